Background: an optimization exercise with open tools, aiming at small area. Do not read the settings as production practice.
At most, simulation tests tie the RTL to the original design; equivalence was not proved.
Runs are listed by start time; runs that overlapped did not see each other's results, and the first one shown may already differ from the original design.
Not every run is shown, and edits may drop behaviour that the tests do not exercise.
For run 1, only the layout was checked, not whether the RTL still works.

==> flow/design.v <==
package mips_pkg;
parameter [31:0] EXC_Vector_Base_Reset          = 32'h0000_0010;     
parameter [31:0] EXC_Vector_Base_Other_NoBoot   = 32'h0000_0000;     
parameter [31:0] EXC_Vector_Base_Other_Boot     = 32'h0000_0000;     
parameter [31:0] EXC_Vector_Offset_General      = 32'h0000_0000;     
parameter [31:0] EXC_Vector_Offset_Special      = 32'h0000_0008;     
parameter [31:0] UMem_Lower = 32'h08000000;
parameter Big_Endian = 1'b1;
parameter [5:0] Op_Type_R   = 6'b00_0000;   
parameter [5:0] Op_Type_R2  = 6'b01_1100;   
parameter [5:0] Op_Type_BI  = 6'b00_0001;   
parameter [5:0] Op_Type_CP0 = 6'b01_0000;   
parameter [5:0] Op_Type_CP1 = 6'b01_0001;   
parameter [5:0] Op_Type_CP2 = 6'b01_0010;   
parameter [5:0] Op_Type_CP3 = 6'b01_0011;   
parameter [5:0] Op_Add      = Op_Type_R;
parameter [5:0] Op_Addi     = 6'b00_1000;
parameter [5:0] Op_Addiu    = 6'b00_1001;
parameter [5:0] Op_Addu     = Op_Type_R;
parameter [5:0] Op_And      = Op_Type_R;
parameter [5:0] Op_Andi     = 6'b00_1100;
parameter [5:0] Op_Beq      = 6'b00_0100;
parameter [5:0] Op_Bgez     = Op_Type_BI;
parameter [5:0] Op_Bgezal   = Op_Type_BI;
parameter [5:0] Op_Bgtz     = 6'b00_0111;
parameter [5:0] Op_Blez     = 6'b00_0110;
parameter [5:0] Op_Bltz     = Op_Type_BI;
parameter [5:0] Op_Bltzal   = Op_Type_BI;
parameter [5:0] Op_Bne      = 6'b00_0101;
parameter [5:0] Op_Break    = Op_Type_R;
parameter [5:0] Op_Clo      = Op_Type_R2;
parameter [5:0] Op_Clz      = Op_Type_R2;
parameter [5:0] Op_Div      = Op_Type_R;
parameter [5:0] Op_Divu     = Op_Type_R;
parameter [5:0] Op_Eret     = Op_Type_CP0;
parameter [5:0] Op_J        = 6'b00_0010;
parameter [5:0] Op_Jal      = 6'b00_0011;
parameter [5:0] Op_Jalr     = Op_Type_R;
parameter [5:0] Op_Jr       = Op_Type_R;
parameter [5:0] Op_Lb       = 6'b10_0000;
parameter [5:0] Op_Lbu      = 6'b10_0100;
parameter [5:0] Op_Lh       = 6'b10_0001;
parameter [5:0] Op_Lhu      = 6'b10_0101;
parameter [5:0] Op_Ll       = 6'b11_0000;
parameter [5:0] Op_Lui      = 6'b00_1111;
parameter [5:0] Op_Lw       = 6'b10_0011;
parameter [5:0] Op_Lwl      = 6'b10_0010;
parameter [5:0] Op_Lwr      = 6'b10_0110;
parameter [5:0] Op_Madd     = Op_Type_R2;
parameter [5:0] Op_Maddu    = Op_Type_R2;
parameter [5:0] Op_Mfc0     = Op_Type_CP0;
parameter [5:0] Op_Mfhi     = Op_Type_R;
parameter [5:0] Op_Mflo     = Op_Type_R;
parameter [5:0] Op_Movn     = Op_Type_R;
parameter [5:0] Op_Movz     = Op_Type_R;
parameter [5:0] Op_Msub     = Op_Type_R2;
parameter [5:0] Op_Msubu    = Op_Type_R2;
parameter [5:0] Op_Mtc0     = Op_Type_CP0;
parameter [5:0] Op_Mthi     = Op_Type_R;
parameter [5:0] Op_Mtlo     = Op_Type_R;
parameter [5:0] Op_Mul      = Op_Type_R2;
parameter [5:0] Op_Mult     = Op_Type_R;
parameter [5:0] Op_Multu    = Op_Type_R;
parameter [5:0] Op_Nor      = Op_Type_R;
parameter [5:0] Op_Or       = Op_Type_R;
parameter [5:0] Op_Ori      = 6'b00_1101;
parameter [5:0] Op_Pref     = 6'b11_0011;  
parameter [5:0] Op_Sb       = 6'b10_1000;
parameter [5:0] Op_Sc       = 6'b11_1000;
parameter [5:0] Op_Sh       = 6'b10_1001;
parameter [5:0] Op_Sll      = Op_Type_R;
parameter [5:0] Op_Sllv     = Op_Type_R;
parameter [5:0] Op_Slt      = Op_Type_R;
parameter [5:0] Op_Slti     = 6'b00_1010;
parameter [5:0] Op_Sltiu    = 6'b00_1011;
parameter [5:0] Op_Sltu     = Op_Type_R;
parameter [5:0] Op_Sra      = Op_Type_R;
parameter [5:0] Op_Srav     = Op_Type_R;
parameter [5:0] Op_Srl      = Op_Type_R;
parameter [5:0] Op_Srlv     = Op_Type_R;
parameter [5:0] Op_Sub      = Op_Type_R;
parameter [5:0] Op_Subu     = Op_Type_R;
parameter [5:0] Op_Sw       = 6'b10_1011;
parameter [5:0] Op_Swl      = 6'b10_1010;
parameter [5:0] Op_Swr      = 6'b10_1110;
parameter [5:0] Op_Syscall  = Op_Type_R;
parameter [5:0] Op_Teq      = Op_Type_R;
parameter [5:0] Op_Teqi     = Op_Type_BI;
parameter [5:0] Op_Tge      = Op_Type_R;
parameter [5:0] Op_Tgei     = Op_Type_BI;
parameter [5:0] Op_Tgeiu    = Op_Type_BI;
parameter [5:0] Op_Tgeu     = Op_Type_R;
parameter [5:0] Op_Tlt      = Op_Type_R;
parameter [5:0] Op_Tlti     = Op_Type_BI;
parameter [5:0] Op_Tltiu    = Op_Type_BI;
parameter [5:0] Op_Tltu     = Op_Type_R;
parameter [5:0] Op_Tne      = Op_Type_R;
parameter [5:0] Op_Tnei     = Op_Type_BI;
parameter [5:0] Op_Xor      = Op_Type_R;
parameter [5:0] Op_Xori     = 6'b00_1110;
parameter [4:0] OpRt_Bgez   = 5'b00001;
parameter [4:0] OpRt_Bgezal = 5'b10001;
parameter [4:0] OpRt_Bltz   = 5'b00000;
parameter [4:0] OpRt_Bltzal = 5'b10000;
parameter [4:0] OpRt_Teqi   = 5'b01100;
parameter [4:0] OpRt_Tgei   = 5'b01000;
parameter [4:0] OpRt_Tgeiu  = 5'b01001;
parameter [4:0] OpRt_Tlti   = 5'b01010;
parameter [4:0] OpRt_Tltiu  = 5'b01011;
parameter [4:0] OpRt_Tnei   = 5'b01110;
parameter [4:0] OpRs_MF     = 5'b00000;
parameter [4:0] OpRs_MT     = 5'b00100;
parameter [4:0] OpRs_ERET   = 5'b10000;
parameter [5:0] Funct_ERET  = 6'b011000;
parameter [5:0] Funct_Add     = 6'b10_0000;
parameter [5:0] Funct_Addu    = 6'b10_0001;
parameter [5:0] Funct_And     = 6'b10_0100;
parameter [5:0] Funct_Break   = 6'b00_1101;
parameter [5:0] Funct_Clo     = 6'b10_0001;  
parameter [5:0] Funct_Clz     = 6'b10_0000;  
parameter [5:0] Funct_Div     = 6'b01_1010;
parameter [5:0] Funct_Divu    = 6'b01_1011;
parameter [5:0] Funct_Jr      = 6'b00_1000;
parameter [5:0] Funct_Jalr    = 6'b00_1001;
parameter [5:0] Funct_Madd    = 6'b00_0000;
parameter [5:0] Funct_Maddu   = 6'b00_0001;
parameter [5:0] Funct_Mfhi    = 6'b01_0000;
parameter [5:0] Funct_Mflo    = 6'b01_0010;
parameter [5:0] Funct_Movn    = 6'b00_1011;
parameter [5:0] Funct_Movz    = 6'b00_1010;
parameter [5:0] Funct_Msub    = 6'b00_0100;  
parameter [5:0] Funct_Msubu   = 6'b00_0101;
parameter [5:0] Funct_Mthi    = 6'b01_0001;
parameter [5:0] Funct_Mtlo    = 6'b01_0011;
parameter [5:0] Funct_Mul     = 6'b00_0010;  
parameter [5:0] Funct_Mult    = 6'b01_1000;
parameter [5:0] Funct_Multu   = 6'b01_1001;
parameter [5:0] Funct_Nor     = 6'b10_0111;
parameter [5:0] Funct_Or      = 6'b10_0101;
parameter [5:0] Funct_Sll     = 6'b00_0000;
parameter [5:0] Funct_Sllv    = 6'b00_0100;
parameter [5:0] Funct_Slt     = 6'b10_1010;
parameter [5:0] Funct_Sltu    = 6'b10_1011;
parameter [5:0] Funct_Sra     = 6'b00_0011;
parameter [5:0] Funct_Srav    = 6'b00_0111;
parameter [5:0] Funct_Srl     = 6'b00_0010;
parameter [5:0] Funct_Srlv    = 6'b00_0110;
parameter [5:0] Funct_Sub     = 6'b10_0010;
parameter [5:0] Funct_Subu    = 6'b10_0011;
parameter [5:0] Funct_Syscall = 6'b00_1100;
parameter [5:0] Funct_Teq     = 6'b11_0100;
parameter [5:0] Funct_Tge     = 6'b11_0000;
parameter [5:0] Funct_Tgeu    = 6'b11_0001;
parameter [5:0] Funct_Tlt     = 6'b11_0010;
parameter [5:0] Funct_Tltu    = 6'b11_0011;
parameter [5:0] Funct_Tne     = 6'b11_0110;
parameter [5:0] Funct_Xor     = 6'b10_0110;
parameter [4:0] AluOp_Add    = 5'd1;
parameter [4:0] AluOp_Addu   = 5'd0;
parameter [4:0] AluOp_And    = 5'd2;
parameter [4:0] AluOp_Clo    = 5'd3;
parameter [4:0] AluOp_Clz    = 5'd4;
parameter [4:0] AluOp_Div    = 5'd5;
parameter [4:0] AluOp_Divu   = 5'd6;
parameter [4:0] AluOp_Madd   = 5'd7;
parameter [4:0] AluOp_Maddu  = 5'd8;
parameter [4:0] AluOp_Mfhi   = 5'd9;
parameter [4:0] AluOp_Mflo   = 5'd10;
parameter [4:0] AluOp_Msub   = 5'd13;
parameter [4:0] AluOp_Msubu  = 5'd14;
parameter [4:0] AluOp_Mthi   = 5'd11;
parameter [4:0] AluOp_Mtlo   = 5'd12;
parameter [4:0] AluOp_Mul    = 5'd15;
parameter [4:0] AluOp_Mult   = 5'd16;
parameter [4:0] AluOp_Multu  = 5'd17;
parameter [4:0] AluOp_Nor    = 5'd18;
parameter [4:0] AluOp_Or     = 5'd19;
parameter [4:0] AluOp_Sll    = 5'd20;
parameter [4:0] AluOp_Sllc   = 5'd21;   
parameter [4:0] AluOp_Sllv   = 5'd22;
parameter [4:0] AluOp_Slt    = 5'd23;
parameter [4:0] AluOp_Sltu   = 5'd24;
parameter [4:0] AluOp_Sra    = 5'd25;
parameter [4:0] AluOp_Srav   = 5'd26;
parameter [4:0] AluOp_Srl    = 5'd27;
parameter [4:0] AluOp_Srlv   = 5'd28;
parameter [4:0] AluOp_Sub    = 5'd29;
parameter [4:0] AluOp_Subu   = 5'd30;
parameter [4:0] AluOp_Xor    = 5'd31;
parameter [15:0] DP_None        = 16'b000_00000_000000_00;     
parameter [15:0] DP_RType       = 16'b000_00001_000000_10;     
parameter [15:0] DP_IType       = 16'b000_10000_000000_10;     
parameter [15:0] DP_Branch      = 16'b100_00000_000000_00;     
parameter [15:0] DP_BranchLink  = 16'b101_00000_000000_10;     
parameter [15:0] DP_HiLoWr      = 16'b000_00000_000000_00;     
parameter [15:0] DP_Jump        = 16'b010_00000_000000_00;     
parameter [15:0] DP_JumpLink    = 16'b011_00000_000000_10;     
parameter [15:0] DP_JumpLinkReg = 16'b111_00000_000000_10;     
parameter [15:0] DP_JumpReg     = 16'b110_00000_000000_00;     
parameter [15:0] DP_LoadByteS   = 16'b000_10000_010011_11;     
parameter [15:0] DP_LoadByteU   = 16'b000_10000_010010_11;     
parameter [15:0] DP_LoadHalfS   = 16'b000_10000_010101_11;     
parameter [15:0] DP_LoadHalfU   = 16'b000_10000_010100_11;     
parameter [15:0] DP_LoadWord    = 16'b000_10000_010000_11;     
parameter [15:0] DP_ExtWrRt     = 16'b000_00000_000000_10;     
parameter [15:0] DP_ExtWrRd     = 16'b000_00001_000000_10;     
parameter [15:0] DP_Movc        = 16'b000_01001_000000_10;     
parameter [15:0] DP_LoadLinked  = 16'b000_10000_110000_11;     
parameter [15:0] DP_StoreCond   = 16'b000_10000_101000_11;     
parameter [15:0] DP_StoreByte   = 16'b000_10000_001010_00;     
parameter [15:0] DP_StoreHalf   = 16'b000_10000_001100_00;     
parameter [15:0] DP_StoreWord   = 16'b000_10000_001000_00;     
parameter [15:0] DP_TrapRegCNZ  = 16'b000_00110_000000_00;     
parameter [15:0] DP_TrapRegCZ   = 16'b000_00100_000000_00;     
parameter [15:0] DP_TrapImmCNZ  = 16'b000_10110_000000_00;     
parameter [15:0] DP_TrapImmCZ   = 16'b000_10100_000000_00;     
parameter [15:0] DP_Add     = DP_RType;
parameter [15:0] DP_Addi    = DP_IType;
parameter [15:0] DP_Addiu   = DP_IType;
parameter [15:0] DP_Addu    = DP_RType;
parameter [15:0] DP_And     = DP_RType;
parameter [15:0] DP_Andi    = DP_IType;
parameter [15:0] DP_Beq     = DP_Branch;
parameter [15:0] DP_Bgez    = DP_Branch;
parameter [15:0] DP_Bgezal  = DP_BranchLink;
parameter [15:0] DP_Bgtz    = DP_Branch;
parameter [15:0] DP_Blez    = DP_Branch;
parameter [15:0] DP_Bltz    = DP_Branch;
parameter [15:0] DP_Bltzal  = DP_BranchLink;
parameter [15:0] DP_Bne     = DP_Branch;
parameter [15:0] DP_Break   = DP_None;
parameter [15:0] DP_Clo     = DP_RType;
parameter [15:0] DP_Clz     = DP_RType;
parameter [15:0] DP_Div     = DP_HiLoWr;
parameter [15:0] DP_Divu    = DP_HiLoWr;
parameter [15:0] DP_Eret    = DP_None;
parameter [15:0] DP_J       = DP_Jump;
parameter [15:0] DP_Jal     = DP_JumpLink;
parameter [15:0] DP_Jalr    = DP_JumpLinkReg;
parameter [15:0] DP_Jr      = DP_JumpReg;
parameter [15:0] DP_Lb      = DP_LoadByteS;
parameter [15:0] DP_Lbu     = DP_LoadByteU;
parameter [15:0] DP_Lh      = DP_LoadHalfS;
parameter [15:0] DP_Lhu     = DP_LoadHalfU;
parameter [15:0] DP_Ll      = DP_LoadLinked;
parameter [15:0] DP_Lui     = DP_IType;
parameter [15:0] DP_Lw      = DP_LoadWord;
parameter [15:0] DP_Lwl     = DP_LoadWord;
parameter [15:0] DP_Lwr     = DP_LoadWord;
parameter [15:0] DP_Madd    = DP_HiLoWr;
parameter [15:0] DP_Maddu   = DP_HiLoWr;
parameter [15:0] DP_Mfc0    = DP_ExtWrRt;
parameter [15:0] DP_Mfhi    = DP_ExtWrRd;
parameter [15:0] DP_Mflo    = DP_ExtWrRd;
parameter [15:0] DP_Movn    = DP_Movc;
parameter [15:0] DP_Movz    = DP_Movc;
parameter [15:0] DP_Msub    = DP_HiLoWr;
parameter [15:0] DP_Msubu   = DP_HiLoWr;
parameter [15:0] DP_Mtc0    = DP_None;
parameter [15:0] DP_Mthi    = DP_HiLoWr;
parameter [15:0] DP_Mtlo    = DP_HiLoWr;
parameter [15:0] DP_Mul     = DP_RType;
parameter [15:0] DP_Mult    = DP_HiLoWr;
parameter [15:0] DP_Multu   = DP_HiLoWr;
parameter [15:0] DP_Nor     = DP_RType;
parameter [15:0] DP_Or      = DP_RType;
parameter [15:0] DP_Ori     = DP_IType;
parameter [15:0] DP_Pref    = DP_None;  
parameter [15:0] DP_Sb      = DP_StoreByte;
parameter [15:0] DP_Sc      = DP_StoreCond;
parameter [15:0] DP_Sh      = DP_StoreHalf;
parameter [15:0] DP_Sll     = DP_RType;
parameter [15:0] DP_Sllv    = DP_RType;
parameter [15:0] DP_Slt     = DP_RType;
parameter [15:0] DP_Slti    = DP_IType;
parameter [15:0] DP_Sltiu   = DP_IType;
parameter [15:0] DP_Sltu    = DP_RType;
parameter [15:0] DP_Sra     = DP_RType;
parameter [15:0] DP_Srav    = DP_RType;
parameter [15:0] DP_Srl     = DP_RType;
parameter [15:0] DP_Srlv    = DP_RType;
parameter [15:0] DP_Sub     = DP_RType;
parameter [15:0] DP_Subu    = DP_RType;
parameter [15:0] DP_Sw      = DP_StoreWord;
parameter [15:0] DP_Swl     = DP_StoreWord;
parameter [15:0] DP_Swr     = DP_StoreWord;
parameter [15:0] DP_Syscall = DP_None;
parameter [15:0] DP_Teq     = DP_TrapRegCZ;
parameter [15:0] DP_Teqi    = DP_TrapImmCZ;
parameter [15:0] DP_Tge     = DP_TrapRegCZ;
parameter [15:0] DP_Tgei    = DP_TrapImmCZ;
parameter [15:0] DP_Tgeiu   = DP_TrapImmCZ;
parameter [15:0] DP_Tgeu    = DP_TrapRegCZ;
parameter [15:0] DP_Tlt     = DP_TrapRegCNZ;
parameter [15:0] DP_Tlti    = DP_TrapImmCNZ;
parameter [15:0] DP_Tltiu   = DP_TrapImmCNZ;
parameter [15:0] DP_Tltu    = DP_TrapRegCNZ;
parameter [15:0] DP_Tne     = DP_TrapRegCNZ;
parameter [15:0] DP_Tnei    = DP_TrapImmCNZ;
parameter [15:0] DP_Xor     = DP_RType;
parameter [15:0] DP_Xori    = DP_IType;
parameter [2:0] EXC_None = 3'b000;
parameter [2:0] EXC_ID   = 3'b100;
parameter [2:0] EXC_EX   = 3'b010;
parameter [2:0] EXC_MEM  = 3'b001;
parameter [2:0] EXC_Add     = EXC_EX;
parameter [2:0] EXC_Addi    = EXC_EX;
parameter [2:0] EXC_Addiu   = EXC_None;
parameter [2:0] EXC_Addu    = EXC_None;
parameter [2:0] EXC_And     = EXC_None;
parameter [2:0] EXC_Andi    = EXC_None;
parameter [2:0] EXC_Beq     = EXC_None;
parameter [2:0] EXC_Bgez    = EXC_None;
parameter [2:0] EXC_Bgezal  = EXC_None;
parameter [2:0] EXC_Bgtz    = EXC_None;
parameter [2:0] EXC_Blez    = EXC_None;
parameter [2:0] EXC_Bltz    = EXC_None;
parameter [2:0] EXC_Bltzal  = EXC_None;
parameter [2:0] EXC_Bne     = EXC_None;
parameter [2:0] EXC_Break   = EXC_ID;
parameter [2:0] EXC_Clo     = EXC_None;
parameter [2:0] EXC_Clz     = EXC_None;
parameter [2:0] EXC_Div     = EXC_None;
parameter [2:0] EXC_Divu    = EXC_None;
parameter [2:0] EXC_Eret    = EXC_ID;
parameter [2:0] EXC_J       = EXC_None;
parameter [2:0] EXC_Jal     = EXC_None;
parameter [2:0] EXC_Jalr    = EXC_None;
parameter [2:0] EXC_Jr      = EXC_None;
parameter [2:0] EXC_Lb      = EXC_MEM;
parameter [2:0] EXC_Lbu     = EXC_MEM;
parameter [2:0] EXC_Lh      = EXC_MEM;
parameter [2:0] EXC_Lhu     = EXC_MEM;
parameter [2:0] EXC_Ll      = EXC_MEM;
parameter [2:0] EXC_Lui     = EXC_None;
parameter [2:0] EXC_Lw      = EXC_MEM;
parameter [2:0] EXC_Lwl     = EXC_MEM;
parameter [2:0] EXC_Lwr     = EXC_MEM;
parameter [2:0] EXC_Madd    = EXC_None;
parameter [2:0] EXC_Maddu   = EXC_None;
parameter [2:0] EXC_Mfc0    = EXC_ID;
parameter [2:0] EXC_Mfhi    = EXC_None;
parameter [2:0] EXC_Mflo    = EXC_None;
parameter [2:0] EXC_Movn    = EXC_None;
parameter [2:0] EXC_Movz    = EXC_None;
parameter [2:0] EXC_Msub    = EXC_None;
parameter [2:0] EXC_Msubu   = EXC_None;
parameter [2:0] EXC_Mtc0    = EXC_ID;
parameter [2:0] EXC_Mthi    = EXC_None;
parameter [2:0] EXC_Mtlo    = EXC_None;
parameter [2:0] EXC_Mul     = EXC_None;
parameter [2:0] EXC_Mult    = EXC_None;
parameter [2:0] EXC_Multu   = EXC_None;
parameter [2:0] EXC_Nor     = EXC_None;
parameter [2:0] EXC_Or      = EXC_None;
parameter [2:0] EXC_Ori     = EXC_None;
parameter [2:0] EXC_Pref    = EXC_None;  
parameter [2:0] EXC_Sb      = EXC_MEM;
parameter [2:0] EXC_Sc      = EXC_MEM;
parameter [2:0] EXC_Sh      = EXC_MEM;
parameter [2:0] EXC_Sll     = EXC_None;
parameter [2:0] EXC_Sllv    = EXC_None;
parameter [2:0] EXC_Slt     = EXC_None;
parameter [2:0] EXC_Slti    = EXC_None;
parameter [2:0] EXC_Sltiu   = EXC_None;
parameter [2:0] EXC_Sltu    = EXC_None;
parameter [2:0] EXC_Sra     = EXC_None;
parameter [2:0] EXC_Srav    = EXC_None;
parameter [2:0] EXC_Srl     = EXC_None;
parameter [2:0] EXC_Srlv    = EXC_None;
parameter [2:0] EXC_Sub     = EXC_EX;
parameter [2:0] EXC_Subu    = EXC_None;
parameter [2:0] EXC_Sw      = EXC_MEM;
parameter [2:0] EXC_Swl     = EXC_MEM;
parameter [2:0] EXC_Swr     = EXC_MEM;
parameter [2:0] EXC_Syscall = EXC_ID;
parameter [2:0] EXC_Teq     = EXC_MEM;
parameter [2:0] EXC_Teqi    = EXC_MEM;
parameter [2:0] EXC_Tge     = EXC_MEM;
parameter [2:0] EXC_Tgei    = EXC_MEM;
parameter [2:0] EXC_Tgeiu   = EXC_MEM;
parameter [2:0] EXC_Tgeu    = EXC_MEM;
parameter [2:0] EXC_Tlt     = EXC_MEM;
parameter [2:0] EXC_Tlti    = EXC_MEM;
parameter [2:0] EXC_Tltiu   = EXC_MEM;
parameter [2:0] EXC_Tltu    = EXC_MEM;
parameter [2:0] EXC_Tne     = EXC_MEM;
parameter [2:0] EXC_Tnei    = EXC_MEM;
parameter [2:0] EXC_Xor     = EXC_None;
parameter [2:0] EXC_Xori    = EXC_None;
parameter [7:0] HAZ_Nothing  = 8'b00000000;  
parameter [7:0] HAZ_IDRsIDRt = 8'b11110000;  
parameter [7:0] HAZ_IDRs     = 8'b11000000;  
parameter [7:0] HAZ_IDRt     = 8'b00110000;  
parameter [7:0] HAZ_IDRtEXRs = 8'b10111100;  
parameter [7:0] HAZ_EXRsEXRt = 8'b10101111;  
parameter [7:0] HAZ_EXRs     = 8'b10001100;  
parameter [7:0] HAZ_EXRsWRt  = 8'b10101110;  
parameter [7:0] HAZ_EXRt     = 8'b00100011;  
parameter [7:0] HAZ_Add     = HAZ_EXRsEXRt;
parameter [7:0] HAZ_Addi    = HAZ_EXRs;
parameter [7:0] HAZ_Addiu   = HAZ_EXRs;
parameter [7:0] HAZ_Addu    = HAZ_EXRsEXRt;
parameter [7:0] HAZ_And     = HAZ_EXRsEXRt;
parameter [7:0] HAZ_Andi    = HAZ_EXRs;
parameter [7:0] HAZ_Beq     = HAZ_IDRsIDRt;
parameter [7:0] HAZ_Bgez    = HAZ_IDRs;
parameter [7:0] HAZ_Bgezal  = HAZ_IDRs;
parameter [7:0] HAZ_Bgtz    = HAZ_IDRs;
parameter [7:0] HAZ_Blez    = HAZ_IDRs;
parameter [7:0] HAZ_Bltz    = HAZ_IDRs;
parameter [7:0] HAZ_Bltzal  = HAZ_IDRs;
parameter [7:0] HAZ_Bne     = HAZ_IDRsIDRt;
parameter [7:0] HAZ_Break   = HAZ_Nothing;
parameter [7:0] HAZ_Clo     = HAZ_EXRs;
parameter [7:0] HAZ_Clz     = HAZ_EXRs;
parameter [7:0] HAZ_Div     = HAZ_EXRsEXRt;
parameter [7:0] HAZ_Divu    = HAZ_EXRsEXRt;
parameter [7:0] HAZ_Eret    = HAZ_Nothing;
parameter [7:0] HAZ_J       = HAZ_Nothing;
parameter [7:0] HAZ_Jal     = HAZ_Nothing;
parameter [7:0] HAZ_Jalr    = HAZ_IDRs;
parameter [7:0] HAZ_Jr      = HAZ_IDRs;
parameter [7:0] HAZ_Lb      = HAZ_EXRs;
parameter [7:0] HAZ_Lbu     = HAZ_EXRs;
parameter [7:0] HAZ_Lh      = HAZ_EXRs;
parameter [7:0] HAZ_Lhu     = HAZ_EXRs;
parameter [7:0] HAZ_Ll      = HAZ_EXRs;
parameter [7:0] HAZ_Lui     = HAZ_Nothing;
parameter [7:0] HAZ_Lw      = HAZ_EXRs;
parameter [7:0] HAZ_Lwl     = HAZ_EXRsEXRt;
parameter [7:0] HAZ_Lwr     = HAZ_EXRsEXRt;
parameter [7:0] HAZ_Madd    = HAZ_EXRsEXRt;
parameter [7:0] HAZ_Maddu   = HAZ_EXRsEXRt;
parameter [7:0] HAZ_Mfc0    = HAZ_Nothing;
parameter [7:0] HAZ_Mfhi    = HAZ_Nothing;
parameter [7:0] HAZ_Mflo    = HAZ_Nothing;
parameter [7:0] HAZ_Movn    = HAZ_IDRtEXRs;
parameter [7:0] HAZ_Movz    = HAZ_IDRtEXRs;
parameter [7:0] HAZ_Msub    = HAZ_EXRsEXRt;
parameter [7:0] HAZ_Msubu   = HAZ_EXRsEXRt;
parameter [7:0] HAZ_Mtc0    = HAZ_IDRt;
parameter [7:0] HAZ_Mthi    = HAZ_EXRs;
parameter [7:0] HAZ_Mtlo    = HAZ_EXRs;
parameter [7:0] HAZ_Mul     = HAZ_EXRsEXRt;
parameter [7:0] HAZ_Mult    = HAZ_EXRsEXRt;
parameter [7:0] HAZ_Multu   = HAZ_EXRsEXRt;
parameter [7:0] HAZ_Nor     = HAZ_EXRsEXRt;
parameter [7:0] HAZ_Or      = HAZ_EXRsEXRt;
parameter [7:0] HAZ_Ori     = HAZ_EXRs;
parameter [7:0] HAZ_Pref    = HAZ_Nothing;  
parameter [7:0] HAZ_Sb      = HAZ_EXRsWRt;
parameter [7:0] HAZ_Sc      = HAZ_EXRsWRt;
parameter [7:0] HAZ_Sh      = HAZ_EXRsWRt;
parameter [7:0] HAZ_Sll     = HAZ_EXRt;
parameter [7:0] HAZ_Sllv    = HAZ_EXRsEXRt;
parameter [7:0] HAZ_Slt     = HAZ_EXRsEXRt;
parameter [7:0] HAZ_Slti    = HAZ_EXRs;
parameter [7:0] HAZ_Sltiu   = HAZ_EXRs;
parameter [7:0] HAZ_Sltu    = HAZ_EXRsEXRt;
parameter [7:0] HAZ_Sra     = HAZ_EXRt;
parameter [7:0] HAZ_Srav    = HAZ_EXRsEXRt;
parameter [7:0] HAZ_Srl     = HAZ_EXRt;
parameter [7:0] HAZ_Srlv    = HAZ_EXRsEXRt;
parameter [7:0] HAZ_Sub     = HAZ_EXRsEXRt;
parameter [7:0] HAZ_Subu    = HAZ_EXRsEXRt;
parameter [7:0] HAZ_Sw      = HAZ_EXRsWRt;
parameter [7:0] HAZ_Swl     = HAZ_EXRsWRt;
parameter [7:0] HAZ_Swr     = HAZ_EXRsWRt;
parameter [7:0] HAZ_Syscall = HAZ_Nothing;
parameter [7:0] HAZ_Teq     = HAZ_EXRsEXRt;
parameter [7:0] HAZ_Teqi    = HAZ_EXRs;
parameter [7:0] HAZ_Tge     = HAZ_EXRsEXRt;
parameter [7:0] HAZ_Tgei    = HAZ_EXRs;
parameter [7:0] HAZ_Tgeiu   = HAZ_EXRs;
parameter [7:0] HAZ_Tgeu    = HAZ_EXRsEXRt;
parameter [7:0] HAZ_Tlt     = HAZ_EXRsEXRt;
parameter [7:0] HAZ_Tlti    = HAZ_EXRs;
parameter [7:0] HAZ_Tltiu   = HAZ_EXRs;
parameter [7:0] HAZ_Tltu    = HAZ_EXRsEXRt;
parameter [7:0] HAZ_Tne     = HAZ_EXRsEXRt;
parameter [7:0] HAZ_Tnei    = HAZ_EXRs;
parameter [7:0] HAZ_Xor     = HAZ_EXRsEXRt;
parameter [7:0] HAZ_Xori    = HAZ_EXRs;
endpackage
`timescale 1ns / 1ps
module Add(
    input  [31:0] A,
    input  [31:0] B,
    output [31:0] C
    );
    assign C = (A + B);
endmodule
`timescale 1ns / 1ps
import mips_pkg::*;
module ALU(
    input  clock,
    input  reset,
    input  EX_Stall,
    input  EX_Flush,
    input  [31:0] A, B,
    input  [4:0]  Operation,
    input  signed [4:0] Shamt,
    output reg signed [31:0] Result,
    output BZero,            
    output reg EXC_Ov,
    output ALU_Stall         
    );
    reg  [63:0] HILO;
    reg  HILO_Access;                    
    reg  [5:0] CLO_Result, CLZ_Result;   
    reg  div_fsm;
    wire [31:0] HI, LO;
    wire HILO_Commit;
    wire signed [31:0] As, Bs;
    wire AddSub_Add;
    wire signed [31:0] AddSub_Result;
    wire signed [63:0] Mult_Result;
    wire [63:0] Multu_Result;
    wire [31:0] Quotient;
    wire [31:0] Remainder;
    wire Div_Stall;
    wire Div_Start, Divu_Start;
    wire DivOp;
    wire Div_Commit;
    assign HI = HILO[63:32];
    assign LO = HILO[31:0];
    assign HILO_Commit = ~(EX_Stall | EX_Flush);
    assign As = A;
    assign Bs = B;
    assign AddSub_Add = ((Operation == AluOp_Add) | (Operation == AluOp_Addu));
    assign AddSub_Result = (AddSub_Add) ? (A + B) : (A - B);
    assign Mult_Result = As * Bs;
    assign Multu_Result = A * B;
    assign BZero = (B == 32'h00000000);
    assign DivOp = (Operation == AluOp_Div) || (Operation == AluOp_Divu);
    assign Div_Commit   = (div_fsm == 1'b1) && (Div_Stall == 1'b0);
    assign Div_Start    = (div_fsm == 1'b0) && (Operation == AluOp_Div)  && (HILO_Commit == 1'b1);
    assign Divu_Start   = (div_fsm == 1'b0) && (Operation == AluOp_Divu) && (HILO_Commit == 1'b1);
    assign ALU_Stall    = (div_fsm == 1'b1) && (HILO_Access == 1'b1);
    always_comb
    begin
        case (Operation)
            AluOp_Add   : Result <= AddSub_Result;
            AluOp_Addu  : Result <= AddSub_Result;
            AluOp_And   : Result <= A & B;
            AluOp_Clo   : Result <= {26'b0, CLO_Result};
            AluOp_Clz   : Result <= {26'b0, CLZ_Result};
            AluOp_Mfhi  : Result <= HI;
            AluOp_Mflo  : Result <= LO;
            AluOp_Mul   : Result <= Mult_Result[31:0];
            AluOp_Nor   : Result <= ~(A | B);
            AluOp_Or    : Result <= A | B;
            AluOp_Sll   : Result <= B << Shamt;
            AluOp_Sllc  : Result <= {B[15:0], 16'b0};
            AluOp_Sllv  : Result <= B << A[4:0];
            AluOp_Slt   : Result <= (As < Bs) ? 32'h00000001 : 32'h00000000;
            AluOp_Sltu  : Result <= (A < B)   ? 32'h00000001 : 32'h00000000;
            AluOp_Sra   : Result <= Bs >>> Shamt;
            AluOp_Srav  : Result <= Bs >>> As[4:0];
            AluOp_Srl   : Result <= B >> Shamt;
            AluOp_Srlv  : Result <= B >> A[4:0];
            AluOp_Sub   : Result <= AddSub_Result;
            AluOp_Subu  : Result <= AddSub_Result;
            AluOp_Xor   : Result <= A ^ B;
            default     : Result <= 32'h00000000;    
        endcase
    end
    always_ff @(posedge clock) begin
        if (reset) begin
            HILO <= 64'h00000000_00000000;
        end
        else if (Div_Commit) begin
            HILO <= {Remainder, Quotient};
        end
        else if (HILO_Commit) begin
            case (Operation)
                AluOp_Mult  : HILO <= Mult_Result;
                AluOp_Multu : HILO <= Multu_Result;
                AluOp_Madd  : HILO <= HILO + Mult_Result;
                AluOp_Maddu : HILO <= HILO + Multu_Result;
                AluOp_Msub  : HILO <= HILO - Mult_Result;
                AluOp_Msubu : HILO <= HILO - Multu_Result;
                AluOp_Mthi  : HILO <= {A, LO};
                AluOp_Mtlo  : HILO <= {HI, B};
                default     : HILO <= HILO;
            endcase
        end
        else begin
            HILO <= HILO;
        end
    end
    always_comb
    begin
        case (Operation)
            AluOp_Div   : HILO_Access <= 1;
            AluOp_Divu  : HILO_Access <= 1;
            AluOp_Mfhi  : HILO_Access <= 1;
            AluOp_Mflo  : HILO_Access <= 1;
            AluOp_Mult  : HILO_Access <= 1;
            AluOp_Multu : HILO_Access <= 1;
            AluOp_Madd  : HILO_Access <= 1;
            AluOp_Maddu : HILO_Access <= 1;
            AluOp_Msub  : HILO_Access <= 1;
            AluOp_Msubu : HILO_Access <= 1;
            AluOp_Mthi  : HILO_Access <= 1;
            AluOp_Mtlo  : HILO_Access <= 1;
            default     : HILO_Access <= 0;
        endcase
    end
    always_ff @(posedge clock) begin
        if (reset) begin
            div_fsm <= 1'd0;
        end
        else begin
            case (div_fsm)
                1'd0 : div_fsm <= (DivOp & HILO_Commit) ? 1'd1 : 1'd0;
                1'd1 : div_fsm <= (~Div_Stall) ? 1'd0 : 1'd1;
            endcase
        end
    end
    always_comb
    begin
        case (Operation)
            AluOp_Add : EXC_Ov <= ((A[31] ~^ B[31]) & (A[31] ^ AddSub_Result[31]));
            AluOp_Sub : EXC_Ov <= ((A[31]  ^ B[31]) & (A[31] ^ AddSub_Result[31]));
            default   : EXC_Ov <= 0;
        endcase
    end
    always_comb
    begin
        case (A)
            A[31]==0: 			CLO_Result <= 6'd0;
            A[31:30] == 2'b10: 	CLO_Result <= 6'd1;
            A[31:29] == 3'b110: CLO_Result <= 6'd2;
            A[31:28] == 4'b1110: CLO_Result <= 6'd3;
            A[31:27] == 5'b1111_0: CLO_Result <= 6'd4;
            A[31:26] == 6'b1111_10: CLO_Result <= 6'd5;
            A[31:25] == 7'b1111_110: CLO_Result <= 6'd6;
            A[31:24] == 8'b1111_1110: CLO_Result <= 6'd7;
            A[31:23] == 9'b1111_1111_0: CLO_Result <= 6'd8;
            A[31:22] == 10'b1111_1111_10: CLO_Result <= 6'd9;
            A[31:21] == 11'b1111_1111_110: CLO_Result <= 6'd10;
            A[31:20] == 12'b1111_1111_1110: CLO_Result <= 6'd11;
            A[31:19] == 13'b1111_1111_1111_0: CLO_Result <= 6'd12;
            A[31:18] == 14'b1111_1111_1111_10: CLO_Result <= 6'd13;
            A[31:17] == 15'b1111_1111_1111_110: CLO_Result <= 6'd14;
            A[31:16] == 16'b1111_1111_1111_1110: CLO_Result <= 6'd15;
            A[31:15] == 17'b1111_1111_1111_1111_0: CLO_Result <= 6'd16;
            A[31:14] == 18'b1111_1111_1111_1111_10: CLO_Result <= 6'd17;
            A[31:13] == 19'b1111_1111_1111_1111_110: CLO_Result <= 6'd18;
            A[31:12] == 20'b1111_1111_1111_1111_1110: CLO_Result <= 6'd19;
            A[31:11] == 21'b1111_1111_1111_1111_1111_0: CLO_Result <= 6'd20;
            A[31:10] == 22'b1111_1111_1111_1111_1111_10: CLO_Result <= 6'd21;
            A[31:9]  == 23'b1111_1111_1111_1111_1111_110: CLO_Result <= 6'd22;
            A[31:8]  == 24'b1111_1111_1111_1111_1111_1110: CLO_Result <= 6'd23;
            A[31:7]  == 25'b1111_1111_1111_1111_1111_1111_0: CLO_Result <= 6'd24;
            A[31:6]  == 26'b1111_1111_1111_1111_1111_1111_10: CLO_Result <= 6'd25;
            A[31:5]  == 27'b1111_1111_1111_1111_1111_1111_110: CLO_Result <= 6'd26;
            A[31:4]  == 28'b1111_1111_1111_1111_1111_1111_1110: CLO_Result <= 6'd27;
            A[31:3]  == 29'b1111_1111_1111_1111_1111_1111_1111_0: CLO_Result <= 6'd28;
            A[31:2]  == 30'b1111_1111_1111_1111_1111_1111_1111_10: CLO_Result <= 6'd29;
            A[31:1]  == 31'b1111_1111_1111_1111_1111_1111_1111_110: CLO_Result <= 6'd30;
            A[31:0]  == 32'b1111_1111_1111_1111_1111_1111_1111_1110 : CLO_Result <= 6'd31;
            A[31:0]  == 32'b1111_1111_1111_1111_1111_1111_1111_1111: CLO_Result <= 6'd32;
            default : CLO_Result <= 6'd0;
        endcase
    end
    always_comb
    begin
        case (A)
            A[31]==1'b1 : CLZ_Result <= 6'd0;
            A[31:30]==2'b01: CLZ_Result <= 6'd1;
            A[31:29]==3'b001 : CLZ_Result <= 6'd2;
            A[31:28]==4'b0001: CLZ_Result <= 6'd3;
            A[31:27]==5'b0000_1: CLZ_Result <= 6'd4;
            A[31:26]==6'b0000_01: CLZ_Result <= 6'd5;
            A[31:25]==7'b0000_001: CLZ_Result <= 6'd6;
            A[31:24]==8'b0000_0001: CLZ_Result <= 6'd7;
            A[31:23]==9'b0000_0000_1: CLZ_Result <= 6'd8;
            A[31:22]==10'b0000_0000_01: CLZ_Result <= 6'd9;
            A[31:21]==11'b0000_0000_001: CLZ_Result <= 6'd10;
            A[31:20]==12'b0000_0000_0001: CLZ_Result <= 6'd11;
            A[31:19]==13'b0000_0000_0000_1: CLZ_Result <= 6'd12;
            A[31:18]==14'b0000_0000_0000_01: CLZ_Result <= 6'd13;
            A[31:17]==15'b0000_0000_0000_001: CLZ_Result <= 6'd14;
            A[31:16]==16'b0000_0000_0000_0001: CLZ_Result <= 6'd15;
            A[31:15]==17'b0000_0000_0000_0000_1: CLZ_Result <= 6'd16;
            A[31:14]==18'b0000_0000_0000_0000_01: CLZ_Result <= 6'd17;
            A[31:13]==19'b0000_0000_0000_0000_001: CLZ_Result <= 6'd18;
            A[31:12]==20'b0000_0000_0000_0000_0001: CLZ_Result <= 6'd19;
            A[31:11]==21'b0000_0000_0000_0000_0000_1: CLZ_Result <= 6'd20;
            A[31:10] == 22'b0000_0000_0000_0000_0000_01: CLZ_Result <= 6'd21;
            A[31:9]  == 23'b0000_0000_0000_0000_0000_001: CLZ_Result <= 6'd22;
            A[31:8]  == 24'b0000_0000_0000_0000_0000_0001: CLZ_Result <= 6'd23;
            A[31:7]  == 25'b0000_0000_0000_0000_0000_0000_1: CLZ_Result <= 6'd24;
            A[31:6]  == 26'b0000_0000_0000_0000_0000_0000_01: CLZ_Result <= 6'd25;
            A[31:5]  == 27'b0000_0000_0000_0000_0000_0000_001: CLZ_Result <= 6'd26;
            A[31:4]  == 28'b0000_0000_0000_0000_0000_0000_0001: CLZ_Result <= 6'd27;
            A[31:3]  == 29'b0000_0000_0000_0000_0000_0000_0000_1: CLZ_Result <= 6'd28;
            A[31:2]  == 30'b0000_0000_0000_0000_0000_0000_0000_01: CLZ_Result <= 6'd29;
            A[31:1]  == 31'b0000_0000_0000_0000_0000_0000_0000_001: CLZ_Result <= 6'd30;
            A[31:0]  == 32'b0000_0000_0000_0000_0000_0000_0000_0001: CLZ_Result <= 6'd31;
            A[31:0]  == 32'b0000_0000_0000_0000_0000_0000_0000_0000: CLZ_Result <= 6'd32;
            default : CLZ_Result <= 6'd0;
        endcase
    end
    Divide Divider (
        .clock      (clock),
        .reset      (reset),
        .OP_div     (Div_Start),
        .OP_divu    (Divu_Start),
        .Dividend   (A),
        .Divisor    (B),
        .Quotient   (Quotient),
        .Remainder  (Remainder),
        .Stall      (Div_Stall)
    );
endmodule
`timescale 1ns / 1ps
module Compare(
    input  [31:0] A,
    input  [31:0] B,
    output EQ,
    output GZ,
    output LZ,
    output GEZ,
    output LEZ
    );
    wire   ZeroA = (A == 32'b0);
    assign EQ  = ( A == B);
    assign GZ  = (~A[31] & ~ZeroA);
    assign LZ  =   A[31];
    assign GEZ =  ~A[31];
    assign LEZ = ( A[31] |  ZeroA);
endmodule
    `timescale 1ns / 1ps
import mips_pkg::*;
module Control(
    input  ID_Stall,
    input  [5:0] OpCode,
    input  [5:0] Funct,
    input  [4:0] Rs,         
    input  [4:0] Rt,         
    input  Cmp_EQ,
    input  Cmp_GZ,
    input  Cmp_GEZ,
    input  Cmp_LZ,
    input  Cmp_LEZ,
    output IF_Flush,
    output reg [7:0] DP_Hazards,
    output [1:0] PCSrc,
    output SignExtend,
    output Link,
    output Movn,
    output Movz,
    output Mfc0,
    output Mtc0,
    output CP1,
    output CP2,
    output CP3,
    output Eret,
    output Trap,
    output TrapCond,
    output EXC_Sys,
    output EXC_Bp,
    output EXC_RI,
    output ID_CanErr,
    output EX_CanErr,
    output M_CanErr,
    output NextIsDelay,
    output RegDst,
    output ALUSrcImm,
    output reg [4:0] ALUOp,
    output LLSC,
    output MemWrite,
    output MemRead,
    output MemByte,
    output MemHalf,
    output MemSignExtend,
    output Left,
    output Right,
    output RegWrite,
    output MemtoReg
    );
    wire Movc;
    wire Branch, Branch_EQ, Branch_GTZ, Branch_LEZ, Branch_NEQ, Branch_GEZ, Branch_LTZ;
    wire Unaligned_Mem;
    reg [15:0] Datapath;
    assign PCSrc[0]      = Datapath[14];
    assign Link          = Datapath[13];
    assign ALUSrcImm     = Datapath[12];
    assign Movc          = Datapath[11];
    assign Trap          = Datapath[10];
    assign TrapCond      = Datapath[9];
    assign RegDst        = Datapath[8];
    assign LLSC          = Datapath[7];
    assign MemRead       = Datapath[6];
    assign MemWrite      = Datapath[5];
    assign MemHalf       = Datapath[4];
    assign MemByte       = Datapath[3];
    assign MemSignExtend = Datapath[2];
    assign RegWrite      = Datapath[1];
    assign MemtoReg      = Datapath[0];
    reg [2:0] DP_Exceptions;
    assign ID_CanErr = DP_Exceptions[2];
    assign EX_CanErr = DP_Exceptions[1];
    assign  M_CanErr = DP_Exceptions[0];
    always_comb
    begin
        if (ID_Stall)
            Datapath <= DP_None;
        else begin
            case (OpCode)
                Op_Type_R  :
                    begin
                        case (Funct)
                            Funct_Add     : Datapath <= DP_Add;
                            Funct_Addu    : Datapath <= DP_Addu;
                            Funct_And     : Datapath <= DP_And;
                            Funct_Break   : Datapath <= DP_Break;
                            Funct_Div     : Datapath <= DP_Div;
                            Funct_Divu    : Datapath <= DP_Divu;
                            Funct_Jalr    : Datapath <= DP_Jalr;
                            Funct_Jr      : Datapath <= DP_Jr;
                            Funct_Mfhi    : Datapath <= DP_Mfhi;
                            Funct_Mflo    : Datapath <= DP_Mflo;
                            Funct_Movn    : Datapath <= DP_Movn;
                            Funct_Movz    : Datapath <= DP_Movz;
                            Funct_Mthi    : Datapath <= DP_Mthi;
                            Funct_Mtlo    : Datapath <= DP_Mtlo;
                            Funct_Mult    : Datapath <= DP_Mult;
                            Funct_Multu   : Datapath <= DP_Multu;
                            Funct_Nor     : Datapath <= DP_Nor;
                            Funct_Or      : Datapath <= DP_Or;
                            Funct_Sll     : Datapath <= DP_Sll;
                            Funct_Sllv    : Datapath <= DP_Sllv;
                            Funct_Slt     : Datapath <= DP_Slt;
                            Funct_Sltu    : Datapath <= DP_Sltu;
                            Funct_Sra     : Datapath <= DP_Sra;
                            Funct_Srav    : Datapath <= DP_Srav;
                            Funct_Srl     : Datapath <= DP_Srl;
                            Funct_Srlv    : Datapath <= DP_Srlv;
                            Funct_Sub     : Datapath <= DP_Sub;
                            Funct_Subu    : Datapath <= DP_Subu;
                            Funct_Syscall : Datapath <= DP_Syscall;
                            Funct_Teq     : Datapath <= DP_Teq;
                            Funct_Tge     : Datapath <= DP_Tge;
                            Funct_Tgeu    : Datapath <= DP_Tgeu;
                            Funct_Tlt     : Datapath <= DP_Tlt;
                            Funct_Tltu    : Datapath <= DP_Tltu;
                            Funct_Tne     : Datapath <= DP_Tne;
                            Funct_Xor     : Datapath <= DP_Xor;
                            default       : Datapath <= DP_None;
                        endcase
                    end
                Op_Type_R2 :
                    begin
                        case (Funct)
                            Funct_Clo   : Datapath <= DP_Clo;
                            Funct_Clz   : Datapath <= DP_Clz;
                            Funct_Madd  : Datapath <= DP_Madd;
                            Funct_Maddu : Datapath <= DP_Maddu;
                            Funct_Msub  : Datapath <= DP_Msub;
                            Funct_Msubu : Datapath <= DP_Msubu;
                            Funct_Mul   : Datapath <= DP_Mul;
                            default     : Datapath <= DP_None;
                        endcase
                    end
                Op_Addi    : Datapath <= DP_Addi;
                Op_Addiu   : Datapath <= DP_Addiu;
                Op_Andi    : Datapath <= DP_Andi;
                Op_Ori     : Datapath <= DP_Ori;
                Op_Pref    : Datapath <= DP_Pref;
                Op_Slti    : Datapath <= DP_Slti;
                Op_Sltiu   : Datapath <= DP_Sltiu;
                Op_Xori    : Datapath <= DP_Xori;
                Op_J       : Datapath <= DP_J;
                Op_Jal     : Datapath <= DP_Jal;
                Op_Type_BI :
                    begin
                        case (Rt)
                            OpRt_Bgez   : Datapath <= DP_Bgez;
                            OpRt_Bgezal : Datapath <= DP_Bgezal;
                            OpRt_Bltz   : Datapath <= DP_Bltz;
                            OpRt_Bltzal : Datapath <= DP_Bltzal;
                            OpRt_Teqi   : Datapath <= DP_Teqi;
                            OpRt_Tgei   : Datapath <= DP_Tgei;
                            OpRt_Tgeiu  : Datapath <= DP_Tgeiu;
                            OpRt_Tlti   : Datapath <= DP_Tlti;
                            OpRt_Tltiu  : Datapath <= DP_Tltiu;
                            OpRt_Tnei   : Datapath <= DP_Tnei;
                            default     : Datapath <= DP_None;
                        endcase
                    end                         
                Op_Beq     : Datapath <= DP_Beq;
                Op_Bgtz    : Datapath <= DP_Bgtz;
                Op_Blez    : Datapath <= DP_Blez;
                Op_Bne     : Datapath <= DP_Bne;
                Op_Type_CP0 :
                    begin
                        case (Rs)
                            OpRs_MF   : Datapath <= DP_Mfc0;
                            OpRs_MT   : Datapath <= DP_Mtc0;
                            OpRs_ERET : Datapath <= (Funct == Funct_ERET) ? DP_Eret : DP_None;
                            default   : Datapath <= DP_None;
                        endcase
                    end
                Op_Lb   : Datapath <= DP_Lb;
                Op_Lbu  : Datapath <= DP_Lbu;
                Op_Lh   : Datapath <= DP_Lh;
                Op_Lhu  : Datapath <= DP_Lhu;
                Op_Ll   : Datapath <= DP_Ll;
                Op_Lui  : Datapath <= DP_Lui;
                Op_Lw   : Datapath <= DP_Lw;
                Op_Lwl  : Datapath <= DP_Lwl;
                Op_Lwr  : Datapath <= DP_Lwr;
                Op_Sb   : Datapath <= DP_Sb;
                Op_Sc   : Datapath <= DP_Sc;
                Op_Sh   : Datapath <= DP_Sh;
                Op_Sw   : Datapath <= DP_Sw;
                Op_Swl  : Datapath <= DP_Swl;
                Op_Swr  : Datapath <= DP_Swr;
                default : Datapath <= DP_None;
            endcase
        end
    end
    always_comb
    begin
        DP_Hazards <= HAZ_Nothing;       
        DP_Exceptions <= EXC_None;
        case (OpCode)
            Op_Type_R  :
                begin
                    case (Funct)
                        Funct_Add     : begin DP_Hazards <= HAZ_Add;     DP_Exceptions <= EXC_Add;     end
                        Funct_Addu    : begin DP_Hazards <= HAZ_Addu;    DP_Exceptions <= EXC_Addu;    end
                        Funct_And     : begin DP_Hazards <= HAZ_And;     DP_Exceptions <= EXC_And;     end
                        Funct_Break   : begin DP_Hazards <= HAZ_Break;   DP_Exceptions <= EXC_Break;   end
                        Funct_Div     : begin DP_Hazards <= HAZ_Div;     DP_Exceptions <= EXC_Div;     end
                        Funct_Divu    : begin DP_Hazards <= HAZ_Divu;    DP_Exceptions <= EXC_Divu;    end
                        Funct_Jalr    : begin DP_Hazards <= HAZ_Jalr;    DP_Exceptions <= EXC_Jalr;    end
                        Funct_Jr      : begin DP_Hazards <= HAZ_Jr;      DP_Exceptions <= EXC_Jr;      end
                        Funct_Mfhi    : begin DP_Hazards <= HAZ_Mfhi;    DP_Exceptions <= EXC_Mfhi;    end
                        Funct_Mflo    : begin DP_Hazards <= HAZ_Mflo;    DP_Exceptions <= EXC_Mflo;    end
                        Funct_Movn    : begin DP_Hazards <= HAZ_Movn;    DP_Exceptions <= EXC_Movn;    end
                        Funct_Movz    : begin DP_Hazards <= HAZ_Movz;    DP_Exceptions <= EXC_Movz;    end
                        Funct_Mthi    : begin DP_Hazards <= HAZ_Mthi;    DP_Exceptions <= EXC_Mthi;    end
                        Funct_Mtlo    : begin DP_Hazards <= HAZ_Mtlo;    DP_Exceptions <= EXC_Mtlo;    end
                        Funct_Mult    : begin DP_Hazards <= HAZ_Mult;    DP_Exceptions <= EXC_Mult;    end
                        Funct_Multu   : begin DP_Hazards <= HAZ_Multu;   DP_Exceptions <= EXC_Multu;   end
                        Funct_Nor     : begin DP_Hazards <= HAZ_Nor;     DP_Exceptions <= EXC_Nor;     end
                        Funct_Or      : begin DP_Hazards <= HAZ_Or;      DP_Exceptions <= EXC_Or;      end
                        Funct_Sll     : begin DP_Hazards <= HAZ_Sll;     DP_Exceptions <= EXC_Sll;     end
                        Funct_Sllv    : begin DP_Hazards <= HAZ_Sllv;    DP_Exceptions <= EXC_Sllv;    end
                        Funct_Slt     : begin DP_Hazards <= HAZ_Slt;     DP_Exceptions <= EXC_Slt;     end
                        Funct_Sltu    : begin DP_Hazards <= HAZ_Sltu;    DP_Exceptions <= EXC_Sltu;    end
                        Funct_Sra     : begin DP_Hazards <= HAZ_Sra;     DP_Exceptions <= EXC_Sra;     end
                        Funct_Srav    : begin DP_Hazards <= HAZ_Srav;    DP_Exceptions <= EXC_Srav;    end
                        Funct_Srl     : begin DP_Hazards <= HAZ_Srl;     DP_Exceptions <= EXC_Srl;     end
                        Funct_Srlv    : begin DP_Hazards <= HAZ_Srlv;    DP_Exceptions <= EXC_Srlv;    end
                        Funct_Sub     : begin DP_Hazards <= HAZ_Sub;     DP_Exceptions <= EXC_Sub;     end
                        Funct_Subu    : begin DP_Hazards <= HAZ_Subu;    DP_Exceptions <= EXC_Subu;    end
                        Funct_Syscall : begin DP_Hazards <= HAZ_Syscall; DP_Exceptions <= EXC_Syscall; end
                        Funct_Teq     : begin DP_Hazards <= HAZ_Teq;     DP_Exceptions <= EXC_Teq;     end
                        Funct_Tge     : begin DP_Hazards <= HAZ_Tge;     DP_Exceptions <= EXC_Tge;     end
                        Funct_Tgeu    : begin DP_Hazards <= HAZ_Tgeu;    DP_Exceptions <= EXC_Tgeu;    end
                        Funct_Tlt     : begin DP_Hazards <= HAZ_Tlt;     DP_Exceptions <= EXC_Tlt;     end
                        Funct_Tltu    : begin DP_Hazards <= HAZ_Tltu;    DP_Exceptions <= EXC_Tltu;    end
                        Funct_Tne     : begin DP_Hazards <= HAZ_Tne;     DP_Exceptions <= EXC_Tne;     end
                        Funct_Xor     : begin DP_Hazards <= HAZ_Xor;     DP_Exceptions <= EXC_Xor;     end
                    endcase
                end
            Op_Type_R2 :
                begin
                    case (Funct)
                        Funct_Clo   : begin DP_Hazards <= HAZ_Clo;   DP_Exceptions <= EXC_Clo;   end
                        Funct_Clz   : begin DP_Hazards <= HAZ_Clz;   DP_Exceptions <= EXC_Clz;   end
                        Funct_Madd  : begin DP_Hazards <= HAZ_Madd;  DP_Exceptions <= EXC_Madd;  end
                        Funct_Maddu : begin DP_Hazards <= HAZ_Maddu; DP_Exceptions <= EXC_Maddu; end
                        Funct_Msub  : begin DP_Hazards <= HAZ_Msub;  DP_Exceptions <= EXC_Msub;  end
                        Funct_Msubu : begin DP_Hazards <= HAZ_Msubu; DP_Exceptions <= EXC_Msubu; end
                        Funct_Mul   : begin DP_Hazards <= HAZ_Mul;   DP_Exceptions <= EXC_Mul;   end
                    endcase
                end
            Op_Addi    : begin DP_Hazards <= HAZ_Addi;  DP_Exceptions <= EXC_Addi;  end
            Op_Addiu   : begin DP_Hazards <= HAZ_Addiu; DP_Exceptions <= EXC_Addiu; end
            Op_Andi    : begin DP_Hazards <= HAZ_Andi;  DP_Exceptions <= EXC_Andi;  end
            Op_Ori     : begin DP_Hazards <= HAZ_Ori;   DP_Exceptions <= EXC_Ori;   end
            Op_Pref    : begin DP_Hazards <= HAZ_Pref;  DP_Exceptions <= EXC_Pref;  end
            Op_Slti    : begin DP_Hazards <= HAZ_Slti;  DP_Exceptions <= EXC_Slti;  end
            Op_Sltiu   : begin DP_Hazards <= HAZ_Sltiu; DP_Exceptions <= EXC_Sltiu; end
            Op_Xori    : begin DP_Hazards <= HAZ_Xori;  DP_Exceptions <= EXC_Xori;  end
            Op_J       : begin DP_Hazards <= HAZ_J;     DP_Exceptions <= EXC_J;     end
            Op_Jal     : begin DP_Hazards <= HAZ_Jal;   DP_Exceptions <= EXC_Jal;   end
            Op_Type_BI :
                begin
                    case (Rt)
                        OpRt_Bgez   : begin DP_Hazards <= HAZ_Bgez;   DP_Exceptions <= EXC_Bgez;   end
                        OpRt_Bgezal : begin DP_Hazards <= HAZ_Bgezal; DP_Exceptions <= EXC_Bgezal; end
                        OpRt_Bltz   : begin DP_Hazards <= HAZ_Bltz;   DP_Exceptions <= EXC_Bltz;   end
                        OpRt_Bltzal : begin DP_Hazards <= HAZ_Bltzal; DP_Exceptions <= EXC_Bltzal; end
                        OpRt_Teqi   : begin DP_Hazards <= HAZ_Teqi;   DP_Exceptions <= EXC_Teqi;   end
                        OpRt_Tgei   : begin DP_Hazards <= HAZ_Tgei;   DP_Exceptions <= EXC_Tgei;   end
                        OpRt_Tgeiu  : begin DP_Hazards <= HAZ_Tgeiu;  DP_Exceptions <= EXC_Tgeiu;  end
                        OpRt_Tlti   : begin DP_Hazards <= HAZ_Tlti;   DP_Exceptions <= EXC_Tlti;   end
                        OpRt_Tltiu  : begin DP_Hazards <= HAZ_Tltiu;  DP_Exceptions <= EXC_Tltiu;  end
                        OpRt_Tnei   : begin DP_Hazards <= HAZ_Tnei;   DP_Exceptions <= EXC_Tnei;   end
                    endcase
                end                         
            Op_Beq     : begin DP_Hazards <= HAZ_Beq;  DP_Exceptions <= EXC_Beq;  end
            Op_Bgtz    : begin DP_Hazards <= HAZ_Bgtz; DP_Exceptions <= EXC_Bgtz; end
            Op_Blez    : begin DP_Hazards <= HAZ_Blez; DP_Exceptions <= EXC_Blez; end
            Op_Bne     : begin DP_Hazards <= HAZ_Bne;  DP_Exceptions <= EXC_Bne;  end
            Op_Type_CP0 :
                begin
                    case (Rs)
                        OpRs_MF   : begin DP_Hazards <= HAZ_Mfc0; DP_Exceptions <= EXC_Mfc0; end
                        OpRs_MT   : begin DP_Hazards <= HAZ_Mtc0; DP_Exceptions <= EXC_Mtc0; end
                        OpRs_ERET : begin 
                        	if(Funct == Funct_ERET)
                        	DP_Hazards <= HAZ_Eret;
                        	DP_Exceptions <= EXC_Eret;
                        	end
                    endcase
                end
            Op_Lb   : begin DP_Hazards <= HAZ_Lb;  DP_Exceptions <= EXC_Lb;  end
            Op_Lbu  : begin DP_Hazards <= HAZ_Lbu; DP_Exceptions <= EXC_Lbu; end
            Op_Lh   : begin DP_Hazards <= HAZ_Lh;  DP_Exceptions <= EXC_Lh;  end
            Op_Lhu  : begin DP_Hazards <= HAZ_Lhu; DP_Exceptions <= EXC_Lhu; end
            Op_Ll   : begin DP_Hazards <= HAZ_Ll;  DP_Exceptions <= EXC_Ll;  end
            Op_Lui  : begin DP_Hazards <= HAZ_Lui; DP_Exceptions <= EXC_Lui; end
            Op_Lw   : begin DP_Hazards <= HAZ_Lw;  DP_Exceptions <= EXC_Lw;  end
            Op_Lwl  : begin DP_Hazards <= HAZ_Lwl; DP_Exceptions <= EXC_Lwl; end
            Op_Lwr  : begin DP_Hazards <= HAZ_Lwr; DP_Exceptions <= EXC_Lwr; end
            Op_Sb   : begin DP_Hazards <= HAZ_Sb;  DP_Exceptions <= EXC_Sb;  end
            Op_Sc   : begin DP_Hazards <= HAZ_Sc;  DP_Exceptions <= EXC_Sc;  end
            Op_Sh   : begin DP_Hazards <= HAZ_Sh;  DP_Exceptions <= EXC_Sh;  end
            Op_Sw   : begin DP_Hazards <= HAZ_Sw;  DP_Exceptions <= EXC_Sw;  end
            Op_Swl  : begin DP_Hazards <= HAZ_Swl; DP_Exceptions <= EXC_Swl; end
            Op_Swr  : begin DP_Hazards <= HAZ_Swr; DP_Exceptions <= EXC_Swr; end
        endcase
    end
    always_comb
    begin
        if (ID_Stall)
            ALUOp <= AluOp_Addu;   
        else begin
            case (OpCode)
                Op_Type_R  :
                    begin
                        case (Funct)
                            Funct_Add     : ALUOp <= AluOp_Add;
                            Funct_Addu    : ALUOp <= AluOp_Addu;
                            Funct_And     : ALUOp <= AluOp_And;
                            Funct_Div     : ALUOp <= AluOp_Div;
                            Funct_Divu    : ALUOp <= AluOp_Divu;
                            Funct_Jalr    : ALUOp <= AluOp_Addu;
                            Funct_Mfhi    : ALUOp <= AluOp_Mfhi;
                            Funct_Mflo    : ALUOp <= AluOp_Mflo;
                            Funct_Movn    : ALUOp <= AluOp_Addu;
                            Funct_Movz    : ALUOp <= AluOp_Addu;
                            Funct_Mthi    : ALUOp <= AluOp_Mthi;
                            Funct_Mtlo    : ALUOp <= AluOp_Mtlo;
                            Funct_Mult    : ALUOp <= AluOp_Mult;
                            Funct_Multu   : ALUOp <= AluOp_Multu;
                            Funct_Nor     : ALUOp <= AluOp_Nor;
                            Funct_Or      : ALUOp <= AluOp_Or;
                            Funct_Sll     : ALUOp <= AluOp_Sll;
                            Funct_Sllv    : ALUOp <= AluOp_Sllv;
                            Funct_Slt     : ALUOp <= AluOp_Slt;
                            Funct_Sltu    : ALUOp <= AluOp_Sltu;
                            Funct_Sra     : ALUOp <= AluOp_Sra;
                            Funct_Srav    : ALUOp <= AluOp_Srav;
                            Funct_Srl     : ALUOp <= AluOp_Srl;
                            Funct_Srlv    : ALUOp <= AluOp_Srlv;
                            Funct_Sub     : ALUOp <= AluOp_Sub;
                            Funct_Subu    : ALUOp <= AluOp_Subu;
                            Funct_Syscall : ALUOp <= AluOp_Addu;
                            Funct_Teq     : ALUOp <= AluOp_Subu;
                            Funct_Tge     : ALUOp <= AluOp_Slt;
                            Funct_Tgeu    : ALUOp <= AluOp_Sltu;
                            Funct_Tlt     : ALUOp <= AluOp_Slt;
                            Funct_Tltu    : ALUOp <= AluOp_Sltu;
                            Funct_Tne     : ALUOp <= AluOp_Subu;
                            Funct_Xor     : ALUOp <= AluOp_Xor;
                            default       : ALUOp <= AluOp_Addu;
                        endcase
                    end
                Op_Type_R2 :
                    begin
                        case (Funct)
                            Funct_Clo   : ALUOp <= AluOp_Clo;
                            Funct_Clz   : ALUOp <= AluOp_Clz;
                            Funct_Madd  : ALUOp <= AluOp_Madd;
                            Funct_Maddu : ALUOp <= AluOp_Maddu;
                            Funct_Msub  : ALUOp <= AluOp_Msub;
                            Funct_Msubu : ALUOp <= AluOp_Msubu;
                            Funct_Mul   : ALUOp <= AluOp_Mul;
                            default     : ALUOp <= AluOp_Addu;
                        endcase
                    end
                Op_Type_BI  :
                    begin
                        case (Rt)
                            OpRt_Teqi   : ALUOp <= AluOp_Subu;
                            OpRt_Tgei   : ALUOp <= AluOp_Slt;
                            OpRt_Tgeiu  : ALUOp <= AluOp_Sltu;
                            OpRt_Tlti   : ALUOp <= AluOp_Slt;
                            OpRt_Tltiu  : ALUOp <= AluOp_Sltu;
                            OpRt_Tnei   : ALUOp <= AluOp_Subu;
                            default     : ALUOp <= AluOp_Addu;   
                        endcase
                    end
                Op_Type_CP0 : ALUOp <= AluOp_Addu;
                Op_Addi     : ALUOp <= AluOp_Add;
                Op_Addiu    : ALUOp <= AluOp_Addu;
                Op_Andi     : ALUOp <= AluOp_And;
                Op_Jal      : ALUOp <= AluOp_Addu;
                Op_Lb       : ALUOp <= AluOp_Addu;
                Op_Lbu      : ALUOp <= AluOp_Addu;
                Op_Lh       : ALUOp <= AluOp_Addu;
                Op_Lhu      : ALUOp <= AluOp_Addu;
                Op_Ll       : ALUOp <= AluOp_Addu;
                Op_Lui      : ALUOp <= AluOp_Sllc;
                Op_Lw       : ALUOp <= AluOp_Addu;
                Op_Lwl      : ALUOp <= AluOp_Addu;
                Op_Lwr      : ALUOp <= AluOp_Addu;
                Op_Ori      : ALUOp <= AluOp_Or;
                Op_Sb       : ALUOp <= AluOp_Addu;
                Op_Sc       : ALUOp <= AluOp_Addu;   
                Op_Sh       : ALUOp <= AluOp_Addu;
                Op_Slti     : ALUOp <= AluOp_Slt;
                Op_Sltiu    : ALUOp <= AluOp_Sltu;
                Op_Sw       : ALUOp <= AluOp_Addu;
                Op_Swl      : ALUOp <= AluOp_Addu;
                Op_Swr      : ALUOp <= AluOp_Addu;
                Op_Xori     : ALUOp <= AluOp_Xor;
                default     : ALUOp <= AluOp_Addu;
            endcase
        end
    end
    assign Branch_EQ  =  OpCode[2] & ~OpCode[1] & ~OpCode[0] &  Cmp_EQ;
    assign Branch_GTZ =  OpCode[2] &  OpCode[1] &  OpCode[0] &  Cmp_GZ;
    assign Branch_LEZ =  OpCode[2] &  OpCode[1] & ~OpCode[0] &  Cmp_LEZ;
    assign Branch_NEQ =  OpCode[2] & ~OpCode[1] &  OpCode[0] & ~Cmp_EQ;
    assign Branch_GEZ = ~OpCode[2] &  Rt[0] & Cmp_GEZ;
    assign Branch_LTZ = ~OpCode[2] & ~Rt[0] & Cmp_LZ;
    assign Branch = Branch_EQ | Branch_GTZ | Branch_LEZ | Branch_NEQ | Branch_GEZ | Branch_LTZ;
    assign PCSrc[1] = (Datapath[15] & ~Datapath[14]) ? Branch : Datapath[15];
    assign IF_Flush = 0;
    assign NextIsDelay = Datapath[15] | Datapath[14];
    assign SignExtend = (OpCode[5:2] != 4'b0011);
    assign Movn = Movc &  Funct[0];
    assign Movz = Movc & ~Funct[0];
    assign Mfc0 = ((OpCode == Op_Type_CP0) && (Rs == OpRs_MF));
    assign Mtc0 = ((OpCode == Op_Type_CP0) && (Rs == OpRs_MT));
    assign Eret = ((OpCode == Op_Type_CP0) && (Rs == OpRs_ERET) && (Funct == Funct_ERET));
    assign CP1 = (OpCode == Op_Type_CP1);
    assign CP2 = (OpCode == Op_Type_CP2);
    assign CP3 = (OpCode == Op_Type_CP3);
    assign EXC_Sys = ((OpCode == Op_Type_R) && (Funct == Funct_Syscall));
    assign EXC_Bp  = ((OpCode == Op_Type_R) && (Funct == Funct_Break));
    assign Unaligned_Mem = OpCode[5] & ~OpCode[4] & OpCode[1] & ~OpCode[0];
    assign Left  = Unaligned_Mem & ~OpCode[2];
    assign Right = Unaligned_Mem &  OpCode[2];
    assign EXC_RI  = 0;
endmodule
`timescale 1ns / 1ps
import mips_pkg::*;
module CPZero(
    input  clock,
    input  Mfc0,                     
    input  Mtc0,                     
    input  IF_Stall,
    input  ID_Stall,                 
    input  COP1,                     
    input  COP2,                     
    input  COP3,                     
    input  ERET,                     
    input  [4:0] Rd,                 
    input  [2:0] Sel,                
    input  [31:0] Reg_In,            
    output reg [31:0] Reg_Out,       
    output KernelMode,               
    output ReverseEndian,            
    input  [4:0] Int,                
    input  reset,                    
    input  EXC_NMI,                  
    input  EXC_AdIF,                 
    input  EXC_AdEL,                 
    input  EXC_AdES,                 
    input  EXC_Ov,                   
    input  EXC_Tr,                   
    input  EXC_Sys,                  
    input  EXC_Bp,                   
    input  EXC_RI,                   
    input  [31:0] ID_RestartPC,      
    input  [31:0] EX_RestartPC,      
    input  [31:0] M_RestartPC,       
    input  ID_IsFlushed,
    input  IF_IsBD,                  
    input  ID_IsBD,                  
    input  EX_IsBD,                  
    input  M_IsBD,                   
    input  [31:0] BadAddr_M,         
    input  [31:0] BadAddr_IF,        
    input  ID_CanErr,                
    input  EX_CanErr,                
    input  M_CanErr,                 
    output IF_Exception_Stall,
    output ID_Exception_Stall,
    output EX_Exception_Stall,
    output M_Exception_Stall,
    output IF_Exception_Flush,
    output ID_Exception_Flush,
    output EX_Exception_Flush,
    output M_Exception_Flush,
    output Exc_PC_Sel,               
    output reg [31:0] Exc_PC_Out,    
    output [7:0] IP                  
    );
    wire EXC_CpU;
    wire Int5;
    wire EXC_Int;
    wire EXC_General = EXC_AdIF | EXC_AdEL | EXC_AdES | EXC_Ov | EXC_Tr | EXC_Sys | EXC_Bp | EXC_RI | EXC_CpU;
    wire CP0_WriteCond;
    reg  [3:0] Cause_ExcCode_bits;
    reg reset_r;
    always_ff @(posedge clock) begin
        reset_r <= reset;
    end
    reg [31:0] BadVAddr;
    reg [31:0] Count;
    reg [31:0] Compare;
    wire [2:0] Status_CU_321 = 3'b000;
    reg  Status_CU_0;        
    wire Status_RP = 0;
    wire Status_FR = 0;
    reg  Status_RE;          
    wire Status_MX = 0;
    wire Status_PX = 0;
    reg  Status_BEV;         
    wire Status_TS = 0;
    wire Status_SR = 0;      
    reg  Status_NMI;         
    wire Status_RES = 0;
    wire [1:0] Status_Custom = 2'b00;
    reg [7:0] Status_IM;     
    wire Status_KX = 0;
    wire Status_SX = 0;
    wire Status_UX = 0;
    reg  Status_UM;          
    wire Status_R0 = 0;
    reg  Status_ERL;         
    reg  Status_EXL;         
    reg  Status_IE;          
    wire [31:0] Status = {Status_CU_321, Status_CU_0, Status_RP, Status_FR, Status_RE, Status_MX, 
                                 Status_PX, Status_BEV, Status_TS, Status_SR, Status_NMI, Status_RES,
                                 Status_Custom, Status_IM, Status_KX, Status_SX, Status_UX,
                                 Status_UM, Status_R0, Status_ERL, Status_EXL, Status_IE};
    reg  Cause_BD;                   
    reg  [1:0] Cause_CE;             
    reg  Cause_IV;                   
    wire Cause_WP = 0;
    reg  [7:0] Cause_IP;             
    wire Cause_ExcCode4 = 0;         
    reg  [3:0] Cause_ExcCode30;      
    wire [31:0] Cause  = {Cause_BD, 1'b0, Cause_CE, 4'b0000, Cause_IV, Cause_WP,
                                 6'b000000, Cause_IP, 1'b0, Cause_ExcCode4, Cause_ExcCode30, 2'b00};
    reg [31:0] EPC;
    wire [7:0] ID_Options = 8'b0000_0000;
    wire [7:0] ID_CID = 8'b0000_0000;
    wire [7:0] ID_PID = 8'b0000_0000;
    wire [7:0] ID_Rev = 8'b0000_0001;
    wire [31:0] PRId = {ID_Options, ID_CID, ID_PID, ID_Rev};
    wire Config_M = 1;
    wire [14:0] Config_Impl = 15'b000_0000_0000_0000;
    wire Config_BE = Big_Endian;     
    wire [1:0] Config_AT = 2'b00;
    wire [2:0] Config_AR = 3'b000;
    wire [2:0] Config_MT = 3'b000;
    wire [2:0] Config_K0 = 3'b000;
    wire [31:0] Config = {Config_M, Config_Impl, Config_BE, Config_AT, Config_AR, Config_MT, 
                                 4'b0000, Config_K0};
    wire Config1_M = 0;
    wire [5:0] Config1_MMU = 6'b000000;
    wire [2:0] Config1_IS = 3'b000;
    wire [2:0] Config1_IL = 3'b000;
    wire [2:0] Config1_IA = 3'b000;
    wire [2:0] Config1_DS = 3'b000;
    wire [2:0] Config1_DL = 3'b000;
    wire [2:0] Config1_DA = 3'b000;
    wire Config1_C2 = 0;
    wire Config1_MD = 0;
    wire Config1_PC = 0;     
    wire Config1_WR = 0;     
    wire Config1_CA = 0;
    wire Config1_EP = 0;
    wire Config1_FP = 0;
    wire [31:0] Config1 = {Config1_M, Config1_MMU, Config1_IS, Config1_IL, Config1_IA,
                                  Config1_DS, Config1_DL, Config1_DA, Config1_C2,
                                  Config1_MD, Config1_PC, Config1_WR, Config1_CA,
                                  Config1_EP, Config1_FP};
    reg [31:0] ErrorEPC;
    wire M_Exception_Detect, EX_Exception_Detect, ID_Exception_Detect, IF_Exception_Detect;
    wire M_Exception_Mask, EX_Exception_Mask, ID_Exception_Mask, IF_Exception_Mask;
    wire M_Exception_Ready, EX_Exception_Ready, ID_Exception_Ready, IF_Exception_Ready;
    assign IP = Cause_IP;
    assign EXC_CpU = COP1 | COP2 | COP3 | ((Mtc0 | Mfc0 | ERET) & ~(Status_CU_0 | KernelMode));
    assign KernelMode = ~Status_UM | Status_EXL | Status_ERL;
    assign ReverseEndian = Status_RE;
    assign Int5 = (Count == Compare);
    wire   Enabled_Interrupt = EXC_NMI | (Status_IE & ((Cause_IP[7:0] & Status_IM[7:0]) != 8'h00));
    assign EXC_Int = Enabled_Interrupt & ~Status_EXL & ~Status_ERL & ~ID_IsFlushed;
    assign CP0_WriteCond = (Status_CU_0 | KernelMode) & Mtc0 & ~ID_Stall;
    assign   M_Exception_Detect = EXC_AdEL | EXC_AdES | EXC_Tr;
    assign  EX_Exception_Detect = EXC_Ov;
    assign  ID_Exception_Detect = EXC_Sys | EXC_Bp | EXC_RI | EXC_CpU | EXC_Int;
    assign  IF_Exception_Detect = EXC_AdIF;
    assign   M_Exception_Mask = IF_Stall;
    assign  EX_Exception_Mask = IF_Stall | M_CanErr;
    assign  ID_Exception_Mask = IF_Stall | M_CanErr | EX_CanErr;
    assign  IF_Exception_Mask = M_CanErr | EX_CanErr | ID_CanErr | EXC_Int;
    assign  M_Exception_Stall  =  M_Exception_Detect  & M_Exception_Mask;
    assign  EX_Exception_Stall =  EX_Exception_Detect & EX_Exception_Mask & ~M_Exception_Detect;
    assign  ID_Exception_Stall = (ID_Exception_Detect | ERET | Mtc0) & ID_Exception_Mask & ~(EX_Exception_Detect | M_Exception_Detect);
    assign  IF_Exception_Stall =  IF_Exception_Detect & IF_Exception_Mask & ~(ID_Exception_Detect | EX_Exception_Detect | M_Exception_Detect);
    assign   M_Exception_Ready =  ~ID_Stall & M_Exception_Detect  & ~M_Exception_Mask;
    assign  EX_Exception_Ready =  ~ID_Stall & EX_Exception_Detect & ~EX_Exception_Mask;
    assign  ID_Exception_Ready =  ~ID_Stall & ID_Exception_Detect & ~ID_Exception_Mask;
    assign  IF_Exception_Ready =  ~ID_Stall & IF_Exception_Detect & ~IF_Exception_Mask;
    assign   M_Exception_Flush = M_Exception_Detect;
    assign  EX_Exception_Flush = M_Exception_Detect | EX_Exception_Detect;
    assign  ID_Exception_Flush = M_Exception_Detect | EX_Exception_Detect | ID_Exception_Detect;
    assign  IF_Exception_Flush = M_Exception_Detect | EX_Exception_Detect | ID_Exception_Detect | IF_Exception_Detect | (ERET & ~ID_Stall) | reset_r;
    always_comb
    begin
        if (Mfc0 & (Status_CU_0 | KernelMode)) begin
            case (Rd)
                5'd8  : Reg_Out <= BadVAddr;
                5'd9  : Reg_Out <= Count;
                5'd11 : Reg_Out <= Compare;
                5'd12 : Reg_Out <= Status;
                5'd13 : Reg_Out <= Cause;
                5'd14 : Reg_Out <= EPC;
                5'd15 : Reg_Out <= PRId;
                5'd16 : Reg_Out <= (Sel == 3'b000) ? Config : Config1;
                5'd30 : Reg_Out <= ErrorEPC;
                default : Reg_Out <= 32'h0000_0000;
            endcase
        end
        else begin
            Reg_Out <= 32'h0000_0000;
        end
    end
    always_ff @(posedge clock) begin
        if (reset) begin
            Status_BEV <= 1;
            Status_NMI <= 0;
            Status_ERL <= 1;
            ErrorEPC   <= 32'b0;
        end
        else if (ID_Exception_Ready & EXC_NMI) begin
            Status_BEV <= 1;
            Status_NMI <= 1;
            Status_ERL <= 1;
            ErrorEPC   <= ID_RestartPC;
        end
        else begin
            Status_BEV    <= (CP0_WriteCond & (Rd == 5'd12) & (Sel == 3'b000)) ? Reg_In[22]   : Status_BEV;
            Status_NMI    <= (CP0_WriteCond & (Rd == 5'd12) & (Sel == 3'b000)) ? Reg_In[19]   : Status_NMI;
            Status_ERL    <= (CP0_WriteCond & (Rd == 5'd12) & (Sel == 3'b000)) ? Reg_In[2]    : ((Status_ERL & ERET & ~ID_Stall) ? 1'b0 : Status_ERL);
            ErrorEPC      <= (CP0_WriteCond & (Rd == 5'd30) & (Sel == 3'b000)) ? Reg_In       : ErrorEPC;
        end
    end
    always_ff @(posedge clock) begin
        if (reset) begin
            Count         <= 32'b0;
            Compare       <= 32'b0;
            Status_CU_0   <= 0;
            Status_RE     <= 0;
            Status_IM     <= 8'b0;
            Status_UM     <= 0;
            Status_IE     <= 0;
            Cause_IV      <= 0;
            Cause_IP      <= 8'b0;
        end
        else begin
            Count         <= (CP0_WriteCond & (Rd == 5'd9 ) & (Sel == 3'b000)) ? Reg_In       : Count + 1;
            Compare       <= (CP0_WriteCond & (Rd == 5'd11) & (Sel == 3'b000)) ? Reg_In       : Compare;
            Status_CU_0   <= (CP0_WriteCond & (Rd == 5'd12) & (Sel == 3'b000)) ? Reg_In[28]   : Status_CU_0;
            Status_RE     <= (CP0_WriteCond & (Rd == 5'd12) & (Sel == 3'b000)) ? Reg_In[25]   : Status_RE;
            Status_IM     <= (CP0_WriteCond & (Rd == 5'd12) & (Sel == 3'b000)) ? Reg_In[15:8] : Status_IM;
            Status_UM     <= (CP0_WriteCond & (Rd == 5'd12) & (Sel == 3'b000)) ? Reg_In[4]    : Status_UM;
            Status_IE     <= (CP0_WriteCond & (Rd == 5'd12) & (Sel == 3'b000)) ? Reg_In[0]    : Status_IE;
            Cause_IV      <= (CP0_WriteCond & (Rd == 5'd13) & (Sel == 3'b000)) ? Reg_In[23]   : Cause_IV;
            Cause_IP[7]   <= (CP0_WriteCond & (Rd == 5'd11) & (Sel == 3'b000)) ? 1'b0 : ((Int5) ? 1'b1 : Cause_IP[7]);
            Cause_IP[6:2] <= Int[4:0];
            Cause_IP[1:0] <= (CP0_WriteCond & (Rd == 5'd13) & (Sel == 3'b000)) ? Reg_In[9:8]  : Cause_IP[1:0];
        end
    end
    always_ff @(posedge clock) begin
        if (reset) begin
            Cause_BD <= 0;
            Cause_CE <= 2'b00;
            Cause_ExcCode30 <= 4'b0000;
            Status_EXL <= 0;
            EPC <= 32'h0;
            BadVAddr <= 32'h0;
        end
        else begin
            if (M_Exception_Ready) begin
                Cause_BD <= (Status_EXL) ? Cause_BD : M_IsBD;
                Cause_CE <= (COP3) ? 2'b11 : ((COP2) ? 2'b10 : ((COP1) ? 2'b01 : 2'b00));
                Cause_ExcCode30 <= Cause_ExcCode_bits;
                Status_EXL <= 1;
                EPC <= (Status_EXL) ? EPC : M_RestartPC;
                BadVAddr <= BadAddr_M;
            end
            else if (EX_Exception_Ready) begin
                Cause_BD <= (Status_EXL) ? Cause_BD : EX_IsBD;
                Cause_CE <= (COP3) ? 2'b11 : ((COP2) ? 2'b10 : ((COP1) ? 2'b01 : 2'b00));
                Cause_ExcCode30 <= Cause_ExcCode_bits;
                Status_EXL <= 1;
                EPC <= (Status_EXL) ? EPC : EX_RestartPC;
                BadVAddr <= BadVAddr;
            end
            else if (ID_Exception_Ready) begin
                Cause_BD <= (Status_EXL) ? Cause_BD : ID_IsBD;
                Cause_CE <= (COP3) ? 2'b11 : ((COP2) ? 2'b10 : ((COP1) ? 2'b01 : 2'b00));
                Cause_ExcCode30 <= Cause_ExcCode_bits;
                Status_EXL <= 1;
                EPC <= (Status_EXL) ? EPC : ID_RestartPC;
                BadVAddr <= BadVAddr;
            end
            else if (IF_Exception_Ready) begin
                Cause_BD <= (Status_EXL) ? Cause_BD : IF_IsBD;
                Cause_CE <= (COP3) ? 2'b11 : ((COP2) ? 2'b10 : ((COP1) ? 2'b01 : 2'b00));
                Cause_ExcCode30 <= Cause_ExcCode_bits;
                Status_EXL <= 1;
                EPC <= (Status_EXL) ? EPC : BadAddr_IF;
                BadVAddr <= BadAddr_IF;
            end
            else begin
                Cause_BD <= 1'b0;
                Cause_CE <= Cause_CE;
                Cause_ExcCode30 <= Cause_ExcCode30;
                Status_EXL <= (CP0_WriteCond & (Rd == 5'd12) & (Sel == 3'b000)) ? Reg_In[1] : ((Status_EXL & ERET & ~ID_Stall) ? 1'b0 : Status_EXL);
                EPC <= (CP0_WriteCond & (Rd == 5'd14) & (Sel == 3'b000)) ? Reg_In : EPC;
                BadVAddr <= BadVAddr;
            end
        end
    end
    always_comb
    begin
        if (reset) begin
            Exc_PC_Out <= EXC_Vector_Base_Reset;
        end
        else if (ERET & ~ID_Stall) begin
            Exc_PC_Out <= (Status_ERL) ? ErrorEPC : EPC;
        end
        else if (EXC_General) begin
            Exc_PC_Out <= (Status_BEV) ? (EXC_Vector_Base_Other_Boot   + EXC_Vector_Offset_General) :
                                         (EXC_Vector_Base_Other_NoBoot + EXC_Vector_Offset_General);
        end
        else if (EXC_NMI) begin
            Exc_PC_Out <= EXC_Vector_Base_Reset;
        end
        else if (EXC_Int & Cause_IV) begin
            Exc_PC_Out <= (Status_BEV) ? (EXC_Vector_Base_Other_Boot   + EXC_Vector_Offset_Special) :
                                         (EXC_Vector_Base_Other_NoBoot + EXC_Vector_Offset_Special);
        end        
        else begin
            Exc_PC_Out <= (Status_BEV) ? (EXC_Vector_Base_Other_Boot   + EXC_Vector_Offset_General) :
                                         (EXC_Vector_Base_Other_NoBoot + EXC_Vector_Offset_General);
        end
    end
    assign Exc_PC_Sel = reset | (ERET & ~ID_Stall) | IF_Exception_Ready | ID_Exception_Ready | EX_Exception_Ready | M_Exception_Ready;
    always_comb
    begin
        if      (EXC_AdEL) Cause_ExcCode_bits <= 4'h4;      
        else if (EXC_AdES) Cause_ExcCode_bits <= 4'h5;      
        else if (EXC_Tr)   Cause_ExcCode_bits <= 4'hd;      
        else if (EXC_Ov)   Cause_ExcCode_bits <= 4'hc;      
        else if (EXC_Sys)  Cause_ExcCode_bits <= 4'h8;      
        else if (EXC_Bp)   Cause_ExcCode_bits <= 4'h9;      
        else if (EXC_RI)   Cause_ExcCode_bits <= 4'ha;      
        else if (EXC_CpU)  Cause_ExcCode_bits <= 4'hb;      
        else if (EXC_AdIF) Cause_ExcCode_bits <= 4'h4;      
        else if (EXC_Int)  Cause_ExcCode_bits <= 4'h0;      
        else               Cause_ExcCode_bits <= 4'h0;      
    end
endmodule
`timescale 1ns / 1ns
module Divide(
    input           clock,
    input           reset,
    input           OP_div,      
    input           OP_divu,     
    input  [31:0]   Dividend,
    input  [31:0]   Divisor,
    output [31:0]   Quotient,
    output [31:0]   Remainder,
    output          Stall        
    );
    reg             active;      
    reg             neg;         
    reg [4:0]       cycle;       
    reg [31:0]      result;      
    reg [31:0]      denom;       
    reg [31:0]      work;        
    wire [32:0]     sub = { work[30:0], result[31] } - denom;
    assign Quotient = !neg ? result : -result;
    assign Remainder = work;
    assign Stall = active;
    always_ff @(posedge clock) begin
        if (reset) begin
            active <= 0;
            neg <= 0;
            cycle <= 0;
            result <= 0;
            denom <= 0;
            work <= 0;
        end
        else begin
            if (OP_div) begin
                cycle <= 5'd31;
                result <= (Dividend[31] == 0) ? Dividend : -Dividend;
                denom <= (Divisor[31] == 0) ? Divisor : -Divisor;
                work <= 32'b0;
                neg <= Dividend[31] ^ Divisor[31];
                active <= 1;
            end
            else if (OP_divu) begin
                cycle <= 5'd31;
                result <= Dividend;
                denom <= Divisor;
                work <= 32'b0;
                neg <= 0;
                active <= 1;
            end
            else if (active) begin
                if (sub[32] == 0) begin
                    work <= sub[31:0];
                    result <= {result[30:0], 1'b1};
                end
                else begin
                    work <= {work[30:0], result[31]};
                    result <= {result[30:0], 1'b0};
                end
                if (cycle == 0) begin
                    active <= 0;
                end
                cycle <= cycle - 5'd1;
            end
        end
    end
endmodule
`timescale 1ns / 1ps
module EXMEM_Stage(
    input  clock,
    input  reset,
    input  EX_Flush,
    input  EX_Stall,
    input  M_Stall,
    input  EX_Movn,
    input  EX_Movz,
    input  EX_BZero,
    input  EX_RegWrite,   
    input  EX_MemtoReg,   
    input  EX_ReverseEndian,
    input  EX_LLSC,
    input  EX_MemRead,
    input  EX_MemWrite,
    input  EX_MemByte,
    input  EX_MemHalf,
    input  EX_MemSignExtend,
    input  EX_Left,
    input  EX_Right,
    input  EX_KernelMode,
    input  [31:0] EX_RestartPC,
    input  EX_IsBDS,
    input  EX_Trap,
    input  EX_TrapCond,
    input  EX_M_CanErr,
    input  [31:0] EX_ALU_Result,
    input  [31:0] EX_ReadData2,
    input  [4:0]  EX_RtRd,
    output reg M_RegWrite,
    output reg M_MemtoReg,
    output reg M_ReverseEndian,
    output reg M_LLSC,
    output reg M_MemRead,
    output reg M_MemWrite,
    output reg M_MemByte,
    output reg M_MemHalf,
    output reg M_MemSignExtend,
    output reg M_Left,
    output reg M_Right,
    output reg M_KernelMode,
    output reg [31:0] M_RestartPC,
    output reg M_IsBDS,
    output reg M_Trap,
    output reg M_TrapCond,
    output reg M_M_CanErr,
    output reg [31:0] M_ALU_Result,
    output reg [31:0] M_ReadData2,
    output reg [4:0]  M_RtRd
    );
    wire MovcRegWrite = (EX_Movn & ~EX_BZero) | (EX_Movz & EX_BZero);
    always_ff @(posedge clock) begin
        M_RegWrite      <= (reset) ? 1'b0  : ((M_Stall) ? M_RegWrite      : ((EX_Stall | EX_Flush) ? 1'b0 : EX_RegWrite));
        M_RegWrite      <= (reset) ? 1'b0  : ((M_Stall) ? M_RegWrite      : ((EX_Stall | EX_Flush) ? 1'b0 : ((EX_Movn | EX_Movz) ? MovcRegWrite : EX_RegWrite)));
        M_MemtoReg      <= (reset) ? 1'b0  : ((M_Stall) ? M_MemtoReg                                      : EX_MemtoReg);
        M_ReverseEndian <= (reset) ? 1'b0  : ((M_Stall) ? M_ReverseEndian                                 : EX_ReverseEndian);
        M_LLSC          <= (reset) ? 1'b0  : ((M_Stall) ? M_LLSC                                          : EX_LLSC);
        M_MemRead       <= (reset) ? 1'b0  : ((M_Stall) ? M_MemRead       : ((EX_Stall | EX_Flush) ? 1'b0 : EX_MemRead));
        M_MemWrite      <= (reset) ? 1'b0  : ((M_Stall) ? M_MemWrite      : ((EX_Stall | EX_Flush) ? 1'b0 : EX_MemWrite));
        M_MemByte       <= (reset) ? 1'b0  : ((M_Stall) ? M_MemByte                                       : EX_MemByte);
        M_MemHalf       <= (reset) ? 1'b0  : ((M_Stall) ? M_MemHalf                                       : EX_MemHalf);
        M_MemSignExtend <= (reset) ? 1'b0  : ((M_Stall) ? M_MemSignExtend                                 : EX_MemSignExtend);
        M_Left          <= (reset) ? 1'b0  : ((M_Stall) ? M_Left                                          : EX_Left);
        M_Right         <= (reset) ? 1'b0  : ((M_Stall) ? M_Right                                         : EX_Right);
        M_KernelMode    <= (reset) ? 1'b0  : ((M_Stall) ? M_KernelMode                                    : EX_KernelMode);
        M_RestartPC     <= (reset) ? 32'b0 : ((M_Stall) ? M_RestartPC                                     : EX_RestartPC);
        M_IsBDS         <= (reset) ? 1'b0  : ((M_Stall) ? M_IsBDS                                         : EX_IsBDS);
        M_Trap          <= (reset) ? 1'b0  : ((M_Stall) ? M_Trap          : ((EX_Stall | EX_Flush) ? 1'b0 : EX_Trap));
        M_TrapCond      <= (reset) ? 1'b0  : ((M_Stall) ? M_TrapCond                                      : EX_TrapCond);
        M_M_CanErr      <= (reset) ? 1'b0  : ((M_Stall) ? M_M_CanErr      : ((EX_Stall | EX_Flush) ? 1'b0 : EX_M_CanErr));
        M_ALU_Result    <= (reset) ? 32'b0 : ((M_Stall) ? M_ALU_Result                                    : EX_ALU_Result);
        M_ReadData2     <= (reset) ? 32'b0 : ((M_Stall) ? M_ReadData2                                     : EX_ReadData2);
        M_RtRd          <= (reset) ? 5'b0  : ((M_Stall) ? M_RtRd                                          : EX_RtRd);
    end
endmodule
`timescale 1ns / 1ps
module Hazard_Detection(
    input  [7:0] DP_Hazards,
    input  [4:0] ID_Rs,
    input  [4:0] ID_Rt,
    input  [4:0] EX_Rs,
    input  [4:0] EX_Rt,
    input  [4:0] EX_RtRd,
    input  [4:0] MEM_RtRd,
    input  [4:0] WB_RtRd,
    input  EX_Link,
    input  EX_RegWrite,
    input  MEM_RegWrite,
    input  WB_RegWrite,
    input  MEM_MemRead,
    input  MEM_MemWrite,         
    input  InstMem_Read,
    input  InstMem_Ready,
    input  Mfc0,                 
    input  IF_Exception_Stall,
    input  ID_Exception_Stall,
    input  EX_Exception_Stall,
    input  EX_ALU_Stall,
    input  M_Stall_Controller,   
    output IF_Stall,
    output ID_Stall,
    output EX_Stall,
    output M_Stall,
    output WB_Stall,
    output [1:0] ID_RsFwdSel,
    output [1:0] ID_RtFwdSel,
    output [1:0] EX_RsFwdSel,
    output [1:0] EX_RtFwdSel,
    output M_WriteDataFwdSel
    );
    wire WantRsByID, NeedRsByID, WantRtByID, NeedRtByID, WantRsByEX, NeedRsByEX, WantRtByEX, NeedRtByEX;
    assign WantRsByID = DP_Hazards[7];
    assign NeedRsByID = DP_Hazards[6];
    assign WantRtByID = DP_Hazards[5];
    assign NeedRtByID = DP_Hazards[4];
    assign WantRsByEX = DP_Hazards[3];
    assign NeedRsByEX = DP_Hazards[2];
    assign WantRtByEX = DP_Hazards[1];
    assign NeedRtByEX = DP_Hazards[0];
    wire [4:0] MEM_Rt = MEM_RtRd;
    wire EX_RtRd_NZ  = (EX_RtRd  != 5'b00000);
    wire MEM_RtRd_NZ = (MEM_RtRd != 5'b00000);
    wire WB_RtRd_NZ  = (WB_RtRd  != 5'b00000);
    wire Rs_IDEX_Match  = (ID_Rs == EX_RtRd)  & EX_RtRd_NZ  & (WantRsByID | NeedRsByID) & EX_RegWrite;
    wire Rt_IDEX_Match  = (ID_Rt == EX_RtRd)  & EX_RtRd_NZ  & (WantRtByID | NeedRtByID) & EX_RegWrite;
    wire Rs_IDMEM_Match = (ID_Rs == MEM_RtRd) & MEM_RtRd_NZ & (WantRsByID | NeedRsByID) & MEM_RegWrite;
    wire Rt_IDMEM_Match = (ID_Rt == MEM_RtRd) & MEM_RtRd_NZ & (WantRtByID | NeedRtByID) & MEM_RegWrite;
    wire Rs_IDWB_Match  = (ID_Rs == WB_RtRd)  & WB_RtRd_NZ  & (WantRsByID | NeedRsByID) & WB_RegWrite;
    wire Rt_IDWB_Match  = (ID_Rt == WB_RtRd)  & WB_RtRd_NZ  & (WantRtByID | NeedRtByID) & WB_RegWrite;
    wire Rs_EXMEM_Match = (EX_Rs == MEM_RtRd) & MEM_RtRd_NZ & (WantRsByEX | NeedRsByEX) & MEM_RegWrite;
    wire Rt_EXMEM_Match = (EX_Rt == MEM_RtRd) & MEM_RtRd_NZ & (WantRtByEX | NeedRtByEX) & MEM_RegWrite;
    wire Rs_EXWB_Match  = (EX_Rs == WB_RtRd)  & WB_RtRd_NZ  & (WantRsByEX | NeedRsByEX) & WB_RegWrite;
    wire Rt_EXWB_Match  = (EX_Rt == WB_RtRd)  & WB_RtRd_NZ  & (WantRtByEX | NeedRtByEX) & WB_RegWrite;
    wire Rt_MEMWB_Match = (MEM_Rt == WB_RtRd) & WB_RtRd_NZ  & WB_RegWrite;
    wire ID_Stall_1 = (Rs_IDEX_Match  &  NeedRsByID);
    wire ID_Stall_2 = (Rt_IDEX_Match  &  NeedRtByID);
    wire ID_Stall_3 = (Rs_IDMEM_Match &  (MEM_MemRead | MEM_MemWrite) & NeedRsByID);
    wire ID_Stall_4 = (Rt_IDMEM_Match &  (MEM_MemRead | MEM_MemWrite) & NeedRtByID);
    wire ID_Fwd_1   = (Rs_IDMEM_Match & ~(MEM_MemRead | MEM_MemWrite));
    wire ID_Fwd_2   = (Rt_IDMEM_Match & ~(MEM_MemRead | MEM_MemWrite));
    wire ID_Fwd_3   = (Rs_IDWB_Match);
    wire ID_Fwd_4   = (Rt_IDWB_Match);
    wire EX_Stall_1 = (Rs_EXMEM_Match &  (MEM_MemRead | MEM_MemWrite) & NeedRsByEX);
    wire EX_Stall_2 = (Rt_EXMEM_Match &  (MEM_MemRead | MEM_MemWrite) & NeedRtByEX);
    wire EX_Fwd_1   = (Rs_EXMEM_Match & ~(MEM_MemRead | MEM_MemWrite));
    wire EX_Fwd_2   = (Rt_EXMEM_Match & ~(MEM_MemRead | MEM_MemWrite));
    wire EX_Fwd_3   = (Rs_EXWB_Match);
    wire EX_Fwd_4   = (Rt_EXWB_Match);
    wire MEM_Fwd_1  = (Rt_MEMWB_Match);
    assign WB_Stall = M_Stall;
    assign  M_Stall = IF_Stall | M_Stall_Controller;
    assign EX_Stall = (EX_Stall_1 | EX_Stall_2 | EX_Exception_Stall) | EX_ALU_Stall | M_Stall;
    assign ID_Stall = (ID_Stall_1 | ID_Stall_2 | ID_Stall_3 | ID_Stall_4 | ID_Exception_Stall) | EX_Stall;
    assign IF_Stall = InstMem_Read | InstMem_Ready | IF_Exception_Stall;
    assign ID_RsFwdSel = (ID_Fwd_1) ? 2'b01 : ((ID_Fwd_3) ? 2'b10 : 2'b00);
    assign ID_RtFwdSel = (Mfc0) ? 2'b11 : ((ID_Fwd_2) ? 2'b01 : ((ID_Fwd_4) ? 2'b10 : 2'b00));
    assign EX_RsFwdSel = (EX_Link) ? 2'b11 : ((EX_Fwd_1) ? 2'b01 : ((EX_Fwd_3) ? 2'b10 : 2'b00));
    assign EX_RtFwdSel = (EX_Link)  ? 2'b11 : ((EX_Fwd_2) ? 2'b01 : ((EX_Fwd_4) ? 2'b10 : 2'b00));
    assign M_WriteDataFwdSel = MEM_Fwd_1;
endmodule
`timescale 1ns / 1ps
module IDEX_Stage(
    input  clock,
    input  reset,
    input  ID_Flush,
    input  ID_Stall,
    input  EX_Stall,
    input  ID_Link,
    input  ID_RegDst,
    input  ID_ALUSrcImm,
    input  [4:0] ID_ALUOp,
    input  ID_Movn,
    input  ID_Movz,
    input  ID_LLSC,
    input  ID_MemRead,
    input  ID_MemWrite,
    input  ID_MemByte,
    input  ID_MemHalf,
    input  ID_MemSignExtend,
    input  ID_Left,
    input  ID_Right,
    input  ID_RegWrite,
    input  ID_MemtoReg,
    input  ID_ReverseEndian,
    input  [4:0] ID_Rs,
    input  [4:0] ID_Rt,
    input  ID_WantRsByEX,
    input  ID_NeedRsByEX,
    input  ID_WantRtByEX,
    input  ID_NeedRtByEX,
    input  ID_KernelMode,
    input  [31:0] ID_RestartPC,
    input  ID_IsBDS,
    input  ID_Trap,
    input  ID_TrapCond,
    input  ID_EX_CanErr,
    input  ID_M_CanErr,
    input  [31:0] ID_ReadData1,
    input  [31:0] ID_ReadData2,
    input  [16:0] ID_SignExtImm,  
    output reg EX_Link,
    output [1:0] EX_LinkRegDst,
    output reg EX_ALUSrcImm,
    output reg [4:0] EX_ALUOp,
    output reg EX_Movn,
    output reg EX_Movz,
    output reg EX_LLSC,
    output reg EX_MemRead,
    output reg EX_MemWrite,
    output reg EX_MemByte,
    output reg EX_MemHalf,
    output reg EX_MemSignExtend,
    output reg EX_Left,
    output reg EX_Right,
    output reg EX_RegWrite,
    output reg EX_MemtoReg,
    output reg EX_ReverseEndian,
    output reg [4:0]  EX_Rs,
    output reg [4:0]  EX_Rt,
    output reg EX_WantRsByEX,
    output reg EX_NeedRsByEX,
    output reg EX_WantRtByEX,
    output reg EX_NeedRtByEX,
    output reg EX_KernelMode,
    output reg [31:0] EX_RestartPC,
    output reg EX_IsBDS,
    output reg EX_Trap,
    output reg EX_TrapCond,
    output reg EX_EX_CanErr,
    output reg EX_M_CanErr,
    output reg [31:0] EX_ReadData1,
    output reg [31:0] EX_ReadData2,
    output [31:0] EX_SignExtImm,
    output [4:0]      EX_Rd,
    output [4:0]      EX_Shamt
    );
    reg [16:0] EX_SignExtImm_pre;
    reg EX_RegDst;
    assign EX_LinkRegDst = (EX_Link) ? 2'b10 : ((EX_RegDst) ? 2'b01 : 2'b00);   
    assign EX_Rd = EX_SignExtImm[15:11];
    assign EX_Shamt = EX_SignExtImm[10:6];
    assign EX_SignExtImm = (EX_SignExtImm_pre[16]) ? {15'h7fff, EX_SignExtImm_pre[16:0]} : {15'h0000, EX_SignExtImm_pre[16:0]};
    always_ff @(posedge clock) begin
        EX_Link           <= (reset) ? 1'b0  : ((EX_Stall) ? EX_Link                                          : ID_Link);
        EX_RegDst         <= (reset) ? 1'b0  : ((EX_Stall) ? EX_RegDst                                        : ID_RegDst);
        EX_ALUSrcImm      <= (reset) ? 1'b0  : ((EX_Stall) ? EX_ALUSrcImm                                     : ID_ALUSrcImm);
        EX_ALUOp          <= (reset) ? 5'b0  : ((EX_Stall) ? EX_ALUOp         : ((ID_Stall | ID_Flush) ? 5'b0 : ID_ALUOp));
        EX_Movn           <= (reset) ? 1'b0  : ((EX_Stall) ? EX_Movn                                          : ID_Movn);
        EX_Movz           <= (reset) ? 1'b0  : ((EX_Stall) ? EX_Movz                                          : ID_Movz);
        EX_LLSC           <= (reset) ? 1'b0  : ((EX_Stall) ? EX_LLSC                                          : ID_LLSC);
        EX_MemRead        <= (reset) ? 1'b0  : ((EX_Stall) ? EX_MemRead       : ((ID_Stall | ID_Flush) ? 1'b0 : ID_MemRead));
        EX_MemWrite       <= (reset) ? 1'b0  : ((EX_Stall) ? EX_MemWrite      : ((ID_Stall | ID_Flush) ? 1'b0 : ID_MemWrite));
        EX_MemByte        <= (reset) ? 1'b0  : ((EX_Stall) ? EX_MemByte                                       : ID_MemByte);
        EX_MemHalf        <= (reset) ? 1'b0  : ((EX_Stall) ? EX_MemHalf                                       : ID_MemHalf);
        EX_MemSignExtend  <= (reset) ? 1'b0  : ((EX_Stall) ? EX_MemSignExtend                                 : ID_MemSignExtend);
        EX_Left           <= (reset) ? 1'b0  : ((EX_Stall) ? EX_Left                                          : ID_Left);
        EX_Right          <= (reset) ? 1'b0  : ((EX_Stall) ? EX_Right                                         : ID_Right);
        EX_RegWrite       <= (reset) ? 1'b0  : ((EX_Stall) ? EX_RegWrite      : ((ID_Stall | ID_Flush) ? 1'b0 : ID_RegWrite));
        EX_MemtoReg       <= (reset) ? 1'b0  : ((EX_Stall) ? EX_MemtoReg                                      : ID_MemtoReg);
        EX_ReverseEndian  <= (reset) ? 1'b0  : ((EX_Stall) ? EX_ReverseEndian                                 : ID_ReverseEndian);
        EX_RestartPC      <= (reset) ? 32'b0 : ((EX_Stall) ? EX_RestartPC                                     : ID_RestartPC);
        EX_IsBDS          <= (reset) ? 1'b0  : ((EX_Stall) ? EX_IsBDS                                         : ID_IsBDS);
        EX_Trap           <= (reset) ? 1'b0  : ((EX_Stall) ? EX_Trap          : ((ID_Stall | ID_Flush) ? 1'b0 : ID_Trap));
        EX_TrapCond       <= (reset) ? 1'b0  : ((EX_Stall) ? EX_TrapCond                                      : ID_TrapCond);
        EX_EX_CanErr      <= (reset) ? 1'b0  : ((EX_Stall) ? EX_EX_CanErr     : ((ID_Stall | ID_Flush) ? 1'b0 : ID_EX_CanErr));
        EX_M_CanErr       <= (reset) ? 1'b0  : ((EX_Stall) ? EX_M_CanErr      : ((ID_Stall | ID_Flush) ? 1'b0 : ID_M_CanErr));
        EX_ReadData1      <= (reset) ? 32'b0 : ((EX_Stall) ? EX_ReadData1                                     : ID_ReadData1);
        EX_ReadData2      <= (reset) ? 32'b0 : ((EX_Stall) ? EX_ReadData2                                     : ID_ReadData2);
        EX_SignExtImm_pre <= (reset) ? 17'b0 : ((EX_Stall) ? EX_SignExtImm_pre                                : ID_SignExtImm);
        EX_Rs             <= (reset) ? 5'b0  : ((EX_Stall) ? EX_Rs                                            : ID_Rs);
        EX_Rt             <= (reset) ? 5'b0  : ((EX_Stall) ? EX_Rt                                            : ID_Rt);
        EX_WantRsByEX     <= (reset) ? 1'b0  : ((EX_Stall) ? EX_WantRsByEX    : ((ID_Stall | ID_Flush) ? 1'b0 : ID_WantRsByEX));
        EX_NeedRsByEX     <= (reset) ? 1'b0  : ((EX_Stall) ? EX_NeedRsByEX    : ((ID_Stall | ID_Flush) ? 1'b0 : ID_NeedRsByEX));
        EX_WantRtByEX     <= (reset) ? 1'b0  : ((EX_Stall) ? EX_WantRtByEX    : ((ID_Stall | ID_Flush) ? 1'b0 : ID_WantRtByEX));
        EX_NeedRtByEX     <= (reset) ? 1'b0  : ((EX_Stall) ? EX_NeedRtByEX    : ((ID_Stall | ID_Flush) ? 1'b0 : ID_NeedRtByEX));
        EX_KernelMode     <= (reset) ? 1'b0  : ((EX_Stall) ? EX_KernelMode                                    : ID_KernelMode);
    end
endmodule
`timescale 1ns / 1ps
module IFID_Stage(
    input  clock,
    input  reset,
    input  IF_Flush,
    input  IF_Stall,
    input  ID_Stall,
    input  [31:0] IF_Instruction,
    input  [31:0] IF_PCAdd4,
    input  [31:0] IF_PC,
    input  IF_IsBDS,
    output reg [31:0] ID_Instruction,
    output reg [31:0] ID_PCAdd4,
    output reg [31:0] ID_RestartPC,
    output reg ID_IsBDS,
    output reg ID_IsFlushed
    );
    always_ff @(posedge clock) begin
        ID_Instruction <= (reset) ? 32'b0 : ((ID_Stall) ? ID_Instruction : ((IF_Stall | IF_Flush) ? 32'b0 : IF_Instruction));
        ID_PCAdd4      <= (reset) ? 32'b0 : ((ID_Stall) ? ID_PCAdd4                                       : IF_PCAdd4);
        ID_IsBDS       <= (reset) ? 1'b0  : ((ID_Stall) ? ID_IsBDS                                        : IF_IsBDS);
        ID_RestartPC   <= (reset) ? 32'b0 : ((ID_Stall | IF_IsBDS) ? ID_RestartPC                         : IF_PC);
        ID_IsFlushed   <= (reset) ? 1'b0  : ((ID_Stall) ? ID_IsFlushed                                    : IF_Flush);
    end
endmodule
`timescale 1ns / 1ps
import mips_pkg::*;
module MemControl(
    input  clock,
    input  reset,
    input  [31:0] DataIn,            
    input  [31:0] Address,           
    input  [31:0] MReadData,         
    input  MemRead,                  
    input  MemWrite,                 
    input  DataMem_Ready,            
    input  Byte,                     
    input  Half,                     
    input  SignExtend,               
    input  KernelMode,               
    input  ReverseEndian,            
    input  LLSC,                     
    input  ERET,                     
    input  Left,                     
    input  Right,                    
    input  M_Exception_Stall,
    input  IF_Stall,                 
    output reg [31:0] DataOut,       
    output [31:0] MWriteData,        
    output reg [3:0] WriteEnable,    
    output ReadEnable,               
    output M_Stall,
    output EXC_AdEL,                 
    output EXC_AdES                  
    );
    wire BE = KernelMode | ~ReverseEndian;
    wire Word = ~(Half | Byte | Left | Right);
    wire EXC_KernelMem = ~KernelMode & (Address < UMem_Lower);
    wire EXC_Word = Word & (Address[1] | Address[0]);
    wire EXC_Half = Half & Address[0];    
    assign EXC_AdEL = MemRead  & (EXC_KernelMem | EXC_Word | EXC_Half);
    assign EXC_AdES = MemWrite & (EXC_KernelMem | EXC_Word | EXC_Half);
    reg  [29:0] LLSC_Address;
    reg  LLSC_Atomic;
    wire LLSC_MemWrite_Mask;
    always_ff @(posedge clock) begin
        LLSC_Address <= (reset) ? 30'b0 : (MemRead & LLSC) ? Address[31:2] : LLSC_Address;
    end
    always_ff @(posedge clock) begin
        if (reset) begin
            LLSC_Atomic <= 1'b0;
        end
        else if (MemRead) begin
            LLSC_Atomic <= (LLSC) ? 1'b1 : LLSC_Atomic;
        end
        else if (ERET | (~M_Stall & ~IF_Stall & MemWrite & (Address[31:2] == LLSC_Address))) begin
            LLSC_Atomic <= 1'b0;
        end
        else begin
            LLSC_Atomic <= LLSC_Atomic;
        end
    end
    assign LLSC_MemWrite_Mask = (LLSC & MemWrite & (~LLSC_Atomic | (Address[31:2] != LLSC_Address)));
    wire WriteCondition = MemWrite & ~(EXC_KernelMem | EXC_Word | EXC_Half) & ~LLSC_MemWrite_Mask;
    wire ReadCondition  = MemRead  & ~(EXC_KernelMem | EXC_Word | EXC_Half);
    reg RW_Mask;
    always_ff @(posedge clock) begin
        RW_Mask <= (reset) ? 1'b0 : (((MemWrite | MemRead) & DataMem_Ready) ? 1'b1 : ((~M_Stall & ~IF_Stall) ? 1'b0 : RW_Mask));
    end
    assign M_Stall = ReadEnable | (WriteEnable != 4'b0000) | DataMem_Ready    | M_Exception_Stall;
    assign ReadEnable  = ReadCondition  & ~RW_Mask;
    wire Half_Access_L  = (Address[1] ^  BE);
    wire Half_Access_R  = (Address[1] ~^ BE);
    wire Byte_Access_LL = Half_Access_L & (Address[1] ~^ Address[0]);
    wire Byte_Access_LM = Half_Access_L & (Address[0] ~^ BE);
    wire Byte_Access_RM = Half_Access_R & (Address[0] ^  BE);
    wire Byte_Access_RR = Half_Access_R & (Address[1] ~^ Address[0]);
    always_comb
    begin
        if (WriteCondition & ~RW_Mask) begin
            if (Byte) begin
                WriteEnable[3] <= Byte_Access_LL;
                WriteEnable[2] <= Byte_Access_LM;
                WriteEnable[1] <= Byte_Access_RM;
                WriteEnable[0] <= Byte_Access_RR;
            end
            else if (Half) begin
                WriteEnable[3] <= Half_Access_L;
                WriteEnable[2] <= Half_Access_L;
                WriteEnable[1] <= Half_Access_R;
                WriteEnable[0] <= Half_Access_R;
            end
            else if (Left) begin
                case (Address[1:0])
                    2'b00 : WriteEnable <= (BE) ? 4'b1111 : 4'b0001;
                    2'b01 : WriteEnable <= (BE) ? 4'b0111 : 4'b0011;
                    2'b10 : WriteEnable <= (BE) ? 4'b0011 : 4'b0111;
                    2'b11 : WriteEnable <= (BE) ? 4'b0001 : 4'b1111;
                endcase
            end
            else if (Right) begin
                case (Address[1:0])
                    2'b00 : WriteEnable <= (BE) ? 4'b1000 : 4'b1111;
                    2'b01 : WriteEnable <= (BE) ? 4'b1100 : 4'b1110;
                    2'b10 : WriteEnable <= (BE) ? 4'b1110 : 4'b1100;
                    2'b11 : WriteEnable <= (BE) ? 4'b1111 : 4'b1000;
                endcase
            end
            else begin
                WriteEnable <= 4'b1111;
            end
        end
        else begin
            WriteEnable <= 4'b0000;
        end
    end
    assign MWriteData[31:24] = (Byte) ? DataIn[7:0] : ((Half) ? DataIn[15:8] : DataIn[31:24]);
    assign MWriteData[23:16] = (Byte | Half) ? DataIn[7:0] : DataIn[23:16];
    assign MWriteData[15:8]  = (Byte) ? DataIn[7:0] : DataIn[15:8];
    assign MWriteData[7:0]   = DataIn[7:0];
    always_comb
    begin
        if (Byte) begin
            if (Byte_Access_LL) begin
                DataOut <= (SignExtend & MReadData[31]) ? {24'hFFFFFF, MReadData[31:24]} : {24'h000000, MReadData[31:24]};
            end
            else if (Byte_Access_LM) begin
                DataOut <= (SignExtend & MReadData[23]) ? {24'hFFFFFF, MReadData[23:16]} : {24'h000000, MReadData[23:16]};
            end
            else if (Byte_Access_RM) begin
                DataOut <= (SignExtend & MReadData[15]) ? {24'hFFFFFF, MReadData[15:8]}  : {24'h000000, MReadData[15:8]};
            end
            else begin
                DataOut <= (SignExtend & MReadData[7])  ? {24'hFFFFFF, MReadData[7:0]}   : {24'h000000, MReadData[7:0]};
            end
        end
        else if (Half) begin
            if (Half_Access_L) begin
                DataOut <= (SignExtend & MReadData[31]) ? {16'hFFFF, MReadData[31:16]} : {16'h0000, MReadData[31:16]};
            end
            else begin
                DataOut <= (SignExtend & MReadData[15]) ? {16'hFFFF, MReadData[15:0]}  : {16'h0000, MReadData[15:0]};
            end
        end
        else if (LLSC & MemWrite) begin
            DataOut <= (LLSC_Atomic & (Address[31:2] == LLSC_Address)) ? 32'h0000_0001 : 32'h0000_0000;
        end
        else if (Left) begin
            case (Address[1:0])
                2'b00 : DataOut <= (BE) ?  MReadData                      : {MReadData[7:0],  DataIn[23:0]};
                2'b01 : DataOut <= (BE) ? {MReadData[23:0], DataIn[7:0]}  : {MReadData[15:0], DataIn[15:0]};
                2'b10 : DataOut <= (BE) ? {MReadData[15:0], DataIn[15:0]} : {MReadData[23:0], DataIn[7:0]};
                2'b11 : DataOut <= (BE) ? {MReadData[7:0],  DataIn[23:0]} :  MReadData;
            endcase
        end
        else if (Right) begin
            case (Address[1:0])
                2'b00 : DataOut <= (BE) ? {DataIn[31:8],  MReadData[31:24]} : MReadData;
                2'b01 : DataOut <= (BE) ? {DataIn[31:16], MReadData[31:16]} : {DataIn[31:24], MReadData[31:8]};
                2'b10 : DataOut <= (BE) ? {DataIn[31:24], MReadData[31:8]}  : {DataIn[31:16], MReadData[31:16]};
                2'b11 : DataOut <= (BE) ? MReadData                         : {DataIn[31:8],  MReadData[31:24]};
            endcase
        end
        else begin
            DataOut <= MReadData;
        end
    end
endmodule
`timescale 1ns / 1ps
module MEMWB_Stage(
    input  clock,
    input  reset,
    input  M_Flush,
    input  M_Stall,
    input  WB_Stall,
    input  M_RegWrite,
    input  M_MemtoReg,
    input  [31:0] M_ReadData,
    input  [31:0] M_ALU_Result,
    input  [4:0]  M_RtRd,
    output reg WB_RegWrite,
    output reg WB_MemtoReg,
    output reg [31:0] WB_ReadData,
    output reg [31:0] WB_ALU_Result,
    output reg [4:0]  WB_RtRd
    );
    always_ff @(posedge clock) begin
        WB_RegWrite   <= (reset) ? 1'b0  : ((WB_Stall) ? WB_RegWrite   : ((M_Stall | M_Flush) ? 1'b0 : M_RegWrite));
        WB_MemtoReg   <= (reset) ? 1'b0  : ((WB_Stall) ? WB_MemtoReg                                 : M_MemtoReg);
        WB_ReadData   <= (reset) ? 32'b0 : ((WB_Stall) ? WB_ReadData                                 : M_ReadData);
        WB_ALU_Result <= (reset) ? 32'b0 : ((WB_Stall) ? WB_ALU_Result                               : M_ALU_Result);
        WB_RtRd       <= (reset) ? 5'b0  : ((WB_Stall) ? WB_RtRd                                     : M_RtRd);
    end
endmodule
`timescale 1ns / 1ps
module Mux2 #(parameter WIDTH = 32)(
    input  sel,
    input  [(WIDTH-1):0] in0, in1,
    output [(WIDTH-1):0] out
    );
    assign out = (sel) ? in1 : in0;
endmodule
`timescale 1ns / 1ps
module Mux4 #(parameter WIDTH = 32)(
    input  [1:0] sel,
    input  [(WIDTH-1):0] in0, in1, in2, in3,
    output reg [(WIDTH-1):0] out
    );
    always @(*) begin
        case (sel)
            2'b00 : out <= in0;
            2'b01 : out <= in1;
            2'b10 : out <= in2;
            2'b11 : out <= in3;
        endcase
    end
endmodule
`timescale 1ns / 1ps
module RegisterFile(
    input  clock,
    input  reset,
    input  [4:0]  ReadReg1, ReadReg2, WriteReg,
    input  [31:0] WriteData,
    input  RegWrite,
    output [31:0] ReadData1, ReadData2
    );
    reg [31:0] registers [1:31];
    always_ff @(posedge clock) begin
        if (reset) begin
            for (int i=1; i<32; i=i+1) begin
                registers[i] <= 0;
            end
        end
        else begin
            if (WriteReg != 0)
                registers[WriteReg] <= (RegWrite) ? WriteData : registers[WriteReg];
        end
    end
    assign ReadData1 = (ReadReg1 == 0) ? 32'h00000000 : registers[ReadReg1];
    assign ReadData2 = (ReadReg2 == 0) ? 32'h00000000 : registers[ReadReg2];
endmodule
`timescale 1ns / 1ps
module Register #(parameter WIDTH = 32, INIT = 0)(
    input  clock,
    input  reset,
    input  enable,
    input  [(WIDTH-1):0] D,
    output reg [(WIDTH-1):0] Q
    );
    always_ff @(posedge clock) begin
        Q <= (reset) ? INIT : ((enable) ? D : Q);
    end
endmodule
`timescale 1ns / 1ps
module TrapDetect(
    input  Trap,
    input  TrapCond,
    input  [31:0] ALUResult,
    output EXC_Tr
    );
    wire ALUZero = (ALUResult == 32'h00000000);
    assign EXC_Tr = Trap & (TrapCond ^ ALUZero);
endmodule
`timescale 1ns / 1ps
import mips_pkg::*;
module Processor(
    input  clock,
    input  reset,
    input  [4:0] Interrupts,             
    input  NMI,                          
    input  [31:0] DataMem_In,
    input  DataMem_Ready,
    output DataMem_Read,
    output [3:0]  DataMem_Write,         
    output [29:0] DataMem_Address,       
    output [31:0] DataMem_Out,
    input  [31:0] InstMem_In,
    output [29:0] InstMem_Address,       
    input  InstMem_Ready,
    output InstMem_Read,
    output [7:0] IP                      
    );
    wire [31:0] Instruction;
    wire [5:0]  OpCode = Instruction[31:26];
    wire [4:0]  Rs = Instruction[25:21];
    wire [4:0]  Rt = Instruction[20:16];
    wire [4:0]  Rd = Instruction[15:11];
    wire [5:0]  Funct = Instruction[5:0];
    wire [15:0] Immediate = Instruction[15:0];
    wire [25:0] JumpAddress = Instruction[25:0];
    wire [2:0]  Cp0_Sel = Instruction[2:0];
    wire IF_Stall, IF_Flush;
    wire IF_EXC_AdIF;
    wire IF_Exception_Stall;
    wire IF_Exception_Flush;
    wire IF_IsBDS;
    wire [31:0] IF_PCAdd4, IF_PC_PreExc, IF_PCIn, IF_PCOut, IF_Instruction;
    wire ID_Stall;
    wire [1:0] ID_PCSrc;
    wire [1:0] ID_RsFwdSel, ID_RtFwdSel;
    wire ID_Link, ID_Movn, ID_Movz;
    wire ID_SignExtend;
    wire ID_LLSC;
    wire ID_RegDst, ID_ALUSrcImm, ID_MemWrite, ID_MemRead, ID_MemByte, ID_MemHalf, ID_MemSignExtend, ID_RegWrite, ID_MemtoReg;
    wire [4:0] ID_ALUOp;
    wire ID_Mfc0, ID_Mtc0, ID_Eret;
    wire ID_NextIsDelay;
    wire ID_CanErr, ID_ID_CanErr, ID_EX_CanErr, ID_M_CanErr;
    wire ID_KernelMode;
    wire ID_ReverseEndian;
    wire ID_Trap, ID_TrapCond;
    wire ID_EXC_Sys, ID_EXC_Bp, ID_EXC_RI;
    wire ID_Exception_Stall;
    wire ID_Exception_Flush;
    wire ID_PCSrc_Exc;
    wire [31:0] ID_ExceptionPC;
    wire ID_CP1, ID_CP2, ID_CP3;
    wire [31:0] ID_PCAdd4;
    wire [31:0] ID_ReadData1_RF, ID_ReadData1_End;
    wire [31:0] ID_ReadData2_RF, ID_ReadData2_End;
    wire [31:0] CP0_RegOut;
    wire ID_CmpEQ, ID_CmpGZ, ID_CmpLZ, ID_CmpGEZ, ID_CmpLEZ;
    wire [29:0] ID_SignExtImm = (ID_SignExtend & Immediate[15]) ? {14'h3FFF, Immediate} : {14'h0000, Immediate};
    wire [31:0] ID_ImmLeftShift2 = {ID_SignExtImm[29:0], 2'b00};
    wire [31:0] ID_JumpAddress = {ID_PCAdd4[31:28], JumpAddress[25:0], 2'b00};
    wire [31:0] ID_BranchAddress;
    wire [31:0] ID_RestartPC;
    wire ID_IsBDS;
    wire ID_Left, ID_Right;
    wire ID_IsFlushed;
    wire EX_ALU_Stall, EX_Stall;
    wire [1:0] EX_RsFwdSel, EX_RtFwdSel;
    wire EX_Link;
    wire [1:0] EX_LinkRegDst;
    wire EX_ALUSrcImm;
    wire [4:0] EX_ALUOp;
    wire EX_Movn, EX_Movz;
    wire EX_LLSC;
    wire EX_MemRead, EX_MemWrite, EX_MemByte, EX_MemHalf, EX_MemSignExtend, EX_RegWrite, EX_MemtoReg;
    wire [4:0] EX_Rs, EX_Rt;
    wire EX_WantRsByEX, EX_NeedRsByEX, EX_WantRtByEX, EX_NeedRtByEX;
    wire EX_Trap, EX_TrapCond;
    wire EX_CanErr, EX_EX_CanErr, EX_M_CanErr;
    wire EX_KernelMode;
    wire EX_ReverseEndian;
    wire EX_Exception_Stall;
    wire EX_Exception_Flush;
    wire [31:0] EX_ReadData1_PR, EX_ReadData1_Fwd, EX_ReadData2_PR, EX_ReadData2_Fwd, EX_ReadData2_Imm;
    wire [31:0] EX_SignExtImm;
    wire [4:0] EX_Rd, EX_RtRd, EX_Shamt;
    wire [31:0] EX_ALUResult;
    wire EX_BZero;
    wire EX_EXC_Ov;
    wire [31:0] EX_RestartPC;
    wire EX_IsBDS;
    wire EX_Left, EX_Right;
    wire M_Stall, M_Stall_Controller;
    wire M_LLSC;
    wire M_MemRead, M_MemWrite, M_MemByte, M_MemHalf, M_MemSignExtend;
    wire M_RegWrite, M_MemtoReg;
    wire M_WriteDataFwdSel;
    wire M_EXC_AdEL, M_EXC_AdES;
    wire M_M_CanErr;
    wire M_KernelMode;
    wire M_ReverseEndian;
    wire M_Trap, M_TrapCond;
    wire M_EXC_Tr;
    wire M_Exception_Flush;
    wire [31:0] M_ALUResult, M_ReadData2_PR;
    wire [4:0] M_RtRd;
    wire [31:0] M_MemReadData;
    wire [31:0] M_RestartPC;
    wire M_IsBDS;
    wire [31:0] M_WriteData_Pre;
    wire M_Left, M_Right;
    wire M_Exception_Stall;
    wire WB_Stall, WB_RegWrite, WB_MemtoReg;
    wire [31:0] WB_ReadData, WB_ALUResult;
    wire [4:0]  WB_RtRd;
    wire [31:0] WB_WriteData;
    wire [7:0] ID_DP_Hazards, HAZ_DP_Hazards;
    assign IF_Instruction = (IF_Stall) ? 32'h00000000 : InstMem_In;
    assign IF_IsBDS = ID_NextIsDelay;
    assign HAZ_DP_Hazards = {ID_DP_Hazards[7:4], EX_WantRsByEX, EX_NeedRsByEX, EX_WantRtByEX, EX_NeedRtByEX};
    assign IF_EXC_AdIF = IF_PCOut[1] | IF_PCOut[0];
    assign ID_CanErr = ID_ID_CanErr | ID_EX_CanErr | ID_M_CanErr;
    assign EX_CanErr = EX_EX_CanErr | EX_M_CanErr;
    reg IRead, IReadMask;
    assign InstMem_Address = IF_PCOut[31:2];
    assign DataMem_Address = M_ALUResult[31:2];
    always_ff @(posedge clock) begin
        IRead <= (reset) ? 1'b1 : ~InstMem_Ready;
        IReadMask <= (reset) ? 1'b0 : ((IRead & InstMem_Ready) ? 1'b1 : ((~IF_Stall) ? 1'b0 : IReadMask));
    end
    assign InstMem_Read = IRead & ~IReadMask;
    Control Controller (
        .ID_Stall       (ID_Stall),
        .OpCode         (OpCode),
        .Funct          (Funct),
        .Rs             (Rs),
        .Rt             (Rt),
        .Cmp_EQ         (ID_CmpEQ),
        .Cmp_GZ         (ID_CmpGZ),
        .Cmp_GEZ        (ID_CmpGEZ),
        .Cmp_LZ         (ID_CmpLZ),
        .Cmp_LEZ        (ID_CmpLEZ),
        .IF_Flush       (IF_Flush),
        .DP_Hazards     (ID_DP_Hazards),
        .PCSrc          (ID_PCSrc),
        .SignExtend     (ID_SignExtend),
        .Link           (ID_Link),
        .Movn           (ID_Movn),
        .Movz           (ID_Movz),
        .Mfc0           (ID_Mfc0),
        .Mtc0           (ID_Mtc0),
        .CP1            (ID_CP1),
        .CP2            (ID_CP2),
        .CP3            (ID_CP3),
        .Eret           (ID_Eret),
        .Trap           (ID_Trap),
        .TrapCond       (ID_TrapCond),
        .EXC_Sys        (ID_EXC_Sys),
        .EXC_Bp         (ID_EXC_Bp),
        .EXC_RI         (ID_EXC_RI),
        .ID_CanErr      (ID_ID_CanErr),
        .EX_CanErr      (ID_EX_CanErr),
        .M_CanErr       (ID_M_CanErr),
        .NextIsDelay    (ID_NextIsDelay),
        .RegDst         (ID_RegDst),
        .ALUSrcImm      (ID_ALUSrcImm),
        .ALUOp          (ID_ALUOp),
        .LLSC           (ID_LLSC),
        .MemWrite       (ID_MemWrite),
        .MemRead        (ID_MemRead),
        .MemByte        (ID_MemByte),
        .MemHalf        (ID_MemHalf),
        .MemSignExtend  (ID_MemSignExtend),
        .Left           (ID_Left),
        .Right          (ID_Right),
        .RegWrite       (ID_RegWrite),
        .MemtoReg       (ID_MemtoReg)
    );
    Hazard_Detection HazardControl (
        .DP_Hazards          (HAZ_DP_Hazards),
        .ID_Rs               (Rs),
        .ID_Rt               (Rt),
        .EX_Rs               (EX_Rs),
        .EX_Rt               (EX_Rt),
        .EX_RtRd             (EX_RtRd),
        .MEM_RtRd            (M_RtRd),
        .WB_RtRd             (WB_RtRd),
        .EX_Link             (EX_Link),
        .EX_RegWrite         (EX_RegWrite),
        .MEM_RegWrite        (M_RegWrite),
        .WB_RegWrite         (WB_RegWrite),
        .MEM_MemRead         (M_MemRead),
        .MEM_MemWrite        (M_MemWrite),
        .InstMem_Read        (InstMem_Read),
        .InstMem_Ready       (InstMem_Ready),
        .Mfc0                (ID_Mfc0),
        .IF_Exception_Stall  (IF_Exception_Stall),
        .ID_Exception_Stall  (ID_Exception_Stall),
        .EX_Exception_Stall  (EX_Exception_Stall),
        .EX_ALU_Stall        (EX_ALU_Stall),
        .M_Stall_Controller  (M_Stall_Controller),
        .IF_Stall            (IF_Stall),
        .ID_Stall            (ID_Stall),
        .EX_Stall            (EX_Stall),
        .M_Stall             (M_Stall),
        .WB_Stall            (WB_Stall),
        .ID_RsFwdSel         (ID_RsFwdSel),
        .ID_RtFwdSel         (ID_RtFwdSel),
        .EX_RsFwdSel         (EX_RsFwdSel),
        .EX_RtFwdSel         (EX_RtFwdSel),
        .M_WriteDataFwdSel   (M_WriteDataFwdSel)
    );
    CPZero CP0 (
        .clock               (clock),
        .Mfc0                (ID_Mfc0),
        .Mtc0                (ID_Mtc0),
        .IF_Stall            (IF_Stall),
        .ID_Stall            (ID_Stall),
        .COP1                (ID_CP1),
        .COP2                (ID_CP2),
        .COP3                (ID_CP3),
        .ERET                (ID_Eret),
        .Rd                  (Rd),
        .Sel                 (Cp0_Sel),
        .Reg_In              (ID_ReadData2_End),
        .Reg_Out             (CP0_RegOut),
        .KernelMode          (ID_KernelMode),
        .ReverseEndian       (ID_ReverseEndian),
        .Int                 (Interrupts),
        .reset               (reset),
        .EXC_NMI             (NMI),
        .EXC_AdIF            (IF_EXC_AdIF),
        .EXC_AdEL            (M_EXC_AdEL),
        .EXC_AdES            (M_EXC_AdES),
        .EXC_Ov              (EX_EXC_Ov),
        .EXC_Tr              (M_EXC_Tr),
        .EXC_Sys             (ID_EXC_Sys),
        .EXC_Bp              (ID_EXC_Bp),
        .EXC_RI              (ID_EXC_RI),
        .ID_RestartPC        (ID_RestartPC),
        .EX_RestartPC        (EX_RestartPC),
        .M_RestartPC         (M_RestartPC),
        .ID_IsFlushed        (ID_IsFlushed),
        .IF_IsBD             (IF_IsBDS),
        .ID_IsBD             (ID_IsBDS),
        .EX_IsBD             (EX_IsBDS),
        .M_IsBD              (M_IsBDS),
        .BadAddr_M           (M_ALUResult),
        .BadAddr_IF          (IF_PCOut),
        .ID_CanErr           (ID_CanErr),
        .EX_CanErr           (EX_CanErr),
        .M_CanErr            (M_M_CanErr),
        .IF_Exception_Stall  (IF_Exception_Stall),
        .ID_Exception_Stall  (ID_Exception_Stall),
        .EX_Exception_Stall  (EX_Exception_Stall),
        .M_Exception_Stall   (M_Exception_Stall),
        .IF_Exception_Flush  (IF_Exception_Flush),
        .ID_Exception_Flush  (ID_Exception_Flush),
        .EX_Exception_Flush  (EX_Exception_Flush),
        .M_Exception_Flush   (M_Exception_Flush),
        .Exc_PC_Sel          (ID_PCSrc_Exc),
        .Exc_PC_Out          (ID_ExceptionPC),
        .IP                  (IP)
    );
    Mux4 #(.WIDTH(32)) PCSrcStd_Mux (
        .sel  (ID_PCSrc),
        .in0  (IF_PCAdd4),
        .in1  (ID_JumpAddress),
        .in2  (ID_BranchAddress),
        .in3  (ID_ReadData1_End),
        .out  (IF_PC_PreExc)
    );
    Mux2 #(.WIDTH(32)) PCSrcExc_Mux (
        .sel  (ID_PCSrc_Exc),
        .in0  (IF_PC_PreExc),
        .in1  (ID_ExceptionPC),
        .out  (IF_PCIn)
    );
    Register #(.WIDTH(32), .INIT(EXC_Vector_Base_Reset)) PC (
        .clock   (clock),
        .reset   (reset),
        .enable (~(IF_Stall | ID_Stall)),
        .D       (IF_PCIn),
        .Q       (IF_PCOut)
    );
    Add PC_Add4 (
        .A  (IF_PCOut),
        .B  (32'h00000004),
        .C  (IF_PCAdd4)
    );
    IFID_Stage IFID (
        .clock           (clock),
        .reset           (reset),
        .IF_Flush        (IF_Exception_Flush | IF_Flush),
        .IF_Stall        (IF_Stall),
        .ID_Stall        (ID_Stall),
        .IF_Instruction  (IF_Instruction),
        .IF_PCAdd4       (IF_PCAdd4),
        .IF_PC           (IF_PCOut),
        .IF_IsBDS        (IF_IsBDS),
        .ID_Instruction  (Instruction),
        .ID_PCAdd4       (ID_PCAdd4),
        .ID_RestartPC    (ID_RestartPC),
        .ID_IsBDS        (ID_IsBDS),
        .ID_IsFlushed    (ID_IsFlushed)
    );
    RegisterFile RegisterFile (
        .clock      (clock),
        .reset      (reset),
        .ReadReg1   (Rs),
        .ReadReg2   (Rt),
        .WriteReg   (WB_RtRd),
        .WriteData  (WB_WriteData),
        .RegWrite   (WB_RegWrite),
        .ReadData1  (ID_ReadData1_RF),
        .ReadData2  (ID_ReadData2_RF)
    );
    Mux4 #(.WIDTH(32)) IDRsFwd_Mux (
        .sel  (ID_RsFwdSel),
        .in0  (ID_ReadData1_RF),
        .in1  (M_ALUResult),
        .in2  (WB_WriteData),
        .in3  (32'h00000000),
        .out  (ID_ReadData1_End)
    );
    Mux4 #(.WIDTH(32)) IDRtFwd_Mux (
        .sel  (ID_RtFwdSel),
        .in0  (ID_ReadData2_RF),
        .in1  (M_ALUResult),
        .in2  (WB_WriteData),
        .in3  (CP0_RegOut),
        .out  (ID_ReadData2_End)
    );
    Compare Compare (
        .A    (ID_ReadData1_End),
        .B    (ID_ReadData2_End),
        .EQ   (ID_CmpEQ),
        .GZ   (ID_CmpGZ),
        .LZ   (ID_CmpLZ),
        .GEZ  (ID_CmpGEZ),
        .LEZ  (ID_CmpLEZ)
    );
    Add BranchAddress_Add (
        .A  (ID_PCAdd4),
        .B  (ID_ImmLeftShift2),
        .C  (ID_BranchAddress)
    );
    IDEX_Stage IDEX (
        .clock             (clock),
        .reset             (reset),
        .ID_Flush          (ID_Exception_Flush),
        .ID_Stall          (ID_Stall),
        .EX_Stall          (EX_Stall),
        .ID_Link           (ID_Link),
        .ID_RegDst         (ID_RegDst),
        .ID_ALUSrcImm      (ID_ALUSrcImm),
        .ID_ALUOp          (ID_ALUOp),
        .ID_Movn           (ID_Movn),
        .ID_Movz           (ID_Movz),
        .ID_LLSC           (ID_LLSC),
        .ID_MemRead        (ID_MemRead),
        .ID_MemWrite       (ID_MemWrite),
        .ID_MemByte        (ID_MemByte),
        .ID_MemHalf        (ID_MemHalf),
        .ID_MemSignExtend  (ID_MemSignExtend),
        .ID_Left           (ID_Left),
        .ID_Right          (ID_Right),
        .ID_RegWrite       (ID_RegWrite),
        .ID_MemtoReg       (ID_MemtoReg),
        .ID_ReverseEndian  (ID_ReverseEndian),
        .ID_Rs             (Rs),
        .ID_Rt             (Rt),
        .ID_WantRsByEX     (ID_DP_Hazards[3]),
        .ID_NeedRsByEX     (ID_DP_Hazards[2]),
        .ID_WantRtByEX     (ID_DP_Hazards[1]),
        .ID_NeedRtByEX     (ID_DP_Hazards[0]),
        .ID_KernelMode     (ID_KernelMode),
        .ID_RestartPC      (ID_RestartPC),
        .ID_IsBDS          (ID_IsBDS),
        .ID_Trap           (ID_Trap),
        .ID_TrapCond       (ID_TrapCond),
        .ID_EX_CanErr      (ID_EX_CanErr),
        .ID_M_CanErr       (ID_M_CanErr),
        .ID_ReadData1      (ID_ReadData1_End),
        .ID_ReadData2      (ID_ReadData2_End),
        .ID_SignExtImm     (ID_SignExtImm[16:0]),
        .EX_Link           (EX_Link),
        .EX_LinkRegDst     (EX_LinkRegDst),
        .EX_ALUSrcImm      (EX_ALUSrcImm),
        .EX_ALUOp          (EX_ALUOp),
        .EX_Movn           (EX_Movn),
        .EX_Movz           (EX_Movz),
        .EX_LLSC           (EX_LLSC),
        .EX_MemRead        (EX_MemRead),
        .EX_MemWrite       (EX_MemWrite),
        .EX_MemByte        (EX_MemByte),
        .EX_MemHalf        (EX_MemHalf),
        .EX_MemSignExtend  (EX_MemSignExtend),
        .EX_Left           (EX_Left),
        .EX_Right          (EX_Right),
        .EX_RegWrite       (EX_RegWrite),
        .EX_MemtoReg       (EX_MemtoReg),
        .EX_ReverseEndian  (EX_ReverseEndian),
        .EX_Rs             (EX_Rs),
        .EX_Rt             (EX_Rt),
        .EX_WantRsByEX     (EX_WantRsByEX),
        .EX_NeedRsByEX     (EX_NeedRsByEX),
        .EX_WantRtByEX     (EX_WantRtByEX),
        .EX_NeedRtByEX     (EX_NeedRtByEX),
        .EX_KernelMode     (EX_KernelMode),
        .EX_RestartPC      (EX_RestartPC),
        .EX_IsBDS          (EX_IsBDS),
        .EX_Trap           (EX_Trap),
        .EX_TrapCond       (EX_TrapCond),
        .EX_EX_CanErr      (EX_EX_CanErr),
        .EX_M_CanErr       (EX_M_CanErr),
        .EX_ReadData1      (EX_ReadData1_PR),
        .EX_ReadData2      (EX_ReadData2_PR),
        .EX_SignExtImm     (EX_SignExtImm),
        .EX_Rd             (EX_Rd),
        .EX_Shamt          (EX_Shamt)
    );
    Mux4 #(.WIDTH(32)) EXRsFwd_Mux (
        .sel  (EX_RsFwdSel),
        .in0  (EX_ReadData1_PR),
        .in1  (M_ALUResult),
        .in2  (WB_WriteData),
        .in3  (EX_RestartPC),
        .out  (EX_ReadData1_Fwd)
    );
    Mux4 #(.WIDTH(32)) EXRtFwdLnk_Mux (
        .sel  (EX_RtFwdSel),
        .in0  (EX_ReadData2_PR),
        .in1  (M_ALUResult),
        .in2  (WB_WriteData),
        .in3  (32'h00000008),
        .out  (EX_ReadData2_Fwd)
    );
    Mux2 #(.WIDTH(32)) EXALUImm_Mux (
        .sel  (EX_ALUSrcImm),
        .in0  (EX_ReadData2_Fwd),
        .in1  (EX_SignExtImm),
        .out  (EX_ReadData2_Imm)
    );
    Mux4 #(.WIDTH(5)) EXRtRdLnk_Mux (
        .sel  (EX_LinkRegDst),
        .in0  (EX_Rt),
        .in1  (EX_Rd),
        .in2  (5'b11111),
        .in3  (5'b00000),
        .out  (EX_RtRd)
    );
    ALU ALU (
        .clock      (clock),
        .reset      (reset),
        .EX_Stall   (EX_Stall),
        .EX_Flush   (EX_Exception_Flush),
        .A          (EX_ReadData1_Fwd),
        .B          (EX_ReadData2_Imm),
        .Operation  (EX_ALUOp),
        .Shamt      (EX_Shamt),
        .Result     (EX_ALUResult),
        .BZero      (EX_BZero),
        .EXC_Ov     (EX_EXC_Ov),
        .ALU_Stall  (EX_ALU_Stall)
    );
    EXMEM_Stage EXMEM (
        .clock             (clock),
        .reset             (reset),
        .EX_Flush          (EX_Exception_Flush),
        .EX_Stall          (EX_Stall),
        .M_Stall           (M_Stall),
        .EX_Movn           (EX_Movn),
        .EX_Movz           (EX_Movz),
        .EX_BZero          (EX_BZero),
        .EX_RegWrite       (EX_RegWrite),
        .EX_MemtoReg       (EX_MemtoReg),
        .EX_ReverseEndian  (EX_ReverseEndian),
        .EX_LLSC           (EX_LLSC),
        .EX_MemRead        (EX_MemRead),
        .EX_MemWrite       (EX_MemWrite),
        .EX_MemByte        (EX_MemByte),
        .EX_MemHalf        (EX_MemHalf),
        .EX_MemSignExtend  (EX_MemSignExtend),
        .EX_Left           (EX_Left),
        .EX_Right          (EX_Right),
        .EX_KernelMode     (EX_KernelMode),
        .EX_RestartPC      (EX_RestartPC),
        .EX_IsBDS          (EX_IsBDS),
        .EX_Trap           (EX_Trap),
        .EX_TrapCond       (EX_TrapCond),
        .EX_M_CanErr       (EX_M_CanErr),
        .EX_ALU_Result     (EX_ALUResult),
        .EX_ReadData2      (EX_ReadData2_Fwd),
        .EX_RtRd           (EX_RtRd),
        .M_RegWrite        (M_RegWrite),
        .M_MemtoReg        (M_MemtoReg),
        .M_ReverseEndian   (M_ReverseEndian),
        .M_LLSC            (M_LLSC),
        .M_MemRead         (M_MemRead),
        .M_MemWrite        (M_MemWrite),
        .M_MemByte         (M_MemByte),
        .M_MemHalf         (M_MemHalf),
        .M_MemSignExtend   (M_MemSignExtend),
        .M_Left            (M_Left),
        .M_Right           (M_Right),
        .M_KernelMode      (M_KernelMode),
        .M_RestartPC       (M_RestartPC),
        .M_IsBDS           (M_IsBDS),
        .M_Trap            (M_Trap),
        .M_TrapCond        (M_TrapCond),
        .M_M_CanErr        (M_M_CanErr),
        .M_ALU_Result      (M_ALUResult),
        .M_ReadData2       (M_ReadData2_PR),
        .M_RtRd            (M_RtRd)
    );
    TrapDetect TrapDetect (
        .Trap       (M_Trap),
        .TrapCond   (M_TrapCond),
        .ALUResult  (M_ALUResult),
        .EXC_Tr     (M_EXC_Tr)
    );
    Mux2 #(.WIDTH(32)) MWriteData_Mux (
        .sel  (M_WriteDataFwdSel),
        .in0  (M_ReadData2_PR),
        .in1  (WB_WriteData),
        .out  (M_WriteData_Pre)
    );
    MemControl DataMem_Controller (
        .clock         (clock),
        .reset         (reset),
        .DataIn        (M_WriteData_Pre),
        .Address       (M_ALUResult),
        .MReadData     (DataMem_In),
        .MemRead       (M_MemRead),
        .MemWrite      (M_MemWrite),
        .DataMem_Ready (DataMem_Ready),
        .Byte          (M_MemByte),
        .Half          (M_MemHalf),
        .SignExtend    (M_MemSignExtend),
        .KernelMode    (M_KernelMode),
        .ReverseEndian (M_ReverseEndian),
        .LLSC          (M_LLSC),
        .ERET          (ID_Eret),
        .Left          (M_Left),
        .Right         (M_Right),
        .M_Exception_Stall (M_Exception_Stall),
        .IF_Stall (IF_Stall),
        .DataOut       (M_MemReadData),
        .MWriteData    (DataMem_Out),
        .WriteEnable   (DataMem_Write),
        .ReadEnable    (DataMem_Read),
        .M_Stall       (M_Stall_Controller),
        .EXC_AdEL      (M_EXC_AdEL),
        .EXC_AdES      (M_EXC_AdES)
    );
    MEMWB_Stage MEMWB (
        .clock          (clock),
        .reset          (reset),
        .M_Flush        (M_Exception_Flush),
        .M_Stall        (M_Stall),
        .WB_Stall       (WB_Stall),
        .M_RegWrite     (M_RegWrite),
        .M_MemtoReg     (M_MemtoReg),
        .M_ReadData     (M_MemReadData),
        .M_ALU_Result   (M_ALUResult),
        .M_RtRd         (M_RtRd),
        .WB_RegWrite    (WB_RegWrite),
        .WB_MemtoReg    (WB_MemtoReg),
        .WB_ReadData    (WB_ReadData),
        .WB_ALU_Result  (WB_ALUResult),
        .WB_RtRd        (WB_RtRd)
    );
    Mux2 #(.WIDTH(32)) WBMemtoReg_Mux (
        .sel  (WB_MemtoReg),
        .in0  (WB_ALUResult),
        .in1  (WB_ReadData),
        .out  (WB_WriteData)
    );
endmodule
==> flow/run.sh <==
#!/bin/bash
# synth_recipe.tcl (not shown) runs the flow's synth.tcl, then flattens the netlist and writes it again
# the make line also repeats each setting of config.mk as NAME=value (left out here)
make -C /OpenROAD-flow-scripts/flow DESIGN_CONFIG=/design/flow/config.mk WORK_HOME=/design/flow/orfs CLKGATE_MAP_FILE= SYNTH_SCRIPT=/design/flow/synth_recipe.tcl finish
==> flow/config.mk <==
export PLATFORM = sky130hd
export DESIGN_NAME = Processor
export DESIGN_NICKNAME = Processor
export VERILOG_FILES = /design/flow/design.v
export SDC_FILE = /design/flow/constraint.sdc
export NUM_CORES = 8
export LEC_CHECK = 0
export CAP_MARGIN = 20
export CORE_MARGIN = 2
export CORE_UTILIZATION = 40
export SLEW_MARGIN = 20
==> flow/constraint.sdc <==
create_clock -name core_clock -period 25.0 [get_ports {clock}]
set_input_delay 5.0000 -clock core_clock [delete_from_list [all_inputs] [get_ports {clock}]]
set_output_delay 5.0000 -clock core_clock [all_outputs]
set_load 0.01 [all_outputs]
==> results.cfg, run 1 <==
[sta]
fin_crit_sh = 0.760
fin_worst_hold_slack_ps = 446
setup_violations = 0
hold_viol = 0
maxSlewHeadroom = 0.0697
rsz0062_at_grt = false
report.final.slew_viol_count = 0
layout_min_cycle_time_ps = 19010
setup-tns-final_ps = 0
clock_skew_ps = 85.2
worst_pin_slew_ps = 1400
fmax_ghz = 0.0526

[logic_synthesis]
synth-adder-area-share = 0.210
yosys.area.top_type_share = 0.173
synth_simple_gate_area_frac = 0.155
synth_top_family_by_area = adder cells
synth_edf_count = 1024
async_reset_ff_frac = 0
syn_area_mm2 = 0.177
ys_seq_area_frac = 0.274
syn_area_per_cell_um2 = 9.02
yosysWarnings = 14
ys_types = 106
synthMuxAreaShare = 0.0982
syn_inst = 19700
ys.flop_type = edfxtp_1
ys_ff_latch = 1917
synth_compound_area_frac = 0.156
synth_area_leader_cell = edfxtp_1
synth_xor_xnor_area_share = 0.0305
synthTopCellsByArea = edfxtp_1, fa_1, dfxtp_1

[global_route]
met1_usage = 0.448
grt_busiest_layer = met2
grtUsageTotal = 0.385
gr-total-overflow = 0
grt_pass1_wl_mm = 1230
met2_usage = 0.567
grt_use_met3 = 0.123
grt_pass1_vias = 158000
antenna_found_initial = 107
grt_max_degree = 216

[floorplanning]
core_area_mm2 = 0.441
fp.dieW_um = 670
dieHeight_um = 670
boundaryPins = 180
initial_core_util = 0.402
rows = 244
die_area_mm2 = 0.449

[hold_path]
holdCritPathClass = flop to flop
whs_path_depth = 2
hold_end = EXMEM.M_LLSC
worstHoldStart = IDEX.EX_LLSC

[clock_tree]
clkTransAtPathRegs_ps = 70
ctsHtreeMaxLevel = 4
post_cts_buffers = 0
clk_latency_ps = 980
ctsHoldBuffers = 0
cts_made_buffers = 214
cts_resized = 0
tritoncts = done
clock-sinks = 1917
clockBufferDepth = 4
cts_root_buf = clkbuf_16

[cells_and_area]
syn_to_final_growth_pct = 9.10
mostFrequentLayoutCell = nor2_1
drive_gt1_frac = 0.107
top_regs = RegisterFile.registers (1024), ALU.HILO (64)
nets = 21300
final_util = 0.438
largest_register_ffs = 1024
layout_common_cells = nor2_1, nand2_1, inv_1
postLayoutCellArea_mm2 = 0.194
largest_register = RegisterFile.registers

[worst_setup_path]
cp_slowest_cell = nor4_1
critPathBufInv = 9
max_stage_delay_ps = 1130
r2r_end = ALU.HILO[56]
worstPathArrival_ps = 19870
worst_setup_path_end_kind = flop
rr_worst_depth = 52
start_kind = flop
crit_type = flop to flop
cp_common_cell = fa_1
r2r_start = EXMEM.M_RtRd[1]
crit_fanout = 34
cpLargestDelayFamily = simple AND/OR/NAND/NOR gates
required_ps = 25860
ff2ff_setup_slack_ps = 5990

[drt]
dr.pass1.iters = 13
drcViolationCount = 0
drt-initial-drc-count = 26700
vias = 166000
routed_wl_mm = 891
ant_nets = 0
vias_per_cell = 6.56
avgRoutedWirePerCell_um = 35.2

[placement]
portBuffers = 179
place.gp.congestion = 1.11
dp_hpwl_mm = 637
placed_cell_area_mm2 = 0.186

[run]
maxCapViolCount = 0

[outcome]
run_status = timing/DRC/antenna clean
## layout make-up
type / instances / area, um^2
diodes: 73 / 183
inverters: 1877 / 7050
clock buffers: 286 / 5930
well taps: 5904 / 7390
repair buffers: 813 / 6690
fillers: 43500 / 248000
multi-input cells: 14300 / 117000
flip-flops and latches: 1917 / 48700
clock inverters: 107 / 945
## per-stage QoR
step | std cells | worst slack (ps)
final | 25300 | 5990
after CTS | 25200 | 6820
after detailed placement | 24800 | 6820
after global placement | 24800 | 5830
after floorplan | 19700 | 10790
after global routing | 25200 | 6190
## Yosys cell counts, drive strengths merged (294+ instances only)
library cell and n:
nor2 2717, dfxtp 893, nand3 294, xnor2 423
fa 1461, o21ai 772, nand2 2225, buf 346
a21oi 1198, clkbuf 1258, inv 1860, ha 645
edfxtp 1024, mux4 640
## worst max path at each step
stage	from	endpoint	slack, ps	cells past startpoint
floorplan	EXMEM.M_RtRd[0]	ALU.HILO[63]	10790	56
global placement	EXMEM.M_RtRd[1]	ALU.HILO[56]	5830	50
detailed placement	EXMEM.M_RtRd[1]	ALU.HILO[53]	6820	51
CTS	EXMEM.M_RtRd[1]	ALU.HILO[53]	6820	51
global route	EXMEM.M_RtRd[1]	ALU.HILO[53]	6190	54
finish	EXMEM.M_RtRd[1]	ALU.HILO[56]	5990	52
## worst register-to-register path: cells and delay by family, from the launching register on
family	cells	cell delay, ps
flip-flops	1	450
AND/OR/NAND/NOR	15	5850
AO/OA/AOI/OAI	14	3860
buffers and inverters	9	2890
multiplexers	1	370
XOR/XNOR	3	1040
adder cells (fa/ha/maj)	10	4450
## kinds of logic after synthesis
logic type,count (synthesis)
compound gates,4186
xor+xnor,615
fa+ha+maj,2107
buf+inv,3481
flops,1917
mux,933
other cells,1
simple gates,6423
## routing by layer
| layer | routed length (um) | part of all wire |
|---|---|---|
| met4 | 101000 | 0.11 |
| met3 | 113000 | 0.13 |
| met1 | 300000 | 0.34 |
| met2 | 375000 | 0.42 |
| met5 | 394 | 0.00044 |
Power of run 1 is not shown: the default activity estimate is doubtful for this run.
## Run 2: large edit since run 1, in outline
flow/design.v: 2702 -> 3778 lines; modules unchanged: 10
  Add: edited, 7 -> 16 lines
  Inc: new, 13 lines
  ALU: edited, 224 -> 158 lines
  CPZero: edited, 324 -> 326 lines
  Mul2: new, 1196 lines, shown in part
  Hazard_Detection: edited, 84 -> 84 lines
  MEMWB_Stage: edited, 25 -> 19 lines
  RegisterFile: edited, 23 -> 30 lines
  Processor: edited, 579 -> 565 lines
  removed: Divide
  code outside the modules changed too, not shown
==> module Add as of run 2 <==
module Add #(parameter W = 32)(
    input  [W-1:0] A,
    input  [W-1:0] B,
    input  Cin,
    output [W-1:0] S,
    output Cout
    );
    wire [W:0] c;
    assign c[0] = Cin;
    genvar i;
    generate for (i = 0; i < W; i = i + 1) begin : bit_
        assign S[i]   = A[i] ^ B[i] ^ c[i];
        assign c[i+1] = (A[i] & B[i]) | (c[i] & (A[i] ^ B[i]));
    end endgenerate
    assign Cout = c[W];
endmodule
==> module Inc as of run 2 <==
module Inc #(parameter W = 32)(
    input  [W-1:0] A,
    input  Cin,
    output [W-1:0] S
    );
    wire [W:0] c;
    assign c[0] = Cin;
    genvar i;
    generate for (i = 0; i < W; i = i + 1) begin : bit_
        assign S[i]   = A[i] ^ c[i];
        assign c[i+1] = A[i] & c[i];
    end endgenerate
endmodule
==> module ALU as of run 2 <==
module ALU(
    input  clock,
    input  reset,
    input  EX_Stall,
    input  EX_Flush,
    input  ph0,
    input  [31:0] A, B,
    input  [4:0]  Operation,
    input  [4:0]  Shamt,
    output reg [31:0] Result,
    output BZero,            
    output reg EXC_Ov,
    output ALU_Stall         
    );
    reg  [63:0] HILO;
    wire [31:0] HI = HILO[63:32];
    wire [31:0] LO = HILO[31:0];
    wire HILO_Commit = ~(EX_Stall | EX_Flush);
    wire op_div   = (Operation == AluOp_Div);
    wire op_divu  = (Operation == AluOp_Divu);
    wire op_mult  = (Operation == AluOp_Mult);
    wire op_multu = (Operation == AluOp_Multu);
    wire op_madd  = (Operation == AluOp_Madd);
    wire op_maddu = (Operation == AluOp_Maddu);
    wire op_msub  = (Operation == AluOp_Msub);
    wire op_msubu = (Operation == AluOp_Msubu);
    wire op_mul   = (Operation == AluOp_Mul);
    wire op_mthi  = (Operation == AluOp_Mthi);
    wire op_mtlo  = (Operation == AluOp_Mtlo);
    wire op_mfhi  = (Operation == AluOp_Mfhi);
    wire op_mflo  = (Operation == AluOp_Mflo);
    wire Mul_Op   = op_mult | op_multu | op_madd | op_maddu | op_msub | op_msubu;
    wire HILO_Access = op_div | op_divu | op_mfhi | op_mflo | Mul_Op | op_mthi | op_mtlo;
    wire AddSub_Add = (Operation == AluOp_Add) | (Operation == AluOp_Addu);
    wire [31:0] AddSub_Result;
    wire AddSub_Cout;
    Add #(.W(32)) AddSub (.A(A), .B(B ^ {32{~AddSub_Add}}), .Cin(~AddSub_Add), .S(AddSub_Result), .Cout(AddSub_Cout));
    wire Ltu = ~AddSub_Cout;
    wire Lts = (A[31] ^ B[31]) ? A[31] : AddSub_Result[31];
    wire Sh_Var   = (Operation == AluOp_Sllv) | (Operation == AluOp_Srav) | (Operation == AluOp_Srlv);
    wire Sh_Left  = (Operation == AluOp_Sll)  | (Operation == AluOp_Sllv);
    wire Sh_Arith = (Operation == AluOp_Sra)  | (Operation == AluOp_Srav);
    wire [4:0] Sh_Amt = Sh_Var ? A[4:0] : Shamt;
    reg  [31:0] Sh_In, Sh_Out;
    wire signed [32:0] Sh_Ext = {Sh_Arith & B[31], Sh_In};
    wire signed [32:0] Sh_R = Sh_Ext >>> Sh_Amt;
    integer k;
    always_comb begin
        for (k = 0; k < 32; k = k + 1) Sh_In[k]  = Sh_Left ? B[31-k]    : B[k];
        for (k = 0; k < 32; k = k + 1) Sh_Out[k] = Sh_Left ? Sh_R[31-k] : Sh_R[k];
    end
    wire Mul_Signed = op_mult | op_madd | op_msub | op_mul;
    wire Mul_Acc    = op_madd | op_maddu | op_msub | op_msubu;
    wire Mul_Sub    = op_msub | op_msubu;
    wire [63:0] Mul_Addend = ph0 ? 64'd0 : ((Mul_Acc ? HILO : 64'd0) ^ {64{Mul_Sub}});
    wire [63:0] Mac_Sum;
    Mul2 Multiplier (
        .clock  (clock),
        .ph0    (ph0),
        .A      ({Mul_Signed & A[31], A}),
        .B      ({Mul_Signed & B[31], B}),
        .Addend (Mul_Addend),
        .Sum    (Mac_Sum)
    );
    wire [63:0] Mac_Result = Mac_Sum ^ {64{Mul_Sub}};
    assign BZero = (B == 32'h00000000);
    always_comb begin
        case (Operation)
            AluOp_Add   : Result = AddSub_Result;
            AluOp_Addu  : Result = AddSub_Result;
            AluOp_And   : Result = A & B;
            AluOp_Clo   : Result = {31'b0, (A == 32'h0)};                
            AluOp_Clz   : Result = (A == 32'h1) ? 32'd31 : 32'd0;       
            AluOp_Mfhi  : Result = HI;
            AluOp_Mflo  : Result = LO;
            AluOp_Mul   : Result = Mac_Sum[31:0];
            AluOp_Nor   : Result = ~(A | B);
            AluOp_Or    : Result = A | B;
            AluOp_Sll   : Result = Sh_Out;
            AluOp_Sllc  : Result = {B[15:0], 16'b0};
            AluOp_Sllv  : Result = Sh_Out;
            AluOp_Slt   : Result = {31'b0, Lts};
            AluOp_Sltu  : Result = {31'b0, Ltu};
            AluOp_Sra   : Result = Sh_Out;
            AluOp_Srav  : Result = Sh_Out;
            AluOp_Srl   : Result = Sh_Out;
            AluOp_Srlv  : Result = Sh_Out;
            AluOp_Sub   : Result = AddSub_Result;
            AluOp_Subu  : Result = AddSub_Result;
            AluOp_Xor   : Result = A ^ B;
            default     : Result = 32'h00000000;
        endcase
    end
    always_comb begin
        case (Operation)
            AluOp_Add : EXC_Ov = ((A[31] ~^ B[31]) & (A[31] ^ AddSub_Result[31]));
            AluOp_Sub : EXC_Ov = ((A[31]  ^ B[31]) & (A[31] ^ AddSub_Result[31]));
            default   : EXC_Ov = 1'b0;
        endcase
    end
    reg  div_fsm;             
    reg  div_active;          
    reg  [4:0] div_cycle;
    reg  div_neg;             
    reg  div_dneg;            
    reg  [31:0] div_denom;    
    wire Div_Start  = ~div_fsm & (op_div | op_divu) & HILO_Commit;
    wire Div_Commit = div_fsm & ~div_active;
    assign ALU_Stall = div_fsm & HILO_Access;
    wire [31:0] Neg_In  = div_fsm ? LO : A;
    wire        Neg_Do  = div_fsm ? div_neg : (op_div & A[31]);
    wire [31:0] Neg_Out;
    Inc #(.W(32)) Negator (.A(Neg_In ^ {32{Neg_Do}}), .Cin(Neg_Do), .S(Neg_Out));
    wire [31:0] Div_Diff;
    wire Div_NoBorrow;
    Add #(.W(32)) DivSub (.A({HI[30:0], LO[31]}), .B(div_denom ^ {32{~div_dneg}}), .Cin(~div_dneg), .S(Div_Diff), .Cout(Div_NoBorrow));
    wire Div_Ok = Div_NoBorrow;
    always_ff @(posedge clock) begin
        if (reset) begin
            div_fsm    <= 1'b0;
            div_active <= 1'b0;
            div_cycle  <= 5'd0;
            div_neg    <= 1'b0;
            div_dneg   <= 1'b0;
            div_denom  <= 32'd0;
        end
        else if (Div_Start) begin
            div_fsm    <= 1'b1;
            div_active <= 1'b1;
            div_cycle  <= 5'd31;
            div_neg    <= op_div & (A[31] ^ B[31]);
            div_dneg   <= op_div & B[31];
            div_denom  <= B;
        end
        else if (div_active) begin
            if (div_cycle == 5'd0) div_active <= 1'b0;
            div_cycle <= div_cycle - 5'd1;
        end
        else if (div_fsm) begin
            div_fsm <= 1'b0;
        end
    end
    always_ff @(posedge clock) begin
        if (reset)
            HILO <= 64'h0;
        else if (Div_Start)
            HILO <= {32'd0, Neg_Out};
        else if (div_active)
            HILO <= Div_Ok ? {Div_Diff, LO[30:0], 1'b1} : {HI[30:0], LO[31], LO[30:0], 1'b0};
        else if (Div_Commit)
            HILO <= {HI, Neg_Out};
        else if (HILO_Commit) begin
            if (Mul_Op)       HILO <= Mac_Result;
            else if (op_mthi) HILO <= {A, LO};
            else if (op_mtlo) HILO <= {HI, B};
        end
    end
endmodule
==> module CPZero, changes in run 2 <==
@@ -204,6 +204,8 @@
             ErrorEPC      <= (CP0_WriteCond & (Rd == 5'd30) & (Sel == 3'b000)) ? Reg_In       : ErrorEPC;
         end
     end
+    wire [31:0] Count_Plus1;
+    Inc #(.W(32)) Count_Inc (.A(Count), .Cin(1'b1), .S(Count_Plus1));
     always_ff @(posedge clock) begin
         if (reset) begin
             Count         <= 32'b0;
@@ -217,7 +219,7 @@
             Cause_IP      <= 8'b0;
         end
         else begin
-            Count         <= (CP0_WriteCond & (Rd == 5'd9 ) & (Sel == 3'b000)) ? Reg_In       : Count + 1;
+            Count         <= (CP0_WriteCond & (Rd == 5'd9 ) & (Sel == 3'b000)) ? Reg_In       : Count_Plus1;
             Compare       <= (CP0_WriteCond & (Rd == 5'd11) & (Sel == 3'b000)) ? Reg_In       : Compare;
             Status_CU_0   <= (CP0_WriteCond & (Rd == 5'd12) & (Sel == 3'b000)) ? Reg_In[28]   : Status_CU_0;
             Status_RE     <= (CP0_WriteCond & (Rd == 5'd12) & (Sel == 3'b000)) ? Reg_In[25]   : Status_RE;
==> module Mul2 as of run 2, first 57 of 1196 lines <==
module Mul2(
    input  clock,
    input  ph0,               
    input  [32:0] A,          
    input  [32:0] B,          
    input  [63:0] Addend,     
    output [63:0] Sum
    );
    reg  [48:0] PL;
    wire [48:0] xr = ph0 ? 49'd0 : PL;
    wire [63:0] ad = Addend;
    wire [16:0] y = ph0 ? {1'b0, B[15:0]} : B[32:16];
    wire [18:0] yx = {y[16], y, 1'b0};
    wire [34:0] a1 = {A[32], A[32], A};
    wire [34:0] a2 = {A[32], A, 1'b0};
    wire [8:0] neg, one, two;
    genvar g, h;
    generate for (g = 0; g < 9; g = g + 1) begin : enc
        assign neg[g] = yx[2*g+2];
        assign one[g] = yx[2*g+1] ^ yx[2*g];
        assign two[g] = (yx[2*g+2] & ~yx[2*g+1] & ~yx[2*g]) | (~yx[2*g+2] & yx[2*g+1] & yx[2*g]);
    end endgenerate
    wire [34:0] pp0_v;
    generate for (h = 0; h < 35; h = h + 1) begin : sel0
        assign pp0_v[h] = ((one[0] & a1[h]) | (two[0] & a2[h])) ^ neg[0];
    end endgenerate
    wire pp0_0 = pp0_v[0];
    wire pp0_1 = pp0_v[1];
    wire pp0_2 = pp0_v[2];
    wire pp0_3 = pp0_v[3];
    wire pp0_4 = pp0_v[4];
    wire pp0_5 = pp0_v[5];
    wire pp0_6 = pp0_v[6];
    wire pp0_7 = pp0_v[7];
    wire pp0_8 = pp0_v[8];
    wire pp0_9 = pp0_v[9];
    wire pp0_10 = pp0_v[10];
    wire pp0_11 = pp0_v[11];
    wire pp0_12 = pp0_v[12];
    wire pp0_13 = pp0_v[13];
    wire pp0_14 = pp0_v[14];
    wire pp0_15 = pp0_v[15];
    wire pp0_16 = pp0_v[16];
    wire pp0_17 = pp0_v[17];
    wire pp0_18 = pp0_v[18];
    wire pp0_19 = pp0_v[19];
    wire pp0_20 = pp0_v[20];
    wire pp0_21 = pp0_v[21];
    wire pp0_22 = pp0_v[22];
    wire pp0_23 = pp0_v[23];
    wire pp0_24 = pp0_v[24];
    wire pp0_25 = pp0_v[25];
    wire pp0_26 = pp0_v[26];
    wire pp0_27 = pp0_v[27];
    wire pp0_28 = pp0_v[28];
    wire pp0_29 = pp0_v[29];
    wire pp0_30 = pp0_v[30];
==> module Hazard_Detection, changes in run 2 <==
@@ -76,8 +76,8 @@
     assign EX_Stall = (EX_Stall_1 | EX_Stall_2 | EX_Exception_Stall) | EX_ALU_Stall | M_Stall;
     assign ID_Stall = (ID_Stall_1 | ID_Stall_2 | ID_Stall_3 | ID_Stall_4 | ID_Exception_Stall) | EX_Stall;
     assign IF_Stall = InstMem_Read | InstMem_Ready | IF_Exception_Stall;
-    assign ID_RsFwdSel = (ID_Fwd_1) ? 2'b01 : ((ID_Fwd_3) ? 2'b10 : 2'b00);
-    assign ID_RtFwdSel = (Mfc0) ? 2'b11 : ((ID_Fwd_2) ? 2'b01 : ((ID_Fwd_4) ? 2'b10 : 2'b00));
+    assign ID_RsFwdSel = (ID_Fwd_1) ? 2'b01 : 2'b00;
+    assign ID_RtFwdSel = (Mfc0) ? 2'b11 : ((ID_Fwd_2) ? 2'b01 : 2'b00);
     assign EX_RsFwdSel = (EX_Link) ? 2'b11 : ((EX_Fwd_1) ? 2'b01 : ((EX_Fwd_3) ? 2'b10 : 2'b00));
     assign EX_RtFwdSel = (EX_Link)  ? 2'b11 : ((EX_Fwd_2) ? 2'b01 : ((EX_Fwd_4) ? 2'b10 : 2'b00));
     assign M_WriteDataFwdSel = MEM_Fwd_1;
==> module MEMWB_Stage as of run 2 <==
module MEMWB_Stage(
    input  clock,
    input  reset,
    input  M_Flush,
    input  M_Stall,
    input  WB_Stall,
    input  M_RegWrite,
    input  [31:0] M_WriteData,      
    input  [4:0]  M_RtRd,
    output reg WB_RegWrite,
    output reg [31:0] WB_WriteData,
    output reg [4:0]  WB_RtRd
    );
    always_ff @(posedge clock) begin
        WB_RegWrite  <= (reset) ? 1'b0  : ((WB_Stall) ? WB_RegWrite  : ((M_Stall | M_Flush) ? 1'b0 : M_RegWrite));
        WB_WriteData <= (reset) ? 32'b0 : ((WB_Stall) ? WB_WriteData : M_WriteData);
        WB_RtRd      <= (reset) ? 5'b0  : ((WB_Stall) ? WB_RtRd      : M_RtRd);
    end
endmodule
==> module RegisterFile as of run 2 <==
module RegisterFile(
    input  clock,
    input  reset,
    input  ph0,
    input  [4:0]  ReadReg1, ReadReg2, WriteReg,
    input  [31:0] WriteData,
    input  RegWrite,
    output [31:0] ReadData1, ReadData2
    );
    reg [31:0] registers [1:31];
    reg [31:0] Rs_Hold;
    wire [31:0] WriteData_R = reset ? 32'd0 : WriteData;
    genvar i;
    generate for (i = 1; i < 32; i = i + 1) begin : r_
        always_ff @(posedge clock)
            if (reset | (RegWrite & (WriteReg == i))) registers[i] <= WriteData_R;
    end endgenerate
    wire [4:0]  ReadReg = ph0 ? ReadReg1 : ReadReg2;
    wire [31:0] regs_z [0:31];
    assign regs_z[0] = 32'd0;
    generate for (i = 1; i < 32; i = i + 1) begin : z_
        assign regs_z[i] = registers[i];
    end endgenerate
    wire [31:0] ReadPort = regs_z[ReadReg];
    wire Rs_Written = RegWrite & (WriteReg == ReadReg1) & (ReadReg1 != 5'd0);
    always_ff @(posedge clock)
        if (ph0) Rs_Hold <= Rs_Written ? WriteData : ReadPort;
    assign ReadData1 = Rs_Hold;
    assign ReadData2 = ReadPort;
endmodule
==> module Processor, changes in run 2 <==
@@ -128,6 +128,10 @@
         IReadMask <= (reset) ? 1'b0 : ((IRead & InstMem_Ready) ? 1'b1 : ((~IF_Stall) ? 1'b0 : IReadMask));
     end
     assign InstMem_Read = IRead & ~IReadMask;
+    reg ph0;
+    always_ff @(posedge clock) begin
+        ph0 <= reset | ~IF_Stall;
+    end
     Control Controller (
         .ID_Stall       (ID_Stall),
         .OpCode         (OpCode),
@@ -282,11 +286,12 @@
         .D       (IF_PCIn),
         .Q       (IF_PCOut)
     );
-    Add PC_Add4 (
-        .A  (IF_PCOut),
-        .B  (32'h00000004),
-        .C  (IF_PCAdd4)
+    Inc #(.W(30)) PC_Add4 (
+        .A   (IF_PCOut[31:2]),
+        .Cin (1'b1),
+        .S   (IF_PCAdd4[31:2])
     );
+    assign IF_PCAdd4[1:0] = IF_PCOut[1:0];
     IFID_Stage IFID (
         .clock           (clock),
         .reset           (reset),
@@ -306,6 +311,7 @@
     RegisterFile RegisterFile (
         .clock      (clock),
         .reset      (reset),
+        .ph0        (ph0),
         .ReadReg1   (Rs),
         .ReadReg2   (Rt),
         .WriteReg   (WB_RtRd),
@@ -314,22 +320,8 @@
         .ReadData1  (ID_ReadData1_RF),
         .ReadData2  (ID_ReadData2_RF)
     );
-    Mux4 #(.WIDTH(32)) IDRsFwd_Mux (
-        .sel  (ID_RsFwdSel),
-        .in0  (ID_ReadData1_RF),
-        .in1  (M_ALUResult),
-        .in2  (WB_WriteData),
-        .in3  (32'h00000000),
-        .out  (ID_ReadData1_End)
-    );
-    Mux4 #(.WIDTH(32)) IDRtFwd_Mux (
-        .sel  (ID_RtFwdSel),
-        .in0  (ID_ReadData2_RF),
-        .in1  (M_ALUResult),
-        .in2  (WB_WriteData),
-        .in3  (CP0_RegOut),
-        .out  (ID_ReadData2_End)
-    );
+    assign ID_ReadData1_End = ID_RsFwdSel[0] ? M_ALUResult : ID_ReadData1_RF;
+    assign ID_ReadData2_End = ID_RtFwdSel[1] ? CP0_RegOut : (ID_RtFwdSel[0] ? M_ALUResult : ID_ReadData2_RF);
     Compare Compare (
         .A    (ID_ReadData1_End),
         .B    (ID_ReadData2_End),
@@ -339,11 +331,14 @@
         .GEZ  (ID_CmpGEZ),
         .LEZ  (ID_CmpLEZ)
     );
-    Add BranchAddress_Add (
-        .A  (ID_PCAdd4),
-        .B  (ID_ImmLeftShift2),
-        .C  (ID_BranchAddress)
+    Add #(.W(30)) BranchAddress_Add (
+        .A    (ID_PCAdd4[31:2]),
+        .B    (ID_SignExtImm[29:0]),
+        .Cin  (1'b0),
+        .S    (ID_BranchAddress[31:2]),
+        .Cout ()
     );
+    assign ID_BranchAddress[1:0] = ID_PCAdd4[1:0];
     IDEX_Stage IDEX (
         .clock             (clock),
         .reset             (reset),
@@ -454,6 +449,7 @@
         .reset      (reset),
         .EX_Stall   (EX_Stall),
         .EX_Flush   (EX_Exception_Flush),
+        .ph0        (ph0),
         .A          (EX_ReadData1_Fwd),
         .B          (EX_ReadData2_Imm),
         .Operation  (EX_ALUOp),
@@ -560,20 +556,10 @@
         .M_Stall        (M_Stall),
         .WB_Stall       (WB_Stall),
         .M_RegWrite     (M_RegWrite),
-        .M_MemtoReg     (M_MemtoReg),
-        .M_ReadData     (M_MemReadData),
-        .M_ALU_Result   (M_ALUResult),
+        .M_WriteData    (M_MemtoReg ? M_MemReadData : M_ALUResult),
         .M_RtRd         (M_RtRd),
         .WB_RegWrite    (WB_RegWrite),
-        .WB_MemtoReg    (WB_MemtoReg),
-        .WB_ReadData    (WB_ReadData),
-        .WB_ALU_Result  (WB_ALUResult),
+        .WB_WriteData   (WB_WriteData),
         .WB_RtRd        (WB_RtRd)
     );
-    Mux2 #(.WIDTH(32)) WBMemtoReg_Mux (
-        .sel  (WB_MemtoReg),
-        .in0  (WB_ALUResult),
-        .in1  (WB_ReadData),
-        .out  (WB_WriteData)
-    );
 endmodule
==> run 2 against run 1 <==
  * Critical endpoint is now ALU.HILO[63]
  * Final cell count decreased by 34%
  * Area after synthesis shrank 33%
  * Worst setup slack got worse by 4800 ps
  * Highest routed layer unchanged
  * Worst hold slack better by 8.0 ps
  * Non-clock buffer count decreased by 91
  * Die area down 33%
  * Clock-buffer cell count is 30 lower
==> results.cfg, run 2 <==
[worst_setup_path]
cp_slowest_cell = dfxtp_1
crit_fanout = 21
max_stage_delay_ps = 840
worst_setup_path_end_kind = flop
start_kind = flop
required_ps = 25710
cp_common_cell = fa_1
worstPathArrival_ps = 24520
crit_type = flop to flop

[cells_and_area]
nets = 13200
largest_register = RegisterFile.registers
fillers = 28100
top_regs = RegisterFile.registers (992), ALU.HILO (64), ALU.Multiplier.PL (49)
regArea_mm2 = 0.0480
final_cells = 16600
mostFrequentLayoutCell = nand2_1
drive_gt1_frac = 0.0966
syn_to_final_growth_pct = 11.5
multi_input_area_mm2 = 0.0641
layout_common_cells = nand2_1, edfxtp_1, a21oi_1
largest_register_ffs = 992
postLayoutCellArea_mm2 = 0.132

[floorplanning]
boundaryPins = 180
rows = 199
dieHeight_um = 548
core_area_mm2 = 0.294
die_area_mm2 = 0.300
fp.dieW_um = 548
initial_core_util = 0.403

[clock_tree]
ctsHtreeMaxLevel = 4
post_cts_buffers = 0
clk_latency_ps = 960
tritoncts = done
clkTransAtPathRegs_ps = 60
clockBufferDepth = 4
cts_root_buf = clkbuf_16
cts_resized = 0
cts_made_buffers = 210
ctsHoldBuffers = 0
clock-sinks = 1860

[logic_synthesis]
ys.flop_type = edfxtp_1
synthTopCellsByArea = edfxtp_1, dfxtp_1, fa_1
ys_seq_area_frac = 0.405
syn_inst = 12900
synth_area_leader_cell = edfxtp_1
synth_most_common_cell = nand2_1
async_reset_ff_frac = 0
synth_edf_count = 1073
yosys.area.top_type_share = 0.272
syn_area_mm2 = 0.118
ys_types = 115
ys_ff_latch = 1860
syn_area_per_cell_um2 = 9.19
synth_common_cells = nand2_1, a21oi_1, nor2_1
yosysWarnings = 15

[global_route]
grt_pass1_vias = 105000
grt_pass1_wl_mm = 846
gr-total-overflow = 0
antenna_found_initial = 61
grtUsageTotal = 0.397
grt_max_degree = 118

[placement]
place_inst = 16200
portBuffers = 179
place.gp.congestion = 1.05
placed_cell_area_mm2 = 0.125
dp_hpwl_mm = 421

[sta]
setup_violations = 0
setup-tns-final_ps = 0
maxSlewHeadroom = 0.0872
layout_min_cycle_time_ps = 23810
worst_pin_slew_ps = 1370
report.final.slew_viol_count = 0
hold_viol = 0
fin_worst_hold_slack_ps = 454
clock_skew_ps = 112
fin_crit_sh = 0.952
fmax_ghz = 0.0420
rsz0062_at_grt = false

[drt]
drt-initial-drc-count = 21200
avgRoutedWirePerCell_um = 37.2
ant_nets = 0
routed_wl_mm = 619
vias = 114000
dr.pass1.iters = 14
drcViolationCount = 0
vias_per_cell = 6.89

[hold_path]
holdCritPathClass = flop to flop

[outcome]
run_status = timing/DRC/antenna clean

[run]
maxCapViolCount = 0
## run 2: cell types whose count changed after synthesis, moves of 459 or more
cell,delta
nand2_1,-796
mux4_2,-631
inv_1,-1334
nor2_1,-1643
ha_1,-459
fa_1,-999
## run 2: area by class of cell
class / count / share of cell area
Clock inverter: 128 / 0.0101
Inverter: 544 / 0.0155
Clock buffer: 256 / 0.0427
Timing Repair Buffer: 722 / 0.0449
Tap cell: 3919 / 0.0371
Multi-Input combinational cell: 9146 / 0.485
Antenna cell: 41 / 0.000777
Sequential cell: 1860 / 0.364
## run 2: path summary, 6_finish.rpt
| kind | startpoint | end | slack [ps] | cells after the start |
|---|---|---|---|---|
| setup reg to reg | IDEX.EX_ALUOp[3] | ALU.HILO[63] | 1190 | 77 |
| setup / recovery | IDEX.EX_ALUOp[3] | ALU.HILO[63] | 1190 | 77 |
| hold reg to reg | IFID.ID_PCAdd4[27] | IFID.ID_PCAdd4[27] | 450 | 2 |
| hold / removal | IFID.ID_PCAdd4[27] | IFID.ID_PCAdd4[27] | 450 | 2 |
## run 2: kinds of logic after synthesis
logic type | after synthesis | synth area share
muxes | 310 | 0.0275
AOI/OAI and AO/OA | 4151 | 0.236
xor gates and xnor gates | 431 | 0.0319
buffers and inverters | 1876 | 0.0646
adders and majority gates | 648 | 0.0978
DFF | 1860 | 0.405
and+or+nand+nor | 3606 | 0.136
## run 2: through the flow
stage,util,setup slack [ps]
finish,0.449,1190
global route,0.449,427
CTS,0.448,1430
detailed placement,0.425,1510
global placement,0.424,1420
floorplan,-,684
## run 2: metal layers
layer / track usage / vias up / routed length [um] / part of all wire
met5: 0.00617 / - / 549 / 0.00089
met3: 0.136 / 2083 / 90500 / 0.15
met4: 0.272 / 30 / 51100 / 0.083
met1: 0.509 / 56100 / 227000 / 0.37
li1: - / 46700 / - / -
met2: 0.558 / 9566 / 250000 / 0.40
## run 2: critical path: cells and delay by family, from the launching register on
family                     cells  cell delay, ps
and+or+nand+nor                5            1230
buffers and inverters          3             290
AOI/OAI and AO/OA              5             800
xor gates and xnor gates       1             170
adders and majority gates     63           20290
DFF                            1             840
Power of run 2 is not shown: the default activity estimate is doubtful for this run.
==> inputs of run 3 (changes only) <==
--- a/flow/design.v
+++ b/flow/design.v
@@ -569,17 +569,18 @@
     wire Mul_Signed = op_mult | op_madd | op_msub | op_mul;
     wire Mul_Acc    = op_madd | op_maddu | op_msub | op_msubu;
     wire Mul_Sub    = op_msub | op_msubu;
-    wire [63:0] Mul_Addend = ph0 ? 64'd0 : ((Mul_Acc ? HILO : 64'd0) ^ {64{Mul_Sub}});
+    wire [63:0] Mul_Addend = (Mul_Acc & ~ph0) ? HILO : 64'd0;
     wire [63:0] Mac_Sum;
     Mul2 Multiplier (
         .clock  (clock),
         .ph0    (ph0),
         .A      ({Mul_Signed & A[31], A}),
         .B      ({Mul_Signed & B[31], B}),
+        .Negate (Mul_Sub),
         .Addend (Mul_Addend),
         .Sum    (Mac_Sum)
     );
-    wire [63:0] Mac_Result = Mac_Sum ^ {64{Mul_Sub}};
+    wire [63:0] Mac_Result = Mac_Sum;
     assign BZero = (B == 32'h00000000);
     always_comb begin
         case (Operation)
@@ -636,10 +637,6 @@
         if (reset) begin
             div_fsm    <= 1'b0;
             div_active <= 1'b0;
-            div_cycle  <= 5'd0;
-            div_neg    <= 1'b0;
-            div_dneg   <= 1'b0;
-            div_denom  <= 32'd0;
         end
         else if (Div_Start) begin
             div_fsm    <= 1'b1;
@@ -1455,6 +1452,7 @@
     input  ph0,               
     input  [32:0] A,          
     input  [32:0] B,          
+    input  Negate,            
     input  [63:0] Addend,     
     output [63:0] Sum
     );
@@ -1468,7 +1466,7 @@
     wire [8:0] neg, one, two;
     genvar g, h;
     generate for (g = 0; g < 9; g = g + 1) begin : enc
-        assign neg[g] = yx[2*g+2];
+        assign neg[g] = yx[2*g+2] ^ Negate;    
         assign one[g] = yx[2*g+1] ^ yx[2*g];
         assign two[g] = (yx[2*g+2] & ~yx[2*g+1] & ~yx[2*g]) | (~yx[2*g+2] & yx[2*g+1] & yx[2*g]);
     end endgenerate
@@ -2712,14 +2710,14 @@
         M_Left          <= (reset) ? 1'b0  : ((M_Stall) ? M_Left                                          : EX_Left);
         M_Right         <= (reset) ? 1'b0  : ((M_Stall) ? M_Right                                         : EX_Right);
         M_KernelMode    <= (reset) ? 1'b0  : ((M_Stall) ? M_KernelMode                                    : EX_KernelMode);
-        M_RestartPC     <= (reset) ? 32'b0 : ((M_Stall) ? M_RestartPC                                     : EX_RestartPC);
+        M_RestartPC     <= ((M_Stall) ? M_RestartPC                                     : EX_RestartPC);
         M_IsBDS         <= (reset) ? 1'b0  : ((M_Stall) ? M_IsBDS                                         : EX_IsBDS);
         M_Trap          <= (reset) ? 1'b0  : ((M_Stall) ? M_Trap          : ((EX_Stall | EX_Flush) ? 1'b0 : EX_Trap));
         M_TrapCond      <= (reset) ? 1'b0  : ((M_Stall) ? M_TrapCond                                      : EX_TrapCond);
         M_M_CanErr      <= (reset) ? 1'b0  : ((M_Stall) ? M_M_CanErr      : ((EX_Stall | EX_Flush) ? 1'b0 : EX_M_CanErr));
-        M_ALU_Result    <= (reset) ? 32'b0 : ((M_Stall) ? M_ALU_Result                                    : EX_ALU_Result);
-        M_ReadData2     <= (reset) ? 32'b0 : ((M_Stall) ? M_ReadData2                                     : EX_ReadData2);
-        M_RtRd          <= (reset) ? 5'b0  : ((M_Stall) ? M_RtRd                                          : EX_RtRd);
+        M_ALU_Result    <= ((M_Stall) ? M_ALU_Result                                    : EX_ALU_Result);
+        M_ReadData2     <= ((M_Stall) ? M_ReadData2                                     : EX_ReadData2);
+        M_RtRd          <= ((M_Stall) ? M_RtRd                                          : EX_RtRd);
     end
 endmodule
 `timescale 1ns / 1ps
@@ -2907,17 +2905,17 @@
         EX_RegWrite       <= (reset) ? 1'b0  : ((EX_Stall) ? EX_RegWrite      : ((ID_Stall | ID_Flush) ? 1'b0 : ID_RegWrite));
         EX_MemtoReg       <= (reset) ? 1'b0  : ((EX_Stall) ? EX_MemtoReg                                      : ID_MemtoReg);
         EX_ReverseEndian  <= (reset) ? 1'b0  : ((EX_Stall) ? EX_ReverseEndian                                 : ID_ReverseEndian);
-        EX_RestartPC      <= (reset) ? 32'b0 : ((EX_Stall) ? EX_RestartPC                                     : ID_RestartPC);
+        EX_RestartPC      <= ((EX_Stall) ? EX_RestartPC                                     : ID_RestartPC);
         EX_IsBDS          <= (reset) ? 1'b0  : ((EX_Stall) ? EX_IsBDS                                         : ID_IsBDS);
         EX_Trap           <= (reset) ? 1'b0  : ((EX_Stall) ? EX_Trap          : ((ID_Stall | ID_Flush) ? 1'b0 : ID_Trap));
         EX_TrapCond       <= (reset) ? 1'b0  : ((EX_Stall) ? EX_TrapCond                                      : ID_TrapCond);
         EX_EX_CanErr      <= (reset) ? 1'b0  : ((EX_Stall) ? EX_EX_CanErr     : ((ID_Stall | ID_Flush) ? 1'b0 : ID_EX_CanErr));
         EX_M_CanErr       <= (reset) ? 1'b0  : ((EX_Stall) ? EX_M_CanErr      : ((ID_Stall | ID_Flush) ? 1'b0 : ID_M_CanErr));
-        EX_ReadData1      <= (reset) ? 32'b0 : ((EX_Stall) ? EX_ReadData1                                     : ID_ReadData1);
-        EX_ReadData2      <= (reset) ? 32'b0 : ((EX_Stall) ? EX_ReadData2                                     : ID_ReadData2);
-        EX_SignExtImm_pre <= (reset) ? 17'b0 : ((EX_Stall) ? EX_SignExtImm_pre                                : ID_SignExtImm);
-        EX_Rs             <= (reset) ? 5'b0  : ((EX_Stall) ? EX_Rs                                            : ID_Rs);
-        EX_Rt             <= (reset) ? 5'b0  : ((EX_Stall) ? EX_Rt                                            : ID_Rt);
+        EX_ReadData1      <= ((EX_Stall) ? EX_ReadData1                                     : ID_ReadData1);
+        EX_ReadData2      <= ((EX_Stall) ? EX_ReadData2                                     : ID_ReadData2);
+        EX_SignExtImm_pre <= ((EX_Stall) ? EX_SignExtImm_pre                                : ID_SignExtImm);
+        EX_Rs             <= ((EX_Stall) ? EX_Rs                                            : ID_Rs);
+        EX_Rt             <= ((EX_Stall) ? EX_Rt                                            : ID_Rt);
         EX_WantRsByEX     <= (reset) ? 1'b0  : ((EX_Stall) ? EX_WantRsByEX    : ((ID_Stall | ID_Flush) ? 1'b0 : ID_WantRsByEX));
         EX_NeedRsByEX     <= (reset) ? 1'b0  : ((EX_Stall) ? EX_NeedRsByEX    : ((ID_Stall | ID_Flush) ? 1'b0 : ID_NeedRsByEX));
         EX_WantRtByEX     <= (reset) ? 1'b0  : ((EX_Stall) ? EX_WantRtByEX    : ((ID_Stall | ID_Flush) ? 1'b0 : ID_WantRtByEX));
@@ -2944,9 +2942,9 @@
     );
     always_ff @(posedge clock) begin
         ID_Instruction <= (reset) ? 32'b0 : ((ID_Stall) ? ID_Instruction : ((IF_Stall | IF_Flush) ? 32'b0 : IF_Instruction));
-        ID_PCAdd4      <= (reset) ? 32'b0 : ((ID_Stall) ? ID_PCAdd4                                       : IF_PCAdd4);
+        ID_PCAdd4      <= ((ID_Stall) ? ID_PCAdd4                                       : IF_PCAdd4);
         ID_IsBDS       <= (reset) ? 1'b0  : ((ID_Stall) ? ID_IsBDS                                        : IF_IsBDS);
-        ID_RestartPC   <= (reset) ? 32'b0 : ((ID_Stall | IF_IsBDS) ? ID_RestartPC                         : IF_PC);
+        ID_RestartPC   <= ((ID_Stall | IF_IsBDS) ? ID_RestartPC                         : IF_PC);
         ID_IsFlushed   <= (reset) ? 1'b0  : ((ID_Stall) ? ID_IsFlushed                                    : IF_Flush);
     end
 endmodule
@@ -2991,7 +2989,7 @@
     reg  LLSC_Atomic;
     wire LLSC_MemWrite_Mask;
     always_ff @(posedge clock) begin
-        LLSC_Address <= (reset) ? 30'b0 : (MemRead & LLSC) ? Address[31:2] : LLSC_Address;
+        LLSC_Address <= (MemRead & LLSC) ? Address[31:2] : LLSC_Address;
     end
     always_ff @(posedge clock) begin
         if (reset) begin
@@ -3129,8 +3127,8 @@
     );
     always_ff @(posedge clock) begin
         WB_RegWrite  <= (reset) ? 1'b0  : ((WB_Stall) ? WB_RegWrite  : ((M_Stall | M_Flush) ? 1'b0 : M_RegWrite));
-        WB_WriteData <= (reset) ? 32'b0 : ((WB_Stall) ? WB_WriteData : M_WriteData);
-        WB_RtRd      <= (reset) ? 5'b0  : ((WB_Stall) ? WB_RtRd      : M_RtRd);
+        WB_WriteData <= ((WB_Stall) ? WB_WriteData : M_WriteData);
+        WB_RtRd      <= ((WB_Stall) ? WB_RtRd      : M_RtRd);
     end
 endmodule
 `timescale 1ns / 1ps
--- a/flow/config.mk
+++ b/flow/config.mk
@@ -7,5 +7,5 @@
 export LEC_CHECK = 0
 export CAP_MARGIN = 20
 export CORE_MARGIN = 2
-export CORE_UTILIZATION = 40
+export CORE_UTILIZATION = 55
 export SLEW_MARGIN = 20
==> run 3 against run 2 <==
  * Still clean on timing, DRC and antenna
  * Global-route usage is 11 points higher
  * Area after synthesis is 5.6% lower
  * Fmax is 2.0% lower
  * Clock-buffer cell count is 4 higher
  * Via count is 13% lower
  * Clock skew is 41 ps lower
  * Synthesized cell count is 18% lower
  * Critical path depth is 2 higher
  * Final cell count is 20% lower
  * First-iteration DRC count is 14% lower
  * Critical path type unchanged
==> results.cfg, run 3 <==
[worst_setup_path]
rr_worst_depth = 79
worst_setup_path_end_kind = flop
worstPathArrival_ps = 24880
max_stage_delay_ps = 430
cp_slowest_cell = fa_2
cp_common_cell = fa_2
start_kind = flop
required_ps = 25580
crit_type = flop to flop
crit_fanout = 7

[logic_synthesis]
synth_common_cells = edfxtp_1, nand2_1, clkbuf_1
synthTopCellsByArea = edfxtp_1, fa_1, dfxtp_1
yosys.area.top_type_share = 0.394
yosysWarnings = 15
syn_area_mm2 = 0.112
ys_seq_area_frac = 0.465
syn_area_per_cell_um2 = 10.5
syn_inst = 10600
async_reset_ff_frac = 0
synth_most_common_cell = edfxtp_1
ys_types = 112
ys.flop_type = edfxtp_1
synth_edf_count = 1467
synth_area_leader_cell = edfxtp_1
ys_ff_latch = 1860

[clock_tree]
clockBufferDepth = 3
clkTransAtPathRegs_ps = 60
cts_made_buffers = 195
clock-sinks = 1860
ctsHtreeMaxLevel = 4
tritoncts = done
clk_latency_ps = 900
cts_root_buf = clkbuf_16

[drt]
drcViolationCount = 0
routed_wl_mm = 534
ant_nets = 0
dr.pass1.iters = 10
vias_per_cell = 7.50
vias = 100000
drt-initial-drc-count = 18100
avgRoutedWirePerCell_um = 40.0

[cells_and_area]
drive_gt1_frac = 0.120
postLayoutCellArea_mm2 = 0.125
largest_register_ffs = 992
layout_common_cells = edfxtp_1, nand2_1, o21ai_0
largest_register = RegisterFile.registers
top_regs = RegisterFile.registers (992), ALU.HILO (64), ALU.Multiplier.PL (49)
mostFrequentLayoutCell = edfxtp_1
syn_to_final_growth_pct = 11.7
nets = 11200

[global_route]
gr-total-overflow = 0
grt_busiest_layer = met2
met1_usage = 0.650
grt_pass1_wl_mm = 730
grt_use_met3 = 0.232
grt_pass1_vias = 92100
grtUsageTotal = 0.505
grt_max_degree = 174
antenna_found_initial = 59
met2_usage = 0.676

[hold_path]
whs_path_depth = 2
holdCritPathClass = flop to flop

[sta]
fmax_ghz = 0.0412
setup_violations = 0
clock_skew_ps = 70.3
layout_min_cycle_time_ps = 24290
worst_pin_slew_ps = 1280
maxSlewHeadroom = 0.125
fin_crit_sh = 0.972
report.final.slew_viol_count = 0
fin_ws_ps = 705
fin_worst_hold_slack_ps = 458
hold_viol = 0
rsz0062_at_grt = false

[floorplanning]
rows = 165
dieHeight_um = 455
core_area_mm2 = 0.202
boundaryPins = 180
fp.dieW_um = 455
initial_core_util = 0.553
die_area_mm2 = 0.207

[placement]
dp_hpwl_mm = 361
place.gp.congestion = 1.06
dpl_worst_slack_ps = -462
placed_cell_area_mm2 = 0.118
portBuffers = 179

[outcome]
run_status = timing/DRC/antenna clean

[run]
maxCapViolCount = 0
-- run 3: cell types whose count changed after synthesis, sizes merged, moves of 88 or more --
cell,before,now
a21oi,1081,600
buf,345,237
nor3,279,148
a222oi,159,63
o221ai,232,56
o21ai,774,667
nor2,1076,620
a211oi,269,81
nand3,223,135
dfxtp,787,393
nand2,1432,933
clkbuf,987,757
edfxtp,1073,1467
xnor2,198,353
-- run 3: routing by layer --
layer | wire length [um] | up-vias
li1 | - | 39100
met2 | 210000 | 9623
met3 | 92700 | 2233
met4 | 44900 | 46
met1 | 185000 | 48900
met5 | 774 | -
-- run 3: critical path: cells and delay by family (launching register included) --
family / cells / cell delay, ps
XOR/XNOR: 6 / 870
buffers and inverters: 3 / 150
flip-flops: 1 / 370
adder cells (fa/ha/maj): 63 / 21690
AO/OA/AOI/OAI: 3 / 360
AND/OR/NAND/NOR: 4 / 570
-- run 3: cell families after synthesis --
group                      synth area share
AOI/OAI and AO/OA                     0.197
adders and majority gates             0.104
DFF                                   0.465
and+or+nand+nor                       0.103
xor gates and xnor gates             0.0424
buffers and inverters                0.0545
muxes                                0.0347
-- run 3: area by class of cell --
cell class | instances | area, um^2
Antenna cell | 52 | 130
Clock buffer | 260 | 5460
Clock inverter | 108 | 1320
Fill cell | 16400 | 77100
Inverter | 513 | 1940
Multi-Input combinational cell | 7220 | 55300
Sequential cell | 1860 | 51900
Tap cell | 2672 | 3340
Timing Repair Buffer | 648 | 5350
-- run 3: through the flow --
step / cells / setup TNS (ps) / utilization
3_5_place_dp: 12900 / -781 / 0.583
2_1_floorplan: 10600 / 0 / -
4_1_cts: 13300 / 0 / 0.617
5_1_grt: 13300 / 0 / 0.618
6_report: 13300 / 0 / 0.618
3_3_place_gp: 12900 / -1150 / 0.583
-- run 3: worst paths after layout --
path	start	to	slack [ps]
worst max-delay path	IDEX.EX_ALUOp[3]	ALU.Multiplier.PL[48]	710
worst min-delay path	IDEX.EX_TrapCond	EXMEM.M_TrapCond	460
worst max register to register	IDEX.EX_ALUOp[3]	ALU.Multiplier.PL[48]	710
worst min register to register	IDEX.EX_TrapCond	EXMEM.M_TrapCond	460
-- run 3: what timing repair did --
| action | in CTS | in global routing |
|---|---|---|
| hold buffers | 0 | 0 |
| pin swaps | 2 | 5 |
| setup endpoints to repair | 3 | 4 |
| gates resized for setup | 12 | 19 |
| setup buffers | 0 | 0 |
Power of run 3 is not shown: the default activity estimate is doubtful for this run.
==> inputs of run 4 (changes only) <==
--- a/flow/design.v
+++ b/flow/design.v
@@ -557,15 +557,11 @@
     wire Sh_Var   = (Operation == AluOp_Sllv) | (Operation == AluOp_Srav) | (Operation == AluOp_Srlv);
     wire Sh_Left  = (Operation == AluOp_Sll)  | (Operation == AluOp_Sllv);
     wire Sh_Arith = (Operation == AluOp_Sra)  | (Operation == AluOp_Srav);
+    wire Sh_Right = Sh_Arith | (Operation == AluOp_Srl) | (Operation == AluOp_Srlv);
+    wire Is_Shift = Sh_Left | Sh_Right;
     wire [4:0] Sh_Amt = Sh_Var ? A[4:0] : Shamt;
-    reg  [31:0] Sh_In, Sh_Out;
-    wire signed [32:0] Sh_Ext = {Sh_Arith & B[31], Sh_In};
-    wire signed [32:0] Sh_R = Sh_Ext >>> Sh_Amt;
-    integer k;
-    always_comb begin
-        for (k = 0; k < 32; k = k + 1) Sh_In[k]  = Sh_Left ? B[31-k]    : B[k];
-        for (k = 0; k < 32; k = k + 1) Sh_Out[k] = Sh_Left ? Sh_R[31-k] : Sh_R[k];
-    end
+    wire [4:0] Sh_Pow = Sh_Left ? Sh_Amt : ~Sh_Amt;
+    wire [31:0] Sh_Mult = 32'd1 << Sh_Pow;
     wire Mul_Signed = op_mult | op_madd | op_msub | op_mul;
     wire Mul_Acc    = op_madd | op_maddu | op_msub | op_msubu;
     wire Mul_Sub    = op_msub | op_msubu;
@@ -574,8 +570,8 @@
     Mul2 Multiplier (
         .clock  (clock),
         .ph0    (ph0),
-        .A      ({Mul_Signed & A[31], A}),
-        .B      ({Mul_Signed & B[31], B}),
+        .A      (Is_Shift ? {1'b0, Sh_Mult} : {Mul_Signed & A[31], A}),
+        .B      ({(Mul_Signed | Sh_Arith) & B[31], B}),
         .Negate (Mul_Sub),
         .Addend (Mul_Addend),
         .Sum    (Mac_Sum)
@@ -594,15 +590,15 @@
             AluOp_Mul   : Result = Mac_Sum[31:0];
             AluOp_Nor   : Result = ~(A | B);
             AluOp_Or    : Result = A | B;
-            AluOp_Sll   : Result = Sh_Out;
+            AluOp_Sll   : Result = Mac_Sum[31:0];
             AluOp_Sllc  : Result = {B[15:0], 16'b0};
-            AluOp_Sllv  : Result = Sh_Out;
+            AluOp_Sllv  : Result = Mac_Sum[31:0];
             AluOp_Slt   : Result = {31'b0, Lts};
             AluOp_Sltu  : Result = {31'b0, Ltu};
-            AluOp_Sra   : Result = Sh_Out;
-            AluOp_Srav  : Result = Sh_Out;
-            AluOp_Srl   : Result = Sh_Out;
-            AluOp_Srlv  : Result = Sh_Out;
+            AluOp_Sra   : Result = Mac_Sum[62:31];
+            AluOp_Srav  : Result = Mac_Sum[62:31];
+            AluOp_Srl   : Result = Mac_Sum[62:31];
+            AluOp_Srlv  : Result = Mac_Sum[62:31];
             AluOp_Sub   : Result = AddSub_Result;
             AluOp_Subu  : Result = AddSub_Result;
             AluOp_Xor   : Result = A ^ B;
@@ -2628,18 +2624,17 @@
         assign lo_s[g] = fa_a[g] ^ fa_b[g] ^ lo_c[g];
         assign lo_c[g+1] = (fa_a[g] & fa_b[g]) | (lo_c[g] & (fa_a[g] ^ fa_b[g]));
     end endgenerate
-    wire [33:0] lo = {lo_c[33], lo_s};
-    wire [31:0] hi0, hi1;
-    wire [32:0] c0, c1;
+    wire [31:0] hi0, hi;
+    wire [32:0] c0, pa;
     assign c0[0] = 1'b0;
-    assign c1[0] = 1'b1;
-    generate for (g = 0; g < 32; g = g + 1) begin : csel
+    assign pa[0] = 1'b1;
+    generate for (g = 0; g < 32; g = g + 1) begin : rhi
         assign hi0[g] = fa_a[33+g] ^ fa_b[33+g] ^ c0[g];
         assign c0[g+1] = (fa_a[33+g] & fa_b[33+g]) | (c0[g] & (fa_a[33+g] ^ fa_b[33+g]));
-        assign hi1[g] = fa_a[33+g] ^ fa_b[33+g] ^ c1[g];
-        assign c1[g+1] = (fa_a[33+g] & fa_b[33+g]) | (c1[g] & (fa_a[33+g] ^ fa_b[33+g]));
+        assign pa[g+1] = pa[g] & hi0[g];
+        assign hi[g] = hi0[g] ^ (lo_c[33] & pa[g]);
     end endgenerate
-    wire [64:0] tot = {lo[33] ? hi1 : hi0, lo[32:0]};
+    wire [64:0] tot = {hi, lo_s};
     assign Sum = tot[63:0];
     always_ff @(posedge clock)
         if (ph0) PL <= tot[64:16];
@@ -3063,53 +3058,36 @@
     assign MWriteData[23:16] = (Byte | Half) ? DataIn[7:0] : DataIn[23:16];
     assign MWriteData[15:8]  = (Byte) ? DataIn[7:0] : DataIn[15:8];
     assign MWriteData[7:0]   = DataIn[7:0];
-    always_comb
-    begin
-        if (Byte) begin
-            if (Byte_Access_LL) begin
-                DataOut <= (SignExtend & MReadData[31]) ? {24'hFFFFFF, MReadData[31:24]} : {24'h000000, MReadData[31:24]};
-            end
-            else if (Byte_Access_LM) begin
-                DataOut <= (SignExtend & MReadData[23]) ? {24'hFFFFFF, MReadData[23:16]} : {24'h000000, MReadData[23:16]};
-            end
-            else if (Byte_Access_RM) begin
-                DataOut <= (SignExtend & MReadData[15]) ? {24'hFFFFFF, MReadData[15:8]}  : {24'h000000, MReadData[15:8]};
-            end
-            else begin
-                DataOut <= (SignExtend & MReadData[7])  ? {24'hFFFFFF, MReadData[7:0]}   : {24'h000000, MReadData[7:0]};
-            end
-        end
-        else if (Half) begin
-            if (Half_Access_L) begin
-                DataOut <= (SignExtend & MReadData[31]) ? {16'hFFFF, MReadData[31:16]} : {16'h0000, MReadData[31:16]};
-            end
-            else begin
-                DataOut <= (SignExtend & MReadData[15]) ? {16'hFFFF, MReadData[15:0]}  : {16'h0000, MReadData[15:0]};
-            end
-        end
-        else if (LLSC & MemWrite) begin
-            DataOut <= (LLSC_Atomic & (Address[31:2] == LLSC_Address)) ? 32'h0000_0001 : 32'h0000_0000;
-        end
-        else if (Left) begin
-            case (Address[1:0])
-                2'b00 : DataOut <= (BE) ?  MReadData                      : {MReadData[7:0],  DataIn[23:0]};
-                2'b01 : DataOut <= (BE) ? {MReadData[23:0], DataIn[7:0]}  : {MReadData[15:0], DataIn[15:0]};
-                2'b10 : DataOut <= (BE) ? {MReadData[15:0], DataIn[15:0]} : {MReadData[23:0], DataIn[7:0]};
-                2'b11 : DataOut <= (BE) ? {MReadData[7:0],  DataIn[23:0]} :  MReadData;
-            endcase
-        end
-        else if (Right) begin
-            case (Address[1:0])
-                2'b00 : DataOut <= (BE) ? {DataIn[31:8],  MReadData[31:24]} : MReadData;
-                2'b01 : DataOut <= (BE) ? {DataIn[31:16], MReadData[31:16]} : {DataIn[31:24], MReadData[31:8]};
-                2'b10 : DataOut <= (BE) ? {DataIn[31:24], MReadData[31:8]}  : {DataIn[31:16], MReadData[31:16]};
-                2'b11 : DataOut <= (BE) ? MReadData                         : {DataIn[31:8],  MReadData[31:24]};
-            endcase
-        end
-        else begin
-            DataOut <= MReadData;
+    wire [1:0] Off = BE ? Address[1:0] : ~Address[1:0];
+    wire [7:0] MR [0:3];
+    wire [7:0] DI [0:3];
+    assign MR[0] = MReadData[31:24]; assign MR[1] = MReadData[23:16];
+    assign MR[2] = MReadData[15:8];  assign MR[3] = MReadData[7:0];
+    assign DI[0] = DataIn[31:24];    assign DI[1] = DataIn[23:16];
+    assign DI[2] = DataIn[15:8];     assign DI[3] = DataIn[7:0];
+    wire SC = LLSC & MemWrite;
+    wire SC_Ok = LLSC_Atomic & (Address[31:2] == LLSC_Address);
+    wire [7:0] ExtSrc = Byte ? MR[Off] : MR[{Off[1], 1'b0}];
+    wire Ext = SignExtend & ExtSrc[7];
+    reg  [7:0] Lane [0:3];
+    integer L;
+    always_comb begin
+        for (L = 0; L < 4; L = L + 1) begin
+            if (Byte)
+                Lane[L] = (L == 3) ? MR[Off] : {8{Ext}};
+            else if (Half)
+                Lane[L] = (L == 2) ? MR[{Off[1], 1'b0}] : ((L == 3) ? MR[{Off[1], 1'b1}] : {8{Ext}});
+            else if (SC)
+                Lane[L] = (L == 3) ? {7'b0, SC_Ok} : 8'd0;
+            else if (Left)
+                Lane[L] = (L + Off <= 3) ? MR[L + Off] : DI[L];
+            else if (Right)
+                Lane[L] = (L >= 3 - Off) ? MR[L - (3 - Off)] : DI[L];
+            else
+                Lane[L] = MR[L];
         end
     end
+    always_comb DataOut = {Lane[0], Lane[1], Lane[2], Lane[3]};
 endmodule
 `timescale 1ns / 1ps
 module MEMWB_Stage(
--- a/flow/config.mk
+++ b/flow/config.mk
@@ -7,5 +7,5 @@
 export LEC_CHECK = 0
 export CAP_MARGIN = 20
 export CORE_MARGIN = 2
-export CORE_UTILIZATION = 55
+export CORE_UTILIZATION = 40
 export SLEW_MARGIN = 20
==> run 4 against run 3 <==
  * Still clean on timing, DRC and antenna
  * Utilization is 16 points lower
  * Clock skew grew 45 ps
  * Synthesized cell count down 5.5%
  * Flip-flop and latch count stayed put
  * First-iteration DRC count shrank 12%
  * Fmax up 15%
  * Area after synthesis fell by 3.6%
  * Cell area fell by 2.5%
  * Critical path type unchanged
  * Highest routed layer unchanged
==> results.cfg, run 4 <==
[global_route]
grtUsageTotal = 0.382
gr-total-overflow = 0
grt_pass1_wl_mm = 726
grt_pass1_vias = 86700
grt_max_degree = 175
antenna_found_initial = 61

[floorplanning]
boundaryPins = 180
dieHeight_um = 523
core_area_mm2 = 0.268
initial_core_util = 0.402
rows = 190
die_area_mm2 = 0.273
fp.dieW_um = 523

[logic_synthesis]
synth_most_common_cell = edfxtp_1
synth_common_cells = edfxtp_1, nand2_1, nor2_1
ys_ff_latch = 1860
synthTopCellsByArea = edfxtp_1, fa_1, dfxtp_1
syn_area_mm2 = 0.108
yosys.area.top_type_share = 0.409
synth_edf_count = 1467
ys_seq_area_frac = 0.482
syn_inst = 10000
yosysWarnings = 16
async_reset_ff_frac = 0
ys.flop_type = edfxtp_1
ys_types = 108
syn_area_per_cell_um2 = 10.8
synth_area_leader_cell = edfxtp_1

[cells_and_area]
fillers = 24500
top_regs = RegisterFile.registers (992), ALU.HILO (64), ALU.Multiplier.PL (49)
layout_common_cells = edfxtp_1, nand2_1, nor2_1
drive_gt1_frac = 0.104
syn_to_final_growth_pct = 13.0
mostFrequentLayoutCell = edfxtp_1
multi_input_area_mm2 = 0.0511
largest_register_ffs = 992
regArea_mm2 = 0.0519
nets = 10700
largest_register = RegisterFile.registers

[clock_tree]
tritoncts = done
ctsHoldBuffers = 0
cts_made_buffers = 209
clk_latency_ps = 960
clkTransAtPathRegs_ps = 60
ctsHtreeMaxLevel = 4
clock-sinks = 1860
cts_root_buf = clkbuf_16
post_cts_buffers = 0
clockBufferDepth = 4
cts_resized = 0

[outcome]
run_status = timing/DRC/antenna clean

[sta]
hold_viol = 0
setup-tns-final_ps = 0
rsz0062_at_grt = false
worst_pin_slew_ps = 1330
maxSlewHeadroom = 0.109
setup_violations = 0
layout_min_cycle_time_ps = 21200
fmax_ghz = 0.0472
fin_crit_sh = 0.848
report.final.slew_viol_count = 0
clock_skew_ps = 115

[drt]
drt-initial-drc-count = 16000
drcViolationCount = 0
routed-wl-met3_mm = 75.4
avgRoutedWirePerCell_um = 38.9
vias = 92800
met1_length_mm = 193
ant_nets = 0
dr.pass1.iters = 8
routed_wl_mm = 535
dr_wl_met2_mm = 220
dr.max_layer_used = met5
vias_per_cell = 6.75

[worst_setup_path]
cp_common_cell = fa_1
cp_slowest_cell = edfxtp_1
required_ps = 25720
worstPathArrival_ps = 21910
crit_type = flop to flop
max_stage_delay_ps = 750
crit_fanout = 73
worst_setup_path_end_kind = flop
start_kind = flop

[hold_path]
holdCritPathClass = flop to flop

[placement]
place.gp.congestion = 1.04
portBuffers = 179
dp_hpwl_mm = 359

[run]
maxCapViolCount = 0
[run 4: cell type report]
cell class / instances / area share
clock inverters: 107 / 0.00861
diodes: 27 / 0.000555
multi-input cells: 6738 / 0.420
well taps: 3552 / 0.0365
clock buffers: 270 / 0.0464
repair buffers: 645 / 0.0440
inverters: 544 / 0.0169
flip-flops and latches: 1860 / 0.427
[run 4: metal layers]
| layer | global-route usage | up-vias |
|---|---|---|
| met1 | 0.488 | 46100 |
| met2 | 0.545 | 7953 |
| li1 | - | 36800 |
| met3 | 0.125 | 1868 |
| met4 | 0.266 | 42 |
| met5 | 0 | - |
[run 4: critical path, delay by kind of cell (launching register included)]
kind / cells / cell delay (ps)
flip-flops: 1 / 750
adder cells (fa/ha/maj): 31 / 12430
buffers and inverters: 9 / 2640
multiplexers: 1 / 190
AO/OA/AOI/OAI: 10 / 2490
AND/OR/NAND/NOR: 10 / 2310
[run 4: worst paths after layout]
check,start,end,depth (start not counted),slack [ps]
max,MEMWB.WB_RtRd[2],CP0.EPC[25],61,3800
min,IRead,IReadMask,2,460
max reg2reg,MEMWB.WB_RtRd[2],CP0.EPC[25],61,3800
min reg2reg,IRead,IReadMask,2,460
[run 4: metrics by stage]
step           cell area (um^2)  setup slack [ps]  utilization  std cells  hold WS [ps]
2_1_floorplan            108000              5120            -      10000           421
3_5_place_dp             115000              4060        0.428      13300           450
5_1_grt                  122000              3150        0.454      13700           483
3_3_place_gp             115000              4280        0.428      13300           442
6_report                 122000              3800        0.454      13700           460
4_1_cts                  121000              3960        0.453      13700           458
[run 4: cells by family (layout without fill, tap and decap cells)]
group,after synthesis,after routing,share of synthesized area
adder cells (fa/ha/maj),644,644,0.107
AND/OR/NAND/NOR,2453,2453,0.106
XOR/XNOR,595,595,0.0484
buffers and inverters,1410,1566,0.0534
AO/OA/AOI/OAI,2736,2736,0.173
multiplexers,310,310,0.0293
other,0,27,0
flip-flops,1860,1860,0.482
Power of run 4 is not shown: the default activity estimate is doubtful for this run.
==> inputs of run 5 (changes only) <==
--- a/flow/config.mk
+++ b/flow/config.mk
@@ -7,5 +7,6 @@
 export LEC_CHECK = 0
 export CAP_MARGIN = 20
 export CORE_MARGIN = 2
-export CORE_UTILIZATION = 40
+export CORE_UTILIZATION = 55
+export CTS_BUF_LIST = sky130_fd_sc_hd__clkbuf_4
 export SLEW_MARGIN = 20
==> run 5 against run 4 <==
  * Global-route usage increased by 13 points
  * Sequential share of layout area rose by 0.41 points
  * Clock-buffer cell count up 522
  * Wire length decreased by 3.5%
  * Worst hold slack got worse by 43 ps
  * Worst setup slack got worse by 1100 ps
  * Critical path depth down 4
  * Highest routed layer unchanged
  * Fmax down 4.9%
==> results.cfg, run 5 <==
[drt]
avgRoutedWirePerCell_um = 38.6
routed_wl_mm = 516
vias = 96700
ant_nets = 0
drt-initial-drc-count = 17700
dr.pass1.iters = 17
drcViolationCount = 0
routed-wl-met3_mm = 88.3
vias_per_cell = 7.23
dr_wl_met2_mm = 205
met1_length_mm = 175
dr.max_layer_used = met5

[worst_setup_path]
start_kind = flop
crit_type = flop to flop
worstPathArrival_ps = 23590
cp_slowest_cell = o21ai_1
cp_common_cell = fa_1
max_stage_delay_ps = 910
crit_fanout = 53
required_ps = 26300
worst_setup_path_end_kind = flop

[cells_and_area]
top_regs = RegisterFile.registers (992), ALU.HILO (64), ALU.Multiplier.PL (49)
syn_to_final_growth_pct = 12.0
largest_register = RegisterFile.registers
largest_register_ffs = 992
nets = 11100
drive_gt1_frac = 0.149
mostFrequentLayoutCell = edfxtp_1
layout_common_cells = edfxtp_1, nand2_1, clkbuf_4

[hold_path]
holdCritPathClass = flop to flop

[floorplanning]
dieHeight_um = 446
die_area_mm2 = 0.199
boundaryPins = 180
rows = 162
initial_core_util = 0.553
fp.dieW_um = 446
core_area_mm2 = 0.195

[clock_tree]
post_cts_buffers = 0
clk_latency_ps = 1470
cts_made_buffers = 530
cts_root_buf = clkbuf_4
ctsHtreeMaxLevel = 6
cts_resized = 0
clkTransAtPathRegs_ps = 70
ctsHoldBuffers = 0
clockBufferDepth = 4
clock-sinks = 1860
tritoncts = done

[sta]
rsz0062_at_grt = false
fin_crit_sh = 0.891
setup-tns-final_ps = 0
hold_viol = 0
fin_ws_ps = 2710
fmax_ghz = 0.0449
report.final.slew_viol_count = 0
setup_violations = 0
layout_min_cycle_time_ps = 22290
maxSlewHeadroom = 0.0334
worst_pin_slew_ps = 1450
clock_skew_ps = 151
fin_worst_hold_slack_ps = 417

[logic_synthesis]
synthTopCellsByArea = edfxtp_1, fa_1, dfxtp_1
synth_common_cells = edfxtp_1, nand2_1, nor2_1
ys_types = 108
yosysWarnings = 16
ys_seq_area_frac = 0.482
ys_ff_latch = 1860
synth_area_leader_cell = edfxtp_1
synth_edf_count = 1467
async_reset_ff_frac = 0
syn_area_mm2 = 0.108
syn_area_per_cell_um2 = 10.8
yosys.area.top_type_share = 0.409
ys.flop_type = edfxtp_1
synth_most_common_cell = edfxtp_1
syn_inst = 10000

[global_route]
antenna_found_initial = 51
grt_max_degree = 115
grt_pass1_vias = 90500
grtUsageTotal = 0.507
grt_pass1_wl_mm = 705
gr-total-overflow = 0

[placement]
dpl_worst_slack_ps = 2940
portBuffers = 179
dp_hpwl_mm = 343
place.gp.congestion = 1.08

[run]
maxCapViolCount = 0

[outcome]
run_status = timing/DRC/antenna clean
-- run 5: cell counts after synthesis --
Identical to the previous run, type by type.
-- run 5: through the flow --
step,cells,cell area [um^2],util
floorplan,10000,108000,-
global placement,12400,114000,0.583
detailed placement,12400,114000,0.583
CTS,13300,120000,0.617
global route,13300,120000,0.618
finish,13400,121000,0.619
-- run 5: cells by family after synthesis --
logic type,count (synthesis),synth area share
xor gates and xnor gates,595,0.0484
muxes,310,0.0293
buffers and inverters,1410,0.0534
AOI/OAI and AO/OA,2736,0.173
and+or+nand+nor,2453,0.106
DFF,1860,0.482
adders and majority gates,644,0.107
-- run 5: final timing paths --
kind                                       start             to  slack [ps]  cells past startpoint
worst max-delay path            MEMWB.WB_RtRd[2]       PC.Q[21]        2710                     57
worst min-delay path               IDEX.EX_Right  EXMEM.M_Right         420                      2
worst max register to register  MEMWB.WB_RtRd[2]       PC.Q[21]        2710                     57
worst min register to register     IDEX.EX_Right  EXMEM.M_Right         420                      2
-- run 5: cell type report --
| class | count | area [um^2] |
|---|---|---|
| clock inverter | 119 | 646 |
| multi-input combinational | 6738 | 51100 |
| fill | 16200 | 74300 |
| sequential | 1860 | 51900 |
| clock buffer | 792 | 5950 |
| inverter | 544 | 2050 |
| antenna | 41 | 103 |
| timing repair buffer | 658 | 5440 |
| tap | 2624 | 3280 |
-- run 5: metal layers --
metal	up-vias	global-route usage
met5	-	0.0120
met4	44	0.347
met1	47000	0.637
li1	37800	-
met2	9351	0.695
met3	2423	0.228
-- run 5: critical path: cells and delay by family (launching register included) --
kind | cells | cell delay, ps
adders and majority gates | 31 | 12260
and+or+nand+nor | 9 | 4030
AOI/OAI and AO/OA | 7 | 2610
buffers and inverters | 8 | 2060
DFF | 1 | 730
xor gates and xnor gates | 1 | 230
muxes | 1 | 190
Power of run 5 is not shown: the default activity estimate is doubtful for this run.
==> inputs of run 6 (changes only) <==
--- a/flow/design.v
+++ b/flow/design.v
@@ -1817,7 +1817,7 @@
     wire pp8_32 = pp8_v[32];
     wire pp8_33 = pp8_v[33];
     wire pp8_34 = pp8_v[34];
-    wire t1, t2, t3, t4, t5, t6, t7, t8, t9, t10, t11, t12, t13, t14, t15, t16, t17, t18, t19, t20, t21, t22, t23, t24, t25, t26, t27, t28, t29, t30, t31, t32, t33, t34, t35, t36, t37, t38, t39, t40, t41, t42, t43, t44, t45, t46, t47, t48, t49, t50, t51, t52, t53, t54, t55, t56, t57, t58, t59, t60, t61, t62, t63, t64, t65, t66, t67, t68, t69, t70, t71, t72, t73, t74, t75, t76, t77, t78, t79, t80, t81, t82, t83, t84, t85, t86, t87, t88, t89, t90, t91, t92, t93, t94, t95, t96, t97, t98, t99, t100, t101, t102, t103, t104, t105, t106, t107, t108, t109, t110, t111, t112, t113, t114, t115, t116, t117, t118, t119, t120, t121, t122, t123, t124, t125, t126, t127, t128, t129, t130, t131, t132, t133, t134, t135, t136, t137, t138, t139, t140, t141, t142, t143, t144, t145, t146, t147, t148, t149, t150, t151, t152, t153, t154, t155, t156, t157, t158, t159, t160, t161, t162, t163, t164, t165, t166, t167, t168, t169, t170, t171, t172, t173, t174, t175, t176, t177, t178, t179, t180, t181, t182, t183, t184, t185, t186, t187, t188, t189, t190, t191, t192, t193, t194, t195, t196, t197, t198, t199, t200, t201, t202, t203, t204, t205, t206, t207, t208, t209, t210, t211, t212, t213, t214, t215, t216, t217, t218, t219, t220, t221, t222, t223, t224, t225, t226, t227, t228, t229, t230, t231, t232, t233, t234, t235, t236, t237, t238, t239, t240, t241, t242, t243, t244, t245, t246, t247, t248, t249, t250, t251, t252, t253, t254, t255, t256, t257, t258, t259, t260, t261, t262, t263, t264, t265, t266, t267, t268, t269, t270, t271, t272, t273, t274, t275, t276, t277, t278, t279, t280, t281, t282, t283, t284, t285, t286, t287, t288, t289, t290, t291, t292, t293, t294, t295, t296, t297, t298, t299, t300, t301, t302, t303, t304, t305, t306, t307, t308, t309, t310, t311, t312, t313, t314, t315, t316, t317, t318, t319, t320, t321, t322, t323, t324, t325, t326, t327, t328, t329, t330, t331, t332, t333, t334, t335, t336, t337, t338, t339, t340, t341, t342, t343, t344, t345, t346, t347, t348, t349, t350, t351, t352, t353, t354, t355, t356, t357, t358, t359, t360, t361, t362, t363, t364, t365, t366, t367, t368, t369, t370, t371, t372, t373, t374, t375, t376, t377, t378, t379, t380, t381, t382, t383, t384, t385, t386, t387, t388, t389, t390, t391, t392, t393, t394, t395, t396, t397, t398, t399, t400, t401, t402, t403, t404, t405, t406, t407, t408, t409, t410, t411, t412, t413, t414, t415, t416, t417, t418, t419, t420, t421, t422, t423, t424, t425, t426, t427, t428, t429, t430, t431, t432, t433, t434, t435, t436, t437, t438, t439, t440, t441, t442, t443, t444, t445, t446, t447, t448, t449, t450, t451, t452, t453, t454, t455, t456, t457, t458, t459, t460, t461, t462, t463, t464, t465, t466, t467, t468, t469, t470, t471, t472, t473, t474, t475, t476, t477, t478, t479, t480, t481, t482, t483, t484, t485, t486, t487, t488, t489, t490, t491, t492, t493, t494, t495, t496, t497, t498, t499, t500, t501, t502, t503, t504, t505, t506, t507, t508, t509, t510, t511, t512, t513, t514, t515, t516, t517, t518, t519, t520, t521, t522, t523, t524, t525, t526, t527, t528, t529, t530, t531, t532, t533, t534, t535, t536, t537, t538, t539, t540, t541, t542, t543, t544, t545, t546, t547, t548, t549, t550, t551, t552, t553, t554, t555, t556, t557, t558, t559, t560, t561, t562, t563, t564, t565, t566, t567, t568, t569, t570, t571, t572, t573, t574, t575, t576, t577, t578, t579, t580, t581, t582, t583, t584, t585, t586, t587, t588, t589, t590, t591, t592, t593, t594, t595, t596, t597, t598, t599, t600, t601, t602, t603, t604, t605, t606, t607, t608, t609, t610, t611, t612, t613, t614, t615, t616, t617, t618, t619, t620, t621, t622, t623, t624, t625, t626, t627, t628, t629, t630, t631, t632, t633, t634, t635, t636, t637, t638, t639, t640, t641, t642, t643, t644, t645, t646, t647, t648, t649, t650, t651, t652, t653, t654, t655, t656, t657, t658, t659, t660, t661, t662, t663, t664, t665, t666, t667, t668;
+    wire t1, t2, t3, t4, t5, t6, t7, t8, t9, t10, t11, t12, t13, t14, t15, t16, t17, t18, t19, t20, t21, t22, t23, t24, t25, t26, t27, t28, t29, t30, t31, t32, t33, t34, t35, t36, t37, t38, t39, t40, t41, t42, t43, t44, t45, t46, t47, t48, t49, t50, t51, t52, t53, t54, t55, t56, t57, t58, t59, t60, t61, t62, t63, t64, t65, t66, t67, t68, t69, t70, t71, t72, t73, t74, t75, t76, t77, t78, t79, t80, t81, t82, t83, t84, t85, t86, t87, t88, t89, t90, t91, t92, t93, t94, t95, t96, t97, t98, t99, t100, t101, t102, t103, t104, t105, t106, t107, t108, t109, t110, t111, t112, t113, t114, t115, t116, t117, t118, t119, t120, t121, t122, t123, t124, t125, t126, t127, t128, t129, t130, t131, t132, t133, t134, t135, t136, t137, t138, t139, t140, t141, t142, t143, t144, t145, t146, t147, t148, t149, t150, t151, t152, t153, t154, t155, t156, t157, t158, t159, t160, t161, t162, t163, t164, t165, t166, t167, t168, t169, t170, t171, t172, t173, t174, t175, t176, t177, t178, t179, t180, t181, t182, t183, t184, t185, t186, t187, t188, t189, t190, t191, t192, t193, t194, t195, t196, t197, t198, t199, t200, t201, t202, t203, t204, t205, t206, t207, t208, t209, t210, t211, t212, t213, t214, t215, t216, t217, t218, t219, t220, t221, t222, t223, t224, t225, t226, t227, t228, t229, t230, t231, t232, t233, t234, t235, t236, t237, t238, t239, t240, t241, t242, t243, t244, t245, t246, t247, t248, t249, t250, t251, t252, t253, t254, t255, t256, t257, t258, t259, t260, t261, t262, t263, t264, t265, t266, t267, t268, t269, t270, t271, t272, t273, t274, t275, t276, t277, t278, t279, t280, t281, t282, t283, t284, t285, t286, t287, t288, t289, t290, t291, t292, t293, t294, t295, t296, t297, t298, t299, t300, t301, t302, t303, t304, t305, t306, t307, t308, t309, t310, t311, t312, t313, t314, t315, t316, t317, t318, t319, t320, t321, t322, t323, t324, t325, t326, t327, t328, t329, t330, t331, t332, t333, t334, t335, t336, t337, t338, t339, t340, t341, t342, t343, t344, t345, t346, t347, t348, t349, t350, t351, t352, t353, t354, t355, t356, t357, t358, t359, t360, t361, t362, t363, t364, t365, t366, t367, t368, t369, t370, t371, t372, t373, t374, t375, t376, t377, t378, t379, t380, t381, t382, t383, t384, t385, t386, t387, t388, t389, t390, t391, t392, t393, t394, t395, t396, t397, t398, t399, t400, t401, t402, t403, t404, t405, t406, t407, t408, t409, t410, t411, t412, t413, t414, t415, t416, t417, t418, t419, t420, t421, t422, t423, t424, t425, t426, t427, t428, t429, t430, t431, t432, t433, t434, t435, t436, t437, t438, t439, t440, t441, t442, t443, t444, t445, t446, t447, t448, t449, t450, t451, t452, t453, t454, t455, t456, t457, t458, t459, t460, t461, t462, t463, t464, t465, t466, t467, t468, t469, t470, t471, t472, t473, t474, t475, t476, t477, t478, t479, t480, t481, t482, t483, t484, t485, t486, t487, t488, t489, t490, t491, t492, t493, t494, t495, t496, t497, t498, t499, t500, t501, t502, t503, t504, t505, t506, t507, t508, t509, t510, t511, t512, t513, t514, t515, t516, t517, t518, t519, t520, t521, t522, t523, t524, t525, t526, t527, t528, t529, t530, t531, t532, t533, t534, t535, t536, t537, t538, t539, t540, t541, t542, t543, t544, t545, t546, t547, t548, t549, t550, t551, t552, t553, t554, t555, t556, t557, t558, t559, t560, t561, t562, t563, t564, t565, t566, t567, t568, t569, t570, t571, t572, t573, t574, t575, t576, t577, t578, t579, t580, t581, t582, t583, t584, t585, t586, t587, t588, t589, t590, t591, t592, t593, t594, t595, t596, t597, t598, t599, t600, t601, t602, t603, t604, t605, t606, t607, t608, t609, t610, t611, t612, t613, t614, t615, t616, t617, t618, t619, t620, t621, t622, t623, t624, t625, t626, t627, t628, t629, t630, t631, t632, t633, t634, t635, t636, t637, t638, t639, t640, t641, t642, t643, t644;
     assign t1 = pp0_0 ^ neg[0] ^ xr[16];
     assign t2 = (pp0_0 & neg[0]) | (pp0_0 & xr[16]) | (neg[0] & xr[16]);
     assign t3 = pp0_1 ^ xr[17] ^ ad[17];
@@ -1986,20 +1986,20 @@
     assign t166 = (pp3_26 & pp4_24) | (pp3_26 & pp5_22) | (pp4_24 & pp5_22);
     assign t167 = pp6_20 ^ pp7_18 ^ pp8_16;
     assign t168 = (pp6_20 & pp7_18) | (pp6_20 & pp8_16) | (pp7_18 & pp8_16);
-    assign t169 = pp0_33 ^ pp1_31 ^ pp2_29;
-    assign t170 = (pp0_33 & pp1_31) | (pp0_33 & pp2_29) | (pp1_31 & pp2_29);
-    assign t171 = pp3_27 ^ pp4_25 ^ pp5_23;
-    assign t172 = (pp3_27 & pp4_25) | (pp3_27 & pp5_23) | (pp4_25 & pp5_23);
-    assign t173 = pp6_21 ^ pp7_19 ^ pp8_17;
-    assign t174 = (pp6_21 & pp7_19) | (pp6_21 & pp8_17) | (pp7_19 & pp8_17);
-    assign t175 = ~pp0_34 ^ pp1_32 ^ pp2_30;
-    assign t176 = (~pp0_34 & pp1_32) | (~pp0_34 & pp2_30) | (pp1_32 & pp2_30);
-    assign t177 = pp3_28 ^ pp4_26 ^ pp5_24;
-    assign t178 = (pp3_28 & pp4_26) | (pp3_28 & pp5_24) | (pp4_26 & pp5_24);
-    assign t179 = pp6_22 ^ pp7_20 ^ pp8_18;
-    assign t180 = (pp6_22 & pp7_20) | (pp6_22 & pp8_18) | (pp7_20 & pp8_18);
-    assign t181 = 1'b1 ^ xr[48] ^ ad[50];
-    assign t182 = (1'b1 & xr[48]) | (1'b1 & ad[50]) | (xr[48] & ad[50]);
+    assign t169 = 1'b1 ^ ~xr[48] ^ ad[48];
+    assign t170 = (1'b1 & ~xr[48]) | (1'b1 & ad[48]) | (~xr[48] & ad[48]);
+    assign t171 = pp0_33 ^ pp1_31 ^ pp2_29;
+    assign t172 = (pp0_33 & pp1_31) | (pp0_33 & pp2_29) | (pp1_31 & pp2_29);
+    assign t173 = pp3_27 ^ pp4_25 ^ pp5_23;
+    assign t174 = (pp3_27 & pp4_25) | (pp3_27 & pp5_23) | (pp4_25 & pp5_23);
+    assign t175 = pp6_21 ^ pp7_19 ^ pp8_17;
+    assign t176 = (pp6_21 & pp7_19) | (pp6_21 & pp8_17) | (pp7_19 & pp8_17);
+    assign t177 = ~pp0_34 ^ pp1_32 ^ pp2_30;
+    assign t178 = (~pp0_34 & pp1_32) | (~pp0_34 & pp2_30) | (pp1_32 & pp2_30);
+    assign t179 = pp3_28 ^ pp4_26 ^ pp5_24;
+    assign t180 = (pp3_28 & pp4_26) | (pp3_28 & pp5_24) | (pp4_26 & pp5_24);
+    assign t181 = pp6_22 ^ pp7_20 ^ pp8_18;
+    assign t182 = (pp6_22 & pp7_20) | (pp6_22 & pp8_18) | (pp7_20 & pp8_18);
     assign t183 = pp1_33 ^ pp2_31 ^ pp3_29;
     assign t184 = (pp1_33 & pp2_31) | (pp1_33 & pp3_29) | (pp2_31 & pp3_29);
     assign t185 = pp4_27 ^ pp5_25 ^ pp6_23;
@@ -2010,482 +2010,458 @@
     assign t190 = (~pp1_34 & pp2_32) | (~pp1_34 & pp3_30) | (pp2_32 & pp3_30);
     assign t191 = pp4_28 ^ pp5_26 ^ pp6_24;
     assign t192 = (pp4_28 & pp5_26) | (pp4_28 & pp6_24) | (pp5_26 & pp6_24);
-    assign t193 = pp7_22 ^ pp8_20 ^ xr[48];
-    assign t194 = (pp7_22 & pp8_20) | (pp7_22 & xr[48]) | (pp8_20 & xr[48]);
+    assign t193 = pp7_22 ^ pp8_20 ^ ad[52];
+    assign t194 = (pp7_22 & pp8_20) | (pp7_22 & ad[52]) | (pp8_20 & ad[52]);
     assign t195 = pp2_33 ^ pp3_31 ^ pp4_29;
     assign t196 = (pp2_33 & pp3_31) | (pp2_33 & pp4_29) | (pp3_31 & pp4_29);
     assign t197 = pp5_27 ^ pp6_25 ^ pp7_23;
     assign t198 = (pp5_27 & pp6_25) | (pp5_27 & pp7_23) | (pp6_25 & pp7_23);
-    assign t199 = pp8_21 ^ 1'b1 ^ xr[48];
-    assign t200 = (pp8_21 & 1'b1) | (pp8_21 & xr[48]) | (1'b1 & xr[48]);
+    assign t199 = pp8_21 ^ 1'b1 ^ ad[53];
+    assign t200 = (pp8_21 & 1'b1) | (pp8_21 & ad[53]) | (1'b1 & ad[53]);
     assign t201 = ~pp2_34 ^ pp3_32 ^ pp4_30;
     assign t202 = (~pp2_34 & pp3_32) | (~pp2_34 & pp4_30) | (pp3_32 & pp4_30);
     assign t203 = pp5_28 ^ pp6_26 ^ pp7_24;
     assign t204 = (pp5_28 & pp6_26) | (pp5_28 & pp7_24) | (pp6_26 & pp7_24);
-    assign t205 = pp8_22 ^ xr[48] ^ ad[54];
-    assign t206 = (pp8_22 & xr[48]) | (pp8_22 & ad[54]) | (xr[48] & ad[54]);
-    assign t207 = pp3_33 ^ pp4_31 ^ pp5_29;
-    assign t208 = (pp3_33 & pp4_31) | (pp3_33 & pp5_29) | (pp4_31 & pp5_29);
-    assign t209 = pp6_27 ^ pp7_25 ^ pp8_23;
-    assign t210 = (pp6_27 & pp7_25) | (pp6_27 & pp8_23) | (pp7_25 & pp8_23);
-    assign t211 = 1'b1 ^ xr[48] ^ ad[55];
-    assign t212 = (1'b1 & xr[48]) | (1'b1 & ad[55]) | (xr[48] & ad[55]);
-    assign t213 = ~pp3_34 ^ pp4_32 ^ pp5_30;
-    assign t214 = (~pp3_34 & pp4_32) | (~pp3_34 & pp5_30) | (pp4_32 & pp5_30);
-    assign t215 = pp6_28 ^ pp7_26 ^ pp8_24;
-    assign t216 = (pp6_28 & pp7_26) | (pp6_28 & pp8_24) | (pp7_26 & pp8_24);
-    assign t217 = pp4_33 ^ pp5_31 ^ pp6_29;
-    assign t218 = (pp4_33 & pp5_31) | (pp4_33 & pp6_29) | (pp5_31 & pp6_29);
-    assign t219 = pp7_27 ^ pp8_25 ^ 1'b1;
-    assign t220 = (pp7_27 & pp8_25) | (pp7_27 & 1'b1) | (pp8_25 & 1'b1);
-    assign t221 = ~pp4_34 ^ pp5_32 ^ pp6_30;
-    assign t222 = (~pp4_34 & pp5_32) | (~pp4_34 & pp6_30) | (pp5_32 & pp6_30);
-    assign t223 = pp7_28 ^ pp8_26 ^ xr[48];
-    assign t224 = (pp7_28 & pp8_26) | (pp7_28 & xr[48]) | (pp8_26 & xr[48]);
-    assign t225 = pp5_33 ^ pp6_31 ^ pp7_29;
-    assign t226 = (pp5_33 & pp6_31) | (pp5_33 & pp7_29) | (pp6_31 & pp7_29);
-    assign t227 = pp8_27 ^ 1'b1 ^ xr[48];
-    assign t228 = (pp8_27 & 1'b1) | (pp8_27 & xr[48]) | (1'b1 & xr[48]);
-    assign t229 = ~pp5_34 ^ pp6_32 ^ pp7_30;
-    assign t230 = (~pp5_34 & pp6_32) | (~pp5_34 & pp7_30) | (pp6_32 & pp7_30);
-    assign t231 = pp8_28 ^ xr[48] ^ ad[60];
-    assign t232 = (pp8_28 & xr[48]) | (pp8_28 & ad[60]) | (xr[48] & ad[60]);
-    assign t233 = pp6_33 ^ pp7_31 ^ pp8_29;
-    assign t234 = (pp6_33 & pp7_31) | (pp6_33 & pp8_29) | (pp7_31 & pp8_29);
-    assign t235 = 1'b1 ^ xr[48] ^ ad[61];
-    assign t236 = (1'b1 & xr[48]) | (1'b1 & ad[61]) | (xr[48] & ad[61]);
-    assign t237 = ~pp6_34 ^ pp7_32 ^ pp8_30;
-    assign t238 = (~pp6_34 & pp7_32) | (~pp6_34 & pp8_30) | (pp7_32 & pp8_30);
-    assign t239 = pp7_33 ^ pp8_31 ^ 1'b1;
-    assign t240 = (pp7_33 & pp8_31) | (pp7_33 & 1'b1) | (pp8_31 & 1'b1);
-    assign t241 = t4 ^ t5 ^ xr[18];
-    assign t242 = (t4 & t5) | (t4 & xr[18]) | (t5 & xr[18]);
-    assign t243 = t6 ^ t7 ^ ad[19];
-    assign t244 = (t6 & t7) | (t6 & ad[19]) | (t7 & ad[19]);
-    assign t245 = t8 ^ t9 ^ t11;
-    assign t246 = (t8 & t9) | (t8 & t11) | (t9 & t11);
-    assign t247 = t10 ^ t12 ^ t13;
-    assign t248 = (t10 & t12) | (t10 & t13) | (t12 & t13);
-    assign t249 = t14 ^ t15 ^ t17;
-    assign t250 = (t14 & t15) | (t14 & t17) | (t15 & t17);
-    assign t251 = t16 ^ t18 ^ t19;
-    assign t252 = (t16 & t18) | (t16 & t19) | (t18 & t19);
-    assign t253 = t20 ^ t22 ^ t23;
-    assign t254 = (t20 & t22) | (t20 & t23) | (t22 & t23);
-    assign t255 = t25 ^ xr[24] ^ ad[24];
-    assign t256 = (t25 & xr[24]) | (t25 & ad[24]) | (xr[24] & ad[24]);
-    assign t257 = t24 ^ t26 ^ t27;
-    assign t258 = (t24 & t26) | (t24 & t27) | (t26 & t27);
-    assign t259 = t28 ^ t30 ^ t31;
-    assign t260 = (t28 & t30) | (t28 & t31) | (t30 & t31);
-    assign t261 = t32 ^ t34 ^ t36;
-    assign t262 = (t32 & t34) | (t32 & t36) | (t34 & t36);
-    assign t263 = t37 ^ t39 ^ xr[27];
-    assign t264 = (t37 & t39) | (t37 & xr[27]) | (t39 & xr[27]);
-    assign t265 = t38 ^ t40 ^ t41;
-    assign t266 = (t38 & t40) | (t38 & t41) | (t40 & t41);
-    assign t267 = t43 ^ t45 ^ ad[28];
-    assign t268 = (t43 & t45) | (t43 & ad[28]) | (t45 & ad[28]);
-    assign t269 = t42 ^ t44 ^ t46;
-    assign t270 = (t42 & t44) | (t42 & t46) | (t44 & t46);
-    assign t271 = t47 ^ t49 ^ t51;
-    assign t272 = (t47 & t49) | (t47 & t51) | (t49 & t51);
-    assign t273 = t48 ^ t50 ^ t52;
-    assign t274 = (t48 & t50) | (t48 & t52) | (t50 & t52);
-    assign t275 = t53 ^ t55 ^ t57;
-    assign t276 = (t53 & t55) | (t53 & t57) | (t55 & t57);
-    assign t277 = t54 ^ t56 ^ t58;
-    assign t278 = (t54 & t56) | (t54 & t58) | (t56 & t58);
-    assign t279 = t59 ^ t61 ^ t63;
-    assign t280 = (t59 & t61) | (t59 & t63) | (t61 & t63);
-    assign t281 = t60 ^ t62 ^ t64;
-    assign t282 = (t60 & t62) | (t60 & t64) | (t62 & t64);
-    assign t283 = t65 ^ t67 ^ t69;
-    assign t284 = (t65 & t67) | (t65 & t69) | (t67 & t69);
-    assign t285 = t66 ^ t68 ^ t70;
-    assign t286 = (t66 & t68) | (t66 & t70) | (t68 & t70);
-    assign t287 = t72 ^ t73 ^ t75;
-    assign t288 = (t72 & t73) | (t72 & t75) | (t73 & t75);
-    assign t289 = t77 ^ xr[33] ^ ad[33];
-    assign t290 = (t77 & xr[33]) | (t77 & ad[33]) | (xr[33] & ad[33]);
-    assign t291 = t74 ^ t76 ^ t78;
-    assign t292 = (t74 & t76) | (t74 & t78) | (t76 & t78);
-    assign t293 = t79 ^ t81 ^ t83;
-    assign t294 = (t79 & t81) | (t79 & t83) | (t81 & t83);
-    assign t295 = t80 ^ t82 ^ t84;
-    assign t296 = (t80 & t82) | (t80 & t84) | (t82 & t84);
-    assign t297 = t85 ^ t87 ^ t89;
-    assign t298 = (t85 & t87) | (t85 & t89) | (t87 & t89);
-    assign t299 = t86 ^ t88 ^ t90;
-    assign t300 = (t86 & t88) | (t86 & t90) | (t88 & t90);
-    assign t301 = t91 ^ t93 ^ t95;
-    assign t302 = (t91 & t93) | (t91 & t95) | (t93 & t95);
-    assign t303 = t92 ^ t94 ^ t96;
-    assign t304 = (t92 & t94) | (t92 & t96) | (t94 & t96);
-    assign t305 = t97 ^ t99 ^ t101;
-    assign t306 = (t97 & t99) | (t97 & t101) | (t99 & t101);
-    assign t307 = t98 ^ t100 ^ t102;
-    assign t308 = (t98 & t100) | (t98 & t102) | (t100 & t102);
-    assign t309 = t103 ^ t105 ^ t107;
-    assign t310 = (t103 & t105) | (t103 & t107) | (t105 & t107);
-    assign t311 = t104 ^ t106 ^ t108;
-    assign t312 = (t104 & t106) | (t104 & t108) | (t106 & t108);
-    assign t313 = t109 ^ t111 ^ t113;
-    assign t314 = (t109 & t111) | (t109 & t113) | (t111 & t113);
-    assign t315 = t110 ^ t112 ^ t114;
-    assign t316 = (t110 & t112) | (t110 & t114) | (t112 & t114);
-    assign t317 = t115 ^ t117 ^ t119;
-    assign t318 = (t115 & t117) | (t115 & t119) | (t117 & t119);
-    assign t319 = t116 ^ t118 ^ t120;
-    assign t320 = (t116 & t118) | (t116 & t120) | (t118 & t120);
-    assign t321 = t121 ^ t123 ^ t125;
-    assign t322 = (t121 & t123) | (t121 & t125) | (t123 & t125);
-    assign t323 = t122 ^ t124 ^ t126;
-    assign t324 = (t122 & t124) | (t122 & t126) | (t124 & t126);
-    assign t325 = t127 ^ t129 ^ t131;
-    assign t326 = (t127 & t129) | (t127 & t131) | (t129 & t131);
-    assign t327 = t128 ^ t130 ^ t132;
-    assign t328 = (t128 & t130) | (t128 & t132) | (t130 & t132);
-    assign t329 = t133 ^ t135 ^ t137;
-    assign t330 = (t133 & t135) | (t133 & t137) | (t135 & t137);
-    assign t331 = t134 ^ t136 ^ t138;
-    assign t332 = (t134 & t136) | (t134 & t138) | (t136 & t138);
-    assign t333 = t139 ^ t141 ^ t143;
-    assign t334 = (t139 & t141) | (t139 & t143) | (t141 & t143);
-    assign t335 = t140 ^ t142 ^ t144;
-    assign t336 = (t140 & t142) | (t140 & t144) | (t142 & t144);
-    assign t337 = t145 ^ t147 ^ t149;
-    assign t338 = (t145 & t147) | (t145 & t149) | (t147 & t149);
-    assign t339 = t146 ^ t148 ^ t150;
-    assign t340 = (t146 & t148) | (t146 & t150) | (t148 & t150);
-    assign t341 = t151 ^ t153 ^ t155;
-    assign t342 = (t151 & t153) | (t151 & t155) | (t153 & t155);
-    assign t343 = t152 ^ t154 ^ t156;
-    assign t344 = (t152 & t154) | (t152 & t156) | (t154 & t156);
-    assign t345 = t157 ^ t159 ^ t161;
-    assign t346 = (t157 & t159) | (t157 & t161) | (t159 & t161);
-    assign t347 = t158 ^ t160 ^ t162;
-    assign t348 = (t158 & t160) | (t158 & t162) | (t160 & t162);
-    assign t349 = t163 ^ t165 ^ t167;
-    assign t350 = (t163 & t165) | (t163 & t167) | (t165 & t167);
-    assign t351 = t164 ^ t166 ^ t168;
-    assign t352 = (t164 & t166) | (t164 & t168) | (t166 & t168);
-    assign t353 = t169 ^ t171 ^ t173;
-    assign t354 = (t169 & t171) | (t169 & t173) | (t171 & t173);
-    assign t355 = t170 ^ t172 ^ t174;
-    assign t356 = (t170 & t172) | (t170 & t174) | (t172 & t174);
-    assign t357 = t175 ^ t177 ^ t179;
-    assign t358 = (t175 & t177) | (t175 & t179) | (t177 & t179);
-    assign t359 = t176 ^ t178 ^ t180;
-    assign t360 = (t176 & t178) | (t176 & t180) | (t178 & t180);
-    assign t361 = t182 ^ t183 ^ t185;
-    assign t362 = (t182 & t183) | (t182 & t185) | (t183 & t185);
-    assign t363 = t187 ^ xr[48] ^ ad[51];
-    assign t364 = (t187 & xr[48]) | (t187 & ad[51]) | (xr[48] & ad[51]);
-    assign t365 = t184 ^ t186 ^ t188;
-    assign t366 = (t184 & t186) | (t184 & t188) | (t186 & t188);
-    assign t367 = t189 ^ t191 ^ t193;
-    assign t368 = (t189 & t191) | (t189 & t193) | (t191 & t193);
-    assign t369 = t190 ^ t192 ^ t194;
-    assign t370 = (t190 & t192) | (t190 & t194) | (t192 & t194);
-    assign t371 = t195 ^ t197 ^ t199;
-    assign t372 = (t195 & t197) | (t195 & t199) | (t197 & t199);
-    assign t373 = t196 ^ t198 ^ t200;
-    assign t374 = (t196 & t198) | (t196 & t200) | (t198 & t200);
-    assign t375 = t201 ^ t203 ^ t205;
-    assign t376 = (t201 & t203) | (t201 & t205) | (t203 & t205);
-    assign t377 = t202 ^ t204 ^ t206;
-    assign t378 = (t202 & t204) | (t202 & t206) | (t204 & t206);
-    assign t379 = t207 ^ t209 ^ t211;
-    assign t380 = (t207 & t209) | (t207 & t211) | (t209 & t211);
-    assign t381 = t208 ^ t210 ^ t212;
-    assign t382 = (t208 & t210) | (t208 & t212) | (t210 & t212);
-    assign t383 = t213 ^ t215 ^ xr[48];
-    assign t384 = (t213 & t215) | (t213 & xr[48]) | (t215 & xr[48]);
-    assign t385 = t214 ^ t216 ^ t217;
-    assign t386 = (t214 & t216) | (t214 & t217) | (t216 & t217);
-    assign t387 = t219 ^ xr[48] ^ ad[57];
-    assign t388 = (t219 & xr[48]) | (t219 & ad[57]) | (xr[48] & ad[57]);
-    assign t389 = t218 ^ t220 ^ t221;
-    assign t390 = (t218 & t220) | (t218 & t221) | (t220 & t221);
-    assign t391 = t222 ^ t224 ^ t225;
-    assign t392 = (t222 & t224) | (t222 & t225) | (t224 & t225);
-    assign t393 = t226 ^ t228 ^ t229;
-    assign t394 = (t226 & t228) | (t226 & t229) | (t228 & t229);
-    assign t395 = t230 ^ t232 ^ t233;
-    assign t396 = (t230 & t232) | (t230 & t233) | (t232 & t233);
-    assign t397 = t234 ^ t236 ^ t237;
-    assign t398 = (t234 & t236) | (t234 & t237) | (t236 & t237);
-    assign t399 = t238 ^ t239 ^ xr[48];
-    assign t400 = (t238 & t239) | (t238 & xr[48]) | (t239 & xr[48]);
-    assign t401 = t240 ^ ~pp7_34 ^ pp8_32;
-    assign t402 = (t240 & ~pp7_34) | (t240 & pp8_32) | (~pp7_34 & pp8_32);
-    assign t403 = t246 ^ t247 ^ xr[21];
-    assign t404 = (t246 & t247) | (t246 & xr[21]) | (t247 & xr[21]);
-    assign t405 = t248 ^ t249 ^ ad[22];
-    assign t406 = (t248 & t249) | (t248 & ad[22]) | (t249 & ad[22]);
-    assign t407 = t250 ^ t251 ^ t21;
-    assign t408 = (t250 & t251) | (t250 & t21) | (t251 & t21);
-    assign t409 = t252 ^ t253 ^ t255;
-    assign t410 = (t252 & t253) | (t252 & t255) | (t253 & t255);
-    assign t411 = t254 ^ t256 ^ t257;
-    assign t412 = (t254 & t256) | (t254 & t257) | (t256 & t257);
-    assign t413 = t258 ^ t259 ^ t33;
-    assign t414 = (t258 & t259) | (t258 & t33) | (t259 & t33);
-    assign t415 = t260 ^ t261 ^ t263;
-    assign t416 = (t260 & t261) | (t260 & t263) | (t261 & t263);
-    assign t417 = t262 ^ t264 ^ t265;
-    assign t418 = (t262 & t264) | (t262 & t265) | (t264 & t265);
-    assign t419 = t266 ^ t268 ^ t269;
-    assign t420 = (t266 & t268) | (t266 & t269) | (t268 & t269);
-    assign t421 = t270 ^ t272 ^ t273;
-    assign t422 = (t270 & t272) | (t270 & t273) | (t272 & t273);
-    assign t423 = t275 ^ xr[30] ^ ad[30];
-    assign t424 = (t275 & xr[30]) | (t275 & ad[30]) | (xr[30] & ad[30]);
-    assign t425 = t274 ^ t276 ^ t277;
-    assign t426 = (t274 & t276) | (t274 & t277) | (t276 & t277);
-    assign t427 = t278 ^ t280 ^ t281;
-    assign t428 = (t278 & t280) | (t278 & t281) | (t280 & t281);
-    assign t429 = t282 ^ t284 ^ t285;
-    assign t430 = (t282 & t284) | (t282 & t285) | (t284 & t285);
-    assign t431 = t286 ^ t288 ^ t290;
-    assign t432 = (t286 & t288) | (t286 & t290) | (t288 & t290);
-    assign t433 = t291 ^ t293 ^ xr[34];
-    assign t434 = (t291 & t293) | (t291 & xr[34]) | (t293 & xr[34]);
-    assign t435 = t292 ^ t294 ^ t295;
-    assign t436 = (t292 & t294) | (t292 & t295) | (t294 & t295);
-    assign t437 = t297 ^ xr[35] ^ ad[35];
-    assign t438 = (t297 & xr[35]) | (t297 & ad[35]) | (xr[35] & ad[35]);
-    assign t439 = t296 ^ t298 ^ t299;
-    assign t440 = (t296 & t298) | (t296 & t299) | (t298 & t299);
-    assign t441 = t301 ^ xr[36] ^ ad[36];
-    assign t442 = (t301 & xr[36]) | (t301 & ad[36]) | (xr[36] & ad[36]);
-    assign t443 = t300 ^ t302 ^ t303;
-    assign t444 = (t300 & t302) | (t300 & t303) | (t302 & t303);
-    assign t445 = t305 ^ xr[37] ^ ad[37];
-    assign t446 = (t305 & xr[37]) | (t305 & ad[37]) | (xr[37] & ad[37]);
-    assign t447 = t304 ^ t306 ^ t307;
-    assign t448 = (t304 & t306) | (t304 & t307) | (t306 & t307);
-    assign t449 = t309 ^ xr[38] ^ ad[38];
-    assign t450 = (t309 & xr[38]) | (t309 & ad[38]) | (xr[38] & ad[38]);
-    assign t451 = t308 ^ t310 ^ t311;
-    assign t452 = (t308 & t310) | (t308 & t311) | (t310 & t311);
-    assign t453 = t313 ^ xr[39] ^ ad[39];
-    assign t454 = (t313 & xr[39]) | (t313 & ad[39]) | (xr[39] & ad[39]);
-    assign t455 = t312 ^ t314 ^ t315;
-    assign t456 = (t312 & t314) | (t312 & t315) | (t314 & t315);
-    assign t457 = t317 ^ xr[40] ^ ad[40];
-    assign t458 = (t317 & xr[40]) | (t317 & ad[40]) | (xr[40] & ad[40]);
-    assign t459 = t316 ^ t318 ^ t319;
-    assign t460 = (t316 & t318) | (t316 & t319) | (t318 & t319);
-    assign t461 = t321 ^ xr[41] ^ ad[41];
-    assign t462 = (t321 & xr[41]) | (t321 & ad[41]) | (xr[41] & ad[41]);
-    assign t463 = t320 ^ t322 ^ t323;
-    assign t464 = (t320 & t322) | (t320 & t323) | (t322 & t323);
-    assign t465 = t325 ^ xr[42] ^ ad[42];
-    assign t466 = (t325 & xr[42]) | (t325 & ad[42]) | (xr[42] & ad[42]);
-    assign t467 = t324 ^ t326 ^ t327;
-    assign t468 = (t324 & t326) | (t324 & t327) | (t326 & t327);
-    assign t469 = t329 ^ xr[43] ^ ad[43];
-    assign t470 = (t329 & xr[43]) | (t329 & ad[43]) | (xr[43] & ad[43]);
-    assign t471 = t328 ^ t330 ^ t331;
-    assign t472 = (t328 & t330) | (t328 & t331) | (t330 & t331);
-    assign t473 = t333 ^ xr[44] ^ ad[44];
-    assign t474 = (t333 & xr[44]) | (t333 & ad[44]) | (xr[44] & ad[44]);
-    assign t475 = t332 ^ t334 ^ t335;
-    assign t476 = (t332 & t334) | (t332 & t335) | (t334 & t335);
-    assign t477 = t337 ^ xr[45] ^ ad[45];
-    assign t478 = (t337 & xr[45]) | (t337 & ad[45]) | (xr[45] & ad[45]);
-    assign t479 = t336 ^ t338 ^ t339;
-    assign t480 = (t336 & t338) | (t336 & t339) | (t338 & t339);
-    assign t481 = t341 ^ xr[46] ^ ad[46];
-    assign t482 = (t341 & xr[46]) | (t341 & ad[46]) | (xr[46] & ad[46]);
-    assign t483 = t340 ^ t342 ^ t343;
-    assign t484 = (t340 & t342) | (t340 & t343) | (t342 & t343);
-    assign t485 = t345 ^ xr[47] ^ ad[47];
-    assign t486 = (t345 & xr[47]) | (t345 & ad[47]) | (xr[47] & ad[47]);
-    assign t487 = t344 ^ t346 ^ t347;
-    assign t488 = (t344 & t346) | (t344 & t347) | (t346 & t347);
-    assign t489 = t349 ^ xr[48] ^ ad[48];
-    assign t490 = (t349 & xr[48]) | (t349 & ad[48]) | (xr[48] & ad[48]);
-    assign t491 = t348 ^ t350 ^ t351;
-    assign t492 = (t348 & t350) | (t348 & t351) | (t350 & t351);
-    assign t493 = t353 ^ xr[48] ^ ad[49];
-    assign t494 = (t353 & xr[48]) | (t353 & ad[49]) | (xr[48] & ad[49]);
-    assign t495 = t352 ^ t354 ^ t355;
-    assign t496 = (t352 & t354) | (t352 & t355) | (t354 & t355);
-    assign t497 = t356 ^ t358 ^ t359;
-    assign t498 = (t356 & t358) | (t356 & t359) | (t358 & t359);
-    assign t499 = t360 ^ t362 ^ t364;
-    assign t500 = (t360 & t362) | (t360 & t364) | (t362 & t364);
-    assign t501 = t365 ^ t367 ^ ad[52];
-    assign t502 = (t365 & t367) | (t365 & ad[52]) | (t367 & ad[52]);
-    assign t503 = t366 ^ t368 ^ t369;
-    assign t504 = (t366 & t368) | (t366 & t369) | (t368 & t369);
-    assign t505 = t370 ^ t372 ^ t373;
-    assign t506 = (t370 & t372) | (t370 & t373) | (t372 & t373);
-    assign t507 = t374 ^ t376 ^ t377;
-    assign t508 = (t374 & t376) | (t374 & t377) | (t376 & t377);
-    assign t509 = t378 ^ t380 ^ t381;
-    assign t510 = (t378 & t380) | (t378 & t381) | (t380 & t381);
-    assign t511 = t382 ^ t384 ^ t385;
-    assign t512 = (t382 & t384) | (t382 & t385) | (t384 & t385);
-    assign t513 = t386 ^ t388 ^ t389;
-    assign t514 = (t386 & t388) | (t386 & t389) | (t388 & t389);
-    assign t515 = t390 ^ t391 ^ t227;
-    assign t516 = (t390 & t391) | (t390 & t227) | (t391 & t227);
-    assign t517 = t392 ^ t393 ^ t231;
-    assign t518 = (t392 & t393) | (t392 & t231) | (t393 & t231);
-    assign t519 = t394 ^ t395 ^ t235;
-    assign t520 = (t394 & t395) | (t394 & t235) | (t395 & t235);
-    assign t521 = t396 ^ t397 ^ xr[48];
-    assign t522 = (t396 & t397) | (t396 & xr[48]) | (t397 & xr[48]);
-    assign t523 = t398 ^ t399 ^ ad[63];
-    assign t524 = (t398 & t399) | (t398 & ad[63]) | (t399 & ad[63]);
-    assign t525 = t410 ^ t411 ^ t29;
-    assign t526 = (t410 & t411) | (t410 & t29) | (t411 & t29);
-    assign t527 = t412 ^ t413 ^ t35;
-    assign t528 = (t412 & t413) | (t412 & t35) | (t413 & t35);
-    assign t529 = t414 ^ t415 ^ ad[27];
-    assign t530 = (t414 & t415) | (t414 & ad[27]) | (t415 & ad[27]);
-    assign t531 = t416 ^ t417 ^ t267;
-    assign t532 = (t416 & t417) | (t416 & t267) | (t417 & t267);
-    assign t533 = t418 ^ t419 ^ t271;
-    assign t534 = (t418 & t419) | (t418 & t271) | (t419 & t271);
-    assign t535 = t420 ^ t421 ^ t423;
-    assign t536 = (t420 & t421) | (t420 & t423) | (t421 & t423);
-    assign t537 = t422 ^ t424 ^ t425;
-    assign t538 = (t422 & t424) | (t422 & t425) | (t424 & t425);
-    assign t539 = t426 ^ t427 ^ t283;
-    assign t540 = (t426 & t427) | (t426 & t283) | (t427 & t283);
-    assign t541 = t428 ^ t429 ^ t287;
-    assign t542 = (t428 & t429) | (t428 & t287) | (t429 & t287);
-    assign t543 = t430 ^ t431 ^ t433;
-    assign t544 = (t430 & t431) | (t430 & t433) | (t431 & t433);
-    assign t545 = t432 ^ t434 ^ t435;
-    assign t546 = (t432 & t434) | (t432 & t435) | (t434 & t435);
-    assign t547 = t436 ^ t438 ^ t439;
-    assign t548 = (t436 & t438) | (t436 & t439) | (t438 & t439);
-    assign t549 = t440 ^ t442 ^ t443;
-    assign t550 = (t440 & t442) | (t440 & t443) | (t442 & t443);
-    assign t551 = t444 ^ t446 ^ t447;
-    assign t552 = (t444 & t446) | (t444 & t447) | (t446 & t447);
-    assign t553 = t448 ^ t450 ^ t451;
-    assign t554 = (t448 & t450) | (t448 & t451) | (t450 & t451);
-    assign t555 = t452 ^ t454 ^ t455;
-    assign t556 = (t452 & t454) | (t452 & t455) | (t454 & t455);
-    assign t557 = t456 ^ t458 ^ t459;
-    assign t558 = (t456 & t458) | (t456 & t459) | (t458 & t459);
-    assign t559 = t460 ^ t462 ^ t463;
-    assign t560 = (t460 & t462) | (t460 & t463) | (t462 & t463);
-    assign t561 = t464 ^ t466 ^ t467;
-    assign t562 = (t464 & t466) | (t464 & t467) | (t466 & t467);
-    assign t563 = t468 ^ t470 ^ t471;
-    assign t564 = (t468 & t470) | (t468 & t471) | (t470 & t471);
-    assign t565 = t472 ^ t474 ^ t475;
-    assign t566 = (t472 & t474) | (t472 & t475) | (t474 & t475);
-    assign t567 = t476 ^ t478 ^ t479;
-    assign t568 = (t476 & t478) | (t476 & t479) | (t478 & t479);
-    assign t569 = t480 ^ t482 ^ t483;
-    assign t570 = (t480 & t482) | (t480 & t483) | (t482 & t483);
-    assign t571 = t484 ^ t486 ^ t487;
-    assign t572 = (t484 & t486) | (t484 & t487) | (t486 & t487);
-    assign t573 = t488 ^ t490 ^ t491;
-    assign t574 = (t488 & t490) | (t488 & t491) | (t490 & t491);
-    assign t575 = t492 ^ t494 ^ t495;
-    assign t576 = (t492 & t494) | (t492 & t495) | (t494 & t495);
-    assign t577 = t496 ^ t497 ^ t361;
-    assign t578 = (t496 & t497) | (t496 & t361) | (t497 & t361);
-    assign t579 = t498 ^ t499 ^ t501;
-    assign t580 = (t498 & t499) | (t498 & t501) | (t499 & t501);
-    assign t581 = t500 ^ t502 ^ t503;
-    assign t582 = (t500 & t502) | (t500 & t503) | (t502 & t503);
-    assign t583 = t504 ^ t505 ^ t375;
-    assign t584 = (t504 & t505) | (t504 & t375) | (t505 & t375);
-    assign t585 = t506 ^ t507 ^ t379;
-    assign t586 = (t506 & t507) | (t506 & t379) | (t507 & t379);
-    assign t587 = t508 ^ t509 ^ t383;
-    assign t588 = (t508 & t509) | (t508 & t383) | (t509 & t383);
-    assign t589 = t510 ^ t511 ^ t387;
-    assign t590 = (t510 & t511) | (t510 & t387) | (t511 & t387);
-    assign t591 = t512 ^ t513 ^ t223;
-    assign t592 = (t512 & t513) | (t512 & t223) | (t513 & t223);
-    assign t593 = t514 ^ t515 ^ ad[59];
-    assign t594 = (t514 & t515) | (t514 & ad[59]) | (t515 & ad[59]);
-    assign t595 = t520 ^ t521 ^ ad[62];
-    assign t596 = (t520 & t521) | (t520 & ad[62]) | (t521 & ad[62]);
-    assign t597 = t524 ^ t400 ^ t401;
-    assign t598 = (t524 & t400) | (t524 & t401) | (t400 & t401);
-    assign t599 = t536 ^ t537 ^ t279;
-    assign t600 = (t536 & t537) | (t536 & t279) | (t537 & t279);
-    assign t601 = t538 ^ t539 ^ t71;
-    assign t602 = (t538 & t539) | (t538 & t71) | (t539 & t71);
-    assign t603 = t540 ^ t541 ^ t289;
-    assign t604 = (t540 & t541) | (t540 & t289) | (t541 & t289);
-    assign t605 = t542 ^ t543 ^ ad[34];
-    assign t606 = (t542 & t543) | (t542 & ad[34]) | (t543 & ad[34]);
-    assign t607 = t544 ^ t545 ^ t437;
-    assign t608 = (t544 & t545) | (t544 & t437) | (t545 & t437);
-    assign t609 = t546 ^ t547 ^ t441;
-    assign t610 = (t546 & t547) | (t546 & t441) | (t547 & t441);
-    assign t611 = t548 ^ t549 ^ t445;
-    assign t612 = (t548 & t549) | (t548 & t445) | (t549 & t445);
-    assign t613 = t550 ^ t551 ^ t449;
-    assign t614 = (t550 & t551) | (t550 & t449) | (t551 & t449);
-    assign t615 = t552 ^ t553 ^ t453;
-    assign t616 = (t552 & t553) | (t552 & t453) | (t553 & t453);
-    assign t617 = t554 ^ t555 ^ t457;
-    assign t618 = (t554 & t555) | (t554 & t457) | (t555 & t457);
-    assign t619 = t556 ^ t557 ^ t461;
-    assign t620 = (t556 & t557) | (t556 & t461) | (t557 & t461);
-    assign t621 = t558 ^ t559 ^ t465;
-    assign t622 = (t558 & t559) | (t558 & t465) | (t559 & t465);
-    assign t623 = t560 ^ t561 ^ t469;
-    assign t624 = (t560 & t561) | (t560 & t469) | (t561 & t469);
-    assign t625 = t562 ^ t563 ^ t473;
-    assign t626 = (t562 & t563) | (t562 & t473) | (t563 & t473);
-    assign t627 = t564 ^ t565 ^ t477;
-    assign t628 = (t564 & t565) | (t564 & t477) | (t565 & t477);
-    assign t629 = t566 ^ t567 ^ t481;
-    assign t630 = (t566 & t567) | (t566 & t481) | (t567 & t481);
-    assign t631 = t568 ^ t569 ^ t485;
-    assign t632 = (t568 & t569) | (t568 & t485) | (t569 & t485);
-    assign t633 = t570 ^ t571 ^ t489;
-    assign t634 = (t570 & t571) | (t570 & t489) | (t571 & t489);
-    assign t635 = t572 ^ t573 ^ t493;
-    assign t636 = (t572 & t573) | (t572 & t493) | (t573 & t493);
-    assign t637 = t574 ^ t575 ^ t357;
-    assign t638 = (t574 & t575) | (t574 & t357) | (t575 & t357);
-    assign t639 = t576 ^ t577 ^ t363;
-    assign t640 = (t576 & t577) | (t576 & t363) | (t577 & t363);
-    assign t641 = t580 ^ t581 ^ t371;
-    assign t642 = (t580 & t581) | (t580 & t371) | (t581 & t371);
-    assign t643 = t586 ^ t587 ^ ad[56];
-    assign t644 = (t586 & t587) | (t586 & ad[56]) | (t587 & ad[56]);
-    assign t645 = t590 ^ t591 ^ ad[58];
-    assign t646 = (t590 & t591) | (t590 & ad[58]) | (t591 & ad[58]);
-    assign t647 = t594 ^ t516 ^ t517;
-    assign t648 = (t594 & t516) | (t594 & t517) | (t516 & t517);
-    assign t649 = t596 ^ t522 ^ t523;
-    assign t650 = (t596 & t522) | (t596 & t523) | (t522 & t523);
-    assign t651 = t636 ^ t637 ^ t181;
-    assign t652 = (t636 & t637) | (t636 & t181) | (t637 & t181);
-    assign t653 = t640 ^ t578 ^ t579;
-    assign t654 = (t640 & t578) | (t640 & t579) | (t578 & t579);
-    assign t655 = t642 ^ t582 ^ t583;
-    assign t656 = (t642 & t582) | (t642 & t583) | (t582 & t583);
-    assign t657 = t644 ^ t588 ^ t589;
-    assign t658 = (t644 & t588) | (t644 & t589) | (t588 & t589);
-    assign t659 = t646 ^ t592 ^ t593;
-    assign t660 = (t646 & t592) | (t646 & t593) | (t592 & t593);
-    assign t661 = t648 ^ t518 ^ t519;
-    assign t662 = (t648 & t518) | (t648 & t519) | (t518 & t519);
-    assign t663 = t652 ^ t638 ^ t639;
-    assign t664 = (t652 & t638) | (t652 & t639) | (t638 & t639);
-    assign t665 = t654 ^ t641 ^ ad[53];
-    assign t666 = (t654 & t641) | (t654 & ad[53]) | (t641 & ad[53]);
-    assign t667 = t656 ^ t584 ^ t585;
-    assign t668 = (t656 & t584) | (t656 & t585) | (t584 & t585);
+    assign t205 = pp3_33 ^ pp4_31 ^ pp5_29;
+    assign t206 = (pp3_33 & pp4_31) | (pp3_33 & pp5_29) | (pp4_31 & pp5_29);
+    assign t207 = pp6_27 ^ pp7_25 ^ pp8_23;
+    assign t208 = (pp6_27 & pp7_25) | (pp6_27 & pp8_23) | (pp7_25 & pp8_23);
+    assign t209 = ~pp3_34 ^ pp4_32 ^ pp5_30;
+    assign t210 = (~pp3_34 & pp4_32) | (~pp3_34 & pp5_30) | (pp4_32 & pp5_30);
+    assign t211 = pp6_28 ^ pp7_26 ^ pp8_24;
+    assign t212 = (pp6_28 & pp7_26) | (pp6_28 & pp8_24) | (pp7_26 & pp8_24);
+    assign t213 = pp4_33 ^ pp5_31 ^ pp6_29;
+    assign t214 = (pp4_33 & pp5_31) | (pp4_33 & pp6_29) | (pp5_31 & pp6_29);
+    assign t215 = pp7_27 ^ pp8_25 ^ 1'b1;
+    assign t216 = (pp7_27 & pp8_25) | (pp7_27 & 1'b1) | (pp8_25 & 1'b1);
+    assign t217 = ~pp4_34 ^ pp5_32 ^ pp6_30;
+    assign t218 = (~pp4_34 & pp5_32) | (~pp4_34 & pp6_30) | (pp5_32 & pp6_30);
+    assign t219 = pp7_28 ^ pp8_26 ^ ad[58];
+    assign t220 = (pp7_28 & pp8_26) | (pp7_28 & ad[58]) | (pp8_26 & ad[58]);
+    assign t221 = pp5_33 ^ pp6_31 ^ pp7_29;
+    assign t222 = (pp5_33 & pp6_31) | (pp5_33 & pp7_29) | (pp6_31 & pp7_29);
+    assign t223 = pp8_27 ^ 1'b1 ^ ad[59];
+    assign t224 = (pp8_27 & 1'b1) | (pp8_27 & ad[59]) | (1'b1 & ad[59]);
+    assign t225 = ~pp5_34 ^ pp6_32 ^ pp7_30;
+    assign t226 = (~pp5_34 & pp6_32) | (~pp5_34 & pp7_30) | (pp6_32 & pp7_30);
+    assign t227 = pp6_33 ^ pp7_31 ^ pp8_29;
+    assign t228 = (pp6_33 & pp7_31) | (pp6_33 & pp8_29) | (pp7_31 & pp8_29);
+    assign t229 = ~pp6_34 ^ pp7_32 ^ pp8_30;
+    assign t230 = (~pp6_34 & pp7_32) | (~pp6_34 & pp8_30) | (pp7_32 & pp8_30);
+    assign t231 = pp7_33 ^ pp8_31 ^ 1'b1;
+    assign t232 = (pp7_33 & pp8_31) | (pp7_33 & 1'b1) | (pp8_31 & 1'b1);
+    assign t233 = t4 ^ t5 ^ xr[18];
+    assign t234 = (t4 & t5) | (t4 & xr[18]) | (t5 & xr[18]);
+    assign t235 = t6 ^ t7 ^ ad[19];
+    assign t236 = (t6 & t7) | (t6 & ad[19]) | (t7 & ad[19]);
+    assign t237 = t8 ^ t9 ^ t11;
+    assign t238 = (t8 & t9) | (t8 & t11) | (t9 & t11);
+    assign t239 = t10 ^ t12 ^ t13;
+    assign t240 = (t10 & t12) | (t10 & t13) | (t12 & t13);
+    assign t241 = t14 ^ t15 ^ t17;
+    assign t242 = (t14 & t15) | (t14 & t17) | (t15 & t17);
+    assign t243 = t16 ^ t18 ^ t19;
+    assign t244 = (t16 & t18) | (t16 & t19) | (t18 & t19);
+    assign t245 = t20 ^ t22 ^ t23;
+    assign t246 = (t20 & t22) | (t20 & t23) | (t22 & t23);
+    assign t247 = t25 ^ xr[24] ^ ad[24];
+    assign t248 = (t25 & xr[24]) | (t25 & ad[24]) | (xr[24] & ad[24]);
+    assign t249 = t24 ^ t26 ^ t27;
+    assign t250 = (t24 & t26) | (t24 & t27) | (t26 & t27);
+    assign t251 = t28 ^ t30 ^ t31;
+    assign t252 = (t28 & t30) | (t28 & t31) | (t30 & t31);
+    assign t253 = t32 ^ t34 ^ t36;
+    assign t254 = (t32 & t34) | (t32 & t36) | (t34 & t36);
+    assign t255 = t37 ^ t39 ^ xr[27];
+    assign t256 = (t37 & t39) | (t37 & xr[27]) | (t39 & xr[27]);
+    assign t257 = t38 ^ t40 ^ t41;
+    assign t258 = (t38 & t40) | (t38 & t41) | (t40 & t41);
+    assign t259 = t43 ^ t45 ^ ad[28];
+    assign t260 = (t43 & t45) | (t43 & ad[28]) | (t45 & ad[28]);
+    assign t261 = t42 ^ t44 ^ t46;
+    assign t262 = (t42 & t44) | (t42 & t46) | (t44 & t46);
+    assign t263 = t47 ^ t49 ^ t51;
+    assign t264 = (t47 & t49) | (t47 & t51) | (t49 & t51);
+    assign t265 = t48 ^ t50 ^ t52;
+    assign t266 = (t48 & t50) | (t48 & t52) | (t50 & t52);
+    assign t267 = t53 ^ t55 ^ t57;
+    assign t268 = (t53 & t55) | (t53 & t57) | (t55 & t57);
+    assign t269 = t54 ^ t56 ^ t58;
+    assign t270 = (t54 & t56) | (t54 & t58) | (t56 & t58);
+    assign t271 = t59 ^ t61 ^ t63;
+    assign t272 = (t59 & t61) | (t59 & t63) | (t61 & t63);
+    assign t273 = t60 ^ t62 ^ t64;
+    assign t274 = (t60 & t62) | (t60 & t64) | (t62 & t64);
+    assign t275 = t65 ^ t67 ^ t69;
+    assign t276 = (t65 & t67) | (t65 & t69) | (t67 & t69);
+    assign t277 = t66 ^ t68 ^ t70;
+    assign t278 = (t66 & t68) | (t66 & t70) | (t68 & t70);
+    assign t279 = t72 ^ t73 ^ t75;
+    assign t280 = (t72 & t73) | (t72 & t75) | (t73 & t75);
+    assign t281 = t77 ^ xr[33] ^ ad[33];
+    assign t282 = (t77 & xr[33]) | (t77 & ad[33]) | (xr[33] & ad[33]);
+    assign t283 = t74 ^ t76 ^ t78;
+    assign t284 = (t74 & t76) | (t74 & t78) | (t76 & t78);
+    assign t285 = t79 ^ t81 ^ t83;
+    assign t286 = (t79 & t81) | (t79 & t83) | (t81 & t83);
+    assign t287 = t80 ^ t82 ^ t84;
+    assign t288 = (t80 & t82) | (t80 & t84) | (t82 & t84);
+    assign t289 = t85 ^ t87 ^ t89;
+    assign t290 = (t85 & t87) | (t85 & t89) | (t87 & t89);
+    assign t291 = t86 ^ t88 ^ t90;
+    assign t292 = (t86 & t88) | (t86 & t90) | (t88 & t90);
+    assign t293 = t91 ^ t93 ^ t95;
+    assign t294 = (t91 & t93) | (t91 & t95) | (t93 & t95);
+    assign t295 = t92 ^ t94 ^ t96;
+    assign t296 = (t92 & t94) | (t92 & t96) | (t94 & t96);
+    assign t297 = t97 ^ t99 ^ t101;
+    assign t298 = (t97 & t99) | (t97 & t101) | (t99 & t101);
+    assign t299 = t98 ^ t100 ^ t102;
+    assign t300 = (t98 & t100) | (t98 & t102) | (t100 & t102);
+    assign t301 = t103 ^ t105 ^ t107;
+    assign t302 = (t103 & t105) | (t103 & t107) | (t105 & t107);
+    assign t303 = t104 ^ t106 ^ t108;
+    assign t304 = (t104 & t106) | (t104 & t108) | (t106 & t108);
+    assign t305 = t109 ^ t111 ^ t113;
+    assign t306 = (t109 & t111) | (t109 & t113) | (t111 & t113);
+    assign t307 = t110 ^ t112 ^ t114;
+    assign t308 = (t110 & t112) | (t110 & t114) | (t112 & t114);
+    assign t309 = t115 ^ t117 ^ t119;
+    assign t310 = (t115 & t117) | (t115 & t119) | (t117 & t119);
+    assign t311 = t116 ^ t118 ^ t120;
+    assign t312 = (t116 & t118) | (t116 & t120) | (t118 & t120);
+    assign t313 = t121 ^ t123 ^ t125;
+    assign t314 = (t121 & t123) | (t121 & t125) | (t123 & t125);
+    assign t315 = t122 ^ t124 ^ t126;
+    assign t316 = (t122 & t124) | (t122 & t126) | (t124 & t126);
+    assign t317 = t127 ^ t129 ^ t131;
+    assign t318 = (t127 & t129) | (t127 & t131) | (t129 & t131);
+    assign t319 = t128 ^ t130 ^ t132;
+    assign t320 = (t128 & t130) | (t128 & t132) | (t130 & t132);
+    assign t321 = t133 ^ t135 ^ t137;
+    assign t322 = (t133 & t135) | (t133 & t137) | (t135 & t137);
+    assign t323 = t134 ^ t136 ^ t138;
+    assign t324 = (t134 & t136) | (t134 & t138) | (t136 & t138);
+    assign t325 = t139 ^ t141 ^ t143;
+    assign t326 = (t139 & t141) | (t139 & t143) | (t141 & t143);
+    assign t327 = t140 ^ t142 ^ t144;
+    assign t328 = (t140 & t142) | (t140 & t144) | (t142 & t144);
+    assign t329 = t145 ^ t147 ^ t149;
+    assign t330 = (t145 & t147) | (t145 & t149) | (t147 & t149);
+    assign t331 = t146 ^ t148 ^ t150;
+    assign t332 = (t146 & t148) | (t146 & t150) | (t148 & t150);
+    assign t333 = t151 ^ t153 ^ t155;
+    assign t334 = (t151 & t153) | (t151 & t155) | (t153 & t155);
+    assign t335 = t152 ^ t154 ^ t156;
+    assign t336 = (t152 & t154) | (t152 & t156) | (t154 & t156);
+    assign t337 = t157 ^ t159 ^ t161;
+    assign t338 = (t157 & t159) | (t157 & t161) | (t159 & t161);
+    assign t339 = t158 ^ t160 ^ t162;
+    assign t340 = (t158 & t160) | (t158 & t162) | (t160 & t162);
+    assign t341 = t163 ^ t165 ^ t167;
+    assign t342 = (t163 & t165) | (t163 & t167) | (t165 & t167);
+    assign t343 = t164 ^ t166 ^ t168;
+    assign t344 = (t164 & t166) | (t164 & t168) | (t166 & t168);
+    assign t345 = t170 ^ t171 ^ t173;
+    assign t346 = (t170 & t171) | (t170 & t173) | (t171 & t173);
+    assign t347 = t175 ^ 1'b1 ^ ad[49];
+    assign t348 = (t175 & 1'b1) | (t175 & ad[49]) | (1'b1 & ad[49]);
+    assign t349 = t172 ^ t174 ^ t176;
+    assign t350 = (t172 & t174) | (t172 & t176) | (t174 & t176);
+    assign t351 = t177 ^ t179 ^ t181;
+    assign t352 = (t177 & t179) | (t177 & t181) | (t179 & t181);
+    assign t353 = t178 ^ t180 ^ t182;
+    assign t354 = (t178 & t180) | (t178 & t182) | (t180 & t182);
+    assign t355 = t183 ^ t185 ^ t187;
+    assign t356 = (t183 & t185) | (t183 & t187) | (t185 & t187);
+    assign t357 = t184 ^ t186 ^ t188;
+    assign t358 = (t184 & t186) | (t184 & t188) | (t186 & t188);
+    assign t359 = t189 ^ t191 ^ t193;
+    assign t360 = (t189 & t191) | (t189 & t193) | (t191 & t193);
+    assign t361 = t190 ^ t192 ^ t194;
+    assign t362 = (t190 & t192) | (t190 & t194) | (t192 & t194);
+    assign t363 = t195 ^ t197 ^ t199;
+    assign t364 = (t195 & t197) | (t195 & t199) | (t197 & t199);
+    assign t365 = t196 ^ t198 ^ t200;
+    assign t366 = (t196 & t198) | (t196 & t200) | (t198 & t200);
+    assign t367 = t201 ^ t203 ^ pp8_22;
+    assign t368 = (t201 & t203) | (t201 & pp8_22) | (t203 & pp8_22);
+    assign t369 = t202 ^ t204 ^ t205;
+    assign t370 = (t202 & t204) | (t202 & t205) | (t204 & t205);
+    assign t371 = t207 ^ 1'b1 ^ ad[55];
+    assign t372 = (t207 & 1'b1) | (t207 & ad[55]) | (1'b1 & ad[55]);
+    assign t373 = t206 ^ t208 ^ t209;
+    assign t374 = (t206 & t208) | (t206 & t209) | (t208 & t209);
+    assign t375 = t210 ^ t212 ^ t213;
+    assign t376 = (t210 & t212) | (t210 & t213) | (t212 & t213);
+    assign t377 = t214 ^ t216 ^ t217;
+    assign t378 = (t214 & t216) | (t214 & t217) | (t216 & t217);
+    assign t379 = t218 ^ t220 ^ t221;
+    assign t380 = (t218 & t220) | (t218 & t221) | (t220 & t221);
+    assign t381 = t222 ^ t224 ^ t225;
+    assign t382 = (t222 & t224) | (t222 & t225) | (t224 & t225);
+    assign t383 = t226 ^ t227 ^ 1'b1;
+    assign t384 = (t226 & t227) | (t226 & 1'b1) | (t227 & 1'b1);
+    assign t385 = t228 ^ t229 ^ ad[62];
+    assign t386 = (t228 & t229) | (t228 & ad[62]) | (t229 & ad[62]);
+    assign t387 = t230 ^ t231 ^ ad[63];
+    assign t388 = (t230 & t231) | (t230 & ad[63]) | (t231 & ad[63]);
+    assign t389 = t232 ^ ~pp7_34 ^ pp8_32;
+    assign t390 = (t232 & ~pp7_34) | (t232 & pp8_32) | (~pp7_34 & pp8_32);
+    assign t391 = t238 ^ t239 ^ xr[21];
+    assign t392 = (t238 & t239) | (t238 & xr[21]) | (t239 & xr[21]);
+    assign t393 = t240 ^ t241 ^ ad[22];
+    assign t394 = (t240 & t241) | (t240 & ad[22]) | (t241 & ad[22]);
+    assign t395 = t242 ^ t243 ^ t21;
+    assign t396 = (t242 & t243) | (t242 & t21) | (t243 & t21);
+    assign t397 = t244 ^ t245 ^ t247;
+    assign t398 = (t244 & t245) | (t244 & t247) | (t245 & t247);
+    assign t399 = t246 ^ t248 ^ t249;
+    assign t400 = (t246 & t248) | (t246 & t249) | (t248 & t249);
+    assign t401 = t250 ^ t251 ^ t33;
+    assign t402 = (t250 & t251) | (t250 & t33) | (t251 & t33);
+    assign t403 = t252 ^ t253 ^ t255;
+    assign t404 = (t252 & t253) | (t252 & t255) | (t253 & t255);
+    assign t405 = t254 ^ t256 ^ t257;
+    assign t406 = (t254 & t256) | (t254 & t257) | (t256 & t257);
+    assign t407 = t258 ^ t260 ^ t261;
+    assign t408 = (t258 & t260) | (t258 & t261) | (t260 & t261);
+    assign t409 = t262 ^ t264 ^ t265;
+    assign t410 = (t262 & t264) | (t262 & t265) | (t264 & t265);
+    assign t411 = t267 ^ xr[30] ^ ad[30];
+    assign t412 = (t267 & xr[30]) | (t267 & ad[30]) | (xr[30] & ad[30]);
+    assign t413 = t266 ^ t268 ^ t269;
+    assign t414 = (t266 & t268) | (t266 & t269) | (t268 & t269);
+    assign t415 = t270 ^ t272 ^ t273;
+    assign t416 = (t270 & t272) | (t270 & t273) | (t272 & t273);
+    assign t417 = t274 ^ t276 ^ t277;
+    assign t418 = (t274 & t276) | (t274 & t277) | (t276 & t277);
+    assign t419 = t278 ^ t280 ^ t282;
+    assign t420 = (t278 & t280) | (t278 & t282) | (t280 & t282);
+    assign t421 = t283 ^ t285 ^ xr[34];
+    assign t422 = (t283 & t285) | (t283 & xr[34]) | (t285 & xr[34]);
+    assign t423 = t284 ^ t286 ^ t287;
+    assign t424 = (t284 & t286) | (t284 & t287) | (t286 & t287);
+    assign t425 = t289 ^ xr[35] ^ ad[35];
+    assign t426 = (t289 & xr[35]) | (t289 & ad[35]) | (xr[35] & ad[35]);
+    assign t427 = t288 ^ t290 ^ t291;
+    assign t428 = (t288 & t290) | (t288 & t291) | (t290 & t291);
+    assign t429 = t293 ^ xr[36] ^ ad[36];
+    assign t430 = (t293 & xr[36]) | (t293 & ad[36]) | (xr[36] & ad[36]);
+    assign t431 = t292 ^ t294 ^ t295;
+    assign t432 = (t292 & t294) | (t292 & t295) | (t294 & t295);
+    assign t433 = t297 ^ xr[37] ^ ad[37];
+    assign t434 = (t297 & xr[37]) | (t297 & ad[37]) | (xr[37] & ad[37]);
+    assign t435 = t296 ^ t298 ^ t299;
+    assign t436 = (t296 & t298) | (t296 & t299) | (t298 & t299);
+    assign t437 = t301 ^ xr[38] ^ ad[38];
+    assign t438 = (t301 & xr[38]) | (t301 & ad[38]) | (xr[38] & ad[38]);
+    assign t439 = t300 ^ t302 ^ t303;
+    assign t440 = (t300 & t302) | (t300 & t303) | (t302 & t303);
+    assign t441 = t305 ^ xr[39] ^ ad[39];
+    assign t442 = (t305 & xr[39]) | (t305 & ad[39]) | (xr[39] & ad[39]);
+    assign t443 = t304 ^ t306 ^ t307;
+    assign t444 = (t304 & t306) | (t304 & t307) | (t306 & t307);
+    assign t445 = t309 ^ xr[40] ^ ad[40];
+    assign t446 = (t309 & xr[40]) | (t309 & ad[40]) | (xr[40] & ad[40]);
+    assign t447 = t308 ^ t310 ^ t311;
+    assign t448 = (t308 & t310) | (t308 & t311) | (t310 & t311);
+    assign t449 = t313 ^ xr[41] ^ ad[41];
+    assign t450 = (t313 & xr[41]) | (t313 & ad[41]) | (xr[41] & ad[41]);
+    assign t451 = t312 ^ t314 ^ t315;
+    assign t452 = (t312 & t314) | (t312 & t315) | (t314 & t315);
+    assign t453 = t317 ^ xr[42] ^ ad[42];
+    assign t454 = (t317 & xr[42]) | (t317 & ad[42]) | (xr[42] & ad[42]);
+    assign t455 = t316 ^ t318 ^ t319;
+    assign t456 = (t316 & t318) | (t316 & t319) | (t318 & t319);
+    assign t457 = t321 ^ xr[43] ^ ad[43];
+    assign t458 = (t321 & xr[43]) | (t321 & ad[43]) | (xr[43] & ad[43]);
+    assign t459 = t320 ^ t322 ^ t323;
+    assign t460 = (t320 & t322) | (t320 & t323) | (t322 & t323);
+    assign t461 = t325 ^ xr[44] ^ ad[44];
+    assign t462 = (t325 & xr[44]) | (t325 & ad[44]) | (xr[44] & ad[44]);
+    assign t463 = t324 ^ t326 ^ t327;
+    assign t464 = (t324 & t326) | (t324 & t327) | (t326 & t327);
+    assign t465 = t329 ^ xr[45] ^ ad[45];
+    assign t466 = (t329 & xr[45]) | (t329 & ad[45]) | (xr[45] & ad[45]);
+    assign t467 = t328 ^ t330 ^ t331;
+    assign t468 = (t328 & t330) | (t328 & t331) | (t330 & t331);
+    assign t469 = t333 ^ xr[46] ^ ad[46];
+    assign t470 = (t333 & xr[46]) | (t333 & ad[46]) | (xr[46] & ad[46]);
+    assign t471 = t332 ^ t334 ^ t335;
+    assign t472 = (t332 & t334) | (t332 & t335) | (t334 & t335);
+    assign t473 = t337 ^ xr[47] ^ ad[47];
+    assign t474 = (t337 & xr[47]) | (t337 & ad[47]) | (xr[47] & ad[47]);
+    assign t475 = t336 ^ t338 ^ t339;
+    assign t476 = (t336 & t338) | (t336 & t339) | (t338 & t339);
+    assign t477 = t340 ^ t342 ^ t343;
+    assign t478 = (t340 & t342) | (t340 & t343) | (t342 & t343);
+    assign t479 = t344 ^ t346 ^ t348;
+    assign t480 = (t344 & t346) | (t344 & t348) | (t346 & t348);
+    assign t481 = t349 ^ t351 ^ ad[50];
+    assign t482 = (t349 & t351) | (t349 & ad[50]) | (t351 & ad[50]);
+    assign t483 = t350 ^ t352 ^ t353;
+    assign t484 = (t350 & t352) | (t350 & t353) | (t352 & t353);
+    assign t485 = t354 ^ t356 ^ t357;
+    assign t486 = (t354 & t356) | (t354 & t357) | (t356 & t357);
+    assign t487 = t358 ^ t360 ^ t361;
+    assign t488 = (t358 & t360) | (t358 & t361) | (t360 & t361);
+    assign t489 = t362 ^ t364 ^ t365;
+    assign t490 = (t362 & t364) | (t362 & t365) | (t364 & t365);
+    assign t491 = t366 ^ t368 ^ t369;
+    assign t492 = (t366 & t368) | (t366 & t369) | (t368 & t369);
+    assign t493 = t370 ^ t372 ^ t373;
+    assign t494 = (t370 & t372) | (t370 & t373) | (t372 & t373);
+    assign t495 = t374 ^ t375 ^ t215;
+    assign t496 = (t374 & t375) | (t374 & t215) | (t375 & t215);
+    assign t497 = t376 ^ t377 ^ t219;
+    assign t498 = (t376 & t377) | (t376 & t219) | (t377 & t219);
+    assign t499 = t378 ^ t379 ^ t223;
+    assign t500 = (t378 & t379) | (t378 & t223) | (t379 & t223);
+    assign t501 = t380 ^ t381 ^ pp8_28;
+    assign t502 = (t380 & t381) | (t380 & pp8_28) | (t381 & pp8_28);
+    assign t503 = t382 ^ t383 ^ ad[61];
+    assign t504 = (t382 & t383) | (t382 & ad[61]) | (t383 & ad[61]);
+    assign t505 = t398 ^ t399 ^ t29;
+    assign t506 = (t398 & t399) | (t398 & t29) | (t399 & t29);
+    assign t507 = t400 ^ t401 ^ t35;
+    assign t508 = (t400 & t401) | (t400 & t35) | (t401 & t35);
+    assign t509 = t402 ^ t403 ^ ad[27];
+    assign t510 = (t402 & t403) | (t402 & ad[27]) | (t403 & ad[27]);
+    assign t511 = t404 ^ t405 ^ t259;
+    assign t512 = (t404 & t405) | (t404 & t259) | (t405 & t259);
+    assign t513 = t406 ^ t407 ^ t263;
+    assign t514 = (t406 & t407) | (t406 & t263) | (t407 & t263);
+    assign t515 = t408 ^ t409 ^ t411;
+    assign t516 = (t408 & t409) | (t408 & t411) | (t409 & t411);
+    assign t517 = t410 ^ t412 ^ t413;
+    assign t518 = (t410 & t412) | (t410 & t413) | (t412 & t413);
+    assign t519 = t414 ^ t415 ^ t275;
+    assign t520 = (t414 & t415) | (t414 & t275) | (t415 & t275);
+    assign t521 = t416 ^ t417 ^ t279;
+    assign t522 = (t416 & t417) | (t416 & t279) | (t417 & t279);
+    assign t523 = t418 ^ t419 ^ t421;
+    assign t524 = (t418 & t419) | (t418 & t421) | (t419 & t421);
+    assign t525 = t420 ^ t422 ^ t423;
+    assign t526 = (t420 & t422) | (t420 & t423) | (t422 & t423);
+    assign t527 = t424 ^ t426 ^ t427;
+    assign t528 = (t424 & t426) | (t424 & t427) | (t426 & t427);
+    assign t529 = t428 ^ t430 ^ t431;
+    assign t530 = (t428 & t430) | (t428 & t431) | (t430 & t431);
+    assign t531 = t432 ^ t434 ^ t435;
+    assign t532 = (t432 & t434) | (t432 & t435) | (t434 & t435);
+    assign t533 = t436 ^ t438 ^ t439;
+    assign t534 = (t436 & t438) | (t436 & t439) | (t438 & t439);
+    assign t535 = t440 ^ t442 ^ t443;
+    assign t536 = (t440 & t442) | (t440 & t443) | (t442 & t443);
+    assign t537 = t444 ^ t446 ^ t447;
+    assign t538 = (t444 & t446) | (t444 & t447) | (t446 & t447);
+    assign t539 = t448 ^ t450 ^ t451;
+    assign t540 = (t448 & t450) | (t448 & t451) | (t450 & t451);
+    assign t541 = t452 ^ t454 ^ t455;
+    assign t542 = (t452 & t454) | (t452 & t455) | (t454 & t455);
+    assign t543 = t456 ^ t458 ^ t459;
+    assign t544 = (t456 & t458) | (t456 & t459) | (t458 & t459);
+    assign t545 = t460 ^ t462 ^ t463;
+    assign t546 = (t460 & t462) | (t460 & t463) | (t462 & t463);
+    assign t547 = t464 ^ t466 ^ t467;
+    assign t548 = (t464 & t466) | (t464 & t467) | (t466 & t467);
+    assign t549 = t468 ^ t470 ^ t471;
+    assign t550 = (t468 & t470) | (t468 & t471) | (t470 & t471);
+    assign t551 = t472 ^ t474 ^ t475;
+    assign t552 = (t472 & t474) | (t472 & t475) | (t474 & t475);
+    assign t553 = t476 ^ t477 ^ t345;
+    assign t554 = (t476 & t477) | (t476 & t345) | (t477 & t345);
+    assign t555 = t478 ^ t479 ^ t481;
+    assign t556 = (t478 & t479) | (t478 & t481) | (t479 & t481);
+    assign t557 = t480 ^ t482 ^ t483;
+    assign t558 = (t480 & t482) | (t480 & t483) | (t482 & t483);
+    assign t559 = t484 ^ t485 ^ t359;
+    assign t560 = (t484 & t485) | (t484 & t359) | (t485 & t359);
+    assign t561 = t486 ^ t487 ^ t363;
+    assign t562 = (t486 & t487) | (t486 & t363) | (t487 & t363);
+    assign t563 = t488 ^ t489 ^ t367;
+    assign t564 = (t488 & t489) | (t488 & t367) | (t489 & t367);
+    assign t565 = t490 ^ t491 ^ t371;
+    assign t566 = (t490 & t491) | (t490 & t371) | (t491 & t371);
+    assign t567 = t492 ^ t493 ^ t211;
+    assign t568 = (t492 & t493) | (t492 & t211) | (t493 & t211);
+    assign t569 = t494 ^ t495 ^ ad[57];
+    assign t570 = (t494 & t495) | (t494 & ad[57]) | (t495 & ad[57]);
+    assign t571 = t500 ^ t501 ^ ad[60];
+    assign t572 = (t500 & t501) | (t500 & ad[60]) | (t501 & ad[60]);
+    assign t573 = t504 ^ t384 ^ t385;
+    assign t574 = (t504 & t384) | (t504 & t385) | (t384 & t385);
+    assign t575 = t516 ^ t517 ^ t271;
+    assign t576 = (t516 & t517) | (t516 & t271) | (t517 & t271);
+    assign t577 = t518 ^ t519 ^ t71;
+    assign t578 = (t518 & t519) | (t518 & t71) | (t519 & t71);
+    assign t579 = t520 ^ t521 ^ t281;
+    assign t580 = (t520 & t521) | (t520 & t281) | (t521 & t281);
+    assign t581 = t522 ^ t523 ^ ad[34];
+    assign t582 = (t522 & t523) | (t522 & ad[34]) | (t523 & ad[34]);
+    assign t583 = t524 ^ t525 ^ t425;
+    assign t584 = (t524 & t525) | (t524 & t425) | (t525 & t425);
+    assign t585 = t526 ^ t527 ^ t429;
+    assign t586 = (t526 & t527) | (t526 & t429) | (t527 & t429);
+    assign t587 = t528 ^ t529 ^ t433;
+    assign t588 = (t528 & t529) | (t528 & t433) | (t529 & t433);
+    assign t589 = t530 ^ t531 ^ t437;
+    assign t590 = (t530 & t531) | (t530 & t437) | (t531 & t437);
+    assign t591 = t532 ^ t533 ^ t441;
+    assign t592 = (t532 & t533) | (t532 & t441) | (t533 & t441);
+    assign t593 = t534 ^ t535 ^ t445;
+    assign t594 = (t534 & t535) | (t534 & t445) | (t535 & t445);
+    assign t595 = t536 ^ t537 ^ t449;
+    assign t596 = (t536 & t537) | (t536 & t449) | (t537 & t449);
+    assign t597 = t538 ^ t539 ^ t453;
+    assign t598 = (t538 & t539) | (t538 & t453) | (t539 & t453);
+    assign t599 = t540 ^ t541 ^ t457;
+    assign t600 = (t540 & t541) | (t540 & t457) | (t541 & t457);
+    assign t601 = t542 ^ t543 ^ t461;
+    assign t602 = (t542 & t543) | (t542 & t461) | (t543 & t461);
+    assign t603 = t544 ^ t545 ^ t465;
+    assign t604 = (t544 & t545) | (t544 & t465) | (t545 & t465);
+    assign t605 = t546 ^ t547 ^ t469;
+    assign t606 = (t546 & t547) | (t546 & t469) | (t547 & t469);
+    assign t607 = t548 ^ t549 ^ t473;
+    assign t608 = (t548 & t549) | (t548 & t473) | (t549 & t473);
+    assign t609 = t550 ^ t551 ^ t341;
+    assign t610 = (t550 & t551) | (t550 & t341) | (t551 & t341);
+    assign t611 = t552 ^ t553 ^ t347;
+    assign t612 = (t552 & t553) | (t552 & t347) | (t553 & t347);
+    assign t613 = t556 ^ t557 ^ t355;
+    assign t614 = (t556 & t557) | (t556 & t355) | (t557 & t355);
+    assign t615 = t562 ^ t563 ^ ad[54];
+    assign t616 = (t562 & t563) | (t562 & ad[54]) | (t563 & ad[54]);
+    assign t617 = t566 ^ t567 ^ ad[56];
+    assign t618 = (t566 & t567) | (t566 & ad[56]) | (t567 & ad[56]);
+    assign t619 = t570 ^ t496 ^ t497;
+    assign t620 = (t570 & t496) | (t570 & t497) | (t496 & t497);
+    assign t621 = t572 ^ t502 ^ t503;
+    assign t622 = (t572 & t502) | (t572 & t503) | (t502 & t503);
+    assign t623 = t574 ^ t386 ^ t387;
+    assign t624 = (t574 & t386) | (t574 & t387) | (t386 & t387);
+    assign t625 = t608 ^ t609 ^ t169;
+    assign t626 = (t608 & t609) | (t608 & t169) | (t609 & t169);
+    assign t627 = t612 ^ t554 ^ t555;
+    assign t628 = (t612 & t554) | (t612 & t555) | (t554 & t555);
+    assign t629 = t614 ^ t558 ^ t559;
+    assign t630 = (t614 & t558) | (t614 & t559) | (t558 & t559);
+    assign t631 = t616 ^ t564 ^ t565;
+    assign t632 = (t616 & t564) | (t616 & t565) | (t564 & t565);
+    assign t633 = t618 ^ t568 ^ t569;
+    assign t634 = (t618 & t568) | (t618 & t569) | (t568 & t569);
+    assign t635 = t620 ^ t498 ^ t499;
+    assign t636 = (t620 & t498) | (t620 & t499) | (t498 & t499);
+    assign t637 = t624 ^ t388 ^ t389;
+    assign t638 = (t624 & t388) | (t624 & t389) | (t388 & t389);
+    assign t639 = t626 ^ t610 ^ t611;
+    assign t640 = (t626 & t610) | (t626 & t611) | (t610 & t611);
+    assign t641 = t628 ^ t613 ^ ad[51];
+    assign t642 = (t628 & t613) | (t628 & ad[51]) | (t613 & ad[51]);
+    assign t643 = t630 ^ t560 ^ t561;
+    assign t644 = (t630 & t560) | (t630 & t561) | (t560 & t561);
     wire [64:0] fa_a, fa_b;
     assign fa_a[0] = xr[0];
     assign fa_b[0] = ad[0];
@@ -2523,100 +2499,100 @@
     assign fa_b[16] = ad[16];
     assign fa_a[17] = t2;
     assign fa_b[17] = t3;
-    assign fa_a[18] = t241;
+    assign fa_a[18] = t233;
     assign fa_b[18] = ad[18];
-    assign fa_a[19] = t242;
-    assign fa_b[19] = t243;
-    assign fa_a[20] = t244;
-    assign fa_b[20] = t245;
-    assign fa_a[21] = t403;
+    assign fa_a[19] = t234;
+    assign fa_b[19] = t235;
+    assign fa_a[20] = t236;
+    assign fa_b[20] = t237;
+    assign fa_a[21] = t391;
     assign fa_b[21] = ad[21];
-    assign fa_a[22] = t404;
-    assign fa_b[22] = t405;
-    assign fa_a[23] = t406;
-    assign fa_b[23] = t407;
-    assign fa_a[24] = t408;
-    assign fa_b[24] = t409;
-    assign fa_a[25] = t525;
+    assign fa_a[22] = t392;
+    assign fa_b[22] = t393;
+    assign fa_a[23] = t394;
+    assign fa_b[23] = t395;
+    assign fa_a[24] = t396;
+    assign fa_b[24] = t397;
+    assign fa_a[25] = t505;
     assign fa_b[25] = ad[25];
-    assign fa_a[26] = t526;
-    assign fa_b[26] = t527;
-    assign fa_a[27] = t528;
-    assign fa_b[27] = t529;
-    assign fa_a[28] = t530;
-    assign fa_b[28] = t531;
-    assign fa_a[29] = t532;
-    assign fa_b[29] = t533;
-    assign fa_a[30] = t534;
-    assign fa_b[30] = t535;
-    assign fa_a[31] = t599;
+    assign fa_a[26] = t506;
+    assign fa_b[26] = t507;
+    assign fa_a[27] = t508;
+    assign fa_b[27] = t509;
+    assign fa_a[28] = t510;
+    assign fa_b[28] = t511;
+    assign fa_a[29] = t512;
+    assign fa_b[29] = t513;
+    assign fa_a[30] = t514;
+    assign fa_b[30] = t515;
+    assign fa_a[31] = t575;
     assign fa_b[31] = ad[31];
-    assign fa_a[32] = t600;
-    assign fa_b[32] = t601;
-    assign fa_a[33] = t602;
-    assign fa_b[33] = t603;
-    assign fa_a[34] = t604;
-    assign fa_b[34] = t605;
-    assign fa_a[35] = t606;
-    assign fa_b[35] = t607;
-    assign fa_a[36] = t608;
-    assign fa_b[36] = t609;
-    assign fa_a[37] = t610;
-    assign fa_b[37] = t611;
-    assign fa_a[38] = t612;
-    assign fa_b[38] = t613;
-    assign fa_a[39] = t614;
-    assign fa_b[39] = t615;
-    assign fa_a[40] = t616;
-    assign fa_b[40] = t617;
-    assign fa_a[41] = t618;
-    assign fa_b[41] = t619;
-    assign fa_a[42] = t620;
-    assign fa_b[42] = t621;
-    assign fa_a[43] = t622;
-    assign fa_b[43] = t623;
-    assign fa_a[44] = t624;
-    assign fa_b[44] = t625;
-    assign fa_a[45] = t626;
-    assign fa_b[45] = t627;
-    assign fa_a[46] = t628;
-    assign fa_b[46] = t629;
-    assign fa_a[47] = t630;
-    assign fa_b[47] = t631;
-    assign fa_a[48] = t632;
-    assign fa_b[48] = t633;
-    assign fa_a[49] = t634;
-    assign fa_b[49] = t635;
-    assign fa_a[50] = t651;
-    assign fa_b[50] = 1'b0;
-    assign fa_a[51] = t663;
+    assign fa_a[32] = t576;
+    assign fa_b[32] = t577;
+    assign fa_a[33] = t578;
+    assign fa_b[33] = t579;
+    assign fa_a[34] = t580;
+    assign fa_b[34] = t581;
+    assign fa_a[35] = t582;
+    assign fa_b[35] = t583;
+    assign fa_a[36] = t584;
+    assign fa_b[36] = t585;
+    assign fa_a[37] = t586;
+    assign fa_b[37] = t587;
+    assign fa_a[38] = t588;
+    assign fa_b[38] = t589;
+    assign fa_a[39] = t590;
+    assign fa_b[39] = t591;
+    assign fa_a[40] = t592;
+    assign fa_b[40] = t593;
+    assign fa_a[41] = t594;
+    assign fa_b[41] = t595;
+    assign fa_a[42] = t596;
+    assign fa_b[42] = t597;
+    assign fa_a[43] = t598;
+    assign fa_b[43] = t599;
+    assign fa_a[44] = t600;
+    assign fa_b[44] = t601;
+    assign fa_a[45] = t602;
+    assign fa_b[45] = t603;
+    assign fa_a[46] = t604;
+    assign fa_b[46] = t605;
+    assign fa_a[47] = t606;
+    assign fa_b[47] = t607;
+    assign fa_a[48] = t625;
+    assign fa_b[48] = 1'b0;
+    assign fa_a[49] = t639;
+    assign fa_b[49] = 1'b0;
+    assign fa_a[50] = t640;
+    assign fa_b[50] = t627;
+    assign fa_a[51] = t641;
     assign fa_b[51] = 1'b0;
-    assign fa_a[52] = t664;
-    assign fa_b[52] = t653;
-    assign fa_a[53] = t665;
+    assign fa_a[52] = t642;
+    assign fa_b[52] = t629;
+    assign fa_a[53] = t643;
     assign fa_b[53] = 1'b0;
-    assign fa_a[54] = t666;
-    assign fa_b[54] = t655;
-    assign fa_a[55] = t667;
+    assign fa_a[54] = t644;
+    assign fa_b[54] = t615;
+    assign fa_a[55] = t631;
     assign fa_b[55] = 1'b0;
-    assign fa_a[56] = t668;
-    assign fa_b[56] = t643;
-    assign fa_a[57] = t657;
+    assign fa_a[56] = t632;
+    assign fa_b[56] = t617;
+    assign fa_a[57] = t633;
     assign fa_b[57] = 1'b0;
-    assign fa_a[58] = t658;
-    assign fa_b[58] = t645;
-    assign fa_a[59] = t659;
+    assign fa_a[58] = t634;
+    assign fa_b[58] = t619;
+    assign fa_a[59] = t635;
     assign fa_b[59] = 1'b0;
-    assign fa_a[60] = t660;
-    assign fa_b[60] = t647;
-    assign fa_a[61] = t661;
+    assign fa_a[60] = t636;
+    assign fa_b[60] = t571;
+    assign fa_a[61] = t621;
     assign fa_b[61] = 1'b0;
-    assign fa_a[62] = t662;
-    assign fa_b[62] = t595;
-    assign fa_a[63] = t649;
+    assign fa_a[62] = t622;
+    assign fa_b[62] = t573;
+    assign fa_a[63] = t623;
     assign fa_b[63] = 1'b0;
-    assign fa_a[64] = t650;
-    assign fa_b[64] = t597;
+    assign fa_a[64] = t637;
+    assign fa_b[64] = 1'b0;
     wire [32:0] lo_s;
     wire [33:0] lo_c;
     assign lo_c[0] = 1'b0;
==> flow/config.mk (replaced) <==
export PLATFORM = sky130hd
export DESIGN_NAME = Processor
export DESIGN_NICKNAME = Processor
export VERILOG_FILES = /design/flow/design.v
export SDC_FILE = /design/flow/constraint.sdc
export NUM_CORES = 8
export LEC_CHECK = 0
export CAP_MARGIN = 10
export CORE_MARGIN = 2
export CORE_UTILIZATION = 40
export CTS_CLUSTER_DIAMETER = 80
export CTS_CLUSTER_SIZE = 24
export SLEW_MARGIN = 10
==> run 6 against run 5 <==
  * Still clean
  * Clock skew decreased by 90 ps
  * Synthesized cell count decreased by 1.4%
  * First-iteration DRC count decreased by 5.8%
  * Flip-flop and latch count unchanged
  * Utilization decreased by 18 points
  * Wire length decreased by 4.8%
==> results.cfg, run 6 <==
[outcome]
run_status = timing/DRC/antenna clean

[drt]
routed_wl_mm = 491
met1_length_mm = 177
vias_per_cell = 6.80
avgRoutedWirePerCell_um = 36.8
drt-initial-drc-count = 16600
drcViolationCount = 0
dr.max_layer_used = met5
vias = 90800
dr_wl_met2_mm = 202
routed-wl-met3_mm = 72.9
dr.pass1.iters = 13
ant_nets = 0

[sta]
rsz0062_at_grt = false
setup_violations = 0
setup-tns-final_ps = 0
layout_min_cycle_time_ps = 21830
fin_worst_hold_slack_ps = 468
hold_viol = 0
report.final.slew_viol_count = 0
fmax_ghz = 0.0458
worst_pin_slew_ps = 1380
fin_crit_sh = 0.873
clock_skew_ps = 61.7
maxSlewHeadroom = 0.0833

[cells_and_area]
mostFrequentLayoutCell = edfxtp_1
final_util = 0.443
nets = 10400
syn_to_final_growth_pct = 9.88
layout_common_cells = edfxtp_1, nand2_1, nor2_1
drive_gt1_frac = 0.0924
fillers = 24500
top_regs = RegisterFile.registers (992), ALU.HILO (64), ALU.Multiplier.PL (49)
largest_register_ffs = 992
largest_register = RegisterFile.registers
postLayoutCellArea_mm2 = 0.118

[logic_synthesis]
syn_area_per_cell_um2 = 10.9
yosysWarnings = 16
synth_edf_count = 1467
async_reset_ff_frac = 0
ys_seq_area_frac = 0.485
ys_ff_latch = 1860
synth_most_common_cell = edfxtp_1
synth_area_leader_cell = edfxtp_1
ys.flop_type = edfxtp_1
syn_area_mm2 = 0.107
synthTopCellsByArea = edfxtp_1, fa_1, dfxtp_1
synth_common_cells = edfxtp_1, nand2_1, nor2_1
syn_inst = 9863
yosys.area.top_type_share = 0.412
ys_types = 105

[clock_tree]
ctsHtreeMaxLevel = 3
clock-sinks = 1860
post_cts_buffers = 0
cts_resized = 0
clk_latency_ps = 870
tritoncts = done
clockBufferDepth = 3
cts_made_buffers = 111
cts_root_buf = clkbuf_16
ctsHoldBuffers = 0
clkTransAtPathRegs_ps = 100

[worst_setup_path]
cp_slowest_cell = nand2_1
worstPathArrival_ps = 22630
crit_fanout = 65
required_ps = 25790
worst_setup_path_end_kind = flop
crit_type = flop to flop
start_kind = flop
cp_common_cell = fa_1
max_stage_delay_ps = 780

[global_route]
gr-total-overflow = 0
antenna_found_initial = 45
grt_pass1_vias = 84200
grtUsageTotal = 0.349
grt_pass1_wl_mm = 674
grt_max_degree = 88

[placement]
dp_hpwl_mm = 328
placed_cell_area_mm2 = 0.114
place.gp.congestion = 1.05
portBuffers = 179

[floorplanning]
core_area_mm2 = 0.266
die_area_mm2 = 0.272
dieHeight_um = 521
boundaryPins = 180
initial_core_util = 0.403
fp.dieW_um = 521
rows = 189

[run]
maxCapViolCount = 0

[hold_path]
holdCritPathClass = flop to flop
==> run 6: cell count changes after synthesis, sizes merged, moves of 28 or more <==
cell | previous run | this run
o211a | 6 | 36
a21o | 37 | 6
nand2 | 921 | 848
o221ai | 46 | 84
o31ai | 70 | 42
a211oi | 137 | 198
inv | 540 | 503
o22ai | 355 | 324
==> run 6: final cells by class <==
cell class	count	area, um^2	area share
Sequential cell	1860	51900	0.441
Antenna cell	23	57.6	0.000489
Tap cell	3533	4420	0.0376
Clock inverter	61	806	0.00685
Multi-Input combinational cell	6634	50600	0.431
Clock buffer	129	2920	0.0248
Inverter	505	1910	0.0162
Timing Repair Buffer	596	4930	0.0420
==> run 6: metrics by stage <==
step / instances / setup slack, ps
after floorplan: 9863 / 4810
after global routing: 13300 / 2370
after detailed placement: 13100 / 3560
after global placement: 13100 / 3920
after CTS: 13300 / 3560
final: 13300 / 3170
==> run 6: worst max-delay path: cells and delay by family, from the launching register on <==
family | cells | cell delay, ps
and+or+nand+nor | 9 | 2960
buffers and inverters | 7 | 2080
DFF | 1 | 650
muxes | 2 | 930
AOI/OAI and AO/OA | 7 | 2460
adders and majority gates | 31 | 12510
==> run 6: worst paths after layout <==
| path | slack [ps] | cells past startpoint | start | endpoint |
|---|---|---|---|---|
| max reg2reg | 3170 | 56 | MEMWB.WB_RtRd[3] | PC.Q[1] |
| min reg2reg | 470 | 2 | IDEX.EX_ReverseEndian | EXMEM.M_ReverseEndian |
| max | 3170 | 56 | MEMWB.WB_RtRd[3] | PC.Q[1] |
| min | 470 | 2 | IDEX.EX_ReverseEndian | EXMEM.M_ReverseEndian |
==> run 6: cells by family after synthesis <==
group,count (synthesis),synth area share
compound gates,2734,0.175
simple gates,2353,0.103
flops,1860,0.485
buf+inv,1369,0.0522
fa+ha+maj,632,0.105
xor+xnor,591,0.0484
mux,324,0.0309
==> run 6: routing by layer <==
layer	up-vias	global-route usage
li1	36200	-
met1	45000	0.454
met2	7805	0.501
met3	1723	0.114
met4	36	0.217
met5	-	0.000878
Power of run 6 is not shown: the default activity estimate is doubtful for this run.
==> inputs of run 7 (changes only) <==
==> flow/flow/run.sh (new file) <==
#!/bin/bash
set -euo pipefail
export CTS_ARGS="-sink_clustering_enable -repair_clock_nets -dont_use_dummy_load -sink_clustering_size 24 -sink_clustering_max_diameter 80"
export BUFFER_PORTS_ARGS="-buffer_cell sky130_fd_sc_hd__buf_1"
bash standard.sh > flow_standard.log 2>&1
==> flow/standard.sh (new file) <==
#!/bin/bash
# synth_recipe.tcl (not shown) runs the flow's synth.tcl, then flattens the netlist and writes it again
# the make line also repeats each setting of config.mk as NAME=value (left out here)
make -C /OpenROAD-flow-scripts/flow DESIGN_CONFIG=/design/flow/config.mk WORK_HOME=/design/flow/orfs CLKGATE_MAP_FILE= SYNTH_SCRIPT=/design/flow/synth_recipe.tcl "${@:-finish}"
removed: flow/run.sh
==> run 7 against run 6 <==
  * Worst hold slack better by 1.0 ps
  * Clock-buffer cell count is 15 lower
  * Clock skew rose by 57 ps
  * Synthesized cell count is the same
  * Worst setup slack got worse by 1.9 ps
==> results.cfg, run 7 <==
[floorplanning]
die_area_mm2 = 0.272
core_area_mm2 = 0.266
dieHeight_um = 521
initial_core_util = 0.403
rows = 189
fp.dieW_um = 521
boundaryPins = 180

[worst_setup_path]
required_ps = 25690
worstPathArrival_ps = 22530
rr_worst_depth = 58
cpLargestDelayFamily = adder cells
crit_type = flop to flop
ff2ff_setup_slack_ps = 3160
cp-startpoint = EXMEM.M_RtRd[4]
crit_fanout = 79
path_depth = 58
cp_slowest_cell = buf_4
r2r_start = EXMEM.M_RtRd[4]
critPathBufInv = 8
start_kind = flop
max_stage_delay_ps = 800
cp_common_cell = fa_1
worst_setup_path_end_kind = flop

[logic_synthesis]
synthTopCellsByArea = edfxtp_1, fa_1, dfxtp_1
ys_types = 105
synth_area_leader_cell = edfxtp_1
synth_edf_count = 1467
syn_inst = 9863
yosys.area.top_type_share = 0.412
async_reset_ff_frac = 0
synth_most_common_cell = edfxtp_1
yosysWarnings = 16
ys.flop_type = edfxtp_1
ys_seq_area_frac = 0.485
ys_ff_latch = 1860
synth_common_cells = edfxtp_1, nand2_1, nor2_1
syn_area_per_cell_um2 = 10.9
syn_area_mm2 = 0.107

[clock_tree]
post_cts_buffers = 0
clk_latency_ps = 850
tritoncts = done
clockBufferDepth = 3
cts_root_buf = clkbuf_16
clock-sinks = 1860
ctsHtreeMaxLevel = 3
ctsHoldBuffers = 0
cts_made_buffers = 114
clkTransAtPathRegs_ps = 110
cts_resized = 0

[cells_and_area]
largest_register_ffs = 992
mostFrequentLayoutCell = edfxtp_1
nets = 10400
top_regs = RegisterFile.registers (992), ALU.HILO (64), ALU.Multiplier.PL (49)
final_util = 0.436
largest_register = RegisterFile.registers
final_cells = 13300
drive_gt1_frac = 0.0870
syn_to_final_growth_pct = 8.06
layout_common_cells = edfxtp_1, nand2_1, nor2_1

[sta]
fin_worst_hold_slack_ps = 469
hold_viol = 0
layout_min_cycle_time_ps = 21840
clock_skew_ps = 119
rsz0062_at_grt = false
setup_violations = 0
fin_crit_sh = 0.873
maxSlewHeadroom = 0.0407
worst_pin_slew_ps = 1430
fmax_ghz = 0.0458
report.final.slew_viol_count = 0
setup-tns-final_ps = 0

[placement]
place_inst = 13100
dp_hpwl_mm = 326
place.gp.congestion = 1.04
portBuffers = 179

[global_route]
grt_use_met3 = 0.109
gr-total-overflow = 0
met2_usage = 0.506
grtUsageTotal = 0.350
grt_pass1_vias = 84100
grt_max_degree = 214
antenna_found_initial = 51
met1_usage = 0.461
grt_pass1_wl_mm = 677
grt_busiest_layer = met2

[drt]
dr.pass1.iters = 13
vias = 90500
drt-initial-drc-count = 15800
drcViolationCount = 0
avgRoutedWirePerCell_um = 37.0
vias_per_cell = 6.82
ant_nets = 0
routed_wl_mm = 491

[hold_path]
holdCritPathClass = flop to flop

[outcome]
run_status = timing/DRC/antenna clean

[run]
maxCapViolCount = 0
## run 7: worst reg2reg max path: cells and delay by family, from the launching register on
family / cells / cell delay (ps)
fa+ha+maj: 32 / 12920
compound gates: 9 / 2490
buf+inv: 8 / 2590
flops: 1 / 590
simple gates: 8 / 2450
mux: 1 / 660
## run 7: kinds of logic after synthesis
| family | synth area share |
|---|---|
| xor+xnor | 0.0484 |
| fa+ha+maj | 0.105 |
| flops | 0.485 |
| mux | 0.0309 |
| simple gates | 0.103 |
| buf+inv | 0.0522 |
| compound gates | 0.175 |
## run 7: area by class of cell
cell class / count / area [um^2]
diodes: 28 / 70.1
clock buffers: 114 / 2850
fillers: 24800 / 150000
inverters: 505 / 1910
multi-input cells: 6634 / 50700
flip-flops and latches: 1860 / 51900
well taps: 3533 / 4420
repair buffers: 593 / 3840
## run 7: worst min-delay path by stage
stage	startpoint	to	slack, ps	depth (start not counted)
2_1_floorplan	IFID.ID_Instruction[25]	IDEX.EX_Rs[4]	400	0
3_3_place_gp	IRead	IReadMask	450	2
3_5_place_dp	IDEX.EX_KernelMode	EXMEM.M_KernelMode	460	2
4_1_cts	IDEX.EX_KernelMode	EXMEM.M_KernelMode	470	2
5_1_grt	IDEX.EX_KernelMode	EXMEM.M_KernelMode	490	2
6_report	IFID.ID_IsBDS	IDEX.EX_IsBDS	470	2
## run 7: layer usage
layer  routed length, um  share of wire
met1              179000           0.36
met2              205000           0.42
met5                 289        0.00059
met4               36400          0.074
met3               70600           0.14
## run 7: metrics by stage
| stage | worst slack [ps] | cell area (um^2) |
|---|---|---|
| after floorplan | 4810 | 107000 |
| after global placement | 3960 | 113000 |
| after detailed placement | 3550 | 113000 |
| after CTS | 3510 | 116000 |
| after global routing | 2310 | 116000 |
| final | 3160 | 116000 |
Power of run 7 is not shown: the default activity estimate is doubtful for this run.

## port drivers added, routing unchanged
No port has a modelled driver above. Below, the same layouts with a new extraction and two added sets of constraints. Step 1: set_driving_cell puts a clkbuf_16 on clock and a buf_2 on each other input, an assumption about the parent block. Step 2 adds t to the input delays and takes it off the output delays; t is the mean of the earliest and latest rising clock arrival at the registers after step 1. Input paths then give back, and output paths get back, about the clock's delay inside the block. Slacks: ideal ports / drivers / drivers and shift; pairs: ideal ports / drivers.
| run | t (ns) | setup WS [ns] | clock arrival spread, ns |
|---|---|---|---|
| run 1 | 1.051 | 5.995 / 5.995 / 5.995 | 0.085 / 0.085 |
| run 2 | 1.016 | 1.192 / 1.192 / 1.192 | 0.116 / 0.116 |
| run 3 | 0.972 | 0.705 / 0.705 / 0.705 | 0.079 / 0.079 |
| run 4 | 0.998 | 3.803 / 3.803 / 3.803 | 0.118 / 0.117 |
| run 5 | 1.493 | 2.714 / 2.714 / 2.714 | 0.168 / 0.168 |
| run 6 | 0.923 | 3.166 / 3.166 / 3.166 | 0.062 / 0.061 |
| run 7 | 0.878 | 3.164 / 3.164 / 3.164 | 0.124 / 0.124 |
After both steps setup and hold are still met in every run listed.
